Source: an optimization exercise on an open RTL-to-GDS flow (aim: small area). Production flows keep margins and buffers that such runs may drop. At most, simulation tests tie the RTL to the original design; equivalence was not proved. The runs stand in the order in which they began. Some may have run side by side, so a run need not build on the results above it, and the first need not be the original design. Not every run is shown, and edits may drop behaviour that the tests do not exercise. Function not checked in run 1: the RTL went through the layout flow alone. Power figures rest on the tool's default switching activity, not on a simulated workload.

**design/flow/config.mk**
```make
export PLATFORM = sky130hd
export DESIGN_NAME = br_compositor
export DESIGN_NICKNAME = br_compositor
export VERILOG_FILES = /design/flow/design.v
export SDC_FILE = /design/flow/constraint.sdc
export NUM_CORES = 4
export LEC_CHECK = 0
export CAP_MARGIN = 20
export CORE_MARGIN = 2
export CORE_UTILIZATION = 40
export SLEW_MARGIN = 20
```
**design/flow/constraint.sdc**
```tcl
create_clock -name core_clock -period 40.0 [get_ports {clk}]
set_input_delay 8.0000 -clock core_clock [delete_from_list [all_inputs] [get_ports {clk}]]
set_output_delay 8.0000 -clock core_clock [all_outputs]
set_load 0.01 [all_outputs]
```
**design/flow/design.v**
```verilog
module br_compositor(
	input wire clk,
	input wire [ 3: 0] status,
	input wire video_on,
	input wire [ 9: 0] pixel_x, pixel_y,
	input wire btn_pos, mycar_pos, explode_pos, game_over_pos, score_pos,
	input wire btn_visible, explode_visible,
	input wire obstacle_pos0, obstacle_pos1, obstacle_pos2, obstacle_pos3, obstacle_pos4,
	input wire digit_pos0, digit_pos1, digit_pos2, digit_pos3,
	input wire [31:0] scroll,
	input wire [11:0] back_data, btn_data, side_data, mycar_data, explode_data, game_over_data, score_data,
	input wire [11:0] obstacle_data0, obstacle_data1, obstacle_data2, obstacle_data3, obstacle_data4,
	input wire [11:0] digit_data0, digit_data1, digit_data2, digit_data3,
	output reg [ 3: 0] red, green, blue
	);
	wire [3:0] red_c, green_c, blue_c;
	Renderer render_unit (
		.status(status), .video_on(video_on),
		.pixel_x(pixel_x), .pixel_y(pixel_y),
		.btn_pos(btn_pos), .mycar_pos(mycar_pos), .explode_pos(explode_pos),
		.game_over_pos(game_over_pos), .score_pos(score_pos),
		.btn_visible(btn_visible), .explode_visible(explode_visible),
		.obstacle_pos0(obstacle_pos0), .obstacle_pos1(obstacle_pos1), .obstacle_pos2(obstacle_pos2),
		.obstacle_pos3(obstacle_pos3), .obstacle_pos4(obstacle_pos4),
		.digit_pos0(digit_pos0), .digit_pos1(digit_pos1), .digit_pos2(digit_pos2), .digit_pos3(digit_pos3),
		.scroll(scroll),
		.back_data(back_data), .btn_data(btn_data), .side_data(side_data), .mycar_data(mycar_data),
		.explode_data(explode_data), .game_over_data(game_over_data), .score_data(score_data),
		.obstacle_data0(obstacle_data0), .obstacle_data1(obstacle_data1), .obstacle_data2(obstacle_data2),
		.obstacle_data3(obstacle_data3), .obstacle_data4(obstacle_data4),
		.digit_data0(digit_data0), .digit_data1(digit_data1), .digit_data2(digit_data2), .digit_data3(digit_data3),
		.red(red_c), .green(green_c), .blue(blue_c)
	);
	always @(posedge clk)
	begin
		red   <= red_c;
		green <= green_c;
		blue  <= blue_c;
	end
endmodule

`timescale 1ns / 1ps
module Renderer(
	input wire [ 3: 0] status,
	input wire video_on,
	input wire [ 9: 0] pixel_x, pixel_y,
	input wire btn_pos, mycar_pos, explode_pos, game_over_pos, score_pos,
	input wire btn_visible, explode_visible,
	input wire obstacle_pos0, obstacle_pos1, obstacle_pos2, obstacle_pos3, obstacle_pos4,
	input wire digit_pos0, digit_pos1, digit_pos2, digit_pos3,
	input wire signed [31:0] scroll,
	input wire [11:0] back_data, btn_data, side_data, mycar_data, explode_data, game_over_data, score_data,
	input wire [11:0] obstacle_data0, obstacle_data1, obstacle_data2, obstacle_data3, obstacle_data4,
	input wire [11:0] digit_data0, digit_data1, digit_data2, digit_data3,
	output reg [ 3: 0] red, green, blue
	);
	localparam [3:0]
		prepare   = 4'b1000,
		activate  = 4'b0100,
		pause     = 4'b0010,
		terminate = 4'b0001;
	wire [11:0] obstacle_data [0:4];
	wire [11:0] digit_data [0:3];
	assign obstacle_data[0] = obstacle_data0;
	assign obstacle_data[1] = obstacle_data1;
	assign obstacle_data[2] = obstacle_data2;
	assign obstacle_data[3] = obstacle_data3;
	assign obstacle_data[4] = obstacle_data4;
	assign digit_data[0] = digit_data0;
	assign digit_data[1] = digit_data1;
	assign digit_data[2] = digit_data2;
	assign digit_data[3] = digit_data3;
	parameter slide_x  = 10;
	parameter slide_y  = 40;
	parameter interval = 20;
	parameter lane_x   = 96;
	integer i;
	wire [9:0] dot_y;
	wire slide_pos, road_pos;
	assign dot_y     = (pixel_y + scroll) % 480;
	assign slide_pos = (pixel_x >= 74 && pixel_x < 85) || (pixel_x >= 554 && pixel_x < 565);
	assign road_pos  = pixel_x >= 85 && pixel_x < 554;
	wire layer0, layer2;	 
	assign layer0 = game_over_pos || score_pos || digit_pos0 || digit_pos1 || digit_pos2 || digit_pos3;
	assign layer2 = mycar_pos || obstacle_pos0 || obstacle_pos1 || obstacle_pos2 || obstacle_pos3 || obstacle_pos4;
	always @*
	begin
		i     = 0;
		red   <= 4'b0;
		green <= 4'b0;
		blue  <= 4'b0;
	 	if (video_on)
	 	begin
			case (status)
				prepare:									 
				begin
					if (btn_pos && btn_visible) 			 
					begin
						if (btn_data == 12'hfff)			 
						begin
							red   <= back_data[ 3: 0];
							green <= back_data[ 7: 4];
							blue  <= back_data[11: 8];
						end
						else
						begin
							red   <= btn_data[ 3: 0];
							green <= btn_data[ 7: 4];
							blue  <= btn_data[11: 8];
						end
					end
					else
					begin
						red   <= back_data[ 3: 0];
						green <= back_data[ 7: 4];
						blue  <= back_data[11: 8];
					end
				end
				activate:									 
				begin
					if (explode_pos && explode_visible)		 
					begin
						if (explode_data == 12'h0f0 || explode_data == 12'h1f1 || explode_data == 12'h2f2 || explode_data == 12'h0e0)
						begin
							if (mycar_pos)
							begin
								if (mycar_data == 12'h0f0 || mycar_data == 12'h1f1 || mycar_data == 12'h2f2 || mycar_data == 12'h0e0)
								begin
									if (slide_pos)
									begin
										red   <= (4'b1111 * 12 + side_data[ 3: 0] * 3) / 15;
										green <= (4'b1111 * 12 + side_data[ 7: 4] * 3) / 15;
										blue  <= (4'b1111 * 12 + side_data[11: 8] * 3) / 15;
									end
									else if (road_pos)
									begin
										red   <= (4'b0101 * 12 + side_data[ 3: 0] * 3) / 15;
										green <= (4'b0101 * 12 + side_data[ 7: 4] * 3) / 15;
										blue  <= (4'b0100 * 12 + side_data[11: 8] * 3) / 15;
									end
									else
									begin
										red   <= side_data[ 3: 0];
										green <= side_data[ 7: 4];
										blue  <= side_data[11: 8];
									end
								end
								else
								begin
									red   <= mycar_data[ 3: 0];
									green <= mycar_data[ 7: 4];
									blue  <= mycar_data[11: 8];
								end
							end
							else if (obstacle_pos0)
							begin
								if (obstacle_data[0] == 12'h0f0 || obstacle_data[0] == 12'h1f1 || obstacle_data[0] == 12'h2f2 || obstacle_data[0] == 12'h0e0)
								begin
									if (slide_pos)
									begin
										red   <= (4'b1111 * 12 + side_data[ 3: 0] * 3) / 15;
										green <= (4'b1111 * 12 + side_data[ 7: 4] * 3) / 15;
										blue  <= (4'b1111 * 12 + side_data[11: 8] * 3) / 15;
									end
									else if (road_pos)
									begin
										red   <= (4'b0101 * 12 + side_data[ 3: 0] * 3) / 15;
										green <= (4'b0101 * 12 + side_data[ 7: 4] * 3) / 15;
										blue  <= (4'b0100 * 12 + side_data[11: 8] * 3) / 15;
									end
									else
									begin
										red   <= side_data[ 3: 0];
										green <= side_data[ 7: 4];
										blue  <= side_data[11: 8];
									end
								end
								else
								begin
									red   <= obstacle_data[0][ 3: 0];
									green <= obstacle_data[0][ 7: 4];
									blue  <= obstacle_data[0][11: 8];
								end
							end
							else if (obstacle_pos1)
							begin
								if (obstacle_data[1] == 12'h0f0 || obstacle_data[1] == 12'h1f1 || obstacle_data[1] == 12'h2f2 || obstacle_data[1] == 12'h0e0)
								begin
									if (slide_pos)
									begin
										red   <= (4'b1111 * 12 + side_data[ 3: 0] * 3) / 15;
										green <= (4'b1111 * 12 + side_data[ 7: 4] * 3) / 15;
										blue  <= (4'b1111 * 12 + side_data[11: 8] * 3) / 15;
									end
									else if (road_pos)
									begin
										red   <= (4'b0101 * 12 + side_data[ 3: 0] * 3) / 15;
										green <= (4'b0101 * 12 + side_data[ 7: 4] * 3) / 15;
										blue  <= (4'b0100 * 12 + side_data[11: 8] * 3) / 15;
									end
									else
									begin
										red   <= side_data[ 3: 0];
										green <= side_data[ 7: 4];
										blue  <= side_data[11: 8];
									end
								end
								else
								begin
									red   <= obstacle_data[1][ 3: 0];
									green <= obstacle_data[1][ 7: 4];
									blue  <= obstacle_data[1][11: 8];
								end
							end
							else if (obstacle_pos2)
							begin
								if (obstacle_data[2] == 12'h0f0 || obstacle_data[2] == 12'h1f1 || obstacle_data[2] == 12'h2f2 || obstacle_data[2] == 12'h0e0)
								begin
									if (slide_pos)
									begin
										red   <= (4'b1111 * 12 + side_data[ 3: 0] * 3) / 15;
										green <= (4'b1111 * 12 + side_data[ 7: 4] * 3) / 15;
										blue  <= (4'b1111 * 12 + side_data[11: 8] * 3) / 15;
									end
									else if (road_pos)
									begin
										red   <= (4'b0101 * 12 + side_data[ 3: 0] * 3) / 15;
										green <= (4'b0101 * 12 + side_data[ 7: 4] * 3) / 15;
										blue  <= (4'b0100 * 12 + side_data[11: 8] * 3) / 15;
									end
									else
									begin
										red   <= side_data[ 3: 0];
										green <= side_data[ 7: 4];
										blue  <= side_data[11: 8];
									end
								end
								else
								begin
									red   <= obstacle_data[2][ 3: 0];
									green <= obstacle_data[2][ 7: 4];
									blue  <= obstacle_data[2][11: 8];
								end
							end
							else if (obstacle_pos3)
							begin
								if (obstacle_data[3] == 12'h0f0 || obstacle_data[3] == 12'h1f1 || obstacle_data[3] == 12'h2f2 || obstacle_data[3] == 12'h0e0)
								begin
									if (slide_pos)
									begin
										red   <= (4'b1111 * 12 + side_data[ 3: 0] * 3) / 15;
										green <= (4'b1111 * 12 + side_data[ 7: 4] * 3) / 15;
										blue  <= (4'b1111 * 12 + side_data[11: 8] * 3) / 15;
									end
									else if (road_pos)
									begin
										red   <= (4'b0101 * 12 + side_data[ 3: 0] * 3) / 15;
										green <= (4'b0101 * 12 + side_data[ 7: 4] * 3) / 15;
										blue  <= (4'b0100 * 12 + side_data[11: 8] * 3) / 15;
									end
									else
									begin
										red   <= side_data[ 3: 0];
										green <= side_data[ 7: 4];
										blue  <= side_data[11: 8];
									end
								end
								else
								begin
									red   <= obstacle_data[3][ 3: 0];
									green <= obstacle_data[3][ 7: 4];
									blue  <= obstacle_data[3][11: 8];
								end
							end
							else if (obstacle_pos4)
							begin
								if (obstacle_data[4] == 12'h0f0 || obstacle_data[4] == 12'h1f1 || obstacle_data[4] == 12'h2f2 || obstacle_data[4] == 12'h0e0)
								begin
									if (slide_pos)
									begin
										red   <= (4'b1111 * 12 + side_data[ 3: 0] * 3) / 15;
										green <= (4'b1111 * 12 + side_data[ 7: 4] * 3) / 15;
										blue  <= (4'b1111 * 12 + side_data[11: 8] * 3) / 15;
									end
									else if (road_pos)
									begin
										red   <= (4'b0101 * 12 + side_data[ 3: 0] * 3) / 15;
										green <= (4'b0101 * 12 + side_data[ 7: 4] * 3) / 15;
										blue  <= (4'b0100 * 12 + side_data[11: 8] * 3) / 15;
									end
									else
									begin
										red   <= side_data[ 3: 0];
										green <= side_data[ 7: 4];
										blue  <= side_data[11: 8];
									end
								end
								else
								begin
									red   <= obstacle_data[4][ 3: 0];
									green <= obstacle_data[4][ 7: 4];
									blue  <= obstacle_data[4][11: 8];
								end
							end
							else if (slide_pos)
							begin
								red   <= (4'b1111 * 12 + side_data[ 3: 0] * 3) / 15;
								green <= (4'b1111 * 12 + side_data[ 7: 4] * 3) / 15;
								blue  <= (4'b1111 * 12 + side_data[11: 8] * 3) / 15;
							end
							else if (road_pos)
							begin
								red   <= (4'b0101 * 12 + side_data[ 3: 0] * 3) / 15;
								green <= (4'b0101 * 12 + side_data[ 7: 4] * 3) / 15;
								blue  <= (4'b0100 * 12 + side_data[11: 8] * 3) / 15;
							end
							else
							begin
								red   <= side_data[ 3: 0];
								green <= side_data[ 7: 4];
								blue  <= side_data[11: 8];
							end		
						end
						else
						begin
							red   <= explode_data[ 3: 0];
							green <= explode_data[ 7: 4];
							blue  <= explode_data[11: 8];
						end
					end
					else if (layer2)						 
					begin
						if (mycar_pos)
						begin
							if (mycar_data == 12'h0f0 || mycar_data == 12'h1f1 || mycar_data == 12'h2f2 || mycar_data == 12'h0e0)
							begin
								if (slide_pos)
								begin
									red   <= (4'b1111 * 12 + side_data[ 3: 0] * 3) / 15;
									green <= (4'b1111 * 12 + side_data[ 7: 4] * 3) / 15;
									blue  <= (4'b1111 * 12 + side_data[11: 8] * 3) / 15;
								end
								else if (road_pos)
								begin
									red   <= (4'b0101 * 12 + side_data[ 3: 0] * 3) / 15;
									green <= (4'b0101 * 12 + side_data[ 7: 4] * 3) / 15;
									blue  <= (4'b0100 * 12 + side_data[11: 8] * 3) / 15;
								end
								else
								begin
									red   <= side_data[ 3: 0];
									green <= side_data[ 7: 4];
									blue  <= side_data[11: 8];
								end
							end
							else
							begin
								red   <= mycar_data[ 3: 0];
								green <= mycar_data[ 7: 4];
								blue  <= mycar_data[11: 8];
							end
						end
						else if (obstacle_pos0)
						begin
							if (obstacle_data[0] == 12'h0f0 || obstacle_data[0] == 12'h1f1 || obstacle_data[0] == 12'h2f2 || obstacle_data[0] == 12'h0e0)
							begin
								if (slide_pos)
								begin
									red   <= (4'b1111 * 12 + side_data[ 3: 0] * 3) / 15;
									green <= (4'b1111 * 12 + side_data[ 7: 4] * 3) / 15;
									blue  <= (4'b1111 * 12 + side_data[11: 8] * 3) / 15;
								end
								else if (road_pos)
								begin
									red   <= (4'b0101 * 12 + side_data[ 3: 0] * 3) / 15;
									green <= (4'b0101 * 12 + side_data[ 7: 4] * 3) / 15;
									blue  <= (4'b0100 * 12 + side_data[11: 8] * 3) / 15;
								end
								else
								begin
									red   <= side_data[ 3: 0];
									green <= side_data[ 7: 4];
									blue  <= side_data[11: 8];
								end
							end
							else
							begin
								red   <= obstacle_data[0][ 3: 0];
								green <= obstacle_data[0][ 7: 4];
								blue  <= obstacle_data[0][11: 8];
							end
						end
						else if (obstacle_pos1)
						begin
							if (obstacle_data[1] == 12'h0f0 || obstacle_data[1] == 12'h1f1 || obstacle_data[1] == 12'h2f2 || obstacle_data[1] == 12'h0e0)
							begin
								if (slide_pos)
								begin
									red   <= (4'b1111 * 12 + side_data[ 3: 0] * 3) / 15;
									green <= (4'b1111 * 12 + side_data[ 7: 4] * 3) / 15;
									blue  <= (4'b1111 * 12 + side_data[11: 8] * 3) / 15;
								end
								else if (road_pos)
								begin
									red   <= (4'b0101 * 12 + side_data[ 3: 0] * 3) / 15;
									green <= (4'b0101 * 12 + side_data[ 7: 4] * 3) / 15;
									blue  <= (4'b0100 * 12 + side_data[11: 8] * 3) / 15;
								end
								else
								begin
									red   <= side_data[ 3: 0];
									green <= side_data[ 7: 4];
									blue  <= side_data[11: 8];
								end
							end
							else
							begin
								red   <= obstacle_data[1][ 3: 0];
								green <= obstacle_data[1][ 7: 4];
								blue  <= obstacle_data[1][11: 8];
							end
						end
						else if (obstacle_pos2)
						begin
							if (obstacle_data[2] == 12'h0f0 || obstacle_data[2] == 12'h1f1 || obstacle_data[2] == 12'h2f2 || obstacle_data[2] == 12'h0e0)
							begin
								if (slide_pos)
								begin
									red   <= (4'b1111 * 12 + side_data[ 3: 0] * 3) / 15;
									green <= (4'b1111 * 12 + side_data[ 7: 4] * 3) / 15;
									blue  <= (4'b1111 * 12 + side_data[11: 8] * 3) / 15;
								end
								else if (road_pos)
								begin
									red   <= (4'b0101 * 12 + side_data[ 3: 0] * 3) / 15;
									green <= (4'b0101 * 12 + side_data[ 7: 4] * 3) / 15;
									blue  <= (4'b0100 * 12 + side_data[11: 8] * 3) / 15;
								end
								else
								begin
									red   <= side_data[ 3: 0];
									green <= side_data[ 7: 4];
									blue  <= side_data[11: 8];
								end
							end
							else
							begin
								red   <= obstacle_data[2][ 3: 0];
								green <= obstacle_data[2][ 7: 4];
								blue  <= obstacle_data[2][11: 8];
							end
						end
						else if (obstacle_pos3)
						begin
							if (obstacle_data[3] == 12'h0f0 || obstacle_data[3] == 12'h1f1 || obstacle_data[3] == 12'h2f2 || obstacle_data[3] == 12'h0e0)
							begin
								if (slide_pos)
								begin
									red   <= (4'b1111 * 12 + side_data[ 3: 0] * 3) / 15;
									green <= (4'b1111 * 12 + side_data[ 7: 4] * 3) / 15;
									blue  <= (4'b1111 * 12 + side_data[11: 8] * 3) / 15;
								end
								else if (road_pos)
								begin
									red   <= (4'b0101 * 12 + side_data[ 3: 0] * 3) / 15;
									green <= (4'b0101 * 12 + side_data[ 7: 4] * 3) / 15;
									blue  <= (4'b0100 * 12 + side_data[11: 8] * 3) / 15;
								end
								else
								begin
									red   <= side_data[ 3: 0];
									green <= side_data[ 7: 4];
									blue  <= side_data[11: 8];
								end
							end
							else
							begin
								red   <= obstacle_data[3][ 3: 0];
								green <= obstacle_data[3][ 7: 4];
								blue  <= obstacle_data[3][11: 8];
							end
						end
						else if (obstacle_pos4)
						begin
							if (obstacle_data[4] == 12'h0f0 || obstacle_data[4] == 12'h1f1 || obstacle_data[4] == 12'h2f2 || obstacle_data[4] == 12'h0e0)
							begin
								if (slide_pos)
								begin
									red   <= (4'b1111 * 12 + side_data[ 3: 0] * 3) / 15;
									green <= (4'b1111 * 12 + side_data[ 7: 4] * 3) / 15;
									blue  <= (4'b1111 * 12 + side_data[11: 8] * 3) / 15;
								end
								else if (road_pos)
								begin
									red   <= (4'b0101 * 12 + side_data[ 3: 0] * 3) / 15;
									green <= (4'b0101 * 12 + side_data[ 7: 4] * 3) / 15;
									blue  <= (4'b0100 * 12 + side_data[11: 8] * 3) / 15;
								end
								else
								begin
									red   <= side_data[ 3: 0];
									green <= side_data[ 7: 4];
									blue  <= side_data[11: 8];
								end
							end
							else
							begin
								red   <= obstacle_data[4][ 3: 0];
								green <= obstacle_data[4][ 7: 4];
								blue  <= obstacle_data[4][11: 8];
							end
						end
					end
					else								 
					begin
						if ((pixel_x >= 74 && pixel_x < 85) || (pixel_x >= 554 && pixel_x < 565))
						begin
							red   <= (4'b1111 * 12 + side_data[ 3: 0] * 3) / 15;
							green <= (4'b1111 * 12 + side_data[ 7: 4] * 3) / 15;
							blue  <= (4'b1111 * 12 + side_data[11: 8] * 3) / 15;
						end
						else
						begin
							if (((pixel_x >= 74 + lane_x) && (pixel_x < 85 + lane_x)) || ((pixel_x >= 74 + 2 * lane_x) && (pixel_x < 85 + 2 * lane_x)) || ((pixel_x >= 74 + 3 * lane_x) && (pixel_x < 85 + 3 * lane_x)) || ((pixel_x >= 74 + 4 * lane_x) && (pixel_x < 85 + 4 * lane_x)))
							begin
								for (i = 0; i < 480; i = i + 60)
								begin
									if (dot_y >= i && dot_y < i + slide_y)
									begin
										red   <= (4'b1111 * 12 + side_data[ 3: 0] * 3) / 15;
										green <= (4'b1111 * 12 + side_data[ 7: 4] * 3) / 15;
										blue  <= (4'b1111 * 12 + side_data[11: 8] * 3) / 15;
									end
									else if (dot_y >= i + slide_y && dot_y < i + slide_y + interval)
									begin
										red   <= (4'b0101 * 12 + side_data[ 3: 0] * 3) / 15;
										green <= (4'b0101 * 12 + side_data[ 7: 4] * 3) / 15;
										blue  <= (4'b0100 * 12 + side_data[11: 8] * 3) / 15;
									end
								end
							end
							else
							begin
								if (pixel_x >= 74 && pixel_x < 565)
								begin
									red   <= (4'b0101 * 12 + side_data[ 3: 0] * 3) / 15;
									green <= (4'b0101 * 12 + side_data[ 7: 4] * 3) / 15;
									blue  <= (4'b0100 * 12 + side_data[11: 8] * 3) / 15;	
								end
								else
								begin
									red   <= side_data[ 3: 0];
									green <= side_data[ 7: 4];
									blue  <= side_data[11: 8];
								end
							end
						end
					end
				end
				pause:
				begin
					if (explode_pos && explode_visible)		 
					begin
						if (explode_data == 12'h0f0 || explode_data == 12'h1f1 || explode_data == 12'h2f2 || explode_data == 12'h0e0)
						begin
							if (mycar_pos)
							begin
								if (mycar_data == 12'h0f0 || mycar_data == 12'h1f1 || mycar_data == 12'h2f2 || mycar_data == 12'h0e0)
								begin
									if (slide_pos)
									begin
										red   <= (4'b1111 * 12 + side_data[ 3: 0] * 3) / 75;
										green <= (4'b1111 * 12 + side_data[ 7: 4] * 3) / 75;
										blue  <= (4'b1111 * 12 + side_data[11: 8] * 3) / 75;
									end
									else if (road_pos)
									begin
										red   <= (4'b0101 * 12 + side_data[ 3: 0] * 3) / 75;
										green <= (4'b0101 * 12 + side_data[ 7: 4] * 3) / 75;
										blue  <= (4'b0100 * 12 + side_data[11: 8] * 3) / 75;
									end
									else
									begin
										red   <= side_data[ 3: 0] / 5;
										green <= side_data[ 7: 4] / 5;
										blue  <= side_data[11: 8] / 5;
									end
								end
								else
								begin
									red   <= mycar_data[ 3: 0] / 5;
									green <= mycar_data[ 7: 4] / 5;
									blue  <= mycar_data[11: 8] / 5;
								end
							end
							else if (obstacle_pos0)
							begin
								if (obstacle_data[0] == 12'h0f0 || obstacle_data[0] == 12'h1f1 || obstacle_data[0] == 12'h2f2 || obstacle_data[0] == 12'h0e0)
								begin
									if (slide_pos)
									begin
										red   <= (4'b1111 * 12 + side_data[ 3: 0] * 3) / 75;
										green <= (4'b1111 * 12 + side_data[ 7: 4] * 3) / 75;
										blue  <= (4'b1111 * 12 + side_data[11: 8] * 3) / 75;
									end
									else if (road_pos)
									begin
										red   <= (4'b0101 * 12 + side_data[ 3: 0] * 3) / 75;
										green <= (4'b0101 * 12 + side_data[ 7: 4] * 3) / 75;
										blue  <= (4'b0100 * 12 + side_data[11: 8] * 3) / 75;
									end
									else
									begin
										red   <= side_data[ 3: 0] / 5;
										green <= side_data[ 7: 4] / 5;
										blue  <= side_data[11: 8] / 5;
									end
								end
								else
								begin
									red   <= obstacle_data[0][ 3: 0] / 5;
									green <= obstacle_data[0][ 7: 4] / 5;
									blue  <= obstacle_data[0][11: 8] / 5;
								end
							end
							else if (obstacle_pos1)
							begin
								if (obstacle_data[1] == 12'h0f0 || obstacle_data[1] == 12'h1f1 || obstacle_data[1] == 12'h2f2 || obstacle_data[1] == 12'h0e0)
								begin
									if (slide_pos)
									begin
										red   <= (4'b1111 * 12 + side_data[ 3: 0] * 3) / 75;
										green <= (4'b1111 * 12 + side_data[ 7: 4] * 3) / 75;
										blue  <= (4'b1111 * 12 + side_data[11: 8] * 3) / 75;
									end
									else if (road_pos)
									begin
										red   <= (4'b0101 * 12 + side_data[ 3: 0] * 3) / 75;
										green <= (4'b0101 * 12 + side_data[ 7: 4] * 3) / 75;
										blue  <= (4'b0100 * 12 + side_data[11: 8] * 3) / 75;
									end
									else
									begin
										red   <= side_data[ 3: 0] / 5;
										green <= side_data[ 7: 4] / 5;
										blue  <= side_data[11: 8] / 5;
									end
								end
								else
								begin
									red   <= obstacle_data[1][ 3: 0] / 5;
									green <= obstacle_data[1][ 7: 4] / 5;
									blue  <= obstacle_data[1][11: 8] / 5;
								end
							end
							else if (obstacle_pos2)
							begin
								if (obstacle_data[2] == 12'h0f0 || obstacle_data[2] == 12'h1f1 || obstacle_data[2] == 12'h2f2 || obstacle_data[2] == 12'h0e0)
								begin
									if (slide_pos)
									begin
										red   <= (4'b1111 * 12 + side_data[ 3: 0] * 3) / 75;
										green <= (4'b1111 * 12 + side_data[ 7: 4] * 3) / 75;
										blue  <= (4'b1111 * 12 + side_data[11: 8] * 3) / 75;
									end
									else if (road_pos)
									begin
										red   <= (4'b0101 * 12 + side_data[ 3: 0] * 3) / 75;
										green <= (4'b0101 * 12 + side_data[ 7: 4] * 3) / 75;
										blue  <= (4'b0100 * 12 + side_data[11: 8] * 3) / 75;
									end
									else
									begin
										red   <= side_data[ 3: 0] / 5;
										green <= side_data[ 7: 4] / 5;
										blue  <= side_data[11: 8] / 5;
									end
								end
								else
								begin
									red   <= obstacle_data[2][ 3: 0] / 5;
									green <= obstacle_data[2][ 7: 4] / 5;
									blue  <= obstacle_data[2][11: 8] / 5;
								end
							end
							else if (obstacle_pos3)
							begin
								if (obstacle_data[3] == 12'h0f0 || obstacle_data[3] == 12'h1f1 || obstacle_data[3] == 12'h2f2 || obstacle_data[3] == 12'h0e0)
								begin
									if (slide_pos)
									begin
										red   <= (4'b1111 * 12 + side_data[ 3: 0] * 3) / 75;
										green <= (4'b1111 * 12 + side_data[ 7: 4] * 3) / 75;
										blue  <= (4'b1111 * 12 + side_data[11: 8] * 3) / 75;
									end
									else if (road_pos)
									begin
										red   <= (4'b0101 * 12 + side_data[ 3: 0] * 3) / 75;
										green <= (4'b0101 * 12 + side_data[ 7: 4] * 3) / 75;
										blue  <= (4'b0100 * 12 + side_data[11: 8] * 3) / 75;
									end
									else
									begin
										red   <= side_data[ 3: 0] / 5;
										green <= side_data[ 7: 4] / 5;
										blue  <= side_data[11: 8] / 5;
									end
								end
								else
								begin
									red   <= obstacle_data[3][ 3: 0] / 5;
									green <= obstacle_data[3][ 7: 4] / 5;
									blue  <= obstacle_data[3][11: 8] / 5;
								end
							end
							else if (obstacle_pos4)
							begin
								if (obstacle_data[4] == 12'h0f0 || obstacle_data[4] == 12'h1f1 || obstacle_data[4] == 12'h2f2 || obstacle_data[4] == 12'h0e0)
								begin
									if (slide_pos)
									begin
										red   <= (4'b1111 * 12 + side_data[ 3: 0] * 3) / 75;
										green <= (4'b1111 * 12 + side_data[ 7: 4] * 3) / 75;
										blue  <= (4'b1111 * 12 + side_data[11: 8] * 3) / 75;
									end
									else if (road_pos)
									begin
										red   <= (4'b0101 * 12 + side_data[ 3: 0] * 3) / 75;
										green <= (4'b0101 * 12 + side_data[ 7: 4] * 3) / 75;
										blue  <= (4'b0100 * 12 + side_data[11: 8] * 3) / 75;
									end
									else
									begin
										red   <= side_data[ 3: 0] / 5;
										green <= side_data[ 7: 4] / 5;
										blue  <= side_data[11: 8] / 5;
									end
								end
								else
								begin
									red   <= obstacle_data[4][ 3: 0] / 5;
									green <= obstacle_data[4][ 7: 4] / 5;
									blue  <= obstacle_data[4][11: 8] / 5;
								end
							end
							else if (slide_pos)
							begin
								red   <= (4'b1111 * 12 + side_data[ 3: 0] * 3) / 75;
								green <= (4'b1111 * 12 + side_data[ 7: 4] * 3) / 75;
								blue  <= (4'b1111 * 12 + side_data[11: 8] * 3) / 75;
							end
							else if (road_pos)
							begin
								red   <= (4'b0101 * 12 + side_data[ 3: 0] * 3) / 75;
								green <= (4'b0101 * 12 + side_data[ 7: 4] * 3) / 75;
								blue  <= (4'b0100 * 12 + side_data[11: 8] * 3) / 75;
							end
							else
							begin
								red   <= side_data[ 3: 0] / 5;
								green <= side_data[ 7: 4] / 5;
								blue  <= side_data[11: 8] / 5;
							end		
						end
						else
						begin
							red   <= explode_data[ 3: 0] / 5;
							green <= explode_data[ 7: 4] / 5;
							blue  <= explode_data[11: 8] / 5;
						end
					end
					else if (layer2)						 
					begin
						if (mycar_pos)
						begin
							if (mycar_data == 12'h0f0 || mycar_data == 12'h1f1 || mycar_data == 12'h2f2 || mycar_data == 12'h0e0)
							begin
								if (slide_pos)
								begin
									red   <= (4'b1111 * 12 + side_data[ 3: 0] * 3) / 75;
									green <= (4'b1111 * 12 + side_data[ 7: 4] * 3) / 75;
									blue  <= (4'b1111 * 12 + side_data[11: 8] * 3) / 75;
								end
								else if (road_pos)
								begin
									red   <= (4'b0101 * 12 + side_data[ 3: 0] * 3) / 75;
									green <= (4'b0101 * 12 + side_data[ 7: 4] * 3) / 75;
									blue  <= (4'b0100 * 12 + side_data[11: 8] * 3) / 75;
								end
								else
								begin
									red   <= side_data[ 3: 0] / 5;
									green <= side_data[ 7: 4] / 5;
									blue  <= side_data[11: 8] / 5;
								end
							end
							else
							begin
								red   <= mycar_data[ 3: 0] / 5;
								green <= mycar_data[ 7: 4] / 5;
								blue  <= mycar_data[11: 8] / 5;
							end
						end
						else if (obstacle_pos0)
						begin
							if (obstacle_data[0] == 12'h0f0 || obstacle_data[0] == 12'h1f1 || obstacle_data[0] == 12'h2f2 || obstacle_data[0] == 12'h0e0)
							begin
								if (slide_pos)
								begin
									red   <= (4'b1111 * 12 + side_data[ 3: 0] * 3) / 75;
									green <= (4'b1111 * 12 + side_data[ 7: 4] * 3) / 75;
									blue  <= (4'b1111 * 12 + side_data[11: 8] * 3) / 75;
								end
								else if (road_pos)
								begin
									red   <= (4'b0101 * 12 + side_data[ 3: 0] * 3) / 75;
									green <= (4'b0101 * 12 + side_data[ 7: 4] * 3) / 75;
									blue  <= (4'b0100 * 12 + side_data[11: 8] * 3) / 75;
								end
								else
								begin
									red   <= side_data[ 3: 0] / 5;
									green <= side_data[ 7: 4] / 5;
									blue  <= side_data[11: 8] / 5;
								end
							end
							else
							begin
								red   <= obstacle_data[0][ 3: 0] / 5;
								green <= obstacle_data[0][ 7: 4] / 5;
								blue  <= obstacle_data[0][11: 8] / 5;
							end
						end
						else if (obstacle_pos1)
						begin
							if (obstacle_data[1] == 12'h0f0 || obstacle_data[1] == 12'h1f1 || obstacle_data[1] == 12'h2f2 || obstacle_data[1] == 12'h0e0)
							begin
								if (slide_pos)
								begin
									red   <= (4'b1111 * 12 + side_data[ 3: 0] * 3) / 75;
									green <= (4'b1111 * 12 + side_data[ 7: 4] * 3) / 75;
									blue  <= (4'b1111 * 12 + side_data[11: 8] * 3) / 75;
								end
								else if (road_pos)
								begin
									red   <= (4'b0101 * 12 + side_data[ 3: 0] * 3) / 75;
									green <= (4'b0101 * 12 + side_data[ 7: 4] * 3) / 75;
									blue  <= (4'b0100 * 12 + side_data[11: 8] * 3) / 75;
								end
								else
								begin
									red   <= side_data[ 3: 0] / 5;
									green <= side_data[ 7: 4] / 5;
									blue  <= side_data[11: 8] / 5;
								end
							end
							else
							begin
								red   <= obstacle_data[1][ 3: 0] / 5;
								green <= obstacle_data[1][ 7: 4] / 5;
								blue  <= obstacle_data[1][11: 8] / 5;
							end
						end
						else if (obstacle_pos2)
						begin
							if (obstacle_data[2] == 12'h0f0 || obstacle_data[2] == 12'h1f1 || obstacle_data[2] == 12'h2f2 || obstacle_data[2] == 12'h0e0)
							begin
								if (slide_pos)
								begin
									red   <= (4'b1111 * 12 + side_data[ 3: 0] * 3) / 75;
									green <= (4'b1111 * 12 + side_data[ 7: 4] * 3) / 75;
									blue  <= (4'b1111 * 12 + side_data[11: 8] * 3) / 75;
								end
								else if (road_pos)
								begin
									red   <= (4'b0101 * 12 + side_data[ 3: 0] * 3) / 75;
									green <= (4'b0101 * 12 + side_data[ 7: 4] * 3) / 75;
									blue  <= (4'b0100 * 12 + side_data[11: 8] * 3) / 75;
								end
								else
								begin
									red   <= side_data[ 3: 0] / 5;
									green <= side_data[ 7: 4] / 5;
									blue  <= side_data[11: 8] / 5;
								end
							end
							else
							begin
								red   <= obstacle_data[2][ 3: 0] / 5;
								green <= obstacle_data[2][ 7: 4] / 5;
								blue  <= obstacle_data[2][11: 8] / 5;
							end
						end
						else if (obstacle_pos3)
						begin
							if (obstacle_data[3] == 12'h0f0 || obstacle_data[3] == 12'h1f1 || obstacle_data[3] == 12'h2f2 || obstacle_data[3] == 12'h0e0)
							begin
								if (slide_pos)
								begin
									red   <= (4'b1111 * 12 + side_data[ 3: 0] * 3) / 75;
									green <= (4'b1111 * 12 + side_data[ 7: 4] * 3) / 75;
									blue  <= (4'b1111 * 12 + side_data[11: 8] * 3) / 75;
								end
								else if (road_pos)
								begin
									red   <= (4'b0101 * 12 + side_data[ 3: 0] * 3) / 75;
									green <= (4'b0101 * 12 + side_data[ 7: 4] * 3) / 75;
									blue  <= (4'b0100 * 12 + side_data[11: 8] * 3) / 75;
								end
								else
								begin
									red   <= side_data[ 3: 0] / 5;
									green <= side_data[ 7: 4] / 5;
									blue  <= side_data[11: 8] / 5;
								end
							end
							else
							begin
								red   <= obstacle_data[3][ 3: 0] / 5;
								green <= obstacle_data[3][ 7: 4] / 5;
								blue  <= obstacle_data[3][11: 8] / 5;
							end
						end
						else if (obstacle_pos4)
						begin
							if (obstacle_data[4] == 12'h0f0 || obstacle_data[4] == 12'h1f1 || obstacle_data[4] == 12'h2f2 || obstacle_data[4] == 12'h0e0)
							begin
								if (slide_pos)
								begin
									red   <= (4'b1111 * 12 + side_data[ 3: 0] * 3) / 75;
									green <= (4'b1111 * 12 + side_data[ 7: 4] * 3) / 75;
									blue  <= (4'b1111 * 12 + side_data[11: 8] * 3) / 75;
								end
								else if (road_pos)
								begin
									red   <= (4'b0101 * 12 + side_data[ 3: 0] * 3) / 75;
									green <= (4'b0101 * 12 + side_data[ 7: 4] * 3) / 75;
									blue  <= (4'b0100 * 12 + side_data[11: 8] * 3) / 75;
								end
								else
								begin
									red   <= side_data[ 3: 0] / 5;
									green <= side_data[ 7: 4] / 5;
									blue  <= side_data[11: 8] / 5;
								end
							end
							else
							begin
								red   <= obstacle_data[4][ 3: 0] / 5;
								green <= obstacle_data[4][ 7: 4] / 5;
								blue  <= obstacle_data[4][11: 8] / 5;
							end
						end
					end
					else								 
					begin
						if ((pixel_x >= 74 && pixel_x < 85) || (pixel_x >= 554 && pixel_x < 565))
						begin
							red   <= (4'b1111 * 12 + side_data[ 3: 0] * 3) / 75;
							green <= (4'b1111 * 12 + side_data[ 7: 4] * 3) / 75;
							blue  <= (4'b1111 * 12 + side_data[11: 8] * 3) / 75;
						end
						else
						begin
							if (((pixel_x >= 74 + lane_x) && (pixel_x < 85 + lane_x)) || ((pixel_x >= 74 + 2 * lane_x) && (pixel_x < 85 + 2 * lane_x)) || ((pixel_x >= 74 + 3 * lane_x) && (pixel_x < 85 + 3 * lane_x)) || ((pixel_x >= 74 + 4 * lane_x) && (pixel_x < 85 + 4 * lane_x)))
							begin
								for (i = 0; i < 480; i = i + 60)
								begin
									if (dot_y >= i && dot_y < i + slide_y)
									begin
										red   <= (4'b1111 * 12 + side_data[ 3: 0] * 3) / 75;
										green <= (4'b1111 * 12 + side_data[ 7: 4] * 3) / 75;
										blue  <= (4'b1111 * 12 + side_data[11: 8] * 3) / 75;
									end
									else if (dot_y >= i + slide_y && dot_y < i + slide_y + interval)
									begin
										red   <= (4'b0101 * 12 + side_data[ 3: 0] * 3) / 75;
										green <= (4'b0101 * 12 + side_data[ 7: 4] * 3) / 75;
										blue  <= (4'b0100 * 12 + side_data[11: 8] * 3) / 75;
									end
								end
							end
							else
							begin
								if (pixel_x >= 74 && pixel_x < 565)
								begin
									red   <= (4'b0101 * 12 + side_data[ 3: 0] * 3) / 75;
									green <= (4'b0101 * 12 + side_data[ 7: 4] * 3) / 75;
									blue  <= (4'b0100 * 12 + side_data[11: 8] * 3) / 75;	
								end
								else
								begin
									red   <= side_data[ 3: 0] / 5;
									green <= side_data[ 7: 4] / 5;
									blue  <= side_data[11: 8] / 5;
								end
							end
						end
					end
				end
				terminate:
				begin
					if (layer0)										 
					begin
						if (game_over_pos)
						begin
							if (game_over_data == 12'h000)
							begin
								if (explode_pos && explode_visible)
								begin
									if (explode_data == 12'h0f0 || explode_data == 12'h1f1 || explode_data == 12'h2f2 || explode_data == 12'h0e0)
									begin
										if (mycar_pos)
										begin
											if (mycar_data == 12'h0f0 || mycar_data == 12'h1f1 || mycar_data == 12'h2f2 || mycar_data == 12'h0e0)
											begin
												if (slide_pos)
												begin
													red   <= (4'b1111 * 12 + side_data[ 3: 0] * 3) / 75;
													green <= (4'b1111 * 12 + side_data[ 7: 4] * 3) / 75;
													blue  <= (4'b1111 * 12 + side_data[11: 8] * 3) / 75;
												end
												else if (road_pos)
												begin
													red   <= (4'b0101 * 12 + side_data[ 3: 0] * 3) / 75;
													green <= (4'b0101 * 12 + side_data[ 7: 4] * 3) / 75;
													blue  <= (4'b0100 * 12 + side_data[11: 8] * 3) / 75;
												end
												else
												begin
													red   <= side_data[ 3: 0] / 5;
													green <= side_data[ 7: 4] / 5;
													blue  <= side_data[11: 8] / 5;
												end
											end
											else
											begin
												red   <= mycar_data[ 3: 0] / 5;
												green <= mycar_data[ 7: 4] / 5;
												blue  <= mycar_data[11: 8] / 5;
											end
										end
										else if (obstacle_pos0)
										begin
											if (obstacle_data[0] == 12'h0f0 || obstacle_data[0] == 12'h1f1 || obstacle_data[0] == 12'h2f2 || obstacle_data[0] == 12'h0e0)
											begin
												if (slide_pos)
												begin
													red   <= (4'b1111 * 12 + side_data[ 3: 0] * 3) / 75;
													green <= (4'b1111 * 12 + side_data[ 7: 4] * 3) / 75;
													blue  <= (4'b1111 * 12 + side_data[11: 8] * 3) / 75;
												end
												else if (road_pos)
												begin
													red   <= (4'b0101 * 12 + side_data[ 3: 0] * 3) / 75;
													green <= (4'b0101 * 12 + side_data[ 7: 4] * 3) / 75;
													blue  <= (4'b0100 * 12 + side_data[11: 8] * 3) / 75;
												end
												else
												begin
													red   <= side_data[ 3: 0] / 5;
													green <= side_data[ 7: 4] / 5;
													blue  <= side_data[11: 8] / 5;
												end
											end
											else
											begin
												red   <= obstacle_data[0][ 3: 0] / 5;
												green <= obstacle_data[0][ 7: 4] / 5;
												blue  <= obstacle_data[0][11: 8] / 5;
											end
										end
										else if (obstacle_pos1)
										begin
											if (obstacle_data[1] == 12'h0f0 || obstacle_data[1] == 12'h1f1 || obstacle_data[1] == 12'h2f2 || obstacle_data[1] == 12'h0e0)
											begin
												if (slide_pos)
												begin
													red   <= (4'b1111 * 12 + side_data[ 3: 0] * 3) / 75;
													green <= (4'b1111 * 12 + side_data[ 7: 4] * 3) / 75;
													blue  <= (4'b1111 * 12 + side_data[11: 8] * 3) / 75;
												end
												else if (road_pos)
												begin
													red   <= (4'b0101 * 12 + side_data[ 3: 0] * 3) / 75;
													green <= (4'b0101 * 12 + side_data[ 7: 4] * 3) / 75;
													blue  <= (4'b0100 * 12 + side_data[11: 8] * 3) / 75;
												end
												else
												begin
													red   <= side_data[ 3: 0] / 5;
													green <= side_data[ 7: 4] / 5;
													blue  <= side_data[11: 8] / 5;
												end
											end
											else
											begin
												red   <= obstacle_data[1][ 3: 0] / 5;
												green <= obstacle_data[1][ 7: 4] / 5;
												blue  <= obstacle_data[1][11: 8] / 5;
											end
										end
										else if (obstacle_pos2)
										begin
											if (obstacle_data[2] == 12'h0f0 || obstacle_data[2] == 12'h1f1 || obstacle_data[2] == 12'h2f2 || obstacle_data[2] == 12'h0e0)
											begin
												if (slide_pos)
												begin
													red   <= (4'b1111 * 12 + side_data[ 3: 0] * 3) / 75;
													green <= (4'b1111 * 12 + side_data[ 7: 4] * 3) / 75;
													blue  <= (4'b1111 * 12 + side_data[11: 8] * 3) / 75;
												end
												else if (road_pos)
												begin
													red   <= (4'b0101 * 12 + side_data[ 3: 0] * 3) / 75;
													green <= (4'b0101 * 12 + side_data[ 7: 4] * 3) / 75;
													blue  <= (4'b0100 * 12 + side_data[11: 8] * 3) / 75;
												end
												else
												begin
													red   <= side_data[ 3: 0] / 5;
													green <= side_data[ 7: 4] / 5;
													blue  <= side_data[11: 8] / 5;
												end
											end
											else
											begin
												red   <= obstacle_data[2][ 3: 0] / 5;
												green <= obstacle_data[2][ 7: 4] / 5;
												blue  <= obstacle_data[2][11: 8] / 5;
											end
										end
										else if (obstacle_pos3)
										begin
											if (obstacle_data[3] == 12'h0f0 || obstacle_data[3] == 12'h1f1 || obstacle_data[3] == 12'h2f2 || obstacle_data[3] == 12'h0e0)
											begin
												if (slide_pos)
												begin
													red   <= (4'b1111 * 12 + side_data[ 3: 0] * 3) / 75;
													green <= (4'b1111 * 12 + side_data[ 7: 4] * 3) / 75;
													blue  <= (4'b1111 * 12 + side_data[11: 8] * 3) / 75;
												end
												else if (road_pos)
												begin
													red   <= (4'b0101 * 12 + side_data[ 3: 0] * 3) / 75;
													green <= (4'b0101 * 12 + side_data[ 7: 4] * 3) / 75;
													blue  <= (4'b0100 * 12 + side_data[11: 8] * 3) / 75;
												end
												else
												begin
													red   <= side_data[ 3: 0] / 5;
													green <= side_data[ 7: 4] / 5;
													blue  <= side_data[11: 8] / 5;
												end
											end
											else
											begin
												red   <= obstacle_data[3][ 3: 0] / 5;
												green <= obstacle_data[3][ 7: 4] / 5;
												blue  <= obstacle_data[3][11: 8] / 5;
											end
										end
										else if (obstacle_pos4)
										begin
											if (obstacle_data[4] == 12'h0f0 || obstacle_data[4] == 12'h1f1 || obstacle_data[4] == 12'h2f2 || obstacle_data[4] == 12'h0e0)
											begin
												if (slide_pos)
												begin
													red   <= (4'b1111 * 12 + side_data[ 3: 0] * 3) / 75;
													green <= (4'b1111 * 12 + side_data[ 7: 4] * 3) / 75;
													blue  <= (4'b1111 * 12 + side_data[11: 8] * 3) / 75;
												end
												else if (road_pos)
												begin
													red   <= (4'b0101 * 12 + side_data[ 3: 0] * 3) / 75;
													green <= (4'b0101 * 12 + side_data[ 7: 4] * 3) / 75;
													blue  <= (4'b0100 * 12 + side_data[11: 8] * 3) / 75;
												end
												else
												begin
													red   <= side_data[ 3: 0] / 5;
													green <= side_data[ 7: 4] / 5;
													blue  <= side_data[11: 8] / 5;
												end
											end
											else
											begin
												red   <= obstacle_data[4][ 3: 0] / 5;
												green <= obstacle_data[4][ 7: 4] / 5;
												blue  <= obstacle_data[4][11: 8] / 5;
											end
										end
										else if (slide_pos)
										begin
											red   <= (4'b1111 * 12 + side_data[ 3: 0] * 3) / 75;
											green <= (4'b1111 * 12 + side_data[ 7: 4] * 3) / 75;
											blue  <= (4'b1111 * 12 + side_data[11: 8] * 3) / 75;
										end
										else if (road_pos)
										begin
											red   <= (4'b0101 * 12 + side_data[ 3: 0] * 3) / 75;
											green <= (4'b0101 * 12 + side_data[ 7: 4] * 3) / 75;
											blue  <= (4'b0100 * 12 + side_data[11: 8] * 3) / 75;
										end
										else
										begin
											red   <= side_data[ 3: 0] / 5;
											green <= side_data[ 7: 4] / 5;
											blue  <= side_data[11: 8] / 5;
										end		
									end
									else
									begin
										red   <= explode_data[ 3: 0] / 5;
										green <= explode_data[ 7: 4] / 5;
										blue  <= explode_data[11: 8] / 5;
									end
								end
								else if (mycar_pos)
								begin
									if (mycar_data == 12'h0f0 || mycar_data == 12'h1f1 || mycar_data == 12'h2f2 || mycar_data == 12'h0e0)
									begin
										if (slide_pos)
										begin
											red   <= (4'b1111 * 12 + side_data[ 3: 0] * 3) / 75;
											green <= (4'b1111 * 12 + side_data[ 7: 4] * 3) / 75;
											blue  <= (4'b1111 * 12 + side_data[11: 8] * 3) / 75;
										end
										else if (road_pos)
										begin
											red   <= (4'b0101 * 12 + side_data[ 3: 0] * 3) / 75;
											green <= (4'b0101 * 12 + side_data[ 7: 4] * 3) / 75;
											blue  <= (4'b0100 * 12 + side_data[11: 8] * 3) / 75;
										end
										else
										begin
											red   <= side_data[ 3: 0] / 5;
											green <= side_data[ 7: 4] / 5;
											blue  <= side_data[11: 8] / 5;
										end
									end
									else
									begin
										red   <= mycar_data[ 3: 0] / 5;
										green <= mycar_data[ 7: 4] / 5;
										blue  <= mycar_data[11: 8] / 5;
									end
								end
								else if (obstacle_pos0)
								begin
									if (obstacle_data[0] == 12'h0f0 || obstacle_data[0] == 12'h1f1 || obstacle_data[0] == 12'h2f2 || obstacle_data[0] == 12'h0e0)
									begin
										if (slide_pos)
										begin
											red   <= (4'b1111 * 12 + side_data[ 3: 0] * 3) / 75;
											green <= (4'b1111 * 12 + side_data[ 7: 4] * 3) / 75;
											blue  <= (4'b1111 * 12 + side_data[11: 8] * 3) / 75;
										end
										else if (road_pos)
										begin
											red   <= (4'b0101 * 12 + side_data[ 3: 0] * 3) / 75;
											green <= (4'b0101 * 12 + side_data[ 7: 4] * 3) / 75;
											blue  <= (4'b0100 * 12 + side_data[11: 8] * 3) / 75;
										end
										else
										begin
											red   <= side_data[ 3: 0] / 5;
											green <= side_data[ 7: 4] / 5;
											blue  <= side_data[11: 8] / 5;
										end
									end
									else
									begin
										red   <= obstacle_data[0][ 3: 0] / 5;
										green <= obstacle_data[0][ 7: 4] / 5;
										blue  <= obstacle_data[0][11: 8] / 5;
									end
								end
								else if (obstacle_pos1)
								begin
									if (obstacle_data[1] == 12'h0f0 || obstacle_data[1] == 12'h1f1 || obstacle_data[1] == 12'h2f2 || obstacle_data[1] == 12'h0e0)
									begin
										if (slide_pos)
										begin
											red   <= (4'b1111 * 12 + side_data[ 3: 0] * 3) / 75;
											green <= (4'b1111 * 12 + side_data[ 7: 4] * 3) / 75;
											blue  <= (4'b1111 * 12 + side_data[11: 8] * 3) / 75;
										end
										else if (road_pos)
										begin
											red   <= (4'b0101 * 12 + side_data[ 3: 0] * 3) / 75;
											green <= (4'b0101 * 12 + side_data[ 7: 4] * 3) / 75;
											blue  <= (4'b0100 * 12 + side_data[11: 8] * 3) / 75;
										end
										else
										begin
											red   <= side_data[ 3: 0] / 5;
											green <= side_data[ 7: 4] / 5;
											blue  <= side_data[11: 8] / 5;
										end
									end
									else
									begin
										red   <= obstacle_data[1][ 3: 0] / 5;
										green <= obstacle_data[1][ 7: 4] / 5;
										blue  <= obstacle_data[1][11: 8] / 5;
									end
								end
								else if (obstacle_pos2)
								begin
									if (obstacle_data[2] == 12'h0f0 || obstacle_data[2] == 12'h1f1 || obstacle_data[2] == 12'h2f2 || obstacle_data[2] == 12'h0e0)
									begin
										if (slide_pos)
										begin
											red   <= (4'b1111 * 12 + side_data[ 3: 0] * 3) / 75;
											green <= (4'b1111 * 12 + side_data[ 7: 4] * 3) / 75;
											blue  <= (4'b1111 * 12 + side_data[11: 8] * 3) / 75;
										end
										else if (road_pos)
										begin
											red   <= (4'b0101 * 12 + side_data[ 3: 0] * 3) / 75;
											green <= (4'b0101 * 12 + side_data[ 7: 4] * 3) / 75;
											blue  <= (4'b0100 * 12 + side_data[11: 8] * 3) / 75;
										end
										else
										begin
											red   <= side_data[ 3: 0] / 5;
											green <= side_data[ 7: 4] / 5;
											blue  <= side_data[11: 8] / 5;
										end
									end
									else
									begin
										red   <= obstacle_data[2][ 3: 0] / 5;
										green <= obstacle_data[2][ 7: 4] / 5;
										blue  <= obstacle_data[2][11: 8] / 5;
									end
								end
								else if (obstacle_pos3)
								begin
									if (obstacle_data[3] == 12'h0f0 || obstacle_data[3] == 12'h1f1 || obstacle_data[3] == 12'h2f2 || obstacle_data[3] == 12'h0e0)
									begin
										if (slide_pos)
										begin
											red   <= (4'b1111 * 12 + side_data[ 3: 0] * 3) / 75;
											green <= (4'b1111 * 12 + side_data[ 7: 4] * 3) / 75;
											blue  <= (4'b1111 * 12 + side_data[11: 8] * 3) / 75;
										end
										else if (road_pos)
										begin
											red   <= (4'b0101 * 12 + side_data[ 3: 0] * 3) / 75;
											green <= (4'b0101 * 12 + side_data[ 7: 4] * 3) / 75;
											blue  <= (4'b0100 * 12 + side_data[11: 8] * 3) / 75;
										end
										else
										begin
											red   <= side_data[ 3: 0] / 5;
											green <= side_data[ 7: 4] / 5;
											blue  <= side_data[11: 8] / 5;
										end
									end
									else
									begin
										red   <= obstacle_data[3][ 3: 0] / 5;
										green <= obstacle_data[3][ 7: 4] / 5;
										blue  <= obstacle_data[3][11: 8] / 5;
									end
								end
								else if (obstacle_pos4)
								begin
									if (obstacle_data[4] == 12'h0f0 || obstacle_data[4] == 12'h1f1 || obstacle_data[4] == 12'h2f2 || obstacle_data[4] == 12'h0e0)
									begin
										if (slide_pos)
										begin
											red   <= (4'b1111 * 12 + side_data[ 3: 0] * 3) / 75;
											green <= (4'b1111 * 12 + side_data[ 7: 4] * 3) / 75;
											blue  <= (4'b1111 * 12 + side_data[11: 8] * 3) / 75;
										end
										else if (road_pos)
										begin
											red   <= (4'b0101 * 12 + side_data[ 3: 0] * 3) / 75;
											green <= (4'b0101 * 12 + side_data[ 7: 4] * 3) / 75;
											blue  <= (4'b0100 * 12 + side_data[11: 8] * 3) / 75;
										end
										else
										begin
											red   <= side_data[ 3: 0] / 5;
											green <= side_data[ 7: 4] / 5;
											blue  <= side_data[11: 8] / 5;
										end
									end
									else
									begin
										red   <= obstacle_data[4][ 3: 0] / 5;
										green <= obstacle_data[4][ 7: 4] / 5;
										blue  <= obstacle_data[4][11: 8] / 5;
									end
								end
								else if (slide_pos)
								begin
									red   <= (4'b1111 * 12 + side_data[ 3: 0] * 3) / 75;
									green <= (4'b1111 * 12 + side_data[ 7: 4] * 3) / 75;
									blue  <= (4'b1111 * 12 + side_data[11: 8] * 3) / 75;
								end
								else if (road_pos)
								begin
									red   <= (4'b0101 * 12 + side_data[ 3: 0] * 3) / 75;
									green <= (4'b0101 * 12 + side_data[ 7: 4] * 3) / 75;
									blue  <= (4'b0100 * 12 + side_data[11: 8] * 3) / 75;
								end
							end
							else
							begin
								red   <= game_over_data[ 3: 0];
								green <= game_over_data[ 7: 4];
								blue  <= game_over_data[11: 8];
							end
						end
						if (score_pos)
						begin
							if (score_data == 12'h000)
							begin
								if (explode_pos && explode_visible)
								begin
									if (explode_data == 12'h0f0 || explode_data == 12'h1f1 || explode_data == 12'h2f2 || explode_data == 12'h0e0)
									begin
										if (mycar_pos)
										begin
											if (mycar_data == 12'h0f0 || mycar_data == 12'h1f1 || mycar_data == 12'h2f2 || mycar_data == 12'h0e0)
											begin
												if (slide_pos)
												begin
													red   <= (4'b1111 * 12 + side_data[ 3: 0] * 3) / 75;
													green <= (4'b1111 * 12 + side_data[ 7: 4] * 3) / 75;
													blue  <= (4'b1111 * 12 + side_data[11: 8] * 3) / 75;
												end
												else if (road_pos)
												begin
													red   <= (4'b0101 * 12 + side_data[ 3: 0] * 3) / 75;
													green <= (4'b0101 * 12 + side_data[ 7: 4] * 3) / 75;
													blue  <= (4'b0100 * 12 + side_data[11: 8] * 3) / 75;
												end
												else
												begin
													red   <= side_data[ 3: 0] / 5;
													green <= side_data[ 7: 4] / 5;
													blue  <= side_data[11: 8] / 5;
												end
											end
											else
											begin
												red   <= mycar_data[ 3: 0] / 5;
												green <= mycar_data[ 7: 4] / 5;
												blue  <= mycar_data[11: 8] / 5;
											end
										end
										else if (obstacle_pos0)
										begin
											if (obstacle_data[0] == 12'h0f0 || obstacle_data[0] == 12'h1f1 || obstacle_data[0] == 12'h2f2 || obstacle_data[0] == 12'h0e0)
											begin
												if (slide_pos)
												begin
													red   <= (4'b1111 * 12 + side_data[ 3: 0] * 3) / 75;
													green <= (4'b1111 * 12 + side_data[ 7: 4] * 3) / 75;
													blue  <= (4'b1111 * 12 + side_data[11: 8] * 3) / 75;
												end
												else if (road_pos)
												begin
													red   <= (4'b0101 * 12 + side_data[ 3: 0] * 3) / 75;
													green <= (4'b0101 * 12 + side_data[ 7: 4] * 3) / 75;
													blue  <= (4'b0100 * 12 + side_data[11: 8] * 3) / 75;
												end
												else
												begin
													red   <= side_data[ 3: 0] / 5;
													green <= side_data[ 7: 4] / 5;
													blue  <= side_data[11: 8] / 5;
												end
											end
											else
											begin
												red   <= obstacle_data[0][ 3: 0] / 5;
												green <= obstacle_data[0][ 7: 4] / 5;
												blue  <= obstacle_data[0][11: 8] / 5;
											end
										end
										else if (obstacle_pos1)
										begin
											if (obstacle_data[1] == 12'h0f0 || obstacle_data[1] == 12'h1f1 || obstacle_data[1] == 12'h2f2 || obstacle_data[1] == 12'h0e0)
											begin
												if (slide_pos)
												begin
													red   <= (4'b1111 * 12 + side_data[ 3: 0] * 3) / 75;
													green <= (4'b1111 * 12 + side_data[ 7: 4] * 3) / 75;
													blue  <= (4'b1111 * 12 + side_data[11: 8] * 3) / 75;
												end
												else if (road_pos)
												begin
													red   <= (4'b0101 * 12 + side_data[ 3: 0] * 3) / 75;
													green <= (4'b0101 * 12 + side_data[ 7: 4] * 3) / 75;
													blue  <= (4'b0100 * 12 + side_data[11: 8] * 3) / 75;
												end
												else
												begin
													red   <= side_data[ 3: 0] / 5;
													green <= side_data[ 7: 4] / 5;
													blue  <= side_data[11: 8] / 5;
												end
											end
											else
											begin
												red   <= obstacle_data[1][ 3: 0] / 5;
												green <= obstacle_data[1][ 7: 4] / 5;
												blue  <= obstacle_data[1][11: 8] / 5;
											end
										end
										else if (obstacle_pos2)
										begin
											if (obstacle_data[2] == 12'h0f0 || obstacle_data[2] == 12'h1f1 || obstacle_data[2] == 12'h2f2 || obstacle_data[2] == 12'h0e0)
											begin
												if (slide_pos)
												begin
													red   <= (4'b1111 * 12 + side_data[ 3: 0] * 3) / 75;
													green <= (4'b1111 * 12 + side_data[ 7: 4] * 3) / 75;
													blue  <= (4'b1111 * 12 + side_data[11: 8] * 3) / 75;
												end
												else if (road_pos)
												begin
													red   <= (4'b0101 * 12 + side_data[ 3: 0] * 3) / 75;
													green <= (4'b0101 * 12 + side_data[ 7: 4] * 3) / 75;
													blue  <= (4'b0100 * 12 + side_data[11: 8] * 3) / 75;
												end
												else
												begin
													red   <= side_data[ 3: 0] / 5;
													green <= side_data[ 7: 4] / 5;
													blue  <= side_data[11: 8] / 5;
												end
											end
											else
											begin
												red   <= obstacle_data[2][ 3: 0] / 5;
												green <= obstacle_data[2][ 7: 4] / 5;
												blue  <= obstacle_data[2][11: 8] / 5;
											end
										end
										else if (obstacle_pos3)
										begin
											if (obstacle_data[3] == 12'h0f0 || obstacle_data[3] == 12'h1f1 || obstacle_data[3] == 12'h2f2 || obstacle_data[3] == 12'h0e0)
											begin
												if (slide_pos)
												begin
													red   <= (4'b1111 * 12 + side_data[ 3: 0] * 3) / 75;
													green <= (4'b1111 * 12 + side_data[ 7: 4] * 3) / 75;
													blue  <= (4'b1111 * 12 + side_data[11: 8] * 3) / 75;
												end
												else if (road_pos)
												begin
													red   <= (4'b0101 * 12 + side_data[ 3: 0] * 3) / 75;
													green <= (4'b0101 * 12 + side_data[ 7: 4] * 3) / 75;
													blue  <= (4'b0100 * 12 + side_data[11: 8] * 3) / 75;
												end
												else
												begin
													red   <= side_data[ 3: 0] / 5;
													green <= side_data[ 7: 4] / 5;
													blue  <= side_data[11: 8] / 5;
												end
											end
											else
											begin
												red   <= obstacle_data[3][ 3: 0] / 5;
												green <= obstacle_data[3][ 7: 4] / 5;
												blue  <= obstacle_data[3][11: 8] / 5;
											end
										end
										else if (obstacle_pos4)
										begin
											if (obstacle_data[4] == 12'h0f0 || obstacle_data[4] == 12'h1f1 || obstacle_data[4] == 12'h2f2 || obstacle_data[4] == 12'h0e0)
											begin
												if (slide_pos)
												begin
													red   <= (4'b1111 * 12 + side_data[ 3: 0] * 3) / 75;
													green <= (4'b1111 * 12 + side_data[ 7: 4] * 3) / 75;
													blue  <= (4'b1111 * 12 + side_data[11: 8] * 3) / 75;
												end
												else if (road_pos)
												begin
													red   <= (4'b0101 * 12 + side_data[ 3: 0] * 3) / 75;
													green <= (4'b0101 * 12 + side_data[ 7: 4] * 3) / 75;
													blue  <= (4'b0100 * 12 + side_data[11: 8] * 3) / 75;
												end
												else
												begin
													red   <= side_data[ 3: 0] / 5;
													green <= side_data[ 7: 4] / 5;
													blue  <= side_data[11: 8] / 5;
												end
											end
											else
											begin
												red   <= obstacle_data[4][ 3: 0] / 5;
												green <= obstacle_data[4][ 7: 4] / 5;
												blue  <= obstacle_data[4][11: 8] / 5;
											end
										end
										else if (slide_pos)
										begin
											red   <= (4'b1111 * 12 + side_data[ 3: 0] * 3) / 75;
											green <= (4'b1111 * 12 + side_data[ 7: 4] * 3) / 75;
											blue  <= (4'b1111 * 12 + side_data[11: 8] * 3) / 75;
										end
										else if (road_pos)
										begin
											red   <= (4'b0101 * 12 + side_data[ 3: 0] * 3) / 75;
											green <= (4'b0101 * 12 + side_data[ 7: 4] * 3) / 75;
											blue  <= (4'b0100 * 12 + side_data[11: 8] * 3) / 75;
										end
										else
										begin
											red   <= side_data[ 3: 0] / 5;
											green <= side_data[ 7: 4] / 5;
											blue  <= side_data[11: 8] / 5;
										end		
									end
									else
									begin
										red   <= explode_data[ 3: 0] / 5;
										green <= explode_data[ 7: 4] / 5;
										blue  <= explode_data[11: 8] / 5;
									end
								end
								else if (mycar_pos)
								begin
									if (mycar_data == 12'h0f0 || mycar_data == 12'h1f1 || mycar_data == 12'h2f2 || mycar_data == 12'h0e0)
									begin
										if (slide_pos)
										begin
											red   <= (4'b1111 * 12 + side_data[ 3: 0] * 3) / 75;
											green <= (4'b1111 * 12 + side_data[ 7: 4] * 3) / 75;
											blue  <= (4'b1111 * 12 + side_data[11: 8] * 3) / 75;
										end
										else if (road_pos)
										begin
											red   <= (4'b0101 * 12 + side_data[ 3: 0] * 3) / 75;
											green <= (4'b0101 * 12 + side_data[ 7: 4] * 3) / 75;
											blue  <= (4'b0100 * 12 + side_data[11: 8] * 3) / 75;
										end
										else
										begin
											red   <= side_data[ 3: 0] / 5;
											green <= side_data[ 7: 4] / 5;
											blue  <= side_data[11: 8] / 5;
										end
									end
									else
									begin
										red   <= mycar_data[ 3: 0] / 5;
										green <= mycar_data[ 7: 4] / 5;
										blue  <= mycar_data[11: 8] / 5;
									end
								end
								else if (obstacle_pos0)
								begin
									if (obstacle_data[0] == 12'h0f0 || obstacle_data[0] == 12'h1f1 || obstacle_data[0] == 12'h2f2 || obstacle_data[0] == 12'h0e0)
									begin
										if (slide_pos)
										begin
											red   <= (4'b1111 * 12 + side_data[ 3: 0] * 3) / 75;
											green <= (4'b1111 * 12 + side_data[ 7: 4] * 3) / 75;
											blue  <= (4'b1111 * 12 + side_data[11: 8] * 3) / 75;
										end
										else if (road_pos)
										begin
											red   <= (4'b0101 * 12 + side_data[ 3: 0] * 3) / 75;
											green <= (4'b0101 * 12 + side_data[ 7: 4] * 3) / 75;
											blue  <= (4'b0100 * 12 + side_data[11: 8] * 3) / 75;
										end
										else
										begin
											red   <= side_data[ 3: 0] / 5;
											green <= side_data[ 7: 4] / 5;
											blue  <= side_data[11: 8] / 5;
										end
									end
									else
									begin
										red   <= obstacle_data[0][ 3: 0] / 5;
										green <= obstacle_data[0][ 7: 4] / 5;
										blue  <= obstacle_data[0][11: 8] / 5;
									end
								end
								else if (obstacle_pos1)
								begin
									if (obstacle_data[1] == 12'h0f0 || obstacle_data[1] == 12'h1f1 || obstacle_data[1] == 12'h2f2 || obstacle_data[1] == 12'h0e0)
									begin
										if (slide_pos)
										begin
											red   <= (4'b1111 * 12 + side_data[ 3: 0] * 3) / 75;
											green <= (4'b1111 * 12 + side_data[ 7: 4] * 3) / 75;
											blue  <= (4'b1111 * 12 + side_data[11: 8] * 3) / 75;
										end
										else if (road_pos)
										begin
											red   <= (4'b0101 * 12 + side_data[ 3: 0] * 3) / 75;
											green <= (4'b0101 * 12 + side_data[ 7: 4] * 3) / 75;
											blue  <= (4'b0100 * 12 + side_data[11: 8] * 3) / 75;
										end
										else
										begin
											red   <= side_data[ 3: 0] / 5;
											green <= side_data[ 7: 4] / 5;
											blue  <= side_data[11: 8] / 5;
										end
									end
									else
									begin
										red   <= obstacle_data[1][ 3: 0] / 5;
										green <= obstacle_data[1][ 7: 4] / 5;
										blue  <= obstacle_data[1][11: 8] / 5;
									end
								end
								else if (obstacle_pos2)
								begin
									if (obstacle_data[2] == 12'h0f0 || obstacle_data[2] == 12'h1f1 || obstacle_data[2] == 12'h2f2 || obstacle_data[2] == 12'h0e0)
									begin
										if (slide_pos)
										begin
											red   <= (4'b1111 * 12 + side_data[ 3: 0] * 3) / 75;
											green <= (4'b1111 * 12 + side_data[ 7: 4] * 3) / 75;
											blue  <= (4'b1111 * 12 + side_data[11: 8] * 3) / 75;
										end
										else if (road_pos)
										begin
											red   <= (4'b0101 * 12 + side_data[ 3: 0] * 3) / 75;
											green <= (4'b0101 * 12 + side_data[ 7: 4] * 3) / 75;
											blue  <= (4'b0100 * 12 + side_data[11: 8] * 3) / 75;
										end
										else
										begin
											red   <= side_data[ 3: 0] / 5;
											green <= side_data[ 7: 4] / 5;
											blue  <= side_data[11: 8] / 5;
										end
									end
									else
									begin
										red   <= obstacle_data[2][ 3: 0] / 5;
										green <= obstacle_data[2][ 7: 4] / 5;
										blue  <= obstacle_data[2][11: 8] / 5;
									end
								end
								else if (obstacle_pos3)
								begin
									if (obstacle_data[3] == 12'h0f0 || obstacle_data[3] == 12'h1f1 || obstacle_data[3] == 12'h2f2 || obstacle_data[3] == 12'h0e0)
									begin
										if (slide_pos)
										begin
											red   <= (4'b1111 * 12 + side_data[ 3: 0] * 3) / 75;
											green <= (4'b1111 * 12 + side_data[ 7: 4] * 3) / 75;
											blue  <= (4'b1111 * 12 + side_data[11: 8] * 3) / 75;
										end
										else if (road_pos)
										begin
											red   <= (4'b0101 * 12 + side_data[ 3: 0] * 3) / 75;
											green <= (4'b0101 * 12 + side_data[ 7: 4] * 3) / 75;
											blue  <= (4'b0100 * 12 + side_data[11: 8] * 3) / 75;
										end
										else
										begin
											red   <= side_data[ 3: 0] / 5;
											green <= side_data[ 7: 4] / 5;
											blue  <= side_data[11: 8] / 5;
										end
									end
									else
									begin
										red   <= obstacle_data[3][ 3: 0] / 5;
										green <= obstacle_data[3][ 7: 4] / 5;
										blue  <= obstacle_data[3][11: 8] / 5;
									end
								end
								else if (obstacle_pos4)
								begin
									if (obstacle_data[4] == 12'h0f0 || obstacle_data[4] == 12'h1f1 || obstacle_data[4] == 12'h2f2 || obstacle_data[4] == 12'h0e0)
									begin
										if (slide_pos)
										begin
											red   <= (4'b1111 * 12 + side_data[ 3: 0] * 3) / 75;
											green <= (4'b1111 * 12 + side_data[ 7: 4] * 3) / 75;
											blue  <= (4'b1111 * 12 + side_data[11: 8] * 3) / 75;
										end
										else if (road_pos)
										begin
											red   <= (4'b0101 * 12 + side_data[ 3: 0] * 3) / 75;
											green <= (4'b0101 * 12 + side_data[ 7: 4] * 3) / 75;
											blue  <= (4'b0100 * 12 + side_data[11: 8] * 3) / 75;
										end
										else
										begin
											red   <= side_data[ 3: 0] / 5;
											green <= side_data[ 7: 4] / 5;
											blue  <= side_data[11: 8] / 5;
										end
									end
									else
									begin
										red   <= obstacle_data[4][ 3: 0] / 5;
										green <= obstacle_data[4][ 7: 4] / 5;
										blue  <= obstacle_data[4][11: 8] / 5;
									end
								end
								else if (slide_pos)
								begin
									red   <= (4'b1111 * 12 + side_data[ 3: 0] * 3) / 75;
									green <= (4'b1111 * 12 + side_data[ 7: 4] * 3) / 75;
									blue  <= (4'b1111 * 12 + side_data[11: 8] * 3) / 75;
								end
								else if (road_pos)
								begin
									red   <= (4'b0101 * 12 + side_data[ 3: 0] * 3) / 75;
									green <= (4'b0101 * 12 + side_data[ 7: 4] * 3) / 75;
									blue  <= (4'b0100 * 12 + side_data[11: 8] * 3) / 75;
								end
							end
							else
							begin
								red   <= score_data[ 3: 0];
								green <= score_data[ 7: 4];
								blue  <= score_data[11: 8];
							end
						end
						if (digit_pos0)
						begin
							if (digit_data[0] == 12'h000)
							begin
								if (explode_pos && explode_visible)
								begin
									if (explode_data == 12'h0f0 || explode_data == 12'h1f1 || explode_data == 12'h2f2 || explode_data == 12'h0e0)
									begin
										if (mycar_pos)
										begin
											if (mycar_data == 12'h0f0 || mycar_data == 12'h1f1 || mycar_data == 12'h2f2 || mycar_data == 12'h0e0)
											begin
												if (slide_pos)
												begin
													red   <= (4'b1111 * 12 + side_data[ 3: 0] * 3) / 75;
													green <= (4'b1111 * 12 + side_data[ 7: 4] * 3) / 75;
													blue  <= (4'b1111 * 12 + side_data[11: 8] * 3) / 75;
												end
												else if (road_pos)
												begin
													red   <= (4'b0101 * 12 + side_data[ 3: 0] * 3) / 75;
													green <= (4'b0101 * 12 + side_data[ 7: 4] * 3) / 75;
													blue  <= (4'b0100 * 12 + side_data[11: 8] * 3) / 75;
												end
												else
												begin
													red   <= side_data[ 3: 0] / 5;
													green <= side_data[ 7: 4] / 5;
													blue  <= side_data[11: 8] / 5;
												end
											end
											else
											begin
												red   <= mycar_data[ 3: 0] / 5;
												green <= mycar_data[ 7: 4] / 5;
												blue  <= mycar_data[11: 8] / 5;
											end
										end
										else if (obstacle_pos0)
										begin
											if (obstacle_data[0] == 12'h0f0 || obstacle_data[0] == 12'h1f1 || obstacle_data[0] == 12'h2f2 || obstacle_data[0] == 12'h0e0)
											begin
												if (slide_pos)
												begin
													red   <= (4'b1111 * 12 + side_data[ 3: 0] * 3) / 75;
													green <= (4'b1111 * 12 + side_data[ 7: 4] * 3) / 75;
													blue  <= (4'b1111 * 12 + side_data[11: 8] * 3) / 75;
												end
												else if (road_pos)
												begin
													red   <= (4'b0101 * 12 + side_data[ 3: 0] * 3) / 75;
													green <= (4'b0101 * 12 + side_data[ 7: 4] * 3) / 75;
													blue  <= (4'b0100 * 12 + side_data[11: 8] * 3) / 75;
												end
												else
												begin
													red   <= side_data[ 3: 0] / 5;
													green <= side_data[ 7: 4] / 5;
													blue  <= side_data[11: 8] / 5;
												end
											end
											else
											begin
												red   <= obstacle_data[0][ 3: 0] / 5;
												green <= obstacle_data[0][ 7: 4] / 5;
												blue  <= obstacle_data[0][11: 8] / 5;
											end
										end
										else if (obstacle_pos1)
										begin
											if (obstacle_data[1] == 12'h0f0 || obstacle_data[1] == 12'h1f1 || obstacle_data[1] == 12'h2f2 || obstacle_data[1] == 12'h0e0)
											begin
												if (slide_pos)
												begin
													red   <= (4'b1111 * 12 + side_data[ 3: 0] * 3) / 75;
													green <= (4'b1111 * 12 + side_data[ 7: 4] * 3) / 75;
													blue  <= (4'b1111 * 12 + side_data[11: 8] * 3) / 75;
												end
												else if (road_pos)
												begin
													red   <= (4'b0101 * 12 + side_data[ 3: 0] * 3) / 75;
													green <= (4'b0101 * 12 + side_data[ 7: 4] * 3) / 75;
													blue  <= (4'b0100 * 12 + side_data[11: 8] * 3) / 75;
												end
												else
												begin
													red   <= side_data[ 3: 0] / 5;
													green <= side_data[ 7: 4] / 5;
													blue  <= side_data[11: 8] / 5;
												end
											end
											else
											begin
												red   <= obstacle_data[1][ 3: 0] / 5;
												green <= obstacle_data[1][ 7: 4] / 5;
												blue  <= obstacle_data[1][11: 8] / 5;
											end
										end
										else if (obstacle_pos2)
										begin
											if (obstacle_data[2] == 12'h0f0 || obstacle_data[2] == 12'h1f1 || obstacle_data[2] == 12'h2f2 || obstacle_data[2] == 12'h0e0)
											begin
												if (slide_pos)
												begin
													red   <= (4'b1111 * 12 + side_data[ 3: 0] * 3) / 75;
													green <= (4'b1111 * 12 + side_data[ 7: 4] * 3) / 75;
													blue  <= (4'b1111 * 12 + side_data[11: 8] * 3) / 75;
												end
												else if (road_pos)
												begin
													red   <= (4'b0101 * 12 + side_data[ 3: 0] * 3) / 75;
													green <= (4'b0101 * 12 + side_data[ 7: 4] * 3) / 75;
													blue  <= (4'b0100 * 12 + side_data[11: 8] * 3) / 75;
												end
												else
												begin
													red   <= side_data[ 3: 0] / 5;
													green <= side_data[ 7: 4] / 5;
													blue  <= side_data[11: 8] / 5;
												end
											end
											else
											begin
												red   <= obstacle_data[2][ 3: 0] / 5;
												green <= obstacle_data[2][ 7: 4] / 5;
												blue  <= obstacle_data[2][11: 8] / 5;
											end
										end
										else if (obstacle_pos3)
										begin
											if (obstacle_data[3] == 12'h0f0 || obstacle_data[3] == 12'h1f1 || obstacle_data[3] == 12'h2f2 || obstacle_data[3] == 12'h0e0)
											begin
												if (slide_pos)
												begin
													red   <= (4'b1111 * 12 + side_data[ 3: 0] * 3) / 75;
													green <= (4'b1111 * 12 + side_data[ 7: 4] * 3) / 75;
													blue  <= (4'b1111 * 12 + side_data[11: 8] * 3) / 75;
												end
												else if (road_pos)
												begin
													red   <= (4'b0101 * 12 + side_data[ 3: 0] * 3) / 75;
													green <= (4'b0101 * 12 + side_data[ 7: 4] * 3) / 75;
													blue  <= (4'b0100 * 12 + side_data[11: 8] * 3) / 75;
												end
												else
												begin
													red   <= side_data[ 3: 0] / 5;
													green <= side_data[ 7: 4] / 5;
													blue  <= side_data[11: 8] / 5;
												end
											end
											else
											begin
												red   <= obstacle_data[3][ 3: 0] / 5;
												green <= obstacle_data[3][ 7: 4] / 5;
												blue  <= obstacle_data[3][11: 8] / 5;
											end
										end
										else if (obstacle_pos4)
										begin
											if (obstacle_data[4] == 12'h0f0 || obstacle_data[4] == 12'h1f1 || obstacle_data[4] == 12'h2f2 || obstacle_data[4] == 12'h0e0)
											begin
												if (slide_pos)
												begin
													red   <= (4'b1111 * 12 + side_data[ 3: 0] * 3) / 75;
													green <= (4'b1111 * 12 + side_data[ 7: 4] * 3) / 75;
													blue  <= (4'b1111 * 12 + side_data[11: 8] * 3) / 75;
												end
												else if (road_pos)
												begin
													red   <= (4'b0101 * 12 + side_data[ 3: 0] * 3) / 75;
													green <= (4'b0101 * 12 + side_data[ 7: 4] * 3) / 75;
													blue  <= (4'b0100 * 12 + side_data[11: 8] * 3) / 75;
												end
												else
												begin
													red   <= side_data[ 3: 0] / 5;
													green <= side_data[ 7: 4] / 5;
													blue  <= side_data[11: 8] / 5;
												end
											end
											else
											begin
												red   <= obstacle_data[4][ 3: 0] / 5;
												green <= obstacle_data[4][ 7: 4] / 5;
												blue  <= obstacle_data[4][11: 8] / 5;
											end
										end
										else if (slide_pos)
										begin
											red   <= (4'b1111 * 12 + side_data[ 3: 0] * 3) / 75;
											green <= (4'b1111 * 12 + side_data[ 7: 4] * 3) / 75;
											blue  <= (4'b1111 * 12 + side_data[11: 8] * 3) / 75;
										end
										else if (road_pos)
										begin
											red   <= (4'b0101 * 12 + side_data[ 3: 0] * 3) / 75;
											green <= (4'b0101 * 12 + side_data[ 7: 4] * 3) / 75;
											blue  <= (4'b0100 * 12 + side_data[11: 8] * 3) / 75;
										end
										else
										begin
											red   <= side_data[ 3: 0] / 5;
											green <= side_data[ 7: 4] / 5;
											blue  <= side_data[11: 8] / 5;
										end		
									end
									else
									begin
										red   <= explode_data[ 3: 0] / 5;
										green <= explode_data[ 7: 4] / 5;
										blue  <= explode_data[11: 8] / 5;
									end
								end
								else if (mycar_pos)
								begin
									if (mycar_data == 12'h0f0 || mycar_data == 12'h1f1 || mycar_data == 12'h2f2 || mycar_data == 12'h0e0)
									begin
										if (slide_pos)
										begin
											red   <= (4'b1111 * 12 + side_data[ 3: 0] * 3) / 75;
											green <= (4'b1111 * 12 + side_data[ 7: 4] * 3) / 75;
											blue  <= (4'b1111 * 12 + side_data[11: 8] * 3) / 75;
										end
										else if (road_pos)
										begin
											red   <= (4'b0101 * 12 + side_data[ 3: 0] * 3) / 75;
											green <= (4'b0101 * 12 + side_data[ 7: 4] * 3) / 75;
											blue  <= (4'b0100 * 12 + side_data[11: 8] * 3) / 75;
										end
										else
										begin
											red   <= side_data[ 3: 0] / 5;
											green <= side_data[ 7: 4] / 5;
											blue  <= side_data[11: 8] / 5;
										end
									end
									else
									begin
										red   <= mycar_data[ 3: 0] / 5;
										green <= mycar_data[ 7: 4] / 5;
										blue  <= mycar_data[11: 8] / 5;
									end
								end
								else if (obstacle_pos0)
								begin
									if (obstacle_data[0] == 12'h0f0 || obstacle_data[0] == 12'h1f1 || obstacle_data[0] == 12'h2f2 || obstacle_data[0] == 12'h0e0)
									begin
										if (slide_pos)
										begin
											red   <= (4'b1111 * 12 + side_data[ 3: 0] * 3) / 75;
											green <= (4'b1111 * 12 + side_data[ 7: 4] * 3) / 75;
											blue  <= (4'b1111 * 12 + side_data[11: 8] * 3) / 75;
										end
										else if (road_pos)
										begin
											red   <= (4'b0101 * 12 + side_data[ 3: 0] * 3) / 75;
											green <= (4'b0101 * 12 + side_data[ 7: 4] * 3) / 75;
											blue  <= (4'b0100 * 12 + side_data[11: 8] * 3) / 75;
										end
										else
										begin
											red   <= side_data[ 3: 0] / 5;
											green <= side_data[ 7: 4] / 5;
											blue  <= side_data[11: 8] / 5;
										end
									end
									else
									begin
										red   <= obstacle_data[0][ 3: 0] / 5;
										green <= obstacle_data[0][ 7: 4] / 5;
										blue  <= obstacle_data[0][11: 8] / 5;
									end
								end
								else if (obstacle_pos1)
								begin
									if (obstacle_data[1] == 12'h0f0 || obstacle_data[1] == 12'h1f1 || obstacle_data[1] == 12'h2f2 || obstacle_data[1] == 12'h0e0)
									begin
										if (slide_pos)
										begin
											red   <= (4'b1111 * 12 + side_data[ 3: 0] * 3) / 75;
											green <= (4'b1111 * 12 + side_data[ 7: 4] * 3) / 75;
											blue  <= (4'b1111 * 12 + side_data[11: 8] * 3) / 75;
										end
										else if (road_pos)
										begin
											red   <= (4'b0101 * 12 + side_data[ 3: 0] * 3) / 75;
											green <= (4'b0101 * 12 + side_data[ 7: 4] * 3) / 75;
											blue  <= (4'b0100 * 12 + side_data[11: 8] * 3) / 75;
										end
										else
										begin
											red   <= side_data[ 3: 0] / 5;
											green <= side_data[ 7: 4] / 5;
											blue  <= side_data[11: 8] / 5;
										end
									end
									else
									begin
										red   <= obstacle_data[1][ 3: 0] / 5;
										green <= obstacle_data[1][ 7: 4] / 5;
										blue  <= obstacle_data[1][11: 8] / 5;
									end
								end
								else if (obstacle_pos2)
								begin
									if (obstacle_data[2] == 12'h0f0 || obstacle_data[2] == 12'h1f1 || obstacle_data[2] == 12'h2f2 || obstacle_data[2] == 12'h0e0)
									begin
										if (slide_pos)
										begin
											red   <= (4'b1111 * 12 + side_data[ 3: 0] * 3) / 75;
											green <= (4'b1111 * 12 + side_data[ 7: 4] * 3) / 75;
											blue  <= (4'b1111 * 12 + side_data[11: 8] * 3) / 75;
										end
										else if (road_pos)
										begin
											red   <= (4'b0101 * 12 + side_data[ 3: 0] * 3) / 75;
											green <= (4'b0101 * 12 + side_data[ 7: 4] * 3) / 75;
											blue  <= (4'b0100 * 12 + side_data[11: 8] * 3) / 75;
										end
										else
										begin
											red   <= side_data[ 3: 0] / 5;
											green <= side_data[ 7: 4] / 5;
											blue  <= side_data[11: 8] / 5;
										end
									end
									else
									begin
										red   <= obstacle_data[2][ 3: 0] / 5;
										green <= obstacle_data[2][ 7: 4] / 5;
										blue  <= obstacle_data[2][11: 8] / 5;
									end
								end
								else if (obstacle_pos3)
								begin
									if (obstacle_data[3] == 12'h0f0 || obstacle_data[3] == 12'h1f1 || obstacle_data[3] == 12'h2f2 || obstacle_data[3] == 12'h0e0)
									begin
										if (slide_pos)
										begin
											red   <= (4'b1111 * 12 + side_data[ 3: 0] * 3) / 75;
											green <= (4'b1111 * 12 + side_data[ 7: 4] * 3) / 75;
											blue  <= (4'b1111 * 12 + side_data[11: 8] * 3) / 75;
										end
										else if (road_pos)
										begin
											red   <= (4'b0101 * 12 + side_data[ 3: 0] * 3) / 75;
											green <= (4'b0101 * 12 + side_data[ 7: 4] * 3) / 75;
											blue  <= (4'b0100 * 12 + side_data[11: 8] * 3) / 75;
										end
										else
										begin
											red   <= side_data[ 3: 0] / 5;
											green <= side_data[ 7: 4] / 5;
											blue  <= side_data[11: 8] / 5;
										end
									end
									else
									begin
										red   <= obstacle_data[3][ 3: 0] / 5;
										green <= obstacle_data[3][ 7: 4] / 5;
										blue  <= obstacle_data[3][11: 8] / 5;
									end
								end
								else if (obstacle_pos4)
								begin
									if (obstacle_data[4] == 12'h0f0 || obstacle_data[4] == 12'h1f1 || obstacle_data[4] == 12'h2f2 || obstacle_data[4] == 12'h0e0)
									begin
										if (slide_pos)
										begin
											red   <= (4'b1111 * 12 + side_data[ 3: 0] * 3) / 75;
											green <= (4'b1111 * 12 + side_data[ 7: 4] * 3) / 75;
											blue  <= (4'b1111 * 12 + side_data[11: 8] * 3) / 75;
										end
										else if (road_pos)
										begin
											red   <= (4'b0101 * 12 + side_data[ 3: 0] * 3) / 75;
											green <= (4'b0101 * 12 + side_data[ 7: 4] * 3) / 75;
											blue  <= (4'b0100 * 12 + side_data[11: 8] * 3) / 75;
										end
										else
										begin
											red   <= side_data[ 3: 0] / 5;
											green <= side_data[ 7: 4] / 5;
											blue  <= side_data[11: 8] / 5;
										end
									end
									else
									begin
										red   <= obstacle_data[4][ 3: 0] / 5;
										green <= obstacle_data[4][ 7: 4] / 5;
										blue  <= obstacle_data[4][11: 8] / 5;
									end
								end
								else if (slide_pos)
								begin
									red   <= (4'b1111 * 12 + side_data[ 3: 0] * 3) / 75;
									green <= (4'b1111 * 12 + side_data[ 7: 4] * 3) / 75;
									blue  <= (4'b1111 * 12 + side_data[11: 8] * 3) / 75;
								end
								else if (road_pos)
								begin
									red   <= (4'b0101 * 12 + side_data[ 3: 0] * 3) / 75;
									green <= (4'b0101 * 12 + side_data[ 7: 4] * 3) / 75;
									blue  <= (4'b0100 * 12 + side_data[11: 8] * 3) / 75;
								end
							end
							else
							begin
								red   <= digit_data[0][ 3: 0];
								green <= digit_data[0][ 7: 4];
								blue  <= digit_data[0][11: 8];
							end
						end
						if (digit_pos1)
						begin
							if (digit_data[1] == 12'h000)
							begin
								if (explode_pos && explode_visible)
								begin
									if (explode_data == 12'h0f0 || explode_data == 12'h1f1 || explode_data == 12'h2f2 || explode_data == 12'h0e0)
									begin
										if (mycar_pos)
										begin
											if (mycar_data == 12'h0f0 || mycar_data == 12'h1f1 || mycar_data == 12'h2f2 || mycar_data == 12'h0e0)
											begin
												if (slide_pos)
												begin
													red   <= (4'b1111 * 12 + side_data[ 3: 0] * 3) / 75;
													green <= (4'b1111 * 12 + side_data[ 7: 4] * 3) / 75;
													blue  <= (4'b1111 * 12 + side_data[11: 8] * 3) / 75;
												end
												else if (road_pos)
												begin
													red   <= (4'b0101 * 12 + side_data[ 3: 0] * 3) / 75;
													green <= (4'b0101 * 12 + side_data[ 7: 4] * 3) / 75;
													blue  <= (4'b0100 * 12 + side_data[11: 8] * 3) / 75;
												end
												else
												begin
													red   <= side_data[ 3: 0] / 5;
													green <= side_data[ 7: 4] / 5;
													blue  <= side_data[11: 8] / 5;
												end
											end
											else
											begin
												red   <= mycar_data[ 3: 0] / 5;
												green <= mycar_data[ 7: 4] / 5;
												blue  <= mycar_data[11: 8] / 5;
											end
										end
										else if (obstacle_pos0)
										begin
											if (obstacle_data[0] == 12'h0f0 || obstacle_data[0] == 12'h1f1 || obstacle_data[0] == 12'h2f2 || obstacle_data[0] == 12'h0e0)
											begin
												if (slide_pos)
												begin
													red   <= (4'b1111 * 12 + side_data[ 3: 0] * 3) / 75;
													green <= (4'b1111 * 12 + side_data[ 7: 4] * 3) / 75;
													blue  <= (4'b1111 * 12 + side_data[11: 8] * 3) / 75;
												end
												else if (road_pos)
												begin
													red   <= (4'b0101 * 12 + side_data[ 3: 0] * 3) / 75;
													green <= (4'b0101 * 12 + side_data[ 7: 4] * 3) / 75;
													blue  <= (4'b0100 * 12 + side_data[11: 8] * 3) / 75;
												end
												else
												begin
													red   <= side_data[ 3: 0] / 5;
													green <= side_data[ 7: 4] / 5;
													blue  <= side_data[11: 8] / 5;
												end
											end
											else
											begin
												red   <= obstacle_data[0][ 3: 0] / 5;
												green <= obstacle_data[0][ 7: 4] / 5;
												blue  <= obstacle_data[0][11: 8] / 5;
											end
										end
										else if (obstacle_pos1)
										begin
											if (obstacle_data[1] == 12'h0f0 || obstacle_data[1] == 12'h1f1 || obstacle_data[1] == 12'h2f2 || obstacle_data[1] == 12'h0e0)
											begin
												if (slide_pos)
												begin
													red   <= (4'b1111 * 12 + side_data[ 3: 0] * 3) / 75;
													green <= (4'b1111 * 12 + side_data[ 7: 4] * 3) / 75;
													blue  <= (4'b1111 * 12 + side_data[11: 8] * 3) / 75;
												end
												else if (road_pos)
												begin
													red   <= (4'b0101 * 12 + side_data[ 3: 0] * 3) / 75;
													green <= (4'b0101 * 12 + side_data[ 7: 4] * 3) / 75;
													blue  <= (4'b0100 * 12 + side_data[11: 8] * 3) / 75;
												end
												else
												begin
													red   <= side_data[ 3: 0] / 5;
													green <= side_data[ 7: 4] / 5;
													blue  <= side_data[11: 8] / 5;
												end
											end
											else
											begin
												red   <= obstacle_data[1][ 3: 0] / 5;
												green <= obstacle_data[1][ 7: 4] / 5;
												blue  <= obstacle_data[1][11: 8] / 5;
											end
										end
										else if (obstacle_pos2)
										begin
											if (obstacle_data[2] == 12'h0f0 || obstacle_data[2] == 12'h1f1 || obstacle_data[2] == 12'h2f2 || obstacle_data[2] == 12'h0e0)
											begin
												if (slide_pos)
												begin
													red   <= (4'b1111 * 12 + side_data[ 3: 0] * 3) / 75;
													green <= (4'b1111 * 12 + side_data[ 7: 4] * 3) / 75;
													blue  <= (4'b1111 * 12 + side_data[11: 8] * 3) / 75;
												end
												else if (road_pos)
												begin
													red   <= (4'b0101 * 12 + side_data[ 3: 0] * 3) / 75;
													green <= (4'b0101 * 12 + side_data[ 7: 4] * 3) / 75;
													blue  <= (4'b0100 * 12 + side_data[11: 8] * 3) / 75;
												end
												else
												begin
													red   <= side_data[ 3: 0] / 5;
													green <= side_data[ 7: 4] / 5;
													blue  <= side_data[11: 8] / 5;
												end
											end
											else
											begin
												red   <= obstacle_data[2][ 3: 0] / 5;
												green <= obstacle_data[2][ 7: 4] / 5;
												blue  <= obstacle_data[2][11: 8] / 5;
											end
										end
										else if (obstacle_pos3)
										begin
											if (obstacle_data[3] == 12'h0f0 || obstacle_data[3] == 12'h1f1 || obstacle_data[3] == 12'h2f2 || obstacle_data[3] == 12'h0e0)
											begin
												if (slide_pos)
												begin
													red   <= (4'b1111 * 12 + side_data[ 3: 0] * 3) / 75;
													green <= (4'b1111 * 12 + side_data[ 7: 4] * 3) / 75;
													blue  <= (4'b1111 * 12 + side_data[11: 8] * 3) / 75;
												end
												else if (road_pos)
												begin
													red   <= (4'b0101 * 12 + side_data[ 3: 0] * 3) / 75;
													green <= (4'b0101 * 12 + side_data[ 7: 4] * 3) / 75;
													blue  <= (4'b0100 * 12 + side_data[11: 8] * 3) / 75;
												end
												else
												begin
													red   <= side_data[ 3: 0] / 5;
													green <= side_data[ 7: 4] / 5;
													blue  <= side_data[11: 8] / 5;
												end
											end
											else
											begin
												red   <= obstacle_data[3][ 3: 0] / 5;
												green <= obstacle_data[3][ 7: 4] / 5;
												blue  <= obstacle_data[3][11: 8] / 5;
											end
										end
										else if (obstacle_pos4)
										begin
											if (obstacle_data[4] == 12'h0f0 || obstacle_data[4] == 12'h1f1 || obstacle_data[4] == 12'h2f2 || obstacle_data[4] == 12'h0e0)
											begin
												if (slide_pos)
												begin
													red   <= (4'b1111 * 12 + side_data[ 3: 0] * 3) / 75;
													green <= (4'b1111 * 12 + side_data[ 7: 4] * 3) / 75;
													blue  <= (4'b1111 * 12 + side_data[11: 8] * 3) / 75;
												end
												else if (road_pos)
												begin
													red   <= (4'b0101 * 12 + side_data[ 3: 0] * 3) / 75;
													green <= (4'b0101 * 12 + side_data[ 7: 4] * 3) / 75;
													blue  <= (4'b0100 * 12 + side_data[11: 8] * 3) / 75;
												end
												else
												begin
													red   <= side_data[ 3: 0] / 5;
													green <= side_data[ 7: 4] / 5;
													blue  <= side_data[11: 8] / 5;
												end
											end
											else
											begin
												red   <= obstacle_data[4][ 3: 0] / 5;
												green <= obstacle_data[4][ 7: 4] / 5;
												blue  <= obstacle_data[4][11: 8] / 5;
											end
										end
										else if (slide_pos)
										begin
											red   <= (4'b1111 * 12 + side_data[ 3: 0] * 3) / 75;
											green <= (4'b1111 * 12 + side_data[ 7: 4] * 3) / 75;
											blue  <= (4'b1111 * 12 + side_data[11: 8] * 3) / 75;
										end
										else if (road_pos)
										begin
											red   <= (4'b0101 * 12 + side_data[ 3: 0] * 3) / 75;
											green <= (4'b0101 * 12 + side_data[ 7: 4] * 3) / 75;
											blue  <= (4'b0100 * 12 + side_data[11: 8] * 3) / 75;
										end
										else
										begin
											red   <= side_data[ 3: 0] / 5;
											green <= side_data[ 7: 4] / 5;
											blue  <= side_data[11: 8] / 5;
										end		
									end
									else
									begin
										red   <= explode_data[ 3: 0] / 5;
										green <= explode_data[ 7: 4] / 5;
										blue  <= explode_data[11: 8] / 5;
									end
								end
								else if (mycar_pos)
								begin
									if (mycar_data == 12'h0f0 || mycar_data == 12'h1f1 || mycar_data == 12'h2f2 || mycar_data == 12'h0e0)
									begin
										if (slide_pos)
										begin
											red   <= (4'b1111 * 12 + side_data[ 3: 0] * 3) / 75;
											green <= (4'b1111 * 12 + side_data[ 7: 4] * 3) / 75;
											blue  <= (4'b1111 * 12 + side_data[11: 8] * 3) / 75;
										end
										else if (road_pos)
										begin
											red   <= (4'b0101 * 12 + side_data[ 3: 0] * 3) / 75;
											green <= (4'b0101 * 12 + side_data[ 7: 4] * 3) / 75;
											blue  <= (4'b0100 * 12 + side_data[11: 8] * 3) / 75;
										end
										else
										begin
											red   <= side_data[ 3: 0] / 5;
											green <= side_data[ 7: 4] / 5;
											blue  <= side_data[11: 8] / 5;
										end
									end
									else
									begin
										red   <= mycar_data[ 3: 0] / 5;
										green <= mycar_data[ 7: 4] / 5;
										blue  <= mycar_data[11: 8] / 5;
									end
								end
								else if (obstacle_pos0)
								begin
									if (obstacle_data[0] == 12'h0f0 || obstacle_data[0] == 12'h1f1 || obstacle_data[0] == 12'h2f2 || obstacle_data[0] == 12'h0e0)
									begin
										if (slide_pos)
										begin
											red   <= (4'b1111 * 12 + side_data[ 3: 0] * 3) / 75;
											green <= (4'b1111 * 12 + side_data[ 7: 4] * 3) / 75;
											blue  <= (4'b1111 * 12 + side_data[11: 8] * 3) / 75;
										end
										else if (road_pos)
										begin
											red   <= (4'b0101 * 12 + side_data[ 3: 0] * 3) / 75;
											green <= (4'b0101 * 12 + side_data[ 7: 4] * 3) / 75;
											blue  <= (4'b0100 * 12 + side_data[11: 8] * 3) / 75;
										end
										else
										begin
											red   <= side_data[ 3: 0] / 5;
											green <= side_data[ 7: 4] / 5;
											blue  <= side_data[11: 8] / 5;
										end
									end
									else
									begin
										red   <= obstacle_data[0][ 3: 0] / 5;
										green <= obstacle_data[0][ 7: 4] / 5;
										blue  <= obstacle_data[0][11: 8] / 5;
									end
								end
								else if (obstacle_pos1)
								begin
									if (obstacle_data[1] == 12'h0f0 || obstacle_data[1] == 12'h1f1 || obstacle_data[1] == 12'h2f2 || obstacle_data[1] == 12'h0e0)
									begin
										if (slide_pos)
										begin
											red   <= (4'b1111 * 12 + side_data[ 3: 0] * 3) / 75;
											green <= (4'b1111 * 12 + side_data[ 7: 4] * 3) / 75;
											blue  <= (4'b1111 * 12 + side_data[11: 8] * 3) / 75;
										end
										else if (road_pos)
										begin
											red   <= (4'b0101 * 12 + side_data[ 3: 0] * 3) / 75;
											green <= (4'b0101 * 12 + side_data[ 7: 4] * 3) / 75;
											blue  <= (4'b0100 * 12 + side_data[11: 8] * 3) / 75;
										end
										else
										begin
											red   <= side_data[ 3: 0] / 5;
											green <= side_data[ 7: 4] / 5;
											blue  <= side_data[11: 8] / 5;
										end
									end
									else
									begin
										red   <= obstacle_data[1][ 3: 0] / 5;
										green <= obstacle_data[1][ 7: 4] / 5;
										blue  <= obstacle_data[1][11: 8] / 5;
									end
								end
								else if (obstacle_pos2)
								begin
									if (obstacle_data[2] == 12'h0f0 || obstacle_data[2] == 12'h1f1 || obstacle_data[2] == 12'h2f2 || obstacle_data[2] == 12'h0e0)
									begin
										if (slide_pos)
										begin
											red   <= (4'b1111 * 12 + side_data[ 3: 0] * 3) / 75;
											green <= (4'b1111 * 12 + side_data[ 7: 4] * 3) / 75;
											blue  <= (4'b1111 * 12 + side_data[11: 8] * 3) / 75;
										end
										else if (road_pos)
										begin
											red   <= (4'b0101 * 12 + side_data[ 3: 0] * 3) / 75;
											green <= (4'b0101 * 12 + side_data[ 7: 4] * 3) / 75;
											blue  <= (4'b0100 * 12 + side_data[11: 8] * 3) / 75;
										end
										else
										begin
											red   <= side_data[ 3: 0] / 5;
											green <= side_data[ 7: 4] / 5;
											blue  <= side_data[11: 8] / 5;
										end
									end
									else
									begin
										red   <= obstacle_data[2][ 3: 0] / 5;
										green <= obstacle_data[2][ 7: 4] / 5;
										blue  <= obstacle_data[2][11: 8] / 5;
									end
								end
								else if (obstacle_pos3)
								begin
									if (obstacle_data[3] == 12'h0f0 || obstacle_data[3] == 12'h1f1 || obstacle_data[3] == 12'h2f2 || obstacle_data[3] == 12'h0e0)
									begin
										if (slide_pos)
										begin
											red   <= (4'b1111 * 12 + side_data[ 3: 0] * 3) / 75;
											green <= (4'b1111 * 12 + side_data[ 7: 4] * 3) / 75;
											blue  <= (4'b1111 * 12 + side_data[11: 8] * 3) / 75;
										end
										else if (road_pos)
										begin
											red   <= (4'b0101 * 12 + side_data[ 3: 0] * 3) / 75;
											green <= (4'b0101 * 12 + side_data[ 7: 4] * 3) / 75;
											blue  <= (4'b0100 * 12 + side_data[11: 8] * 3) / 75;
										end
										else
										begin
											red   <= side_data[ 3: 0] / 5;
											green <= side_data[ 7: 4] / 5;
											blue  <= side_data[11: 8] / 5;
										end
									end
									else
									begin
										red   <= obstacle_data[3][ 3: 0] / 5;
										green <= obstacle_data[3][ 7: 4] / 5;
										blue  <= obstacle_data[3][11: 8] / 5;
									end
								end
								else if (obstacle_pos4)
								begin
									if (obstacle_data[4] == 12'h0f0 || obstacle_data[4] == 12'h1f1 || obstacle_data[4] == 12'h2f2 || obstacle_data[4] == 12'h0e0)
									begin
										if (slide_pos)
										begin
											red   <= (4'b1111 * 12 + side_data[ 3: 0] * 3) / 75;
											green <= (4'b1111 * 12 + side_data[ 7: 4] * 3) / 75;
											blue  <= (4'b1111 * 12 + side_data[11: 8] * 3) / 75;
										end
										else if (road_pos)
										begin
											red   <= (4'b0101 * 12 + side_data[ 3: 0] * 3) / 75;
											green <= (4'b0101 * 12 + side_data[ 7: 4] * 3) / 75;
											blue  <= (4'b0100 * 12 + side_data[11: 8] * 3) / 75;
										end
										else
										begin
											red   <= side_data[ 3: 0] / 5;
											green <= side_data[ 7: 4] / 5;
											blue  <= side_data[11: 8] / 5;
										end
									end
									else
									begin
										red   <= obstacle_data[4][ 3: 0] / 5;
										green <= obstacle_data[4][ 7: 4] / 5;
										blue  <= obstacle_data[4][11: 8] / 5;
									end
								end
								else if (slide_pos)
								begin
									red   <= (4'b1111 * 12 + side_data[ 3: 0] * 3) / 75;
									green <= (4'b1111 * 12 + side_data[ 7: 4] * 3) / 75;
									blue  <= (4'b1111 * 12 + side_data[11: 8] * 3) / 75;
								end
								else if (road_pos)
								begin
									red   <= (4'b0101 * 12 + side_data[ 3: 0] * 3) / 75;
									green <= (4'b0101 * 12 + side_data[ 7: 4] * 3) / 75;
									blue  <= (4'b0100 * 12 + side_data[11: 8] * 3) / 75;
								end
							end
							else
							begin
								red   <= digit_data[1][ 3: 0];
								green <= digit_data[1][ 7: 4];
								blue  <= digit_data[1][11: 8];
							end
						end
						if (digit_pos2)
						begin
							if (digit_data[2] == 12'h000)
							begin
								if (explode_pos && explode_visible)
								begin
									if (explode_data == 12'h0f0 || explode_data == 12'h1f1 || explode_data == 12'h2f2 || explode_data == 12'h0e0)
									begin
										if (mycar_pos)
										begin
											if (mycar_data == 12'h0f0 || mycar_data == 12'h1f1 || mycar_data == 12'h2f2 || mycar_data == 12'h0e0)
											begin
												if (slide_pos)
												begin
													red   <= (4'b1111 * 12 + side_data[ 3: 0] * 3) / 75;
													green <= (4'b1111 * 12 + side_data[ 7: 4] * 3) / 75;
													blue  <= (4'b1111 * 12 + side_data[11: 8] * 3) / 75;
												end
												else if (road_pos)
												begin
													red   <= (4'b0101 * 12 + side_data[ 3: 0] * 3) / 75;
													green <= (4'b0101 * 12 + side_data[ 7: 4] * 3) / 75;
													blue  <= (4'b0100 * 12 + side_data[11: 8] * 3) / 75;
												end
												else
												begin
													red   <= side_data[ 3: 0] / 5;
													green <= side_data[ 7: 4] / 5;
													blue  <= side_data[11: 8] / 5;
												end
											end
											else
											begin
												red   <= mycar_data[ 3: 0] / 5;
												green <= mycar_data[ 7: 4] / 5;
												blue  <= mycar_data[11: 8] / 5;
											end
										end
										else if (obstacle_pos0)
										begin
											if (obstacle_data[0] == 12'h0f0 || obstacle_data[0] == 12'h1f1 || obstacle_data[0] == 12'h2f2 || obstacle_data[0] == 12'h0e0)
											begin
												if (slide_pos)
												begin
													red   <= (4'b1111 * 12 + side_data[ 3: 0] * 3) / 75;
													green <= (4'b1111 * 12 + side_data[ 7: 4] * 3) / 75;
													blue  <= (4'b1111 * 12 + side_data[11: 8] * 3) / 75;
												end
												else if (road_pos)
												begin
													red   <= (4'b0101 * 12 + side_data[ 3: 0] * 3) / 75;
													green <= (4'b0101 * 12 + side_data[ 7: 4] * 3) / 75;
													blue  <= (4'b0100 * 12 + side_data[11: 8] * 3) / 75;
												end
												else
												begin
													red   <= side_data[ 3: 0] / 5;
													green <= side_data[ 7: 4] / 5;
													blue  <= side_data[11: 8] / 5;
												end
											end
											else
											begin
												red   <= obstacle_data[0][ 3: 0] / 5;
												green <= obstacle_data[0][ 7: 4] / 5;
												blue  <= obstacle_data[0][11: 8] / 5;
											end
										end
										else if (obstacle_pos1)
										begin
											if (obstacle_data[1] == 12'h0f0 || obstacle_data[1] == 12'h1f1 || obstacle_data[1] == 12'h2f2 || obstacle_data[1] == 12'h0e0)
											begin
												if (slide_pos)
												begin
													red   <= (4'b1111 * 12 + side_data[ 3: 0] * 3) / 75;
													green <= (4'b1111 * 12 + side_data[ 7: 4] * 3) / 75;
													blue  <= (4'b1111 * 12 + side_data[11: 8] * 3) / 75;
												end
												else if (road_pos)
												begin
													red   <= (4'b0101 * 12 + side_data[ 3: 0] * 3) / 75;
													green <= (4'b0101 * 12 + side_data[ 7: 4] * 3) / 75;
													blue  <= (4'b0100 * 12 + side_data[11: 8] * 3) / 75;
												end
												else
												begin
													red   <= side_data[ 3: 0] / 5;
													green <= side_data[ 7: 4] / 5;
													blue  <= side_data[11: 8] / 5;
												end
											end
											else
											begin
												red   <= obstacle_data[1][ 3: 0] / 5;
												green <= obstacle_data[1][ 7: 4] / 5;
												blue  <= obstacle_data[1][11: 8] / 5;
											end
										end
										else if (obstacle_pos2)
										begin
											if (obstacle_data[2] == 12'h0f0 || obstacle_data[2] == 12'h1f1 || obstacle_data[2] == 12'h2f2 || obstacle_data[2] == 12'h0e0)
											begin
												if (slide_pos)
												begin
													red   <= (4'b1111 * 12 + side_data[ 3: 0] * 3) / 75;
													green <= (4'b1111 * 12 + side_data[ 7: 4] * 3) / 75;
													blue  <= (4'b1111 * 12 + side_data[11: 8] * 3) / 75;
												end
												else if (road_pos)
												begin
													red   <= (4'b0101 * 12 + side_data[ 3: 0] * 3) / 75;
													green <= (4'b0101 * 12 + side_data[ 7: 4] * 3) / 75;
													blue  <= (4'b0100 * 12 + side_data[11: 8] * 3) / 75;
												end
												else
												begin
													red   <= side_data[ 3: 0] / 5;
													green <= side_data[ 7: 4] / 5;
													blue  <= side_data[11: 8] / 5;
												end
											end
											else
											begin
												red   <= obstacle_data[2][ 3: 0] / 5;
												green <= obstacle_data[2][ 7: 4] / 5;
												blue  <= obstacle_data[2][11: 8] / 5;
											end
										end
										else if (obstacle_pos3)
										begin
											if (obstacle_data[3] == 12'h0f0 || obstacle_data[3] == 12'h1f1 || obstacle_data[3] == 12'h2f2 || obstacle_data[3] == 12'h0e0)
											begin
												if (slide_pos)
												begin
													red   <= (4'b1111 * 12 + side_data[ 3: 0] * 3) / 75;
													green <= (4'b1111 * 12 + side_data[ 7: 4] * 3) / 75;
													blue  <= (4'b1111 * 12 + side_data[11: 8] * 3) / 75;
												end
												else if (road_pos)
												begin
													red   <= (4'b0101 * 12 + side_data[ 3: 0] * 3) / 75;
													green <= (4'b0101 * 12 + side_data[ 7: 4] * 3) / 75;
													blue  <= (4'b0100 * 12 + side_data[11: 8] * 3) / 75;
												end
												else
												begin
													red   <= side_data[ 3: 0] / 5;
													green <= side_data[ 7: 4] / 5;
													blue  <= side_data[11: 8] / 5;
												end
											end
											else
											begin
												red   <= obstacle_data[3][ 3: 0] / 5;
												green <= obstacle_data[3][ 7: 4] / 5;
												blue  <= obstacle_data[3][11: 8] / 5;
											end
										end
										else if (obstacle_pos4)
										begin
											if (obstacle_data[4] == 12'h0f0 || obstacle_data[4] == 12'h1f1 || obstacle_data[4] == 12'h2f2 || obstacle_data[4] == 12'h0e0)
											begin
												if (slide_pos)
												begin
													red   <= (4'b1111 * 12 + side_data[ 3: 0] * 3) / 75;
													green <= (4'b1111 * 12 + side_data[ 7: 4] * 3) / 75;
													blue  <= (4'b1111 * 12 + side_data[11: 8] * 3) / 75;
												end
												else if (road_pos)
												begin
													red   <= (4'b0101 * 12 + side_data[ 3: 0] * 3) / 75;
													green <= (4'b0101 * 12 + side_data[ 7: 4] * 3) / 75;
													blue  <= (4'b0100 * 12 + side_data[11: 8] * 3) / 75;
												end
												else
												begin
													red   <= side_data[ 3: 0] / 5;
													green <= side_data[ 7: 4] / 5;
													blue  <= side_data[11: 8] / 5;
												end
											end
											else
											begin
												red   <= obstacle_data[4][ 3: 0] / 5;
												green <= obstacle_data[4][ 7: 4] / 5;
												blue  <= obstacle_data[4][11: 8] / 5;
											end
										end
										else if (slide_pos)
										begin
											red   <= (4'b1111 * 12 + side_data[ 3: 0] * 3) / 75;
											green <= (4'b1111 * 12 + side_data[ 7: 4] * 3) / 75;
											blue  <= (4'b1111 * 12 + side_data[11: 8] * 3) / 75;
										end
										else if (road_pos)
										begin
											red   <= (4'b0101 * 12 + side_data[ 3: 0] * 3) / 75;
											green <= (4'b0101 * 12 + side_data[ 7: 4] * 3) / 75;
											blue  <= (4'b0100 * 12 + side_data[11: 8] * 3) / 75;
										end
										else
										begin
											red   <= side_data[ 3: 0] / 5;
											green <= side_data[ 7: 4] / 5;
											blue  <= side_data[11: 8] / 5;
										end		
									end
									else
									begin
										red   <= explode_data[ 3: 0] / 5;
										green <= explode_data[ 7: 4] / 5;
										blue  <= explode_data[11: 8] / 5;
									end
								end
								else if (mycar_pos)
								begin
									if (mycar_data == 12'h0f0 || mycar_data == 12'h1f1 || mycar_data == 12'h2f2 || mycar_data == 12'h0e0)
									begin
										if (slide_pos)
										begin
											red   <= (4'b1111 * 12 + side_data[ 3: 0] * 3) / 75;
											green <= (4'b1111 * 12 + side_data[ 7: 4] * 3) / 75;
											blue  <= (4'b1111 * 12 + side_data[11: 8] * 3) / 75;
										end
										else if (road_pos)
										begin
											red   <= (4'b0101 * 12 + side_data[ 3: 0] * 3) / 75;
											green <= (4'b0101 * 12 + side_data[ 7: 4] * 3) / 75;
											blue  <= (4'b0100 * 12 + side_data[11: 8] * 3) / 75;
										end
										else
										begin
											red   <= side_data[ 3: 0] / 5;
											green <= side_data[ 7: 4] / 5;
											blue  <= side_data[11: 8] / 5;
										end
									end
									else
									begin
										red   <= mycar_data[ 3: 0] / 5;
										green <= mycar_data[ 7: 4] / 5;
										blue  <= mycar_data[11: 8] / 5;
									end
								end
								else if (obstacle_pos0)
								begin
									if (obstacle_data[0] == 12'h0f0 || obstacle_data[0] == 12'h1f1 || obstacle_data[0] == 12'h2f2 || obstacle_data[0] == 12'h0e0)
									begin
										if (slide_pos)
										begin
											red   <= (4'b1111 * 12 + side_data[ 3: 0] * 3) / 75;
											green <= (4'b1111 * 12 + side_data[ 7: 4] * 3) / 75;
											blue  <= (4'b1111 * 12 + side_data[11: 8] * 3) / 75;
										end
										else if (road_pos)
										begin
											red   <= (4'b0101 * 12 + side_data[ 3: 0] * 3) / 75;
											green <= (4'b0101 * 12 + side_data[ 7: 4] * 3) / 75;
											blue  <= (4'b0100 * 12 + side_data[11: 8] * 3) / 75;
										end
										else
										begin
											red   <= side_data[ 3: 0] / 5;
											green <= side_data[ 7: 4] / 5;
											blue  <= side_data[11: 8] / 5;
										end
									end
									else
									begin
										red   <= obstacle_data[0][ 3: 0] / 5;
										green <= obstacle_data[0][ 7: 4] / 5;
										blue  <= obstacle_data[0][11: 8] / 5;
									end
								end
								else if (obstacle_pos1)
								begin
									if (obstacle_data[1] == 12'h0f0 || obstacle_data[1] == 12'h1f1 || obstacle_data[1] == 12'h2f2 || obstacle_data[1] == 12'h0e0)
									begin
										if (slide_pos)
										begin
											red   <= (4'b1111 * 12 + side_data[ 3: 0] * 3) / 75;
											green <= (4'b1111 * 12 + side_data[ 7: 4] * 3) / 75;
											blue  <= (4'b1111 * 12 + side_data[11: 8] * 3) / 75;
										end
										else if (road_pos)
										begin
											red   <= (4'b0101 * 12 + side_data[ 3: 0] * 3) / 75;
											green <= (4'b0101 * 12 + side_data[ 7: 4] * 3) / 75;
											blue  <= (4'b0100 * 12 + side_data[11: 8] * 3) / 75;
										end
										else
										begin
											red   <= side_data[ 3: 0] / 5;
											green <= side_data[ 7: 4] / 5;
											blue  <= side_data[11: 8] / 5;
										end
									end
									else
									begin
										red   <= obstacle_data[1][ 3: 0] / 5;
										green <= obstacle_data[1][ 7: 4] / 5;
										blue  <= obstacle_data[1][11: 8] / 5;
									end
								end
								else if (obstacle_pos2)
								begin
									if (obstacle_data[2] == 12'h0f0 || obstacle_data[2] == 12'h1f1 || obstacle_data[2] == 12'h2f2 || obstacle_data[2] == 12'h0e0)
									begin
										if (slide_pos)
										begin
											red   <= (4'b1111 * 12 + side_data[ 3: 0] * 3) / 75;
											green <= (4'b1111 * 12 + side_data[ 7: 4] * 3) / 75;
											blue  <= (4'b1111 * 12 + side_data[11: 8] * 3) / 75;
										end
										else if (road_pos)
										begin
											red   <= (4'b0101 * 12 + side_data[ 3: 0] * 3) / 75;
											green <= (4'b0101 * 12 + side_data[ 7: 4] * 3) / 75;
											blue  <= (4'b0100 * 12 + side_data[11: 8] * 3) / 75;
										end
										else
										begin
											red   <= side_data[ 3: 0] / 5;
											green <= side_data[ 7: 4] / 5;
											blue  <= side_data[11: 8] / 5;
										end
									end
									else
									begin
										red   <= obstacle_data[2][ 3: 0] / 5;
										green <= obstacle_data[2][ 7: 4] / 5;
										blue  <= obstacle_data[2][11: 8] / 5;
									end
								end
								else if (obstacle_pos3)
								begin
									if (obstacle_data[3] == 12'h0f0 || obstacle_data[3] == 12'h1f1 || obstacle_data[3] == 12'h2f2 || obstacle_data[3] == 12'h0e0)
									begin
										if (slide_pos)
										begin
											red   <= (4'b1111 * 12 + side_data[ 3: 0] * 3) / 75;
											green <= (4'b1111 * 12 + side_data[ 7: 4] * 3) / 75;
											blue  <= (4'b1111 * 12 + side_data[11: 8] * 3) / 75;
										end
										else if (road_pos)
										begin
											red   <= (4'b0101 * 12 + side_data[ 3: 0] * 3) / 75;
											green <= (4'b0101 * 12 + side_data[ 7: 4] * 3) / 75;
											blue  <= (4'b0100 * 12 + side_data[11: 8] * 3) / 75;
										end
										else
										begin
											red   <= side_data[ 3: 0] / 5;
											green <= side_data[ 7: 4] / 5;
											blue  <= side_data[11: 8] / 5;
										end
									end
									else
									begin
										red   <= obstacle_data[3][ 3: 0] / 5;
										green <= obstacle_data[3][ 7: 4] / 5;
										blue  <= obstacle_data[3][11: 8] / 5;
									end
								end
								else if (obstacle_pos4)
								begin
									if (obstacle_data[4] == 12'h0f0 || obstacle_data[4] == 12'h1f1 || obstacle_data[4] == 12'h2f2 || obstacle_data[4] == 12'h0e0)
									begin
										if (slide_pos)
										begin
											red   <= (4'b1111 * 12 + side_data[ 3: 0] * 3) / 75;
											green <= (4'b1111 * 12 + side_data[ 7: 4] * 3) / 75;
											blue  <= (4'b1111 * 12 + side_data[11: 8] * 3) / 75;
										end
										else if (road_pos)
										begin
											red   <= (4'b0101 * 12 + side_data[ 3: 0] * 3) / 75;
											green <= (4'b0101 * 12 + side_data[ 7: 4] * 3) / 75;
											blue  <= (4'b0100 * 12 + side_data[11: 8] * 3) / 75;
										end
										else
										begin
											red   <= side_data[ 3: 0] / 5;
											green <= side_data[ 7: 4] / 5;
											blue  <= side_data[11: 8] / 5;
										end
									end
									else
									begin
										red   <= obstacle_data[4][ 3: 0] / 5;
										green <= obstacle_data[4][ 7: 4] / 5;
										blue  <= obstacle_data[4][11: 8] / 5;
									end
								end
								else if (slide_pos)
								begin
									red   <= (4'b1111 * 12 + side_data[ 3: 0] * 3) / 75;
									green <= (4'b1111 * 12 + side_data[ 7: 4] * 3) / 75;
									blue  <= (4'b1111 * 12 + side_data[11: 8] * 3) / 75;
								end
								else if (road_pos)
								begin
									red   <= (4'b0101 * 12 + side_data[ 3: 0] * 3) / 75;
									green <= (4'b0101 * 12 + side_data[ 7: 4] * 3) / 75;
									blue  <= (4'b0100 * 12 + side_data[11: 8] * 3) / 75;
								end
							end
							else
							begin
								red   <= digit_data[2][ 3: 0];
								green <= digit_data[2][ 7: 4];
								blue  <= digit_data[2][11: 8];
							end
						end
						if (digit_pos3)
						begin
							if (digit_data[3] == 12'h000)
							begin
								if (explode_pos && explode_visible)
								begin
									if (explode_data == 12'h0f0 || explode_data == 12'h1f1 || explode_data == 12'h2f2 || explode_data == 12'h0e0)
									begin
										if (mycar_pos)
										begin
											if (mycar_data == 12'h0f0 || mycar_data == 12'h1f1 || mycar_data == 12'h2f2 || mycar_data == 12'h0e0)
											begin
												if (slide_pos)
												begin
													red   <= (4'b1111 * 12 + side_data[ 3: 0] * 3) / 75;
													green <= (4'b1111 * 12 + side_data[ 7: 4] * 3) / 75;
													blue  <= (4'b1111 * 12 + side_data[11: 8] * 3) / 75;
												end
												else if (road_pos)
												begin
													red   <= (4'b0101 * 12 + side_data[ 3: 0] * 3) / 75;
													green <= (4'b0101 * 12 + side_data[ 7: 4] * 3) / 75;
													blue  <= (4'b0100 * 12 + side_data[11: 8] * 3) / 75;
												end
												else
												begin
													red   <= side_data[ 3: 0] / 5;
													green <= side_data[ 7: 4] / 5;
													blue  <= side_data[11: 8] / 5;
												end
											end
											else
											begin
												red   <= mycar_data[ 3: 0] / 5;
												green <= mycar_data[ 7: 4] / 5;
												blue  <= mycar_data[11: 8] / 5;
											end
										end
										else if (obstacle_pos0)
										begin
											if (obstacle_data[0] == 12'h0f0 || obstacle_data[0] == 12'h1f1 || obstacle_data[0] == 12'h2f2 || obstacle_data[0] == 12'h0e0)
											begin
												if (slide_pos)
												begin
													red   <= (4'b1111 * 12 + side_data[ 3: 0] * 3) / 75;
													green <= (4'b1111 * 12 + side_data[ 7: 4] * 3) / 75;
													blue  <= (4'b1111 * 12 + side_data[11: 8] * 3) / 75;
												end
												else if (road_pos)
												begin
													red   <= (4'b0101 * 12 + side_data[ 3: 0] * 3) / 75;
													green <= (4'b0101 * 12 + side_data[ 7: 4] * 3) / 75;
													blue  <= (4'b0100 * 12 + side_data[11: 8] * 3) / 75;
												end
												else
												begin
													red   <= side_data[ 3: 0] / 5;
													green <= side_data[ 7: 4] / 5;
													blue  <= side_data[11: 8] / 5;
												end
											end
											else
											begin
												red   <= obstacle_data[0][ 3: 0] / 5;
												green <= obstacle_data[0][ 7: 4] / 5;
												blue  <= obstacle_data[0][11: 8] / 5;
											end
										end
										else if (obstacle_pos1)
										begin
											if (obstacle_data[1] == 12'h0f0 || obstacle_data[1] == 12'h1f1 || obstacle_data[1] == 12'h2f2 || obstacle_data[1] == 12'h0e0)
											begin
												if (slide_pos)
												begin
													red   <= (4'b1111 * 12 + side_data[ 3: 0] * 3) / 75;
													green <= (4'b1111 * 12 + side_data[ 7: 4] * 3) / 75;
													blue  <= (4'b1111 * 12 + side_data[11: 8] * 3) / 75;
												end
												else if (road_pos)
												begin
													red   <= (4'b0101 * 12 + side_data[ 3: 0] * 3) / 75;
													green <= (4'b0101 * 12 + side_data[ 7: 4] * 3) / 75;
													blue  <= (4'b0100 * 12 + side_data[11: 8] * 3) / 75;
												end
												else
												begin
													red   <= side_data[ 3: 0] / 5;
													green <= side_data[ 7: 4] / 5;
													blue  <= side_data[11: 8] / 5;
												end
											end
											else
											begin
												red   <= obstacle_data[1][ 3: 0] / 5;
												green <= obstacle_data[1][ 7: 4] / 5;
												blue  <= obstacle_data[1][11: 8] / 5;
											end
										end
										else if (obstacle_pos2)
										begin
											if (obstacle_data[2] == 12'h0f0 || obstacle_data[2] == 12'h1f1 || obstacle_data[2] == 12'h2f2 || obstacle_data[2] == 12'h0e0)
											begin
												if (slide_pos)
												begin
													red   <= (4'b1111 * 12 + side_data[ 3: 0] * 3) / 75;
													green <= (4'b1111 * 12 + side_data[ 7: 4] * 3) / 75;
													blue  <= (4'b1111 * 12 + side_data[11: 8] * 3) / 75;
												end
												else if (road_pos)
												begin
													red   <= (4'b0101 * 12 + side_data[ 3: 0] * 3) / 75;
													green <= (4'b0101 * 12 + side_data[ 7: 4] * 3) / 75;
													blue  <= (4'b0100 * 12 + side_data[11: 8] * 3) / 75;
												end
												else
												begin
													red   <= side_data[ 3: 0] / 5;
													green <= side_data[ 7: 4] / 5;
													blue  <= side_data[11: 8] / 5;
												end
											end
											else
											begin
												red   <= obstacle_data[2][ 3: 0] / 5;
												green <= obstacle_data[2][ 7: 4] / 5;
												blue  <= obstacle_data[2][11: 8] / 5;
											end
										end
										else if (obstacle_pos3)
										begin
											if (obstacle_data[3] == 12'h0f0 || obstacle_data[3] == 12'h1f1 || obstacle_data[3] == 12'h2f2 || obstacle_data[3] == 12'h0e0)
											begin
												if (slide_pos)
												begin
													red   <= (4'b1111 * 12 + side_data[ 3: 0] * 3) / 75;
													green <= (4'b1111 * 12 + side_data[ 7: 4] * 3) / 75;
													blue  <= (4'b1111 * 12 + side_data[11: 8] * 3) / 75;
												end
												else if (road_pos)
												begin
													red   <= (4'b0101 * 12 + side_data[ 3: 0] * 3) / 75;
													green <= (4'b0101 * 12 + side_data[ 7: 4] * 3) / 75;
													blue  <= (4'b0100 * 12 + side_data[11: 8] * 3) / 75;
												end
												else
												begin
													red   <= side_data[ 3: 0] / 5;
													green <= side_data[ 7: 4] / 5;
													blue  <= side_data[11: 8] / 5;
												end
											end
											else
											begin
												red   <= obstacle_data[3][ 3: 0] / 5;
												green <= obstacle_data[3][ 7: 4] / 5;
												blue  <= obstacle_data[3][11: 8] / 5;
											end
										end
										else if (obstacle_pos4)
										begin
											if (obstacle_data[4] == 12'h0f0 || obstacle_data[4] == 12'h1f1 || obstacle_data[4] == 12'h2f2 || obstacle_data[4] == 12'h0e0)
											begin
												if (slide_pos)
												begin
													red   <= (4'b1111 * 12 + side_data[ 3: 0] * 3) / 75;
													green <= (4'b1111 * 12 + side_data[ 7: 4] * 3) / 75;
													blue  <= (4'b1111 * 12 + side_data[11: 8] * 3) / 75;
												end
												else if (road_pos)
												begin
													red   <= (4'b0101 * 12 + side_data[ 3: 0] * 3) / 75;
													green <= (4'b0101 * 12 + side_data[ 7: 4] * 3) / 75;
													blue  <= (4'b0100 * 12 + side_data[11: 8] * 3) / 75;
												end
												else
												begin
													red   <= side_data[ 3: 0] / 5;
													green <= side_data[ 7: 4] / 5;
													blue  <= side_data[11: 8] / 5;
												end
											end
											else
											begin
												red   <= obstacle_data[4][ 3: 0] / 5;
												green <= obstacle_data[4][ 7: 4] / 5;
												blue  <= obstacle_data[4][11: 8] / 5;
											end
										end
										else if (slide_pos)
										begin
											red   <= (4'b1111 * 12 + side_data[ 3: 0] * 3) / 75;
											green <= (4'b1111 * 12 + side_data[ 7: 4] * 3) / 75;
											blue  <= (4'b1111 * 12 + side_data[11: 8] * 3) / 75;
										end
										else if (road_pos)
										begin
											red   <= (4'b0101 * 12 + side_data[ 3: 0] * 3) / 75;
											green <= (4'b0101 * 12 + side_data[ 7: 4] * 3) / 75;
											blue  <= (4'b0100 * 12 + side_data[11: 8] * 3) / 75;
										end
										else
										begin
											red   <= side_data[ 3: 0] / 5;
											green <= side_data[ 7: 4] / 5;
											blue  <= side_data[11: 8] / 5;
										end		
									end
									else
									begin
										red   <= explode_data[ 3: 0] / 5;
										green <= explode_data[ 7: 4] / 5;
										blue  <= explode_data[11: 8] / 5;
									end
								end
								else if (mycar_pos)
								begin
									if (mycar_data == 12'h0f0 || mycar_data == 12'h1f1 || mycar_data == 12'h2f2 || mycar_data == 12'h0e0)
									begin
										if (slide_pos)
										begin
											red   <= (4'b1111 * 12 + side_data[ 3: 0] * 3) / 75;
											green <= (4'b1111 * 12 + side_data[ 7: 4] * 3) / 75;
											blue  <= (4'b1111 * 12 + side_data[11: 8] * 3) / 75;
										end
										else if (road_pos)
										begin
											red   <= (4'b0101 * 12 + side_data[ 3: 0] * 3) / 75;
											green <= (4'b0101 * 12 + side_data[ 7: 4] * 3) / 75;
											blue  <= (4'b0100 * 12 + side_data[11: 8] * 3) / 75;
										end
										else
										begin
											red   <= side_data[ 3: 0] / 5;
											green <= side_data[ 7: 4] / 5;
											blue  <= side_data[11: 8] / 5;
										end
									end
									else
									begin
										red   <= mycar_data[ 3: 0] / 5;
										green <= mycar_data[ 7: 4] / 5;
										blue  <= mycar_data[11: 8] / 5;
									end
								end
								else if (obstacle_pos0)
								begin
									if (obstacle_data[0] == 12'h0f0 || obstacle_data[0] == 12'h1f1 || obstacle_data[0] == 12'h2f2 || obstacle_data[0] == 12'h0e0)
									begin
										if (slide_pos)
										begin
											red   <= (4'b1111 * 12 + side_data[ 3: 0] * 3) / 75;
											green <= (4'b1111 * 12 + side_data[ 7: 4] * 3) / 75;
											blue  <= (4'b1111 * 12 + side_data[11: 8] * 3) / 75;
										end
										else if (road_pos)
										begin
											red   <= (4'b0101 * 12 + side_data[ 3: 0] * 3) / 75;
											green <= (4'b0101 * 12 + side_data[ 7: 4] * 3) / 75;
											blue  <= (4'b0100 * 12 + side_data[11: 8] * 3) / 75;
										end
										else
										begin
											red   <= side_data[ 3: 0] / 5;
											green <= side_data[ 7: 4] / 5;
											blue  <= side_data[11: 8] / 5;
										end
									end
									else
									begin
										red   <= obstacle_data[0][ 3: 0] / 5;
										green <= obstacle_data[0][ 7: 4] / 5;
										blue  <= obstacle_data[0][11: 8] / 5;
									end
								end
								else if (obstacle_pos1)
								begin
									if (obstacle_data[1] == 12'h0f0 || obstacle_data[1] == 12'h1f1 || obstacle_data[1] == 12'h2f2 || obstacle_data[1] == 12'h0e0)
									begin
										if (slide_pos)
										begin
											red   <= (4'b1111 * 12 + side_data[ 3: 0] * 3) / 75;
											green <= (4'b1111 * 12 + side_data[ 7: 4] * 3) / 75;
											blue  <= (4'b1111 * 12 + side_data[11: 8] * 3) / 75;
										end
										else if (road_pos)
										begin
											red   <= (4'b0101 * 12 + side_data[ 3: 0] * 3) / 75;
											green <= (4'b0101 * 12 + side_data[ 7: 4] * 3) / 75;
											blue  <= (4'b0100 * 12 + side_data[11: 8] * 3) / 75;
										end
										else
										begin
											red   <= side_data[ 3: 0] / 5;
											green <= side_data[ 7: 4] / 5;
											blue  <= side_data[11: 8] / 5;
										end
									end
									else
									begin
										red   <= obstacle_data[1][ 3: 0] / 5;
										green <= obstacle_data[1][ 7: 4] / 5;
										blue  <= obstacle_data[1][11: 8] / 5;
									end
								end
								else if (obstacle_pos2)
								begin
									if (obstacle_data[2] == 12'h0f0 || obstacle_data[2] == 12'h1f1 || obstacle_data[2] == 12'h2f2 || obstacle_data[2] == 12'h0e0)
									begin
										if (slide_pos)
										begin
											red   <= (4'b1111 * 12 + side_data[ 3: 0] * 3) / 75;
											green <= (4'b1111 * 12 + side_data[ 7: 4] * 3) / 75;
											blue  <= (4'b1111 * 12 + side_data[11: 8] * 3) / 75;
										end
										else if (road_pos)
										begin
											red   <= (4'b0101 * 12 + side_data[ 3: 0] * 3) / 75;
											green <= (4'b0101 * 12 + side_data[ 7: 4] * 3) / 75;
											blue  <= (4'b0100 * 12 + side_data[11: 8] * 3) / 75;
										end
										else
										begin
											red   <= side_data[ 3: 0] / 5;
											green <= side_data[ 7: 4] / 5;
											blue  <= side_data[11: 8] / 5;
										end
									end
									else
									begin
										red   <= obstacle_data[2][ 3: 0] / 5;
										green <= obstacle_data[2][ 7: 4] / 5;
										blue  <= obstacle_data[2][11: 8] / 5;
									end
								end
								else if (obstacle_pos3)
								begin
									if (obstacle_data[3] == 12'h0f0 || obstacle_data[3] == 12'h1f1 || obstacle_data[3] == 12'h2f2 || obstacle_data[3] == 12'h0e0)
									begin
										if (slide_pos)
										begin
											red   <= (4'b1111 * 12 + side_data[ 3: 0] * 3) / 75;
											green <= (4'b1111 * 12 + side_data[ 7: 4] * 3) / 75;
											blue  <= (4'b1111 * 12 + side_data[11: 8] * 3) / 75;
										end
										else if (road_pos)
										begin
											red   <= (4'b0101 * 12 + side_data[ 3: 0] * 3) / 75;
											green <= (4'b0101 * 12 + side_data[ 7: 4] * 3) / 75;
											blue  <= (4'b0100 * 12 + side_data[11: 8] * 3) / 75;
										end
										else
										begin
											red   <= side_data[ 3: 0] / 5;
											green <= side_data[ 7: 4] / 5;
											blue  <= side_data[11: 8] / 5;
										end
									end
									else
									begin
										red   <= obstacle_data[3][ 3: 0] / 5;
										green <= obstacle_data[3][ 7: 4] / 5;
										blue  <= obstacle_data[3][11: 8] / 5;
									end
								end
								else if (obstacle_pos4)
								begin
									if (obstacle_data[4] == 12'h0f0 || obstacle_data[4] == 12'h1f1 || obstacle_data[4] == 12'h2f2 || obstacle_data[4] == 12'h0e0)
									begin
										if (slide_pos)
										begin
											red   <= (4'b1111 * 12 + side_data[ 3: 0] * 3) / 75;
											green <= (4'b1111 * 12 + side_data[ 7: 4] * 3) / 75;
											blue  <= (4'b1111 * 12 + side_data[11: 8] * 3) / 75;
										end
										else if (road_pos)
										begin
											red   <= (4'b0101 * 12 + side_data[ 3: 0] * 3) / 75;
											green <= (4'b0101 * 12 + side_data[ 7: 4] * 3) / 75;
											blue  <= (4'b0100 * 12 + side_data[11: 8] * 3) / 75;
										end
										else
										begin
											red   <= side_data[ 3: 0] / 5;
											green <= side_data[ 7: 4] / 5;
											blue  <= side_data[11: 8] / 5;
										end
									end
									else
									begin
										red   <= obstacle_data[4][ 3: 0] / 5;
										green <= obstacle_data[4][ 7: 4] / 5;
										blue  <= obstacle_data[4][11: 8] / 5;
									end
								end
								else if (slide_pos)
								begin
									red   <= (4'b1111 * 12 + side_data[ 3: 0] * 3) / 75;
									green <= (4'b1111 * 12 + side_data[ 7: 4] * 3) / 75;
									blue  <= (4'b1111 * 12 + side_data[11: 8] * 3) / 75;
								end
								else if (road_pos)
								begin
									red   <= (4'b0101 * 12 + side_data[ 3: 0] * 3) / 75;
									green <= (4'b0101 * 12 + side_data[ 7: 4] * 3) / 75;
									blue  <= (4'b0100 * 12 + side_data[11: 8] * 3) / 75;
								end
							end
							else
							begin
								red   <= digit_data[3][ 3: 0];
								green <= digit_data[3][ 7: 4];
								blue  <= digit_data[3][11: 8];
							end
						end
					end
					else if (explode_pos && explode_visible)		 
					begin
						if (explode_data == 12'h0f0 || explode_data == 12'h1f1 || explode_data == 12'h2f2 || explode_data == 12'h0e0)
						begin
							if (mycar_pos)
							begin
								if (mycar_data == 12'h0f0 || mycar_data == 12'h1f1 || mycar_data == 12'h2f2 || mycar_data == 12'h0e0)
								begin
									if (slide_pos)
									begin
										red   <= (4'b1111 * 12 + side_data[ 3: 0] * 3) / 75;
										green <= (4'b1111 * 12 + side_data[ 7: 4] * 3) / 75;
										blue  <= (4'b1111 * 12 + side_data[11: 8] * 3) / 75;
									end
									else if (road_pos)
									begin
										red   <= (4'b0101 * 12 + side_data[ 3: 0] * 3) / 75;
										green <= (4'b0101 * 12 + side_data[ 7: 4] * 3) / 75;
										blue  <= (4'b0100 * 12 + side_data[11: 8] * 3) / 75;
									end
									else
									begin
										red   <= side_data[ 3: 0] / 5;
										green <= side_data[ 7: 4] / 5;
										blue  <= side_data[11: 8] / 5;
									end
								end
								else
								begin
									red   <= mycar_data[ 3: 0] / 5;
									green <= mycar_data[ 7: 4] / 5;
									blue  <= mycar_data[11: 8] / 5;
								end
							end
							else if (obstacle_pos0)
							begin
								if (obstacle_data[0] == 12'h0f0 || obstacle_data[0] == 12'h1f1 || obstacle_data[0] == 12'h2f2 || obstacle_data[0] == 12'h0e0)
								begin
									if (slide_pos)
									begin
										red   <= (4'b1111 * 12 + side_data[ 3: 0] * 3) / 75;
										green <= (4'b1111 * 12 + side_data[ 7: 4] * 3) / 75;
										blue  <= (4'b1111 * 12 + side_data[11: 8] * 3) / 75;
									end
									else if (road_pos)
									begin
										red   <= (4'b0101 * 12 + side_data[ 3: 0] * 3) / 75;
										green <= (4'b0101 * 12 + side_data[ 7: 4] * 3) / 75;
										blue  <= (4'b0100 * 12 + side_data[11: 8] * 3) / 75;
									end
									else
									begin
										red   <= side_data[ 3: 0] / 5;
										green <= side_data[ 7: 4] / 5;
										blue  <= side_data[11: 8] / 5;
									end
								end
								else
								begin
									red   <= obstacle_data[0][ 3: 0] / 5;
									green <= obstacle_data[0][ 7: 4] / 5;
									blue  <= obstacle_data[0][11: 8] / 5;
								end
							end
							else if (obstacle_pos1)
							begin
								if (obstacle_data[1] == 12'h0f0 || obstacle_data[1] == 12'h1f1 || obstacle_data[1] == 12'h2f2 || obstacle_data[1] == 12'h0e0)
								begin
									if (slide_pos)
									begin
										red   <= (4'b1111 * 12 + side_data[ 3: 0] * 3) / 75;
										green <= (4'b1111 * 12 + side_data[ 7: 4] * 3) / 75;
										blue  <= (4'b1111 * 12 + side_data[11: 8] * 3) / 75;
									end
									else if (road_pos)
									begin
										red   <= (4'b0101 * 12 + side_data[ 3: 0] * 3) / 75;
										green <= (4'b0101 * 12 + side_data[ 7: 4] * 3) / 75;
										blue  <= (4'b0100 * 12 + side_data[11: 8] * 3) / 75;
									end
									else
									begin
										red   <= side_data[ 3: 0] / 5;
										green <= side_data[ 7: 4] / 5;
										blue  <= side_data[11: 8] / 5;
									end
								end
								else
								begin
									red   <= obstacle_data[1][ 3: 0] / 5;
									green <= obstacle_data[1][ 7: 4] / 5;
									blue  <= obstacle_data[1][11: 8] / 5;
								end
							end
							else if (obstacle_pos2)
							begin
								if (obstacle_data[2] == 12'h0f0 || obstacle_data[2] == 12'h1f1 || obstacle_data[2] == 12'h2f2 || obstacle_data[2] == 12'h0e0)
								begin
									if (slide_pos)
									begin
										red   <= (4'b1111 * 12 + side_data[ 3: 0] * 3) / 75;
										green <= (4'b1111 * 12 + side_data[ 7: 4] * 3) / 75;
										blue  <= (4'b1111 * 12 + side_data[11: 8] * 3) / 75;
									end
									else if (road_pos)
									begin
										red   <= (4'b0101 * 12 + side_data[ 3: 0] * 3) / 75;
										green <= (4'b0101 * 12 + side_data[ 7: 4] * 3) / 75;
										blue  <= (4'b0100 * 12 + side_data[11: 8] * 3) / 75;
									end
									else
									begin
										red   <= side_data[ 3: 0] / 5;
										green <= side_data[ 7: 4] / 5;
										blue  <= side_data[11: 8] / 5;
									end
								end
								else
								begin
									red   <= obstacle_data[2][ 3: 0] / 5;
									green <= obstacle_data[2][ 7: 4] / 5;
									blue  <= obstacle_data[2][11: 8] / 5;
								end
							end
							else if (obstacle_pos3)
							begin
								if (obstacle_data[3] == 12'h0f0 || obstacle_data[3] == 12'h1f1 || obstacle_data[3] == 12'h2f2 || obstacle_data[3] == 12'h0e0)
								begin
									if (slide_pos)
									begin
										red   <= (4'b1111 * 12 + side_data[ 3: 0] * 3) / 75;
										green <= (4'b1111 * 12 + side_data[ 7: 4] * 3) / 75;
										blue  <= (4'b1111 * 12 + side_data[11: 8] * 3) / 75;
									end
									else if (road_pos)
									begin
										red   <= (4'b0101 * 12 + side_data[ 3: 0] * 3) / 75;
										green <= (4'b0101 * 12 + side_data[ 7: 4] * 3) / 75;
										blue  <= (4'b0100 * 12 + side_data[11: 8] * 3) / 75;
									end
									else
									begin
										red   <= side_data[ 3: 0] / 5;
										green <= side_data[ 7: 4] / 5;
										blue  <= side_data[11: 8] / 5;
									end
								end
								else
								begin
									red   <= obstacle_data[3][ 3: 0] / 5;
									green <= obstacle_data[3][ 7: 4] / 5;
									blue  <= obstacle_data[3][11: 8] / 5;
								end
							end
							else if (obstacle_pos4)
							begin
								if (obstacle_data[4] == 12'h0f0 || obstacle_data[4] == 12'h1f1 || obstacle_data[4] == 12'h2f2 || obstacle_data[4] == 12'h0e0)
								begin
									if (slide_pos)
									begin
										red   <= (4'b1111 * 12 + side_data[ 3: 0] * 3) / 75;
										green <= (4'b1111 * 12 + side_data[ 7: 4] * 3) / 75;
										blue  <= (4'b1111 * 12 + side_data[11: 8] * 3) / 75;
									end
									else if (road_pos)
									begin
										red   <= (4'b0101 * 12 + side_data[ 3: 0] * 3) / 75;
										green <= (4'b0101 * 12 + side_data[ 7: 4] * 3) / 75;
										blue  <= (4'b0100 * 12 + side_data[11: 8] * 3) / 75;
									end
									else
									begin
										red   <= side_data[ 3: 0] / 5;
										green <= side_data[ 7: 4] / 5;
										blue  <= side_data[11: 8] / 5;
									end
								end
								else
								begin
									red   <= obstacle_data[4][ 3: 0] / 5;
									green <= obstacle_data[4][ 7: 4] / 5;
									blue  <= obstacle_data[4][11: 8] / 5;
								end
							end
							else if (slide_pos)
							begin
								red   <= (4'b1111 * 12 + side_data[ 3: 0] * 3) / 75;
								green <= (4'b1111 * 12 + side_data[ 7: 4] * 3) / 75;
								blue  <= (4'b1111 * 12 + side_data[11: 8] * 3) / 75;
							end
							else if (road_pos)
							begin
								red   <= (4'b0101 * 12 + side_data[ 3: 0] * 3) / 75;
								green <= (4'b0101 * 12 + side_data[ 7: 4] * 3) / 75;
								blue  <= (4'b0100 * 12 + side_data[11: 8] * 3) / 75;
							end
							else
							begin
								red   <= side_data[ 3: 0] / 5;
								green <= side_data[ 7: 4] / 5;
								blue  <= side_data[11: 8] / 5;
							end		
						end
						else
						begin
							red   <= explode_data[ 3: 0] / 5;
							green <= explode_data[ 7: 4] / 5;
							blue  <= explode_data[11: 8] / 5;
						end
					end
					else if (layer2)						 
					begin
						if (mycar_pos)
						begin
							if (mycar_data == 12'h0f0 || mycar_data == 12'h1f1 || mycar_data == 12'h2f2 || mycar_data == 12'h0e0)
							begin
								if (slide_pos)
								begin
									red   <= (4'b1111 * 12 + side_data[ 3: 0] * 3) / 75;
									green <= (4'b1111 * 12 + side_data[ 7: 4] * 3) / 75;
									blue  <= (4'b1111 * 12 + side_data[11: 8] * 3) / 75;
								end
								else if (road_pos)
								begin
									red   <= (4'b0101 * 12 + side_data[ 3: 0] * 3) / 75;
									green <= (4'b0101 * 12 + side_data[ 7: 4] * 3) / 75;
									blue  <= (4'b0100 * 12 + side_data[11: 8] * 3) / 75;
								end
								else
								begin
									red   <= side_data[ 3: 0] / 5;
									green <= side_data[ 7: 4] / 5;
									blue  <= side_data[11: 8] / 5;
								end
							end
							else
							begin
								red   <= mycar_data[ 3: 0] / 5;
								green <= mycar_data[ 7: 4] / 5;
								blue  <= mycar_data[11: 8] / 5;
							end
						end
						else if (obstacle_pos0)
						begin
							if (obstacle_data[0] == 12'h0f0 || obstacle_data[0] == 12'h1f1 || obstacle_data[0] == 12'h2f2 || obstacle_data[0] == 12'h0e0)
							begin
								if (slide_pos)
								begin
									red   <= (4'b1111 * 12 + side_data[ 3: 0] * 3) / 75;
									green <= (4'b1111 * 12 + side_data[ 7: 4] * 3) / 75;
									blue  <= (4'b1111 * 12 + side_data[11: 8] * 3) / 75;
								end
								else if (road_pos)
								begin
									red   <= (4'b0101 * 12 + side_data[ 3: 0] * 3) / 75;
									green <= (4'b0101 * 12 + side_data[ 7: 4] * 3) / 75;
									blue  <= (4'b0100 * 12 + side_data[11: 8] * 3) / 75;
								end
								else
								begin
									red   <= side_data[ 3: 0] / 5;
									green <= side_data[ 7: 4] / 5;
									blue  <= side_data[11: 8] / 5;
								end
							end
							else
							begin
								red   <= obstacle_data[0][ 3: 0] / 5;
								green <= obstacle_data[0][ 7: 4] / 5;
								blue  <= obstacle_data[0][11: 8] / 5;
							end
						end
						else if (obstacle_pos1)
						begin
							if (obstacle_data[1] == 12'h0f0 || obstacle_data[1] == 12'h1f1 || obstacle_data[1] == 12'h2f2 || obstacle_data[1] == 12'h0e0)
							begin
								if (slide_pos)
								begin
									red   <= (4'b1111 * 12 + side_data[ 3: 0] * 3) / 75;
									green <= (4'b1111 * 12 + side_data[ 7: 4] * 3) / 75;
									blue  <= (4'b1111 * 12 + side_data[11: 8] * 3) / 75;
								end
								else if (road_pos)
								begin
									red   <= (4'b0101 * 12 + side_data[ 3: 0] * 3) / 75;
									green <= (4'b0101 * 12 + side_data[ 7: 4] * 3) / 75;
									blue  <= (4'b0100 * 12 + side_data[11: 8] * 3) / 75;
								end
								else
								begin
									red   <= side_data[ 3: 0] / 5;
									green <= side_data[ 7: 4] / 5;
									blue  <= side_data[11: 8] / 5;
								end
							end
							else
							begin
								red   <= obstacle_data[1][ 3: 0] / 5;
								green <= obstacle_data[1][ 7: 4] / 5;
								blue  <= obstacle_data[1][11: 8] / 5;
							end
						end
						else if (obstacle_pos2)
						begin
							if (obstacle_data[2] == 12'h0f0 || obstacle_data[2] == 12'h1f1 || obstacle_data[2] == 12'h2f2 || obstacle_data[2] == 12'h0e0)
							begin
								if (slide_pos)
								begin
									red   <= (4'b1111 * 12 + side_data[ 3: 0] * 3) / 75;
									green <= (4'b1111 * 12 + side_data[ 7: 4] * 3) / 75;
									blue  <= (4'b1111 * 12 + side_data[11: 8] * 3) / 75;
								end
								else if (road_pos)
								begin
									red   <= (4'b0101 * 12 + side_data[ 3: 0] * 3) / 75;
									green <= (4'b0101 * 12 + side_data[ 7: 4] * 3) / 75;
									blue  <= (4'b0100 * 12 + side_data[11: 8] * 3) / 75;
								end
								else
								begin
									red   <= side_data[ 3: 0] / 5;
									green <= side_data[ 7: 4] / 5;
									blue  <= side_data[11: 8] / 5;
								end
							end
							else
							begin
								red   <= obstacle_data[2][ 3: 0] / 5;
								green <= obstacle_data[2][ 7: 4] / 5;
								blue  <= obstacle_data[2][11: 8] / 5;
							end
						end
						else if (obstacle_pos3)
						begin
							if (obstacle_data[3] == 12'h0f0 || obstacle_data[3] == 12'h1f1 || obstacle_data[3] == 12'h2f2 || obstacle_data[3] == 12'h0e0)
							begin
								if (slide_pos)
								begin
									red   <= (4'b1111 * 12 + side_data[ 3: 0] * 3) / 75;
									green <= (4'b1111 * 12 + side_data[ 7: 4] * 3) / 75;
									blue  <= (4'b1111 * 12 + side_data[11: 8] * 3) / 75;
								end
								else if (road_pos)
								begin
									red   <= (4'b0101 * 12 + side_data[ 3: 0] * 3) / 75;
									green <= (4'b0101 * 12 + side_data[ 7: 4] * 3) / 75;
									blue  <= (4'b0100 * 12 + side_data[11: 8] * 3) / 75;
								end
								else
								begin
									red   <= side_data[ 3: 0] / 5;
									green <= side_data[ 7: 4] / 5;
									blue  <= side_data[11: 8] / 5;
								end
							end
							else
							begin
								red   <= obstacle_data[3][ 3: 0] / 5;
								green <= obstacle_data[3][ 7: 4] / 5;
								blue  <= obstacle_data[3][11: 8] / 5;
							end
						end
						else if (obstacle_pos4)
						begin
							if (obstacle_data[4] == 12'h0f0 || obstacle_data[4] == 12'h1f1 || obstacle_data[4] == 12'h2f2 || obstacle_data[4] == 12'h0e0)
							begin
								if (slide_pos)
								begin
									red   <= (4'b1111 * 12 + side_data[ 3: 0] * 3) / 75;
									green <= (4'b1111 * 12 + side_data[ 7: 4] * 3) / 75;
									blue  <= (4'b1111 * 12 + side_data[11: 8] * 3) / 75;
								end
								else if (road_pos)
								begin
									red   <= (4'b0101 * 12 + side_data[ 3: 0] * 3) / 75;
									green <= (4'b0101 * 12 + side_data[ 7: 4] * 3) / 75;
									blue  <= (4'b0100 * 12 + side_data[11: 8] * 3) / 75;
								end
								else
								begin
									red   <= side_data[ 3: 0] / 5;
									green <= side_data[ 7: 4] / 5;
									blue  <= side_data[11: 8] / 5;
								end
							end
							else
							begin
								red   <= obstacle_data[4][ 3: 0] / 5;
								green <= obstacle_data[4][ 7: 4] / 5;
								blue  <= obstacle_data[4][11: 8] / 5;
							end
						end
					end
					else								 
					begin
						if ((pixel_x >= 74 && pixel_x < 85) || (pixel_x >= 554 && pixel_x < 565))
						begin
							red   <= (4'b1111 * 12 + side_data[ 3: 0] * 3) / 75;
							green <= (4'b1111 * 12 + side_data[ 7: 4] * 3) / 75;
							blue  <= (4'b1111 * 12 + side_data[11: 8] * 3) / 75;
						end
						else
						begin
							if (((pixel_x >= 74 + lane_x) && (pixel_x < 85 + lane_x)) || ((pixel_x >= 74 + 2 * lane_x) && (pixel_x < 85 + 2 * lane_x)) || ((pixel_x >= 74 + 3 * lane_x) && (pixel_x < 85 + 3 * lane_x)) || ((pixel_x >= 74 + 4 * lane_x) && (pixel_x < 85 + 4 * lane_x)))
							begin
								for (i = 0; i < 480; i = i + 60)
								begin
									if (dot_y >= i && dot_y < i + slide_y)
									begin
										red   <= (4'b1111 * 12 + side_data[ 3: 0] * 3) / 75;
										green <= (4'b1111 * 12 + side_data[ 7: 4] * 3) / 75;
										blue  <= (4'b1111 * 12 + side_data[11: 8] * 3) / 75;
									end
									else if (dot_y >= i + slide_y && dot_y < i + slide_y + interval)
									begin
										red   <= (4'b0101 * 12 + side_data[ 3: 0] * 3) / 75;
										green <= (4'b0101 * 12 + side_data[ 7: 4] * 3) / 75;
										blue  <= (4'b0100 * 12 + side_data[11: 8] * 3) / 75;
									end
								end
							end
							else
							begin
								if (pixel_x >= 74 && pixel_x < 565)
								begin
									red   <= (4'b0101 * 12 + side_data[ 3: 0] * 3) / 75;
									green <= (4'b0101 * 12 + side_data[ 7: 4] * 3) / 75;
									blue  <= (4'b0100 * 12 + side_data[11: 8] * 3) / 75;	
								end
								else
								begin
									red   <= side_data[ 3: 0] / 5;
									green <= side_data[ 7: 4] / 5;
									blue  <= side_data[11: 8] / 5;
								end
							end
						end
					end
				end
			endcase
		end
		else
	 	begin
	 		red   <= 4'b0;
	 		green <= 4'b0;
	 		blue  <= 4'b0;
	 	end
	 end
endmodule
```
**design/flow/run.sh**
```bash
#!/bin/bash
# synth_recipe.tcl (not shown) runs the flow's synth.tcl, then flattens the netlist and writes it again
# the make line also repeats each setting of config.mk as NAME=value (left out here)
make -C /OpenROAD-flow-scripts/flow DESIGN_CONFIG=/design/flow/config.mk WORK_HOME=/design/flow/orfs CLKGATE_MAP_FILE= SYNTH_SCRIPT=/design/flow/synth_recipe.tcl finish
```
==> flow_metrics.tcl, run 1 <==
set metrics [dict create \
    gr-total-overflow 0 \
    max_clock_freq_mhz 41.4 \
    clock-sinks 12 \
    post_cts_buffers 0 \
    cap_violations 0 \
    powerDensity_nw_per_um2 76.4 \
    outcome "no timing/DRC/antenna violations" \
    drt_iter0_markers 3008 \
    drive_above_1_share 0.0462 \
    crit_slowest_cell "a2111oi_0" \
    initial_core_util 0.405 \
    yosysSeqAreaShare 0.0131 \
    vias_per_cell 6.75 \
    setup_violations 0 \
    drv_slew 0 \
    final_area_um2 21900 \
    synth-edff-count 0 \
    grt_usage 0.345 \
    worst_pin_slew_ps 1240 \
    met2_wirelength_um 40600 \
    antenna_left 0 \
    wl_met1_um 33800 \
    highest_layer "met5" \
    port_buffers 277 \
    met3RoutedLength_um 7900 \
    final_common_cell "nor2_1" \
    syn2layout_area_growth_pct 19.3 \
    synthTopCellsByArea "ha_1 (11%), o21ai_0 (7.8%), a21oi_1 (7.0%)" \
    syn-mean-instance-area_um2 6.42 \
    synthCells 2856 \
    max-vdd-ir-drop_mv 0.181 \
    dr_total_vias 24819 \
    synthArstFlopShare 0 \
    clkTransAtPathRegs_ps 50 \
    drt-total-wl_um 86700 \
    tns_ps 0 \
    gp_congestion 1.02 \
    grt_pass1_wl_um 131000 \
    hold_viol_final 0 \
    totalPowerFinal_mw 1.67 \
    hold_path_class "primary input to register" \
    die_h_um 218 \
    p_leak_nw 8.30 \
    htree_levels 1 \
    antenna_found_initial 3 \
    ys_ff_latch 12 \
    grt_pass1_vias 22980 \
    post-route-drc-count 0 \
    finalCriticalPeriod_ps 24170 \
    rows 78 \
    crit_path_frequent_cell "nor2_1" \
    dp_worst_setup_slack_ps 16040 \
    crit_required_ps 40090 \
    mostFrequentLayoutCells "nor2_1 (304), o21ai_0 (287), clkdlybuf4s50_1 (277)" \
    cts_resized 0 \
    syn_nets 3287 \
    num_io_pins 278 \
    nets 3508 \
    cts_buffers 3 \
    placed_area_um2 21800 \
    cts-hold-fix-buffers 0 \
    post-route-period-util 0.604 \
    critPathArrivalTime_ps 24260 \
    ys.flop_type "dfxtp_1" \
    endpoint_kind "register" \
    yosysTopAreaCell "ha_1" \
    worstSetupPathType "primary input to register" \
    yosysUniqueCellTypes 123 \
    core_area_um2 45300 \
    clock_path_buffers 2 \
    setup_ws_ps 15830 \
    max_stage_delay_ps 730 \
    path_max_fanout 18 \
    yosysTopAreaCellShare 0.110 \
    detailed_place_hpwl_um 70200 \
    grt_max_degree 35 \
    syn_area_um2 18300 \
    start_kind "primary input" \
    cts_tree "yes" \
    rsz0062_at_grt "false" \
    post_drt_wl_per_cell_um 23.6 \
    dieArea_um2 47600 \
    slew_headroom 0.163 \
    cts_root_buf "clkbuf_16" \
    die_w_um 218 \
    first_pass_iters 7 \
    synth_warnings 2 \
]
report_power, final:
| part | internal [mW] | total [mW] | switching (mW) |
|---|---|---|---|
| sequential | 0.0123 | 0.0124 | 0.000143 |
| clock | 0.0152 | 0.0212 | 0.00600 |
| combinational | 0.595 | 1.64 | 1.04 |
through the flow:
step           instances  hold WS, ps   util
6_report            3677         8600  0.483
5_1_grt             3676         8600  0.483
4_1_cts             3676         8560  0.483
3_5_place_dp        3672         8770  0.481
3_3_place_gp        3672         8770  0.481
2_1_floorplan       2856         8200      -
kinds of logic (layout without fill, tap and decap cells):
logic type / Yosys count / in the layout / synth area share
AND/OR/NAND/NOR: 1061 / 1061 / 0.285
buffers and inverters: 247 / 467 / 0.0519
multiplexers: 61 / 61 / 0.0346
AO/OA/AOI/OAI: 1209 / 1209 / 0.451
XOR/XNOR: 95 / 95 / 0.0473
other: 0 / 1 / 0
adder cells (fa/ha/maj): 171 / 171 / 0.117
flip-flops: 12 / 12 / 0.0131
worst max-delay path: cells and delay by family:
kind,cells,cell delay [ps]
adder cells (fa/ha/maj),3,1080
multiplexers,2,700
AO/OA/AOI/OAI,30,11350
buffers and inverters,1,400
AND/OR/NAND/NOR,12,2670
final cells by class:
cell class | count | area, µm²
Tap cell | 600 | 751
Timing Repair Buffer | 314 | 3050
Inverter | 149 | 559
Fill cell | 4695 | 23400
Clock buffer | 4 | 88.8
Sequential cell | 12 | 240
Antenna cell | 1 | 2.50
Multi-Input combinational cell | 2597 | 17200
flip-flops by register name, summed over array words and instances (netlist names):
name and cells:
blue 4, red 4, green 4
synthesized netlist by cell type, types with 35 or more instances:
cell	number
nor4_1	37
nor2_1	304
inv_1	147
and3_1	39
ha_1	161
nand3_1	95
o211ai_1	54
a21o_1	36
nand2_1	255
a31oi_1	49
clkbuf_1	78
mux2i_1	50
a21oi_1	255
a211oi_1	45
o21ai_0	287
nor3_1	89
xnor2_1	60
o21a_1	35
per-layer routing:
layer	up-vias	global-route usage
li1	11484	-
met1	11639	0.419
met2	1418	0.601
met3	272	0.0526
met4	6	0.149
met5	-	0
path summary, 6_finish.rpt:
check                 startpoint      end  slack (ps)  depth (start not counted)
worst max-delay path  pixel_y[0]   red[3]       15830                         48
worst min-delay path    video_on  blue[3]        8600                          4
==> inputs of run 2 (changes only) <==
==> design/flow/design.v (replaced) <==
module br_compositor(
	input wire clk,
	input wire [ 3: 0] status,
	input wire video_on,
	input wire [ 9: 0] pixel_x, pixel_y,
	input wire btn_pos, mycar_pos, explode_pos, game_over_pos, score_pos,
	input wire btn_visible, explode_visible,
	input wire obstacle_pos0, obstacle_pos1, obstacle_pos2, obstacle_pos3, obstacle_pos4,
	input wire digit_pos0, digit_pos1, digit_pos2, digit_pos3,
	input wire [31:0] scroll,
	input wire [11:0] back_data, btn_data, side_data, mycar_data, explode_data, game_over_data, score_data,
	input wire [11:0] obstacle_data0, obstacle_data1, obstacle_data2, obstacle_data3, obstacle_data4,
	input wire [11:0] digit_data0, digit_data1, digit_data2, digit_data3,
	output reg [ 3: 0] red, green, blue
	);
	wire [3:0] red_c, green_c, blue_c;
	Renderer render_unit (
		.status(status), .video_on(video_on),
		.pixel_x(pixel_x), .pixel_y(pixel_y),
		.btn_pos(btn_pos), .mycar_pos(mycar_pos), .explode_pos(explode_pos),
		.game_over_pos(game_over_pos), .score_pos(score_pos),
		.btn_visible(btn_visible), .explode_visible(explode_visible),
		.obstacle_pos0(obstacle_pos0), .obstacle_pos1(obstacle_pos1), .obstacle_pos2(obstacle_pos2),
		.obstacle_pos3(obstacle_pos3), .obstacle_pos4(obstacle_pos4),
		.digit_pos0(digit_pos0), .digit_pos1(digit_pos1), .digit_pos2(digit_pos2), .digit_pos3(digit_pos3),
		.scroll(scroll),
		.back_data(back_data), .btn_data(btn_data), .side_data(side_data), .mycar_data(mycar_data),
		.explode_data(explode_data), .game_over_data(game_over_data), .score_data(score_data),
		.obstacle_data0(obstacle_data0), .obstacle_data1(obstacle_data1), .obstacle_data2(obstacle_data2),
		.obstacle_data3(obstacle_data3), .obstacle_data4(obstacle_data4),
		.digit_data0(digit_data0), .digit_data1(digit_data1), .digit_data2(digit_data2), .digit_data3(digit_data3),
		.red(red_c), .green(green_c), .blue(blue_c)
	);
	always @(posedge clk)
	begin
		red   <= red_c;
		green <= green_c;
		blue  <= blue_c;
	end
endmodule

`timescale 1ns / 1ps
module Renderer(
	input wire [ 3: 0] status,
	input wire video_on,
	input wire [ 9: 0] pixel_x, pixel_y,
	input wire btn_pos, mycar_pos, explode_pos, game_over_pos, score_pos,
	input wire btn_visible, explode_visible,
	input wire obstacle_pos0, obstacle_pos1, obstacle_pos2, obstacle_pos3, obstacle_pos4,
	input wire digit_pos0, digit_pos1, digit_pos2, digit_pos3,
	input wire signed [31:0] scroll,
	input wire [11:0] back_data, btn_data, side_data, mycar_data, explode_data, game_over_data, score_data,
	input wire [11:0] obstacle_data0, obstacle_data1, obstacle_data2, obstacle_data3, obstacle_data4,
	input wire [11:0] digit_data0, digit_data1, digit_data2, digit_data3,
	output reg [ 3: 0] red, green, blue
	);
	function is_key;
		input [11:0] d;
		is_key = (d == 12'h0f0) || (d == 12'h1f1) || (d == 12'h2f2) || (d == 12'h0e0);
	endfunction
	function [3:0] div5;
		input [3:0] d;
		div5 = d / 5;
	endfunction
	wire slide  = (pixel_x >= 74 && pixel_x < 85) || (pixel_x >= 554 && pixel_x < 565);
	wire inroad = (pixel_x >= 74 && pixel_x < 565);
	wire lane   = (pixel_x >= 170 && pixel_x < 181) || (pixel_x >= 266 && pixel_x < 277) ||
	              (pixel_x >= 362 && pixel_x < 373) || (pixel_x >= 458 && pixel_x < 469);
	wire [2:0]  lo2 = {1'b0, pixel_y[1:0]} + {1'b0, scroll[1:0]};
	wire        c2  = lo2[2];
	wire [10:0] lo  = {1'b0, pixel_y} + {1'b0, scroll[9:0]};
	wire        c32 = lo[10] & (&scroll[31:10]);
	wire [7:0] nsum = pixel_y[5:2] + pixel_y[9:6]
	                + scroll[5:2] + scroll[9:6] + scroll[13:10] + scroll[17:14]
	                + scroll[21:18] + scroll[25:22] + scroll[29:26] + scroll[31:30]
	                + c2 + (c32 ? 8'd11 : 8'd0);
	wire [3:0] qmod = nsum % 15;
	wire light = qmod < 10;
	wire exp_on  = explode_pos && explode_visible;
	wire exp_key = is_key(explode_data);
	wire any_spr = mycar_pos || obstacle_pos0 || obstacle_pos1 || obstacle_pos2 || obstacle_pos3 || obstacle_pos4;
	wire [11:0] spr = mycar_pos     ? mycar_data     :
	                  obstacle_pos0 ? obstacle_data0 :
	                  obstacle_pos1 ? obstacle_data1 :
	                  obstacle_pos2 ? obstacle_data2 :
	                  obstacle_pos3 ? obstacle_data3 : obstacle_data4;
	wire spr_key = is_key(spr);
	wire layer0    = game_over_pos || score_pos || digit_pos0 || digit_pos1 || digit_pos2 || digit_pos3;
	wire term      = (status == 4'b0001);
	wire stripe_en = !exp_on && !any_spr && !(term && layer0);
	wire use_exp = exp_on && !exp_key;
	wire use_spr = !use_exp && any_spr && !spr_key;
	wire road_light = slide || (lane && stripe_en && light);
	wire [3:0] sr = side_data[3:0], sg = side_data[7:4], sb = side_data[11:8];
	wire [3:0] rr = road_light ? 4'd12 + sr / 5 : inroad ? 4'd4 + sr / 5 : sr;
	wire [3:0] rg = road_light ? 4'd12 + sg / 5 : inroad ? 4'd4 + sg / 5 : sg;
	wire [3:0] rb = road_light ? 4'd12 + sb / 5 : inroad ? (5'd16 + sb) / 5 : sb;
	wire [11:0] scene = use_exp ? explode_data : use_spr ? spr : {rb, rg, rr};
	wire [11:0] dim   = {div5(scene[11:8]), div5(scene[7:4]), div5(scene[3:0])};
	wire blk = !inroad && !exp_on && !any_spr;
	wire v0 = game_over_pos && (game_over_data != 12'h000 || !blk);
	wire v1 = score_pos     && (score_data     != 12'h000 || !blk);
	wire v2 = digit_pos0    && (digit_data0    != 12'h000 || !blk);
	wire v3 = digit_pos1    && (digit_data1    != 12'h000 || !blk);
	wire v4 = digit_pos2    && (digit_data2    != 12'h000 || !blk);
	wire v5 = digit_pos3    && (digit_data3    != 12'h000 || !blk);
	wire [11:0] prm = v5 ? digit_data3 : v4 ? digit_data2 : v3 ? digit_data1 :
	                  v2 ? digit_data0 : v1 ? score_data  : v0 ? game_over_data : 12'h000;
	wire prm_none  = !(v0 || v1 || v2 || v3 || v4 || v5);
	wire prm_black = !prm_none && (prm == 12'h000);
	wire [11:0] term_c = !layer0 ? dim : prm_black ? dim : prm;
	wire [11:0] prep_c = (btn_pos && btn_visible && btn_data != 12'hfff) ? btn_data : back_data;
	reg [11:0] c;
	always @*
	begin
		c = 12'h000;
		if (video_on)
			case (status)
				4'b1000: c = prep_c;
				4'b0100: c = scene;
				4'b0010: c = dim;
				4'b0001: c = term_c;
				default: c = 12'h000;
			endcase
		red   = c[3:0];
		green = c[7:4];
		blue  = c[11:8];
	end
endmodule
--- a/design/flow/config.mk
+++ b/design/flow/config.mk
@@ -7,2 +7,3 @@
 export LEC_CHECK = 0
+export ABC_AREA = 1
 export CAP_MARGIN = 20
==> run 2 against run 1 <==
Effect of this change:
- still clean on timing, DRC and antenna
- via count fell by 71%
- critical path depth rose by 9
- non-clock buffer count fell by 35
- hold slack got worse by 210 ps
- flip-flop and latch count did not move
- area after synthesis fell by 69%
- die area fell by 68%
- core utilization rose by 14 points
- count of clock-buffer cells in the layout did not move
- wire length fell by 76%
- critical endpoint is now blue[0]
==> flow_metrics.tcl, run 2 <==
set metrics [dict create \
    outcome "no timing/DRC/antenna violations" \
    grt_pass1_wl_um 32500 \
    internal_power_mw 0.281 \
    detailed_place_hpwl_um 18400 \
    num_io_pins 278 \
    post-route-period-util 0.418 \
    cts_tree "yes" \
    reg_top3 "blue (4), green (4), red (4)" \
    drt_iter0_markers 415 \
    tns_ps 0 \
    cts_resized 0 \
    yosysUniqueCellTypes 57 \
    syn_nets 1297 \
    cts-hold-fix-buffers 0 \
    clkTransAtPathRegs_ps 40 \
    combPwrFrac 0.951 \
    seqPwrFrac 0.019 \
    first_pass_iters 5 \
    grt_max_degree 22 \
    initial_core_util 0.408 \
    endpoint_kind "register" \
    syn_area_um2 5640 \
    p_leak_nw 4.03 \
    worst_pin_slew_ps 804 \
    nets 1560 \
    max_stage_delay_ps 560 \
    hold_viol_final 0 \
    p_clk_frac 0.030 \
    yosysSeqAreaShare 0.0426 \
    start_kind "primary input" \
    gp_congestion 0.940 \
    die_h_um 123 \
    yosysTopAreaCellShare 0.158 \
    antenna_found_initial 0 \
    synth_common_cells "nand2_1 (238), inv_1 (157), nor2_1 (105)" \
    yosysTopAreaCell "nand2_1" \
    yosysMostFrequentCell "nand2_1" \
    gr-total-overflow 0 \
    ys.flop_type "dfxtp_1" \
    port_buffers 277 \
    die_w_um 123 \
    dr_total_vias 7203 \
    max_clock_freq_mhz 59.8 \
    drive_above_1_share 0.0533 \
    placed_area_um2 8580 \
    rows 43 \
    hold_path_class "primary input to register" \
    powerDensity_nw_per_um2 78.0 \
    synth_warnings 2 \
    swShare 0.585 \
    grt_pass1_vias 6874 \
    critPathArrivalTime_ps 16830 \
    core_area_um2 13800 \
    post-route-drc-count 0 \
    drt-total-wl_um 21000 \
    mostFrequentLayoutCells "clkdlybuf4s50_1 (277), nand2_1 (238), inv_1 (157)" \
    drv_slew 0 \
    p_sw_mw 0.395 \
    worstSetupPathType "primary input to register" \
    htree_levels 1 \
    path_max_fanout 6 \
    final_common_cell "clkdlybuf4s50_1" \
    synth-edff-count 0 \
    post_drt_wl_per_cell_um 15.0 \
    final_area_um2 8660 \
    syn2layout_area_growth_pct 53.5 \
    finalCriticalPeriod_ps 16710 \
    setup_violations 0 \
    synthArstFlopShare 0 \
    rsz0062_at_grt "false" \
    crit_path_frequent_cell "inv_1" \
    max-vdd-ir-drop_mv 0.0941 \
    synthTopCellsByArea "nand2_1 (16%), fa_1 (11%), inv_1 (10%)" \
    ys_ff_latch 12 \
    antenna_cells 0 \
    grt_usage 0.265 \
    cts_root_buf "clkbuf_16" \
    cts_buffers 3 \
    crit_required_ps 40120 \
    cap_violations 0 \
    slew_headroom 0.461 \
    post_cts_buffers 0 \
    dieArea_um2 15100 \
    vias_per_cell 5.15 \
    antenna_left 0 \
    clock-sinks 12 \
    crit_slowest_cell "fa_1" \
    synthCells 957 \
    clock_path_buffers 2 \
    syn-mean-instance-area_um2 5.90 \
]
[run 2: cell types whose count changed in the layout (fill, tap and decap cells not counted), sizes merged, moves of 34 or more]
cell	delta
nor2	-195
nor3	-84
ha	-118
buf	-35
nand3	-39
and3	-39
a21o	-34
xnor2	-57
mux2i	-53
a21oi	-209
a211oi	-43
o21ai	-256
o211ai	-51
[run 2: final timing paths]
kind                       start  endpoint  slack (ps)  depth (start not counted)
worst max-delay path  pixel_y[1]   blue[0]       23290                         57
worst min-delay path    video_on    red[1]        8390                          2
[run 2: layer usage]
metal / part of all wire / global-route usage / up-vias
met5: 0 / 0 / -
met4: 0.022 / 0.0553 / 0
met3: 0.081 / 0.0414 / 33
met2: 0.48 / 0.478 / 267
met1: 0.41 / 0.331 / 3187
li1: - / - / 3716
[run 2: critical path: cells and delay by family]
family          cells  cell delay, ps
xor+xnor            1             170
buf+inv            10             950
fa+ha+maj          11            3730
simple gates       23            2200
compound gates     12            1790
[run 2: layout make-up]
type / instances / area (µm²)
Fill cell: 1384 / 5160
Multi-Input combinational cell: 758 / 4700
Timing Repair Buffer: 279 / 2790
Inverter: 166 / 623
Sequential cell: 12 / 240
Tap cell: 180 / 225
Clock buffer: 4 / 88.8
[run 2: power by group through the flow]
stage / combinational, mW / clock (mW) / sequential (mW)
6_report: 0.642 / 0.0205 / 0.0126
5_1_grt: 0.725 / 0.0212 / 0.0126
4_1_cts: 0.645 / 0.0207 / 0.0126
3_5_place_dp: 0.642 / 0 / 0.0128
3_3_place_gp: 0.637 / 0 / 0.0128
2_1_floorplan: 0.536 / 0 / 0.0130
[run 2: per-stage QoR]
step	hold slack [ps]	util	instances	total power, mW	setup slack (ps)
floorplan	8120	-	957	0.549	24040
global placement	8630	0.620	1395	0.650	23230
detailed placement	8620	0.620	1395	0.655	23010
CTS	8380	0.627	1399	0.678	23250
global route	8420	0.627	1399	0.759	22550
finish	8390	0.627	1399	0.676	23290
[run 2: kinds of logic after synthesis]
logic type               synth area share
AO/OA/AOI/OAI                       0.224
buffers and inverters               0.126
AND/OR/NAND/NOR                     0.389
XOR/XNOR                           0.0137
flip-flops                         0.0426
adder cells (fa/ha/maj)             0.205
==> inputs of run 3 (changes only) <==
==> design/flow/design.v (replaced) <==
module br_compositor(
	input wire clk,
	input wire [ 3: 0] status,
	input wire video_on,
	input wire [ 9: 0] pixel_x, pixel_y,
	input wire btn_pos, mycar_pos, explode_pos, game_over_pos, score_pos,
	input wire btn_visible, explode_visible,
	input wire obstacle_pos0, obstacle_pos1, obstacle_pos2, obstacle_pos3, obstacle_pos4,
	input wire digit_pos0, digit_pos1, digit_pos2, digit_pos3,
	input wire [31:0] scroll,
	input wire [11:0] back_data, btn_data, side_data, mycar_data, explode_data, game_over_data, score_data,
	input wire [11:0] obstacle_data0, obstacle_data1, obstacle_data2, obstacle_data3, obstacle_data4,
	input wire [11:0] digit_data0, digit_data1, digit_data2, digit_data3,
	output reg [ 3: 0] red, green, blue
	);
	wire [3:0] red_c, green_c, blue_c;
	Renderer render_unit (
		.status(status), .video_on(video_on),
		.pixel_x(pixel_x), .pixel_y(pixel_y),
		.btn_pos(btn_pos), .mycar_pos(mycar_pos), .explode_pos(explode_pos),
		.game_over_pos(game_over_pos), .score_pos(score_pos),
		.btn_visible(btn_visible), .explode_visible(explode_visible),
		.obstacle_pos0(obstacle_pos0), .obstacle_pos1(obstacle_pos1), .obstacle_pos2(obstacle_pos2),
		.obstacle_pos3(obstacle_pos3), .obstacle_pos4(obstacle_pos4),
		.digit_pos0(digit_pos0), .digit_pos1(digit_pos1), .digit_pos2(digit_pos2), .digit_pos3(digit_pos3),
		.scroll(scroll),
		.back_data(back_data), .btn_data(btn_data), .side_data(side_data), .mycar_data(mycar_data),
		.explode_data(explode_data), .game_over_data(game_over_data), .score_data(score_data),
		.obstacle_data0(obstacle_data0), .obstacle_data1(obstacle_data1), .obstacle_data2(obstacle_data2),
		.obstacle_data3(obstacle_data3), .obstacle_data4(obstacle_data4),
		.digit_data0(digit_data0), .digit_data1(digit_data1), .digit_data2(digit_data2), .digit_data3(digit_data3),
		.red(red_c), .green(green_c), .blue(blue_c)
	);
	always @(posedge clk)
	begin
		red   <= red_c;
		green <= green_c;
		blue  <= blue_c;
	end
endmodule

`timescale 1ns / 1ps
module Renderer(
	input wire [ 3: 0] status,
	input wire video_on,
	input wire [ 9: 0] pixel_x, pixel_y,
	input wire btn_pos, mycar_pos, explode_pos, game_over_pos, score_pos,
	input wire btn_visible, explode_visible,
	input wire obstacle_pos0, obstacle_pos1, obstacle_pos2, obstacle_pos3, obstacle_pos4,
	input wire digit_pos0, digit_pos1, digit_pos2, digit_pos3,
	input wire signed [31:0] scroll,
	input wire [11:0] back_data, btn_data, side_data, mycar_data, explode_data, game_over_data, score_data,
	input wire [11:0] obstacle_data0, obstacle_data1, obstacle_data2, obstacle_data3, obstacle_data4,
	input wire [11:0] digit_data0, digit_data1, digit_data2, digit_data3,
	output wire [ 3: 0] red, green, blue
	);
	function is_key;
		input [11:0] d;
		is_key = (d == 12'h0f0) || (d == 12'h1f1) || (d == 12'h2f2) || (d == 12'h0e0);
	endfunction
	function [1:0] q5;
		input [3:0] d;
		case (d)
			4'd0, 4'd1, 4'd2, 4'd3, 4'd4:       q5 = 2'd0;
			4'd5, 4'd6, 4'd7, 4'd8, 4'd9:       q5 = 2'd1;
			4'd10, 4'd11, 4'd12, 4'd13, 4'd14:  q5 = 2'd2;
			default:                            q5 = 2'd3;
		endcase
	endfunction
	function [11:0] div5;
		input [11:0] d;
		div5 = {2'b00, q5(d[11:8]), 2'b00, q5(d[7:4]), 2'b00, q5(d[3:0])};
	endfunction
	function [3:0] asb;
		input [3:0] d;
		case (d)
			4'd0, 4'd1, 4'd2, 4'd3:             asb = 4'd3;
			4'd4, 4'd5, 4'd6, 4'd7, 4'd8:       asb = 4'd4;
			4'd9, 4'd10, 4'd11, 4'd12, 4'd13:   asb = 4'd5;
			default:                            asb = 4'd6;
		endcase
	endfunction
	function ge;
		input [9:0] x;
		input [9:0] k;
		integer j;
		begin
			ge = 1'b1;
			for (j = 0; j < 10; j = j + 1)
				ge = k[j] ? (x[j] & ge) : (x[j] | ge);
		end
	endfunction
	wire slide  = (ge(pixel_x, 74) && !ge(pixel_x, 85)) || (ge(pixel_x, 554) && !ge(pixel_x, 565));
	wire inroad = ge(pixel_x, 74) && !ge(pixel_x, 565);
	wire lane   = (ge(pixel_x, 170) && !ge(pixel_x, 181)) || (ge(pixel_x, 266) && !ge(pixel_x, 277)) ||
	              (ge(pixel_x, 362) && !ge(pixel_x, 373)) || (ge(pixel_x, 458) && !ge(pixel_x, 469));
	wire c2 = (pixel_y[1] & scroll[1]) | ((pixel_y[1] | scroll[1]) & pixel_y[0] & scroll[0]);
	reg c10;
	integer b;
	always @*
	begin
		c10 = 1'b0;
		for (b = 0; b < 10; b = b + 1)
			c10 = (pixel_y[b] & scroll[b]) | ((pixel_y[b] | scroll[b]) & c10);
	end
	wire nc32 = !(c10 && (&scroll[31:10]));
	wire fs0 = scroll[2] ^ scroll[6] ^ scroll[10];
	wire fc0 = (scroll[2] & scroll[6]) | (scroll[2] & scroll[10]) | (scroll[6] & scroll[10]);
	wire fs1 = scroll[3] ^ scroll[7] ^ scroll[11];
	wire fc1 = (scroll[3] & scroll[7]) | (scroll[3] & scroll[11]) | (scroll[7] & scroll[11]);
	wire fs2 = scroll[4] ^ scroll[8] ^ scroll[12];
	wire fc2 = (scroll[4] & scroll[8]) | (scroll[4] & scroll[12]) | (scroll[8] & scroll[12]);
	wire fs3 = scroll[5] ^ scroll[9] ^ scroll[13];
	wire fc3 = (scroll[5] & scroll[9]) | (scroll[5] & scroll[13]) | (scroll[9] & scroll[13]);
	wire fs4 = scroll[14] ^ scroll[18] ^ scroll[22];
	wire fc4 = (scroll[14] & scroll[18]) | (scroll[14] & scroll[22]) | (scroll[18] & scroll[22]);
	wire fs5 = scroll[15] ^ scroll[19] ^ scroll[23];
	wire fc5 = (scroll[15] & scroll[19]) | (scroll[15] & scroll[23]) | (scroll[19] & scroll[23]);
	wire fs6 = scroll[16] ^ scroll[20] ^ scroll[24];
	wire fc6 = (scroll[16] & scroll[20]) | (scroll[16] & scroll[24]) | (scroll[20] & scroll[24]);
	wire fs7 = scroll[17] ^ scroll[21] ^ scroll[25];
	wire fc7 = (scroll[17] & scroll[21]) | (scroll[17] & scroll[25]) | (scroll[21] & scroll[25]);
	wire fs8 = scroll[26] ^ scroll[30] ^ pixel_y[2];
	wire fc8 = (scroll[26] & scroll[30]) | (scroll[26] & pixel_y[2]) | (scroll[30] & pixel_y[2]);
	wire fs9 = scroll[27] ^ scroll[31] ^ pixel_y[3];
	wire fc9 = (scroll[27] & scroll[31]) | (scroll[27] & pixel_y[3]) | (scroll[31] & pixel_y[3]);
	wire fs10 = scroll[28] ^ pixel_y[4] ^ pixel_y[8];
	wire fc10 = (scroll[28] & pixel_y[4]) | (scroll[28] & pixel_y[8]) | (pixel_y[4] & pixel_y[8]);
	wire fs11 = scroll[29] ^ pixel_y[5] ^ pixel_y[9];
	wire fc11 = (scroll[29] & pixel_y[5]) | (scroll[29] & pixel_y[9]) | (pixel_y[5] & pixel_y[9]);
	wire fs12 = pixel_y[6] ^ c2 ^ fs0;
	wire fc12 = (pixel_y[6] & c2) | (pixel_y[6] & fs0) | (c2 & fs0);
	wire fs13 = pixel_y[7] ^ fc0 ^ fs1;
	wire fc13 = (pixel_y[7] & fc0) | (pixel_y[7] & fs1) | (fc0 & fs1);
	wire fs14 = nc32 ^ fc1 ^ fs2;
	wire fc14 = (nc32 & fc1) | (nc32 & fs2) | (fc1 & fs2);
	wire fs15 = fc2 ^ fs3 ^ fc6;
	wire fc15 = (fc2 & fs3) | (fc2 & fc6) | (fs3 & fc6);
	wire fs16 = fc3 ^ fs4 ^ fc7;
	wire fc16 = (fc3 & fs4) | (fc3 & fc7) | (fs4 & fc7);
	wire fs17 = fc4 ^ fs5 ^ fc8;
	wire fc17 = (fc4 & fs5) | (fc4 & fc8) | (fs5 & fc8);
	wire fs18 = fc5 ^ fs6 ^ fc9;
	wire fc18 = (fc5 & fs6) | (fc5 & fc9) | (fs6 & fc9);
	wire fs19 = fs7 ^ fc10 ^ fs11;
	wire fc19 = (fs7 & fc10) | (fs7 & fs11) | (fc10 & fs11);
	wire fs20 = fs8 ^ fc11 ^ fs12;
	wire fc20 = (fs8 & fc11) | (fs8 & fs12) | (fc11 & fs12);
	wire fs21 = fs9 ^ fc12 ^ fs13;
	wire fc21 = (fs9 & fc12) | (fs9 & fs13) | (fc12 & fs13);
	wire fs22 = fs10 ^ fc13 ^ fs14;
	wire fc22 = (fs10 & fc13) | (fs10 & fs14) | (fc13 & fs14);
	wire fs23 = fc14 ^ fs15 ^ fc18;
	wire fc23 = (fc14 & fs15) | (fc14 & fc18) | (fs15 & fc18);
	wire fs24 = fc15 ^ fs16 ^ fc19;
	wire fc24 = (fc15 & fs16) | (fc15 & fc19) | (fs16 & fc19);
	wire fs25 = fc16 ^ fs17 ^ fc20;
	wire fc25 = (fc16 & fs17) | (fc16 & fc20) | (fs17 & fc20);
	wire fs26 = fc17 ^ fs18 ^ fc21;
	wire fc26 = (fc17 & fs18) | (fc17 & fc21) | (fs18 & fc21);
	wire fs27 = fs19 ^ fc22 ^ fs23;
	wire fc27 = (fs19 & fc22) | (fs19 & fs23) | (fc22 & fs23);
	wire fs28 = fs20 ^ fc23 ^ fs24;
	wire fc28 = (fs20 & fc23) | (fs20 & fs24) | (fc23 & fs24);
	wire fs29 = fs21 ^ fc24 ^ fs25;
	wire fc29 = (fs21 & fc24) | (fs21 & fs25) | (fc24 & fs25);
	wire fs30 = fs22 ^ fc25 ^ fs26;
	wire fc30 = (fs22 & fc25) | (fs22 & fs26) | (fc25 & fs26);
	wire fs31 = fc26 ^ fs27 ^ fc30;
	wire fc31 = (fc26 & fs27) | (fc26 & fc30) | (fs27 & fc30);
	wire fs32 = fc27 ^ fs28 ^ fc31;
	wire fc32 = (fc27 & fs28) | (fc27 & fc31) | (fs28 & fc31);
	wire fs33 = fc28 ^ fs29 ^ fc32;
	wire fc33 = (fc28 & fs29) | (fc28 & fc32) | (fs29 & fc32);
	wire fs34 = fc29 ^ fs30 ^ fc33;
	wire fc34 = (fc29 & fs30) | (fc29 & fc33) | (fs30 & fc33);
	wire [3:0] qa = {fs31, fs34, fs33, fs32};
	wire [3:0] qb = {fc34, 1'b0, 1'b0, 1'b0};
	localparam [31:0] LIGHT_TAB = 32'hf83f3ff0;
	wire [4:0] lidx = {qb[3], qa};
	wire light = LIGHT_TAB[lidx];
	wire exp_on  = explode_pos && explode_visible;
	wire exp_key = is_key(explode_data);
	wire any_spr = mycar_pos || obstacle_pos0 || obstacle_pos1 || obstacle_pos2 || obstacle_pos3 || obstacle_pos4;
	wire s0 = mycar_pos;
	wire s1 = !mycar_pos && obstacle_pos0;
	wire s2 = !mycar_pos && !obstacle_pos0 && obstacle_pos1;
	wire s3 = !mycar_pos && !obstacle_pos0 && !obstacle_pos1 && obstacle_pos2;
	wire s4 = !mycar_pos && !obstacle_pos0 && !obstacle_pos1 && !obstacle_pos2 && obstacle_pos3;
	wire s5 = !mycar_pos && !obstacle_pos0 && !obstacle_pos1 && !obstacle_pos2 && !obstacle_pos3 && obstacle_pos4;
	wire [11:0] spr = ({12{s0}} & mycar_data) | ({12{s1}} & obstacle_data0) | ({12{s2}} & obstacle_data1) |
	                  ({12{s3}} & obstacle_data2) | ({12{s4}} & obstacle_data3) | ({12{s5}} & obstacle_data4);
	wire spr_key = is_key(spr);
	wire layer0    = game_over_pos || score_pos || digit_pos0 || digit_pos1 || digit_pos2 || digit_pos3;
	wire term      = (status == 4'b0001);
	wire stripe_en = !exp_on && !any_spr && !(term && layer0);
	wire use_exp  = exp_on && !exp_key;
	wire use_spr  = !use_exp && any_spr && !spr_key;
	wire use_road = !use_exp && !(any_spr && !spr_key);
	wire road_light = slide || (lane && stripe_en && light);
	wire [3:0] sr = side_data[3:0], sg = side_data[7:4], sb = side_data[11:8];
	wire [3:0] rr = road_light ? {2'b11, q5(sr)} : inroad ? {2'b01, q5(sr)} : sr;
	wire [3:0] rg = road_light ? {2'b11, q5(sg)} : inroad ? {2'b01, q5(sg)} : sg;
	wire [3:0] rb = road_light ? {2'b11, q5(sb)} : inroad ? asb(sb) : sb;
	wire [11:0] scene = ({12{use_exp}} & explode_data) | ({12{use_spr}} & spr) | ({12{use_road}} & {rb, rg, rr});
	wire [11:0] dim   = div5(scene);
	wire blk = !inroad && !exp_on && !any_spr;
	wire z0 = (game_over_data == 12'h000);
	wire z1 = (score_data     == 12'h000);
	wire z2 = (digit_data0    == 12'h000);
	wire z3 = (digit_data1    == 12'h000);
	wire z4 = (digit_data2    == 12'h000);
	wire z5 = (digit_data3    == 12'h000);
	wire v0 = game_over_pos && !(z0 && blk);
	wire v1 = score_pos     && !(z1 && blk);
	wire v2 = digit_pos0    && !(z2 && blk);
	wire v3 = digit_pos1    && !(z3 && blk);
	wire v4 = digit_pos2    && !(z4 && blk);
	wire v5 = digit_pos3    && !(z5 && blk);
	wire p5 = v5;
	wire p4 = !v5 && v4;
	wire p3 = !v5 && !v4 && v3;
	wire p2 = !v5 && !v4 && !v3 && v2;
	wire p1 = !v5 && !v4 && !v3 && !v2 && v1;
	wire p0 = !v5 && !v4 && !v3 && !v2 && !v1 && v0;
	wire [11:0] prm = ({12{p5}} & digit_data3) | ({12{p4}} & digit_data2) | ({12{p3}} & digit_data1) |
	                  ({12{p2}} & digit_data0) | ({12{p1}} & score_data)  | ({12{p0}} & game_over_data);
	wire prm_black = (p5 && z5) || (p4 && z4) || (p3 && z3) || (p2 && z2) || (p1 && z1) || (p0 && z0);
	wire btn_sel = btn_pos && btn_visible && (btn_data != 12'hfff);
	wire st_prep  = video_on && (status == 4'b1000);
	wire st_act   = video_on && (status == 4'b0100);
	wire st_pause = video_on && (status == 4'b0010);
	wire st_term  = video_on && term;
	wire sel_back = st_prep && !btn_sel;
	wire sel_btn  = st_prep && btn_sel;
	wire sel_dim  = st_pause || (st_term && (!layer0 || prm_black));
	wire sel_prm  = st_term && layer0;
	wire [11:0] c = ({12{sel_back}} & back_data) | ({12{sel_btn}} & btn_data) |
	                ({12{st_act}} & scene) | ({12{sel_dim}} & dim) | ({12{sel_prm}} & prm);
	assign red   = c[3:0];
	assign green = c[7:4];
	assign blue  = c[11:8];
endmodule
==> design/flow/flow/run.sh (new file) <==
#!/bin/bash
set -euo pipefail
bash standard.sh "BUFFER_PORTS_ARGS=-buffer_cell sky130_fd_sc_hd__buf_1" finish > make_finish.log 2>&1
==> design/flow/standard.sh (new file) <==
#!/bin/bash
# synth_recipe.tcl (not shown) runs the flow's synth.tcl, then flattens the netlist and writes it again
# the make line also repeats each setting of config.mk as NAME=value (left out here)
make -C /OpenROAD-flow-scripts/flow DESIGN_CONFIG=/design/flow/config.mk WORK_HOME=/design/flow/orfs CLKGATE_MAP_FILE= SYNTH_SCRIPT=/design/flow/synth_recipe.tcl "${@:-finish}"
--- a/design/flow/config.mk
+++ b/design/flow/config.mk
@@ -7,3 +7,2 @@
 export LEC_CHECK = 0
-export ABC_AREA = 1
 export CAP_MARGIN = 20
removed: design/flow/run.sh
==> run 3 against run 2 <==
Effect of this change:
- largest cell class unchanged
- area after synthesis is 26% lower
- critical path depth shrank 27
- core utilization shrank 10 points
- count of clock-buffer cells in the layout unchanged
- critical endpoint is now blue[0]
- flip-flop and latch count is the same
==> flow_metrics.tcl, run 3 <==
set metrics [dict create \
    seqPwrFrac 0.091 \
    vias_per_cell 5.90 \
    outcome "no timing/DRC/antenna violations" \
    cts_resized 0 \
    synthArstFlopShare 0 \
    yosysTopAreaCellShare 0.167 \
    antenna_left 0 \
    clkTransAtPathRegs_ps 50 \
    post_drt_wl_per_cell_um 17.9 \
    path_max_fanout 8 \
    max-vdd-ir-drop_mv 0.0357 \
    port_buffers 277 \
    p_leak_nw 1.91 \
    post-route-period-util 0.392 \
    die_h_um 106 \
    antenna_cells 0 \
    post-route-drc-count 0 \
    gp_congestion 0.954 \
    synth_common_cells "inv_1 (46), nand2_1 (41), nor2_1 (39)" \
    powerDensity_nw_per_um2 26.1 \
    crit_path_frequent_cell "fa_1" \
    initial_core_util 0.410 \
    htree_levels 1 \
    drv_slew 0 \
    cts_buffers 3 \
    endpoint_kind "register" \
    yosysSeqAreaShare 0.0573 \
    combPwrFrac 0.816 \
    internal_power_mw 0.0727 \
    finalCriticalPeriod_ps 15660 \
    die_w_um 106 \
    whs_ps 8080 \
    cap_violations 0 \
    syn2layout_area_growth_pct 27.9 \
    p_clk_frac 0.093 \
    dr_total_vias 5559 \
    cts_tree "yes" \
    reg_top3 "blue (4), green (4), red (4)" \
    multi_input_area_um2 3670 \
    gr-total-overflow 0 \
    start_kind "primary input" \
    yosysMostFrequentCell "inv_1" \
    tns_ps 0 \
    clock_path_buffers 2 \
    grt_usage 0.279 \
    synth-edff-count 0 \
    first_pass_iters 7 \
    utilization 0.524 \
    hold_viol_final 0 \
    setup_violations 0 \
    dieArea_um2 11300 \
    yosysTopAreaCell "fa_1" \
    nets 1109 \
    clock-sinks 12 \
    drt_iter0_markers 444 \
    worstSetupPathType "primary input to register" \
    grt_pass1_wl_um 25600 \
    syn_area_um2 4190 \
    detailed_place_hpwl_um 14700 \
    max_stage_delay_ps 490 \
    crit_slowest_cell "fa_1" \
    max_clock_freq_mhz 63.8 \
    syn-mean-instance-area_um2 7.58 \
    rows 37 \
    synthCells 553 \
    cts-hold-fix-buffers 0 \
    worst_pin_slew_ps 1030 \
    final_common_cell "buf_1" \
    swShare 0.480 \
    post_cts_buffers 0 \
    fillers 1066 \
    grt_pass1_vias 5378 \
    layout.area.seq_um2 240 \
    ys_ff_latch 12 \
    synth_warnings 2 \
    grt_max_degree 29 \
    slew_headroom 0.312 \
    hold_path_class "primary input to register" \
    yosysUniqueCellTypes 85 \
    cts_root_buf "clkbuf_8" \
    crit_required_ps 40120 \
    critPathArrivalTime_ps 15780 \
    core_area_um2 10200 \
    mostFrequentLayoutCells "buf_1 (277), inv_1 (46), nand2_1 (41)" \
    syn_nets 854 \
    synthTopCellsByArea "fa_1 (17%), dfxtp_1 (5.7%), a21oi_1 (4.4%)" \
    ys.flop_type "dfxtp_1" \
    num_io_pins 278 \
    drive_above_1_share 0.0384 \
    antenna_found_initial 0 \
    p_sw_mw 0.0672 \
    drt-total-wl_um 16800 \
    rsz0062_at_grt "false" \
]
## run 3: cell types whose count changed after synthesis, moves of 11 or more
cell | before | now
nand3b_1 | 4 | 15
nand2_2 | 15 | 0
a31oi_1 | 17 | 3
nand3_1 | 46 | 14
ha_1 | 43 | 0
nor2_1 | 105 | 39
inv_1 | 157 | 46
a32o_1 | 0 | 11
nand2_1 | 238 | 41
o21ai_0 | 43 | 17
mux2i_1 | 0 | 16
## run 3: worst paths after layout
path              slack (ps)        to    startpoint  cells after the start
setup / recovery       24340   blue[0]     scroll[0]                     30
hold / removal          8080  green[3]  back_data[7]                      3
## run 3: per-stage QoR
stage,worst slack [ps],std cells,power (mW),cell area (µm²)
detailed placement,24120,939,0.126,5290
floorplan,24590,553,0.0925,4190
CTS,24310,943,0.140,5350
finish,24340,943,0.140,5360
global route,23800,943,0.159,5360
global placement,24280,939,0.120,5290
## run 3: cells by family after synthesis
| logic type | synth area share |
|---|---|
| simple gates | 0.288 |
| compound gates | 0.351 |
| buf+inv | 0.0738 |
| mux | 0.0409 |
| xor+xnor | 0.00418 |
| flops | 0.0573 |
| fa+ha+maj | 0.184 |
## run 3: power by group through the flow
stage | combinational (mW) | sequential, mW | clock [mW]
5_1_grt | 0.132 | 0.0127 | 0.0139
2_1_floorplan | 0.0794 | 0.0131 | 0
3_3_place_gp | 0.107 | 0.0129 | 0
4_1_cts | 0.114 | 0.0127 | 0.0130
3_5_place_dp | 0.113 | 0.0129 | 0
6_report | 0.114 | 0.0127 | 0.0130
## run 3: layout make-up
| class | count | share of cell area |
|---|---|---|
| tap | 136 | 0.0318 |
| timing repair buffer | 279 | 0.197 |
| clock buffer | 4 | 0.0103 |
| inverter | 46 | 0.0322 |
| sequential | 12 | 0.0448 |
| multi-input combinational | 466 | 0.684 |
## run 3: worst max-delay path, delay by kind of cell
| kind | cells | cell delay (ps) |
|---|---|---|
| AOI/OAI and AO/OA | 11 | 2160 |
| adders and majority gates | 12 | 4580 |
| buffers and inverters | 3 | 200 |
| muxes | 1 | 150 |
| and+or+nand+nor | 3 | 670 |
## run 3: metal layers
metal,track usage,share of wire,vias up
met1,0.360,0.41,2636
met3,0.0337,0.076,21
met5,0,0,-
li1,-,-,2668
met4,0.0432,0.013,0
met2,0.507,0.50,234
==> inputs of run 4 (changes only) <==
==> design/flow/flow/run.sh (replaced) <==
#!/bin/bash
# The standard layout (standard.sh) with two changes:
#  - synthesis maps with the area-oriented ABC script flow/area.abc (the standard flow's
#    synthesis script otherwise unchanged: same passes, flatten and rename);
#  - the port buffers use the smallest buffer cell.
set -euo pipefail
W=$(pwd)
sed "s|^\(\s*\)log_cmd abc {\*}\$abc_args|\1log_cmd abc -script $W/flow/area.abc {*}[lrange \$abc_args 2 end]|" \
  "$FLOW_HOME/scripts/synth.tcl" > "$W/synth_custom.tcl"
grep -q "flow/area.abc" "$W/synth_custom.tcl"
sed "s|\$::env(SCRIPTS_DIR)/synth.tcl|$W/synth_custom.tcl|" "$W/synth_recipe.tcl" > "$W/synth_recipe_custom.tcl"
grep -q "synth_custom.tcl" "$W/synth_recipe_custom.tcl"
bash standard.sh "SYNTH_SCRIPT=$W/synth_recipe_custom.tcl" \
  "BUFFER_PORTS_ARGS=-buffer_cell sky130_fd_sc_hd__buf_1" finish > "$W/make_finish.log" 2>&1
==> design/flow/flow/area.abc (new file) <==
strash
&get -n
&st
&dch -f
&nf -R 1000
&put
mfs2
strash
&get -n
&st
&dch -f
&nf -R 1000
&put
topo
--- a/design/flow/config.mk
+++ b/design/flow/config.mk
@@ -10,2 +10,3 @@
 export CORE_UTILIZATION = 40
+export CTS_BUF_LIST = sky130_fd_sc_hd__clkbuf_4
 export SLEW_MARGIN = 20
==> run 4 against run 3 <==
Effect of this change:
- count of clock-buffer cells in the layout fell by 1
- total power is 9.6% lower
- sequential share of layout area up 0.87 points
- sequential power is essentially flat
- wire length is 15% lower
- hold slack worse by 130 ps
- non-clock buffer count increased by 3
- area after synthesis fell by 22%
- critical path depth rose by 5
- cell count shrank 12%
- critical path type unchanged
- highest routed layer unchanged
==> flow_metrics.tcl, run 4 <==
set metrics [dict create \
    powerDensity_nw_per_um2 28.1 \
    synthCells 442 \
    initial_core_util 0.417 \
    p_leak_nw 1.39 \
    drt_iter0_markers 388 \
    path_max_fanout 6 \
    hold_path_class "primary input to register" \
    port_buffers 277 \
    syn2layout_area_growth_pct 38.0 \
    slew_headroom 0.289 \
    rows 32 \
    syn-mean-instance-area_um2 7.36 \
    setup_violations 0 \
    clock_path_buffers 2 \
    drv_slew 0 \
    fillers 773 \
    dieArea_um2 8870 \
    syn_area_um2 3250 \
    gp_congestion 0.946 \
    cts_buffers 3 \
    synth-edff-count 0 \
    drive_above_1_share 0.0124 \
    antenna_cells 0 \
    post-route-period-util 0.368 \
    die_h_um 94.2 \
    grt_usage 0.295 \
    nets 1030 \
    antenna_left 0 \
    crit_path_frequent_cell "fa_1" \
    ys_ff_latch 12 \
    layout.area.seq_um2 240 \
    yosysSeqAreaShare 0.0738 \
    placed_area_um2 4460 \
    finalCriticalPeriod_ps 14720 \
    synthTopCellsByArea "fa_1 (22%), a222oi_1 (8.6%), dfxtp_1 (7.4%)" \
    yosysMostFrequentCell "nand2_1" \
    multi_input_area_um2 2830 \
    tns_ps 0 \
    yosysUniqueCellTypes 45 \
    max-vdd-ir-drop_mv 0.0254 \
    post_cts_buffers 0 \
    synth_common_cells "nand2_1 (53), clkinv_1 (51), o21ai_0 (43)" \
    worst_pin_slew_ps 1060 \
    final_area_um2 4490 \
    syn_nets 743 \
    yosysTopAreaCell "fa_1" \
    drt-total-wl_um 14300 \
    grt_pass1_wl_um 20900 \
    start_kind "primary input" \
    hold_viol_final 0 \
    clkTransAtPathRegs_ps 80 \
    dr_total_vias 4940 \
    crit_required_ps 40180 \
    post-route-drc-count 0 \
    endpoint_kind "register" \
    max_clock_freq_mhz 67.9 \
    post_drt_wl_per_cell_um 17.2 \
    antenna_found_initial 0 \
    vias_per_cell 5.95 \
    outcome "no timing/DRC/antenna violations" \
    reg_top3 "blue (4), green (4), red (4)" \
    synthArstFlopShare 0 \
    yosysTopAreaCellShare 0.215 \
    detailed_place_hpwl_um 12600 \
    synth_warnings 2 \
    min_from "back_data[4]" \
    gr-total-overflow 0 \
    core_area_um2 7810 \
    cts_root_buf "clkbuf_4" \
    worstSetupPathType "primary input to register" \
    num_io_pins 278 \
    whs_ps 7950 \
    htree_levels 1 \
    cap_violations 0 \
    grt_pass1_vias 4505 \
    critPathArrivalTime_ps 14900 \
    final_common_cell "buf_1" \
    cts-hold-fix-buffers 0 \
    first_pass_iters 7 \
    die_w_um 94.2 \
    cts_resized 0 \
    crit_slowest_cell "fa_1" \
    worstSetupStartpoint "scroll[1]" \
    cp_num_buf_inv 5 \
    rsz0062_at_grt "false" \
    grt_max_degree 17 \
    mostFrequentLayoutCells "buf_1 (277), nand2_1 (53), clkinv_1 (52)" \
    totalPowerFinal_mw 0.126 \
    cts_tree "yes" \
    ys.flop_type "dfxtp_1" \
    max_stage_delay_ps 540 \
    crit_family "adder cells" \
    utilization 0.575 \
    clock-sinks 12 \
]
[run 4: changes by cell type after synthesis, sizes merged, moves of 12 or more]
cell and change:
a21oi -25, a222oi +27, clkbuf -21, clkinv +51, inv -46, mux2i -13
nand2 +12, nand3b -15, nor2 -14, o21ai +18
[run 4: stage by stage]
step | setup slack [ps] | cells
3_5_place_dp | 25020 | 825
6_report | 25280 | 830
2_1_floorplan | 25700 | 442
4_1_cts | 25290 | 829
5_1_grt | 24640 | 830
3_3_place_gp | 25300 | 825
[run 4: logic make-up (layout without fill, tap and decap cells)]
family | Yosys count | count (layout) | share of synthesized area
AOI/OAI and AO/OA | 171 | 171 | 0.379
and+or+nand+nor | 165 | 165 | 0.249
DFF | 12 | 12 | 0.0738
adders and majority gates | 37 | 37 | 0.222
buffers and inverters | 51 | 337 | 0.0588
xor gates and xnor gates | 2 | 2 | 0.00539
muxes | 4 | 4 | 0.0127
[run 4: report_power, final]
group	internal, mW	total, mW	switching, mW
logic	0.0474	0.106	0.0581
registers	0.0125	0.0126	0.000123
clock network	0.00363	0.00822	0.00459
[run 4: final timing paths]
path	cells past startpoint	end
max	35	blue[0]
min	3	green[0]
[run 4: area by class of cell]
class	count	area share
multi-input cells	379	0.630
repair buffers	282	0.240
flip-flops and latches	12	0.0535
inverters	51	0.0426
well taps	102	0.0284
clock buffers	3	0.00502
clock inverters	1	0.000836
[run 4: worst min-delay path, stage by stage]
cell,delay (ps)
buf_1,80
a21oi_1,60
o21ai_0,60
[run 4: per-layer routing]
metal / up-vias / part of all wire / track usage
met1: 2322 / 0.38 / 0.355
met4: 0 / 0.019 / 0.0688
li1: 2335 / - / -
met3: 24 / 0.072 / 0.0313
met2: 259 / 0.52 / 0.558
met5: - / 0 / 0
==> inputs of run 5 (changes only) <==
--- a/design/flow/config.mk
+++ b/design/flow/config.mk
@@ -7,3 +7,3 @@
 export LEC_CHECK = 0
-export CAP_MARGIN = 20
+export CAP_MARGIN = 0
 export CORE_MARGIN = 2
@@ -11,2 +11,2 @@
 export CTS_BUF_LIST = sky130_fd_sc_hd__clkbuf_4
-export SLEW_MARGIN = 20
+export SLEW_MARGIN = 0
==> run 5 against run 4 <==
Effect of this change:
- critical path type unchanged
- setup slack got worse by 8.2 ps
- count of clock-buffer cells in the layout did not move
- still clean
- area after synthesis did not move
- largest cell class unchanged
- largest power group unchanged
- first-iteration DRC count fell by 0.26%
- critical path depth rose by 1
==> flow_metrics.tcl, run 5 <==
set metrics [dict create \
    endpoint_kind "register" \
    tns_ps 0 \
    gp_congestion 0.946 \
    p_leak_nw 1.38 \
    dieArea_um2 8870 \
    post-route-period-util 0.368 \
    setup_ws_ps 25270 \
    nets 1029 \
    dp_cells 825 \
    crit_slowest_cell "fa_1" \
    cts_resized 0 \
    mostFrequentLayoutCells "buf_1 (277), nand2_1 (53), clkinv_1 (52)" \
    vias_per_cell 5.99 \
    clock-sinks 12 \
    worstSetupPathType "primary input to register" \
    reg_top3 "blue (4), green (4), red (4)" \
    max-vdd-ir-drop_mv 0.0253 \
    synth_top_family_by_area "compound AO/OA/AOI/OAI gates" \
    ys_ff_latch 12 \
    yosysTopAreaCell "fa_1" \
    dp_worst_setup_slack_ps 25020 \
    drive_above_1_share 0.0110 \
    finalCriticalPeriod_ps 14730 \
    antenna_left 0 \
    totalPowerFinal_mw 0.126 \
    core_area_um2 7810 \
    crit_required_ps 40180 \
    utilization 0.574 \
    syn_nets 743 \
    clock_path_buffers 2 \
    cts_root_buf "clkbuf_4" \
    fin_cells 829 \
    die_w_um 94.2 \
    synth_warnings 2 \
    ys.flop_type "dfxtp_1" \
    yosysMostFrequentCell "nand2_1" \
    crit_path_frequent_cell "fa_1" \
    path_max_fanout 6 \
    final_common_cell "buf_1" \
    synth_common_cells "nand2_1 (53), clkinv_1 (51), o21ai_0 (43)" \
    yosysSeqAreaShare 0.0738 \
    htree_levels 1 \
    grt_pass1_wl_um 20900 \
    syn2layout_area_growth_pct 37.8 \
    hold_depth 3 \
    synth_xor_area_frac 0.00538 \
    cts_tree "yes" \
    cts_buffers 3 \
    first_pass_iters 6 \
    cap_violations 0 \
    grt_pass1_vias 4505 \
    start_kind "primary input" \
    max_clock_freq_mhz 67.9 \
    drt-total-wl_um 14200 \
    synth_mux_area_frac 0.0127 \
    yosysTopAreaCellShare 0.215 \
    synth-edff-count 0 \
    port_buffers 277 \
    rsz0062_at_grt "false" \
    max_stage_delay_ps 540 \
    hold_viol_final 0 \
    post-route-drc-count 0 \
    drt_iter0_markers 387 \
    synthTopCellsByArea "fa_1 (22%), a222oi_1 (8.6%), dfxtp_1 (7.4%)" \
    post_drt_wl_per_cell_um 17.2 \
    outcome "no timing/DRC/antenna violations" \
    setup_violations 0 \
    syn-mean-instance-area_um2 7.36 \
    slew_headroom 0.290 \
    grt_max_degree 17 \
    clkTransAtPathRegs_ps 80 \
    synth_compound_area_frac 0.379 \
    drv_slew 0 \
    yosysUniqueCellTypes 45 \
    post_cts_buffers 0 \
    die_h_um 94.2 \
    synth-simple-area-share 0.249 \
    cts-hold-fix-buffers 0 \
    gr-total-overflow 0 \
    critPathArrivalTime_ps 14910 \
    hold_path_class "primary input to register" \
    initial_core_util 0.417 \
    synthArstFlopShare 0 \
    dr_total_vias 4963 \
    detailed_place_hpwl_um 12600 \
    rows 32 \
    antenna_found_initial 0 \
    syn_area_um2 3250 \
    num_io_pins 278 \
    synthCells 442 \
    powerDensity_nw_per_um2 28.1 \
    worst_pin_slew_ps 1060 \
    synth-adder-area-share 0.222 \
    antenna_cells 0 \
    grt_usage 0.295 \
]
==> run 5: worst paths after layout <==
path,from,to
hold / removal,back_data[4],green[0]
setup / recovery,scroll[1],blue[0]
==> run 5: cell type report <==
cell class / instances / area (µm²)
fillers: 776 / 3320
multi-input cells: 379 / 2830
repair buffers: 281 / 1070
flip-flops and latches: 12 / 240
inverters: 51 / 191
well taps: 102 / 128
clock buffers: 3 / 22.5
clock inverters: 1 / 3.75
==> run 5: worst max-delay path, delay by kind of cell <==
family,cells,cell delay [ps]
AO/OA/AOI/OAI,15,2410
AND/OR/NAND/NOR,8,1170
adder cells (fa/ha/maj),7,2700
buffers and inverters,5,380
multiplexers,1,250
==> run 5: where the power goes <==
group          switching (mW)  leakage [nW]  total (mW)  internal, mW
logic                  0.0580          1.27       0.105        0.0474
clock network         0.00448        0.0154     0.00811       0.00362
registers            0.000123        0.0976      0.0126        0.0125
==> run 5: stage by stage <==
step	hold slack, ps	cell area, µm²
after floorplan	8120	3250
after global placement	8240	4460
after detailed placement	8240	4460
after CTS	7950	4480
after global routing	7970	4480
final	7960	4480
==> run 5: kinds of logic after synthesis <==
kind of cell               Yosys count
DFF                                 12
and+or+nand+nor                    165
adders and majority gates           37
AOI/OAI and AO/OA                  171
buffers and inverters               51
xor gates and xnor gates             2
muxes                                4
==> run 5: per-layer routing <==
layer	up-vias	part of all wire	GRT usage	wire length (µm)
li1	2336	-	-	-
met1	2314	0.38	0.355	5420
met2	283	0.52	0.558	7430
met3	30	0.076	0.0313	1080
met4	0	0.021	0.0688	300
met5	-	0	0	0
==> inputs of run 6 (changes only) <==
--- a/design/flow/design.v
+++ b/design/flow/design.v
@@ -225,4 +225,2 @@
 	wire p0 = !v5 && !v4 && !v3 && !v2 && !v1 && v0;
-	wire [11:0] prm = ({12{p5}} & digit_data3) | ({12{p4}} & digit_data2) | ({12{p3}} & digit_data1) |
-	                  ({12{p2}} & digit_data0) | ({12{p1}} & score_data)  | ({12{p0}} & game_over_data);
 	wire prm_black = (p5 && z5) || (p4 && z4) || (p3 && z3) || (p2 && z2) || (p1 && z1) || (p0 && z0);
@@ -237,4 +235,8 @@
 	wire sel_prm  = st_term && layer0;
+	wire t5 = sel_prm && p5, t4 = sel_prm && p4, t3 = sel_prm && p3;
+	wire t2 = sel_prm && p2, t1 = sel_prm && p1, t0 = sel_prm && p0;
 	wire [11:0] c = ({12{sel_back}} & back_data) | ({12{sel_btn}} & btn_data) |
-	                ({12{st_act}} & scene) | ({12{sel_dim}} & dim) | ({12{sel_prm}} & prm);
+	                ({12{st_act}} & scene) | ({12{sel_dim}} & dim) |
+	                ({12{t5}} & digit_data3) | ({12{t4}} & digit_data2) | ({12{t3}} & digit_data1) |
+	                ({12{t2}} & digit_data0) | ({12{t1}} & score_data)  | ({12{t0}} & game_over_data);
 	assign red   = c[3:0];
--- a/design/flow/config.mk
+++ b/design/flow/config.mk
@@ -11,2 +11,3 @@
 export CTS_BUF_LIST = sky130_fd_sc_hd__clkbuf_4
+export GPL_TIMING_DRIVEN = 0
 export SLEW_MARGIN = 0
==> run 6 against run 5 <==
Effect of this change:
- core utilization shrank 0.12 points
- largest power group unchanged
- total power shrank 1.9%
- first-iteration DRC count grew 32%
- combinational power is essentially flat
- cell count shrank 1.2%
- critical path type unchanged
- hold slack gained 40 ps
- design area shrank 0.73%
- clock power shrank 4.3%
- non-clock buffer count shrank 3
- sequential share of layout area is essentially flat
==> flow_metrics.tcl, run 6 <==
set metrics [dict create \
    whs_ps 8000 \
    crit_required_ps 40160 \
    placed_area_um2 4420 \
    yosysMostFrequentCell "nand2_1" \
    worstSetupPathType "primary input to register" \
    cap_violations 0 \
    htree_levels 1 \
    worstSetupStartpoint "scroll[1]" \
    clkTransAtPathRegs_ps 80 \
    synth_common_cells "nand2_1 (53), clkinv_1 (48), o21ai_0 (37)" \
    cts_root_buf "clkbuf_4" \
    cts-hold-fix-buffers 0 \
    post-route-drc-count 0 \
    crit_path_frequent_cell "fa_1" \
    setup_violations 0 \
    worst_pin_slew_ps 1380 \
    ys.flop_type "dfxtp_1" \
    dieArea_um2 8820 \
    path_max_fanout 7 \
    reg_top3 "blue (4), green (4), red (4)" \
    detailed_place_hpwl_um 13400 \
    vias_per_cell 6.15 \
    syn_nets 736 \
    drive_above_1_share 0.00976 \
    core_area_um2 7770 \
    drv_slew 0 \
    hold_path_class "primary input to register" \
    cts_tree "yes" \
    slew_headroom 0.0726 \
    start_kind "primary input" \
    gr-total-overflow 0 \
    cts_resized 0 \
    cts_buffers 3 \
    synthCells 435 \
    antenna_found_initial 0 \
    powerDensity_nw_per_um2 27.8 \
    synthArstFlopShare 0 \
    dp_cells 815 \
    fillers 794 \
    antenna_left 0 \
    grt_pass1_vias 4655 \
    post_drt_wl_per_cell_um 18.6 \
    critPathArrivalTime_ps 14800 \
    yosysTopAreaCell "fa_1" \
    gp_congestion 1.00 \
    totalPowerFinal_mw 0.124 \
    crit_slowest_cell "a21oi_1" \
    hold_end "red[2]" \
    grt_max_degree 17 \
    outcome "no timing/DRC/antenna violations" \
    yosysSeqAreaShare 0.0743 \
    rsz0062_at_grt "false" \
    post_cts_buffers 0 \
    clock_path_buffers 2 \
    max_clock_freq_mhz 68.3 \
    syn-mean-instance-area_um2 7.43 \
    yosysUniqueCellTypes 41 \
    grt_usage 0.326 \
    synthTopCellsByArea "fa_1 (22%), a222oi_1 (11%), dfxtp_1 (7.4%)" \
    p_leak_nw 1.39 \
    fin_cells 819 \
    drt-total-wl_um 15200 \
    nets 1019 \
    tns_ps 0 \
    grt_pass1_wl_um 22500 \
    initial_core_util 0.416 \
    synth-edff-count 0 \
    max_stage_delay_ps 580 \
    min_from "digit_data0[2]" \
    rows 32 \
    mostFrequentLayoutCells "buf_1 (277), nand2_1 (53), clkinv_1 (49)" \
    endpoint_kind "register" \
    ys_ff_latch 12 \
    post-route-period-util 0.366 \
    syn2layout_area_growth_pct 37.7 \
    dr_total_vias 5034 \
    first_pass_iters 8 \
    max-vdd-ir-drop_mv 0.0264 \
    die_w_um 93.9 \
    yosysTopAreaCellShare 0.217 \
    clock-sinks 12 \
    antenna_cells 0 \
    hold_viol_final 0 \
    drt_iter0_markers 510 \
    die_h_um 93.9 \
    port_buffers 277 \
    hold_depth 3 \
    synth_warnings 2 \
    syn_area_um2 3230 \
    finalCriticalPeriod_ps 14640 \
    num_io_pins 278 \
    final_area_um2 4450 \
    final_common_cell "buf_1" \
]
[run 6: cell count changes after synthesis, sizes merged, moves of 4 or more]
cell	change
a22oi	-5
a31oi	-7
o21ai	-6
o211ai	+4
a222oi	+6
a21oi	+10
nand2b	-4
a221oi	-5
[run 6: worst max path at each step]
stage              end  slack (ps)
2_1_floorplan  blue[0]       25980
3_3_place_gp   blue[0]       25300
3_5_place_dp   blue[0]       25110
4_1_cts        blue[0]       25380
5_1_grt        blue[0]       24750
6_report       blue[0]       25360
[run 6: cell families (layout without fill, tap and decap cells)]
group / after synthesis / in the layout / synth area share
and+or+nand+nor: 166 / 166 / 0.253
xor gates and xnor gates: 2 / 2 / 0.00542
adders and majority gates: 37 / 37 / 0.223
buffers and inverters: 48 / 330 / 0.0557
DFF: 12 / 12 / 0.0743
muxes: 5 / 5 / 0.0159
AOI/OAI and AO/OA: 165 / 165 / 0.372
[run 6: routing by layer]
layer | wire length, µm | up-vias | global-route usage | part of all wire
li1 | - | 2312 | - | -
met1 | 6270 | 2395 | 0.467 | 0.41
met2 | 7300 | 308 | 0.538 | 0.48
met3 | 1450 | 19 | 0.0449 | 0.095
met4 | 195 | 0 | 0.0386 | 0.013
met5 | 0 | - | 0 | 0
[run 6: area by class of cell]
class / instances / area [µm²] / area share
clock buffer: 3 / 22.5 / 0.00506
inverter: 48 / 180 / 0.0405
timing repair buffer: 278 / 1050 / 0.235
sequential: 12 / 240 / 0.0540
clock inverter: 1 / 3.75 / 0.000843
tap: 102 / 128 / 0.0287
multi-input combinational: 375 / 2830 / 0.636
[run 6: power breakdown]
| group | internal (mW) | switching, mW |
|---|---|---|
| Sequential | 0.0124 | 0.000225 |
| Clock | 0.00362 | 0.00414 |
| Combinational | 0.0452 | 0.0580 |
[run 6: through the flow]
stage / setup WS [ps] / util
3_3_place_gp: 25300 / 0.567
5_1_grt: 24750 / 0.573
4_1_cts: 25380 / 0.572
2_1_floorplan: 25980 / -
3_5_place_dp: 25110 / 0.569
6_report: 25360 / 0.573
[run 6: worst max-delay path: cells and delay by family]
kind                       cells  cell delay [ps]
AOI/OAI and AO/OA             16             2480
adders and majority gates      7             2730
buffers and inverters          5              400
muxes                          1              380
and+or+nand+nor                4              800
==> inputs of run 7 (changes only) <==
==> design/flow/flow/run.sh (replaced) <==
#!/bin/bash
# The standard layout (standard.sh) with three changes:
#  - synthesis skips the quick ABC pre-mapping inside Yosys's "synth -run fine:"
#    (synth -noabc), so extract_fa sees the RTL's adder structure and leaves no
#    inverters around the full adders;
#  - the final ABC mapping uses the area-oriented script flow/area.abc
#    (the standard flow's synthesis script otherwise unchanged: same passes, flatten, rename);
#  - the port buffers use the smallest buffer cell.
set -euo pipefail
W=$(pwd)
sed -e "s|^\(\s*\)log_cmd abc {\*}\$abc_args|\1log_cmd abc -script $W/flow/area.abc {*}[lrange \$abc_args 2 end]|" \
    -e "s|-run fine: {\*}\$synth_full_args|-run fine: -noabc {*}\$synth_full_args|" \
  "$FLOW_HOME/scripts/synth.tcl" > "$W/synth_custom.tcl"
grep -q "flow/area.abc" "$W/synth_custom.tcl"
grep -q "run fine: -noabc" "$W/synth_custom.tcl"
sed "s|\$::env(SCRIPTS_DIR)/synth.tcl|$W/synth_custom.tcl|" "$W/synth_recipe.tcl" > "$W/synth_recipe_custom.tcl"
grep -q "synth_custom.tcl" "$W/synth_recipe_custom.tcl"
bash standard.sh "SYNTH_SCRIPT=$W/synth_recipe_custom.tcl" \
  "BUFFER_PORTS_ARGS=-buffer_cell sky130_fd_sc_hd__buf_1" finish > "$W/make_finish.log" 2>&1
==> design/flow/flow/area.abc (replaced) <==
strash
&get -n
&st
&dc2
&dch -f
&nf -R 1000
&put
mfs2 -a
strash
&get -n
&st
&dch -f
&nf -R 1000
&put
topo
--- a/design/flow/config.mk
+++ b/design/flow/config.mk
@@ -7,3 +7,3 @@
 export LEC_CHECK = 0
-export CAP_MARGIN = 0
+export CAP_MARGIN = 10
 export CORE_MARGIN = 2
@@ -12,2 +12,2 @@
 export GPL_TIMING_DRIVEN = 0
-export SLEW_MARGIN = 0
+export SLEW_MARGIN = 10
==> run 7 against run 6 <==
Effect of this change:
- still clean on timing, DRC and antenna
- total power shrank 4.4%
- first-iteration DRC count fell by 14%
- global-route usage shrank 0.60 points
- core utilization is 0.31 points lower
- wire length down 1.9%
- area after synthesis fell by 3.5%
- clock power grew 6.7%
- die area decreased by 3.4%
- non-clock buffer count increased by 1
- setup slack worse by 410 ps
- via count fell by 1.2%
- highest routed layer unchanged
==> flow_metrics.tcl, run 7 <==
set metrics [dict create \
    start_kind "primary input" \
    reg_top3 "blue (4), green (4), red (4)" \
    antenna_found_initial 0 \
    grt_pass1_wl_um 21900 \
    gp_congestion 1.04 \
    dr_total_vias 4975 \
    drv_slew 0 \
    final_common_cell "buf_1" \
    yosysTopAreaCellShare 0.225 \
    ys.flop_type "dfxtp_1" \
    synthCells 411 \
    dieArea_um2 8520 \
    hold_path_class "primary input to register" \
    rsz0062_at_grt "false" \
    yosysTopAreaCell "fa_1" \
    max_stage_delay_ps 580 \
    yosysMostFrequentCell "nand2_1" \
    hold_depth 3 \
    max_clock_freq_mhz 66.5 \
    cap_violations 0 \
    yosysUniqueCellTypes 38 \
    slew_headroom 0.214 \
    setup_violations 0 \
    drt_iter0_markers 439 \
    placed_area_um2 4310 \
    critPathArrivalTime_ps 15260 \
    dp_worst_setup_slack_ps 24700 \
    finalCriticalPeriod_ps 15050 \
    max-vdd-ir-drop_mv 0.0298 \
    die_w_um 92.3 \
    final_area_um2 4360 \
    cts_resized 0 \
    tns_ps 0 \
    grt_max_degree 17 \
    utilization 0.570 \
    cts_buffers 3 \
    ys_ff_latch 12 \
    htree_levels 1 \
    drive_above_1_share 0.0159 \
    syn-mean-instance-area_um2 7.59 \
    mostFrequentLayoutCells "buf_1 (277), nand2_1 (53), o21ai_0 (38)" \
    initial_core_util 0.408 \
    syn2layout_area_growth_pct 39.7 \
    port_buffers 277 \
    clkTransAtPathRegs_ps 90 \
    synthArstFlopShare 0 \
    crit_required_ps 40210 \
    endpoint_kind "register" \
    syn_nets 712 \
    post-route-period-util 0.376 \
    outcome "no timing/DRC/antenna violations" \
    post-route-drc-count 0 \
    worst_pin_slew_ps 1180 \
    core_area_um2 7650 \
    rows 32 \
    drt-total-wl_um 14900 \
    powerDensity_nw_per_um2 27.1 \
    worstSetupPathType "primary input to register" \
    p_leak_nw 1.33 \
    totalPowerFinal_mw 0.118 \
    die_h_um 92.3 \
    synth-edff-count 0 \
    nets 996 \
    hold_viol_final 0 \
    post_cts_buffers 0 \
    path_max_fanout 7 \
    detailed_place_hpwl_um 13000 \
    cts_root_buf "clkbuf_4" \
    post_drt_wl_per_cell_um 18.7 \
    crit_slowest_cell "fa_1" \
    clock-sinks 12 \
    setup_ws_ps 24950 \
    clock_path_buffers 2 \
    synthTopCellsByArea "fa_1 (22%), a222oi_1 (9.9%), dfxtp_1 (7.7%)" \
    synth_warnings 2 \
    first_pass_iters 8 \
    vias_per_cell 6.24 \
    cts-hold-fix-buffers 0 \
    cts_tree "yes" \
    yosysSeqAreaShare 0.0770 \
    gr-total-overflow 0 \
    antenna_left 0 \
    synth_common_cells "nand2_1 (53), o21ai_0 (38), fa_1 (35)" \
    grt_pass1_vias 4686 \
    crit_path_frequent_cell "fa_1" \
    syn_area_um2 3120 \
    num_io_pins 278 \
    grt_usage 0.320 \
]
[run 7: area by class of cell]
| type | count | area (µm²) |
|---|---|---|
| inverter | 14 | 52.6 |
| timing repair buffer | 279 | 1050 |
| multi-input combinational | 385 | 2860 |
| clock buffer | 3 | 22.5 |
| clock inverter | 1 | 3.75 |
| antenna | 1 | 2.50 |
| tap | 102 | 128 |
| fill | 792 | 3290 |
| sequential | 12 | 240 |
[run 7: kinds of logic (layout without fill, tap and decap cells)]
group	Yosys count	count (layout)	share of synthesized area
muxes	2	2	0.00642
buffers and inverters	14	297	0.0168
and+or+nand+nor	177	177	0.281
adders and majority gates	36	36	0.228
other	0	1	0
AOI/OAI and AO/OA	168	168	0.385
xor gates and xnor gates	2	2	0.00562
DFF	12	12	0.0770
[run 7: report_power, final]
part	internal (mW)	switching (mW)
sequential	0.0125	0.000169
clock	0.00363	0.00465
combinational	0.0452	0.0520
[run 7: metal layers]
layer	track usage	up-vias	share of wire
met3	0.0374	45	0.089
met5	0	-	0
met2	0.591	337	0.50
met4	0.118	0	0.034
li1	-	2281	-
met1	0.377	2312	0.37
[run 7: critical path, delay by kind of cell]
kind,cells,cell delay [ps]
adder cells (fa/ha/maj),7,3280
AO/OA/AOI/OAI,17,2770
AND/OR/NAND/NOR,6,1040
buffers and inverters,2,170
[run 7: worst paths after layout]
check / from / to / slack (ps)
setup / recovery: pixel_y[1] / blue[0] / 24950
hold / removal: digit_data0[11] / blue[3] / 8000
[run 7: through the flow]
step,std cells,hold WS [ps]
6_report,797,8000
3_3_place_gp,790,8290
2_1_floorplan,411,8120
3_5_place_dp,792,8290
5_1_grt,796,8010
4_1_cts,796,8000
==> inputs of run 8 (changes only) <==
--- a/design/flow/config.mk
+++ b/design/flow/config.mk
@@ -11,2 +11,4 @@
 export CTS_BUF_LIST = sky130_fd_sc_hd__clkbuf_4
+export CTS_CLUSTER_DIAMETER = 500
+export CTS_CLUSTER_SIZE = 30
 export GPL_TIMING_DRIVEN = 0
==> run 8 against run 7 <==
Effect of this change:
- combinational power barely moved
- design area did not move
- total power did not move
- hold slack did not move
- sequential power barely moved
==> flow_metrics.tcl, run 8 <==
set metrics [dict create \
    outcome "no timing/DRC/antenna violations" \
    grt_pass1_vias 4686 \
    reg_top3 "blue (4), green (4), red (4)" \
    setup_violations 0 \
    dp_cells 792 \
    ys.flop_type "dfxtp_1" \
    post-route-period-util 0.376 \
    cts_resized 0 \
    yosysMostFrequentCell "nand2_1" \
    cts_buffers 3 \
    gp_congestion 1.04 \
    gr-total-overflow 0 \
    cts_root_buf "clkbuf_4" \
    hold_path_class "primary input to register" \
    synthCells 411 \
    crit_required_ps 40210 \
    max_stage_delay_ps 580 \
    grt_usage 0.320 \
    cap_violations 0 \
    rows 32 \
    drt_iter0_markers 439 \
    die_h_um 92.3 \
    worstSetupPathType "primary input to register" \
    hold_depth 3 \
    htree_levels 1 \
    crit_path_frequent_cell "fa_1" \
    drt-total-wl_um 14900 \
    die_w_um 92.3 \
    detailed_place_hpwl_um 13000 \
    tns_ps 0 \
    synth_warnings 2 \
    totalPowerFinal_mw 0.118 \
    final_common_cell "buf_1" \
    yosysUniqueCellTypes 38 \
    crit_slowest_cell "fa_1" \
    syn-mean-instance-area_um2 7.59 \
    synthTopCellsByArea "fa_1 (22%), a222oi_1 (9.9%), dfxtp_1 (7.7%)" \
    utilization 0.570 \
    num_io_pins 278 \
    synth-edff-count 0 \
    max_clock_freq_mhz 66.5 \
    mostFrequentLayoutCells "buf_1 (277), nand2_1 (53), o21ai_0 (38)" \
    yosysSeqAreaShare 0.0770 \
    endpoint_kind "register" \
    critPathArrivalTime_ps 15260 \
    path_max_fanout 7 \
    rsz0062_at_grt "false" \
    ys_ff_latch 12 \
    slew_headroom 0.214 \
    setup_ws_ps 24950 \
    start_kind "primary input" \
    nets 996 \
    grt_max_degree 17 \
    syn_area_um2 3120 \
    antenna_found_initial 0 \
    synth_common_cells "nand2_1 (53), o21ai_0 (38), fa_1 (35)" \
    synthArstFlopShare 0 \
    yosysTopAreaCellShare 0.225 \
    post_drt_wl_per_cell_um 18.7 \
    vias_per_cell 6.24 \
    core_area_um2 7650 \
    powerDensity_nw_per_um2 27.1 \
    post-route-drc-count 0 \
    syn_nets 712 \
    dp_worst_setup_slack_ps 24700 \
    fin_cells 797 \
    finalCriticalPeriod_ps 15050 \
    worst_pin_slew_ps 1180 \
    dieArea_um2 8520 \
    clock-sinks 12 \
    port_buffers 277 \
    hold_viol_final 0 \
    grt_pass1_wl_um 21900 \
    syn2layout_area_growth_pct 39.7 \
    clkTransAtPathRegs_ps 90 \
    post_cts_buffers 0 \
    yosysTopAreaCell "fa_1" \
    drv_slew 0 \
    dr_total_vias 4975 \
    max-vdd-ir-drop_mv 0.0298 \
    antenna_left 0 \
    cts-hold-fix-buffers 0 \
    clock_path_buffers 2 \
    initial_core_util 0.408 \
    first_pass_iters 8 \
    p_leak_nw 1.33 \
    cts_tree "yes" \
    drive_above_1_share 0.0159 \
]
## run 8: cell type report
| cell class | instances | area (µm²) |
|---|---|---|
| fillers | 792 | 3290 |
| multi-input cells | 385 | 2860 |
| repair buffers | 279 | 1050 |
| flip-flops and latches | 12 | 240 |
| well taps | 102 | 128 |
| inverters | 14 | 52.6 |
| clock buffers | 3 | 22.5 |
| clock inverters | 1 | 3.75 |
| diodes | 1 | 2.50 |
## run 8: cells by family (layout without fill, tap and decap cells)
| group | Yosys count | in the layout | synth area share |
|---|---|---|---|
| buffers and inverters | 14 | 297 | 0.0168 |
| muxes | 2 | 2 | 0.00642 |
| AOI/OAI and AO/OA | 168 | 168 | 0.385 |
| xor gates and xnor gates | 2 | 2 | 0.00562 |
| DFF | 12 | 12 | 0.0770 |
| adders and majority gates | 36 | 36 | 0.228 |
| and+or+nand+nor | 177 | 177 | 0.281 |
| other | 0 | 1 | 0 |
## run 8: critical path, delay by kind of cell
| family | cells | cell delay (ps) |
|---|---|---|
| adders and majority gates | 7 | 3280 |
| AOI/OAI and AO/OA | 17 | 2770 |
| and+or+nand+nor | 6 | 1040 |
| buffers and inverters | 2 | 170 |
## run 8: through the flow
step           hold slack, ps  area (µm²)
2_1_floorplan            8120        3120
3_3_place_gp             8290        4290
3_5_place_dp             8290        4310
4_1_cts                  8000        4340
5_1_grt                  8010        4360
6_report                 8000        4360
## run 8: where the power goes
group / internal [mW] / switching (mW)
Clock: 0.00363 / 0.00465
Combinational: 0.0452 / 0.0520
Sequential: 0.0125 / 0.000169
Total: 0.0613 / 0.0569
## run 8: routing by layer
layer	up-vias	GRT usage	wire, µm
li1	2281	-	-
met1	2312	0.377	5560
met2	337	0.591	7520
met3	45	0.0374	1320
met4	0	0.118	507
met5	-	0	0
## run 8: worst paths after layout
check       startpoint  endpoint  slack [ps]
max         pixel_y[1]   blue[0]       24950
min    digit_data0[11]   blue[3]        8000
==> inputs of run 9 (changes only) <==
--- a/design/flow/design.v
+++ b/design/flow/design.v
@@ -96,84 +96,76 @@
 	              (ge(pixel_x, 362) && !ge(pixel_x, 373)) || (ge(pixel_x, 458) && !ge(pixel_x, 469));
-	wire c2 = (pixel_y[1] & scroll[1]) | ((pixel_y[1] | scroll[1]) & pixel_y[0] & scroll[0]);
-	reg c10;
-	integer b;
-	always @*
-	begin
-		c10 = 1'b0;
-		for (b = 0; b < 10; b = b + 1)
-			c10 = (pixel_y[b] & scroll[b]) | ((pixel_y[b] | scroll[b]) & c10);
-	end
-	wire nc32 = !(c10 && (&scroll[31:10]));
-	wire fs0 = scroll[2] ^ scroll[6] ^ scroll[10];
-	wire fc0 = (scroll[2] & scroll[6]) | (scroll[2] & scroll[10]) | (scroll[6] & scroll[10]);
-	wire fs1 = scroll[3] ^ scroll[7] ^ scroll[11];
-	wire fc1 = (scroll[3] & scroll[7]) | (scroll[3] & scroll[11]) | (scroll[7] & scroll[11]);
-	wire fs2 = scroll[4] ^ scroll[8] ^ scroll[12];
-	wire fc2 = (scroll[4] & scroll[8]) | (scroll[4] & scroll[12]) | (scroll[8] & scroll[12]);
-	wire fs3 = scroll[5] ^ scroll[9] ^ scroll[13];
-	wire fc3 = (scroll[5] & scroll[9]) | (scroll[5] & scroll[13]) | (scroll[9] & scroll[13]);
-	wire fs4 = scroll[14] ^ scroll[18] ^ scroll[22];
-	wire fc4 = (scroll[14] & scroll[18]) | (scroll[14] & scroll[22]) | (scroll[18] & scroll[22]);
+	wire rc2 = (pixel_y[1] & scroll[1]) | ((pixel_y[1] | scroll[1]) & pixel_y[0] & scroll[0]);
+	wire rs2 = pixel_y[2] ^ scroll[2] ^ rc2;
+	wire rc3 = (pixel_y[2] & scroll[2]) | (pixel_y[2] & rc2) | (scroll[2] & rc2);
+	wire rs3 = pixel_y[3] ^ scroll[3] ^ rc3;
+	wire rc4 = (pixel_y[3] & scroll[3]) | (pixel_y[3] & rc3) | (scroll[3] & rc3);
+	wire rs4 = pixel_y[4] ^ scroll[4] ^ rc4;
+	wire rc5 = (pixel_y[4] & scroll[4]) | (pixel_y[4] & rc4) | (scroll[4] & rc4);
+	wire rs5 = pixel_y[5] ^ scroll[5] ^ rc5;
+	wire rc6 = (pixel_y[5] & scroll[5]) | (pixel_y[5] & rc5) | (scroll[5] & rc5);
+	wire rs6 = pixel_y[6] ^ scroll[6] ^ rc6;
+	wire rc7 = (pixel_y[6] & scroll[6]) | (pixel_y[6] & rc6) | (scroll[6] & rc6);
+	wire rs7 = pixel_y[7] ^ scroll[7] ^ rc7;
+	wire rc8 = (pixel_y[7] & scroll[7]) | (pixel_y[7] & rc7) | (scroll[7] & rc7);
+	wire rs8 = pixel_y[8] ^ scroll[8] ^ rc8;
+	wire rc9 = (pixel_y[8] & scroll[8]) | (pixel_y[8] & rc8) | (scroll[8] & rc8);
+	wire rs9 = pixel_y[9] ^ scroll[9] ^ rc9;
+	wire rc10 = (pixel_y[9] & scroll[9]) | (pixel_y[9] & rc9) | (scroll[9] & rc9);
+	wire nc32 = !(rc10 && (&scroll[31:10]));
+	wire fs0 = rs2 ^ rs6 ^ rc10;
+	wire fc0 = (rs2 & rs6) | (rs2 & rc10) | (rs6 & rc10);
+	wire fs1 = rs3 ^ rs7 ^ scroll[11];
+	wire fc1 = (rs3 & rs7) | (rs3 & scroll[11]) | (rs7 & scroll[11]);
+	wire fs2 = nc32 ^ rs4 ^ rs8;
+	wire fc2 = (nc32 & rs4) | (nc32 & rs8) | (rs4 & rs8);
+	wire fs3 = rs5 ^ rs9 ^ scroll[13];
+	wire fc3 = (rs5 & rs9) | (rs5 & scroll[13]) | (rs9 & scroll[13]);
+	wire fs4 = scroll[10] ^ scroll[14] ^ scroll[18];
+	wire fc4 = (scroll[10] & scroll[14]) | (scroll[10] & scroll[18]) | (scroll[14] & scroll[18]);
 	wire fs5 = scroll[15] ^ scroll[19] ^ scroll[23];
 	wire fc5 = (scroll[15] & scroll[19]) | (scroll[15] & scroll[23]) | (scroll[19] & scroll[23]);
-	wire fs6 = scroll[16] ^ scroll[20] ^ scroll[24];
-	wire fc6 = (scroll[16] & scroll[20]) | (scroll[16] & scroll[24]) | (scroll[20] & scroll[24]);
+	wire fs6 = scroll[12] ^ scroll[16] ^ scroll[20];
+	wire fc6 = (scroll[12] & scroll[16]) | (scroll[12] & scroll[20]) | (scroll[16] & scroll[20]);
 	wire fs7 = scroll[17] ^ scroll[21] ^ scroll[25];
 	wire fc7 = (scroll[17] & scroll[21]) | (scroll[17] & scroll[25]) | (scroll[21] & scroll[25]);
-	wire fs8 = scroll[26] ^ scroll[30] ^ pixel_y[2];
-	wire fc8 = (scroll[26] & scroll[30]) | (scroll[26] & pixel_y[2]) | (scroll[30] & pixel_y[2]);
-	wire fs9 = scroll[27] ^ scroll[31] ^ pixel_y[3];
-	wire fc9 = (scroll[27] & scroll[31]) | (scroll[27] & pixel_y[3]) | (scroll[31] & pixel_y[3]);
-	wire fs10 = scroll[28] ^ pixel_y[4] ^ pixel_y[8];
-	wire fc10 = (scroll[28] & pixel_y[4]) | (scroll[28] & pixel_y[8]) | (pixel_y[4] & pixel_y[8]);
-	wire fs11 = scroll[29] ^ pixel_y[5] ^ pixel_y[9];
-	wire fc11 = (scroll[29] & pixel_y[5]) | (scroll[29] & pixel_y[9]) | (pixel_y[5] & pixel_y[9]);
-	wire fs12 = pixel_y[6] ^ c2 ^ fs0;
-	wire fc12 = (pixel_y[6] & c2) | (pixel_y[6] & fs0) | (c2 & fs0);
-	wire fs13 = pixel_y[7] ^ fc0 ^ fs1;
-	wire fc13 = (pixel_y[7] & fc0) | (pixel_y[7] & fs1) | (fc0 & fs1);
-	wire fs14 = nc32 ^ fc1 ^ fs2;
-	wire fc14 = (nc32 & fc1) | (nc32 & fs2) | (fc1 & fs2);
-	wire fs15 = fc2 ^ fs3 ^ fc6;
-	wire fc15 = (fc2 & fs3) | (fc2 & fc6) | (fs3 & fc6);
-	wire fs16 = fc3 ^ fs4 ^ fc7;
-	wire fc16 = (fc3 & fs4) | (fc3 & fc7) | (fs4 & fc7);
-	wire fs17 = fc4 ^ fs5 ^ fc8;
-	wire fc17 = (fc4 & fs5) | (fc4 & fc8) | (fs5 & fc8);
-	wire fs18 = fc5 ^ fs6 ^ fc9;
-	wire fc18 = (fc5 & fs6) | (fc5 & fc9) | (fs6 & fc9);
-	wire fs19 = fs7 ^ fc10 ^ fs11;
-	wire fc19 = (fs7 & fc10) | (fs7 & fs11) | (fc10 & fs11);
-	wire fs20 = fs8 ^ fc11 ^ fs12;
-	wire fc20 = (fs8 & fc11) | (fs8 & fs12) | (fc11 & fs12);
-	wire fs21 = fs9 ^ fc12 ^ fs13;
-	wire fc21 = (fs9 & fc12) | (fs9 & fs13) | (fc12 & fs13);
-	wire fs22 = fs10 ^ fc13 ^ fs14;
-	wire fc22 = (fs10 & fc13) | (fs10 & fs14) | (fc13 & fs14);
-	wire fs23 = fc14 ^ fs15 ^ fc18;
-	wire fc23 = (fc14 & fs15) | (fc14 & fc18) | (fs15 & fc18);
-	wire fs24 = fc15 ^ fs16 ^ fc19;
-	wire fc24 = (fc15 & fs16) | (fc15 & fc19) | (fs16 & fc19);
-	wire fs25 = fc16 ^ fs17 ^ fc20;
-	wire fc25 = (fc16 & fs17) | (fc16 & fc20) | (fs17 & fc20);
-	wire fs26 = fc17 ^ fs18 ^ fc21;
-	wire fc26 = (fc17 & fs18) | (fc17 & fc21) | (fs18 & fc21);
-	wire fs27 = fs19 ^ fc22 ^ fs23;
-	wire fc27 = (fs19 & fc22) | (fs19 & fs23) | (fc22 & fs23);
-	wire fs28 = fs20 ^ fc23 ^ fs24;
-	wire fc28 = (fs20 & fc23) | (fs20 & fs24) | (fc23 & fs24);
-	wire fs29 = fs21 ^ fc24 ^ fs25;
-	wire fc29 = (fs21 & fc24) | (fs21 & fs25) | (fc24 & fs25);
-	wire fs30 = fs22 ^ fc25 ^ fs26;
-	wire fc30 = (fs22 & fc25) | (fs22 & fs26) | (fc25 & fs26);
-	wire fs31 = fc26 ^ fs27 ^ fc30;
-	wire fc31 = (fc26 & fs27) | (fc26 & fc30) | (fs27 & fc30);
-	wire fs32 = fc27 ^ fs28 ^ fc31;
-	wire fc32 = (fc27 & fs28) | (fc27 & fc31) | (fs28 & fc31);
-	wire fs33 = fc28 ^ fs29 ^ fc32;
-	wire fc33 = (fc28 & fs29) | (fc28 & fc32) | (fs29 & fc32);
-	wire fs34 = fc29 ^ fs30 ^ fc33;
-	wire fc34 = (fc29 & fs30) | (fc29 & fc33) | (fs30 & fc33);
-	wire [3:0] qa = {fs31, fs34, fs33, fs32};
-	wire [3:0] qb = {fc34, 1'b0, 1'b0, 1'b0};
+	wire fs8 = scroll[22] ^ scroll[26] ^ scroll[30];
+	wire fc8 = (scroll[22] & scroll[26]) | (scroll[22] & scroll[30]) | (scroll[26] & scroll[30]);
+	wire fs9 = scroll[27] ^ scroll[31] ^ fc0;
+	wire fc9 = (scroll[27] & scroll[31]) | (scroll[27] & fc0) | (scroll[31] & fc0);
+	wire fs10 = scroll[24] ^ scroll[28] ^ fc1;
+	wire fc10 = (scroll[24] & scroll[28]) | (scroll[24] & fc1) | (scroll[28] & fc1);
+	wire fs11 = scroll[29] ^ fc2 ^ fs3;
+	wire fc11 = (scroll[29] & fc2) | (scroll[29] & fs3) | (fc2 & fs3);
+	wire fs12 = fs0 ^ fc3 ^ fs4;
+	wire fc12 = (fs0 & fc3) | (fs0 & fs4) | (fc3 & fs4);
+	wire fs13 = fs1 ^ fc4 ^ fs5;
+	wire fc13 = (fs1 & fc4) | (fs1 & fs5) | (fc4 & fs5);
+	wire fs14 = fs2 ^ fc5 ^ fs6;
+	wire fc14 = (fs2 & fc5) | (fs2 & fs6) | (fc5 & fs6);
+	wire fs15 = fc6 ^ fs7 ^ fc10;
+	wire fc15 = (fc6 & fs7) | (fc6 & fc10) | (fs7 & fc10);
+	wire fs16 = fc7 ^ fs8 ^ fc11;
+	wire fc16 = (fc7 & fs8) | (fc7 & fc11) | (fs8 & fc11);
+	wire fs17 = fc8 ^ fs9 ^ fc12;
+	wire fc17 = (fc8 & fs9) | (fc8 & fc12) | (fs9 & fc12);
+	wire fs18 = fc9 ^ fs10 ^ fc13;
+	wire fc18 = (fc9 & fs10) | (fc9 & fc13) | (fs10 & fc13);
+	wire fs19 = fs11 ^ fc14 ^ fs15;
+	wire fc19 = (fs11 & fc14) | (fs11 & fs15) | (fc14 & fs15);
+	wire fs20 = fs12 ^ fc15 ^ fs16;
+	wire fc20 = (fs12 & fc15) | (fs12 & fs16) | (fc15 & fs16);
+	wire fs21 = fs13 ^ fc16 ^ fs17;
+	wire fc21 = (fs13 & fc16) | (fs13 & fs17) | (fc16 & fs17);
+	wire fs22 = fs14 ^ fc17 ^ fs18;
+	wire fc22 = (fs14 & fc17) | (fs14 & fs18) | (fc17 & fs18);
+	wire fs23 = fc18 ^ fs19 ^ fc22;
+	wire fc23 = (fc18 & fs19) | (fc18 & fc22) | (fs19 & fc22);
+	wire fs24 = fc19 ^ fs20 ^ fc23;
+	wire fc24 = (fc19 & fs20) | (fc19 & fc23) | (fs20 & fc23);
+	wire fs25 = fc20 ^ fs21 ^ fc24;
+	wire fc25 = (fc20 & fs21) | (fc20 & fc24) | (fs21 & fc24);
+	wire fs26 = fc21 ^ fs22 ^ fc25;
+	wire fc26 = (fc21 & fs22) | (fc21 & fc25) | (fs22 & fc25);
+	wire [3:0] qa = {fs23, fs26, fs25, fs24};
+	wire [3:0] qb = {fc26, 1'b0, 1'b0, 1'b0};
 	localparam [31:0] LIGHT_TAB = 32'hf83f3ff0;
--- a/design/flow/config.mk
+++ b/design/flow/config.mk
@@ -11,4 +11,2 @@
 export CTS_BUF_LIST = sky130_fd_sc_hd__clkbuf_4
-export CTS_CLUSTER_DIAMETER = 500
-export CTS_CLUSTER_SIZE = 30
 export GPL_TIMING_DRIVEN = 0
==> run 9 against run 8 <==
Effect of this change:
- still clean on timing, DRC and antenna
- first-iteration DRC count fell by 10%
- cell count fell by 2.5%
- sequential share of layout area rose by 0.079 points
- setup slack got worse by 2300 ps
- die area fell by 1.9%
- largest cell class unchanged
- largest power group unchanged
- highest routed layer unchanged
==> flow_metrics.tcl, run 9 <==
set metrics [dict create \
    synthTopCellsByArea "fa_1 (23%), a222oi_1 (8.8%), dfxtp_1 (7.9%)" \
    mostFrequentLayoutCells "buf_1 (277), nand2_1 (51), fa_1 (35)" \
    yosysSeqAreaShare 0.0786 \
    worst_pin_slew_ps 1230 \
    nets 980 \
    crit_slowest_cell "fa_1" \
    hold_path_class "primary input to register" \
    combPwrFrac 0.835 \
    setup_violations 0 \
    synth_xor_area_frac 0.0143 \
    core_area_um2 7330 \
    powerDensity_nw_per_um2 28.9 \
    wl_met1_um 4830 \
    first_pass_iters 7 \
    crit_required_ps 40210 \
    detailed_place_hpwl_um 11900 \
    crit_path_frequent_cell "fa_1" \
    die_w_um 91.4 \
    yosysMostFrequentCell "nand2_1" \
    post-route-period-util 0.433 \
    yosysTopAreaCell "fa_1" \
    syn-mean-instance-area_um2 7.74 \
    synth_top_family_by_area "compound AO/OA/AOI/OAI gates" \
    synth-adder-area-share 0.229 \
    finalCriticalPeriod_ps 17320 \
    synth_mux_area_frac 0.00696 \
    antenna_cells 0 \
    rows 31 \
    grt_max_degree 20 \
    syn_nets 696 \
    slew_headroom 0.177 \
    clock_path_buffers 2 \
    drt-total-wl_um 13400 \
    ys.flop_type "dfxtp_1" \
    outcome "no timing/DRC/antenna violations" \
    antenna_left 0 \
    post_cts_buffers 0 \
    max_clock_freq_mhz 57.7 \
    yosysTopAreaCellShare 0.229 \
    drv_slew 0 \
    vias_per_cell 6.09 \
    reg_top3 "blue (4), green (4), red (4)" \
    max_stage_delay_ps 570 \
    path_max_fanout 7 \
    start_kind "primary input" \
    post_drt_wl_per_cell_um 17.2 \
    met3RoutedLength_um 1130 \
    met2_wirelength_um 6800 \
    num_io_pins 278 \
    internal_power_mw 0.0657 \
    clock-sinks 12 \
    critPathArrivalTime_ps 17530 \
    synth-simple-area-share 0.300 \
    final_common_cell "buf_1" \
    die_h_um 91.4 \
    port_buffers 277 \
    endpoint_kind "register" \
    drive_above_1_share 0.0177 \
    cts_tree "yes" \
    cts-hold-fix-buffers 0 \
    swShare 0.470 \
    p_leak_nw 1.31 \
    synthCells 395 \
    highest_layer "met4" \
    dr_total_vias 4734 \
    ys_ff_latch 12 \
    grt_usage 0.300 \
    setup_ws_ps 22680 \
    rsz0062_at_grt "false" \
    cap_violations 0 \
    synth_warnings 2 \
    grt_pass1_vias 4555 \
    gr-total-overflow 0 \
    antenna_found_initial 0 \
    max-vdd-ir-drop_mv 0.0319 \
    grt_pass1_wl_um 20500 \
    hold_viol_final 0 \
    initial_core_util 0.417 \
    htree_levels 1 \
    drt_iter0_markers 393 \
    worstSetupPathType "primary input to register" \
    syn2layout_area_growth_pct 40.6 \
    synth_compound_area_frac 0.357 \
    cts_root_buf "clkbuf_4" \
    dieArea_um2 8360 \
    p_clk_frac 0.064 \
    cts_resized 0 \
    seqPwrFrac 0.101 \
    synth_common_cells "nand2_1 (51), fa_1 (35), nand3_1 (33)" \
    post-route-drc-count 0 \
    gp_congestion 0.937 \
    cts_buffers 3 \
    tns_ps 0 \
    p_sw_mw 0.0583 \
    clkTransAtPathRegs_ps 80 \
    synth-edff-count 0 \
    synthArstFlopShare 0 \
    dp_worst_setup_slack_ps 22380 \
    syn_area_um2 3060 \
    yosysUniqueCellTypes 42 \
]
## run 9: cell count changes after synthesis, sizes merged, moves of 5 or more
cell	delta
nor3	+6
o211ai	-7
nand3	+8
a22oi	+11
o21ai	-11
nand2b	-5
a21oi	-12
## run 9: power groups by stage
stage | logic [mW] | clock network [mW] | registers, mW
6_report | 0.104 | 0.00791 | 0.0125
4_1_cts | 0.104 | 0.00799 | 0.0126
3_3_place_gp | 0.102 | 0 | 0.0128
3_5_place_dp | 0.104 | 0 | 0.0128
2_1_floorplan | 0.0741 | 0 | 0.0131
5_1_grt | 0.121 | 0.00863 | 0.0126
## run 9: metrics by stage
stage	total power, mW	hold WS [ps]	utilization	cell area, µm²	instances
floorplan	0.0872	8120	-	3060	395
global placement	0.115	8250	0.576	4220	771
detailed placement	0.117	8250	0.580	4250	773
CTS	0.125	7950	0.583	4280	777
global route	0.142	7980	0.586	4300	777
finish	0.124	7950	0.586	4300	777
## run 9: cell type report
type,count,area (µm²)
flip-flops and latches,12,240
well taps,99,124
repair buffers,279,1050
clock inverters,1,3.75
inverters,11,41.3
multi-input cells,372,2810
fillers,745,3030
clock buffers,3,22.5
## run 9: critical path: cells and delay by family
kind	cells	cell delay [ps]
AO/OA/AOI/OAI	9	1800
AND/OR/NAND/NOR	4	420
buffers and inverters	1	80
adder cells (fa/ha/maj)	16	6920
multiplexers	1	290
## run 9: cell families (layout without fill, tap and decap cells)
family | count (synthesis) | after routing
xor gates and xnor gates | 5 | 5
adders and majority gates | 35 | 35
buffers and inverters | 11 | 294
AOI/OAI and AO/OA | 147 | 147
DFF | 12 | 12
and+or+nand+nor | 183 | 183
muxes | 2 | 2
## run 9: layer usage
layer | GRT usage | up-vias
met5 | 0 | -
met4 | 0.136 | 0
met3 | 0.0407 | 47
met2 | 0.555 | 280
met1 | 0.337 | 2184
li1 | - | 2223
## run 9: worst paths after layout
check / from / to / slack, ps / cells after the start
max: scroll[1] / red[0] / 22680 / 31
min: back_data[8] / blue[0] / 7950 / 3
==> inputs of run 10 (changes only) <==
--- a/design/flow/flow/run.sh
+++ b/design/flow/flow/run.sh
@@ -7,3 +7,4 @@
 #    (the standard flow's synthesis script otherwise unchanged: same passes, flatten, rename);
-#  - the port buffers use the smallest buffer cell.
+#  - the port buffers use the smallest buffer cell;
+#  - clock tree synthesis without sink clustering or dummy loads (12 registers).
 set -euo pipefail
@@ -18,2 +19,3 @@
 bash standard.sh "SYNTH_SCRIPT=$W/synth_recipe_custom.tcl" \
-  "BUFFER_PORTS_ARGS=-buffer_cell sky130_fd_sc_hd__buf_1" finish > "$W/make_finish.log" 2>&1
+  "BUFFER_PORTS_ARGS=-buffer_cell sky130_fd_sc_hd__buf_1" \
+  "CTS_ARGS=-buf_list sky130_fd_sc_hd__clkbuf_4 -root_buf sky130_fd_sc_hd__clkbuf_4 -dont_use_dummy_load -repair_clock_nets" finish > "$W/make_finish.log" 2>&1
==> run 10 against run 9 <==
Effect of this change:
- clock power shrank 9.0%
- synthesized cell count unchanged
- largest power group unchanged
- fmax about the same
- sequential share of layout area barely moved
- area after synthesis stayed put
- total power decreased by 0.38%
- global-route usage barely moved
- cell count shrank 0.13%
- first-iteration DRC count up 5.9%
- setup slack worse by 9.5 ps
- via count rose by 0.17%
- critical path type unchanged
- combinational power barely moved
==> flow_metrics.tcl, run 10 <==
set metrics [dict create \
    placed_area_um2 4250 \
    gr-total-overflow 0 \
    synth-edff-count 0 \
    setup_violations 0 \
    mostFrequentLayoutCells "buf_1 (277), nand2_1 (51), fa_1 (35)" \
    grt_pass1_vias 4561 \
    post_cts_buffers 0 \
    swShare 0.469 \
    worstSetupStartpoint "scroll[1]" \
    post-route-drc-count 0 \
    drt-total-wl_um 13400 \
    dr_total_vias 4742 \
    cts_tree "yes" \
    critPathArrivalTime_ps 17470 \
    endpoint "blue[0]" \
    synthTopCellsByArea "fa_1 (23%), a222oi_1 (8.8%), dfxtp_1 (7.9%)" \
    worstSetupPathType "primary input to register" \
    p_leak_nw 1.31 \
    htree_levels 1 \
    cts_resized 0 \
    drive_above_1_share 0.0177 \
    first_pass_iters 8 \
    layout.area.seq_um2 240 \
    tns_ps 0 \
    die_h_um 91.4 \
    crit_path_frequent_cell "fa_1" \
    cts_buffers 3 \
    rows 31 \
    antenna_cells 0 \
    start_kind "primary input" \
    slew_headroom 0.164 \
    rsz0062_at_grt "false" \
    hold_path_class "primary input to register" \
    max_clock_freq_mhz 57.7 \
    synth_warnings 2 \
    endpoint_kind "register" \
    yosysTopAreaCellShare 0.229 \
    cts-hold-fix-buffers 0 \
    path_max_fanout 7 \
    yosysMostFrequentCell "nand2_1" \
    nets 980 \
    internal_power_mw 0.0656 \
    syn2layout_area_growth_pct 40.4 \
    ys.flop_type "dfxtp_1" \
    post_drt_wl_per_cell_um 17.2 \
    antenna_found_initial 0 \
    p_clk_frac 0.058 \
    drt_iter0_markers 416 \
    multi_input_area_um2 2810 \
    combPwrFrac 0.840 \
    max_stage_delay_ps 570 \
    antenna_left 0 \
    synth_common_cells "nand2_1 (51), fa_1 (35), nand3_1 (33)" \
    clock-sinks 12 \
    detailed_place_hpwl_um 11900 \
    die_w_um 91.4 \
    post-route-period-util 0.433 \
    crit_slowest_cell "fa_1" \
    finalCriticalPeriod_ps 17330 \
    syn_area_um2 3060 \
    clkTransAtPathRegs_ps 60 \
    gp_congestion 0.937 \
    fillers 747 \
    outcome "no timing/DRC/antenna violations" \
    yosysUniqueCellTypes 42 \
    final_area_um2 4290 \
    clock_path_buffers 2 \
    syn_nets 696 \
    core_area_um2 7330 \
    max-vdd-ir-drop_mv 0.0321 \
    crit_required_ps 40140 \
    seqPwrFrac 0.102 \
    cts_root_buf "clkbuf_4" \
    vias_per_cell 6.11 \
    ys_ff_latch 12 \
    grt_max_degree 20 \
    p_sw_mw 0.0579 \
    grt_usage 0.299 \
    hold_viol_final 0 \
    yosysTopAreaCell "fa_1" \
    initial_core_util 0.417 \
    synthCells 395 \
    num_io_pins 278 \
    grt_pass1_wl_um 20500 \
    syn-mean-instance-area_um2 7.74 \
    drv_slew 0 \
    powerDensity_nw_per_um2 28.8 \
    cap_violations 0 \
    worst_pin_slew_ps 1250 \
    yosysSeqAreaShare 0.0786 \
    final_common_cell "buf_1" \
    synthArstFlopShare 0 \
    dieArea_um2 8360 \
    reg_top3 "blue (4), green (4), red (4)" \
    port_buffers 277 \
]
## run 10: layer usage
metal,share of wire,global-route usage
met5,0,0
met4,0.040,0.133
met3,0.088,0.0407
met2,0.51,0.557
met1,0.36,0.336
## run 10: logic make-up (layout without fill, tap and decap cells)
group,count (synthesis),count (layout),share of synthesized area
mux,2,2,0.00696
buf+inv,11,293,0.0135
flops,12,12,0.0786
xor+xnor,5,5,0.0143
compound gates,147,147,0.357
fa+ha+maj,35,35,0.229
simple gates,183,183,0.300
## run 10: cell type report
cell class	count	share of cell area
multi-input combinational	372	0.655
timing repair buffer	279	0.245
sequential	12	0.0560
tap	99	0.0289
inverter	11	0.00962
clock buffer	3	0.00525
## run 10: worst max-delay path: cells and delay by family
kind                     cells  cell delay [ps]
AO/OA/AOI/OAI                9             1760
buffers and inverters        1               80
multiplexers                 1              290
adder cells (fa/ha/maj)     16             6920
AND/OR/NAND/NOR              5              410
## run 10: power groups by stage
stage	clock, mW	sequential (mW)	combinational [mW]
after floorplan	0	0.0131	0.0741
after global placement	0	0.0128	0.102
after detailed placement	0	0.0128	0.104
after CTS	0.00731	0.0126	0.104
after global routing	0.00801	0.0126	0.121
final	0.00720	0.0126	0.104
## run 10: how the worst min path moves through the flow
stage	slack [ps]	depth (start not counted)	endpoint	startpoint
floorplan	8120	2	red[0]	score_data[0]
global placement	8250	3	blue[0]	back_data[8]
detailed placement	8250	3	blue[0]	back_data[8]
CTS	7970	3	blue[0]	back_data[8]
global route	8000	3	blue[0]	back_data[8]
finish	7980	3	blue[0]	back_data[8]
## run 10: metrics by stage
step	util	power, mW	std cells	hold slack, ps	setup slack (ps)
2_1_floorplan	-	0.0872	395	8120	23100
3_3_place_gp	0.576	0.115	771	8250	22440
3_5_place_dp	0.580	0.117	773	8250	22380
4_1_cts	0.583	0.124	776	7970	22620
5_1_grt	0.586	0.142	776	8000	22120
6_report	0.586	0.124	776	7980	22670
==> inputs of run 11 (changes only) <==
--- a/design/flow/flow/run.sh
+++ b/design/flow/flow/run.sh
@@ -7,4 +7,3 @@
 #    (the standard flow's synthesis script otherwise unchanged: same passes, flatten, rename);
-#  - the port buffers use the smallest buffer cell;
-#  - clock tree synthesis without sink clustering or dummy loads (12 registers).
+#  - the port buffers use the smallest buffer cell.
 set -euo pipefail
@@ -19,3 +18,2 @@
 bash standard.sh "SYNTH_SCRIPT=$W/synth_recipe_custom.tcl" \
-  "BUFFER_PORTS_ARGS=-buffer_cell sky130_fd_sc_hd__buf_1" \
-  "CTS_ARGS=-buf_list sky130_fd_sc_hd__clkbuf_4 -root_buf sky130_fd_sc_hd__clkbuf_4 -dont_use_dummy_load -repair_clock_nets" finish > "$W/make_finish.log" 2>&1
+  "BUFFER_PORTS_ARGS=-buffer_cell sky130_fd_sc_hd__buf_1" finish > "$W/make_finish.log" 2>&1
--- a/design/flow/config.mk
+++ b/design/flow/config.mk
@@ -7,3 +7,3 @@
 export LEC_CHECK = 0
-export CAP_MARGIN = 10
+export CAP_MARGIN = 5
 export CORE_MARGIN = 2
@@ -12,2 +12,2 @@
 export GPL_TIMING_DRIVEN = 0
-export SLEW_MARGIN = 10
+export SLEW_MARGIN = 0
==> run 11 against run 10 <==
Effect of this change:
- still clean on timing, DRC and antenna
- fmax shrank 0.18%
- via count shrank 0.86%
- die area is the same
- sequential share of layout area is essentially flat
- area after synthesis is the same
- largest cell class unchanged
- flip-flop and latch count is the same
- global-route usage shrank 0.38 points
- clock power is essentially flat
- critical endpoint is now red[0]
- hold slack lost 5.8 ps
- setup slack lost 31 ps
- design area shrank 0.15%
- synthesized cell count is the same
==> flow_metrics.tcl, run 11 <==
set metrics [dict create \
    rows 31 \
    post_drt_wl_per_cell_um 17.2 \
    cts_resized 0 \
    core_area_um2 7330 \
    cts_buffers 3 \
    syn_area_um2 3060 \
    ys.flop_type "dfxtp_1" \
    die_h_um 91.4 \
    synthCells 395 \
    cts_root_buf "clkbuf_4" \
    grt_max_degree 20 \
    antenna_found_initial 0 \
    post-route-period-util 0.434 \
    crit_required_ps 40180 \
    antenna_cells 0 \
    cp_num_cells 31 \
    final_common_cell "buf_1" \
    drv_slew 0 \
    antenna_left 0 \
    path_max_fanout 7 \
    whs_ps 7970 \
    worst_pin_slew_ps 1220 \
    hold_path_class "primary input to register" \
    syn2layout_area_growth_pct 40.2 \
    crit_family "adder cells" \
    htree_levels 1 \
    max_clock_freq_mhz 57.6 \
    crit_slowest_cell "fa_1" \
    dp_cells 772 \
    hold_viol_final 0 \
    setup_violations 0 \
    critPathArrivalTime_ps 17540 \
    initial_core_util 0.417 \
    cp_num_buf_inv 1 \
    endpoint_kind "register" \
    num_io_pins 278 \
    dr_total_vias 4701 \
    yosysTopAreaCellShare 0.229 \
    tns_ps 0 \
    slew_headroom 0.178 \
    cap_violations 0 \
    grt_pass1_vias 4499 \
    rsz0062_at_grt "false" \
    gp_congestion 0.937 \
    syn-mean-instance-area_um2 7.74 \
    mostFrequentLayoutCells "buf_1 (277), nand2_1 (51), fa_1 (35)" \
    first_pass_iters 8 \
    ys_ff_latch 12 \
    synthArstFlopShare 0 \
    start_kind "primary input" \
    gr-total-overflow 0 \
    yosysMostFrequentCell "nand2_1" \
    port_buffers 277 \
    drive_above_1_share 0.0147 \
    dieArea_um2 8360 \
    cts-hold-fix-buffers 0 \
    max_stage_delay_ps 580 \
    powerDensity_nw_per_um2 29.0 \
    endpoint "red[0]" \
    worstSetupPathType "primary input to register" \
    max-vdd-ir-drop_mv 0.0395 \
    synthTopCellsByArea "fa_1 (23%), a222oi_1 (8.8%), dfxtp_1 (7.9%)" \
    worstSetupStartpoint "scroll[1]" \
    crit_path_frequent_cell "fa_1" \
    cts_tree "yes" \
    synth_warnings 2 \
    yosysUniqueCellTypes 42 \
    grt_usage 0.296 \
    grt_pass1_wl_um 20400 \
    yosysSeqAreaShare 0.0786 \
    outcome "no timing/DRC/antenna violations" \
    reg_top3 "blue (4), green (4), red (4)" \
    synth-edff-count 0 \
    clock_path_buffers 2 \
    fin_cells 779 \
    die_w_um 91.4 \
    post-route-drc-count 0 \
    finalCriticalPeriod_ps 17360 \
    vias_per_cell 6.03 \
    yosysTopAreaCell "fa_1" \
    syn_nets 696 \
    post_cts_buffers 0 \
    drt_iter0_markers 319 \
    clkTransAtPathRegs_ps 80 \
    nets 982 \
    p_leak_nw 1.32 \
    clock-sinks 12 \
    detailed_place_hpwl_um 11900 \
    drt-total-wl_um 13400 \
    synth_common_cells "nand2_1 (51), fa_1 (35), nand3_1 (33)" \
]
-- run 11: kinds of logic after synthesis --
group	Yosys count	share of synthesized area
buffers and inverters	11	0.0135
multiplexers	2	0.00696
flip-flops	12	0.0786
adder cells (fa/ha/maj)	35	0.229
XOR/XNOR	5	0.0143
AND/OR/NAND/NOR	183	0.300
AO/OA/AOI/OAI	147	0.357
-- run 11: power by group --
group          internal (mW)  switching (mW)  leakage, nW  total, mW
Combinational         0.0499          0.0546         1.21      0.105
Clock                0.00359         0.00364       0.0154    0.00723
Sequential            0.0124        0.000137       0.0974     0.0125
-- run 11: area by class of cell --
| type | instances | area, µm² |
|---|---|---|
| clock inverters | 1 | 3.75 |
| inverters | 11 | 41.3 |
| multi-input cells | 372 | 2790 |
| repair buffers | 281 | 1060 |
| well taps | 99 | 124 |
| fillers | 778 | 3040 |
| clock buffers | 3 | 22.5 |
| flip-flops and latches | 12 | 240 |
-- run 11: how the worst min path moves through the flow --
stage / start / end / slack, ps / depth (start not counted)
final: back_data[8] / blue[0] / 7970 / 3
after global routing: back_data[8] / blue[0] / 8000 / 3
after detailed placement: back_data[8] / blue[0] / 8250 / 3
after floorplan: score_data[0] / red[0] / 8120 / 2
after global placement: back_data[8] / blue[0] / 8250 / 3
after CTS: back_data[8] / blue[0] / 7970 / 3
-- run 11: metrics by stage --
| step | util | total power [mW] | cell area (µm²) | setup slack, ps |
|---|---|---|---|---|
| after global routing | 0.585 | 0.139 | 4290 | 22160 |
| final | 0.585 | 0.124 | 4290 | 22640 |
| after CTS | 0.582 | 0.125 | 4270 | 22600 |
| after floorplan | - | 0.0872 | 3060 | 23100 |
| after global placement | 0.576 | 0.115 | 4220 | 22440 |
| after detailed placement | 0.578 | 0.117 | 4240 | 22340 |
-- run 11: per-layer routing --
metal  GRT usage  up-vias  part of all wire
li1            -     2223                 -
met4       0.101        0             0.035
met1       0.338     2167              0.37
met5           0        -                 0
met3      0.0299       38             0.080
met2       0.564      273              0.52
==> inputs of run 12 (changes only) <==
--- a/design/flow/flow/run.sh
+++ b/design/flow/flow/run.sh
@@ -1,3 +1,3 @@
 #!/bin/bash
-# The standard layout (standard.sh) with three changes:
+# The standard layout (standard.sh) with these changes:
 #  - synthesis skips the quick ABC pre-mapping inside Yosys's "synth -run fine:"
@@ -7,3 +7,4 @@
 #    (the standard flow's synthesis script otherwise unchanged: same passes, flatten, rename);
-#  - the port buffers use the smallest buffer cell.
+#  - the port buffers use the smallest buffer cell;
+#  - clock tree synthesis without sink clustering or dummy loads (12 registers).
 set -euo pipefail
@@ -18,2 +19,3 @@
 bash standard.sh "SYNTH_SCRIPT=$W/synth_recipe_custom.tcl" \
-  "BUFFER_PORTS_ARGS=-buffer_cell sky130_fd_sc_hd__buf_1" finish > "$W/make_finish.log" 2>&1
+  "BUFFER_PORTS_ARGS=-buffer_cell sky130_fd_sc_hd__buf_1" \
+  "CTS_ARGS=-buf_list sky130_fd_sc_hd__clkbuf_4 -root_buf sky130_fd_sc_hd__clkbuf_4 -dont_use_dummy_load -repair_clock_nets" finish > "$W/make_finish.log" 2>&1
==> design/flow/flow/area.abc (replaced) <==
strash
&get -n
&st
&dc2
&dch -f
&nf -R 1000 -C 32 -F 8
&put
mfs2 -a
strash
&get -n
&st
&dc2
&dch -f
&nf -R 1000 -C 32 -F 8
&put
mfs2 -a
strash
&get -n
&st
&dc2
&dch -f
&nf -R 1000 -C 32 -F 8
&put
mfs2 -a
strash
&get -n
&st
&dch -f
&nf -R 1000 -C 32 -F 8
&put
topo
==> run 12 against run 11 <==
Effect of this change:
- fmax fell by 1.4%
- core utilization decreased by 0.24 points
- flip-flop and latch count unchanged
- first-iteration DRC count grew 12%
- hold slack better by 53 ps
- largest cell class unchanged
==> flow_metrics.tcl, run 12 <==
set metrics [dict create \
    outcome "no timing/DRC/antenna violations" \
    post-route-drc-count 0 \
    synthTopCellsByArea "fa_1 (23%), a222oi_1 (9.3%), dfxtp_1 (8.0%)" \
    drt_iter0_markers 358 \
    cts-hold-fix-buffers 0 \
    detailed_place_hpwl_um 12600 \
    cts_root_buf "clkbuf_4" \
    p_leak_nw 1.27 \
    path_max_fanout 7 \
    grt_max_degree 17 \
    synth_common_cells "nand2_1 (40), fa_1 (35), nor2_1 (34)" \
    powerDensity_nw_per_um2 30.1 \
    nets 974 \
    setup_violations 0 \
    yosysTopAreaCellShare 0.233 \
    first_pass_iters 6 \
    final_common_cell "buf_1" \
    fin_cells 770 \
    crit_path_frequent_cell "fa_1" \
    yosysMostFrequentCell "nand2_1" \
    clock-sinks 12 \
    hold_end "green[3]" \
    cap_violations 0 \
    core_area_um2 7250 \
    synth-edff-count 0 \
    initial_core_util 0.414 \
    hold_depth 3 \
    max-vdd-ir-drop_mv 0.0285 \
    cts_buffers 3 \
    gp_congestion 1.00 \
    antenna_cells 0 \
    finalCriticalPeriod_ps 17610 \
    max_stage_delay_ps 620 \
    start_kind "primary input" \
    critPathArrivalTime_ps 17750 \
    cts_tree "yes" \
    hold_path_class "primary input to register" \
    clock_path_buffers 2 \
    synth_warnings 2 \
    dr_total_vias 4727 \
    rows 31 \
    min_from "game_over_data[7]" \
    drt-total-wl_um 14300 \
    reg_top3 "blue (4), green (4), red (4)" \
    antenna_found_initial 0 \
    dieArea_um2 8210 \
    die_w_um 90.6 \
    grt_pass1_wl_um 21800 \
    post_cts_buffers 0 \
    rsz0062_at_grt "false" \
    syn2layout_area_growth_pct 40.7 \
    worst_pin_slew_ps 1320 \
    yosysSeqAreaShare 0.0800 \
    max_clock_freq_mhz 56.8 \
    die_h_um 90.6 \
    drive_above_1_share 0.0134 \
    tns_ps 0 \
    yosysTopAreaCell "fa_1" \
    worstSetupPathType "primary input to register" \
    syn_nets 689 \
    placed_area_um2 4180 \
    post_drt_wl_per_cell_um 18.6 \
    antenna_left 0 \
    synthCells 388 \
    drv_slew 0 \
    hold_viol_final 0 \
    gr-total-overflow 0 \
    syn-mean-instance-area_um2 7.74 \
    slew_headroom 0.119 \
    syn_area_um2 3000 \
    dp_cells 765 \
    vias_per_cell 6.14 \
    post-route-period-util 0.440 \
    whs_ps 8030 \
    clkTransAtPathRegs_ps 80 \
    totalPowerFinal_mw 0.127 \
    crit_required_ps 40140 \
    grt_pass1_vias 4446 \
    ys_ff_latch 12 \
    mostFrequentLayoutCells "buf_1 (277), nand2_1 (40), fa_1 (35)" \
    grt_usage 0.325 \
    endpoint_kind "register" \
    final_area_um2 4220 \
    port_buffers 277 \
    htree_levels 1 \
    yosysUniqueCellTypes 41 \
    ys.flop_type "dfxtp_1" \
    num_io_pins 278 \
    cts_resized 0 \
    synthArstFlopShare 0 \
    crit_slowest_cell "fa_1" \
]
## run 12: cell families after synthesis
| kind of cell | Yosys count | synth area share |
|---|---|---|
| compound gates | 150 | 0.369 |
| simple gates | 175 | 0.292 |
| xor+xnor | 2 | 0.00584 |
| fa+ha+maj | 35 | 0.233 |
| mux | 1 | 0.00375 |
| buf+inv | 13 | 0.0163 |
| flops | 12 | 0.0800 |
## run 12: layout make-up
type,instances,area [µm²]
fill,769,3030
multi-input combinational,363,2730
tap,99,124
timing repair buffer,280,1060
inverter,13,48.8
sequential,12,240
clock buffer,3,22.5
## run 12: worst max path at each step
stage / start / to / slack (ps) / cells past startpoint
6_report: scroll[1] / blue[0] / 22390 / 31
5_1_grt: scroll[1] / blue[0] / 21810 / 31
4_1_cts: scroll[1] / blue[0] / 22310 / 31
3_5_place_dp: scroll[1] / blue[0] / 22060 / 31
3_3_place_gp: scroll[1] / blue[0] / 22240 / 31
2_1_floorplan: scroll[1] / blue[0] / 23110 / 30
## run 12: metrics by stage
step | setup slack (ps) | utilization
final | 22390 | 0.582
after global routing | 21810 | 0.582
after CTS | 22310 | 0.579
after detailed placement | 22060 | 0.576
after global placement | 22240 | 0.574
after floorplan | 23110 | -
## run 12: routing by layer
layer  share of wire  routed length, µm  track usage  vias to the layer above
li1                -                  -            -                     2187
met3           0.091               1300       0.0576                       39
met5               0                  0            0                        -
met4           0.028                403       0.0910                        0
met1            0.39               5520        0.402                     2217
met2            0.49               7080        0.577                      284
## run 12: report_power, final
| group | internal [mW] | switching (mW) |
|---|---|---|
| clock | 0.00347 | 0.00371 |
| combinational | 0.0486 | 0.0585 |
| sequential | 0.0125 | 0.000152 |
## run 12: worst max-delay path, delay by kind of cell
family	cells	cell delay, ps
mux	1	230
buf+inv	1	80
fa+ha+maj	16	7040
compound gates	8	1430
simple gates	5	950
==> inputs of run 13 (changes only) <==
--- a/design/flow/config.mk
+++ b/design/flow/config.mk
@@ -9,5 +9,6 @@
 export CORE_MARGIN = 2
-export CORE_UTILIZATION = 40
+export CORE_UTILIZATION = 65
 export CTS_BUF_LIST = sky130_fd_sc_hd__clkbuf_4
 export GPL_TIMING_DRIVEN = 0
+export PLACE_DENSITY = 0.75
 export SLEW_MARGIN = 0
==> run 13 against run 12 <==
Effect of this change:
- the run now fails in 3_2_place_iop
- synthesized cell count unchanged
- area after synthesis stayed put
==> flow_metrics.tcl, run 13 <==
set metrics [dict create \
    lastStage "3_2_place_iop" \
    synth-edff-count 0 \
    synth_warnings 2 \
    syn-mean-instance-area_um2 7.74 \
    ys_ff_latch 12 \
    yosysTopAreaCellShare 0.233 \
    syn_area_um2 3000 \
    outcome "aborted with a tool error" \
    ys.flop_type "dfxtp_1" \
    synth_common_cells "nand2_1 (40), fa_1 (35), nor2_1 (34)" \
    yosysMostFrequentCell "nand2_1" \
    rows 24 \
    synthCells 388 \
    error "[ERROR PPL-0024] Number of IO pins (278) exceeds maximum number of available positions (250). Increase the die perimeter from 287.82um to 378.08um." \
    yosysTopAreaCell "fa_1" \
    syn_nets 689 \
    die_w_um 72.0 \
    yosysUniqueCellTypes 41 \
    die_h_um 72.0 \
    yosysSeqAreaShare 0.0800 \
    synthTopCellsByArea "fa_1 (23%), a222oi_1 (9.3%), dfxtp_1 (8.0%)" \
    synthArstFlopShare 0 \
    initial_core_util 0.680 \
]
## run 13: logic make-up after synthesis
group           share of synthesized area
mux                               0.00375
buf+inv                            0.0163
flops                              0.0800
compound gates                      0.369
fa+ha+maj                           0.233
simple gates                        0.292
xor+xnor                          0.00584
==> inputs of run 14 (changes only) <==
--- a/design/flow/flow/run.sh
+++ b/design/flow/flow/run.sh
@@ -8,3 +8,3 @@
 #  - the port buffers use the smallest buffer cell;
-#  - clock tree synthesis without sink clustering or dummy loads (12 registers).
+#  - clock tree synthesis without dummy loads.
 set -euo pipefail
@@ -20,2 +20,2 @@
   "BUFFER_PORTS_ARGS=-buffer_cell sky130_fd_sc_hd__buf_1" \
-  "CTS_ARGS=-buf_list sky130_fd_sc_hd__clkbuf_4 -root_buf sky130_fd_sc_hd__clkbuf_4 -dont_use_dummy_load -repair_clock_nets" finish > "$W/make_finish.log" 2>&1
+  "CTS_ARGS=-sink_clustering_enable -repair_clock_nets -buf_list sky130_fd_sc_hd__clkbuf_4 -dont_use_dummy_load" finish > "$W/make_finish.log" 2>&1
--- a/design/flow/config.mk
+++ b/design/flow/config.mk
@@ -9,6 +9,5 @@
 export CORE_MARGIN = 2
-export CORE_UTILIZATION = 65
+export CORE_UTILIZATION = 40
 export CTS_BUF_LIST = sky130_fd_sc_hd__clkbuf_4
 export GPL_TIMING_DRIVEN = 0
-export PLACE_DENSITY = 0.75
 export SLEW_MARGIN = 0
==> run 14 against run 13 <==
Effect of this change:
- the run now finishes clean
- synthesized cell count unchanged
- area after synthesis unchanged
==> flow_metrics.tcl, run 14 <==
set metrics [dict create \
    die_h_um 90.6 \
    p_sw_mw 0.0624 \
    antenna_found_initial 0 \
    grt_max_degree 17 \
    yosysSeqAreaShare 0.0800 \
    setup_violations 0 \
    yosysTopAreaCellShare 0.233 \
    num_io_pins 278 \
    worst_pin_slew_ps 1320 \
    gp_congestion 1.00 \
    gr-total-overflow 0 \
    grt_usage 0.325 \
    cts_root_buf "clkbuf_4" \
    max_clock_freq_mhz 56.8 \
    finalCriticalPeriod_ps 17610 \
    clock_path_buffers 2 \
    syn2layout_area_growth_pct 40.7 \
    mostFrequentLayoutCells "buf_1 (277), nand2_1 (40), fa_1 (35)" \
    combPwrFrac 0.844 \
    drv_slew 0 \
    endpoint_kind "register" \
    port_buffers 277 \
    p_leak_nw 1.27 \
    dp_cells 765 \
    crit_family "adder cells" \
    tns_ps 0 \
    synthArstFlopShare 0 \
    vias_per_cell 6.14 \
    final_common_cell "buf_1" \
    powerDensity_nw_per_um2 30.1 \
    yosysUniqueCellTypes 41 \
    hold_viol_final 0 \
    post_cts_buffers 0 \
    htree_levels 1 \
    yosysMostFrequentCell "nand2_1" \
    cap_violations 0 \
    cts_resized 0 \
    nets 974 \
    ys.flop_type "dfxtp_1" \
    fillers 769 \
    grt_pass1_wl_um 21800 \
    drt_iter0_markers 358 \
    dieArea_um2 8210 \
    syn-mean-instance-area_um2 7.74 \
    cts_tree "yes" \
    ys_ff_latch 12 \
    syn_nets 689 \
    synth_common_cells "nand2_1 (40), fa_1 (35), nor2_1 (34)" \
    layout.area.seq_um2 240 \
    cp_num_buf_inv 1 \
    critPathArrivalTime_ps 17750 \
    clkTransAtPathRegs_ps 80 \
    internal_power_mw 0.0646 \
    yosysTopAreaCell "fa_1" \
    initial_core_util 0.414 \
    path_max_fanout 7 \
    reg_top3 "blue (4), green (4), red (4)" \
    seqPwrFrac 0.100 \
    fin_cells 770 \
    synth_warnings 2 \
    start_kind "primary input" \
    multi_input_area_um2 2730 \
    crit_slowest_cell "fa_1" \
    grt_pass1_vias 4446 \
    drt-total-wl_um 14300 \
    core_area_um2 7250 \
    dr_total_vias 4727 \
    swShare 0.491 \
    crit_required_ps 40140 \
    rows 31 \
    post-route-drc-count 0 \
    die_w_um 90.6 \
    post_drt_wl_per_cell_um 18.6 \
    post-route-period-util 0.440 \
    antenna_cells 0 \
    setup_ws_ps 22390 \
    cts_buffers 3 \
    dp_worst_setup_slack_ps 22060 \
    rsz0062_at_grt "false" \
    slew_headroom 0.119 \
    max-vdd-ir-drop_mv 0.0285 \
    synth-edff-count 0 \
    cts-hold-fix-buffers 0 \
    p_clk_frac 0.057 \
    outcome "no timing/DRC/antenna violations" \
    first_pass_iters 6 \
    hold_path_class "primary input to register" \
    detailed_place_hpwl_um 12600 \
    synthTopCellsByArea "fa_1 (23%), a222oi_1 (9.3%), dfxtp_1 (8.0%)" \
    max_stage_delay_ps 620 \
    worstSetupPathType "primary input to register" \
    antenna_left 0 \
    clock-sinks 12 \
    drive_above_1_share 0.0134 \
    syn_area_um2 3000 \
    synthCells 388 \
    crit_path_frequent_cell "fa_1" \
    utilization 0.582 \
]
run 14: cell counts after synthesis:
No cell type changed its count.
run 14: final cells by class:
type	count	share of cell area
multi-input cells	363	0.646
flip-flops and latches	12	0.0569
repair buffers	280	0.251
clock buffers	3	0.00533
well taps	99	0.0293
inverters	13	0.0116
run 14: metrics by stage:
step                      hold WS [ps]  cell area [µm²]  total power [mW]
final                             8030             4220             0.127
after global routing              8030             4220             0.143
after CTS                         8010             4200             0.128
after detailed placement          8290             4180             0.121
after global placement            8290             4170             0.114
after floorplan                   8130             3000            0.0874
run 14: power by group through the flow:
| stage | combinational, mW | clock, mW | sequential [mW] |
|---|---|---|---|
| detailed placement | 0.108 | 0 | 0.0129 |
| global placement | 0.101 | 0 | 0.0129 |
| CTS | 0.108 | 0.00721 | 0.0126 |
| finish | 0.107 | 0.00718 | 0.0127 |
| floorplan | 0.0742 | 0 | 0.0132 |
| global route | 0.122 | 0.00817 | 0.0127 |
run 14: worst paths after layout:
| check | from | endpoint | slack (ps) | depth (start not counted) |
|---|---|---|---|---|
| setup / recovery | scroll[1] | blue[0] | 22390 | 31 |
| hold / removal | game_over_data[7] | green[3] | 8030 | 3 |
run 14: logic make-up (layout without fill, tap and decap cells):
kind of cell | after synthesis | after routing | share of synthesized area
AND/OR/NAND/NOR | 175 | 175 | 0.292
AO/OA/AOI/OAI | 150 | 150 | 0.369
adder cells (fa/ha/maj) | 35 | 35 | 0.233
buffers and inverters | 13 | 296 | 0.0163
flip-flops | 12 | 12 | 0.0800
XOR/XNOR | 2 | 2 | 0.00584
multiplexers | 1 | 1 | 0.00375
run 14: layer usage:
layer,GRT usage,part of all wire,up-vias
met5,0,0,-
met4,0.0910,0.028,0
met3,0.0576,0.091,39
met2,0.577,0.49,284
met1,0.402,0.39,2217
li1,-,-,2187
==> inputs of run 15 (changes only) <==
--- a/design/flow/flow/run.sh
+++ b/design/flow/flow/run.sh
@@ -20,2 +20,2 @@
   "BUFFER_PORTS_ARGS=-buffer_cell sky130_fd_sc_hd__buf_1" \
-  "CTS_ARGS=-sink_clustering_enable -repair_clock_nets -buf_list sky130_fd_sc_hd__clkbuf_4 -dont_use_dummy_load" finish > "$W/make_finish.log" 2>&1
+  "CTS_ARGS=-sink_clustering_enable -sink_clustering_size 12 -sink_clustering_max_diameter 500 -repair_clock_nets -buf_list sky130_fd_sc_hd__clkbuf_4 -root_buf sky130_fd_sc_hd__clkbuf_4 -dont_use_dummy_load" finish > "$W/make_finish.log" 2>&1
==> run 15 against run 14 <==
Effect of this change:
- still clean on timing, DRC and antenna
- synthesized cell count did not move
- non-clock buffer count unchanged
- critical path depth did not move
- sequential share of layout area unchanged
- via count unchanged
- hold slack did not move
==> flow_metrics.tcl, run 15 <==
set metrics [dict create \
    synth_common_cells "nand2_1 (40), fa_1 (35), nor2_1 (34)" \
    syn-mean-instance-area_um2 7.74 \
    synth-adder-area-share 0.233 \
    post_cts_buffers 0 \
    gr-total-overflow 0 \
    syn2layout_area_growth_pct 40.7 \
    max-vdd-ir-drop_mv 0.0285 \
    grt_pass1_vias 4446 \
    yosysSeqAreaShare 0.0800 \
    layout.area.seq_um2 240 \
    drive_above_1_share 0.0134 \
    synthCells 388 \
    worstSetupPathType "primary input to register" \
    grt_max_degree 17 \
    ys.flop_type "dfxtp_1" \
    post-route-period-util 0.440 \
    crit_path_frequent_cell "fa_1" \
    clock_path_buffers 2 \
    dieArea_um2 8210 \
    yosysUniqueCellTypes 41 \
    synth_mux_area_frac 0.00375 \
    synth-simple-area-share 0.292 \
    cts_tree "yes" \
    antenna_cells 0 \
    yosysTopAreaCellShare 0.233 \
    drt_iter0_markers 358 \
    hold_viol_final 0 \
    fin_cells 770 \
    yosysMostFrequentCell "nand2_1" \
    post-route-drc-count 0 \
    worstSetupStartpoint "scroll[1]" \
    rsz0062_at_grt "false" \
    synthTopCellsByArea "fa_1 (23%), a222oi_1 (9.3%), dfxtp_1 (8.0%)" \
    detailed_place_hpwl_um 12600 \
    drv_slew 0 \
    cap_violations 0 \
    synth_top_family_by_area "compound AO/OA/AOI/OAI gates" \
    slew_headroom 0.119 \
    critPathArrivalTime_ps 17750 \
    first_pass_iters 6 \
    setup_violations 0 \
    powerDensity_nw_per_um2 30.1 \
    clkTransAtPathRegs_ps 80 \
    yosysTopAreaCell "fa_1" \
    rows 31 \
    antenna_left 0 \
    final_area_um2 4220 \
    port_buffers 277 \
    core_area_um2 7250 \
    hold_path_class "primary input to register" \
    min_from "game_over_data[7]" \
    start_kind "primary input" \
    antenna_found_initial 0 \
    die_w_um 90.6 \
    dr_total_vias 4727 \
    crit_required_ps 40140 \
    synthArstFlopShare 0 \
    outcome "no timing/DRC/antenna violations" \
    cts_root_buf "clkbuf_4" \
    max_stage_delay_ps 620 \
    num_io_pins 278 \
    grt_pass1_wl_um 21800 \
    nets 974 \
    cts_resized 0 \
    clock-sinks 12 \
    synth_xor_area_frac 0.00584 \
    synth-edff-count 0 \
    endpoint_kind "register" \
    die_h_um 90.6 \
    gp_congestion 1.00 \
    initial_core_util 0.414 \
    placed_area_um2 4180 \
    final_common_cell "buf_1" \
    hold_depth 3 \
    syn_area_um2 3000 \
    worst_pin_slew_ps 1320 \
    mostFrequentLayoutCells "buf_1 (277), nand2_1 (40), fa_1 (35)" \
    crit_slowest_cell "fa_1" \
    syn_nets 689 \
    synth_warnings 2 \
    hold_end "green[3]" \
    tns_ps 0 \
    ys_ff_latch 12 \
    grt_usage 0.325 \
    multi_input_area_um2 2730 \
    htree_levels 1 \
    vias_per_cell 6.14 \
    max_clock_freq_mhz 56.8 \
    synth_compound_area_frac 0.369 \
    totalPowerFinal_mw 0.127 \
    drt-total-wl_um 14300 \
    cts-hold-fix-buffers 0 \
    reg_top3 "blue (4), green (4), red (4)" \
    post_drt_wl_per_cell_um 18.6 \
    p_leak_nw 1.27 \
    cts_buffers 3 \
    finalCriticalPeriod_ps 17610 \
    fillers 769 \
    path_max_fanout 7 \
    dp_cells 765 \
]
-- run 15: kinds of logic (layout without fill, tap and decap cells) --
kind of cell | after synthesis | after routing
muxes | 1 | 1
buffers and inverters | 13 | 296
DFF | 12 | 12
adders and majority gates | 35 | 35
AOI/OAI and AO/OA | 150 | 150
xor gates and xnor gates | 2 | 2
and+or+nand+nor | 175 | 175
-- run 15: worst max path at each step --
| stage | end | slack (ps) | cells after the start |
|---|---|---|---|
| 2_1_floorplan | blue[0] | 23110 | 30 |
| 3_3_place_gp | blue[0] | 22240 | 31 |
| 3_5_place_dp | blue[0] | 22060 | 31 |
| 4_1_cts | blue[0] | 22310 | 31 |
| 5_1_grt | blue[0] | 21810 | 31 |
| 6_report | blue[0] | 22390 | 31 |
-- run 15: through the flow --
stage          hold slack, ps  worst slack, ps  utilization
6_report                 8030            22390        0.582
5_1_grt                  8030            21810        0.582
4_1_cts                  8010            22310        0.579
3_5_place_dp             8290            22060        0.576
3_3_place_gp             8290            22240        0.574
2_1_floorplan            8130            23110            -
-- run 15: worst max-delay path, delay by kind of cell --
kind	cells	cell delay, ps
buffers and inverters	1	80
and+or+nand+nor	5	950
AOI/OAI and AO/OA	8	1430
adders and majority gates	16	7040
muxes	1	230
-- run 15: layer usage --
layer / track usage / share of wire / routed length (µm)
met5: 0 / 0 / 0
met4: 0.0910 / 0.028 / 403
met3: 0.0576 / 0.091 / 1300
met2: 0.577 / 0.49 / 7080
met1: 0.402 / 0.39 / 5520
-- run 15: power breakdown --
| part | total [mW] | internal (mW) | leakage, nW | switching, mW |
|---|---|---|---|---|
| combinational | 0.107 | 0.0486 | 1.15 | 0.0585 |
| sequential | 0.0127 | 0.0125 | 0.0976 | 0.000152 |
| clock | 0.00718 | 0.00347 | 0.0138 | 0.00371 |
-- run 15: layout make-up --
cell class | instances | area share
clock buffer | 3 | 0.00533
timing repair buffer | 280 | 0.251
inverter | 13 | 0.0116
sequential | 12 | 0.0569
multi-input combinational | 363 | 0.646
tap | 99 | 0.0293
==> inputs of run 16 (changes only) <==
--- a/design/flow/flow/run.sh
+++ b/design/flow/flow/run.sh
@@ -20,2 +20,2 @@
   "BUFFER_PORTS_ARGS=-buffer_cell sky130_fd_sc_hd__buf_1" \
-  "CTS_ARGS=-sink_clustering_enable -sink_clustering_size 12 -sink_clustering_max_diameter 500 -repair_clock_nets -buf_list sky130_fd_sc_hd__clkbuf_4 -root_buf sky130_fd_sc_hd__clkbuf_4 -dont_use_dummy_load" finish > "$W/make_finish.log" 2>&1
+  "CTS_ARGS=-sink_clustering_enable -repair_clock_nets -buf_list sky130_fd_sc_hd__clkbuf_4 -dont_use_dummy_load" finish > "$W/make_finish.log" 2>&1
--- a/design/flow/flow/area.abc
+++ b/design/flow/flow/area.abc
@@ -1,9 +1 @@
-strash
-&get -n
-&st
-&dc2
-&dch -f
-&nf -R 1000 -C 32 -F 8
-&put
-mfs2 -a
 strash
==> run 16 against run 15 <==
Effect of this change:
- clock power up 4.0%
- still clean
- core utilization up 0.17 points
- setup slack worse by 76 ps
==> flow_metrics.tcl, run 16 <==
set metrics [dict create \
    outcome "no timing/DRC/antenna violations" \
    cts_root_buf "clkbuf_4" \
    yosysTopAreaCell "fa_1" \
    cts_tree "yes" \
    final_area_um2 4280 \
    ys_ff_latch 12 \
    cts_buffers 3 \
    crit_path_frequent_cell "fa_1" \
    clock-sinks 12 \
    ys.flop_type "dfxtp_1" \
    crit_slowest_cell "a311oi_1" \
    hold_path_class "primary input to register" \
    max_clock_freq_mhz 56.5 \
    first_pass_iters 8 \
    hold_end "red[2]" \
    powerDensity_nw_per_um2 29.3 \
    num_io_pins 278 \
    dp_worst_setup_slack_ps 22010 \
    worstSetupPathType "primary input to register" \
    setup_ws_ps 22310 \
    detailed_place_hpwl_um 12300 \
    clock_path_buffers 2 \
    syn_area_um2 3060 \
    synthArstFlopShare 0 \
    antenna_left 0 \
    die_h_um 91.4 \
    post-route-period-util 0.442 \
    nets 982 \
    drive_above_1_share 0.0133 \
    cap_violations 0 \
    mostFrequentLayoutCells "buf_1 (277), nand2_1 (52), fa_1 (35)" \
    core_area_um2 7330 \
    path_max_fanout 7 \
    syn2layout_area_growth_pct 40.0 \
    rsz0062_at_grt "false" \
    antenna_found_initial 0 \
    synthCells 397 \
    p_leak_nw 1.30 \
    yosysSeqAreaShare 0.0786 \
    yosysTopAreaCellShare 0.229 \
    max-vdd-ir-drop_mv 0.0356 \
    layout.area.seq_um2 240 \
    min_from "back_data[2]" \
    grt_pass1_vias 4543 \
    post-route-drc-count 0 \
    start_kind "primary input" \
    initial_core_util 0.417 \
    post_drt_wl_per_cell_um 18.0 \
    grt_pass1_wl_um 20800 \
    yosysUniqueCellTypes 43 \
    grt_usage 0.306 \
    gr-total-overflow 0 \
    whs_ps 7970 \
    drt-total-wl_um 14000 \
    fillers 775 \
    synthTopCellsByArea "fa_1 (23%), a222oi_1 (8.8%), dfxtp_1 (7.9%)" \
    vias_per_cell 6.04 \
    synth_warnings 2 \
    syn-mean-instance-area_um2 7.70 \
    cts_resized 0 \
    rows 31 \
    utilization 0.584 \
    dr_total_vias 4701 \
    setup_violations 0 \
    hold_depth 3 \
    cts-hold-fix-buffers 0 \
    htree_levels 1 \
    port_buffers 277 \
    post_cts_buffers 0 \
    clkTransAtPathRegs_ps 70 \
    multi_input_area_um2 2800 \
    synth-edff-count 0 \
    dieArea_um2 8360 \
    worst_pin_slew_ps 1260 \
    tns_ps 0 \
    yosysMostFrequentCell "nand2_1" \
    drt_iter0_markers 423 \
    final_common_cell "buf_1" \
    slew_headroom 0.156 \
    reg_top3 "blue (4), green (4), red (4)" \
    syn_nets 698 \
    endpoint_kind "register" \
    synth_common_cells "nand2_1 (52), fa_1 (35), nand3_1 (32)" \
    placed_area_um2 4240 \
    gp_congestion 0.959 \
    max_stage_delay_ps 800 \
    hold_viol_final 0 \
    grt_max_degree 17 \
    finalCriticalPeriod_ps 17690 \
    antenna_cells 0 \
    die_w_um 91.4 \
    drv_slew 0 \
    crit_required_ps 40210 \
    critPathArrivalTime_ps 17900 \
]
==> run 16: cell count changes in the layout (fill, tap and decap cells not counted), sizes merged, moves of 5 or more <==
cell / before / now
nor2: 34 / 23
o21ai: 30 / 24
nand2b: 1 / 9
o21a: 3 / 8
nand2: 40 / 52
==> run 16: worst max-delay path by stage <==
stage | start | end
2_1_floorplan | scroll[1] | blue[0]
3_3_place_gp | scroll[1] | blue[0]
3_5_place_dp | scroll[1] | blue[0]
4_1_cts | scroll[1] | blue[0]
5_1_grt | scroll[1] | blue[0]
6_report | scroll[1] | blue[0]
==> run 16: cells by family after synthesis <==
logic type,after synthesis,share of synthesized area
XOR/XNOR,3,0.00859
AO/OA/AOI/OAI,148,0.358
multiplexers,1,0.00368
flip-flops,12,0.0786
AND/OR/NAND/NOR,186,0.307
buffers and inverters,12,0.0147
adder cells (fa/ha/maj),35,0.229
==> run 16: metrics by stage <==
step | cells | power [mW]
after floorplan | 397 | 0.0875
after global routing | 778 | 0.139
after detailed placement | 774 | 0.118
after global placement | 773 | 0.115
after CTS | 777 | 0.126
final | 778 | 0.125
==> run 16: cell type report <==
cell class                 count  area share
multi-input combinational    373       0.653
timing repair buffer         279       0.246
sequential                    12      0.0561
tap                           99      0.0289
inverter                      12      0.0105
clock buffer                   3     0.00526
==> run 16: power breakdown <==
group	leakage, nW	internal (mW)	switching, mW
combinational	1.19	0.0476	0.0576
clock	0.0138	0.00349	0.00398
sequential	0.0976	0.0125	0.000181
total	1.30	0.0636	0.0617
==> run 16: per-layer routing <==
metal / vias up / GRT usage / wire length (µm)
li1: 2212 / - / -
met1: 2179 / 0.352 / 5230
met2: 266 / 0.570 / 7090
met3: 44 / 0.0365 / 1150
met4: 0 / 0.120 / 535
met5: - / 0 / 0
==> run 16: worst max-delay path, delay by kind of cell <==
family	cells	cell delay (ps)
adder cells (fa/ha/maj)	16	7070
AO/OA/AOI/OAI	8	1930
AND/OR/NAND/NOR	4	430
multiplexers	1	390
buffers and inverters	1	100

==> port drivers added, routing unchanged <==
The results above use ideal ports. As a check the final layouts listed here were re-extracted and re-timed, cells and wires unchanged.
Step 1, drivers: a clkbuf_16 drives clk and a buf_2 each remaining input, both assumed.
Step 2 also shifts input and output timing later by t, the mid clock arrival at the registers, as if the neighbouring blocks saw the same clock.
a / b / c = ideal / step 1 / step 2; a / b = the first two.
| run | t, ns | setup WS [ns] | hold slack, ns | clock arrival spread, ns | worst register clock-pin slew, ns |
|---|---|---|---|---|---|
| run 1 | 0.281 | 15.831 / 15.844 / 15.563 | 8.600 / 8.612 / 8.788 | 0.003 / 0.003 | 0.05 / 0.05 |
| run 2 | 0.272 | 23.291 / 23.302 / 23.030 | 8.393 / 8.396 / 8.667 | 0.001 / 0.001 | 0.04 / 0.04 |
| run 3 | 0.263 | 24.335 / 24.340 / 24.078 | 8.083 / 8.087 / 8.350 | 0.007 / 0.007 | 0.05 / 0.05 |
| run 4 | 0.303 | 25.278 / 25.273 / 24.970 | 7.953 / 7.956 / 8.260 | 0.004 / 0.003 | 0.08 / 0.08 |
| run 5 | 0.302 | 25.270 / 25.268 / 24.965 | 7.959 / 7.960 / 8.263 | 0.002 / 0.001 | 0.08 / 0.08 |
| run 6 | 0.301 | 25.363 / 25.365 / 25.064 | 7.999 / 8.007 / 8.308 | 0.008 / 0.008 | 0.08 / 0.08 |
| run 7 | 0.302 | 24.953 / 24.949 / 24.647 | 8.003 / 8.006 / 8.308 | 0.006 / 0.006 | 0.09 / 0.09 |
| run 8 | 0.302 | 24.953 / 24.949 / 24.647 | 8.003 / 8.006 / 8.308 | 0.006 / 0.006 | 0.09 / 0.09 |
| run 9 | 0.295 | 22.680 / 22.678 / 22.382 | 7.954 / 7.964 / 8.259 | 0.001 / 0.001 | 0.08 / 0.08 |
| run 10 | 0.284 | 22.670 / 22.668 / 22.384 | 7.978 / 7.990 / 8.274 | 0.011 / 0.011 | 0.07 / 0.07 |
| run 11 | 0.273 | 22.639 / 22.635 / 22.362 | 7.973 / 7.983 / 8.256 | 0.007 / 0.008 | 0.08 / 0.08 |
| run 12 | 0.279 | 22.390 / 22.387 / 22.108 | 8.026 / 8.033 / 8.312 | 0.009 / 0.008 | 0.08 / 0.08 |
| run 14 | 0.279 | 22.390 / 22.387 / 22.108 | 8.026 / 8.033 / 8.312 | 0.009 / 0.008 | 0.08 / 0.08 |
| run 15 | 0.279 | 22.390 / 22.387 / 22.108 | 8.026 / 8.033 / 8.312 | 0.009 / 0.008 | 0.08 / 0.08 |
| run 16 | 0.295 | 22.314 / 22.315 / 22.019 | 7.974 / 7.981 / 8.276 | 0.001 / 0.001 | 0.07 / 0.07 |
After both steps setup and hold are still met in every run listed. The setup slack of run 4, which loses most, moves by -0.005 ns with the drivers and by -0.308 ns with both steps.
